From an optimization exercise on the open Yosys and OpenROAD flow, aimed at small area; shortcuts taken in it are not production practice. Where RTL was checked, it was by simulation tests only, not by an equivalence proof against the original. Runs are listed by start time; runs that overlapped did not see each other's results, and the first one shown may already differ from the original design. Not every run is shown, and edits may drop behaviour that the tests do not exercise. Function not checked in runs 14 and 15: the RTL went through the layout flow alone.

==> design/flow/design.v <==
`timescale 1ns / 1ps
module full_adder(
    input a,
    input b,
    input c,
    output sum,
    output carry
    );
assign sum= a ^ b ^ c;
assign carry = a&b | b&c | c&a;
endmodule
`timescale 1ns / 1ps
module memory_reg_16bit(
	 input [15:0] d,
    input en,clk,rst,
    output [15:0] q
    );
	 reg [15:0] mem;
always@(posedge clk) begin
	if(rst)	mem<=16'b0;
	else begin
		if(en)
			mem<=d;
		else
			mem<=16'b0;
	end
end
assign q=mem;
endmodule
`timescale 1ns / 1ps
module adder_16bit(
    input [15:0] a,b,
	 input ctrl,en,clk,rst,
    output [15:0] sum
     );
	 wire [15:0] sum1,sum2;
	 wire [15:1] carry;
	 full_adder X1(a[0],ctrl^b[0],ctrl,sum1[0],carry[1]);
	 full_adder X2(a[1],ctrl^b[1],carry[1],sum1[1],carry[2]);
	 full_adder X3(a[2],ctrl^b[2],carry[2],sum1[2],carry[3]);
	 full_adder X4(a[3],ctrl^b[3],carry[3],sum1[3],carry[4]);
	 full_adder X5(a[4],ctrl^b[4],carry[4],sum1[4],carry[5]);
	 full_adder X6(a[5],ctrl^b[5],carry[5],sum1[5],carry[6]);
	 full_adder X7(a[6],ctrl^b[6],carry[6],sum1[6],carry[7]);
	 full_adder X8(a[7],ctrl^b[7],carry[7],sum1[7],carry[8]);
	 full_adder X9(a[8],ctrl^b[8],carry[8],sum1[8],carry[9]);
	 full_adder X10(a[9],ctrl^b[9],carry[9],sum1[9],carry[10]);
	 full_adder X11(a[10],ctrl^b[10],carry[10],sum1[10],carry[11]);
	 full_adder X12(a[11],ctrl^b[11],carry[11],sum1[11],carry[12]);
	 full_adder X13(a[12],ctrl^b[12],carry[12],sum1[12],carry[13]);
	 full_adder X14(a[13],ctrl^b[13],carry[13],sum1[13],carry[14]);
	 full_adder X15(a[14],ctrl^b[14],carry[14],sum1[14],carry[15]);
	 full_adder X16(a[15],ctrl^b[15],carry[15],sum1[15],);
	 memory_reg_16bit R1(sum1,en,clk,rst,sum2);
	 assign sum=sum2;
endmodule
`timescale 1ns / 1ps
module constant_multiplier_16bit_RSH1(
    input [15:0] in,
    output [15:0] out
    );
	assign out[0]=in[1];
	assign out[1]=in[2];
	assign out[2]=in[3];
	assign out[3]=in[4];
	assign out[4]=in[5];
	assign out[5]=in[6];
	assign out[6]=in[7];
	assign out[7]=in[8];
	assign out[8]=in[9];
	assign out[9]=in[10];
	assign out[10]=in[11];
	assign out[11]=in[12];
	assign out[12]=in[13];
	assign out[13]=in[14];
	assign out[14]=in[15];
	assign out[15]=in[15];
endmodule
`timescale 1ns / 1ps
module constant_multiplier_16bit_1byroot2(
    input [15:0] in,
	 input en,clk,rst,
    output [15:0] out
    );
	 wire[15:0] o [8:1];
	 wire[15:0] t1,t2,t3,t4,t5;
constant_multiplier_16bit_RSH1 X1(in,o[1]);
constant_multiplier_16bit_RSH1 X2(o[1],o[2]);
constant_multiplier_16bit_RSH1 X3(o[2],o[3]);
constant_multiplier_16bit_RSH1 X4(o[3],o[4]);
constant_multiplier_16bit_RSH1 X5(o[4],o[5]);
constant_multiplier_16bit_RSH1 X6(o[5],o[6]);
constant_multiplier_16bit_RSH1 X7(o[6],o[7]);
constant_multiplier_16bit_RSH1 X8(o[7],o[8]);
adder_16bit A1(o[1],o[3],1'b0,en,clk,rst,t1);
adder_16bit A2(o[4],o[6],1'b0,en,clk,rst,t2);
adder_16bit A3(t1,t2,1'b0,en,clk,rst,t3);
memory_reg_16bit d4(o[8],en,clk,rst,t4);
memory_reg_16bit d5(t4,en,clk,rst,t5);
adder_16bit A4(t3,t5,1'b0,en,clk,rst,out);
endmodule
`timescale 1ns / 1ps
module butterfly1_FFT(
    input [15:0] a,b,
	 input en,clk,rst,ctrl,
    output [15:0] c,d
    );
	adder_16bit A1(b,a,ctrl,en,clk,rst,c);
	adder_16bit A2(a,b,~ctrl,en,clk,rst,d);
endmodule
`timescale 1ns / 1ps
module butterfly2_FFT(
    input [15:0] r,i,
	 input en,clk,rst,
    output [15:0] r1,i1,r2,i2 );
	 wire [15:0] _i;
	 memory_reg_16bit R1(r,en,clk,rst,r1);
	 memory_reg_16bit R2(i,en,clk,rst,i1);
	 memory_reg_16bit R3(r,en,clk,rst,r2);
	 memory_reg_16bit R4(i,en,clk,rst,_i);
	 assign i2=-_i;
endmodule
`timescale 1ns / 1ps
module complex_multiplier_FFT(
    input [15:0] a,b,
	 input en,clk,rst,ctrl,
    output [15:0] r,i
    );
	 wire [15:0] t1,t2,r1,i1;
	adder_16bit A1(b,a,ctrl,en,clk,rst,t1);  
	adder_16bit A2(b,a,~ctrl,en,clk,rst,t2); 
	constant_multiplier_16bit_1byroot2 X1(t1,en,clk,rst,r1);
	constant_multiplier_16bit_1byroot2 X2(t2,en,clk,rst,i1);
	assign r=r1;
	assign i=i1;
endmodule
`timescale 1ns / 1ps
module delay_16bit_4unit(
    input [15:0] in,
    input en,clk,rst,
    output [15:0] out
    );
	 wire [15:0] t[2:0];
	memory_reg_16bit d1(in,en,clk,rst,t[0]);
	memory_reg_16bit d2(t[0],en,clk,rst,t[1]);
	memory_reg_16bit d3(t[1],en,clk,rst,t[2]);
	memory_reg_16bit d4(t[2],en,clk,rst,out);
endmodule
`timescale 1ns / 1ps
module FFT_8point_16bit(
    input [15:0] x0,x1,x2,x3,x4,x5,x6,x7,
	 input en,clk,rst,
    output [15:0] r7,r6,r5,r4,r3,r2,r1,r0,i7,i6,i5,i4,i3,i2,i1,i0);
	 wire [15:0] w[7:0];  
	 wire [15:0] r [7:0];  
	 wire [15:0] i [7:0];  
	 wire [15:0] t1,t2,t3,t4;  
	 wire [15:0] re[7:0];  
	 wire [15:0] im[7:0];  
	 assign r[6]=16'b0;
	 assign i0=16'b0;
	 assign i4=16'b0;
	butterfly1_FFT BF1(x0,x4,en,clk,rst,1'b0,w[0],w[1]);
	butterfly1_FFT BF2(x6,x2,en,clk,rst,1'b0,w[2],w[3]);
	butterfly1_FFT BF3(x1,x5,en,clk,rst,1'b0,w[4],w[5]);
	butterfly1_FFT BF4(x7,x3,en,clk,rst,1'b0,w[6],w[7]);
	butterfly1_FFT BF5(w[0],w[2],en,clk,rst,1'b0,re[0],re[2]);
	butterfly2_FFT BF6(w[1],w[3],en,clk,rst,re[1],im[1],re[3],im[3]);
	butterfly1_FFT BF7(w[4],w[6],en,clk,rst,1'b0,re[4],im[6]);
	delay_16bit_4unit D1(re[0],en,clk,rst,r[0]);   
	delay_16bit_4unit D2(re[2],en,clk,rst,r[2]);
	delay_16bit_4unit D3(re[1],en,clk,rst,r[1]);
	delay_16bit_4unit D4(re[3],en,clk,rst,r[3]);
	delay_16bit_4unit D5(re[4],en,clk,rst,r[4]);
	delay_16bit_4unit D6(im[1],en,clk,rst,i[1]);
	delay_16bit_4unit D7(im[3],en,clk,rst,i[3]);
	delay_16bit_4unit D8(im[6],en,clk,rst,i[6]);
	butterfly2_FFT BF8(w[5],w[7],en,clk,rst,t1,t2,t3,t4);
	complex_multiplier_FFT C1(t1,t2,en,clk,rst,1'b0,r[5],i[5]);
	complex_multiplier_FFT C2(t3,t4,en,clk,rst,1'b1,i[7],r[7]);
	butterfly1_FFT BF9(r[0],r[4],en,clk,rst,1'b0,r0,r4);
	butterfly1_FFT BF10(r[1],r[5],en,clk,rst,1'b0,r1,r5);
	butterfly1_FFT BF11(r[2],r[6],en,clk,rst,1'b0,r2,r6);
	butterfly1_FFT BF12(r[3],i[7],en,clk,rst,1'b0,r3,r7);  
	assign i[2]=16'b0;
	butterfly1_FFT BF13(i[1],i[5],en,clk,rst,1'b0,i1,i5);
	butterfly1_FFT BF14(i[2],i[6],en,clk,rst,1'b0,i6,i2);
	butterfly1_FFT BF15(r[7],i[3],en,clk,rst,1'b1,i3,i7);  
endmodule
==> design/flow/run.sh <==
#!/bin/bash
# synth_recipe.tcl (not shown) runs the flow's synth.tcl, then flattens the netlist and writes it again
# the make line also repeats each setting of config.mk as NAME=value (left out here)
make -C /OpenROAD-flow-scripts/flow DESIGN_CONFIG=/design/flow/config.mk WORK_HOME=/design/flow/orfs CLKGATE_MAP_FILE= SYNTH_SCRIPT=/design/flow/synth_recipe.tcl finish
==> design/flow/config.mk <==
export PLATFORM = sky130hd
export DESIGN_NAME = FFT_8point_16bit
export DESIGN_NICKNAME = FFT_8point_16bit
export VERILOG_FILES = /design/flow/design.v
export SDC_FILE = /design/flow/constraint.sdc
export NUM_CORES = 4
export LEC_CHECK = 0
export CAP_MARGIN = 20
export CORE_MARGIN = 2
export CORE_UTILIZATION = 40
export SLEW_MARGIN = 20
==> design/flow/constraint.sdc <==
create_clock -name core_clock -period 8.5 [get_ports {clk}]
set_input_delay 1.7000 -clock core_clock [delete_from_list [all_inputs] [get_ports {clk}]]
set_output_delay 1.7000 -clock core_clock [all_outputs]
set_load 0.01 [all_outputs]
==> run summary, run 1 <==
outcome=finished clean; Final GP Congestion=0.8079; I/O Buffers=354; pin count of the biggest net entering global routing=276; reg2reg start=D6.d4.mem[0]$_SDFF_PP0_; CP max-delay cell=clkdlybuf4s50_1; required time of the critical path=9.07 ns; Worst R2R Setup Slack=0.93 ns; first-pass GRT wire length=140500 um; total CTS buffers=136; clk_skew=0.02405 ns; # hold bufs at CTS=0; Mapped Area=0.04745 mm^2; grt ovf=0; CP Capture Type=register; most used cell, CP=fa_1; setup TNS=0 ns; Syn-to-layout area delta=20.01%; Post-DP HPWL=65360 um; maxcap violations=0; CTS H-tree depth=4; fin. max-slew vios=0; wire per inst=15.55 um; DR iter-0 viols=968; CP max stage delay=0.48 ns; CP arrival=8.17 ns; CP Cell Sequence=clkdlybuf4s50_1 -> inv_1 -> ha_1 -> fa_1 -> fa_1 -> fa_1 -> fa_1 -> fa_1 -> fa_1 -> fa_1 -> fa_1 -> fa_1 -> fa_1 -> fa_1 -> fa_1 -> fa_1 -> fa_1 -> xnor2_1 -> nor2_1; WL final=88390 um; Clk Latency, worst-skew pair=0.73 ns; Core ar.=0.1179 mm^2; Top Ports=387; main flop type after synthesis=dfxtp_1; Syn Inst Count=3709; remaining antenna violation count after routing=0; CTS Sinks=1268; sequential area share after synthesis=53.50%; Slew HR=37.07%; vias post-DR=23760; Synth Register Bits=1268; fillers=10490; Root Buffer=clkbuf_16; CTS tree=yes; WS Path Type=input port to register; setup ws final=0.8950 ns; Final Hold Fails=0; Die H=348.4 um; most frequent cells in the layout=1268 x dfxtp_1, 971 x and2_1, 568 x fa_1; post-CTS setup buffer count=0; share of layout cells above drive strength 1=5.689%; Avg Inst Size Synth=12.79 um^2; synth warn=4; Die Area=0.1214 mm^2; Post-synth EDFFs=0; Worst Setup SP=x1[0]; biggest area consumer among synthesized cells=dfxtp_1; Worst-path clk slew=0.06 ns; # DRC=0; post-CTS sizing=0; Place WS=0.1778 ns; Synth cell types=37; Yosys top cell area share=53.50%; CP max FO=2; vias in the first global route=25610; DR vias/cell=4.178; Clock Tree Buf Depth=3; actual slew at the worst max-slew pin=0.9439 ns; Initial Utilization=40.23%; Global Route Usage Sum=15.16%; setup violators final=0; RSZ-0062 raised after global routing=false; final period utilization=89.47%; NumNets Final=4797; most common cell after layout, fill and taps aside=dfxtp_1; top post-synthesis cells by area=dfxtp_1 54%, fa_1 24%, and2_1 13%; Register-to-Register Path Depth=18; min cycle time layout=7.605 ns; FF-to-FF End=BF15.A1.R1.mem[15]$_SDFF_PP0_; chip width=348.4 um; # rows=126; FFs w/ async S/R, synth=0%; initial antenna violation count=9; Startpoint Class=input port; HP Class=register to register; Critical Path End=BF3.A2.R1.mem[15]$_SDFF_PP0_; DR pass1 iterations=4; Max Fclk=131.5 MHz
==> cell families after synthesis <==
family	Yosys count	synth area share, %
AO/OA/AOI/OAI	9	0.1345
XOR/XNOR	82	1.514
adder cells (fa/ha/maj)	622	25.39
buffers and inverters	414	3.710
flip-flops	1268	53.50
multiplexers	1	0.02373
other	1	0.007904
AND/OR/NAND/NOR	1312	15.72
==> per-layer routing <==
metal  GRT usage, %  vias up  part of all wire, %
met5              0        -                    0
met4          5.428        0                  2.7
met3          3.070      140                  4.7
met2          25.30      421                   48
met1          19.56    11570                   44
li1               -    11630                    -
==> synthesized netlist by cell type, types with 2 or more instances <==
| cell | instances |
|---|---|
| a21oi_1 | 2 |
| xnor2_1 | 55 |
| buf_4 | 54 |
| nand4_1 | 4 |
| inv_1 | 218 |
| nor2b_1 | 2 |
| buf_1 | 3 |
| nand2b_1 | 3 |
| or3_1 | 4 |
| ha_1 | 54 |
| nor2_1 | 299 |
| xor2_1 | 27 |
| and2_1 | 971 |
| dfxtp_1 | 1268 |
| clkbuf_1 | 136 |
| o21ai_0 | 2 |
| nor4_1 | 4 |
| buf_2 | 3 |
| nand2_1 | 6 |
| fa_1 | 568 |
| nor3_1 | 6 |
| nand3_1 | 5 |
==> how the worst min path moves through the flow <==
stage | startpoint | endpoint | cells after the start
global route | D4.d3.mem[14]$_SDFF_PP0_ | D4.d4.mem[14]$_SDFF_PP0_ | 1
finish | D4.d3.mem[14]$_SDFF_PP0_ | D4.d4.mem[14]$_SDFF_PP0_ | 1
global placement | C2.X2.d4.mem[7]$_SDFF_PP0_ | C2.X2.d5.mem[7]$_SDFF_PP0_ | 1
floorplan | D2.d4.mem[10]$_SDFF_PP0_ | BF11.A2.R1.mem[10]$_SDFF_PP0_ | 1
CTS | D4.d1.mem[2]$_SDFF_PP0_ | D4.d2.mem[2]$_SDFF_PP0_ | 1
detailed placement | BF1.A2.R1.mem[6]$_SDFF_PP0_ | BF6.R1.mem[6]$_SDFF_PP0_ | 1
==> per-stage QoR <==
stage / std cells / instance area, um^2 / util, % / hold WS, ns
finish: 5686 / 56940 / 48.29 / 0.4040
detailed placement: 5442 / 52220 / 44.29 / 0.4097
floorplan: 3740 / 47560 / - / 0.4057
CTS: 5684 / 56930 / 48.28 / 0.4080
global placement: 5442 / 52220 / 44.29 / 0.4080
global route: 5684 / 56930 / 48.28 / 0.4225
==> final cells by class <==
type                       count  area (um^2)  share of cell area (%)
clock inverter                54        759.5                   1.334
sequential                  1268        25380                   44.58
antenna                        2        5.005                0.008790
clock buffer                 188         3946                   6.931
timing repair buffer         362         3666                   6.438
inverter                     218        818.3                   1.437
multi-input combinational   2058        20440                   35.89
tap                         1536         1922                   3.375
==> critical path, delay by kind of cell <==
kind | cells | cell delay, ns
and+or+nand+nor | 1 | 0.05
buffers and inverters | 2 | 0.53
xor gates and xnor gates | 1 | 0.16
adders and majority gates | 15 | 5.71
Power of run 1 is not shown: the default activity estimate is doubtful for this run.
--- run 2: outline of the changes from run 1 ---
design/flow/design.v: 189 -> 3259 lines; modules unchanged: 9
  FFT_8point_16bit: edited, 40 -> 3110 lines, shown in part
==> module FFT_8point_16bit as of run 2, first 58 of 3110 lines <==
module FFT_8point_16bit(
    input [15:0] x0,x1,x2,x3,x4,x5,x6,x7,
    input en,clk,rst,
    output [15:0] r7,r6,r5,r4,r3,r2,r1,r0,i7,i6,i5,i4,i3,i2,i1,i0);
  reg [120:0] q1;
  reg [119:0] q2, q3, q4, q5, q6;
  reg [125:0] q7;
  reg [5:0] v;
  wire ok = en & ~rst;
  wire g = v[5] & ok;
  wire n_1;
  assign n_1 = x0[0] ^ x4[0];
  wire n_2;
  assign n_2 = x0[0] & x4[0];
  wire n_3;
  assign n_3 = x0[1] ^ x4[1] ^ n_2;
  wire n_4;
  assign n_4 = (x0[1] & x4[1]) | (x0[1] & n_2) | (x4[1] & n_2);
  wire n_5;
  assign n_5 = x0[2] ^ x4[2] ^ n_4;
  wire n_6;
  assign n_6 = (x0[2] & x4[2]) | (x0[2] & n_4) | (x4[2] & n_4);
  wire n_7;
  assign n_7 = x0[3] ^ x4[3] ^ n_6;
  wire n_8;
  assign n_8 = (x0[3] & x4[3]) | (x0[3] & n_6) | (x4[3] & n_6);
  wire n_9;
  assign n_9 = x0[4] ^ x4[4] ^ n_8;
  wire n_10;
  assign n_10 = (x0[4] & x4[4]) | (x0[4] & n_8) | (x4[4] & n_8);
  wire n_11;
  assign n_11 = x0[5] ^ x4[5] ^ n_10;
  wire n_12;
  assign n_12 = (x0[5] & x4[5]) | (x0[5] & n_10) | (x4[5] & n_10);
  wire n_13;
  assign n_13 = x0[6] ^ x4[6] ^ n_12;
  wire n_14;
  assign n_14 = (x0[6] & x4[6]) | (x0[6] & n_12) | (x4[6] & n_12);
  wire n_15;
  assign n_15 = x0[7] ^ x4[7] ^ n_14;
  wire n_16;
  assign n_16 = (x0[7] & x4[7]) | (x0[7] & n_14) | (x4[7] & n_14);
  wire n_17;
  assign n_17 = x0[8] ^ x4[8] ^ n_16;
  wire n_18;
  assign n_18 = (x0[8] & x4[8]) | (x0[8] & n_16) | (x4[8] & n_16);
  wire n_19;
  assign n_19 = x0[9] ^ x4[9] ^ n_18;
  wire n_20;
  assign n_20 = (x0[9] & x4[9]) | (x0[9] & n_18) | (x4[9] & n_18);
  wire n_21;
  assign n_21 = x0[10] ^ x4[10] ^ n_20;
  wire n_22;
  assign n_22 = (x0[10] & x4[10]) | (x0[10] & n_20) | (x4[10] & n_20);
  wire n_23;
  assign n_23 = x0[11] ^ x4[11] ^ n_22;
  wire n_24;
  assign n_24 = (x0[11] & x4[11]) | (x0[11] & n_22) | (x4[11] & n_22);
==> run 2 against run 1 <==
Compared with the run above: the layout now fails its checks (setup timing); clock-buffer cell count shrank 80; synthesized area shrank 34%; final cell count down 32%; critical endpoint is now q7[122]$_DFF_P_.
==> run summary, run 2 <==
multiplexer share of the synthesized area=0.03193% (+0.0082 points); count leader, synth=dfxtp_1; main flop type after synthesis=dfxtp_1; SO Faults=setup timing; actual slew at the worst max-slew pin=0.5996 ns (-0.3443 ns); fin. max-slew vios=0 (unchanged); Final Hold Fails=0 (unchanged); initial antenna violation count=5 (-4); top post-synthesis cells by area=dfxtp_1 54%, fa_1 24%, inv_1 6.8%; largest registers=q7: 126 flops, q1: 121 flops; DR iter-0 viols=413 (-57%); Root Buffer=clkbuf_16; grt ovf=0 (unchanged); chip width=284.0 um (-19%); Worst R2R Setup Slack=-0.10 ns (-1.03 ns); Adder-Cell Fraction of Synth Area=27.89% (+2.5 points); WS Path Type=input port to register; biggest area consumer among synthesized cells=dfxtp_1; setup violators final=8 (+8); CTS tree=yes; Startpoint Class=input port; Die H=284.0 um (-19%); min cycle time layout=9.405 ns (+1.800 ns); Initial Utilization=40.47% (+0.23 points); Slew HR=59.93% (+23 points); Syn-to-layout area delta=24.00%; Clock Tree Buf Depth=3 (unchanged); post-synthesis simple-gate area fraction=2.598% (-13 points); vias in the first global route=17000 (-34%); Global Route Usage Sum=14.48% (-0.69 points); Core ar.=0.07747 mm^2 (-34%); wire per inst=14.72 um (-5.3%); NumNets Final=3369 (-30%); I/O Buffers=354 (unchanged); CP max FO=4 (+2); most common cell after layout, fill and taps aside=dfxtp_1; # DRC=0 (unchanged); FFs w/ async S/R, synth=0% (unchanged); Die Area=0.08063 mm^2 (-34%); final period utilization=110.6% (+21 points); vias post-DR=15070 (-37%); Top Ports=387 (unchanged); fillers=6738 (-36%); Synth cell types=32 (-14%); CP arrival=9.91 ns (+1.74 ns); sequential area share after synthesis=54.47% (+0.97 points); Max Fclk=106.3 MHz (-19%); max reg flops=126; Worst-path clk slew=0.06 ns (about the same); Mapped Area=0.03135 mm^2 (-34%); remaining antenna violation count after routing=0 (unchanged); synth warn=1 (-3); setup ws final=-0.9049 ns (-1.800 ns); CTS H-tree depth=3 (-1); Synth Area in XOR/XNOR=1.848% (+0.33 points); total CTS buffers=81 (-40%); area occupied by multi-input gates=0.01059 mm^2 (-48%); # rows=102 (-19%); Post-synth EDFFs=0 (unchanged); Avg Inst Size Synth=13.13 um^2 (+2.6%); CP Capture Type=register; Final GP Congestion=0.8093 (+0.17%); Synth Register Bits=853 (-33%); largest family of logic cells by synthesized area=adder cells; WL final=57050 um (-35%); Clk Latency, worst-skew pair=0.62 ns (-0.11 ns); storage element area=0.01708 mm^2 (-33%); DR pass1 iterations=5 (+1); most frequent cells in the layout=853 x dfxtp_1, 559 x inv_1, 351 x clkdlybuf4s50_1; DP Cell Count=3670 (-33%); first-pass GRT wire length=89900 um (-36%); required time of the critical path=9.00 ns (-0.07 ns); maxcap violations=0 (unchanged); Largest Register=q7; Yosys top cell area share=54.47% (+0.97 points); DR vias/cell=3.890 (-6.9%); Finished Layout Cells=3875 (-32%); compound-gate portion of the synthesized area=0.3273% (+0.19 points); Syn Inst Count=2388 (-36%); pin count of the biggest net entering global routing=47 (-83%); Post-DP HPWL=46080 um (-30%); CTS Sinks=853 (-33%); clk_skew=0.02133 ns (-0.002716 ns); RSZ-0062 raised after global routing=true; Synth top cells by count=853 x dfxtp_1, 570 x inv_1, 382 x fa_1; share of layout cells above drive strength 1=14.15% (+8.5 points); outcome=finished with violations; HP Class=register to register
-- run 2: worst paths after layout --
| kind | from | to | cells past startpoint |
|---|---|---|---|
| worst min register to register | q3[86]$_DFF_P_ | q4[86]$_DFF_P_ | 0 |
| worst max-delay path | rst | q7[122]$_DFF_P_ | 28 |
| worst min-delay path | q3[86]$_DFF_P_ | q4[86]$_DFF_P_ | 0 |
| worst max register to register | v[5]$_DFF_P_ | q7[122]$_DFF_P_ | 25 |
-- run 2: layout make-up --
class,count,area share (%)
inverters,570,5.511
multi-input cells,741,27.25
diodes,1,0.006438
well taps,1040,3.348
flip-flops and latches,853,43.93
repair buffers,523,12.57
clock buffers,108,6.000
clock inverters,39,1.387
-- run 2: critical path, stage by stage --
cell	delay, ns
buf_8	0.11
and3b_4	0.31
buf_6	0.11
nand2_4	0.05
inv_4	0.06
fa_1	0.44
fa_1	0.52
fa_1	0.53
inv_2	0.04
fa_2	0.54
inv_2	0.04
buf_6	0.10
maj3_2	0.31
fa_2	0.38
fa_2	0.40
fa_2	0.37
fa_2	0.35
fa_2	0.35
fa_2	0.36
fa_2	0.35
fa_2	0.36
fa_2	0.39
fa_2	0.35
fa_2	0.40
fa_2	0.37
fa_2	0.35
xor2_2	0.15
xnor2_1	0.12
-- run 2: metal layers --
metal	vias up	wire, um	part of all wire [%]	track usage [%]
met4	8	1887	3.3	6.071
met2	309	29570	52	25.84
met3	115	2913	5.1	3.264
met1	7354	22620	40	16.66
met5	-	51	0.089	0
li1	7288	-	-	-
-- run 2: per-stage QoR --
stage	setup WS [ns]	hold WS (ns)	TNS (ns)	instance area (um^2)	util (%)
after global routing	-1.069	0.3008	-6.508	38870	50.17
after floorplan	-1.256	0.3096	-8.002	31650	-
after CTS	-0.7255	0.2986	-3.966	38720	49.98
final	-0.9049	0.3056	-4.894	38870	50.18
after global placement	-1.777	0.3099	-24.11	35440	45.75
after detailed placement	-1.875	0.3121	-27.01	35440	45.75
-- run 2: timing repair --
item | 4_1_cts | 5_1_grt
setup endpoints to repair | 14 | 21
setup buffers | 50 | 8
hold buffers | 0 | 0
pin swaps | 13 | 8
hold endpoints to repair | 0 | 0
cloned | 1 | 0
resized for setup | 21 | 30
-- run 2: logic make-up (layout without fill, tap and decap cells) --
| group | count (synthesis) | count (layout) |
|---|---|---|
| other | 1 | 33 |
| buffers and inverters | 826 | 1240 |
| multiplexers | 1 | 1 |
| flip-flops | 853 | 853 |
| AND/OR/NAND/NOR | 160 | 161 |
| AO/OA/AOI/OAI | 15 | 15 |
| adder cells (fa/ha/maj) | 470 | 470 |
| XOR/XNOR | 62 | 62 |
Power of run 2 is not shown: the default activity estimate is doubtful for this run.
## Run 3: large edit since run 2, in outline
design/flow/design.v: 3259 -> 3296 lines; modules unchanged: 9
  FFT_8point_16bit: edited, 3110 -> 3147 lines, shown in part
==> module FFT_8point_16bit, changes in run 3, first 60 of 2749 lines <==
@@ -4,5 +4,6 @@
     output [15:0] r7,r6,r5,r4,r3,r2,r1,r0,i7,i6,i5,i4,i3,i2,i1,i0);
   reg [120:0] q1;
-  reg [119:0] q2, q3, q4, q5, q6;
+  reg [119:0] q2, q3, q4, q5;
+  reg [127:0] q6;
   reg [125:0] q7;
   reg [5:0] v;
@@ -1247,1515 +1248,1523 @@
   assign d2[119] = q1[120];
   wire n_498;
-  assign n_498 = q6[0] & g;
+  assign n_498 = q5[0] ^ q5[89];
   wire n_499;
-  assign n_499 = q6[1] & g;
+  assign n_499 = q5[1] ^ q5[15];
   wire n_500;
-  assign n_500 = q6[2] & g;
+  assign n_500 = ~q5[0] & n_498;
   wire n_501;
-  assign n_501 = q6[3] & g;
+  assign n_501 = n_499 ^ n_500;
   wire n_502;
-  assign n_502 = q6[4] & g;
+  assign n_502 = n_501 ^ q5[90];
   wire n_503;
-  assign n_503 = q6[5] & g;
+  assign n_503 = n_502 ^ q5[105];
   wire n_504;
-  assign n_504 = q6[6] & g;
+  assign n_504 = q5[90] ^ q5[92];
   wire n_505;
-  assign n_505 = q6[7] & g;
+  assign n_505 = q5[90] & q5[92];
   wire n_506;
-  assign n_506 = q6[8] & g;
+  assign n_506 = q5[91] ^ q5[93] ^ q5[94];
   wire n_507;
-  assign n_507 = q6[9] & g;
+  assign n_507 = (q5[91] & q5[93]) | (q5[91] & q5[94]) | (q5[93] & q5[94]);
   wire n_508;
-  assign n_508 = q6[10] & g;
+  assign n_508 = q5[92] ^ q5[94] ^ q5[95];
   wire n_509;
-  assign n_509 = q6[11] & g;
+  assign n_509 = (q5[92] & q5[94]) | (q5[92] & q5[95]) | (q5[94] & q5[95]);
   wire n_510;
-  assign n_510 = q6[12] & g;
+  assign n_510 = q5[93] ^ q5[95] ^ q5[96];
   wire n_511;
-  assign n_511 = q6[13] & g;
+  assign n_511 = (q5[93] & q5[95]) | (q5[93] & q5[96]) | (q5[95] & q5[96]);
   wire n_512;
-  assign n_512 = q6[14] & g;
+  assign n_512 = q5[94] ^ q5[96] ^ q5[97];
   wire n_513;
-  assign n_513 = q6[15] & g;
+  assign n_513 = (q5[94] & q5[96]) | (q5[94] & q5[97]) | (q5[96] & q5[97]);
   wire n_514;
-  assign n_514 = q6[16] & g;
==> run 3 against run 2 <==
Compared with the run above: now clean on timing, DRC and antenna; synthesized area increased by 4.2%; clock-buffer cell count up 12; final cell count grew 4.6%; via count up 13%; sequential cell count is 8 higher; first-iteration DRC count up 45%; non-clock buffer count shrank 106; wire length rose by 16%; register-to-register slack better by 1.1 ns; critical path depth is 6 lower; utilization is 1.6 points lower; synthesized cell count grew 11%; critical endpoint is now q1[58]$_DFF_P_.
==> run summary, run 3 <==
critical path depth in cells=22 (-21%); Post-DP HPWL=52910 um (+15%); Top Ports=387 (unchanged); biggest area consumer among synthesized cells=dfxtp_1; NumNets Final=3506 (+4.1%); outcome=finished clean; fin. max-slew vios=0 (unchanged); required time of the critical path=9.06 ns (+0.06 ns); largest family of logic cells by synthesized area=adder cells; CP max-delay cell=clkdlybuf4s50_1; count leader, synth=dfxtp_1; top post-synthesis cells by area=dfxtp_1 53%, fa_1 18%, inv_1 5.9%; setup TNS=0 ns (+4.894 ns); grt ovf=0 (unchanged); WL final=65980 um (+16%); remaining antenna violation count after routing=0 (unchanged); Worst-path clk slew=0.07 ns (about the same); main flop type after synthesis=dfxtp_1; sequential area share after synthesis=52.76% (-1.7 points); Mapped Area=0.03267 mm^2 (+4.2%); max reg flops=128 (+1.6%); post-synthesis simple-gate area fraction=4.316% (+1.7 points); Final GP Congestion=0.8701 (+7.5%); actual slew at the worst max-slew pin=1.088 ns (+0.4881 ns); Startpoint Class=input port; vias post-DR=17110 (+13%); Largest Register=q6; HP Class=register to register; share of layout cells above drive strength 1=8.021% (-6.1 points); Worst Setup SP=x3[0]; Initial Utilization=40.49% (about the same); Core ar.=0.08068 mm^2 (+4.1%); total CTS buffers=84 (+3.7%); Synth top cells by count=861 x dfxtp_1, 513 x inv_1, 301 x fa_1; Synth Area in XOR/XNOR=4.259% (+2.4 points); Max Fclk=119.9 MHz (+13%); Final Hold Fails=0 (unchanged); CP max stage delay=0.49 ns (-0.05 ns); maxcap violations=0 (unchanged); I/O Buffers=354 (unchanged); min cycle time layout=8.342 ns (-1.062 ns); # rows=104 (+2.0%); CP arrival=8.90 ns (-1.01 ns); Post-synth EDFFs=0 (unchanged); CP Capture Type=register; wire per inst=16.28 um (+11%); CP Cell Sequence=clkdlybuf4s50_1 -> ha_1 -> inv_1 -> fa_1 -> fa_1 -> fa_1 -> fa_1 -> fa_2 -> fa_1 -> fa_1 -> fa_2 -> fa_1 -> fa_2 -> fa_1 -> fa_2 -> fa_1 -> fa_2 -> xnor2_2 -> xnor2_2 -> buf_4 -> or4_1 -> nand3_1; Register-to-Register Path Depth=20 (-20%); largest registers=q6: 128 flops, q7: 126 flops, q1: 121 flops; number of buffers and inverters on the critical path=3 (-3); multiplexer share of the synthesized area=0.03064% (-0.0013 points); most common cell after layout, fill and taps aside=dfxtp_1; RSZ-0062 raised after global routing=false; initial antenna violation count=3 (-2); synth warn=1 (unchanged); CTS H-tree depth=3 (unchanged); DR pass1 iterations=5 (unchanged); CTS tree=yes; Root Buffer=clkbuf_16; clk_skew=0.02526 ns (+0.003931 ns); WS Path Type=input port to register; Yosys top cell area share=52.76% (-1.7 points); DR vias/cell=4.220 (+8.5%); delay-heaviest family, CP=adder cells; setup violators final=0 (-8); Clk Latency, worst-skew pair=0.62 ns (about the same); min-delay src=q4[60]$_DFF_P_; final period utilization=98.15% (-12 points); Avg Inst Size Synth=12.29 um^2 (-6.4%); chip width=289.8 um (+2.1%); Global Route Usage Sum=16.00% (+1.5 points); Clock Tree Buf Depth=3 (unchanged); pin count of the biggest net entering global routing=94 (+100%); vias in the first global route=18940 (+11%); Synth Register Bits=861 (+0.94%); Slew HR=27.49% (-32 points); CTS Sinks=861 (+0.94%); Syn Inst Count=2659 (+11%); Die H=289.8 um (+2.1%); FFs w/ async S/R, synth=0% (unchanged); Syn-to-layout area delta=19.85%; DR iter-0 viols=599 (+45%); reg2reg start=q5[90]$_DFF_P_; Worst R2R Setup Slack=0.99 ns (+1.09 ns); Die Area=0.08398 mm^2 (+4.2%); WHS Path Cells=0 (unchanged); CP max FO=7 (+3); first-pass GRT wire length=103200 um (+15%); FF-to-FF End=q6[103]$_DFF_P_; Critical Path End=q1[58]$_DFF_P_; compound-gate portion of the synthesized area=2.397% (+2.1 points); most used cell, CP=fa_1; Synth cell types=56 (+75%); # DRC=0 (unchanged); Adder-Cell Fraction of Synth Area=24.52% (-3.4 points); most frequent cells in the layout=860 x dfxtp_1, 513 x inv_1, 354 x clkdlybuf4s50_1
run 3: kinds of logic (layout without fill, tap and decap cells):
group	count (synthesis)	count (layout)
DFF	861	861
buffers and inverters	778	1080
xor gates and xnor gates	158	158
and+or+nand+nor	279	279
other	1	34
adders and majority gates	462	462
AOI/OAI and AO/OA	119	119
muxes	1	1
run 3: worst min-delay path by stage:
stage / endpoint / slack (ns)
6_report: q5[60]$_DFF_P_ / 0.31
5_1_grt: q4[89]$_DFF_P_ / 0.33
4_1_cts: q5[60]$_DFF_P_ / 0.31
3_5_place_dp: q4[31]$_DFF_P_ / 0.31
3_3_place_gp: q6[45]$_DFF_P_ / 0.31
2_1_floorplan: q2[100]$_DFF_P_ / 0.31
run 3: layout make-up:
type                       count  area (um^2)
antenna                        2        5.005
clock buffer                 120         2460
clock inverter                30        384.1
fill                        7072        41520
inverter                     513         1926
multi-input combinational   1051        11800
sequential                   861        17240
tap                         1060         1326
timing repair buffer         417         4016
run 3: timing repair:
action / in CTS / in global routing
gates resized for setup: 6 / 14
gates cloned: 0 / 0
pin swaps: 0 / 4
buffers inserted: 0 / 4
hold buffers: 0 / 0
setup endpoints to repair: 3 / 6
run 3: routing by layer:
layer	part of all wire [%]	wire length [um]	up-vias	global-route usage, %
met5	0.041	27	-	0
met4	2.7	1749	4	4.923
met3	4.6	3031	114	3.250
met2	49	32500	378	27.83
met1	43	28670	8337	19.99
li1	-	-	8274	-
run 3: worst reg2reg max path: cells and delay by family, from the launching register on:
kind       cells  cell delay [ns]
fa+ha+maj     16             6.76
flops          1             0.44
buf+inv        4             0.25
run 3: stage by stage:
step                worst slack [ns]  instance area [um^2]  cells  hold slack [ns]  util [%]
floorplan                     0.2991                 32790   2690           0.3096         -
global placement             -0.6244                 36210   3898           0.3100     44.88
detailed placement           -0.7981                 36210   3898           0.3121     44.88
CTS                          0.01963                 39080   4048           0.3094     48.44
global route                 0.01117                 39150   4053           0.3268     48.53
finish                        0.1576                 39160   4054           0.3068     48.53
Power of run 3 is not shown: the default activity estimate is doubtful for this run.
==> run 4, diff against run 3 <==
--- a/design/flow/config.mk
+++ b/design/flow/config.mk
@@ -9,3 +9,4 @@
 export CORE_MARGIN = 2
 export CORE_UTILIZATION = 40
+export CTS_BUF_LIST = sky130_fd_sc_hd__clkbuf_4
 export SLEW_MARGIN = 20
==> run 4 against run 3 <==
Compared with the run above: hold slack got worse by 0.0066 ns; non-clock buffer count decreased by 4; synthesized area unchanged; first-iteration DRC count decreased by 9.0%; fmax increased by 0.16%; clock-buffer cell count increased by 169; clock skew increased by 0.031 ns; final area decreased by 0.80%; register-to-register slack about the same; utilization decreased by 0.39 points; via count increased by 4.1%; critical endpoint is now q1[44]$_DFF_P_; highest routed layer unchanged.
==> run summary, run 4 <==
outcome=finished clean; FFs w/ async S/R, synth=0% (unchanged); HP Class=register to register; Worst-path clk slew=0.07 ns (about the same); CTS tree=yes; WL met1=28540 um (-0.47%); grt ovf=0 (unchanged); largest registers=q6: 128 flops, q7: 126 flops, q1: 121 flops; total CTS buffers=207 (+150%); # hold bufs at CTS=0 (unchanged); WL final=66700 um (+1.1%); post-CTS setup buffer count=0 (unchanged); max reg flops=128 (unchanged); Post-DP HPWL=52910 um (unchanged); remaining antenna violation count after routing=0 (unchanged); top post-synthesis cells by area=dfxtp_1 53%, fa_1 18%, inv_1 5.9%; biggest area consumer among synthesized cells=dfxtp_1; Post-synth EDFFs=0 (unchanged); count leader, synth=dfxtp_1; Max Fclk=120.1 MHz (+0.16%); CP Capture Type=register; metal2 WL=33150 um (+2.0%); Final Hold Fails=0 (unchanged); Avg Inst Size Synth=12.29 um^2 (unchanged); setup violators final=0 (unchanged); CTS Sinks=861 (unchanged); # DRC=0 (unchanged); vias post-DR=17810 (+4.1%); Global Route Usage Sum=16.36% (+0.36 points); most frequent cells in the layout=860 x dfxtp_1, 513 x inv_1, 353 x clkdlybuf4s50_1; chip width=289.8 um (unchanged); CP arrival=9.21 ns (+0.31 ns); Top Ports=387 (unchanged); NumNets Final=3625 (+3.4%); pin count of the biggest net entering global routing=94 (unchanged); Place WS=-0.7981 ns (unchanged); min cycle time layout=8.330 ns (-0.01291 ns); most common cell after layout, fill and taps aside=dfxtp_1; Mapped Area=0.03267 mm^2 (unchanged); met3 WL=3411 um (+13%); Syn-to-layout area delta=18.90%; actual slew at the worst max-slew pin=1.061 ns (-0.02693 ns); Yosys top cell area share=52.76% (unchanged); Synth cell types=56 (unchanged); DR pass1 iterations=5 (unchanged); Largest Register=q6; initial antenna violation count=5 (+2); Slew HR=29.28% (+1.8 points); fin. max-slew vios=0 (unchanged); share of layout cells above drive strength 1=12.54% (+4.5 points); Final GP Congestion=0.8701 (unchanged); Highest Signal Layer=met5; Die H=289.8 um (unchanged); WS Path Type=input port to register; # rows=104 (unchanged); setup ws final=0.1705 ns (+0.01291 ns); vias in the first global route=20060 (+5.9%); sequential area share after synthesis=52.76% (unchanged); Synth top cells by count=861 x dfxtp_1, 513 x inv_1, 301 x fa_1; DR iter-0 viols=545 (-9.0%); Die Area=0.08398 mm^2 (unchanged); Syn Inst Count=2659 (unchanged); I/O Buffers=354 (unchanged); Startpoint Class=input port; DR vias/cell=4.174 (-1.1%); synth warn=1 (unchanged); Synth Register Bits=861 (unchanged); wire per inst=15.63 um (-4.0%); Root Buffer=clkbuf_4; CP max FO=8 (+1); main flop type after synthesis=dfxtp_1; RSZ-0062 raised after global routing=false; Clk Latency, worst-skew pair=1.00 ns (+0.38 ns); clk_skew=0.05621 ns (+0.03095 ns); Clock Tree Buf Depth=3 (unchanged); Core ar.=0.08068 mm^2 (unchanged); CTS H-tree depth=4 (+1); required time of the critical path=9.38 ns (+0.32 ns); final period utilization=97.99% (-0.15 points); maxcap violations=0 (unchanged); Initial Utilization=40.49% (unchanged); first-pass GRT wire length=105100 um (+1.9%)
run 4: per-layer routing:
metal | track usage [%] | vias up
met3 | 4.317 | 96
li1 | - | 8660
met4 | 6.679 | 4
met1 | 19.59 | 8592
met2 | 27.94 | 461
met5 | 0 | -
run 4: timing repair:
| action | CTS | global route |
|---|---|---|
| gates resized for setup | 0 | 1 |
| endpoints found under the hold margin | 0 | 0 |
| setup endpoints to repair | 0 | 1 |
run 4: final timing paths:
check,from,endpoint,slack (ns),depth (start not counted)
setup / recovery,x3[0],q1[44]$_DFF_P_,0.17,23
hold / removal,q1[71]$_DFF_P_,q2[69]$_DFF_P_,0.30,0
setup reg to reg,q5[90]$_DFF_P_,q6[103]$_DFF_P_,1.00,20
hold reg to reg,q1[71]$_DFF_P_,q2[69]$_DFF_P_,0.30,0
run 4: cell type report:
type	count	area, um^2
Timing Repair Buffer	413	3989
Tap cell	1060	1326
Clock inverter	72	437.9
Fill cell	7257	41830
Inverter	513	1926
Multi-Input combinational cell	1051	11730
Clock buffer	289	2170
Sequential cell	861	17240
Antenna cell	9	22.52
run 4: worst max-delay path: stages:
cell and delay [ns]:
clkdlybuf4s50_1 0.49, ha_1 0.15, inv_1 0.05, fa_1 0.40
fa_1 0.40, fa_1 0.39, fa_1 0.39, fa_1 0.40
fa_1 0.40, fa_1 0.40, fa_1 0.43, fa_1 0.40
fa_1 0.42, fa_1 0.41, fa_1 0.41, fa_1 0.40
fa_1 0.39, xnor2_1 0.15, xnor2_1 0.49, nor3_1 0.14
a31oi_1 0.17, nand2_1 0.06, nor3_1 0.18
run 4: cells by family after synthesis:
| kind of cell | Yosys count | synth area share [%] |
|---|---|---|
| AO/OA/AOI/OAI | 119 | 2.397 |
| XOR/XNOR | 158 | 4.259 |
| adder cells (fa/ha/maj) | 462 | 24.52 |
| buffers and inverters | 778 | 11.71 |
| flip-flops | 861 | 52.76 |
| multiplexers | 1 | 0.03064 |
| other | 1 | 0.01148 |
| AND/OR/NAND/NOR | 279 | 4.316 |
run 4: stage by stage:
step | utilization (%) | hold WS [ns] | instances | setup TNS, ns | instance area, um^2
2_1_floorplan | - | 0.3096 | 2690 | 0 | 32790
3_3_place_gp | 44.88 | 0.3100 | 3898 | -3.696 | 36210
3_5_place_dp | 44.88 | 0.3121 | 3898 | -6.463 | 36210
4_1_cts | 48.12 | 0.2878 | 4259 | 0 | 38820
5_1_grt | 48.15 | 0.2833 | 4268 | 0 | 38840
6_report | 48.15 | 0.3003 | 4268 | 0 | 38840
Power of run 4 is not shown: the default activity estimate is doubtful for this run.
==> run 5, diff against run 4 <==
==> design/flow/design.v (replaced) <==
`timescale 1ns / 1ps
module full_adder(
    input a,
    input b,
    input c,
    output sum,
    output carry
    );
assign sum= a ^ b ^ c;
assign carry = a&b | b&c | c&a;
endmodule
`timescale 1ns / 1ps
module memory_reg_16bit(
	 input [15:0] d,
    input en,clk,rst,
    output [15:0] q
    );
	 reg [15:0] mem;
always@(posedge clk) begin
	if(rst)	mem<=16'b0;
	else begin
		if(en)
			mem<=d;
		else
			mem<=16'b0;
	end
end
assign q=mem;
endmodule
`timescale 1ns / 1ps
module adder_16bit(
    input [15:0] a,b,
	 input ctrl,en,clk,rst,
    output [15:0] sum
     );
	 wire [15:0] sum1,sum2;
	 wire [15:1] carry;
	 full_adder X1(a[0],ctrl^b[0],ctrl,sum1[0],carry[1]);
	 full_adder X2(a[1],ctrl^b[1],carry[1],sum1[1],carry[2]);
	 full_adder X3(a[2],ctrl^b[2],carry[2],sum1[2],carry[3]);
	 full_adder X4(a[3],ctrl^b[3],carry[3],sum1[3],carry[4]);
	 full_adder X5(a[4],ctrl^b[4],carry[4],sum1[4],carry[5]);
	 full_adder X6(a[5],ctrl^b[5],carry[5],sum1[5],carry[6]);
	 full_adder X7(a[6],ctrl^b[6],carry[6],sum1[6],carry[7]);
	 full_adder X8(a[7],ctrl^b[7],carry[7],sum1[7],carry[8]);
	 full_adder X9(a[8],ctrl^b[8],carry[8],sum1[8],carry[9]);
	 full_adder X10(a[9],ctrl^b[9],carry[9],sum1[9],carry[10]);
	 full_adder X11(a[10],ctrl^b[10],carry[10],sum1[10],carry[11]);
	 full_adder X12(a[11],ctrl^b[11],carry[11],sum1[11],carry[12]);
	 full_adder X13(a[12],ctrl^b[12],carry[12],sum1[12],carry[13]);
	 full_adder X14(a[13],ctrl^b[13],carry[13],sum1[13],carry[14]);
	 full_adder X15(a[14],ctrl^b[14],carry[14],sum1[14],carry[15]);
	 full_adder X16(a[15],ctrl^b[15],carry[15],sum1[15],);
	 memory_reg_16bit R1(sum1,en,clk,rst,sum2);
	 assign sum=sum2;
endmodule
`timescale 1ns / 1ps
module constant_multiplier_16bit_RSH1(
    input [15:0] in,
    output [15:0] out
    );
	assign out[0]=in[1];
	assign out[1]=in[2];
	assign out[2]=in[3];
	assign out[3]=in[4];
	assign out[4]=in[5];
	assign out[5]=in[6];
	assign out[6]=in[7];
	assign out[7]=in[8];
	assign out[8]=in[9];
	assign out[9]=in[10];
	assign out[10]=in[11];
	assign out[11]=in[12];
	assign out[12]=in[13];
	assign out[13]=in[14];
	assign out[14]=in[15];
	assign out[15]=in[15];
endmodule
`timescale 1ns / 1ps
module constant_multiplier_16bit_1byroot2(
    input [15:0] in,
	 input en,clk,rst,
    output [15:0] out
    );
	 wire[15:0] o [8:1];
	 wire[15:0] t1,t2,t3,t4,t5;
constant_multiplier_16bit_RSH1 X1(in,o[1]);
constant_multiplier_16bit_RSH1 X2(o[1],o[2]);
constant_multiplier_16bit_RSH1 X3(o[2],o[3]);
constant_multiplier_16bit_RSH1 X4(o[3],o[4]);
constant_multiplier_16bit_RSH1 X5(o[4],o[5]);
constant_multiplier_16bit_RSH1 X6(o[5],o[6]);
constant_multiplier_16bit_RSH1 X7(o[6],o[7]);
constant_multiplier_16bit_RSH1 X8(o[7],o[8]);
adder_16bit A1(o[1],o[3],1'b0,en,clk,rst,t1);
adder_16bit A2(o[4],o[6],1'b0,en,clk,rst,t2);
adder_16bit A3(t1,t2,1'b0,en,clk,rst,t3);
memory_reg_16bit d4(o[8],en,clk,rst,t4);
memory_reg_16bit d5(t4,en,clk,rst,t5);
adder_16bit A4(t3,t5,1'b0,en,clk,rst,out);
endmodule
`timescale 1ns / 1ps
module butterfly1_FFT(
    input [15:0] a,b,
	 input en,clk,rst,ctrl,
    output [15:0] c,d
    );
	adder_16bit A1(b,a,ctrl,en,clk,rst,c);
	adder_16bit A2(a,b,~ctrl,en,clk,rst,d);
endmodule
`timescale 1ns / 1ps
module butterfly2_FFT(
    input [15:0] r,i,
	 input en,clk,rst,
    output [15:0] r1,i1,r2,i2 );
	 wire [15:0] _i;
	 memory_reg_16bit R1(r,en,clk,rst,r1);
	 memory_reg_16bit R2(i,en,clk,rst,i1);
	 memory_reg_16bit R3(r,en,clk,rst,r2);
	 memory_reg_16bit R4(i,en,clk,rst,_i);
	 assign i2=-_i;
endmodule
`timescale 1ns / 1ps
module complex_multiplier_FFT(
    input [15:0] a,b,
	 input en,clk,rst,ctrl,
    output [15:0] r,i
    );
	 wire [15:0] t1,t2,r1,i1;
	adder_16bit A1(b,a,ctrl,en,clk,rst,t1);  
	adder_16bit A2(b,a,~ctrl,en,clk,rst,t2); 
	constant_multiplier_16bit_1byroot2 X1(t1,en,clk,rst,r1);
	constant_multiplier_16bit_1byroot2 X2(t2,en,clk,rst,i1);
	assign r=r1;
	assign i=i1;
endmodule
`timescale 1ns / 1ps
module delay_16bit_4unit(
    input [15:0] in,
    input en,clk,rst,
    output [15:0] out
    );
	 wire [15:0] t[2:0];
	memory_reg_16bit d1(in,en,clk,rst,t[0]);
	memory_reg_16bit d2(t[0],en,clk,rst,t[1]);
	memory_reg_16bit d3(t[1],en,clk,rst,t[2]);
	memory_reg_16bit d4(t[2],en,clk,rst,out);
endmodule
`timescale 1ns / 1ps
module FFT_8point_16bit(
    input [15:0] x0,x1,x2,x3,x4,x5,x6,x7,
    input en,clk,rst,
    output [15:0] r7,r6,r5,r4,r3,r2,r1,r0,i7,i6,i5,i4,i3,i2,i1,i0);
  reg [120:0] q1;
  reg [119:0] q2, q3, q4, q5;
  reg [127:0] q6;
  reg [125:0] q7;
  reg [5:0] v;
  wire ok = en & ~rst;
  wire g = v[5] & ok;
  wire n_1;
  wire n_2;
  half_adder h2(x0[0], x4[0], n_1, n_2);
  wire n_3;
  wire n_4;
  full_adder f4(x0[1], x4[1], n_2, n_3, n_4);
  wire n_5;
  wire n_6;
  full_adder f6(x0[2], x4[2], n_4, n_5, n_6);
  wire n_7;
  wire n_8;
  full_adder f8(x0[3], x4[3], n_6, n_7, n_8);
  wire n_9;
  wire n_10;
  full_adder f10(x0[4], x4[4], n_8, n_9, n_10);
  wire n_11;
  wire n_12;
  full_adder f12(x0[5], x4[5], n_10, n_11, n_12);
  wire n_13;
  wire n_14;
  full_adder f14(x0[6], x4[6], n_12, n_13, n_14);
  wire n_15;
  wire n_16;
  full_adder f16(x0[7], x4[7], n_14, n_15, n_16);
  wire n_17;
  wire n_18;
  full_adder f18(x0[8], x4[8], n_16, n_17, n_18);
  wire n_19;
  wire n_20;
  full_adder f20(x0[9], x4[9], n_18, n_19, n_20);
  wire n_21;
  wire n_22;
  full_adder f22(x0[10], x4[10], n_20, n_21, n_22);
  wire n_23;
  wire n_24;
  full_adder f24(x0[11], x4[11], n_22, n_23, n_24);
  wire n_25;
  wire n_26;
  full_adder f26(x0[12], x4[12], n_24, n_25, n_26);
  wire n_27;
  wire n_28;
  full_adder f28(x0[13], x4[13], n_26, n_27, n_28);
  wire n_29;
  wire n_30;
  full_adder f30(x0[14], x4[14], n_28, n_29, n_30);
  wire n_31;
  assign n_31 = x0[15] ^ x4[15] ^ n_30;
  wire n_32;
  assign n_32 = x0[0] ^ ~x4[0];
  wire n_33;
  assign n_33 = ~x0[0] & x4[0];
  wire n_34;
  wire n_35;
  full_adder f35(x0[1], ~x4[1], ~n_33, n_34, n_35);
  wire n_36;
  wire n_37;
  full_adder f37(x0[2], ~x4[2], n_35, n_36, n_37);
  wire n_38;
  wire n_39;
  full_adder f39(x0[3], ~x4[3], n_37, n_38, n_39);
  wire n_40;
  wire n_41;
  full_adder f41(x0[4], ~x4[4], n_39, n_40, n_41);
  wire n_42;
  wire n_43;
  full_adder f43(x0[5], ~x4[5], n_41, n_42, n_43);
  wire n_44;
  wire n_45;
  full_adder f45(x0[6], ~x4[6], n_43, n_44, n_45);
  wire n_46;
  wire n_47;
  full_adder f47(x0[7], ~x4[7], n_45, n_46, n_47);
  wire n_48;
  wire n_49;
  full_adder f49(x0[8], ~x4[8], n_47, n_48, n_49);
  wire n_50;
  wire n_51;
  full_adder f51(x0[9], ~x4[9], n_49, n_50, n_51);
  wire n_52;
  wire n_53;
  full_adder f53(x0[10], ~x4[10], n_51, n_52, n_53);
  wire n_54;
  wire n_55;
  full_adder f55(x0[11], ~x4[11], n_53, n_54, n_55);
  wire n_56;
  wire n_57;
  full_adder f57(x0[12], ~x4[12], n_55, n_56, n_57);
  wire n_58;
  wire n_59;
  full_adder f59(x0[13], ~x4[13], n_57, n_58, n_59);
  wire n_60;
  wire n_61;
  full_adder f61(x0[14], ~x4[14], n_59, n_60, n_61);
  wire n_62;
  assign n_62 = x0[15] ^ ~x4[15] ^ n_61;
  wire n_63;
  wire n_64;
  half_adder h64(x6[0], x2[0], n_63, n_64);
  wire n_65;
  wire n_66;
  full_adder f66(x6[1], x2[1], n_64, n_65, n_66);
  wire n_67;
  wire n_68;
  full_adder f68(x6[2], x2[2], n_66, n_67, n_68);
  wire n_69;
  wire n_70;
  full_adder f70(x6[3], x2[3], n_68, n_69, n_70);
  wire n_71;
  wire n_72;
  full_adder f72(x6[4], x2[4], n_70, n_71, n_72);
  wire n_73;
  wire n_74;
  full_adder f74(x6[5], x2[5], n_72, n_73, n_74);
  wire n_75;
  wire n_76;
  full_adder f76(x6[6], x2[6], n_74, n_75, n_76);
  wire n_77;
  wire n_78;
  full_adder f78(x6[7], x2[7], n_76, n_77, n_78);
  wire n_79;
  wire n_80;
  full_adder f80(x6[8], x2[8], n_78, n_79, n_80);
  wire n_81;
  wire n_82;
  full_adder f82(x6[9], x2[9], n_80, n_81, n_82);
  wire n_83;
  wire n_84;
  full_adder f84(x6[10], x2[10], n_82, n_83, n_84);
  wire n_85;
  wire n_86;
  full_adder f86(x6[11], x2[11], n_84, n_85, n_86);
  wire n_87;
  wire n_88;
  full_adder f88(x6[12], x2[12], n_86, n_87, n_88);
  wire n_89;
  wire n_90;
  full_adder f90(x6[13], x2[13], n_88, n_89, n_90);
  wire n_91;
  wire n_92;
  full_adder f92(x6[14], x2[14], n_90, n_91, n_92);
  wire n_93;
  assign n_93 = x6[15] ^ x2[15] ^ n_92;
  wire n_94;
  assign n_94 = x6[0] ^ ~x2[0];
  wire n_95;
  assign n_95 = ~x6[0] & x2[0];
  wire n_96;
  wire n_97;
  full_adder f97(x6[1], ~x2[1], ~n_95, n_96, n_97);
  wire n_98;
  wire n_99;
  full_adder f99(x6[2], ~x2[2], n_97, n_98, n_99);
  wire n_100;
  wire n_101;
  full_adder f101(x6[3], ~x2[3], n_99, n_100, n_101);
  wire n_102;
  wire n_103;
  full_adder f103(x6[4], ~x2[4], n_101, n_102, n_103);
  wire n_104;
  wire n_105;
  full_adder f105(x6[5], ~x2[5], n_103, n_104, n_105);
  wire n_106;
  wire n_107;
  full_adder f107(x6[6], ~x2[6], n_105, n_106, n_107);
  wire n_108;
  wire n_109;
  full_adder f109(x6[7], ~x2[7], n_107, n_108, n_109);
  wire n_110;
  wire n_111;
  full_adder f111(x6[8], ~x2[8], n_109, n_110, n_111);
  wire n_112;
  wire n_113;
  full_adder f113(x6[9], ~x2[9], n_111, n_112, n_113);
  wire n_114;
  wire n_115;
  full_adder f115(x6[10], ~x2[10], n_113, n_114, n_115);
  wire n_116;
  wire n_117;
  full_adder f117(x6[11], ~x2[11], n_115, n_116, n_117);
  wire n_118;
  wire n_119;
  full_adder f119(x6[12], ~x2[12], n_117, n_118, n_119);
  wire n_120;
  wire n_121;
  full_adder f121(x6[13], ~x2[13], n_119, n_120, n_121);
  wire n_122;
  wire n_123;
  full_adder f123(x6[14], ~x2[14], n_121, n_122, n_123);
  wire n_124;
  assign n_124 = x6[15] ^ ~x2[15] ^ n_123;
  wire n_125;
  wire n_126;
  half_adder h126(x1[0], x5[0], n_125, n_126);
  wire n_127;
  wire n_128;
  full_adder f128(x1[1], x5[1], n_126, n_127, n_128);
  wire n_129;
  wire n_130;
  full_adder f130(x1[2], x5[2], n_128, n_129, n_130);
  wire n_131;
  wire n_132;
  full_adder f132(x1[3], x5[3], n_130, n_131, n_132);
  wire n_133;
  wire n_134;
  full_adder f134(x1[4], x5[4], n_132, n_133, n_134);
  wire n_135;
  wire n_136;
  full_adder f136(x1[5], x5[5], n_134, n_135, n_136);
  wire n_137;
  wire n_138;
  full_adder f138(x1[6], x5[6], n_136, n_137, n_138);
  wire n_139;
  wire n_140;
  full_adder f140(x1[7], x5[7], n_138, n_139, n_140);
  wire n_141;
  wire n_142;
  full_adder f142(x1[8], x5[8], n_140, n_141, n_142);
  wire n_143;
  wire n_144;
  full_adder f144(x1[9], x5[9], n_142, n_143, n_144);
  wire n_145;
  wire n_146;
  full_adder f146(x1[10], x5[10], n_144, n_145, n_146);
  wire n_147;
  wire n_148;
  full_adder f148(x1[11], x5[11], n_146, n_147, n_148);
  wire n_149;
  wire n_150;
  full_adder f150(x1[12], x5[12], n_148, n_149, n_150);
  wire n_151;
  wire n_152;
  full_adder f152(x1[13], x5[13], n_150, n_151, n_152);
  wire n_153;
  wire n_154;
  full_adder f154(x1[14], x5[14], n_152, n_153, n_154);
  wire n_155;
  assign n_155 = x1[15] ^ x5[15] ^ n_154;
  wire n_156;
  assign n_156 = x1[0] ^ ~x5[0];
  wire n_157;
  assign n_157 = ~x1[0] & x5[0];
  wire n_158;
  wire n_159;
  full_adder f159(x1[1], ~x5[1], ~n_157, n_158, n_159);
  wire n_160;
  wire n_161;
  full_adder f161(x1[2], ~x5[2], n_159, n_160, n_161);
  wire n_162;
  wire n_163;
  full_adder f163(x1[3], ~x5[3], n_161, n_162, n_163);
  wire n_164;
  wire n_165;
  full_adder f165(x1[4], ~x5[4], n_163, n_164, n_165);
  wire n_166;
  wire n_167;
  full_adder f167(x1[5], ~x5[5], n_165, n_166, n_167);
  wire n_168;
  wire n_169;
  full_adder f169(x1[6], ~x5[6], n_167, n_168, n_169);
  wire n_170;
  wire n_171;
  full_adder f171(x1[7], ~x5[7], n_169, n_170, n_171);
  wire n_172;
  wire n_173;
  full_adder f173(x1[8], ~x5[8], n_171, n_172, n_173);
  wire n_174;
  wire n_175;
  full_adder f175(x1[9], ~x5[9], n_173, n_174, n_175);
  wire n_176;
  wire n_177;
  full_adder f177(x1[10], ~x5[10], n_175, n_176, n_177);
  wire n_178;
  wire n_179;
  full_adder f179(x1[11], ~x5[11], n_177, n_178, n_179);
  wire n_180;
  wire n_181;
  full_adder f181(x1[12], ~x5[12], n_179, n_180, n_181);
  wire n_182;
  wire n_183;
  full_adder f183(x1[13], ~x5[13], n_181, n_182, n_183);
  wire n_184;
  wire n_185;
  full_adder f185(x1[14], ~x5[14], n_183, n_184, n_185);
  wire n_186;
  assign n_186 = x1[15] ^ ~x5[15] ^ n_185;
  wire n_187;
  wire n_188;
  half_adder h188(x7[0], x3[0], n_187, n_188);
  wire n_189;
  wire n_190;
  full_adder f190(x7[1], x3[1], n_188, n_189, n_190);
  wire n_191;
  wire n_192;
  full_adder f192(x7[2], x3[2], n_190, n_191, n_192);
  wire n_193;
  wire n_194;
  full_adder f194(x7[3], x3[3], n_192, n_193, n_194);
  wire n_195;
  wire n_196;
  full_adder f196(x7[4], x3[4], n_194, n_195, n_196);
  wire n_197;
  wire n_198;
  full_adder f198(x7[5], x3[5], n_196, n_197, n_198);
  wire n_199;
  wire n_200;
  full_adder f200(x7[6], x3[6], n_198, n_199, n_200);
  wire n_201;
  wire n_202;
  full_adder f202(x7[7], x3[7], n_200, n_201, n_202);
  wire n_203;
  wire n_204;
  full_adder f204(x7[8], x3[8], n_202, n_203, n_204);
  wire n_205;
  wire n_206;
  full_adder f206(x7[9], x3[9], n_204, n_205, n_206);
  wire n_207;
  wire n_208;
  full_adder f208(x7[10], x3[10], n_206, n_207, n_208);
  wire n_209;
  wire n_210;
  full_adder f210(x7[11], x3[11], n_208, n_209, n_210);
  wire n_211;
  wire n_212;
  full_adder f212(x7[12], x3[12], n_210, n_211, n_212);
  wire n_213;
  wire n_214;
  full_adder f214(x7[13], x3[13], n_212, n_213, n_214);
  wire n_215;
  wire n_216;
  full_adder f216(x7[14], x3[14], n_214, n_215, n_216);
  wire n_217;
  assign n_217 = x7[15] ^ x3[15] ^ n_216;
  wire n_218;
  assign n_218 = x7[0] ^ ~x3[0];
  wire n_219;
  assign n_219 = ~x7[0] & x3[0];
  wire n_220;
  wire n_221;
  full_adder f221(x7[1], ~x3[1], ~n_219, n_220, n_221);
  wire n_222;
  wire n_223;
  full_adder f223(x7[2], ~x3[2], n_221, n_222, n_223);
  wire n_224;
  wire n_225;
  full_adder f225(x7[3], ~x3[3], n_223, n_224, n_225);
  wire n_226;
  wire n_227;
  full_adder f227(x7[4], ~x3[4], n_225, n_226, n_227);
  wire n_228;
  wire n_229;
  full_adder f229(x7[5], ~x3[5], n_227, n_228, n_229);
  wire n_230;
  wire n_231;
  full_adder f231(x7[6], ~x3[6], n_229, n_230, n_231);
  wire n_232;
  wire n_233;
  full_adder f233(x7[7], ~x3[7], n_231, n_232, n_233);
  wire n_234;
  wire n_235;
  full_adder f235(x7[8], ~x3[8], n_233, n_234, n_235);
  wire n_236;
  wire n_237;
  full_adder f237(x7[9], ~x3[9], n_235, n_236, n_237);
  wire n_238;
  wire n_239;
  full_adder f239(x7[10], ~x3[10], n_237, n_238, n_239);
  wire n_240;
  wire n_241;
  full_adder f241(x7[11], ~x3[11], n_239, n_240, n_241);
  wire n_242;
  wire n_243;
  full_adder f243(x7[12], ~x3[12], n_241, n_242, n_243);
  wire n_244;
  wire n_245;
  full_adder f245(x7[13], ~x3[13], n_243, n_244, n_245);
  wire n_246;
  wire n_247;
  full_adder f247(x7[14], ~x3[14], n_245, n_246, n_247);
  wire n_248;
  assign n_248 = x7[15] ^ ~x3[15] ^ n_247;
  wire n_249;
  wire n_250;
  half_adder h250(n_1, n_63, n_249, n_250);
  wire n_251;
  wire n_252;
  full_adder f252(n_3, n_65, n_250, n_251, n_252);
  wire n_253;
  wire n_254;
  full_adder f254(n_5, n_67, n_252, n_253, n_254);
  wire n_255;
  wire n_256;
  full_adder f256(n_7, n_69, n_254, n_255, n_256);
  wire n_257;
  wire n_258;
  full_adder f258(n_9, n_71, n_256, n_257, n_258);
  wire n_259;
  wire n_260;
  full_adder f260(n_11, n_73, n_258, n_259, n_260);
  wire n_261;
  wire n_262;
  full_adder f262(n_13, n_75, n_260, n_261, n_262);
  wire n_263;
  wire n_264;
  full_adder f264(n_15, n_77, n_262, n_263, n_264);
  wire n_265;
  wire n_266;
  full_adder f266(n_17, n_79, n_264, n_265, n_266);
  wire n_267;
  wire n_268;
  full_adder f268(n_19, n_81, n_266, n_267, n_268);
  wire n_269;
  wire n_270;
  full_adder f270(n_21, n_83, n_268, n_269, n_270);
  wire n_271;
  wire n_272;
  full_adder f272(n_23, n_85, n_270, n_271, n_272);
  wire n_273;
  wire n_274;
  full_adder f274(n_25, n_87, n_272, n_273, n_274);
  wire n_275;
  wire n_276;
  full_adder f276(n_27, n_89, n_274, n_275, n_276);
  wire n_277;
  wire n_278;
  full_adder f278(n_29, n_91, n_276, n_277, n_278);
  wire n_279;
  assign n_279 = n_31 ^ n_93 ^ n_278;
  wire n_280;
  assign n_280 = n_1 ^ ~n_63;
  wire n_281;
  assign n_281 = ~n_1 & n_63;
  wire n_282;
  wire n_283;
  full_adder f283(n_3, ~n_65, ~n_281, n_282, n_283);
  wire n_284;
  wire n_285;
  full_adder f285(n_5, ~n_67, n_283, n_284, n_285);
  wire n_286;
  wire n_287;
  full_adder f287(n_7, ~n_69, n_285, n_286, n_287);
  wire n_288;
  wire n_289;
  full_adder f289(n_9, ~n_71, n_287, n_288, n_289);
  wire n_290;
  wire n_291;
  full_adder f291(n_11, ~n_73, n_289, n_290, n_291);
  wire n_292;
  wire n_293;
  full_adder f293(n_13, ~n_75, n_291, n_292, n_293);
  wire n_294;
  wire n_295;
  full_adder f295(n_15, ~n_77, n_293, n_294, n_295);
  wire n_296;
  wire n_297;
  full_adder f297(n_17, ~n_79, n_295, n_296, n_297);
  wire n_298;
  wire n_299;
  full_adder f299(n_19, ~n_81, n_297, n_298, n_299);
  wire n_300;
  wire n_301;
  full_adder f301(n_21, ~n_83, n_299, n_300, n_301);
  wire n_302;
  wire n_303;
  full_adder f303(n_23, ~n_85, n_301, n_302, n_303);
  wire n_304;
  wire n_305;
  full_adder f305(n_25, ~n_87, n_303, n_304, n_305);
  wire n_306;
  wire n_307;
  full_adder f307(n_27, ~n_89, n_305, n_306, n_307);
  wire n_308;
  wire n_309;
  full_adder f309(n_29, ~n_91, n_307, n_308, n_309);
  wire n_310;
  assign n_310 = n_31 ^ ~n_93 ^ n_309;
  wire n_311;
  wire n_312;
  half_adder h312(n_125, n_187, n_311, n_312);
  wire n_313;
  wire n_314;
  full_adder f314(n_127, n_189, n_312, n_313, n_314);
  wire n_315;
  wire n_316;
  full_adder f316(n_129, n_191, n_314, n_315, n_316);
  wire n_317;
  wire n_318;
  full_adder f318(n_131, n_193, n_316, n_317, n_318);
  wire n_319;
  wire n_320;
  full_adder f320(n_133, n_195, n_318, n_319, n_320);
  wire n_321;
  wire n_322;
  full_adder f322(n_135, n_197, n_320, n_321, n_322);
  wire n_323;
  wire n_324;
  full_adder f324(n_137, n_199, n_322, n_323, n_324);
  wire n_325;
  wire n_326;
  full_adder f326(n_139, n_201, n_324, n_325, n_326);
  wire n_327;
  wire n_328;
  full_adder f328(n_141, n_203, n_326, n_327, n_328);
  wire n_329;
  wire n_330;
  full_adder f330(n_143, n_205, n_328, n_329, n_330);
  wire n_331;
  wire n_332;
  full_adder f332(n_145, n_207, n_330, n_331, n_332);
  wire n_333;
  wire n_334;
  full_adder f334(n_147, n_209, n_332, n_333, n_334);
  wire n_335;
  wire n_336;
  full_adder f336(n_149, n_211, n_334, n_335, n_336);
  wire n_337;
  wire n_338;
  full_adder f338(n_151, n_213, n_336, n_337, n_338);
  wire n_339;
  wire n_340;
  full_adder f340(n_153, n_215, n_338, n_339, n_340);
  wire n_341;
  assign n_341 = n_155 ^ n_217 ^ n_340;
  wire n_342;
  assign n_342 = n_187 ^ ~n_125;
  wire n_343;
  assign n_343 = ~n_187 & n_125;
  wire n_344;
  wire n_345;
  full_adder f345(n_189, ~n_127, ~n_343, n_344, n_345);
  wire n_346;
  wire n_347;
  full_adder f347(n_191, ~n_129, n_345, n_346, n_347);
  wire n_348;
  wire n_349;
  full_adder f349(n_193, ~n_131, n_347, n_348, n_349);
  wire n_350;
  wire n_351;
  full_adder f351(n_195, ~n_133, n_349, n_350, n_351);
  wire n_352;
  wire n_353;
  full_adder f353(n_197, ~n_135, n_351, n_352, n_353);
  wire n_354;
  wire n_355;
  full_adder f355(n_199, ~n_137, n_353, n_354, n_355);
  wire n_356;
  wire n_357;
  full_adder f357(n_201, ~n_139, n_355, n_356, n_357);
  wire n_358;
  wire n_359;
  full_adder f359(n_203, ~n_141, n_357, n_358, n_359);
  wire n_360;
  wire n_361;
  full_adder f361(n_205, ~n_143, n_359, n_360, n_361);
  wire n_362;
  wire n_363;
  full_adder f363(n_207, ~n_145, n_361, n_362, n_363);
  wire n_364;
  wire n_365;
  full_adder f365(n_209, ~n_147, n_363, n_364, n_365);
  wire n_366;
  wire n_367;
  full_adder f367(n_211, ~n_149, n_365, n_366, n_367);
  wire n_368;
  wire n_369;
  full_adder f369(n_213, ~n_151, n_367, n_368, n_369);
  wire n_370;
  wire n_371;
  full_adder f371(n_215, ~n_153, n_369, n_370, n_371);
  wire n_372;
  assign n_372 = n_217 ^ ~n_155 ^ n_371;
  wire n_373;
  assign n_373 = ~n_218 ^ ~n_156;
  wire n_374;
  assign n_374 = ~n_218 & ~n_156;
  wire n_375;
  wire n_376;
  full_adder f376(n_220, n_158, n_374, n_375, n_376);
  wire n_377;
  wire n_378;
  full_adder f378(n_222, n_160, n_376, n_377, n_378);
  wire n_379;
  wire n_380;
  full_adder f380(n_224, n_162, n_378, n_379, n_380);
  wire n_381;
  wire n_382;
  full_adder f382(n_226, n_164, n_380, n_381, n_382);
  wire n_383;
  wire n_384;
  full_adder f384(n_228, n_166, n_382, n_383, n_384);
  wire n_385;
  wire n_386;
  full_adder f386(n_230, n_168, n_384, n_385, n_386);
  wire n_387;
  wire n_388;
  full_adder f388(n_232, n_170, n_386, n_387, n_388);
  wire n_389;
  wire n_390;
  full_adder f390(n_234, n_172, n_388, n_389, n_390);
  wire n_391;
  wire n_392;
  full_adder f392(n_236, n_174, n_390, n_391, n_392);
  wire n_393;
  wire n_394;
  full_adder f394(n_238, n_176, n_392, n_393, n_394);
  wire n_395;
  wire n_396;
  full_adder f396(n_240, n_178, n_394, n_395, n_396);
  wire n_397;
  wire n_398;
  full_adder f398(n_242, n_180, n_396, n_397, n_398);
  wire n_399;
  wire n_400;
  full_adder f400(n_244, n_182, n_398, n_399, n_400);
  wire n_401;
  wire n_402;
  full_adder f402(n_246, n_184, n_400, n_401, n_402);
  wire n_403;
  assign n_403 = n_248 ^ n_186 ^ n_402;
  wire n_404;
  assign n_404 = ~n_218 ^ n_156;
  wire n_405;
  assign n_405 = n_218 & ~n_156;
  wire n_406;
  wire n_407;
  full_adder f407(n_220, ~n_158, ~n_405, n_406, n_407);
  wire n_408;
  wire n_409;
  full_adder f409(n_222, ~n_160, n_407, n_408, n_409);
  wire n_410;
  wire n_411;
  full_adder f411(n_224, ~n_162, n_409, n_410, n_411);
  wire n_412;
  wire n_413;
  full_adder f413(n_226, ~n_164, n_411, n_412, n_413);
  wire n_414;
  wire n_415;
  full_adder f415(n_228, ~n_166, n_413, n_414, n_415);
  wire n_416;
  wire n_417;
  full_adder f417(n_230, ~n_168, n_415, n_416, n_417);
  wire n_418;
  wire n_419;
  full_adder f419(n_232, ~n_170, n_417, n_418, n_419);
  wire n_420;
  wire n_421;
  full_adder f421(n_234, ~n_172, n_419, n_420, n_421);
  wire n_422;
  wire n_423;
  full_adder f423(n_236, ~n_174, n_421, n_422, n_423);
  wire n_424;
  wire n_425;
  full_adder f425(n_238, ~n_176, n_423, n_424, n_425);
  wire n_426;
  wire n_427;
  full_adder f427(n_240, ~n_178, n_425, n_426, n_427);
  wire n_428;
  wire n_429;
  full_adder f429(n_242, ~n_180, n_427, n_428, n_429);
  wire n_430;
  wire n_431;
  full_adder f431(n_244, ~n_182, n_429, n_430, n_431);
  wire n_432;
  wire n_433;
  full_adder f433(n_246, ~n_184, n_431, n_432, n_433);
  wire n_434;
  assign n_434 = n_248 ^ ~n_186 ^ n_433;
  wire [120:0] d1;
  assign d1[0] = n_251;
  assign d1[1] = n_253;
  assign d1[2] = n_255;
  assign d1[3] = n_257;
  assign d1[4] = n_259;
  assign d1[5] = n_261;
  assign d1[6] = n_263;
  assign d1[7] = n_265;
  assign d1[8] = n_267;
  assign d1[9] = n_269;
  assign d1[10] = n_271;
  assign d1[11] = n_273;
  assign d1[12] = n_275;
  assign d1[13] = n_277;
  assign d1[14] = n_279;
  assign d1[15] = n_284;
  assign d1[16] = n_286;
  assign d1[17] = n_288;
  assign d1[18] = n_290;
  assign d1[19] = n_292;
  assign d1[20] = n_294;
  assign d1[21] = n_296;
  assign d1[22] = n_298;
  assign d1[23] = n_300;
  assign d1[24] = n_302;
  assign d1[25] = n_304;
  assign d1[26] = n_306;
  assign d1[27] = n_308;
  assign d1[28] = n_310;
  assign d1[29] = n_311;
  assign d1[30] = n_313;
  assign d1[31] = n_315;
  assign d1[32] = n_317;
  assign d1[33] = n_319;
  assign d1[34] = n_321;
  assign d1[35] = n_323;
  assign d1[36] = n_325;
  assign d1[37] = n_327;
  assign d1[38] = n_329;
  assign d1[39] = n_331;
  assign d1[40] = n_333;
  assign d1[41] = n_335;
  assign d1[42] = n_337;
  assign d1[43] = n_339;
  assign d1[44] = n_341;
  assign d1[45] = n_346;
  assign d1[46] = n_348;
  assign d1[47] = n_350;
  assign d1[48] = n_352;
  assign d1[49] = n_354;
  assign d1[50] = n_356;
  assign d1[51] = n_358;
  assign d1[52] = n_360;
  assign d1[53] = n_362;
  assign d1[54] = n_364;
  assign d1[55] = n_366;
  assign d1[56] = n_368;
  assign d1[57] = n_370;
  assign d1[58] = n_372;
  assign d1[59] = ~n_32;
  assign d1[60] = n_34;
  assign d1[61] = n_36;
  assign d1[62] = n_38;
  assign d1[63] = n_40;
  assign d1[64] = n_42;
  assign d1[65] = n_44;
  assign d1[66] = n_46;
  assign d1[67] = n_48;
  assign d1[68] = n_50;
  assign d1[69] = n_52;
  assign d1[70] = n_54;
  assign d1[71] = n_56;
  assign d1[72] = n_58;
  assign d1[73] = n_60;
  assign d1[74] = n_62;
  assign d1[75] = ~n_94;
  assign d1[76] = n_96;
  assign d1[77] = n_98;
  assign d1[78] = n_100;
  assign d1[79] = n_102;
  assign d1[80] = n_104;
  assign d1[81] = n_106;
  assign d1[82] = n_108;
  assign d1[83] = n_110;
  assign d1[84] = n_112;
  assign d1[85] = n_114;
  assign d1[86] = n_116;
  assign d1[87] = n_118;
  assign d1[88] = n_120;
  assign d1[89] = n_122;
  assign d1[90] = n_124;
  assign d1[91] = n_375;
  assign d1[92] = n_377;
  assign d1[93] = n_379;
  assign d1[94] = n_381;
  assign d1[95] = n_383;
  assign d1[96] = n_385;
  assign d1[97] = n_387;
  assign d1[98] = n_389;
  assign d1[99] = n_391;
  assign d1[100] = n_393;
  assign d1[101] = n_395;
  assign d1[102] = n_397;
  assign d1[103] = n_399;
  assign d1[104] = n_401;
  assign d1[105] = n_403;
  assign d1[106] = n_406;
  assign d1[107] = n_408;
  assign d1[108] = n_410;
  assign d1[109] = n_412;
  assign d1[110] = n_414;
  assign d1[111] = n_416;
  assign d1[112] = n_418;
  assign d1[113] = n_420;
  assign d1[114] = n_422;
  assign d1[115] = n_424;
  assign d1[116] = n_426;
  assign d1[117] = n_428;
  assign d1[118] = n_430;
  assign d1[119] = n_432;
  assign d1[120] = n_434;
  wire n_435;
  assign n_435 = q1[59] ^ q1[75];
  wire n_436;
  wire n_437;
  half_adder h437(n_435, q1[29], n_436, n_437);
  wire n_438;
  wire n_439;
  full_adder f439(q1[0], q1[30], n_437, n_438, n_439);
  wire n_440;
  wire n_441;
  full_adder f441(q1[1], q1[31], n_439, n_440, n_441);
  wire n_442;
  wire n_443;
  full_adder f443(q1[2], q1[32], n_441, n_442, n_443);
  wire n_444;
  wire n_445;
  full_adder f445(q1[3], q1[33], n_443, n_444, n_445);
  wire n_446;
  wire n_447;
  full_adder f447(q1[4], q1[34], n_445, n_446, n_447);
  wire n_448;
  wire n_449;
  full_adder f449(q1[5], q1[35], n_447, n_448, n_449);
  wire n_450;
  wire n_451;
  full_adder f451(q1[6], q1[36], n_449, n_450, n_451);
  wire n_452;
  wire n_453;
  full_adder f453(q1[7], q1[37], n_451, n_452, n_453);
  wire n_454;
  wire n_455;
  full_adder f455(q1[8], q1[38], n_453, n_454, n_455);
  wire n_456;
  wire n_457;
  full_adder f457(q1[9], q1[39], n_455, n_456, n_457);
  wire n_458;
  wire n_459;
  full_adder f459(q1[10], q1[40], n_457, n_458, n_459);
  wire n_460;
  wire n_461;
  full_adder f461(q1[11], q1[41], n_459, n_460, n_461);
  wire n_462;
  wire n_463;
  full_adder f463(q1[12], q1[42], n_461, n_462, n_463);
  wire n_464;
  wire n_465;
  full_adder f465(q1[13], q1[43], n_463, n_464, n_465);
  wire n_466;
  assign n_466 = q1[14] ^ q1[44] ^ n_465;
  wire n_467;
  assign n_467 = n_435 ^ ~q1[29];
  wire n_468;
  assign n_468 = ~n_435 & q1[29];
  wire n_469;
  wire n_470;
  full_adder f470(q1[0], ~q1[30], ~n_468, n_469, n_470);
  wire n_471;
  wire n_472;
  full_adder f472(q1[1], ~q1[31], n_470, n_471, n_472);
  wire n_473;
  wire n_474;
  full_adder f474(q1[2], ~q1[32], n_472, n_473, n_474);
  wire n_475;
  wire n_476;
  full_adder f476(q1[3], ~q1[33], n_474, n_475, n_476);
  wire n_477;
  wire n_478;
  full_adder f478(q1[4], ~q1[34], n_476, n_477, n_478);
  wire n_479;
  wire n_480;
  full_adder f480(q1[5], ~q1[35], n_478, n_479, n_480);
  wire n_481;
  wire n_482;
  full_adder f482(q1[6], ~q1[36], n_480, n_481, n_482);
  wire n_483;
  wire n_484;
  full_adder f484(q1[7], ~q1[37], n_482, n_483, n_484);
  wire n_485;
  wire n_486;
  full_adder f486(q1[8], ~q1[38], n_484, n_485, n_486);
  wire n_487;
  wire n_488;
  full_adder f488(q1[9], ~q1[39], n_486, n_487, n_488);
  wire n_489;
  wire n_490;
  full_adder f490(q1[10], ~q1[40], n_488, n_489, n_490);
  wire n_491;
  wire n_492;
  full_adder f492(q1[11], ~q1[41], n_490, n_491, n_492);
  wire n_493;
  wire n_494;
  full_adder f494(q1[12], ~q1[42], n_492, n_493, n_494);
  wire n_495;
  wire n_496;
  full_adder f496(q1[13], ~q1[43], n_494, n_495, n_496);
  wire n_497;
  assign n_497 = q1[14] ^ ~q1[44] ^ n_496;
  wire [119:0] d2;
  assign d2[0] = n_438;
  assign d2[1] = n_440;
  assign d2[2] = n_442;
  assign d2[3] = n_444;
  assign d2[4] = n_446;
  assign d2[5] = n_448;
  assign d2[6] = n_450;
  assign d2[7] = n_452;
  assign d2[8] = n_454;
  assign d2[9] = n_456;
  assign d2[10] = n_458;
  assign d2[11] = n_460;
  assign d2[12] = n_462;
  assign d2[13] = n_464;
  assign d2[14] = n_466;
  assign d2[15] = n_471;
  assign d2[16] = n_473;
  assign d2[17] = n_475;
  assign d2[18] = n_477;
  assign d2[19] = n_479;
  assign d2[20] = n_481;
  assign d2[21] = n_483;
  assign d2[22] = n_485;
  assign d2[23] = n_487;
  assign d2[24] = n_489;
  assign d2[25] = n_491;
  assign d2[26] = n_493;
  assign d2[27] = n_495;
  assign d2[28] = n_497;
  assign d2[29] = q1[15];
  assign d2[30] = q1[16];
  assign d2[31] = q1[17];
  assign d2[32] = q1[18];
  assign d2[33] = q1[19];
  assign d2[34] = q1[20];
  assign d2[35] = q1[21];
  assign d2[36] = q1[22];
  assign d2[37] = q1[23];
  assign d2[38] = q1[24];
  assign d2[39] = q1[25];
  assign d2[40] = q1[26];
  assign d2[41] = q1[27];
  assign d2[42] = q1[28];
  assign d2[43] = q1[45];
  assign d2[44] = q1[46];
  assign d2[45] = q1[47];
  assign d2[46] = q1[48];
  assign d2[47] = q1[49];
  assign d2[48] = q1[50];
  assign d2[49] = q1[51];
  assign d2[50] = q1[52];
  assign d2[51] = q1[53];
  assign d2[52] = q1[54];
  assign d2[53] = q1[55];
  assign d2[54] = q1[56];
  assign d2[55] = q1[57];
  assign d2[56] = q1[58];
  assign d2[57] = q1[59];
  assign d2[58] = q1[60];
  assign d2[59] = q1[61];
  assign d2[60] = q1[62];
  assign d2[61] = q1[63];
  assign d2[62] = q1[64];
  assign d2[63] = q1[65];
  assign d2[64] = q1[66];
  assign d2[65] = q1[67];
  assign d2[66] = q1[68];
  assign d2[67] = q1[69];
  assign d2[68] = q1[70];
  assign d2[69] = q1[71];
  assign d2[70] = q1[72];
  assign d2[71] = q1[73];
  assign d2[72] = q1[74];
  assign d2[73] = q1[75];
  assign d2[74] = q1[76];
  assign d2[75] = q1[77];
  assign d2[76] = q1[78];
  assign d2[77] = q1[79];
  assign d2[78] = q1[80];
  assign d2[79] = q1[81];
  assign d2[80] = q1[82];
  assign d2[81] = q1[83];
  assign d2[82] = q1[84];
  assign d2[83] = q1[85];
  assign d2[84] = q1[86];
  assign d2[85] = q1[87];
  assign d2[86] = q1[88];
  assign d2[87] = q1[89];
  assign d2[88] = q1[90];
  assign d2[89] = q1[29];
  assign d2[90] = q1[91];
  assign d2[91] = q1[92];
  assign d2[92] = q1[93];
  assign d2[93] = q1[94];
  assign d2[94] = q1[95];
  assign d2[95] = q1[96];
  assign d2[96] = q1[97];
  assign d2[97] = q1[98];
  assign d2[98] = q1[99];
  assign d2[99] = q1[100];
  assign d2[100] = q1[101];
  assign d2[101] = q1[102];
  assign d2[102] = q1[103];
  assign d2[103] = q1[104];
  assign d2[104] = q1[105];
  assign d2[105] = q1[106];
  assign d2[106] = q1[107];
  assign d2[107] = q1[108];
  assign d2[108] = q1[109];
  assign d2[109] = q1[110];
  assign d2[110] = q1[111];
  assign d2[111] = q1[112];
  assign d2[112] = q1[113];
  assign d2[113] = q1[114];
  assign d2[114] = q1[115];
  assign d2[115] = q1[116];
  assign d2[116] = q1[117];
  assign d2[117] = q1[118];
  assign d2[118] = q1[119];
  assign d2[119] = q1[120];
  wire n_498;
  assign n_498 = q5[0] ^ q5[89];
  wire n_499;
  assign n_499 = q5[1] ^ q5[15];
  wire n_500;
  assign n_500 = ~q5[0] & n_498;
  wire n_501;
  assign n_501 = n_499 ^ n_500;
  wire n_502;
  assign n_502 = n_501 ^ q5[90];
  wire n_503;
  assign n_503 = n_502 ^ q5[105];
  wire n_504;
  wire n_505;
  half_adder h505(q5[90], q5[92], n_504, n_505);
  wire n_506;
  wire n_507;
  full_adder f507(q5[91], q5[93], q5[94], n_506, n_507);
  wire n_508;
  wire n_509;
  full_adder f509(q5[92], q5[94], q5[95], n_508, n_509);
  wire n_510;
  wire n_511;
  full_adder f511(q5[93], q5[95], q5[96], n_510, n_511);
  wire n_512;
  wire n_513;
  full_adder f513(q5[94], q5[96], q5[97], n_512, n_513);
  wire n_514;
  wire n_515;
  full_adder f515(q5[95], q5[97], q5[98], n_514, n_515);
  wire n_516;
  wire n_517;
  full_adder f517(q5[96], q5[98], q5[99], n_516, n_517);
  wire n_518;
  wire n_519;
  full_adder f519(q5[97], q5[99], q5[100], n_518, n_519);
  wire n_520;
  wire n_521;
  full_adder f521(q5[98], q5[100], q5[101], n_520, n_521);
  wire n_522;
  wire n_523;
  half_adder h523(q5[93], q5[95], n_522, n_523);
  wire n_524;
  wire n_525;
  full_adder f525(q5[96], q5[98], n_505, n_524, n_525);
  wire n_526;
  wire n_527;
  full_adder f527(q5[97], q5[99], n_507, n_526, n_527);
  wire n_528;
  wire n_529;
  full_adder f529(q5[98], q5[100], n_509, n_528, n_529);
  wire n_530;
  wire n_531;
  full_adder f531(q5[99], q5[101], n_511, n_530, n_531);
  wire n_532;
  wire n_533;
  full_adder f533(q5[100], q5[102], n_513, n_532, n_533);
  wire n_534;
  wire n_535;
  full_adder f535(q5[101], q5[103], n_515, n_534, n_535);
  wire n_536;
  wire n_537;
  full_adder f537(q5[102], q5[104], n_517, n_536, n_537);
  wire n_538;
  wire n_539;
  full_adder f539(q5[103], q5[104], n_519, n_538, n_539);
  wire n_540;
  wire n_541;
  full_adder f541(q5[99], q5[101], q5[102], n_540, n_541);
  wire n_542;
  wire n_543;
  full_adder f543(q5[100], q5[102], q5[103], n_542, n_543);
  wire n_544;
  wire n_545;
  half_adder h545(q5[97], n_504, n_544, n_545);
  wire n_546;
  wire n_547;
  full_adder f547(n_506, n_523, n_524, n_546, n_547);
  wire n_548;
  wire n_549;
  full_adder f549(n_508, n_525, n_526, n_548, n_549);
  wire n_550;
  wire n_551;
  full_adder f551(n_510, n_527, n_528, n_550, n_551);
  wire n_552;
  wire n_553;
  full_adder f553(n_512, n_529, n_530, n_552, n_553);
  wire n_554;
  wire n_555;
  full_adder f555(n_514, n_531, n_532, n_554, n_555);
  wire n_556;
  wire n_557;
  full_adder f557(n_516, n_533, n_534, n_556, n_557);
  wire n_558;
  wire n_559;
  full_adder f559(n_518, n_535, n_536, n_558, n_559);
  wire n_560;
  wire n_561;
  full_adder f561(n_520, n_537, n_538, n_560, n_561);
  wire n_562;
  wire n_563;
  full_adder f563(n_521, n_539, n_540, n_562, n_563);
  wire n_564;
  wire n_565;
  full_adder f565(q5[104], n_541, n_542, n_564, n_565);
  wire n_566;
  wire n_567;
  full_adder f567(q5[101], q5[103], n_543, n_566, n_567);
  wire n_568;
  wire n_569;
  half_adder h569(n_522, n_544, n_568, n_569);
  wire n_570;
  wire n_571;
  full_adder f571(n_545, n_546, n_569, n_570, n_571);
  wire n_572;
  wire n_573;
  full_adder f573(n_547, n_548, n_571, n_572, n_573);
  wire n_574;
  wire n_575;
  full_adder f575(n_549, n_550, n_573, n_574, n_575);
  wire n_576;
  wire n_577;
  full_adder f577(n_551, n_552, n_575, n_576, n_577);
  wire n_578;
  wire n_579;
  full_adder f579(n_553, n_554, n_577, n_578, n_579);
  wire n_580;
  wire n_581;
  full_adder f581(n_555, n_556, n_579, n_580, n_581);
  wire n_582;
  wire n_583;
  full_adder f583(n_557, n_558, n_581, n_582, n_583);
  wire n_584;
  wire n_585;
  full_adder f585(n_559, n_560, n_583, n_584, n_585);
  wire n_586;
  wire n_587;
  full_adder f587(n_561, n_562, n_585, n_586, n_587);
  wire n_588;
  wire n_589;
  full_adder f589(n_563, n_564, n_587, n_588, n_589);
  wire n_590;
  wire n_591;
  full_adder f591(n_565, n_566, n_589, n_590, n_591);
  wire n_592;
  wire n_593;
  full_adder f593(q5[102], n_567, n_591, n_592, n_593);
  wire n_594;
  wire n_595;
  full_adder f595(q5[103], q5[104], n_593, n_594, n_595);
  wire n_596;
  wire n_597;
  half_adder h597(q5[105], q5[107], n_596, n_597);
  wire n_598;
  wire n_599;
  full_adder f599(q5[106], q5[108], q5[109], n_598, n_599);
  wire n_600;
  wire n_601;
  full_adder f601(q5[107], q5[109], q5[110], n_600, n_601);
  wire n_602;
  wire n_603;
  full_adder f603(q5[108], q5[110], q5[111], n_602, n_603);
  wire n_604;
  wire n_605;
  full_adder f605(q5[109], q5[111], q5[112], n_604, n_605);
  wire n_606;
  wire n_607;
  full_adder f607(q5[110], q5[112], q5[113], n_606, n_607);
  wire n_608;
  wire n_609;
  full_adder f609(q5[111], q5[113], q5[114], n_608, n_609);
  wire n_610;
  wire n_611;
  full_adder f611(q5[112], q5[114], q5[115], n_610, n_611);
  wire n_612;
  wire n_613;
  full_adder f613(q5[113], q5[115], q5[116], n_612, n_613);
  wire n_614;
  wire n_615;
  half_adder h615(q5[108], q5[110], n_614, n_615);
  wire n_616;
  wire n_617;
  full_adder f617(q5[111], q5[113], n_597, n_616, n_617);
  wire n_618;
  wire n_619;
  full_adder f619(q5[112], q5[114], n_599, n_618, n_619);
  wire n_620;
  wire n_621;
  full_adder f621(q5[113], q5[115], n_601, n_620, n_621);
  wire n_622;
  wire n_623;
  full_adder f623(q5[114], q5[116], n_603, n_622, n_623);
  wire n_624;
  wire n_625;
  full_adder f625(q5[115], q5[117], n_605, n_624, n_625);
  wire n_626;
  wire n_627;
  full_adder f627(q5[116], q5[118], n_607, n_626, n_627);
  wire n_628;
  wire n_629;
  full_adder f629(q5[117], q5[119], n_609, n_628, n_629);
  wire n_630;
  wire n_631;
  full_adder f631(q5[118], q5[119], n_611, n_630, n_631);
  wire n_632;
  wire n_633;
  full_adder f633(q5[114], q5[116], q5[117], n_632, n_633);
  wire n_634;
  wire n_635;
  full_adder f635(q5[115], q5[117], q5[118], n_634, n_635);
  wire n_636;
  wire n_637;
  half_adder h637(q5[112], n_596, n_636, n_637);
  wire n_638;
  wire n_639;
  full_adder f639(n_598, n_615, n_616, n_638, n_639);
  wire n_640;
  wire n_641;
  full_adder f641(n_600, n_617, n_618, n_640, n_641);
  wire n_642;
  wire n_643;
  full_adder f643(n_602, n_619, n_620, n_642, n_643);
  wire n_644;
  wire n_645;
  full_adder f645(n_604, n_621, n_622, n_644, n_645);
  wire n_646;
  wire n_647;
  full_adder f647(n_606, n_623, n_624, n_646, n_647);
  wire n_648;
  wire n_649;
  full_adder f649(n_608, n_625, n_626, n_648, n_649);
  wire n_650;
  wire n_651;
  full_adder f651(n_610, n_627, n_628, n_650, n_651);
  wire n_652;
  wire n_653;
  full_adder f653(n_612, n_629, n_630, n_652, n_653);
  wire n_654;
  wire n_655;
  full_adder f655(n_613, n_631, n_632, n_654, n_655);
  wire n_656;
  wire n_657;
  full_adder f657(q5[119], n_633, n_634, n_656, n_657);
  wire n_658;
  wire n_659;
  full_adder f659(q5[116], q5[118], n_635, n_658, n_659);
  wire n_660;
  wire n_661;
  half_adder h661(n_614, n_636, n_660, n_661);
  wire n_662;
  wire n_663;
  full_adder f663(n_637, n_638, n_661, n_662, n_663);
  wire n_664;
  wire n_665;
  full_adder f665(n_639, n_640, n_663, n_664, n_665);
  wire n_666;
  wire n_667;
  full_adder f667(n_641, n_642, n_665, n_666, n_667);
  wire n_668;
  wire n_669;
  full_adder f669(n_643, n_644, n_667, n_668, n_669);
  wire n_670;
  wire n_671;
  full_adder f671(n_645, n_646, n_669, n_670, n_671);
  wire n_672;
  wire n_673;
  full_adder f673(n_647, n_648, n_671, n_672, n_673);
  wire n_674;
  wire n_675;
  full_adder f675(n_649, n_650, n_673, n_674, n_675);
  wire n_676;
  wire n_677;
  full_adder f677(n_651, n_652, n_675, n_676, n_677);
  wire n_678;
  wire n_679;
  full_adder f679(n_653, n_654, n_677, n_678, n_679);
  wire n_680;
  wire n_681;
  full_adder f681(n_655, n_656, n_679, n_680, n_681);
  wire n_682;
  wire n_683;
  full_adder f683(n_657, n_658, n_681, n_682, n_683);
  wire n_684;
  wire n_685;
  full_adder f685(q5[117], n_659, n_683, n_684, n_685);
  wire n_686;
  wire n_687;
  full_adder f687(q5[118], q5[119], n_685, n_686, n_687);
  wire n_688;
  assign n_688 = ~q5[89] & ~q5[90];
  wire n_689;
  assign n_689 = n_688 & ~q5[91];
  wire n_690;
  assign n_690 = n_689 & ~q5[92];
  wire n_691;
  assign n_691 = n_690 & ~q5[93];
  wire n_692;
  assign n_692 = n_691 & ~q5[94];
  wire n_693;
  assign n_693 = n_692 & ~q5[95];
  wire n_694;
  assign n_694 = n_693 & ~q5[96];
  wire n_695;
  assign n_695 = ~q5[97] & ~q5[98];
  wire n_696;
  assign n_696 = n_695 & ~q5[99];
  wire n_697;
  assign n_697 = n_696 & ~q5[100];
  wire n_698;
  assign n_698 = n_697 & ~q5[101];
  wire n_699;
  assign n_699 = n_698 & ~q5[102];
  wire n_700;
  assign n_700 = n_699 & ~q5[103];
  wire n_701;
  assign n_701 = n_700 & n_694;
  wire n_702;
  assign n_702 = q5[104] & n_701;
  wire n_703;
  assign n_703 = ~n_694 & n_692;
  wire n_704;
  assign n_704 = ~n_690 & n_689;
  wire n_705;
  assign n_705 = ~n_703 & ~n_704;
  wire n_706;
  assign n_706 = n_705 & ~q5[89];
  wire n_707;
  assign n_707 = ~n_692 & n_689;
  wire n_708;
  assign n_708 = ~n_707 & ~n_702;
  wire n_709;
  assign n_709 = n_689 & ~n_702;
  wire n_710;
  assign n_710 = ~q5[89] & ~q5[105];
  wire n_711;
  assign n_711 = n_710 & ~q5[106];
  wire n_712;
  assign n_712 = n_711 & ~q5[107];
  wire n_713;
  assign n_713 = n_712 & ~q5[108];
  wire n_714;
  assign n_714 = n_713 & ~q5[109];
  wire n_715;
  assign n_715 = n_714 & ~q5[110];
  wire n_716;
  assign n_716 = n_715 & ~q5[111];
  wire n_717;
  assign n_717 = ~q5[112] & ~q5[113];
  wire n_718;
  assign n_718 = n_717 & ~q5[114];
  wire n_719;
  assign n_719 = n_718 & ~q5[115];
  wire n_720;
  assign n_720 = n_719 & ~q5[116];
  wire n_721;
  assign n_721 = n_720 & ~q5[117];
  wire n_722;
  assign n_722 = n_721 & ~q5[118];
  wire n_723;
  assign n_723 = n_722 & n_716;
  wire n_724;
  assign n_724 = q5[119] & n_723;
  wire n_725;
  assign n_725 = ~n_716 & n_714;
  wire n_726;
  assign n_726 = ~n_712 & n_711;
  wire n_727;
  assign n_727 = ~n_725 & ~n_726;
  wire n_728;
  assign n_728 = n_727 & ~q5[89];
  wire n_729;
  assign n_729 = ~n_714 & n_711;
  wire n_730;
  assign n_730 = ~n_729 & ~n_724;
  wire n_731;
  assign n_731 = n_711 & ~n_724;
  wire [127:0] d6;
  assign d6[0] = q5[0];
  assign d6[1] = q5[1];
  assign d6[2] = q5[2];
  assign d6[3] = q5[3];
  assign d6[4] = q5[4];
  assign d6[5] = q5[5];
  assign d6[6] = q5[6];
  assign d6[7] = q5[7];
  assign d6[8] = q5[8];
  assign d6[9] = q5[9];
  assign d6[10] = q5[10];
  assign d6[11] = q5[11];
  assign d6[12] = q5[12];
  assign d6[13] = q5[13];
  assign d6[14] = q5[14];
  assign d6[15] = q5[15];
  assign d6[16] = q5[16];
  assign d6[17] = q5[17];
  assign d6[18] = q5[18];
  assign d6[19] = q5[19];
  assign d6[20] = q5[20];
  assign d6[21] = q5[21];
  assign d6[22] = q5[22];
  assign d6[23] = q5[23];
  assign d6[24] = q5[24];
  assign d6[25] = q5[25];
  assign d6[26] = q5[26];
  assign d6[27] = q5[27];
  assign d6[28] = q5[28];
  assign d6[29] = q5[29];
  assign d6[30] = q5[30];
  assign d6[31] = q5[31];
  assign d6[32] = q5[32];
  assign d6[33] = q5[33];
  assign d6[34] = q5[34];
  assign d6[35] = q5[35];
  assign d6[36] = q5[36];
  assign d6[37] = q5[37];
  assign d6[38] = q5[38];
  assign d6[39] = q5[39];
  assign d6[40] = q5[40];
  assign d6[41] = q5[41];
  assign d6[42] = q5[42];
  assign d6[43] = n_503;
  assign d6[44] = q5[43];
  assign d6[45] = q5[44];
  assign d6[46] = q5[45];
  assign d6[47] = q5[46];
  assign d6[48] = q5[47];
  assign d6[49] = q5[48];
  assign d6[50] = q5[49];
  assign d6[51] = q5[50];
  assign d6[52] = q5[51];
  assign d6[53] = q5[52];
  assign d6[54] = q5[53];
  assign d6[55] = q5[54];
  assign d6[56] = q5[55];
  assign d6[57] = q5[56];
  assign d6[58] = q5[57];
  assign d6[59] = q5[58];
  assign d6[60] = q5[59];
  assign d6[61] = q5[60];
  assign d6[62] = q5[61];
  assign d6[63] = q5[62];
  assign d6[64] = q5[63];
  assign d6[65] = q5[64];
  assign d6[66] = q5[65];
  assign d6[67] = q5[66];
  assign d6[68] = q5[67];
  assign d6[69] = q5[68];
  assign d6[70] = q5[69];
  assign d6[71] = q5[70];
  assign d6[72] = q5[71];
  assign d6[73] = q5[72];
  assign d6[74] = q5[73];
  assign d6[75] = q5[74];
  assign d6[76] = q5[75];
  assign d6[77] = q5[76];
  assign d6[78] = q5[77];
  assign d6[79] = q5[78];
  assign d6[80] = q5[79];
  assign d6[81] = q5[80];
  assign d6[82] = q5[81];
  assign d6[83] = q5[82];
  assign d6[84] = q5[83];
  assign d6[85] = q5[84];
  assign d6[86] = q5[85];
  assign d6[87] = q5[86];
  assign d6[88] = q5[87];
  assign d6[89] = q5[88];
  assign d6[90] = n_568;
  assign d6[91] = n_570;
  assign d6[92] = n_572;
  assign d6[93] = n_574;
  assign d6[94] = n_576;
  assign d6[95] = n_578;
  assign d6[96] = n_580;
  assign d6[97] = n_582;
  assign d6[98] = n_584;
  assign d6[99] = n_586;
  assign d6[100] = n_588;
  assign d6[101] = n_590;
  assign d6[102] = n_592;
  assign d6[103] = n_594;
  assign d6[104] = n_595;
  assign d6[105] = q5[104];
  assign d6[106] = n_660;
  assign d6[107] = n_662;
  assign d6[108] = n_664;
  assign d6[109] = n_666;
  assign d6[110] = n_668;
  assign d6[111] = n_670;
  assign d6[112] = n_672;
  assign d6[113] = n_674;
  assign d6[114] = n_676;
  assign d6[115] = n_678;
  assign d6[116] = n_680;
  assign d6[117] = n_682;
  assign d6[118] = n_684;
  assign d6[119] = n_686;
  assign d6[120] = n_687;
  assign d6[121] = q5[119];
  assign d6[122] = ~n_706;
  assign d6[123] = ~n_708;
  assign d6[124] = ~n_709;
  assign d6[125] = ~n_728;
  assign d6[126] = ~n_730;
  assign d6[127] = ~n_731;
  wire n_732;
  wire n_733;
  half_adder h733(q6[58], q6[90], n_732, n_733);
  wire n_734;
  wire n_735;
  full_adder f735(q6[59], q6[91], n_733, n_734, n_735);
  wire n_736;
  wire n_737;
  full_adder f737(q6[60], q6[92], n_735, n_736, n_737);
  wire n_738;
  wire n_739;
  full_adder f739(q6[61], q6[93], n_737, n_738, n_739);
  wire n_740;
  wire n_741;
  full_adder f741(q6[62], q6[94], n_739, n_740, n_741);
  wire n_742;
  wire n_743;
  full_adder f743(q6[63], q6[95], n_741, n_742, n_743);
  wire n_744;
  wire n_745;
  full_adder f745(q6[64], q6[96], n_743, n_744, n_745);
  wire n_746;
  wire n_747;
  full_adder f747(q6[65], q6[97], n_745, n_746, n_747);
  wire n_748;
  wire n_749;
  full_adder f749(q6[66], q6[98], n_747, n_748, n_749);
  wire n_750;
  wire n_751;
  full_adder f751(q6[67], q6[99], n_749, n_750, n_751);
  wire n_752;
  wire n_753;
  full_adder f753(q6[68], q6[100], n_751, n_752, n_753);
  wire n_754;
  wire n_755;
  full_adder f755(q6[69], q6[101], n_753, n_754, n_755);
  wire n_756;
  wire n_757;
  full_adder f757(q6[70], q6[102], n_755, n_756, n_757);
  wire n_758;
  wire n_759;
  full_adder f759(q6[71], q6[103], n_757, n_758, n_759);
  wire n_760;
  wire n_761;
  full_adder f761(q6[72], q6[104], n_759, n_760, n_761);
  wire n_762;
  assign n_762 = q6[73] ^ q6[105] ^ n_761;
  wire n_763;
  assign n_763 = q6[58] ^ ~q6[90];
  wire n_764;
  assign n_764 = ~q6[58] & q6[90];
  wire n_765;
  wire n_766;
  full_adder f766(q6[59], ~q6[91], ~n_764, n_765, n_766);
  wire n_767;
  wire n_768;
  full_adder f768(q6[60], ~q6[92], n_766, n_767, n_768);
  wire n_769;
  wire n_770;
  full_adder f770(q6[61], ~q6[93], n_768, n_769, n_770);
  wire n_771;
  wire n_772;
  full_adder f772(q6[62], ~q6[94], n_770, n_771, n_772);
  wire n_773;
  wire n_774;
  full_adder f774(q6[63], ~q6[95], n_772, n_773, n_774);
  wire n_775;
  wire n_776;
  full_adder f776(q6[64], ~q6[96], n_774, n_775, n_776);
  wire n_777;
  wire n_778;
  full_adder f778(q6[65], ~q6[97], n_776, n_777, n_778);
  wire n_779;
  wire n_780;
  full_adder f780(q6[66], ~q6[98], n_778, n_779, n_780);
  wire n_781;
  wire n_782;
  full_adder f782(q6[67], ~q6[99], n_780, n_781, n_782);
  wire n_783;
  wire n_784;
  full_adder f784(q6[68], ~q6[100], n_782, n_783, n_784);
  wire n_785;
  wire n_786;
  full_adder f786(q6[69], ~q6[101], n_784, n_785, n_786);
  wire n_787;
  wire n_788;
  full_adder f788(q6[70], ~q6[102], n_786, n_787, n_788);
  wire n_789;
  wire n_790;
  full_adder f790(q6[71], ~q6[103], n_788, n_789, n_790);
  wire n_791;
  wire n_792;
  full_adder f792(q6[72], ~q6[104], n_790, n_791, n_792);
  wire n_793;
  assign n_793 = q6[73] ^ ~q6[105] ^ n_792;
  wire n_794;
  wire n_795;
  half_adder h795(q6[74], q6[106], n_794, n_795);
  wire n_796;
  wire n_797;
  full_adder f797(q6[75], q6[107], n_795, n_796, n_797);
  wire n_798;
  wire n_799;
  full_adder f799(q6[76], q6[108], n_797, n_798, n_799);
  wire n_800;
  wire n_801;
  full_adder f801(q6[77], q6[109], n_799, n_800, n_801);
  wire n_802;
  wire n_803;
  full_adder f803(q6[78], q6[110], n_801, n_802, n_803);
  wire n_804;
  wire n_805;
  full_adder f805(q6[79], q6[111], n_803, n_804, n_805);
  wire n_806;
  wire n_807;
  full_adder f807(q6[80], q6[112], n_805, n_806, n_807);
  wire n_808;
  wire n_809;
  full_adder f809(q6[81], q6[113], n_807, n_808, n_809);
  wire n_810;
  wire n_811;
  full_adder f811(q6[82], q6[114], n_809, n_810, n_811);
  wire n_812;
  wire n_813;
  full_adder f813(q6[83], q6[115], n_811, n_812, n_813);
  wire n_814;
  wire n_815;
  full_adder f815(q6[84], q6[116], n_813, n_814, n_815);
  wire n_816;
  wire n_817;
  full_adder f817(q6[85], q6[117], n_815, n_816, n_817);
  wire n_818;
  wire n_819;
  full_adder f819(q6[86], q6[118], n_817, n_818, n_819);
  wire n_820;
  wire n_821;
  full_adder f821(q6[87], q6[119], n_819, n_820, n_821);
  wire n_822;
  wire n_823;
  full_adder f823(q6[88], q6[120], n_821, n_822, n_823);
  wire n_824;
  assign n_824 = q6[89] ^ q6[121] ^ n_823;
  wire n_825;
  assign n_825 = q6[74] ^ ~q6[106];
  wire n_826;
  assign n_826 = ~q6[74] & q6[106];
  wire n_827;
  wire n_828;
  full_adder f828(q6[75], ~q6[107], ~n_826, n_827, n_828);
  wire n_829;
  wire n_830;
  full_adder f830(q6[76], ~q6[108], n_828, n_829, n_830);
  wire n_831;
  wire n_832;
  full_adder f832(q6[77], ~q6[109], n_830, n_831, n_832);
  wire n_833;
  wire n_834;
  full_adder f834(q6[78], ~q6[110], n_832, n_833, n_834);
  wire n_835;
  wire n_836;
  full_adder f836(q6[79], ~q6[111], n_834, n_835, n_836);
  wire n_837;
  wire n_838;
  full_adder f838(q6[80], ~q6[112], n_836, n_837, n_838);
  wire n_839;
  wire n_840;
  full_adder f840(q6[81], ~q6[113], n_838, n_839, n_840);
  wire n_841;
  wire n_842;
  full_adder f842(q6[82], ~q6[114], n_840, n_841, n_842);
  wire n_843;
  wire n_844;
  full_adder f844(q6[83], ~q6[115], n_842, n_843, n_844);
  wire n_845;
  wire n_846;
  full_adder f846(q6[84], ~q6[116], n_844, n_845, n_846);
  wire n_847;
  wire n_848;
  full_adder f848(q6[85], ~q6[117], n_846, n_847, n_848);
  wire n_849;
  wire n_850;
  full_adder f850(q6[86], ~q6[118], n_848, n_849, n_850);
  wire n_851;
  wire n_852;
  full_adder f852(q6[87], ~q6[119], n_850, n_851, n_852);
  wire n_853;
  wire n_854;
  full_adder f854(q6[88], ~q6[120], n_852, n_853, n_854);
  wire n_855;
  assign n_855 = q6[89] ^ ~q6[121] ^ n_854;
  wire n_856;
  assign n_856 = q6[0] & g;
  wire n_857;
  assign n_857 = q6[1] & g;
  wire n_858;
  assign n_858 = q6[2] & g;
  wire n_859;
  assign n_859 = q6[3] & g;
  wire n_860;
  assign n_860 = q6[4] & g;
  wire n_861;
  assign n_861 = q6[5] & g;
  wire n_862;
  assign n_862 = q6[6] & g;
  wire n_863;
  assign n_863 = q6[7] & g;
  wire n_864;
  assign n_864 = q6[8] & g;
  wire n_865;
  assign n_865 = q6[9] & g;
  wire n_866;
  assign n_866 = q6[10] & g;
  wire n_867;
  assign n_867 = q6[11] & g;
  wire n_868;
  assign n_868 = q6[12] & g;
  wire n_869;
  assign n_869 = q6[13] & g;
  wire n_870;
  assign n_870 = q6[14] & g;
  wire n_871;
  assign n_871 = q6[15] & g;
  wire n_872;
  assign n_872 = q6[16] & g;
  wire n_873;
  assign n_873 = q6[17] & g;
  wire n_874;
  assign n_874 = q6[18] & g;
  wire n_875;
  assign n_875 = q6[19] & g;
  wire n_876;
  assign n_876 = q6[20] & g;
  wire n_877;
  assign n_877 = q6[21] & g;
  wire n_878;
  assign n_878 = q6[22] & g;
  wire n_879;
  assign n_879 = q6[23] & g;
  wire n_880;
  assign n_880 = q6[24] & g;
  wire n_881;
  assign n_881 = q6[25] & g;
  wire n_882;
  assign n_882 = q6[26] & g;
  wire n_883;
  assign n_883 = q6[27] & g;
  wire n_884;
  assign n_884 = q6[28] & g;
  wire n_885;
  assign n_885 = q6[29] & g;
  wire n_886;
  assign n_886 = q6[30] & g;
  wire n_887;
  assign n_887 = q6[31] & g;
  wire n_888;
  assign n_888 = q6[32] & g;
  wire n_889;
  assign n_889 = q6[33] & g;
  wire n_890;
  assign n_890 = q6[34] & g;
  wire n_891;
  assign n_891 = q6[35] & g;
  wire n_892;
  assign n_892 = q6[36] & g;
  wire n_893;
  assign n_893 = q6[37] & g;
  wire n_894;
  assign n_894 = q6[38] & g;
  wire n_895;
  assign n_895 = q6[39] & g;
  wire n_896;
  assign n_896 = q6[40] & g;
  wire n_897;
  assign n_897 = q6[41] & g;
  wire n_898;
  assign n_898 = q6[42] & g;
  wire n_899;
  assign n_899 = q6[43] & g;
  wire n_900;
  assign n_900 = q6[44] & g;
  wire n_901;
  assign n_901 = q6[45] & g;
  wire n_902;
  assign n_902 = q6[46] & g;
  wire n_903;
  assign n_903 = q6[47] & g;
  wire n_904;
  assign n_904 = q6[48] & g;
  wire n_905;
  assign n_905 = q6[49] & g;
  wire n_906;
  assign n_906 = q6[50] & g;
  wire n_907;
  assign n_907 = q6[51] & g;
  wire n_908;
  assign n_908 = q6[52] & g;
  wire n_909;
  assign n_909 = q6[53] & g;
  wire n_910;
  assign n_910 = q6[54] & g;
  wire n_911;
  assign n_911 = q6[55] & g;
  wire n_912;
  assign n_912 = q6[56] & g;
  wire n_913;
  assign n_913 = q6[57] & g;
  wire n_914;
  assign n_914 = n_732 & g;
  wire n_915;
  assign n_915 = n_734 & g;
  wire n_916;
  assign n_916 = n_736 & g;
  wire n_917;
  assign n_917 = n_738 & g;
  wire n_918;
  assign n_918 = n_740 & g;
  wire n_919;
  assign n_919 = n_742 & g;
  wire n_920;
  assign n_920 = n_744 & g;
  wire n_921;
  assign n_921 = n_746 & g;
  wire n_922;
  assign n_922 = n_748 & g;
  wire n_923;
  assign n_923 = n_750 & g;
  wire n_924;
  assign n_924 = n_752 & g;
  wire n_925;
  assign n_925 = n_754 & g;
  wire n_926;
  assign n_926 = n_756 & g;
  wire n_927;
  assign n_927 = n_758 & g;
  wire n_928;
  assign n_928 = n_760 & g;
  wire n_929;
  assign n_929 = n_762 & g;
  wire n_930;
  assign n_930 = n_765 & g;
  wire n_931;
  assign n_931 = n_767 & g;
  wire n_932;
  assign n_932 = n_769 & g;
  wire n_933;
  assign n_933 = n_771 & g;
  wire n_934;
  assign n_934 = n_773 & g;
  wire n_935;
  assign n_935 = n_775 & g;
  wire n_936;
  assign n_936 = n_777 & g;
  wire n_937;
  assign n_937 = n_779 & g;
  wire n_938;
  assign n_938 = n_781 & g;
  wire n_939;
  assign n_939 = n_783 & g;
  wire n_940;
  assign n_940 = n_785 & g;
  wire n_941;
  assign n_941 = n_787 & g;
  wire n_942;
  assign n_942 = n_789 & g;
  wire n_943;
  assign n_943 = n_791 & g;
  wire n_944;
  assign n_944 = n_793 & g;
  wire n_945;
  assign n_945 = q6[122] & g;
  wire n_946;
  assign n_946 = q6[123] & g;
  wire n_947;
  assign n_947 = q6[124] & g;
  wire n_948;
  assign n_948 = n_794 & g;
  wire n_949;
  assign n_949 = n_796 & g;
  wire n_950;
  assign n_950 = n_798 & g;
  wire n_951;
  assign n_951 = n_800 & g;
  wire n_952;
  assign n_952 = n_802 & g;
  wire n_953;
  assign n_953 = n_804 & g;
  wire n_954;
  assign n_954 = n_806 & g;
  wire n_955;
  assign n_955 = n_808 & g;
  wire n_956;
  assign n_956 = n_810 & g;
  wire n_957;
  assign n_957 = n_812 & g;
  wire n_958;
  assign n_958 = n_814 & g;
  wire n_959;
  assign n_959 = n_816 & g;
  wire n_960;
  assign n_960 = n_818 & g;
  wire n_961;
  assign n_961 = n_820 & g;
  wire n_962;
  assign n_962 = n_822 & g;
  wire n_963;
  assign n_963 = n_824 & g;
  wire n_964;
  assign n_964 = n_827 & g;
  wire n_965;
  assign n_965 = n_829 & g;
  wire n_966;
  assign n_966 = n_831 & g;
  wire n_967;
  assign n_967 = n_833 & g;
  wire n_968;
  assign n_968 = n_835 & g;
  wire n_969;
  assign n_969 = n_837 & g;
  wire n_970;
  assign n_970 = n_839 & g;
  wire n_971;
  assign n_971 = n_841 & g;
  wire n_972;
  assign n_972 = n_843 & g;
  wire n_973;
  assign n_973 = n_845 & g;
  wire n_974;
  assign n_974 = n_847 & g;
  wire n_975;
  assign n_975 = n_849 & g;
  wire n_976;
  assign n_976 = n_851 & g;
  wire n_977;
  assign n_977 = n_853 & g;
  wire n_978;
  assign n_978 = n_855 & g;
  wire n_979;
  assign n_979 = q6[125] & g;
  wire n_980;
  assign n_980 = q6[126] & g;
  wire n_981;
  assign n_981 = q6[127] & g;
  wire [125:0] d7;
  assign d7[0] = n_856;
  assign d7[1] = n_857;
  assign d7[2] = n_858;
  assign d7[3] = n_859;
  assign d7[4] = n_860;
  assign d7[5] = n_861;
  assign d7[6] = n_862;
  assign d7[7] = n_863;
  assign d7[8] = n_864;
  assign d7[9] = n_865;
  assign d7[10] = n_866;
  assign d7[11] = n_867;
  assign d7[12] = n_868;
  assign d7[13] = n_869;
  assign d7[14] = n_870;
  assign d7[15] = n_871;
  assign d7[16] = n_872;
  assign d7[17] = n_873;
  assign d7[18] = n_874;
  assign d7[19] = n_875;
  assign d7[20] = n_876;
  assign d7[21] = n_877;
  assign d7[22] = n_878;
  assign d7[23] = n_879;
  assign d7[24] = n_880;
  assign d7[25] = n_881;
  assign d7[26] = n_882;
  assign d7[27] = n_883;
  assign d7[28] = n_884;
  assign d7[29] = n_885;
  assign d7[30] = n_886;
  assign d7[31] = n_887;
  assign d7[32] = n_888;
  assign d7[33] = n_889;
  assign d7[34] = n_890;
  assign d7[35] = n_891;
  assign d7[36] = n_892;
  assign d7[37] = n_893;
  assign d7[38] = n_894;
  assign d7[39] = n_895;
  assign d7[40] = n_896;
  assign d7[41] = n_897;
  assign d7[42] = n_898;
  assign d7[43] = n_899;
  assign d7[44] = n_900;
  assign d7[45] = n_901;
  assign d7[46] = n_902;
  assign d7[47] = n_903;
  assign d7[48] = n_904;
  assign d7[49] = n_905;
  assign d7[50] = n_906;
  assign d7[51] = n_907;
  assign d7[52] = n_908;
  assign d7[53] = n_909;
  assign d7[54] = n_910;
  assign d7[55] = n_911;
  assign d7[56] = n_912;
  assign d7[57] = n_913;
  assign d7[58] = n_914;
  assign d7[59] = n_915;
  assign d7[60] = n_916;
  assign d7[61] = n_917;
  assign d7[62] = n_918;
  assign d7[63] = n_919;
  assign d7[64] = n_920;
  assign d7[65] = n_921;
  assign d7[66] = n_922;
  assign d7[67] = n_923;
  assign d7[68] = n_924;
  assign d7[69] = n_925;
  assign d7[70] = n_926;
  assign d7[71] = n_927;
  assign d7[72] = n_928;
  assign d7[73] = n_929;
  assign d7[74] = n_930;
  assign d7[75] = n_931;
  assign d7[76] = n_932;
  assign d7[77] = n_933;
  assign d7[78] = n_934;
  assign d7[79] = n_935;
  assign d7[80] = n_936;
  assign d7[81] = n_937;
  assign d7[82] = n_938;
  assign d7[83] = n_939;
  assign d7[84] = n_940;
  assign d7[85] = n_941;
  assign d7[86] = n_942;
  assign d7[87] = n_943;
  assign d7[88] = n_944;
  assign d7[89] = n_945;
  assign d7[90] = n_946;
  assign d7[91] = n_947;
  assign d7[92] = n_948;
  assign d7[93] = n_949;
  assign d7[94] = n_950;
  assign d7[95] = n_951;
  assign d7[96] = n_952;
  assign d7[97] = n_953;
  assign d7[98] = n_954;
  assign d7[99] = n_955;
  assign d7[100] = n_956;
  assign d7[101] = n_957;
  assign d7[102] = n_958;
  assign d7[103] = n_959;
  assign d7[104] = n_960;
  assign d7[105] = n_961;
  assign d7[106] = n_962;
  assign d7[107] = n_963;
  assign d7[108] = n_964;
  assign d7[109] = n_965;
  assign d7[110] = n_966;
  assign d7[111] = n_967;
  assign d7[112] = n_968;
  assign d7[113] = n_969;
  assign d7[114] = n_970;
  assign d7[115] = n_971;
  assign d7[116] = n_972;
  assign d7[117] = n_973;
  assign d7[118] = n_974;
  assign d7[119] = n_975;
  assign d7[120] = n_976;
  assign d7[121] = n_977;
  assign d7[122] = n_978;
  assign d7[123] = n_979;
  assign d7[124] = n_980;
  assign d7[125] = n_981;
  wire n_982;
  assign n_982 = q7[91] & q7[89];
  wire n_983;
  assign n_983 = q7[59] ^ q7[74];
  wire n_984;
  assign n_984 = n_983 ^ q7[58];
  wire n_985;
  assign n_985 = q7[93] ^ q7[108];
  wire n_986;
  assign n_986 = n_985 ^ q7[92];
  wire n_987;
  assign n_987 = n_984 ^ n_986;
  wire n_988;
  assign n_988 = n_987 ^ n_982;
  wire n_989;
  assign n_989 = q7[0] ^ n_982;
  wire n_990;
  assign n_990 = q7[0] & n_989;
  wire n_991;
  assign n_991 = q7[0] & n_988;
  wire n_992;
  assign n_992 = ~n_990 & ~n_991;
  wire n_993;
  assign n_993 = n_989 & n_988;
  wire n_994;
  assign n_994 = n_992 & ~n_993;
  wire n_995;
  assign n_995 = q7[1] ^ q7[15];
  wire n_996;
  assign n_996 = n_995 ^ ~n_994;
  wire n_997;
  assign n_997 = n_996 ^ n_986;
  wire n_998;
  assign n_998 = q7[91] & q7[90];
  wire n_999;
  assign n_999 = q7[90] & ~q7[91];
  wire n_1000;
  assign n_1000 = q7[91] & ~q7[90];
  wire n_1001;
  assign n_1001 = q7[125] & q7[124];
  wire n_1002;
  assign n_1002 = q7[124] & ~q7[125];
  wire n_1003;
  assign n_1003 = q7[125] & ~q7[124];
  wire n_1004;
  wire n_1005;
  half_adder h1005(q7[58], q7[89], n_1004, n_1005);
  wire n_1006;
  wire n_1007;
  full_adder f1007(q7[59], n_999, n_1005, n_1006, n_1007);
  wire n_1008;
  wire n_1009;
  full_adder f1009(q7[60], n_1000, n_1007, n_1008, n_1009);
  wire n_1010;
  wire n_1011;
  half_adder h1011(q7[61], n_1009, n_1010, n_1011);
  wire n_1012;
  wire n_1013;
  half_adder h1013(q7[62], n_1011, n_1012, n_1013);
  wire n_1014;
  wire n_1015;
  half_adder h1015(q7[63], n_1013, n_1014, n_1015);
  wire n_1016;
  wire n_1017;
  half_adder h1017(q7[64], n_1015, n_1016, n_1017);
  wire n_1018;
  wire n_1019;
  half_adder h1019(q7[65], n_1017, n_1018, n_1019);
  wire n_1020;
  wire n_1021;
  full_adder f1021(q7[66], n_998, n_1019, n_1020, n_1021);
  wire n_1022;
  wire n_1023;
  half_adder h1023(q7[67], n_1021, n_1022, n_1023);
  wire n_1024;
  wire n_1025;
  full_adder f1025(q7[68], n_998, n_1023, n_1024, n_1025);
  wire n_1026;
  wire n_1027;
  half_adder h1027(q7[69], n_1025, n_1026, n_1027);
  wire n_1028;
  wire n_1029;
  full_adder f1029(q7[70], n_998, n_1027, n_1028, n_1029);
  wire n_1030;
  wire n_1031;
  full_adder f1031(q7[71], n_998, n_1029, n_1030, n_1031);
  wire n_1032;
  wire n_1033;
  half_adder h1033(q7[72], n_1031, n_1032, n_1033);
  wire n_1034;
  assign n_1034 = q7[73] ^ n_998 ^ n_1033;
  wire n_1035;
  assign n_1035 = ~q7[58] ^ q7[89];
  wire n_1036;
  assign n_1036 = ~q7[58] & q7[89];
  wire n_1037;
  wire n_1038;
  full_adder f1038(~q7[74], n_999, n_1036, n_1037, n_1038);
  wire n_1039;
  wire n_1040;
  full_adder f1040(~q7[75], n_1000, n_1038, n_1039, n_1040);
  wire n_1041;
  assign n_1041 = ~q7[76] ^ n_1040;
  wire n_1042;
  assign n_1042 = ~q7[76] & n_1040;
  wire n_1043;
  assign n_1043 = ~q7[77] ^ n_1042;
  wire n_1044;
  assign n_1044 = ~q7[77] & n_1042;
  wire n_1045;
  assign n_1045 = ~q7[78] ^ n_1044;
  wire n_1046;
  assign n_1046 = ~q7[78] & n_1044;
  wire n_1047;
  assign n_1047 = ~q7[79] ^ n_1046;
  wire n_1048;
  assign n_1048 = ~q7[79] & n_1046;
  wire n_1049;
  assign n_1049 = ~q7[80] ^ n_1048;
  wire n_1050;
  assign n_1050 = ~q7[80] & n_1048;
  wire n_1051;
  wire n_1052;
  full_adder f1052(~q7[81], n_998, n_1050, n_1051, n_1052);
  wire n_1053;
  assign n_1053 = ~q7[82] ^ n_1052;
  wire n_1054;
  assign n_1054 = ~q7[82] & n_1052;
  wire n_1055;
  wire n_1056;
  full_adder f1056(~q7[83], n_998, n_1054, n_1055, n_1056);
  wire n_1057;
  assign n_1057 = ~q7[84] ^ n_1056;
  wire n_1058;
  assign n_1058 = ~q7[84] & n_1056;
  wire n_1059;
  wire n_1060;
  full_adder f1060(~q7[85], n_998, n_1058, n_1059, n_1060);
  wire n_1061;
  wire n_1062;
  full_adder f1062(~q7[86], n_998, n_1060, n_1061, n_1062);
  wire n_1063;
  assign n_1063 = ~q7[87] ^ n_1062;
  wire n_1064;
  assign n_1064 = ~q7[87] & n_1062;
  wire n_1065;
  assign n_1065 = ~q7[88] ^ n_998 ^ n_1064;
  wire n_1066;
  assign n_1066 = ~q7[92] ^ q7[123];
  wire n_1067;
  assign n_1067 = q7[92] & ~q7[123];
  wire n_1068;
  wire n_1069;
  full_adder f1069(~q7[108], n_1002, ~n_1067, n_1068, n_1069);
  wire n_1070;
  wire n_1071;
  full_adder f1071(~q7[109], n_1003, n_1069, n_1070, n_1071);
  wire n_1072;
  assign n_1072 = ~q7[110] ^ n_1071;
  wire n_1073;
  assign n_1073 = ~q7[110] & n_1071;
  wire n_1074;
  assign n_1074 = ~q7[111] ^ n_1073;
  wire n_1075;
  assign n_1075 = ~q7[111] & n_1073;
  wire n_1076;
  assign n_1076 = ~q7[112] ^ n_1075;
  wire n_1077;
  assign n_1077 = ~q7[112] & n_1075;
  wire n_1078;
  assign n_1078 = ~q7[113] ^ n_1077;
  wire n_1079;
  assign n_1079 = ~q7[113] & n_1077;
  wire n_1080;
  assign n_1080 = ~q7[114] ^ n_1079;
  wire n_1081;
  assign n_1081 = ~q7[114] & n_1079;
  wire n_1082;
  wire n_1083;
  full_adder f1083(~q7[115], n_1001, n_1081, n_1082, n_1083);
  wire n_1084;
  assign n_1084 = ~q7[116] ^ n_1083;
  wire n_1085;
  assign n_1085 = ~q7[116] & n_1083;
  wire n_1086;
  wire n_1087;
  full_adder f1087(~q7[117], n_1001, n_1085, n_1086, n_1087);
  wire n_1088;
  assign n_1088 = ~q7[118] ^ n_1087;
  wire n_1089;
  assign n_1089 = ~q7[118] & n_1087;
  wire n_1090;
  wire n_1091;
  full_adder f1091(~q7[119], n_1001, n_1089, n_1090, n_1091);
  wire n_1092;
  wire n_1093;
  full_adder f1093(~q7[120], n_1001, n_1091, n_1092, n_1093);
  wire n_1094;
  assign n_1094 = ~q7[121] ^ n_1093;
  wire n_1095;
  assign n_1095 = ~q7[121] & n_1093;
  wire n_1096;
  assign n_1096 = ~q7[122] ^ n_1001 ^ n_1095;
  wire n_1097;
  wire n_1098;
  half_adder h1098(q7[92], q7[123], n_1097, n_1098);
  wire n_1099;
  wire n_1100;
  full_adder f1100(q7[93], n_1002, n_1098, n_1099, n_1100);
  wire n_1101;
  wire n_1102;
  full_adder f1102(q7[94], n_1003, n_1100, n_1101, n_1102);
  wire n_1103;
  wire n_1104;
  half_adder h1104(q7[95], n_1102, n_1103, n_1104);
  wire n_1105;
  wire n_1106;
  half_adder h1106(q7[96], n_1104, n_1105, n_1106);
  wire n_1107;
  wire n_1108;
  half_adder h1108(q7[97], n_1106, n_1107, n_1108);
  wire n_1109;
  wire n_1110;
  half_adder h1110(q7[98], n_1108, n_1109, n_1110);
  wire n_1111;
  wire n_1112;
  half_adder h1112(q7[99], n_1110, n_1111, n_1112);
  wire n_1113;
  wire n_1114;
  full_adder f1114(q7[100], n_1001, n_1112, n_1113, n_1114);
  wire n_1115;
  wire n_1116;
  half_adder h1116(q7[101], n_1114, n_1115, n_1116);
  wire n_1117;
  wire n_1118;
  full_adder f1118(q7[102], n_1001, n_1116, n_1117, n_1118);
  wire n_1119;
  wire n_1120;
  half_adder h1120(q7[103], n_1118, n_1119, n_1120);
  wire n_1121;
  wire n_1122;
  full_adder f1122(q7[104], n_1001, n_1120, n_1121, n_1122);
  wire n_1123;
  wire n_1124;
  full_adder f1124(q7[105], n_1001, n_1122, n_1123, n_1124);
  wire n_1125;
  wire n_1126;
  half_adder h1126(q7[106], n_1124, n_1125, n_1126);
  wire n_1127;
  assign n_1127 = q7[107] ^ n_1001 ^ n_1126;
  wire n_1128;
  assign n_1128 = ~n_1099 ^ ~n_1097;
  wire n_1129;
  assign n_1129 = ~n_1099 & ~n_1097;
  wire n_1130;
  assign n_1130 = ~n_1101 ^ n_1129;
  wire n_1131;
  assign n_1131 = ~n_1101 & n_1129;
  wire n_1132;
  assign n_1132 = ~n_1103 ^ n_1131;
  wire n_1133;
  assign n_1133 = ~n_1103 & n_1131;
  wire n_1134;
  assign n_1134 = ~n_1105 ^ n_1133;
  wire n_1135;
  assign n_1135 = ~n_1105 & n_1133;
  wire n_1136;
  assign n_1136 = ~n_1107 ^ n_1135;
  wire n_1137;
  assign n_1137 = ~n_1107 & n_1135;
  wire n_1138;
  assign n_1138 = ~n_1109 ^ n_1137;
  wire n_1139;
  assign n_1139 = ~n_1109 & n_1137;
  wire n_1140;
  assign n_1140 = ~n_1111 ^ n_1139;
  wire n_1141;
  assign n_1141 = ~n_1111 & n_1139;
  wire n_1142;
  assign n_1142 = ~n_1113 ^ n_1141;
  wire n_1143;
  assign n_1143 = ~n_1113 & n_1141;
  wire n_1144;
  assign n_1144 = ~n_1115 ^ n_1143;
  wire n_1145;
  assign n_1145 = ~n_1115 & n_1143;
  wire n_1146;
  assign n_1146 = ~n_1117 ^ n_1145;
  wire n_1147;
  assign n_1147 = ~n_1117 & n_1145;
  wire n_1148;
  assign n_1148 = ~n_1119 ^ n_1147;
  wire n_1149;
  assign n_1149 = ~n_1119 & n_1147;
  wire n_1150;
  assign n_1150 = ~n_1121 ^ n_1149;
  wire n_1151;
  assign n_1151 = ~n_1121 & n_1149;
  wire n_1152;
  assign n_1152 = ~n_1123 ^ n_1151;
  wire n_1153;
  assign n_1153 = ~n_1123 & n_1151;
  wire n_1154;
  assign n_1154 = ~n_1125 ^ n_1153;
  wire n_1155;
  assign n_1155 = ~n_1125 & n_1153;
  wire n_1156;
  assign n_1156 = ~n_1127 ^ n_1155;
  wire n_1157;
  assign n_1157 = ~q7[43] ^ ~n_982;
  wire n_1158;
  assign n_1158 = ~q7[43] & ~n_982;
  wire n_1159;
  assign n_1159 = ~q7[44] ^ n_1158;
  wire n_1160;
  assign n_1160 = ~q7[44] & n_1158;
  wire n_1161;
  assign n_1161 = ~q7[45] ^ n_1160;
  wire n_1162;
  assign n_1162 = ~q7[45] & n_1160;
  wire n_1163;
  assign n_1163 = ~q7[46] ^ n_1162;
  wire n_1164;
  assign n_1164 = ~q7[46] & n_1162;
  wire n_1165;
  assign n_1165 = ~q7[47] ^ n_1164;
  wire n_1166;
  assign n_1166 = ~q7[47] & n_1164;
  wire n_1167;
  assign n_1167 = ~q7[48] ^ n_1166;
  wire n_1168;
  assign n_1168 = ~q7[48] & n_1166;
  wire n_1169;
  assign n_1169 = ~q7[49] ^ n_1168;
  wire n_1170;
  assign n_1170 = ~q7[49] & n_1168;
  wire n_1171;
  assign n_1171 = ~q7[50] ^ n_1170;
  wire n_1172;
  assign n_1172 = ~q7[50] & n_1170;
  wire n_1173;
  assign n_1173 = ~q7[51] ^ n_1172;
  wire n_1174;
  assign n_1174 = ~q7[51] & n_1172;
  wire n_1175;
  assign n_1175 = ~q7[52] ^ n_1174;
  wire n_1176;
  assign n_1176 = ~q7[52] & n_1174;
  wire n_1177;
  assign n_1177 = ~q7[53] ^ n_1176;
  wire n_1178;
  assign n_1178 = ~q7[53] & n_1176;
  wire n_1179;
  assign n_1179 = ~q7[54] ^ n_1178;
  wire n_1180;
  assign n_1180 = ~q7[54] & n_1178;
  wire n_1181;
  assign n_1181 = ~q7[55] ^ n_1180;
  wire n_1182;
  assign n_1182 = ~q7[55] & n_1180;
  wire n_1183;
  assign n_1183 = ~q7[56] ^ n_1182;
  wire n_1184;
  assign n_1184 = ~q7[56] & n_1182;
  wire n_1185;
  assign n_1185 = ~q7[57] ^ n_1184;
  assign r0[0] = n_988;
  assign r0[1] = q7[0];
  assign r0[2] = q7[1];
  assign r0[3] = q7[2];
  assign r0[4] = q7[3];
  assign r0[5] = q7[4];
  assign r0[6] = q7[5];
  assign r0[7] = q7[6];
  assign r0[8] = q7[7];
  assign r0[9] = q7[8];
  assign r0[10] = q7[9];
  assign r0[11] = q7[10];
  assign r0[12] = q7[11];
  assign r0[13] = q7[12];
  assign r0[14] = q7[13];
  assign r0[15] = q7[14];
  assign r1[0] = q7[58];
  assign r1[1] = q7[59];
  assign r1[2] = q7[60];
  assign r1[3] = q7[61];
  assign r1[4] = q7[62];
  assign r1[5] = q7[63];
  assign r1[6] = q7[64];
  assign r1[7] = q7[65];
  assign r1[8] = q7[66];
  assign r1[9] = q7[67];
  assign r1[10] = q7[68];
  assign r1[11] = q7[69];
  assign r1[12] = q7[70];
  assign r1[13] = q7[71];
  assign r1[14] = q7[72];
  assign r1[15] = q7[73];
  assign r2[0] = n_987;
  assign r2[1] = n_997;
  assign r2[2] = q7[29];
  assign r2[3] = q7[30];
  assign r2[4] = q7[31];
  assign r2[5] = q7[32];
  assign r2[6] = q7[33];
  assign r2[7] = q7[34];
  assign r2[8] = q7[35];
  assign r2[9] = q7[36];
  assign r2[10] = q7[37];
  assign r2[11] = q7[38];
  assign r2[12] = q7[39];
  assign r2[13] = q7[40];
  assign r2[14] = q7[41];
  assign r2[15] = q7[42];
  assign r3[0] = ~n_1035;
  assign r3[1] = ~n_1037;
  assign r3[2] = ~n_1039;
  assign r3[3] = ~n_1041;
  assign r3[4] = ~n_1043;
  assign r3[5] = ~n_1045;
  assign r3[6] = ~n_1047;
  assign r3[7] = ~n_1049;
  assign r3[8] = ~n_1051;
  assign r3[9] = ~n_1053;
  assign r3[10] = ~n_1055;
  assign r3[11] = ~n_1057;
  assign r3[12] = ~n_1059;
  assign r3[13] = ~n_1061;
  assign r3[14] = ~n_1063;
  assign r3[15] = ~n_1065;
  assign r4[0] = n_988;
  assign r4[1] = n_989;
  assign r4[2] = q7[15];
  assign r4[3] = q7[16];
  assign r4[4] = q7[17];
  assign r4[5] = q7[18];
  assign r4[6] = q7[19];
  assign r4[7] = q7[20];
  assign r4[8] = q7[21];
  assign r4[9] = q7[22];
  assign r4[10] = q7[23];
  assign r4[11] = q7[24];
  assign r4[12] = q7[25];
  assign r4[13] = q7[26];
  assign r4[14] = q7[27];
  assign r4[15] = q7[28];
  assign r5[0] = q7[58];
  assign r5[1] = q7[74];
  assign r5[2] = q7[75];
  assign r5[3] = q7[76];
  assign r5[4] = q7[77];
  assign r5[5] = q7[78];
  assign r5[6] = q7[79];
  assign r5[7] = q7[80];
  assign r5[8] = q7[81];
  assign r5[9] = q7[82];
  assign r5[10] = q7[83];
  assign r5[11] = q7[84];
  assign r5[12] = q7[85];
  assign r5[13] = q7[86];
  assign r5[14] = q7[87];
  assign r5[15] = q7[88];
  assign r6[0] = n_987;
  assign r6[1] = n_997;
  assign r6[2] = q7[29];
  assign r6[3] = q7[30];
  assign r6[4] = q7[31];
  assign r6[5] = q7[32];
  assign r6[6] = q7[33];
  assign r6[7] = q7[34];
  assign r6[8] = q7[35];
  assign r6[9] = q7[36];
  assign r6[10] = q7[37];
  assign r6[11] = q7[38];
  assign r6[12] = q7[39];
  assign r6[13] = q7[40];
  assign r6[14] = q7[41];
  assign r6[15] = q7[42];
  assign r7[0] = n_1004;
  assign r7[1] = n_1006;
  assign r7[2] = n_1008;
  assign r7[3] = n_1010;
  assign r7[4] = n_1012;
  assign r7[5] = n_1014;
  assign r7[6] = n_1016;
  assign r7[7] = n_1018;
  assign r7[8] = n_1020;
  assign r7[9] = n_1022;
  assign r7[10] = n_1024;
  assign r7[11] = n_1026;
  assign r7[12] = n_1028;
  assign r7[13] = n_1030;
  assign r7[14] = n_1032;
  assign r7[15] = n_1034;
  assign i0[0] = 1'b0;
  assign i0[1] = 1'b0;
  assign i0[2] = 1'b0;
  assign i0[3] = 1'b0;
  assign i0[4] = 1'b0;
  assign i0[5] = 1'b0;
  assign i0[6] = 1'b0;
  assign i0[7] = 1'b0;
  assign i0[8] = 1'b0;
  assign i0[9] = 1'b0;
  assign i0[10] = 1'b0;
  assign i0[11] = 1'b0;
  assign i0[12] = 1'b0;
  assign i0[13] = 1'b0;
  assign i0[14] = 1'b0;
  assign i0[15] = 1'b0;
  assign i1[0] = q7[92];
  assign i1[1] = q7[93];
  assign i1[2] = q7[94];
  assign i1[3] = q7[95];
  assign i1[4] = q7[96];
  assign i1[5] = q7[97];
  assign i1[6] = q7[98];
  assign i1[7] = q7[99];
  assign i1[8] = q7[100];
  assign i1[9] = q7[101];
  assign i1[10] = q7[102];
  assign i1[11] = q7[103];
  assign i1[12] = q7[104];
  assign i1[13] = q7[105];
  assign i1[14] = q7[106];
  assign i1[15] = q7[107];
  assign i2[0] = n_982;
  assign i2[1] = q7[43];
  assign i2[2] = q7[44];
  assign i2[3] = q7[45];
  assign i2[4] = q7[46];
  assign i2[5] = q7[47];
  assign i2[6] = q7[48];
  assign i2[7] = q7[49];
  assign i2[8] = q7[50];
  assign i2[9] = q7[51];
  assign i2[10] = q7[52];
  assign i2[11] = q7[53];
  assign i2[12] = q7[54];
  assign i2[13] = q7[55];
  assign i2[14] = q7[56];
  assign i2[15] = q7[57];
  assign i3[0] = ~n_1066;
  assign i3[1] = n_1068;
  assign i3[2] = n_1070;
  assign i3[3] = n_1072;
  assign i3[4] = n_1074;
  assign i3[5] = n_1076;
  assign i3[6] = n_1078;
  assign i3[7] = n_1080;
  assign i3[8] = n_1082;
  assign i3[9] = n_1084;
  assign i3[10] = n_1086;
  assign i3[11] = n_1088;
  assign i3[12] = n_1090;
  assign i3[13] = n_1092;
  assign i3[14] = n_1094;
  assign i3[15] = n_1096;
  assign i4[0] = 1'b0;
  assign i4[1] = 1'b0;
  assign i4[2] = 1'b0;
  assign i4[3] = 1'b0;
  assign i4[4] = 1'b0;
  assign i4[5] = 1'b0;
  assign i4[6] = 1'b0;
  assign i4[7] = 1'b0;
  assign i4[8] = 1'b0;
  assign i4[9] = 1'b0;
  assign i4[10] = 1'b0;
  assign i4[11] = 1'b0;
  assign i4[12] = 1'b0;
  assign i4[13] = 1'b0;
  assign i4[14] = 1'b0;
  assign i4[15] = 1'b0;
  assign i5[0] = q7[92];
  assign i5[1] = q7[108];
  assign i5[2] = q7[109];
  assign i5[3] = q7[110];
  assign i5[4] = q7[111];
  assign i5[5] = q7[112];
  assign i5[6] = q7[113];
  assign i5[7] = q7[114];
  assign i5[8] = q7[115];
  assign i5[9] = q7[116];
  assign i5[10] = q7[117];
  assign i5[11] = q7[118];
  assign i5[12] = q7[119];
  assign i5[13] = q7[120];
  assign i5[14] = q7[121];
  assign i5[15] = q7[122];
  assign i6[0] = n_982;
  assign i6[1] = n_1157;
  assign i6[2] = n_1159;
  assign i6[3] = n_1161;
  assign i6[4] = n_1163;
  assign i6[5] = n_1165;
  assign i6[6] = n_1167;
  assign i6[7] = n_1169;
  assign i6[8] = n_1171;
  assign i6[9] = n_1173;
  assign i6[10] = n_1175;
  assign i6[11] = n_1177;
  assign i6[12] = n_1179;
  assign i6[13] = n_1181;
  assign i6[14] = n_1183;
  assign i6[15] = n_1185;
  assign i7[0] = n_1097;
  assign i7[1] = n_1128;
  assign i7[2] = n_1130;
  assign i7[3] = n_1132;
  assign i7[4] = n_1134;
  assign i7[5] = n_1136;
  assign i7[6] = n_1138;
  assign i7[7] = n_1140;
  assign i7[8] = n_1142;
  assign i7[9] = n_1144;
  assign i7[10] = n_1146;
  assign i7[11] = n_1148;
  assign i7[12] = n_1150;
  assign i7[13] = n_1152;
  assign i7[14] = n_1154;
  assign i7[15] = n_1156;
  always @(posedge clk) begin
    v <= {v[4:0], 1'b1} & {6{ok}};
    q1 <= d1;
    q2 <= d2;
    q3 <= q2;
    q4 <= q3;
    q5 <= q4;
    q6 <= d6;
    q7 <= d7;
  end
endmodule
module half_adder(input a, b, output sum, carry);
  assign sum = a ^ b;
  assign carry = a & b;
endmodule
--- a/design/flow/config.mk
+++ b/design/flow/config.mk
@@ -9,4 +9,4 @@
 export CORE_MARGIN = 2
 export CORE_UTILIZATION = 40
-export CTS_BUF_LIST = sky130_fd_sc_hd__clkbuf_4
 export SLEW_MARGIN = 20
+export SYNTH_HIERARCHICAL = 1
==> run 5 against run 4 <==
Compared with the run above: sequential cell count stayed put; worst setup slack better by 0.058 ns; critical path type unchanged; final area is 5.8% lower; hold slack better by 0.0078 ns; die area is 6.9% lower; sequential share of layout area is 2.7 points higher; utilization is 0.26 points higher; still clean on timing, DRC and antenna; global-route usage is 1.4 points lower.
==> run summary, run 5 <==
CP Capture Type=register; WS Path Type=input port to register; biggest area consumer among synthesized cells=dfxtp_1; CP arrival=8.76 ns (-0.45 ns); first-pass GRT wire length=87800 um (-16%); WL final=57410 um (-14%); Die Area=0.07815 mm^2 (-6.9%); DR pass1 iterations=4 (-1); Slew HR=46.01% (+17 points); CP max FO=2 (-6); total CTS buffers=85 (-59%); most frequent cells in the layout=860 x dfxtp_1, 388 x fa_1, 354 x clkdlybuf4s50_1; grt ovf=0 (unchanged); outcome=finished clean; clk_skew=0.01936 ns (-0.03685 ns); pin count of the biggest net entering global routing=86 (-8.5%); sequential area share after synthesis=56.75% (+4.0 points); Root Buffer=clkbuf_16; max reg flops=128 (unchanged); NumNets Final=2896 (-20%); post-CTS setup buffer count=0 (unchanged); Final GP Congestion=0.8075 (-7.2%); min cycle time layout=8.272 ns (-0.05774 ns); wire per inst=17.16 um (+9.8%); fin area=0.03658 mm^2 (-5.8%); Startpoint Class=input port; Post-synth EDFFs=0 (unchanged); final period utilization=97.32% (-0.68 points); main flop type after synthesis=dfxtp_1; Initial Utilization=40.19% (-0.30 points); Top Ports=387 (unchanged); placed cell area=0.03362 mm^2 (-7.2%); vias post-DR=13700 (-23%); maxcap violations=0 (unchanged); top post-synthesis cells by area=dfxtp_1 57%, fa_1 26%, buf_4 5.9%; Yosys top cell area share=56.75% (+4.0 points); actual slew at the worst max-slew pin=0.8099 ns (-0.2509 ns); CTS H-tree depth=3 (-1); count leader, synth=dfxtp_1; # hold bufs at CTS=0 (unchanged); share of layout cells above drive strength 1=7.288% (-5.2 points); Syn-to-layout area delta=20.43%; Avg Inst Size Synth=14.78 um^2 (+20%); Max Fclk=120.9 MHz (+0.70%); fillers=6494 (-11%); Clk Latency, worst-skew pair=0.63 ns (-0.37 ns); CTS Sinks=861 (unchanged); initial antenna violation count=17 (+12); Post-DP HPWL=46460 um (-12%); Synth Register Bits=861 (unchanged); Syn Inst Count=2055 (-23%); synth warn=7 (+6); post-CTS sizing=0 (unchanged); storage element area=0.01724 mm^2 (unchanged); setup violators final=0 (unchanged); CTS tree=yes; Core ar.=0.07557 mm^2 (-6.3%); # DRC=0 (unchanged); fin. max-slew vios=0 (unchanged); Clock Tree Buf Depth=3 (unchanged); I/O Buffers=354 (unchanged); Mapped Area=0.03037 mm^2 (-7.0%); Largest Register=q6; Synth top cells by count=861 x dfxtp_1, 388 x fa_1, 239 x buf_4; chip width=279.6 um (-3.5%); HP Class=register to register; Die H=279.6 um (-3.5%); most common cell after layout, fill and taps aside=dfxtp_1; FFs w/ async S/R, synth=0% (unchanged); required time of the critical path=8.99 ns (-0.39 ns); largest registers=q6: 128 flops, q7: 126 flops, q1: 121 flops; DR iter-0 viols=402 (-26%); # rows=101 (-2.9%); Worst-path clk slew=0.06 ns (about the same); area occupied by multi-input gates=0.01050 mm^2 (-11%); Final Hold Fails=0 (unchanged); Global Route Usage Sum=14.98% (-1.4 points); vias in the first global route=15530 (-23%); Synth cell types=28 (-50%); DR vias/cell=4.094 (-1.9%); remaining antenna violation count after routing=0 (unchanged); Hold Slack=0.3081 ns (+0.007803 ns); RSZ-0062 raised after global routing=false
## run 5: changes by cell type after synthesis, sizes merged, moves of 15 or more
cell | previous run | this run
fa | 301 | 388
nand2 | 67 | 4
and3 | 95 | 122
xor2 | 45 | 16
ha | 146 | 85
inv | 513 | 231
maj3 | 15 | 0
xnor2 | 113 | 34
o21ai | 18 | 2
a21oi | 40 | 0
nor2 | 66 | 7
## run 5: final cells by class
| cell class | count | area share [%] |
|---|---|---|
| Tap cell | 978 | 3.345 |
| Inverter | 231 | 2.371 |
| Antenna cell | 8 | 0.05473 |
| Timing Repair Buffer | 385 | 10.36 |
| Sequential cell | 861 | 47.13 |
| Clock inverter | 35 | 1.399 |
| Multi-Input combinational cell | 728 | 28.70 |
| Clock buffer | 120 | 6.643 |
## run 5: kinds of logic after synthesis
| kind of cell | Yosys count | share of synthesized area, % |
|---|---|---|
| simple gates | 164 | 3.271 |
| mux | 1 | 0.03296 |
| flops | 861 | 56.75 |
| fa+ha+maj | 473 | 29.08 |
| other cells | 1 | 0.01235 |
| compound gates | 6 | 0.1401 |
| xor+xnor | 52 | 1.619 |
| buf+inv | 497 | 9.100 |
## run 5: worst paths after layout
check / slack, ns / cells past startpoint / to / startpoint
setup / recovery: 0.23 / 18 / q1[28]$_DFF_P_ / x0[0]
hold / removal: 0.31 / 0 / q4[107]$_DFF_P_ / q3[107]$_DFF_P_
setup reg to reg: 1.56 / 15 / q6[119]$_DFF_P_ / q5[113]$_DFF_P_
hold reg to reg: 0.31 / 0 / q4[107]$_DFF_P_ / q3[107]$_DFF_P_
## run 5: worst max-delay path: stages
cell,delay [ns]
clkdlybuf4s50_1,0.45
ha_1,0.25
fa_1,0.40
fa_1,0.39
fa_1,0.39
fa_1,0.40
fa_1,0.42
fa_1,0.40
fa_1,0.39
fa_1,0.39
fa_1,0.40
fa_1,0.41
fa_1,0.40
fa_1,0.41
fa_1,0.41
fa_1,0.52
fa_1,0.46
xor2_1,0.18
## run 5: layer usage
layer	vias up	share of wire (%)	global-route usage, %
met1	6812	42	18.69
met5	-	0.19	0
met3	87	6.7	3.887
met2	330	50	25.59
li1	6451	-	-
met4	18	1.9	4.429
## run 5: per-module statistics from Yosys, one instance, submodules excluded
module,area (um^2),flip-flops and latches
full_adder,20.02,0
half_adder,12.51,0
FFT_8point_16bit,22170,861
## run 5: metrics by stage
stage | setup WS (ns) | utilization [%] | TNS (ns) | cells
2_1_floorplan | 0.4028 | - | 0 | 2086
3_3_place_gp | -0.3390 | 44.46 | -3.146 | 3182
3_5_place_dp | -0.5298 | 44.48 | -4.814 | 3183
4_1_cts | 0.1904 | 48.38 | 0 | 3338
5_1_grt | 0.02495 | 48.38 | 0 | 3338
6_report | 0.2282 | 48.40 | 0 | 3346
Power of run 5 is not shown: the default activity estimate is doubtful for this run.
==> run 6, diff against run 5 <==
--- a/design/flow/config.mk
+++ b/design/flow/config.mk
@@ -9,4 +9,7 @@
 export CORE_MARGIN = 2
 export CORE_UTILIZATION = 40
+export CTS_BUF_LIST = sky130_fd_sc_hd__clkbuf_8
+export CTS_CLUSTER_DIAMETER = 40
+export CTS_CLUSTER_SIZE = 20
 export SLEW_MARGIN = 20
 export SYNTH_HIERARCHICAL = 1
==> run 6 against run 5 <==
Compared with the run above: still clean; die area unchanged; synthesized cell count unchanged; critical path depth unchanged; first-iteration DRC count increased by 24%; sequential cell count unchanged; utilization decreased by 0.71 points; hold slack got worse by 0.0077 ns; register-to-register slack about the same; fmax increased by 1.0%; non-clock buffer count unchanged; worst setup slack improved by 0.083 ns; critical endpoint unchanged; largest cell class unchanged.
==> run summary, run 6 <==
max reg flops=128 (unchanged); pin count of the biggest net entering global routing=86 (unchanged); count leader, synth=dfxtp_1; CP max FO=2 (unchanged); remaining antenna violation count after routing=0 (unchanged); WS Path Type=input port to register; Post-DP HPWL=46460 um (unchanged); main flop type after synthesis=dfxtp_1; Mapped Area=0.03037 mm^2 (unchanged); CTS Sinks=861 (unchanged); CP Capture Type=register; Synth top cells by count=861 x dfxtp_1, 388 x fa_1, 239 x buf_4; min-delay src=q3[100]$_DFF_P_; DR pass1 iterations=6 (+2); fin. max-slew vios=0 (unchanged); Worst Setup SP=x0[0]; Max Fclk=122.1 MHz (+1.0%); Final Hold Fails=0 (unchanged); Root Buffer=clkbuf_8; first-pass GRT wire length=87250 um (-0.63%); Top Ports=387 (unchanged); Largest Register=q6; Core ar.=0.07557 mm^2 (unchanged); Global Route Usage Sum=14.90% (-0.081 points); required time of the critical path=9.07 ns (+0.08 ns); Post-synth EDFFs=0 (unchanged); most common cell after layout, fill and taps aside=dfxtp_1; most frequent cells in the layout=860 x dfxtp_1, 388 x fa_1, 354 x clkdlybuf4s50_1; # hold bufs at CTS=0 (unchanged); Worst R2R Setup Slack=1.55 ns (about the same); Final GP Congestion=0.8075 (unchanged); share of layout cells above drive strength 1=9.034% (+1.7 points); fin area=0.03604 mm^2 (-1.5%); Synth Register Bits=861 (unchanged); largest family of logic cells by synthesized area=adder cells; WL final=57260 um (-0.26%); Avg Inst Size Synth=14.78 um^2 (unchanged); initial antenna violation count=18 (+1); Syn-to-layout area delta=18.65%; Yosys top cell area share=56.75% (unchanged); post-CTS sizing=0 (unchanged); Clock Tree Buf Depth=3 (unchanged); Clk Latency, worst-skew pair=0.71 ns (+0.08 ns); grt ovf=0 (unchanged); Syn Inst Count=2055 (unchanged); min cycle time layout=8.189 ns (-0.08284 ns); multiplexer share of the synthesized area=0.03296% (unchanged); # rows=101 (unchanged); gr busiest metal=met2; Die Area=0.07815 mm^2 (unchanged); clk_skew=0.04351 ns (+0.02415 ns); M3 GR Usage=3.711% (-0.18 points); grt met1 use=18.76% (+0.070 points); setup violators final=0 (unchanged); I/O Buffers=354 (unchanged); Synth cell types=28 (unchanged); placed cell area=0.03362 mm^2 (unchanged); total CTS buffers=98 (+15%); Slew HR=43.36% (-2.7 points); fillers=6538 (+0.68%); outcome=finished clean; Startpoint Class=input port; chip width=279.6 um (unchanged); post-synthesis simple-gate area fraction=3.271% (unchanged); top post-synthesis cells by area=dfxtp_1 57%, fa_1 26%, buf_4 5.9%; synth warn=7 (unchanged); largest registers=q6: 128 flops, q7: 126 flops, q1: 121 flops; wire per inst=16.95 um (-1.2%); reg2reg start=q5[113]$_DFF_P_; met2 Use GR=25.19% (-0.40 points); vias in the first global route=15520 (-0.019%); final period utilization=96.34% (-0.97 points); RSZ-0062 raised after global routing=false; compound-gate portion of the synthesized area=0.1401% (unchanged); CTS H-tree depth=3 (unchanged); maxcap violations=0 (unchanged); CP arrival=8.76 ns (about the same); FFs w/ async S/R, synth=0% (unchanged); CTS tree=yes; Die H=279.6 um (unchanged); post-CTS setup buffer count=0 (unchanged); NumNets Final=2909 (+0.45%); DR vias/cell=4.097 (about the same); actual slew at the worst max-slew pin=0.8496 ns (+0.03975 ns); biggest area consumer among synthesized cells=dfxtp_1; sequential area share after synthesis=56.75% (unchanged); Worst-path clk slew=0.10 ns (+0.04 ns); # DRC=0 (unchanged); vias post-DR=13840 (+1.0%); DR iter-0 viols=497 (+24%); Initial Utilization=40.19% (unchanged); Synth Area in XOR/XNOR=1.619% (unchanged); Adder-Cell Fraction of Synth Area=29.08% (unchanged); HP Class=register to register
## run 6: changes by cell type in the layout (fill, tap and decap cells not counted), sizes merged
cell | before | now
inv | 234 | 272
clkbuf | 120 | 105
clkinv | 17 | 23
clkinvlp | 5 | 10
bufinv | 10 | 7
diode | 8 | 9
## run 6: worst paths after layout
path,end,depth (start not counted)
max,q1[28]$_DFF_P_,18
max reg2reg,q6[119]$_DFF_P_,15
min reg2reg,q4[100]$_DFF_P_,0
min,q4[100]$_DFF_P_,0
## run 6: critical path: stages
cell and delay (ns):
clkdlybuf4s50_1 0.45, ha_1 0.25, fa_1 0.40, fa_1 0.39
fa_1 0.39, fa_1 0.40, fa_1 0.43, fa_1 0.40
fa_1 0.39, fa_1 0.39, fa_1 0.40, fa_1 0.41
fa_1 0.39, fa_1 0.41, fa_1 0.41, fa_1 0.52
fa_1 0.46, xor2_1 0.18
## run 6: modules after synthesis, one instance, submodules excluded
module            cells inside  flip-flops and latches  times used  cell area [um^2]
full_adder                   1                       0         388             20.02
half_adder                   1                       0          35             12.51
FFT_8point_16bit          1632                     861           1             22170
## run 6: kinds of logic after synthesis
group	count (synthesis)
AND/OR/NAND/NOR	164
flip-flops	861
buffers and inverters	497
other	1
XOR/XNOR	52
AO/OA/AOI/OAI	6
adder cells (fa/ha/maj)	473
multiplexers	1
## run 6: metal layers
layer | vias to the layer above | share of wire, %
met1 | 6871 | 41
li1 | 6501 | -
met5 | - | 0.18
met3 | 93 | 7.5
met4 | 16 | 2.0
met2 | 357 | 49
## run 6: through the flow
| stage | std cells | TNS, ns | hold slack, ns | setup WS, ns | util [%] |
|---|---|---|---|---|---|
| after floorplan | 2086 | 0 | 0.3096 | 0.4028 | - |
| after global placement | 3182 | -3.146 | 0.3099 | -0.3390 | 44.46 |
| after detailed placement | 3183 | -4.814 | 0.3121 | -0.5298 | 44.48 |
| after CTS | 3369 | 0 | 0.3017 | 0.2462 | 47.66 |
| after global routing | 3370 | 0 | 0.3073 | 0.01402 | 47.66 |
| final | 3378 | 0 | 0.3003 | 0.3111 | 47.69 |
## run 6: area by class of cell
cell class                 count  area (um^2)  share of cell area, %
tap                          978         1224                  3.395
inverter                     231        867.1                  2.406
sequential                   861        17240                  47.84
clock inverter                81        954.7                  2.649
timing repair buffer         385         3789                  10.51
multi-input combinational    728        10500                  29.13
clock buffer                 105         1445                  4.010
antenna                        9        22.52                0.06249
Power of run 6 is not shown: the default activity estimate is doubtful for this run.
==> run 7, diff against run 6 <==
--- a/design/flow/config.mk
+++ b/design/flow/config.mk
@@ -10,6 +10,6 @@
 export CORE_UTILIZATION = 40
 export CTS_BUF_LIST = sky130_fd_sc_hd__clkbuf_8
-export CTS_CLUSTER_DIAMETER = 40
-export CTS_CLUSTER_SIZE = 20
+export CTS_CLUSTER_DIAMETER = 50
+export CTS_CLUSTER_SIZE = 16
 export SLEW_MARGIN = 20
 export SYNTH_HIERARCHICAL = 1
==> run 7 against run 6 <==
Compared with the run above: utilization is 1.1 points lower; non-clock buffer count stayed put; hold slack better by 0.016 ns; largest cell class unchanged; first-iteration DRC count is 13% lower; die area stayed put; highest routed layer unchanged; critical path depth stayed put; critical endpoint unchanged; wire length is 0.94% lower; sequential cell count stayed put; clock skew is 0.012 ns lower; synthesized area stayed put; worst setup slack worse by 0.024 ns; global-route usage is 0.085 points lower.
==> run summary, run 7 <==
outcome=finished clean; Syn-to-layout area delta=15.98%; DR vias/cell=4.101 (+0.12%); Final Hold Fails=0 (unchanged); I/O Buffers=354 (unchanged); Synth Register Bits=861 (unchanged); # hold bufs at CTS=0 (unchanged); post-CTS setup buffer count=0 (unchanged); most used cell, CP=fa_1; # DRC=0 (unchanged); Post-DP HPWL=46460 um (unchanged); Yosys top cell area share=56.75% (unchanged); Root Buffer=clkbuf_8; Die H=279.6 um (unchanged); CTS Sinks=861 (unchanged); setup violators final=0 (unchanged); WS Path Type=input port to register; chip width=279.6 um (unchanged); HP Class=register to register; DP Cell Count=3183 (unchanged); CP max FO=2 (unchanged); wire per inst=17.11 um (+0.94%); most frequent cells in the layout=860 x dfxtp_1, 388 x fa_1, 353 x clkdlybuf4s50_1; fin. max-slew vios=0 (unchanged); Initial Utilization=40.19% (unchanged); final period utilization=96.62% (+0.28 points); actual slew at the worst max-slew pin=0.8238 ns (-0.02584 ns); top post-synthesis cells by area=dfxtp_1 57%, fa_1 26%, buf_4 5.9%; Post-synth EDFFs=0 (unchanged); CP max stage delay=0.52 ns (about the same); synth warn=7 (unchanged); largest registers=q6: 128 flops, q7: 126 flops, q1: 121 flops; Max Fclk=121.8 MHz (-0.29%); maxcap violations=0 (unchanged); Worst-path clk slew=0.09 ns (about the same); Mapped Area=0.03037 mm^2 (unchanged); remaining antenna violation count after routing=0 (unchanged); Avg Inst Size Synth=14.78 um^2 (unchanged); WL final=56720 um (-0.94%); grt ovf=0 (unchanged); Global Route Usage Sum=14.82% (-0.085 points); RSZ-0062 raised after global routing=false; min cycle time layout=8.213 ns (+0.02380 ns); Die Area=0.07815 mm^2 (unchanged); Syn Inst Count=2055 (unchanged); Startpoint Class=input port; count leader, synth=dfxtp_1; Final GP Congestion=0.8075 (unchanged); most common cell after layout, fill and taps aside=dfxtp_1; Core ar.=0.07557 mm^2 (unchanged); Slew HR=45.08% (+1.7 points); first-pass GRT wire length=86700 um (-0.63%); Largest Register=q6; Synth top cells by count=861 x dfxtp_1, 388 x fa_1, 239 x buf_4; CP Capture Type=register; NumNets Final=2889 (-0.69%); pin count of the biggest net entering global routing=86 (unchanged); main flop type after synthesis=dfxtp_1; Synth cell types=28 (unchanged); CP max-delay cell=fa_1; CTS H-tree depth=3 (unchanged); CP arrival=8.75 ns (about the same); FFs w/ async S/R, synth=0% (unchanged); sequential area share after synthesis=56.75% (unchanged); post-CTS sizing=0 (unchanged); clk_skew=0.03160 ns (-0.01191 ns); CTS tree=yes; share of layout cells above drive strength 1=6.650% (-2.4 points); DR iter-0 viols=431 (-13%); # rows=101 (unchanged); biggest area consumer among synthesized cells=dfxtp_1; required time of the critical path=9.04 ns (-0.03 ns); vias post-DR=13600 (-1.7%); Clock Tree Buf Depth=3 (unchanged); vias in the first global route=15380 (-0.95%); initial antenna violation count=18 (unchanged); DR pass1 iterations=5 (-1); Clk Latency, worst-skew pair=0.67 ns (-0.04 ns); CP Cell Sequence=clkdlybuf4s50_1 -> ha_1 -> fa_1 -> fa_1 -> fa_1 -> fa_1 -> fa_1 -> fa_1 -> fa_1 -> fa_1 -> fa_1 -> fa_1 -> fa_1 -> fa_1 -> fa_1 -> fa_1 -> fa_1 -> xor2_1; max reg flops=128 (unchanged); Finished Layout Cells=3315 (-1.9%); Worst R2R Setup Slack=1.56 ns (about the same); total CTS buffers=78 (-20%); Top Ports=387 (unchanged)
## run 7: routing by layer
| layer | GRT usage (%) | share of wire (%) | wire length [um] | vias up |
|---|---|---|---|---|
| li1 | - | - | - | 6407 |
| met5 | 0 | 0.18 | 103 | - |
| met3 | 3.686 | 6.8 | 3862 | 91 |
| met2 | 25.14 | 49 | 27930 | 332 |
| met4 | 4.511 | 2.0 | 1158 | 16 |
| met1 | 18.68 | 42 | 23660 | 6750 |
## run 7: final timing paths
check,startpoint,to,cells past startpoint
worst max-delay path,x0[0],q1[28]$_DFF_P_,18
worst min-delay path,q1[88]$_DFF_P_,q2[86]$_DFF_P_,0
worst max register to register,q5[113]$_DFF_P_,q6[119]$_DFF_P_,15
worst min register to register,q1[88]$_DFF_P_,q2[86]$_DFF_P_,0
## run 7: cells by family after synthesis
group	after synthesis	synth area share, %
AOI/OAI and AO/OA	6	0.1401
xor gates and xnor gates	52	1.619
adders and majority gates	473	29.08
buffers and inverters	497	9.100
DFF	861	56.75
muxes	1	0.03296
other	1	0.01235
and+or+nand+nor	164	3.271
## run 7: worst max-delay path, delay by kind of cell
family | cells | cell delay (ns)
fa+ha+maj | 16 | 6.45
xor+xnor | 1 | 0.18
buf+inv | 1 | 0.45
## run 7: stage by stage
step                area, um^2  hold WS [ns]  utilization (%)  TNS, ns  setup WS (ns)
floorplan                30490        0.3096                -        0         0.4028
global placement         33600        0.3099            44.46   -3.146        -0.3390
detailed placement       33620        0.3121            44.48   -4.814        -0.5298
CTS                      35210        0.3135            46.59        0         0.2355
global route             35220        0.3088            46.60        0         0.1024
finish                   35230        0.3159            46.62        0         0.2873
## run 7: modules after synthesis, one instance, submodules excluded
module	cells inside	flops+latches	area [um^2]
full_adder	1	0	20.02
FFT_8point_16bit	1632	861	22170
half_adder	1	0	12.51
## run 7: cell type report
cell class	count	area, um^2
flip-flops and latches	861	17240
repair buffers	385	3791
clock inverters	42	437.9
multi-input cells	728	10500
fillers	6586	40340
inverters	231	867.1
diodes	6	15.01
well taps	978	1224
clock buffers	84	1156
Power of run 7 is not shown: the default activity estimate is doubtful for this run.
==> run 8, diff against run 7 <==
--- a/design/flow/config.mk
+++ b/design/flow/config.mk
@@ -8,5 +8,5 @@
 export CAP_MARGIN = 20
 export CORE_MARGIN = 2
-export CORE_UTILIZATION = 40
+export CORE_UTILIZATION = 60
 export CTS_BUF_LIST = sky130_fd_sc_hd__clkbuf_8
 export CTS_CLUSTER_DIAMETER = 50
==> run 8 against run 7 <==
Compared with the run above: largest cell class unchanged; global-route usage rose by 5.5 points; synthesized cell count did not move; synthesized area did not move; first-iteration DRC count rose by 7.7%.
==> run summary, run 8 <==
outcome=finished clean; CP Capture Type=register; total CTS buffers=69 (-12%); Avg Inst Size Synth=14.78 um^2 (unchanged); CP arrival=8.81 ns (+0.06 ns); DR iter-0 viols=464 (+7.7%); Syn Inst Count=2055 (unchanged); CP max FO=2 (unchanged); largest registers=q6: 128 flops, q7: 126 flops, q1: 121 flops; HP Class=register to register; DR pass1 iterations=4 (-1); compound-gate portion of the synthesized area=0.1401% (unchanged); WS Path Type=input port to register; Clk Latency, worst-skew pair=0.64 ns (-0.03 ns); Final Hold Fails=0 (unchanged); # DRC=0 (unchanged); Adder-Cell Fraction of Synth Area=29.08% (unchanged); Initial Utilization=60.66% (+20 points); FFs w/ async S/R, synth=0% (unchanged); RSZ-0062 raised after global routing=false; main flop type after synthesis=dfxtp_1; Critical Path End=q1[58]$_DFF_P_; vias in the first global route=14520 (-5.6%); clk_skew=0.03535 ns (+0.003759 ns); final period utilization=97.62% (+1.0 points); Slew HR=39.96% (-5.1 points); multiplexer share of the synthesized area=0.03296% (unchanged); wire per inst=17.31 um (+1.2%); first-pass GRT wire length=79430 um (-8.4%); I/O Buffers=354 (unchanged); Core ar.=0.05007 mm^2 (-34%); Register-to-Register Path Depth=15 (unchanged); Die Area=0.05244 mm^2 (-33%); # hold bufs at CTS=0 (unchanged); Post-synth EDFFs=0 (unchanged); WL final=51560 um (-9.1%); post-synthesis simple-gate area fraction=3.271% (unchanged); CTS Sinks=861 (unchanged); pin count of the biggest net entering global routing=89 (+3.5%); FF-to-FF End=q6[103]$_DFF_P_; Post-DP HPWL=41780 um (-10%); DR vias/cell=4.519 (+10%); count leader, synth=dfxtp_1; top post-synthesis cells by area=dfxtp_1 57%, fa_1 26%, buf_4 5.9%; NumNets Final=2878 (-0.38%); Yosys top cell area share=56.75% (unchanged); Max Fclk=120.5 MHz (-1.0%); min cycle time layout=8.298 ns (+0.08513 ns); vias post-DR=13460 (-1.0%); maxcap violations=0 (unchanged); Die H=229.0 um (-18%); Worst R2R Setup Slack=1.58 ns (+0.02 ns); chip width=229.0 um (-18%); CTS H-tree depth=3 (unchanged); actual slew at the worst max-slew pin=0.9006 ns (+0.07682 ns); Global Route Usage Sum=20.29% (+5.5 points); Root Buffer=clkbuf_8; fin area=0.03442 mm^2 (-2.3%); share of layout cells above drive strength 1=5.493% (-1.2 points); Synth cell types=28 (unchanged); required time of the critical path=9.01 ns (-0.03 ns); Largest Register=q6; Clock Tree Buf Depth=3 (unchanged); max reg flops=128 (unchanged); sequential area share after synthesis=56.75% (unchanged); initial antenna violation count=7 (-11); fin. max-slew vios=0 (unchanged); Startpoint Class=input port; # rows=82 (-19%); Worst Setup SP=x1[0]; biggest area consumer among synthesized cells=dfxtp_1; Final GP Congestion=0.8626 (+6.8%); remaining antenna violation count after routing=0 (unchanged); reg2reg start=q5[98]$_DFF_P_; most common cell after layout, fill and taps aside=dfxtp_1; Synth top cells by count=861 x dfxtp_1, 388 x fa_1, 239 x buf_4; CTS tree=yes; largest family of logic cells by synthesized area=adder cells; synth warn=7 (unchanged); placed cell area=0.03321 mm^2 (-1.2%); Syn-to-layout area delta=13.31%; grt ovf=0 (unchanged); Worst-path clk slew=0.09 ns (about the same); Mapped Area=0.03037 mm^2 (unchanged); Synth Register Bits=861 (unchanged); Synth Area in XOR/XNOR=1.619% (unchanged); setup violators final=0 (unchanged); most frequent cells in the layout=860 x dfxtp_1, 387 x fa_1, 354 x clkdlybuf4s50_1; Top Ports=387 (unchanged)
-- run 8: cell counts after synthesis --
No cell type changed its count.
-- run 8: routing by layer --
| layer | vias up | global-route usage (%) | share of wire (%) |
|---|---|---|---|
| li1 | 6367 | - | - |
| met3 | 88 | 3.573 | 5.1 |
| met5 | - | 0 | 0.023 |
| met4 | 2 | 8.076 | 3.0 |
| met1 | 6696 | 25.60 | 41 |
| met2 | 305 | 34.94 | 51 |
-- run 8: through the flow --
stage          hold WS, ns  setup slack, ns  instances  utilization, %  TNS [ns]
2_1_floorplan       0.3096           0.4028       2086               -         0
3_3_place_gp        0.3098          -0.4610       2875           66.32    -3.254
3_5_place_dp        0.3121          -0.6114       2875           66.32    -4.817
4_1_cts             0.3044           0.1901       2966           68.66         0
5_1_grt             0.3208          0.03209       2970           68.70         0
6_report            0.3019           0.2021       2978           68.74         0
-- run 8: Yosys stat by module, one instance, submodules excluded --
module | cell area (um^2) | cells | flops+latches
full_adder | 20.02 | 1 | 0
half_adder | 12.51 | 1 | 0
FFT_8point_16bit | 22170 | 1632 | 861
-- run 8: cell type report --
type / instances / area, um^2
antenna: 12 / 30.03
clock buffer: 73 / 1005
clock inverter: 18 / 165.2
fill: 3623 / 15650
inverter: 231 / 867.1
multi-input combinational: 728 / 10510
sequential: 861 / 17240
tap: 672 / 840.8
timing repair buffer: 383 / 3761
-- run 8: logic make-up after synthesis --
logic type / after synthesis
and+or+nand+nor: 164
AOI/OAI and AO/OA: 6
DFF: 861
xor gates and xnor gates: 52
buffers and inverters: 497
muxes: 1
adders and majority gates: 473
other: 1
-- run 8: worst min path at each step --
stage,startpoint,endpoint,slack [ns],cells after the start
6_report,q3[76]$_DFF_P_,q4[76]$_DFF_P_,0.30,0
5_1_grt,q2[104]$_DFF_P_,q3[104]$_DFF_P_,0.32,0
4_1_cts,q4[2]$_DFF_P_,q5[2]$_DFF_P_,0.30,0
3_5_place_dp,q3[45]$_DFF_P_,q4[45]$_DFF_P_,0.31,0
3_3_place_gp,q5[58]$_DFF_P_,q6[59]$_DFF_P_,0.31,0
2_1_floorplan,q1[101]$_DFF_P_,q2[100]$_DFF_P_,0.31,0
-- run 8: repair_timing --
action / in CTS / in global routing
setup endpoints to repair: 0 / 2
setup buffers: 0 / 0
resized for setup: 0 / 2
-- run 8: worst max-delay path, stage by stage --
cell	delay, ns
clkdlybuf4s50_1	0.45
ha_1	0.23
fa_1	0.40
fa_1	0.40
fa_1	0.39
fa_1	0.40
fa_1	0.40
fa_1	0.39
fa_1	0.39
fa_1	0.40
fa_1	0.56
inv_1	0.08
fa_1	0.41
fa_1	0.40
fa_1	0.41
fa_1	0.42
fa_1	0.40
fa_1	0.39
xor2_1	0.17
Power of run 8 is not shown: the default activity estimate is doubtful for this run.
==> run 9, diff against run 8 <==
==> design/flow/flow/run.sh (new file) <==
#!/bin/bash
# The standard layout (standard.sh, all ORFS steps), with two changes:
# the port buffers use the smallest buffer cell, and CTS inserts no dummy loads.
set -o pipefail
export BUFFER_PORTS_ARGS="-buffer_cell sky130_fd_sc_hd__buf_1"
export CTS_ARGS="-sink_clustering_enable -repair_clock_nets -buf_list sky130_fd_sc_hd__clkbuf_8 -sink_clustering_size 16 -sink_clustering_max_diameter 50 -dont_use_dummy_load"
bash standard.sh > standard.log 2>&1
==> design/flow/standard.sh (new file) <==
#!/bin/bash
# synth_recipe.tcl (not shown) runs the flow's synth.tcl, then flattens the netlist and writes it again
# the make line also repeats each setting of config.mk as NAME=value (left out here)
make -C /OpenROAD-flow-scripts/flow DESIGN_CONFIG=/design/flow/config.mk WORK_HOME=/design/flow/orfs CLKGATE_MAP_FILE= SYNTH_SCRIPT=/design/flow/synth_recipe.tcl "${@:-finish}"
--- a/design/flow/config.mk
+++ b/design/flow/config.mk
@@ -8,5 +8,5 @@
 export CAP_MARGIN = 20
 export CORE_MARGIN = 2
-export CORE_UTILIZATION = 60
+export CORE_UTILIZATION = 40
 export CTS_BUF_LIST = sky130_fd_sc_hd__clkbuf_8
 export CTS_CLUSTER_DIAMETER = 50
removed: design/flow/run.sh
==> run 9 against run 8 <==
Compared with the run above: still clean; final area down 6.0%; clock-buffer cell count rose by 4; global-route usage fell by 5.5 points; critical path depth up 2; synthesized cell count is the same; sequential share of layout area grew 3.2 points; clock skew rose by 0.046 ns; die area up 49%; fmax increased by 5.3%; via count grew 0.21%; utilization shrank 26 points; largest cell class unchanged.
==> run summary, run 9 <==
outcome=finished clean; Syn Inst Count=2055 (unchanged); delay-heaviest family, CP=adder cells; CTS Sinks=861 (unchanged); CP Cell Sequence=buf_1 -> inv_1 -> ha_1 -> inv_1 -> fa_1 -> inv_1 -> fa_1 -> fa_1 -> fa_1 -> fa_1 -> fa_1 -> fa_1 -> fa_1 -> fa_1 -> fa_1 -> fa_1 -> fa_1 -> fa_1 -> fa_1 -> fa_1 -> xor2_1; met2 Use GR=24.53% (-10 points); Avg Inst Size Synth=14.78 um^2 (unchanged); RSZ-0062 raised after global routing=false; placed cell area=0.03127 mm^2 (-5.8%); final period utilization=92.70% (-4.9 points); fin area=0.03236 mm^2 (-6.0%); top post-synthesis cells by area=dfxtp_1 57%, fa_1 26%, buf_4 5.9%; most frequent cells in the layout=860 x dfxtp_1, 388 x fa_1, 354 x buf_1; Top Ports=387 (unchanged); wire per inst=17.45 um (+0.79%); required time of the critical path=9.01 ns (about the same); Post-DP HPWL=46480 um (+11%); Worst-path clk slew=0.09 ns (about the same); most common cell after layout, fill and taps aside=dfxtp_1; HP Class=register to register; WL final=56800 um (+10%); DR pass1 iterations=7 (+3); vias in the first global route=14850 (+2.3%); DR iter-0 viols=519 (+12%); Slew HR=56.77% (+17 points); # DRC=0 (unchanged); critical path depth in cells=21 (+2); Die H=279.6 um (+22%); share of layout cells above drive strength 1=4.281% (-1.2 points); Core ar.=0.07557 mm^2 (+51%); DR vias/cell=4.143 (-8.3%); Synth cell types=28 (unchanged); total CTS buffers=77 (+12%); reg2reg start=q5[113]$_DFF_P_; post-CTS setup buffer count=0 (unchanged); maxcap violations=0 (unchanged); Root Buffer=clkbuf_8; pin count of the biggest net entering global routing=70 (-21%); FFs w/ async S/R, synth=0% (unchanged); Initial Utilization=40.19% (-20 points); Clock Tree Buf Depth=3 (unchanged); # rows=101 (+23%); Largest Register=q6; Final Hold Fails=0 (unchanged); WHS Path Cells=0 (unchanged); WS Path Type=input port to register; M3 GR Usage=4.554% (+0.98 points); setup violators final=0 (unchanged); initial antenna violation count=25 (+18); Die Area=0.07815 mm^2 (+49%); Synth Register Bits=861 (unchanged); count leader, synth=dfxtp_1; min cycle time layout=7.880 ns (-0.4184 ns); number of buffers and inverters on the critical path=4 (+2); most used cell, CP=fa_1; Final GP Congestion=0.8543 (-0.96%); I/O Buffers=354 (unchanged); Clk Latency, worst-skew pair=0.67 ns (+0.03 ns); vias post-DR=13490 (+0.21%); CP Capture Type=register; fin. max-slew vios=0 (unchanged); synth warn=7 (unchanged); Max Fclk=126.9 MHz (+5.3%); CP max stage delay=0.53 ns (-0.03 ns); Yosys top cell area share=56.75% (unchanged); CTS H-tree depth=3 (unchanged); actual slew at the worst max-slew pin=0.6463 ns (-0.2543 ns); clk_skew=0.08145 ns (+0.04610 ns); # hold bufs at CTS=0 (unchanged); grt ovf=0 (unchanged); CTS tree=yes; min-delay src=q3[61]$_DFF_P_; Global Route Usage Sum=14.77% (-5.5 points); NumNets Final=2872 (-0.21%); CP max-delay cell=fa_1; biggest area consumer among synthesized cells=dfxtp_1; main flop type after synthesis=dfxtp_1; first-pass GRT wire length=85400 um (+7.5%); FF-to-FF End=q6[119]$_DFF_P_; Register-to-Register Path Depth=15 (unchanged); sequential area share after synthesis=56.75% (unchanged); Worst R2R Setup Slack=1.44 ns (-0.14 ns); max reg flops=128 (unchanged); largest registers=q6: 128 flops, q7: 126 flops, q1: 121 flops; Post-synth EDFFs=0 (unchanged); chip width=279.6 um (+22%); WHS Endpoint=q4[61]$_DFF_P_; gr busiest metal=met2; Syn-to-layout area delta=6.529%; Mapped Area=0.03037 mm^2 (unchanged); Synth top cells by count=861 x dfxtp_1, 388 x fa_1, 239 x buf_4; CP max FO=2 (unchanged); Startpoint Class=input port; CP arrival=8.39 ns (-0.42 ns); grt met1 use=18.33% (-7.3 points); remaining antenna violation count after routing=0 (unchanged); post-CTS sizing=0 (unchanged)
==> run 9: Yosys stat by module (local to each module, per instance) <==
module,cells inside,times used,cell area (um^2)
FFT_8point_16bit,1632,1,22170
full_adder,1,388,20.02
half_adder,1,35,12.51
==> run 9: worst max path at each step <==
stage | start | end | slack (ns)
finish | x1[0] | q1[120]$_DFF_P_ | 0.62
global route | q7[92]$_DFF_P_ | i7[15] | 0.40
floorplan | x1[0] | q1[120]$_DFF_P_ | 0.40
detailed placement | x4[0] | q1[28]$_DFF_P_ | -0.15
CTS | x1[0] | q1[120]$_DFF_P_ | 0.63
global placement | x6[0] | q1[28]$_DFF_P_ | -0.007
==> run 9: final cells by class <==
cell class / instances / area [um^2]
clock buffer: 77 / 1060
sequential: 861 / 17240
multi-input combinational: 728 / 10500
inverter: 231 / 867.1
timing repair buffer: 369 / 1441
fill: 6932 / 43210
antenna: 11 / 27.53
tap: 978 / 1224
==> run 9: cell families after synthesis <==
logic type	synth area share [%]
flops	56.75
buf+inv	9.100
fa+ha+maj	29.08
simple gates	3.271
xor+xnor	1.619
compound gates	0.1401
other cells	0.01235
mux	0.03296
==> run 9: routing by layer <==
| layer | up-vias | share of wire, % |
|---|---|---|
| met5 | - | 0.20 |
| met4 | 16 | 2.9 |
| met3 | 119 | 6.1 |
| met2 | 330 | 48 |
| met1 | 6700 | 42 |
| li1 | 6321 | - |
==> run 9: worst reg2reg max path: stages (launching register included) <==
cell	delay (ns)
dfxtp_1	0.64
fa_1	0.53
fa_1	0.48
fa_1	0.43
fa_1	0.40
fa_1	0.39
fa_1	0.39
fa_1	0.39
fa_1	0.39
fa_1	0.40
fa_1	0.41
fa_1	0.42
fa_1	0.40
fa_1	0.41
fa_1	0.40
fa_1	0.45
==> run 9: per-stage QoR <==
step	worst slack (ns)	TNS, ns	util [%]	std cells	hold WS, ns
6_report	0.6205	0	42.82	3255	0.2766
5_1_grt	0.4039	0	42.79	3246	0.2702
4_1_cts	0.6298	0	42.78	3244	0.2751
3_5_place_dp	-0.1474	-0.6535	41.38	3167	0.3121
3_3_place_gp	-0.006771	-0.006771	41.38	3167	0.3096
2_1_floorplan	0.4028	0	-	2086	0.3096
Power of run 9 is not shown: the default activity estimate is doubtful for this run.
==> run 10, diff against run 9 <==
==> design/flow/flow/run.sh (replaced) <==
#!/bin/bash
# The standard layout (standard.sh, all ORFS steps), with two changes:
# the port buffers use the smallest buffer cell, and CTS inserts no dummy loads.
set -o pipefail
export BUFFER_PORTS_ARGS="-buffer_cell sky130_fd_sc_hd__buf_1"
export CTS_ARGS="-sink_clustering_enable -repair_clock_nets -buf_list sky130_fd_sc_hd__clkbuf_8 -sink_clustering_size 20 -sink_clustering_max_diameter 50 -dont_use_dummy_load"
bash standard.sh > standard.log 2>&1
--- a/design/flow/config.mk
+++ b/design/flow/config.mk
@@ -8,8 +8,5 @@
 export CAP_MARGIN = 20
 export CORE_MARGIN = 2
-export CORE_UTILIZATION = 40
-export CTS_BUF_LIST = sky130_fd_sc_hd__clkbuf_8
-export CTS_CLUSTER_DIAMETER = 50
-export CTS_CLUSTER_SIZE = 16
+export CORE_UTILIZATION = 60
 export SLEW_MARGIN = 20
 export SYNTH_HIERARCHICAL = 1
==> run 10 against run 9 <==
Compared with the run above: sequential cell count is the same; worst setup slack improved by 0.0015 ns; highest routed layer is now met4; utilization increased by 20 points; via count shrank 2.4%; clock skew down 0.0065 ns; largest cell class unchanged; hold slack improved by 0.0057 ns; critical endpoint unchanged; die area decreased by 33%.
==> run summary, run 10 <==
outcome=finished clean; Avg Inst Size Synth=14.78 um^2 (unchanged); CP arrival=8.39 ns (about the same); compound-gate portion of the synthesized area=0.1401% (unchanged); WL final=49220 um (-13%); final period utilization=92.68% (about the same); total CTS buffers=59 (-23%); Worst R2R Setup Slack=1.54 ns (+0.10 ns); max reg flops=128 (unchanged); most common cell after layout, fill and taps aside=dfxtp_1; CTS Sinks=861 (unchanged); Hold Slack=0.2823 ns (+0.005668 ns); main flop type after synthesis=dfxtp_1; multiplexer share of the synthesized area=0.03296% (unchanged); Synth top cells by count=861 x dfxtp_1, 388 x fa_1, 239 x buf_4; FFs w/ async S/R, synth=0% (unchanged); vias in the first global route=14120 (-5.0%); Syn Inst Count=2055 (unchanged); min cycle time layout=7.878 ns (-0.001471 ns); first-pass GRT wire length=76710 um (-10%); # DRC=0 (unchanged); Worst-path clk slew=0.10 ns (about the same); post-CTS sizing=0 (unchanged); Clk Latency, worst-skew pair=0.69 ns (+0.02 ns); Synth Register Bits=861 (unchanged); grt ovf=0 (unchanged); CTS H-tree depth=2 (-1); CP max FO=2 (unchanged); wire per inst=16.91 um (-3.1%); Initial Utilization=60.66% (+20 points); Synth cell types=28 (unchanged); sequential area share after synthesis=56.75% (unchanged); post-synthesis simple-gate area fraction=3.271% (unchanged); initial antenna violation count=3 (-88%); Die H=229.0 um (-18%); largest registers=q6: 128 flops, q7: 126 flops, q1: 121 flops; biggest area consumer among synthesized cells=dfxtp_1; setup violators final=0 (unchanged); WS Path Type=input port to register; chip width=229.0 um (-18%); DR vias/cell=4.521 (+9.1%); actual slew at the worst max-slew pin=0.9023 ns (+0.2560 ns); DR pass1 iterations=4 (-3); CP Capture Type=register; Slew HR=39.85% (-17 points); count leader, synth=dfxtp_1; Adder-Cell Fraction of Synth Area=29.08% (unchanged); maxcap violations=0 (unchanged); setup TNS=0 ns (unchanged); pin count of the biggest net entering global routing=108 (+54%); Syn-to-layout area delta=4.066%; Synth Area in XOR/XNOR=1.619% (unchanged); Core ar.=0.05007 mm^2 (-34%); # hold bufs at CTS=0 (unchanged); CTS tree=yes; synth warn=7 (unchanged); largest family of logic cells by synthesized area=adder cells; # rows=82 (-19%); required time of the critical path=9.02 ns (about the same); RSZ-0062 raised after global routing=false; Global Route Usage Sum=19.35% (+4.6 points); Largest Register=q6; most frequent cells in the layout=860 x dfxtp_1, 388 x fa_1, 354 x buf_1; Die Area=0.05244 mm^2 (-33%); Final Hold Fails=0 (unchanged); Clock Tree Buf Depth=3 (unchanged); HP Class=register to register; remaining antenna violation count after routing=0 (unchanged); Max Fclk=126.9 MHz (about the same); I/O Buffers=354 (unchanged); top post-synthesis cells by area=dfxtp_1 57%, fa_1 26%, buf_4 5.9%; NumNets Final=2841 (-1.1%); Post-synth EDFFs=0 (unchanged); Post-DP HPWL=40120 um (-14%); Root Buffer=clkbuf_8; fin. max-slew vios=0 (unchanged); Yosys top cell area share=56.75% (unchanged); Mapped Area=0.03037 mm^2 (unchanged); Final GP Congestion=0.8574 (+0.36%); vias post-DR=13160 (-2.4%); post-CTS setup buffer count=0 (unchanged); share of layout cells above drive strength 1=2.953% (-1.3 points); DR iter-0 viols=522 (+0.58%); Startpoint Class=input port; clk_skew=0.07495 ns (-0.006502 ns); Finished Core Util=63.13% (+20 points); Top Ports=387 (unchanged)
run 10: cell types whose count changed in the layout (fill, tap and decap cells not counted):
cell	previous run	this run
buf_4	15	2
diode_2	11	3
clkbuf_8	77	59
run 10: logic make-up after synthesis:
kind of cell	Yosys count
simple gates	164
buf+inv	497
xor+xnor	52
fa+ha+maj	473
flops	861
other cells	1
compound gates	6
mux	1
run 10: area by class of cell:
cell class,count,area [um^2]
multi-input cells,728,10500
repair buffers,356,1344
well taps,672,840.8
clock buffers,59,812.0
diodes,3,7.507
flip-flops and latches,861,17240
inverters,231,867.1
fillers,3938,18460
run 10: worst paths after layout:
check / depth (start not counted) / end / start
min: 0 / q4[52]$_DFF_P_ / q3[52]$_DFF_P_
min reg2reg: 0 / q4[52]$_DFF_P_ / q3[52]$_DFF_P_
max: 21 / q1[120]$_DFF_P_ / x1[0]
max reg2reg: 15 / q6[103]$_DFF_P_ / q5[98]$_DFF_P_
run 10: through the flow:
stage | instances | worst slack [ns] | instance area [um^2]
6_report | 2910 | 0.6220 | 31610
3_3_place_gp | 2848 | 0.02691 | 30790
4_1_cts | 2907 | 0.6638 | 31600
2_1_floorplan | 2086 | 0.4028 | 30490
3_5_place_dp | 2848 | -0.08755 | 30790
5_1_grt | 2909 | 0.4621 | 31610
run 10: layer usage:
layer,track usage (%),wire (um),up-vias
li1,-,-,6254
met1,25.35,21190,6541
met2,33.17,24770,289
met3,3.760,2138,72
met4,5.235,1118,0
met5,0,0,-
run 10: worst max-delay path, stage by stage:
cell and delay (ns):
buf_1 0.09, inv_1 0.06, ha_1 0.15, inv_1 0.06, fa_1 0.38, fa_1 0.39, fa_1 0.39, fa_1 0.38
fa_1 0.41, fa_1 0.39, fa_1 0.39, fa_1 0.39, fa_1 0.40, fa_1 0.40, fa_1 0.56, inv_1 0.08
fa_1 0.42, fa_1 0.40, fa_1 0.39, fa_1 0.38, xor2_1 0.17
run 10: per-module statistics from Yosys (local to each module, per instance):
| module | cells inside | area (um^2) | flops+latches |
|---|---|---|---|
| FFT_8point_16bit | 1632 | 22170 | 861 |
| half_adder | 1 | 12.51 | 0 |
| full_adder | 1 | 20.02 | 0 |
Power of run 10 is not shown: the default activity estimate is doubtful for this run.
==> run 11, diff against run 10 <==
--- a/design/flow/design.v
+++ b/design/flow/design.v
@@ -541,5 +541,5 @@
   wire n_249;
   wire n_250;
-  half_adder h250(n_1, n_63, n_249, n_250);
+  assign n_250 = n_1 & n_63;
   wire n_251;
   wire n_252;
@@ -587,10 +587,9 @@
   assign n_279 = n_31 ^ n_93 ^ n_278;
   wire n_280;
-  assign n_280 = n_1 ^ ~n_63;
   wire n_281;
   assign n_281 = ~n_1 & n_63;
   wire n_282;
   wire n_283;
-  full_adder f283(n_3, ~n_65, ~n_281, n_282, n_283);
+  assign n_283 = (n_3 & ~n_65) | (n_3 & ~n_281) | (~n_65 & ~n_281);
   wire n_284;
   wire n_285;
@@ -682,10 +681,9 @@
   assign n_341 = n_155 ^ n_217 ^ n_340;
   wire n_342;
-  assign n_342 = n_187 ^ ~n_125;
   wire n_343;
   assign n_343 = ~n_187 & n_125;
   wire n_344;
   wire n_345;
-  full_adder f345(n_189, ~n_127, ~n_343, n_344, n_345);
+  assign n_345 = (n_189 & ~n_127) | (n_189 & ~n_343) | (~n_127 & ~n_343);
   wire n_346;
   wire n_347;
@@ -730,5 +728,4 @@
   assign n_372 = n_217 ^ ~n_155 ^ n_371;
   wire n_373;
-  assign n_373 = ~n_218 ^ ~n_156;
   wire n_374;
   assign n_374 = ~n_218 & ~n_156;
@@ -778,5 +775,4 @@
   assign n_403 = n_248 ^ n_186 ^ n_402;
   wire n_404;
-  assign n_404 = ~n_218 ^ n_156;
   wire n_405;
   assign n_405 = n_218 & ~n_156;
@@ -951,5 +947,5 @@
   wire n_436;
   wire n_437;
-  half_adder h437(n_435, q1[29], n_436, n_437);
+  assign n_437 = n_435 & q1[29];
   wire n_438;
   wire n_439;
@@ -997,10 +993,9 @@
   assign n_466 = q1[14] ^ q1[44] ^ n_465;
   wire n_467;
-  assign n_467 = n_435 ^ ~q1[29];
   wire n_468;
   assign n_468 = ~n_435 & q1[29];
   wire n_469;
   wire n_470;
-  full_adder f470(q1[0], ~q1[30], ~n_468, n_469, n_470);
+  assign n_470 = (q1[0] & ~q1[30]) | (q1[0] & ~n_468) | (~q1[30] & ~n_468);
   wire n_471;
   wire n_472;
@@ -1718,5 +1713,4 @@
   assign n_762 = q6[73] ^ q6[105] ^ n_761;
   wire n_763;
-  assign n_763 = q6[58] ^ ~q6[90];
   wire n_764;
   assign n_764 = ~q6[58] & q6[90];
@@ -1813,5 +1807,4 @@
   assign n_824 = q6[89] ^ q6[121] ^ n_823;
   wire n_825;
-  assign n_825 = q6[74] ^ ~q6[106];
   wire n_826;
   assign n_826 = ~q6[74] & q6[106];
--- a/design/flow/config.mk
+++ b/design/flow/config.mk
@@ -8,5 +8,5 @@
 export CAP_MARGIN = 20
 export CORE_MARGIN = 2
-export CORE_UTILIZATION = 60
+export CORE_UTILIZATION = 70
 export SLEW_MARGIN = 20
 export SYNTH_HIERARCHICAL = 1
==> run 11 against run 10 <==
Compared with the run above: still clean; wire length decreased by 2.2%; sequential cell count unchanged; final area decreased by 0.56%; fmax increased by 0.26%; worst setup slack improved by 0.020 ns; clock-buffer cell count decreased by 4; utilization increased by 10 points; global-route usage increased by 2.7 points; first-iteration DRC count decreased by 5.6%; critical path depth unchanged; register-to-register slack got worse by 0.06 ns; synthesized area decreased by 0.16%; largest cell class unchanged.
==> run summary, run 11 <==
Yosys top cell area share=56.84% (+0.094 points); Slew HR=44.20% (+4.4 points); maxcap violations=0 (unchanged); Clock Tree Buf Depth=3 (unchanged); Die Area=0.04500 mm^2 (-14%); # rows=76 (-7.3%); Root Buffer=clkbuf_8; required time of the critical path=9.04 ns (+0.02 ns); most common cell after layout, fill and taps aside=dfxtp_1; NumNets Final=2832 (-0.32%); Post-DP HPWL=38760 um (-3.4%); share of layout cells above drive strength 1=2.734% (-0.22 points); CP max FO=2 (unchanged); chip width=212.1 um (-7.4%); Syn-to-layout area delta=3.652%; fin area=0.03143 mm^2 (-0.56%); Clk Latency, worst-skew pair=0.67 ns (-0.02 ns); final period utilization=92.45% (-0.24 points); WL final=48140 um (-2.2%); min cycle time layout=7.858 ns (-0.02007 ns); DR iter-0 viols=493 (-5.6%); sequential area share after synthesis=56.84% (+0.094 points); post-CTS sizing=0 (unchanged); pin count of the biggest net entering global routing=130 (+20%); Top Ports=387 (unchanged); Core ar.=0.04289 mm^2 (-14%); FFs w/ async S/R, synth=0% (unchanged); setup violators final=0 (unchanged); CP Capture Type=register; post-CTS setup buffer count=0 (unchanged); Worst-path clk slew=0.11 ns (about the same); Syn Inst Count=2055 (unchanged); biggest area consumer among synthesized cells=dfxtp_1; Synth cell types=29 (+3.6%); Post-synth EDFFs=0 (unchanged); clk_skew=0.07151 ns (-0.003435 ns); CP arrival=8.40 ns (about the same); HP Class=register to register; WS Path Type=input port to register; placed cell area=0.03062 mm^2 (-0.54%); Hold Slack=0.2403 ns (-0.04202 ns); Finished Layout Cells=2824 (-3.0%); Max Fclk=127.3 MHz (+0.26%); Synth top cells by count=861 x dfxtp_1, 385 x fa_1, 239 x buf_4; synth warn=7 (unchanged); # DRC=0 (unchanged); fin. max-slew vios=0 (unchanged); top post-synthesis cells by area=dfxtp_1 57%, fa_1 25%, buf_4 5.9%; Die H=212.1 um (-7.4%); Mapped Area=0.03032 mm^2 (-0.16%); I/O Buffers=354 (unchanged); remaining antenna violation count after routing=0 (unchanged); CTS Sinks=861 (unchanged); DP Cell Count=2760 (-3.1%); DR vias/cell=4.677 (+3.5%); Startpoint Class=input port; outcome=finished clean; RSZ-0062 raised after global routing=false; main flop type after synthesis=dfxtp_1; largest registers=q6: 128 flops, q7: 126 flops, q1: 121 flops; Synth Register Bits=861 (unchanged); Final Hold Fails=0 (unchanged); DR pass1 iterations=4 (unchanged); # hold bufs at CTS=0 (unchanged); grt ovf=0 (unchanged); initial antenna violation count=13 (+10); max reg flops=128 (unchanged); Avg Inst Size Synth=14.76 um^2 (-0.16%); Final GP Congestion=0.8382 (-2.2%); most frequent cells in the layout=860 x dfxtp_1, 385 x fa_1, 354 x buf_1; Global Route Usage Sum=22.08% (+2.7 points); Largest Register=q6; actual slew at the worst max-slew pin=0.8370 ns (-0.06533 ns); vias post-DR=13210 (+0.40%); Initial Utilization=70.71% (+10 points); total CTS buffers=55 (-6.8%); wire per inst=17.05 um (+0.79%); first-pass GRT wire length=73390 um (-4.3%); count leader, synth=dfxtp_1; CTS H-tree depth=2 (unchanged); CTS tree=yes; vias in the first global route=13910 (-1.5%)
## run 11: logic make-up (layout without fill, tap and decap cells)
logic type / Yosys count / after routing / share of synthesized area [%]
AO/OA/AOI/OAI: 9 / 9 / 0.2022
XOR/XNOR: 52 / 52 / 1.622
adder cells (fa/ha/maj): 469 / 469 / 28.88
buffers and inverters: 495 / 640 / 9.090
flip-flops: 861 / 861 / 56.84
multiplexers: 1 / 1 / 0.03301
other: 1 / 40 / 0.01237
AND/OR/NAND/NOR: 167 / 167 / 3.322
## run 11: routing by layer
layer | track usage, % | routed length [um]
met1 | 27.92 | 20020
met2 | 38.30 | 24470
met3 | 4.594 | 2401
met4 | 7.212 | 1175
met5 | 0 | 74
## run 11: cell type report
class	count	area, um^2
Multi-Input combinational cell	730	10450
Timing Repair Buffer	356	1368
Sequential cell	861	17240
Tap cell	585	732.0
Fill cell	2822	11460
Inverter	229	859.6
Clock buffer	55	757.0
Antenna cell	8	20.02
## run 11: critical path, cell delays in order
cell and delay, ns:
buf_1 0.09, inv_1 0.05, ha_1 0.13, inv_1 0.04, fa_1 0.38, fa_1 0.58, inv_1 0.08, fa_1 0.41
fa_1 0.39, fa_1 0.39, fa_1 0.39, fa_1 0.40, fa_1 0.40, fa_1 0.41, fa_1 0.40, fa_1 0.39
fa_1 0.39, fa_1 0.41, fa_1 0.40, fa_1 0.39, xor2_1 0.18
## run 11: final timing paths
path,start,end,slack [ns],cells after the start
worst max-delay path,x1[0],q1[120]$_DFF_P_,0.64,21
worst min register to register,q1[64]$_DFF_P_,q2[62]$_DFF_P_,0.24,0
worst min-delay path,q1[64]$_DFF_P_,q2[62]$_DFF_P_,0.24,0
worst max register to register,q5[113]$_DFF_P_,q6[119]$_DFF_P_,1.48,15
## run 11: Yosys stat by module (local to each module, per instance)
module,copies in the design,area (um^2),flip-flops and latches
full_adder,385,20.02,0
FFT_8point_16bit,1,22200,861
half_adder,33,12.51,0
## run 11: metrics by stage
stage                     setup TNS [ns]  util, %  worst slack [ns]
after detailed placement         -0.3190    71.40          -0.09743
after global routing                   0    73.25            0.4529
after global placement                 0    71.40          0.009687
after floorplan                        0        -            0.4028
after CTS                              0    73.17            0.6546
final                                  0    73.29            0.6420
Power of run 11 is not shown: the default activity estimate is doubtful for this run.
==> run 12, diff against run 11 <==
==> design/flow/flow/run.sh (replaced) <==
#!/bin/bash
# The standard layout (standard.sh, all ORFS steps), with two changes:
# the port buffers use the smallest buffer cell, and CTS inserts no dummy loads.
set -o pipefail
export BUFFER_PORTS_ARGS="-buffer_cell sky130_fd_sc_hd__buf_1"
export CTS_ARGS="-sink_clustering_enable -repair_clock_nets -buf_list sky130_fd_sc_hd__clkbuf_8 -sink_clustering_size 20 -sink_clustering_max_diameter 45 -dont_use_dummy_load"
bash standard.sh > standard.log 2>&1
--- a/design/flow/config.mk
+++ b/design/flow/config.mk
@@ -8,5 +8,5 @@
 export CAP_MARGIN = 20
 export CORE_MARGIN = 2
-export CORE_UTILIZATION = 70
+export CORE_UTILIZATION = 88
 export SLEW_MARGIN = 20
 export SYNTH_HIERARCHICAL = 1
==> run 12 against run 11 <==
Compared with the run above: the run now fails in detailed placement; synthesized cell count is the same; synthesized area is the same.
==> run summary, run 12 <==
Synth cell types=29 (unchanged); Synth top cells by count=861 x dfxtp_1, 385 x fa_1, 239 x buf_4; chip width=189.6 um (-11%); compound-gate portion of the synthesized area=0.2022% (unchanged); Post-synth EDFFs=0 (unchanged); count leader, synth=dfxtp_1; I/O Buffers=354 (unchanged); Initial Utilization=89.98% (+19 points); Stopped at=detailed placement; multiplexer share of the synthesized area=0.03301% (unchanged); Mapped Area=0.03032 mm^2 (unchanged); Syn Inst Count=2055 (unchanged); Final GP Congestion=0.8746 (+4.3%); Synth Area in XOR/XNOR=1.622% (unchanged); outcome=aborted with a tool error; post-synthesis simple-gate area fraction=3.322% (unchanged); largest family of logic cells by synthesized area=adder cells; # rows=67 (-12%); top post-synthesis cells by area=dfxtp_1 57%, fa_1 25%, buf_4 5.9%; main flop type after synthesis=dfxtp_1; Post-DP HPWL=53080 um (+37%); Yosys top cell area share=56.84% (unchanged); Avg Inst Size Synth=14.76 um^2 (unchanged); sequential area share after synthesis=56.84% (unchanged); Adder-Cell Fraction of Synth Area=28.88% (unchanged); synth warn=7 (unchanged); first error=[ERROR DPL-0033] detailed placement checks failed during check placement.; Die H=189.6 um (-11%); Synth Register Bits=861 (unchanged); biggest area consumer among synthesized cells=dfxtp_1; Top Ports=387 (unchanged); FFs w/ async S/R, synth=0% (unchanged)
[run 12: cell families after synthesis]
group / count (synthesis)
fa+ha+maj: 469
simple gates: 167
compound gates: 9
buf+inv: 495
other cells: 1
xor+xnor: 52
mux: 1
flops: 861
[run 12: Yosys stat by module (local to each module, per instance)]
| module | copies in the design | flops+latches | cell area [um^2] |
|---|---|---|---|
| half_adder | 33 | 0 | 12.51 |
| full_adder | 385 | 0 | 20.02 |
| FFT_8point_16bit | 1 | 861 | 22200 |
[run 12: worst max-delay path by stage]
| stage | from | to | slack (ns) | depth (start not counted) |
|---|---|---|---|---|
| after global placement | x6[0] | q1[28]$_DFF_P_ | 0.08 | 19 |
| after floorplan | x1[0] | q1[120]$_DFF_P_ | 0.40 | 20 |
[run 12: metrics by stage]
step,cells,hold WS (ns),instance area (um^2),setup WS (ns)
after global placement,2624,0.3098,30460,0.07698
after floorplan,2086,0.3096,30440,0.4028
==> run 13, diff against run 12 <==
==> design/flow/flow/run.sh (replaced) <==
#!/bin/bash
# The standard layout (standard.sh, all ORFS steps), with two changes:
# the port buffers use the smallest buffer cell, and CTS inserts no dummy loads.
set -o pipefail
export BUFFER_PORTS_ARGS="-buffer_cell sky130_fd_sc_hd__buf_1"
export CTS_ARGS="-sink_clustering_enable -repair_clock_nets -buf_list sky130_fd_sc_hd__clkbuf_8 -sink_clustering_size 20 -sink_clustering_max_diameter 50 -dont_use_dummy_load"
bash standard.sh > standard.log 2>&1
--- a/design/flow/config.mk
+++ b/design/flow/config.mk
@@ -8,5 +8,5 @@
 export CAP_MARGIN = 20
 export CORE_MARGIN = 2
-export CORE_UTILIZATION = 88
+export CORE_UTILIZATION = 80
 export SLEW_MARGIN = 20
 export SYNTH_HIERARCHICAL = 1
==> run 13 against run 12 <==
Compared with the run above: the run now finishes clean; synthesized area is the same; synthesized cell count is the same.
==> run summary, run 13 <==
total CTS buffers=52; WS Path Type=input port to register; Synth cell types=29 (unchanged); top post-synthesis cells by area=dfxtp_1 57%, fa_1 25%, buf_4 5.9%; Core ar.=0.03749 mm^2; post-CTS setup buffer count=0; Syn Inst Count=2055 (unchanged); CTS H-tree depth=2; # DRC=0; RSZ-0062 raised after global routing=false; Syn-to-layout area delta=3.173%; synth warn=7 (unchanged); DR vias/cell=4.957; Synth Area in XOR/XNOR=1.622% (unchanged); CP max FO=2; CP Capture Type=register; vias post-DR=13620; sequential area share after synthesis=56.84% (unchanged); DR iter-0 viols=547; Finished Layout Cells=2747; maxcap violations=0; Startpoint Class=input port; Final GP Congestion=0.8788 (+0.48%); clk_skew=0.06469 ns; CTS tree=yes; Clock Tree Buf Depth=3; multiplexer share of the synthesized area=0.03301% (unchanged); WL final=53620 um; Largest Register=q6; Worst Setup SP=x0[0]; Avg Inst Size Synth=14.76 um^2 (unchanged); Post-synth EDFFs=0 (unchanged); I/O Buffers=354 (unchanged); CTS Sinks=861; post-synthesis simple-gate area fraction=3.322% (unchanged); FFs w/ async S/R, synth=0% (unchanged); Global Route Usage Sum=27.86%; fillers=1883; chip width=198.7 um (+4.8%); largest registers=q6: 128 flops, q7: 126 flops, q1: 121 flops; Final Hold Fails=0; Worst-path clk slew=0.11 ns; compound-gate portion of the synthesized area=0.2022% (unchanged); min-delay src=q2[46]$_DFF_P_; reg2reg start=q5[98]$_DFF_P_; DP Cell Count=2686; Mapped Area=0.03032 mm^2 (unchanged); Max Fclk=122.7 MHz; HP Class=register to register; grt ovf=0; vias in the first global route=14830; wire per inst=19.52 um; largest family of logic cells by synthesized area=adder cells; Synth Register Bits=861 (unchanged); Die Area=0.03948 mm^2; remaining antenna violation count after routing=0; Slew HR=26.53%; Yosys top cell area share=56.84% (unchanged); # hold bufs at CTS=0; initial antenna violation count=14; most common cell after layout, fill and taps aside=dfxtp_1; CP arrival=8.70 ns; Die H=198.7 um (+4.8%); # rows=71 (+6.0%); setup violators final=0; Post-DP HPWL=42030 um (-21%); pin count of the biggest net entering global routing=124; share of layout cells above drive strength 1=2.603%; biggest area consumer among synthesized cells=dfxtp_1; Root Buffer=clkbuf_8; Synth top cells by count=861 x dfxtp_1, 385 x fa_1, 239 x buf_4; fin. max-slew vios=0; outcome=finished clean; Initial Utilization=80.89% (-9.1 points); Adder-Cell Fraction of Synth Area=28.88% (unchanged); count leader, synth=dfxtp_1; main flop type after synthesis=dfxtp_1; Clk Latency, worst-skew pair=0.65 ns; required time of the critical path=9.05 ns; actual slew at the worst max-slew pin=1.102 ns; most frequent cells in the layout=860 x dfxtp_1, 385 x fa_1, 354 x buf_1; min cycle time layout=8.148 ns; post-CTS sizing=0; first-pass GRT wire length=79640 um; DR pass1 iterations=4; Top Ports=387 (unchanged); NumNets Final=2829; final period utilization=95.85%; max reg flops=128
## run 13: cell families after synthesis
logic type / Yosys count
AOI/OAI and AO/OA: 9
xor gates and xnor gates: 52
adders and majority gates: 469
buffers and inverters: 495
DFF: 861
muxes: 1
other: 1
and+or+nand+nor: 167
## run 13: layer usage
| metal | wire length (um) | up-vias | global-route usage [%] |
|---|---|---|---|
| li1 | - | 6254 | - |
| met1 | 20170 | 6828 | 32.54 |
| met2 | 28480 | 398 | 50.63 |
| met3 | 2866 | 125 | 5.426 |
| met4 | 2014 | 12 | 11.33 |
| met5 | 87 | - | 0 |
## run 13: Yosys stat by module (local to each module, per instance)
module	cell area (um^2)	flops+latches	cells inside
FFT_8point_16bit	22200	861	1637
full_adder	20.02	0	1
half_adder	12.51	0	1
## run 13: final timing paths
kind         slack [ns]               to  cells past startpoint
min reg2reg        0.28   q3[46]$_DFF_P_                      0
max                0.35   q1[28]$_DFF_P_                     18
min                0.28   q3[46]$_DFF_P_                      0
max reg2reg        1.51  q6[103]$_DFF_P_                     15
## run 13: critical path: stages
cell and delay, ns:
buf_1 0.09, ha_1 0.21, fa_1 0.45, fa_1 0.43, fa_1 0.45, fa_1 0.41, fa_1 0.42, fa_1 0.43
fa_1 0.47, fa_1 0.43, fa_1 0.40, fa_1 0.40, fa_1 0.41, fa_1 0.42, fa_1 0.40, fa_1 0.54
fa_1 0.47, xor2_1 0.17
## run 13: final cells by class
cell class / count / area (um^2) / area share [%]
Antenna cell: 8 / 20.02 / 0.06399
Multi-Input combinational cell: 730 / 10450 / 33.41
Sequential cell: 861 / 17240 / 55.11
Inverter: 229 / 859.6 / 2.748
Clock buffer: 52 / 715.7 / 2.288
Tap cell: 511 / 639.4 / 2.044
Timing Repair Buffer: 356 / 1356 / 4.335
## run 13: metrics by stage
| stage | TNS [ns] | util, % | instance area, um^2 | setup slack (ns) | hold WS [ns] |
|---|---|---|---|---|---|
| after floorplan | 0 | - | 30440 | 0.4028 | 0.3096 |
| after global placement | 0 | 81.44 | 30530 | 0.06334 | 0.3099 |
| after detailed placement | -0.7938 | 81.44 | 30530 | -0.2497 | 0.3121 |
| after CTS | 0 | 83.35 | 31250 | 0.4644 | 0.2857 |
| after global routing | 0 | 83.43 | 31280 | 0.2839 | 0.2811 |
| final | 0 | 83.45 | 31290 | 0.3524 | 0.2848 |
Power of run 13 is not shown: the default activity estimate is doubtful for this run.
==> run 14, diff against run 13 <==
--- a/design/flow/design.v
+++ b/design/flow/design.v
@@ -2380,222 +2380,201 @@
   assign n_1065 = ~q7[88] ^ n_998 ^ n_1064;
   wire n_1066;
-  assign n_1066 = ~q7[92] ^ q7[123];
+  assign n_1066 = q7[92] ^ ~q7[123];
   wire n_1067;
   assign n_1067 = q7[92] & ~q7[123];
   wire n_1068;
   wire n_1069;
-  full_adder f1069(~q7[108], n_1002, ~n_1067, n_1068, n_1069);
+  full_adder f1069(q7[108], ~n_1002, n_1067, n_1068, n_1069);
   wire n_1070;
   wire n_1071;
-  full_adder f1071(~q7[109], n_1003, n_1069, n_1070, n_1071);
+  full_adder f1071(q7[109], ~n_1003, n_1069, n_1070, n_1071);
   wire n_1072;
-  assign n_1072 = ~q7[110] ^ n_1071;
+  assign n_1072 = q7[110] ^ n_1071;
   wire n_1073;
-  assign n_1073 = ~q7[110] & n_1071;
+  assign n_1073 = ~q7[110] & ~n_1071;
   wire n_1074;
-  assign n_1074 = ~q7[111] ^ n_1073;
+  assign n_1074 = q7[111] ^ ~n_1073;
   wire n_1075;
   assign n_1075 = ~q7[111] & n_1073;
   wire n_1076;
-  assign n_1076 = ~q7[112] ^ n_1075;
+  assign n_1076 = q7[112] ^ ~n_1075;
   wire n_1077;
   assign n_1077 = ~q7[112] & n_1075;
   wire n_1078;
-  assign n_1078 = ~q7[113] ^ n_1077;
+  assign n_1078 = q7[113] ^ ~n_1077;
   wire n_1079;
   assign n_1079 = ~q7[113] & n_1077;
   wire n_1080;
-  assign n_1080 = ~q7[114] ^ n_1079;
+  assign n_1080 = q7[114] ^ ~n_1079;
   wire n_1081;
   assign n_1081 = ~q7[114] & n_1079;
   wire n_1082;
   wire n_1083;
-  full_adder f1083(~q7[115], n_1001, n_1081, n_1082, n_1083);
+  full_adder f1083(q7[115], ~n_1001, ~n_1081, n_1082, n_1083);
   wire n_1084;
-  assign n_1084 = ~q7[116] ^ n_1083;
+  assign n_1084 = q7[116] ^ n_1083;
   wire n_1085;
-  assign n_1085 = ~q7[116] & n_1083;
+  assign n_1085 = ~q7[116] & ~n_1083;
   wire n_1086;
   wire n_1087;
-  full_adder f1087(~q7[117], n_1001, n_1085, n_1086, n_1087);
+  full_adder f1087(q7[117], ~n_1001, ~n_1085, n_1086, n_1087);
   wire n_1088;
-  assign n_1088 = ~q7[118] ^ n_1087;
+  assign n_1088 = q7[118] ^ n_1087;
   wire n_1089;
-  assign n_1089 = ~q7[118] & n_1087;
+  assign n_1089 = ~q7[118] & ~n_1087;
   wire n_1090;
   wire n_1091;
-  full_adder f1091(~q7[119], n_1001, n_1089, n_1090, n_1091);
+  full_adder f1091(q7[119], ~n_1001, ~n_1089, n_1090, n_1091);
   wire n_1092;
   wire n_1093;
-  full_adder f1093(~q7[120], n_1001, n_1091, n_1092, n_1093);
+  full_adder f1093(q7[120], ~n_1001, n_1091, n_1092, n_1093);
   wire n_1094;
-  assign n_1094 = ~q7[121] ^ n_1093;
+  assign n_1094 = q7[121] ^ n_1093;
   wire n_1095;
-  assign n_1095 = ~q7[121] & n_1093;
+  assign n_1095 = ~q7[121] & ~n_1093;
   wire n_1096;
-  assign n_1096 = ~q7[122] ^ n_1001 ^ n_1095;
+  assign n_1096 = q7[122] ^ ~n_1001 ^ ~n_1095;
   wire n_1097;
+  assign n_1097 = q7[125] & q7[124];
   wire n_1098;
-  half_adder h1098(q7[92], q7[123], n_1097, n_1098);
   wire n_1099;
   wire n_1100;
-  full_adder f1100(q7[93], n_1002, n_1098, n_1099, n_1100);
+  assign n_1100 = ~q7[123] & ~q7[124];
   wire n_1101;
+  assign n_1101 = n_1100 & ~q7[125];
   wire n_1102;
-  full_adder f1102(q7[94], n_1003, n_1100, n_1101, n_1102);
+  assign n_1102 = q7[124] ^ q7[123];
   wire n_1103;
+  assign n_1103 = n_1102 & ~n_1097;
   wire n_1104;
-  half_adder h1104(q7[95], n_1102, n_1103, n_1104);
+  assign n_1104 = q7[125] & q7[123];
   wire n_1105;
+  assign n_1105 = ~n_1101 & ~n_1104;
   wire n_1106;
-  half_adder h1106(q7[96], n_1104, n_1105, n_1106);
+  assign n_1106 = n_1105 & ~n_1097;
   wire n_1107;
+  assign n_1107 = ~n_1101 & ~n_1097;
   wire n_1108;
-  half_adder h1108(q7[97], n_1106, n_1107, n_1108);
+  assign n_1108 = ~n_1101 & ~n_1097;
   wire n_1109;
+  assign n_1109 = ~n_1101 & ~n_1097;
   wire n_1110;
-  half_adder h1110(q7[98], n_1108, n_1109, n_1110);
+  assign n_1110 = ~n_1101 & ~n_1097;
   wire n_1111;
+  assign n_1111 = ~n_1101 & ~n_1097;
   wire n_1112;
-  half_adder h1112(q7[99], n_1110, n_1111, n_1112);
+  assign n_1112 = ~n_1101 & ~n_1097;
   wire n_1113;
+  assign n_1113 = ~n_1101 & ~n_1097;
   wire n_1114;
-  full_adder f1114(q7[100], n_1001, n_1112, n_1113, n_1114);
+  assign n_1114 = ~n_1101 & ~n_1097;
   wire n_1115;
+  assign n_1115 = ~n_1101 & ~n_1097;
   wire n_1116;
-  half_adder h1116(q7[101], n_1114, n_1115, n_1116);
+  assign n_1116 = q7[92] ^ ~q7[123];
   wire n_1117;
+  assign n_1117 = q7[92] & ~q7[123];
   wire n_1118;
-  full_adder f1118(q7[102], n_1001, n_1116, n_1117, n_1118);
   wire n_1119;
+  full_adder f1119(q7[93], ~n_1103, n_1117, n_1118, n_1119);
   wire n_1120;
-  half_adder h1120(q7[103], n_1118, n_1119, n_1120);
   wire n_1121;
+  full_adder f1121(q7[94], ~n_1106, n_1119, n_1120, n_1121);
   wire n_1122;
-  full_adder f1122(q7[104], n_1001, n_1120, n_1121, n_1122);
   wire n_1123;
+  full_adder f1123(q7[95], ~n_1107, n_1121, n_1122, n_1123);
   wire n_1124;
-  full_adder f1124(q7[105], n_1001, n_1122, n_1123, n_1124);
   wire n_1125;
+  full_adder f1125(q7[96], ~n_1108, n_1123, n_1124, n_1125);
   wire n_1126;
-  half_adder h1126(q7[106], n_1124, n_1125, n_1126);
   wire n_1127;
-  assign n_1127 = q7[107] ^ n_1001 ^ n_1126;
+  full_adder f1127(q7[97], ~n_1109, n_1125, n_1126, n_1127);
   wire n_1128;
-  assign n_1128 = ~n_1099 ^ ~n_1097;
   wire n_1129;
-  assign n_1129 = ~n_1099 & ~n_1097;
+  full_adder f1129(q7[98], ~n_1110, n_1127, n_1128, n_1129);
   wire n_1130;
-  assign n_1130 = ~n_1101 ^ n_1129;
   wire n_1131;
-  assign n_1131 = ~n_1101 & n_1129;
+  full_adder f1131(q7[99], ~n_1111, n_1129, n_1130, n_1131);
   wire n_1132;
-  assign n_1132 = ~n_1103 ^ n_1131;
   wire n_1133;
-  assign n_1133 = ~n_1103 & n_1131;
+  full_adder f1133(q7[100], n_1101, n_1131, n_1132, n_1133);
   wire n_1134;
-  assign n_1134 = ~n_1105 ^ n_1133;
   wire n_1135;
-  assign n_1135 = ~n_1105 & n_1133;
+  full_adder f1135(q7[101], n_1101, n_1133, n_1134, n_1135);
   wire n_1136;
-  assign n_1136 = ~n_1107 ^ n_1135;
   wire n_1137;
-  assign n_1137 = ~n_1107 & n_1135;
+  full_adder f1137(q7[102], ~n_1112, n_1135, n_1136, n_1137);
   wire n_1138;
-  assign n_1138 = ~n_1109 ^ n_1137;
   wire n_1139;
-  assign n_1139 = ~n_1109 & n_1137;
+  full_adder f1139(q7[103], n_1101, n_1137, n_1138, n_1139);
   wire n_1140;
-  assign n_1140 = ~n_1111 ^ n_1139;
   wire n_1141;
-  assign n_1141 = ~n_1111 & n_1139;
+  full_adder f1141(q7[104], ~n_1113, n_1139, n_1140, n_1141);
   wire n_1142;
-  assign n_1142 = ~n_1113 ^ n_1141;
   wire n_1143;
-  assign n_1143 = ~n_1113 & n_1141;
+  full_adder f1143(q7[105], ~n_1114, n_1141, n_1142, n_1143);
   wire n_1144;
-  assign n_1144 = ~n_1115 ^ n_1143;
   wire n_1145;
-  assign n_1145 = ~n_1115 & n_1143;
+  full_adder f1145(q7[106], n_1101, n_1143, n_1144, n_1145);
   wire n_1146;
-  assign n_1146 = ~n_1117 ^ n_1145;
+  assign n_1146 = q7[107] ^ ~n_1115 ^ n_1145;
   wire n_1147;
-  assign n_1147 = ~n_1117 & n_1145;
+  assign n_1147 = ~q7[43] ^ ~n_982;
   wire n_1148;
-  assign n_1148 = ~n_1119 ^ n_1147;
+  assign n_1148 = ~q7[43] & ~n_982;
   wire n_1149;
-  assign n_1149 = ~n_1119 & n_1147;
+  assign n_1149 = ~q7[44] ^ n_1148;
   wire n_1150;
-  assign n_1150 = ~n_1121 ^ n_1149;
+  assign n_1150 = ~q7[44] & n_1148;
   wire n_1151;
-  assign n_1151 = ~n_1121 & n_1149;
+  assign n_1151 = ~q7[45] ^ n_1150;
   wire n_1152;
-  assign n_1152 = ~n_1123 ^ n_1151;
+  assign n_1152 = ~q7[45] & n_1150;
   wire n_1153;
-  assign n_1153 = ~n_1123 & n_1151;
+  assign n_1153 = ~q7[46] ^ n_1152;
   wire n_1154;
-  assign n_1154 = ~n_1125 ^ n_1153;
+  assign n_1154 = ~q7[46] & n_1152;
   wire n_1155;
-  assign n_1155 = ~n_1125 & n_1153;
+  assign n_1155 = ~q7[47] ^ n_1154;
   wire n_1156;
-  assign n_1156 = ~n_1127 ^ n_1155;
+  assign n_1156 = ~q7[47] & n_1154;
   wire n_1157;
-  assign n_1157 = ~q7[43] ^ ~n_982;
+  assign n_1157 = ~q7[48] ^ n_1156;
   wire n_1158;
-  assign n_1158 = ~q7[43] & ~n_982;
+  assign n_1158 = ~q7[48] & n_1156;
   wire n_1159;
-  assign n_1159 = ~q7[44] ^ n_1158;
+  assign n_1159 = ~q7[49] ^ n_1158;
   wire n_1160;
-  assign n_1160 = ~q7[44] & n_1158;
+  assign n_1160 = ~q7[49] & n_1158;
   wire n_1161;
-  assign n_1161 = ~q7[45] ^ n_1160;
+  assign n_1161 = ~q7[50] ^ n_1160;
   wire n_1162;
-  assign n_1162 = ~q7[45] & n_1160;
+  assign n_1162 = ~q7[50] & n_1160;
   wire n_1163;
-  assign n_1163 = ~q7[46] ^ n_1162;
+  assign n_1163 = ~q7[51] ^ n_1162;
   wire n_1164;
-  assign n_1164 = ~q7[46] & n_1162;
+  assign n_1164 = ~q7[51] & n_1162;
   wire n_1165;
-  assign n_1165 = ~q7[47] ^ n_1164;
+  assign n_1165 = ~q7[52] ^ n_1164;
   wire n_1166;
-  assign n_1166 = ~q7[47] & n_1164;
+  assign n_1166 = ~q7[52] & n_1164;
   wire n_1167;
-  assign n_1167 = ~q7[48] ^ n_1166;
+  assign n_1167 = ~q7[53] ^ n_1166;
   wire n_1168;
-  assign n_1168 = ~q7[48] & n_1166;
+  assign n_1168 = ~q7[53] & n_1166;
   wire n_1169;
-  assign n_1169 = ~q7[49] ^ n_1168;
+  assign n_1169 = ~q7[54] ^ n_1168;
   wire n_1170;
-  assign n_1170 = ~q7[49] & n_1168;
+  assign n_1170 = ~q7[54] & n_1168;
   wire n_1171;
-  assign n_1171 = ~q7[50] ^ n_1170;
+  assign n_1171 = ~q7[55] ^ n_1170;
   wire n_1172;
-  assign n_1172 = ~q7[50] & n_1170;
+  assign n_1172 = ~q7[55] & n_1170;
   wire n_1173;
-  assign n_1173 = ~q7[51] ^ n_1172;
+  assign n_1173 = ~q7[56] ^ n_1172;
   wire n_1174;
-  assign n_1174 = ~q7[51] & n_1172;
+  assign n_1174 = ~q7[56] & n_1172;
   wire n_1175;
-  assign n_1175 = ~q7[52] ^ n_1174;
-  wire n_1176;
-  assign n_1176 = ~q7[52] & n_1174;
-  wire n_1177;
-  assign n_1177 = ~q7[53] ^ n_1176;
-  wire n_1178;
-  assign n_1178 = ~q7[53] & n_1176;
-  wire n_1179;
-  assign n_1179 = ~q7[54] ^ n_1178;
-  wire n_1180;
-  assign n_1180 = ~q7[54] & n_1178;
-  wire n_1181;
-  assign n_1181 = ~q7[55] ^ n_1180;
-  wire n_1182;
-  assign n_1182 = ~q7[55] & n_1180;
-  wire n_1183;
-  assign n_1183 = ~q7[56] ^ n_1182;
-  wire n_1184;
-  assign n_1184 = ~q7[56] & n_1182;
-  wire n_1185;
-  assign n_1185 = ~q7[57] ^ n_1184;
+  assign n_1175 = ~q7[57] ^ n_1174;
   assign r0[0] = n_988;
   assign r0[1] = q7[0];
@@ -2775,6 +2754,6 @@
   assign i2[15] = q7[57];
   assign i3[0] = ~n_1066;
-  assign i3[1] = n_1068;
-  assign i3[2] = n_1070;
+  assign i3[1] = ~n_1068;
+  assign i3[2] = ~n_1070;
   assign i3[3] = n_1072;
   assign i3[4] = n_1074;
@@ -2782,12 +2761,12 @@
   assign i3[6] = n_1078;
   assign i3[7] = n_1080;
-  assign i3[8] = n_1082;
+  assign i3[8] = ~n_1082;
   assign i3[9] = n_1084;
-  assign i3[10] = n_1086;
+  assign i3[10] = ~n_1086;
   assign i3[11] = n_1088;
-  assign i3[12] = n_1090;
-  assign i3[13] = n_1092;
+  assign i3[12] = ~n_1090;
+  assign i3[13] = ~n_1092;
   assign i3[14] = n_1094;
-  assign i3[15] = n_1096;
+  assign i3[15] = ~n_1096;
   assign i4[0] = 1'b0;
   assign i4[1] = 1'b0;
@@ -2823,35 +2802,35 @@
   assign i5[15] = q7[122];
   assign i6[0] = n_982;
-  assign i6[1] = n_1157;
-  assign i6[2] = n_1159;
-  assign i6[3] = n_1161;
-  assign i6[4] = n_1163;
-  assign i6[5] = n_1165;
-  assign i6[6] = n_1167;
-  assign i6[7] = n_1169;
-  assign i6[8] = n_1171;
-  assign i6[9] = n_1173;
-  assign i6[10] = n_1175;
-  assign i6[11] = n_1177;
-  assign i6[12] = n_1179;
-  assign i6[13] = n_1181;
-  assign i6[14] = n_1183;
-  assign i6[15] = n_1185;
-  assign i7[0] = n_1097;
-  assign i7[1] = n_1128;
-  assign i7[2] = n_1130;
-  assign i7[3] = n_1132;
-  assign i7[4] = n_1134;
-  assign i7[5] = n_1136;
-  assign i7[6] = n_1138;
-  assign i7[7] = n_1140;
-  assign i7[8] = n_1142;
-  assign i7[9] = n_1144;
-  assign i7[10] = n_1146;
-  assign i7[11] = n_1148;
-  assign i7[12] = n_1150;
-  assign i7[13] = n_1152;
-  assign i7[14] = n_1154;
-  assign i7[15] = n_1156;
+  assign i6[1] = n_1147;
+  assign i6[2] = n_1149;
+  assign i6[3] = n_1151;
+  assign i6[4] = n_1153;
+  assign i6[5] = n_1155;
+  assign i6[6] = n_1157;
+  assign i6[7] = n_1159;
+  assign i6[8] = n_1161;
+  assign i6[9] = n_1163;
+  assign i6[10] = n_1165;
+  assign i6[11] = n_1167;
+  assign i6[12] = n_1169;
+  assign i6[13] = n_1171;
+  assign i6[14] = n_1173;
+  assign i6[15] = n_1175;
+  assign i7[0] = ~n_1116;
+  assign i7[1] = ~n_1118;
+  assign i7[2] = ~n_1120;
+  assign i7[3] = ~n_1122;
+  assign i7[4] = ~n_1124;
+  assign i7[5] = ~n_1126;
+  assign i7[6] = ~n_1128;
+  assign i7[7] = ~n_1130;
+  assign i7[8] = ~n_1132;
+  assign i7[9] = ~n_1134;
+  assign i7[10] = ~n_1136;
+  assign i7[11] = ~n_1138;
+  assign i7[12] = ~n_1140;
+  assign i7[13] = ~n_1142;
+  assign i7[14] = ~n_1144;
+  assign i7[15] = ~n_1146;
   always @(posedge clk) begin
     v <= {v[4:0], 1'b1} & {6{ok}};
==> run 14 against run 13 <==
Compared with the run above: final area about the same; still clean on timing, DRC and antenna; final cell count down 1.5%; sequential cell count unchanged; sequential share of layout area about the same; fmax down 2.0%; largest cell class unchanged; via count down 2.8%; global-route usage down 2.4 points; die area down 0.78%; register-to-register slack better by 0.07 ns; synthesized area down 0.79%.
==> run summary, run 14 <==
outcome=finished clean; multiplexer share of the synthesized area=0.03327% (+0.00026 points); total CTS buffers=53 (+1.9%); CP Capture Type=primary output; Mapped Area=0.03008 mm^2 (-0.79%); top post-synthesis cells by area=dfxtp_1 57%, fa_1 26%, buf_4 5.4%; CTS Sinks=861 (unchanged); chip width=197.9 um (-0.39%); Initial Utilization=80.63% (-0.26 points); remaining antenna violation count after routing=0 (unchanged); vias post-DR=13240 (-2.8%); WS Path Type=register to primary output; wire per inst=17.82 um (-8.7%); fillers=1910 (+1.4%); Syn Inst Count=2027 (-1.4%); DP Cell Count=2646 (-1.5%); synth warn=7 (unchanged); final period utilization=97.77% (+1.9 points); Largest Register=q6; placed cell area=0.03045 mm^2 (-0.26%); CP arrival=6.61 ns (-2.09 ns); setup ws final=0.1899 ns (-0.1625 ns); Core ar.=0.03731 mm^2 (-0.47%); CTS H-tree depth=2 (unchanged); maxcap violations=0 (unchanged); Final Hold Fails=0 (unchanged); sequential area share after synthesis=57.30% (+0.45 points); DR vias/cell=4.894 (-1.3%); DR iter-0 viols=519 (-5.1%); Synth cell types=31 (+6.9%); WHS Path Cells=0 (unchanged); Max Fclk=120.3 MHz (-2.0%); Synth Register Bits=861 (unchanged); Register-to-Register Path Depth=15 (unchanged); DR pass1 iterations=4 (unchanged); first-pass GRT wire length=73800 um (-7.3%); fin. max-slew vios=0 (unchanged); Global Route Usage Sum=25.48% (-2.4 points); Worst R2R Setup Slack=1.58 ns (+0.07 ns); Worst Setup SP=q7[124]$_DFF_P_; HP Class=register to register; initial antenna violation count=12 (-2); CTS tree=yes; area occupied by multi-input gates=0.01041 mm^2 (-0.42%); setup violators final=0 (unchanged); post-synthesis simple-gate area fraction=3.394% (+0.072 points); share of layout cells above drive strength 1=3.774% (+1.2 points); post-CTS setup buffer count=0 (unchanged); largest registers=q6: 128 flops, q7: 126 flops, q1: 121 flops; max reg flops=128 (unchanged); Post-synth EDFFs=0 (unchanged); Startpoint Class=register; fin area=0.03127 mm^2 (about the same); actual slew at the worst max-slew pin=0.6908 ns (-0.4112 ns); Finished Layout Cells=2705 (-1.5%); Yosys top cell area share=57.30% (+0.45 points); vias in the first global route=14190 (-4.3%); required time of the critical path=6.80 ns (-2.25 ns); FFs w/ async S/R, synth=0% (unchanged); count leader, synth=dfxtp_1; Die Area=0.03917 mm^2 (-0.78%); biggest area consumer among synthesized cells=dfxtp_1; setup TNS=0 ns (unchanged); pin count of the biggest net entering global routing=124 (unchanged); main flop type after synthesis=dfxtp_1; most frequent cells in the layout=858 x dfxtp_1, 379 x fa_1, 353 x buf_1; CP max-delay cell=dfxtp_2; Final GP Congestion=0.8798 (+0.11%); Clock Tree Buf Depth=3 (unchanged); Critical Path End=i7[15]; I/O Buffers=354 (unchanged); Root Buffer=clkbuf_8; Clk Latency, worst-skew pair=0.64 ns (about the same); Top Ports=387 (unchanged); NumNets Final=2813 (-0.57%); # DRC=0 (unchanged); CP max FO=3 (+1); compound-gate portion of the synthesized area=0.2329% (+0.031 points); Avg Inst Size Synth=14.84 um^2 (+0.58%); largest family of logic cells by synthesized area=adder cells; Place WS=-0.1360 ns (+0.1137 ns); clk_skew=0.06062 ns (-0.004063 ns); Synth Area in XOR/XNOR=1.630% (+0.0088 points); FF-to-FF End=q6[119]$_DFF_P_; min cycle time layout=8.310 ns (+0.1625 ns); # rows=71 (unchanged); Die H=197.9 um (-0.39%); Adder-Cell Fraction of Synth Area=28.72% (-0.15 points); WL final=48210 um (-10%); # hold bufs at CTS=0 (unchanged); Synth top cells by count=861 x dfxtp_1, 393 x fa_1, 234 x inv_1; CP max stage delay=0.35 ns (-0.19 ns); storage element area=0.01724 mm^2 (about the same); Post-DP HPWL=39250 um (-6.6%); reg2reg start=q5[113]$_DFF_P_; CP Cell Sequence=inv_2 -> ha_4 -> nand2_2 -> fa_2 -> fa_2 -> fa_2 -> fa_2 -> fa_2 -> fa_2 -> fa_2 -> fa_2 -> fa_2 -> fa_2 -> fa_2 -> fa_2 -> fa_2 -> fa_2 -> xor2_1 -> xnor2_1 -> buf_2; Syn-to-layout area delta=3.959%; Slew HR=53.85% (+27 points); Worst-path clk slew=0.10 ns (about the same); most common cell after layout, fill and taps aside=dfxtp_1; grt ovf=0 (unchanged); most used cell, CP=fa_2; RSZ-0062 raised after global routing=true
[run 14: cells by family after synthesis]
group | Yosys count
buf+inv | 478
flops | 861
compound gates | 10
mux | 1
other cells | 1
xor+xnor | 51
fa+ha+maj | 455
simple gates | 170
[run 14: stage by stage]
| stage | util [%] | hold slack (ns) |
|---|---|---|
| 6_report | 83.82 | 0.2710 |
| 5_1_grt | 83.79 | 0.2737 |
| 4_1_cts | 83.66 | 0.2718 |
| 3_5_place_dp | 81.61 | 0.3121 |
| 3_3_place_gp | 81.54 | 0.3100 |
| 2_1_floorplan | - | 0.3096 |
[run 14: routing by layer]
metal / wire [um] / share of wire [%] / global-route usage, %
met5: 74 / 0.15 / 0
met2: 25440 / 53 / 45.80
met4: 1551 / 3.2 / 8.855
met1: 18460 / 38 / 30.48
met3: 2685 / 5.6 / 5.638
[run 14: worst min path at each step]
stage                           end            start  slack [ns]
floorplan           q2[100]$_DFF_P_  q1[101]$_DFF_P_        0.31
finish               q4[27]$_DFF_P_   q3[27]$_DFF_P_        0.27
CTS                  q4[27]$_DFF_P_   q3[27]$_DFF_P_        0.27
global placement     q6[28]$_DFF_P_   q5[28]$_DFF_P_        0.31
detailed placement   q2[49]$_DFF_P_   q1[51]$_DFF_P_        0.31
global route         q4[27]$_DFF_P_   q3[27]$_DFF_P_        0.27
[run 14: critical path, delay by kind of cell, from the launching register on]
| family | cells | cell delay (ns) |
|---|---|---|
| XOR/XNOR | 2 | 0.31 |
| adder cells (fa/ha/maj) | 15 | 5.11 |
| buffers and inverters | 2 | 0.20 |
| flip-flops | 1 | 0.35 |
| AND/OR/NAND/NOR | 1 | 0.05 |
[run 14: modules after synthesis, one instance, submodules excluded]
module | flops+latches | cell area [um^2] | copies in the design | cells
FFT_8point_16bit | 861 | 21910 | 1 | 1610
full_adder | 0 | 20.02 | 393 | 1
half_adder | 0 | 12.51 | 24 | 1
[run 14: final cells by class]
cell class | instances | share of cell area [%]
well taps | 474 | 1.896
multi-input cells | 719 | 33.29
inverters | 234 | 2.809
repair buffers | 359 | 4.501
clock buffers | 53 | 2.332
diodes | 5 | 0.04001
flip-flops and latches | 861 | 55.14
[run 14: repair_timing]
| item | CTS | global route |
|---|---|---|
| pin swaps | 0 | 2 |
| endpoints found under the setup margin | 2 | 2 |
| resized for setup | 15 | 6 |
Power of run 14 is not shown: the default activity estimate is doubtful for this run.
==> run 15, diff against run 14 <==
==> design/flow/flow/run.sh (replaced) <==
#!/bin/bash
# The standard layout (standard.sh, all ORFS steps), with three changes:
# the port buffers use the smallest buffer cell, and CTS inserts no dummy loads, and one tie cell drives all constant outputs.
set -o pipefail
export BUFFER_PORTS_ARGS="-buffer_cell sky130_fd_sc_hd__buf_1"
export SKIP_REPAIR_TIE_FANOUT=1
export CTS_ARGS="-sink_clustering_enable -repair_clock_nets -buf_list sky130_fd_sc_hd__clkbuf_8 -sink_clustering_size 20 -sink_clustering_max_diameter 50 -dont_use_dummy_load"
bash standard.sh > standard.log 2>&1
==> run 15 against run 14 <==
Compared with the run above: wire length grew 3.0%; synthesized cell count stayed put; worst setup slack got worse by 0.10 ns; first-iteration DRC count up 7.7%; sequential cell count is the same.
==> run summary, run 15 <==
Post-DP HPWL=39750 um (+1.3%); setup ws final=0.08664 ns (-0.1032 ns); remaining antenna violation count after routing=0 (unchanged); Slew HR=27.45% (-26 points); Global Route Usage Sum=26.28% (+0.80 points); setup violators final=0 (unchanged); Finished Core Util=83.46% (-0.36 points); WS Path Type=register to primary output; most common cell after layout, fill and taps aside=dfxtp_1; WL final=49680 um (+3.0%); Die H=197.9 um (unchanged); # rows=71 (unchanged); Startpoint Class=register; FFs w/ async S/R, synth=0% (unchanged); Synth Register Bits=861 (unchanged); Worst-path clk slew=0.11 ns (about the same); DR vias/cell=4.966 (+1.5%); NumNets Final=2781 (-1.1%); synth warn=7 (unchanged); Final Hold Fails=0 (unchanged); Max Fclk=118.9 MHz (-1.2%); Top Ports=387 (unchanged); actual slew at the worst max-slew pin=1.088 ns (+0.3974 ns); top post-synthesis cells by area=dfxtp_1 57%, fa_1 26%, buf_4 5.4%; Mapped Area=0.03008 mm^2 (unchanged); wire per inst=18.57 um (+4.2%); gr busiest metal=met2; Place WS=-0.1643 ns (-0.02837 ns); Syn Inst Count=2027 (unchanged); met2 Use GR=47.01% (+1.2 points); fillers=1901 (-0.47%); Hold Slack=0.2802 ns (+0.009272 ns); min cycle time layout=8.413 ns (+0.1032 ns); main flop type after synthesis=dfxtp_1; HP Class=register to register; CTS tree=yes; Yosys top cell area share=57.30% (unchanged); M3 GR Usage=6.404% (+0.77 points); required time of the critical path=6.80 ns (about the same); sequential area share after synthesis=57.30% (unchanged); Initial Utilization=80.63% (unchanged); Root Buffer=clkbuf_8; CTS Sinks=861 (unchanged); largest registers=q6: 128 flops, q7: 126 flops, q1: 121 flops; Clock Tree Buf Depth=3 (unchanged); Synth top cells by count=861 x dfxtp_1, 393 x fa_1, 234 x inv_1; Clk Latency, worst-skew pair=0.63 ns (about the same); CP arrival=6.71 ns (+0.10 ns); CTS H-tree depth=2 (unchanged); Largest Register=q6; I/O Buffers=354 (unchanged); placed cell area=0.03033 mm^2 (-0.41%); CP Capture Type=primary output; most frequent cells in the layout=858 x dfxtp_1, 379 x fa_1, 352 x buf_1; vias post-DR=13280 (+0.35%); CP max FO=3 (unchanged); maxcap violations=0 (unchanged); share of layout cells above drive strength 1=3.874% (+0.10 points); clk_skew=0.04189 ns (-0.01873 ns); count leader, synth=dfxtp_1; Syn-to-layout area delta=3.519%; fin area=0.03114 mm^2 (-0.42%); max reg flops=128 (unchanged); Avg Inst Size Synth=14.84 um^2 (unchanged); # DRC=0 (unchanged); outcome=finished clean; biggest area consumer among synthesized cells=dfxtp_1; Final GP Congestion=0.8352 (-5.1%); chip width=197.9 um (unchanged); Post-synth EDFFs=0 (unchanged); DR pass1 iterations=5 (+1); Core ar.=0.03731 mm^2 (unchanged); RSZ-0062 raised after global routing=true; total CTS buffers=53 (unchanged); DR iter-0 viols=559 (+7.7%); first-pass GRT wire length=75380 um (+2.1%); vias in the first global route=14370 (+1.3%); fin. max-slew vios=0 (unchanged); grt met1 use=31.02% (+0.54 points); Synth cell types=31 (unchanged); initial antenna violation count=15 (+3); grt ovf=0 (unchanged); pin count of the biggest net entering global routing=124 (unchanged); Die Area=0.03917 mm^2 (unchanged); final period utilization=98.98% (+1.2 points)
[run 15: cell count changes in the layout (fill, tap and decap cells not counted)]
cell,change
nand2_2,-1
clkbuf_2,+1
xor2_2,+1
buf_1,-1
nand2_4,+1
diode_2,+2
conb_1,-31
buf_16,-2
buf_12,+1
xor2_1,-1
[run 15: layout make-up]
cell class,instances,area (um^2),area share (%)
Clock buffer,53,729.5,2.342
Inverter,234,878.3,2.821
Sequential cell,861,17240,55.37
Antenna cell,7,17.52,0.05625
Timing Repair Buffer,358,1374,4.412
Tap cell,474,593.1,1.904
Multi-Input combinational cell,688,10310,33.09
[run 15: cells by family (layout without fill, tap and decap cells)]
family	after synthesis	count (layout)	synth area share, %
other	1	8	0.01247
adders and majority gates	455	455	28.72
AOI/OAI and AO/OA	10	10	0.2329
buffers and inverters	478	645	8.676
muxes	1	1	0.03328
and+or+nand+nor	170	170	3.394
DFF	861	861	57.30
xor gates and xnor gates	51	51	1.630
[run 15: modules after synthesis, one instance, submodules excluded]
| module | flip-flops and latches | copies in the design | cell area [um^2] | cells inside |
|---|---|---|---|---|
| full_adder | 0 | 393 | 20.02 | 1 |
| half_adder | 0 | 24 | 12.51 | 1 |
| FFT_8point_16bit | 861 | 1 | 21910 | 1610 |
[run 15: through the flow]
step                      TNS, ns  std cells
after floorplan                 0       2027
after global placement          0       2614
after detailed placement  -0.4082       2615
after CTS                       0       2668
after global routing      -0.1195       2671
final                           0       2675
[run 15: layer usage]
metal,routed length (um),vias to the layer above,share of wire (%)
met5,80,-,0.16
met4,1754,14,3.5
met3,3127,104,6.3
met2,25950,392,52
met1,18770,6588,38
li1,-,6186,-
[run 15: what timing repair did]
item,in CTS,in global routing
hold buffers,0,0
gates resized for setup,18,6
pin swaps,0,0
endpoints found under the setup margin,3,2
buffers inserted,0,0
[run 15: path summary, 6_finish.rpt]
path                                       from               to  slack (ns)  cells after the start
worst max-delay path            q7[124]$_DFF_P_           i7[15]        0.09                     20
worst min-delay path            q1[113]$_DFF_P_  q2[112]$_DFF_P_        0.28                      0
worst max register to register   q5[92]$_DFF_P_  q6[103]$_DFF_P_        1.49                     16
worst min register to register  q1[113]$_DFF_P_  q2[112]$_DFF_P_        0.28                      0
[run 15: worst max-delay path, stage by stage (launching register included)]
cell and delay [ns]:
dfxtp_2 0.36, inv_2 0.05, ha_4 0.27, nand2_4 0.04, fa_2 0.35, fa_2 0.35
fa_2 0.34, fa_2 0.35, fa_2 0.35, fa_2 0.35, fa_2 0.35, fa_2 0.35
fa_2 0.34, fa_2 0.35, fa_2 0.35, fa_2 0.35, fa_2 0.35, fa_2 0.36
xor2_2 0.18, xnor2_1 0.14, buf_2 0.15
Power of run 15 is not shown: the default activity estimate is doubtful for this run.
==> run 16, diff against run 15 <==
--- a/design/flow/design.v
+++ b/design/flow/design.v
@@ -2436,145 +2436,166 @@
   assign n_1096 = q7[122] ^ ~n_1001 ^ ~n_1095;
   wire n_1097;
-  assign n_1097 = q7[125] & q7[124];
   wire n_1098;
+  half_adder h1098(q7[92], q7[123], n_1097, n_1098);
   wire n_1099;
   wire n_1100;
-  assign n_1100 = ~q7[123] & ~q7[124];
+  full_adder f1100(q7[93], n_1002, n_1098, n_1099, n_1100);
   wire n_1101;
-  assign n_1101 = n_1100 & ~q7[125];
   wire n_1102;
-  assign n_1102 = q7[124] ^ q7[123];
+  full_adder f1102(q7[94], n_1003, n_1100, n_1101, n_1102);
   wire n_1103;
-  assign n_1103 = n_1102 & ~n_1097;
   wire n_1104;
-  assign n_1104 = q7[125] & q7[123];
+  half_adder h1104(q7[95], n_1102, n_1103, n_1104);
   wire n_1105;
-  assign n_1105 = ~n_1101 & ~n_1104;
   wire n_1106;
-  assign n_1106 = n_1105 & ~n_1097;
+  half_adder h1106(q7[96], n_1104, n_1105, n_1106);
   wire n_1107;
-  assign n_1107 = ~n_1101 & ~n_1097;
   wire n_1108;
-  assign n_1108 = ~n_1101 & ~n_1097;
+  half_adder h1108(q7[97], n_1106, n_1107, n_1108);
   wire n_1109;
-  assign n_1109 = ~n_1101 & ~n_1097;
   wire n_1110;
-  assign n_1110 = ~n_1101 & ~n_1097;
+  half_adder h1110(q7[98], n_1108, n_1109, n_1110);
   wire n_1111;
-  assign n_1111 = ~n_1101 & ~n_1097;
   wire n_1112;
-  assign n_1112 = ~n_1101 & ~n_1097;
+  half_adder h1112(q7[99], n_1110, n_1111, n_1112);
   wire n_1113;
-  assign n_1113 = ~n_1101 & ~n_1097;
   wire n_1114;
-  assign n_1114 = ~n_1101 & ~n_1097;
+  full_adder f1114(q7[100], n_1001, n_1112, n_1113, n_1114);
   wire n_1115;
-  assign n_1115 = ~n_1101 & ~n_1097;
   wire n_1116;
-  assign n_1116 = q7[92] ^ ~q7[123];
+  half_adder h1116(q7[101], n_1114, n_1115, n_1116);
   wire n_1117;
-  assign n_1117 = q7[92] & ~q7[123];
   wire n_1118;
+  full_adder f1118(q7[102], n_1001, n_1116, n_1117, n_1118);
   wire n_1119;
-  full_adder f1119(q7[93], ~n_1103, n_1117, n_1118, n_1119);
   wire n_1120;
+  half_adder h1120(q7[103], n_1118, n_1119, n_1120);
   wire n_1121;
-  full_adder f1121(q7[94], ~n_1106, n_1119, n_1120, n_1121);
   wire n_1122;
+  full_adder f1122(q7[104], n_1001, n_1120, n_1121, n_1122);
   wire n_1123;
-  full_adder f1123(q7[95], ~n_1107, n_1121, n_1122, n_1123);
   wire n_1124;
+  full_adder f1124(q7[105], n_1001, n_1122, n_1123, n_1124);
   wire n_1125;
-  full_adder f1125(q7[96], ~n_1108, n_1123, n_1124, n_1125);
   wire n_1126;
+  half_adder h1126(q7[106], n_1124, n_1125, n_1126);
   wire n_1127;
-  full_adder f1127(q7[97], ~n_1109, n_1125, n_1126, n_1127);
+  assign n_1127 = q7[107] ^ n_1001 ^ n_1126;
   wire n_1128;
+  assign n_1128 = ~n_1099 ^ ~n_1097;
   wire n_1129;
-  full_adder f1129(q7[98], ~n_1110, n_1127, n_1128, n_1129);
+  assign n_1129 = ~n_1099 & ~n_1097;
   wire n_1130;
+  assign n_1130 = ~n_1101 ^ n_1129;
   wire n_1131;
-  full_adder f1131(q7[99], ~n_1111, n_1129, n_1130, n_1131);
+  assign n_1131 = ~n_1101 & n_1129;
   wire n_1132;
+  assign n_1132 = ~n_1103 ^ n_1131;
   wire n_1133;
-  full_adder f1133(q7[100], n_1101, n_1131, n_1132, n_1133);
+  assign n_1133 = ~n_1103 & n_1131;
   wire n_1134;
+  assign n_1134 = ~n_1105 ^ n_1133;
   wire n_1135;
-  full_adder f1135(q7[101], n_1101, n_1133, n_1134, n_1135);
+  assign n_1135 = ~n_1105 & n_1133;
   wire n_1136;
+  assign n_1136 = ~n_1107 ^ n_1135;
   wire n_1137;
-  full_adder f1137(q7[102], ~n_1112, n_1135, n_1136, n_1137);
+  assign n_1137 = ~n_1107 & n_1135;
   wire n_1138;
+  assign n_1138 = ~n_1109 ^ n_1137;
   wire n_1139;
-  full_adder f1139(q7[103], n_1101, n_1137, n_1138, n_1139);
+  assign n_1139 = ~n_1109 & n_1137;
   wire n_1140;
+  assign n_1140 = ~n_1111 ^ n_1139;
   wire n_1141;
-  full_adder f1141(q7[104], ~n_1113, n_1139, n_1140, n_1141);
+  assign n_1141 = ~n_1111 & n_1139;
   wire n_1142;
+  assign n_1142 = ~n_1113 ^ n_1141;
   wire n_1143;
-  full_adder f1143(q7[105], ~n_1114, n_1141, n_1142, n_1143);
+  assign n_1143 = ~n_1113 & n_1141;
   wire n_1144;
+  assign n_1144 = ~n_1115 ^ n_1143;
   wire n_1145;
-  full_adder f1145(q7[106], n_1101, n_1143, n_1144, n_1145);
+  assign n_1145 = ~n_1115 & n_1143;
   wire n_1146;
-  assign n_1146 = q7[107] ^ ~n_1115 ^ n_1145;
+  assign n_1146 = ~n_1117 ^ n_1145;
   wire n_1147;
-  assign n_1147 = ~q7[43] ^ ~n_982;
+  assign n_1147 = ~n_1117 & n_1145;
   wire n_1148;
-  assign n_1148 = ~q7[43] & ~n_982;
+  assign n_1148 = ~n_1119 ^ n_1147;
   wire n_1149;
-  assign n_1149 = ~q7[44] ^ n_1148;
+  assign n_1149 = ~n_1119 & n_1147;
   wire n_1150;
-  assign n_1150 = ~q7[44] & n_1148;
+  assign n_1150 = ~n_1121 ^ n_1149;
   wire n_1151;
-  assign n_1151 = ~q7[45] ^ n_1150;
+  assign n_1151 = ~n_1121 & n_1149;
   wire n_1152;
-  assign n_1152 = ~q7[45] & n_1150;
+  assign n_1152 = ~n_1123 ^ n_1151;
   wire n_1153;
-  assign n_1153 = ~q7[46] ^ n_1152;
+  assign n_1153 = ~n_1123 & n_1151;
   wire n_1154;
-  assign n_1154 = ~q7[46] & n_1152;
+  assign n_1154 = ~n_1125 ^ n_1153;
   wire n_1155;
-  assign n_1155 = ~q7[47] ^ n_1154;
+  assign n_1155 = ~n_1125 & n_1153;
   wire n_1156;
-  assign n_1156 = ~q7[47] & n_1154;
+  assign n_1156 = ~n_1127 ^ n_1155;
   wire n_1157;
-  assign n_1157 = ~q7[48] ^ n_1156;
+  assign n_1157 = ~q7[43] ^ ~n_982;
   wire n_1158;
-  assign n_1158 = ~q7[48] & n_1156;
+  assign n_1158 = ~q7[43] & ~n_982;
   wire n_1159;
-  assign n_1159 = ~q7[49] ^ n_1158;
+  assign n_1159 = ~q7[44] ^ n_1158;
   wire n_1160;
-  assign n_1160 = ~q7[49] & n_1158;
+  assign n_1160 = ~q7[44] & n_1158;
   wire n_1161;
-  assign n_1161 = ~q7[50] ^ n_1160;
+  assign n_1161 = ~q7[45] ^ n_1160;
   wire n_1162;
-  assign n_1162 = ~q7[50] & n_1160;
+  assign n_1162 = ~q7[45] & n_1160;
   wire n_1163;
-  assign n_1163 = ~q7[51] ^ n_1162;
+  assign n_1163 = ~q7[46] ^ n_1162;
   wire n_1164;
-  assign n_1164 = ~q7[51] & n_1162;
+  assign n_1164 = ~q7[46] & n_1162;
   wire n_1165;
-  assign n_1165 = ~q7[52] ^ n_1164;
+  assign n_1165 = ~q7[47] ^ n_1164;
   wire n_1166;
-  assign n_1166 = ~q7[52] & n_1164;
+  assign n_1166 = ~q7[47] & n_1164;
   wire n_1167;
-  assign n_1167 = ~q7[53] ^ n_1166;
+  assign n_1167 = ~q7[48] ^ n_1166;
   wire n_1168;
-  assign n_1168 = ~q7[53] & n_1166;
+  assign n_1168 = ~q7[48] & n_1166;
   wire n_1169;
-  assign n_1169 = ~q7[54] ^ n_1168;
+  assign n_1169 = ~q7[49] ^ n_1168;
   wire n_1170;
-  assign n_1170 = ~q7[54] & n_1168;
+  assign n_1170 = ~q7[49] & n_1168;
   wire n_1171;
-  assign n_1171 = ~q7[55] ^ n_1170;
+  assign n_1171 = ~q7[50] ^ n_1170;
   wire n_1172;
-  assign n_1172 = ~q7[55] & n_1170;
+  assign n_1172 = ~q7[50] & n_1170;
   wire n_1173;
-  assign n_1173 = ~q7[56] ^ n_1172;
+  assign n_1173 = ~q7[51] ^ n_1172;
   wire n_1174;
-  assign n_1174 = ~q7[56] & n_1172;
+  assign n_1174 = ~q7[51] & n_1172;
   wire n_1175;
-  assign n_1175 = ~q7[57] ^ n_1174;
+  assign n_1175 = ~q7[52] ^ n_1174;
+  wire n_1176;
+  assign n_1176 = ~q7[52] & n_1174;
+  wire n_1177;
+  assign n_1177 = ~q7[53] ^ n_1176;
+  wire n_1178;
+  assign n_1178 = ~q7[53] & n_1176;
+  wire n_1179;
+  assign n_1179 = ~q7[54] ^ n_1178;
+  wire n_1180;
+  assign n_1180 = ~q7[54] & n_1178;
+  wire n_1181;
+  assign n_1181 = ~q7[55] ^ n_1180;
+  wire n_1182;
+  assign n_1182 = ~q7[55] & n_1180;
+  wire n_1183;
+  assign n_1183 = ~q7[56] ^ n_1182;
+  wire n_1184;
+  assign n_1184 = ~q7[56] & n_1182;
+  wire n_1185;
+  assign n_1185 = ~q7[57] ^ n_1184;
   assign r0[0] = n_988;
   assign r0[1] = q7[0];
@@ -2802,35 +2823,35 @@
   assign i5[15] = q7[122];
   assign i6[0] = n_982;
-  assign i6[1] = n_1147;
-  assign i6[2] = n_1149;
-  assign i6[3] = n_1151;
-  assign i6[4] = n_1153;
-  assign i6[5] = n_1155;
-  assign i6[6] = n_1157;
-  assign i6[7] = n_1159;
-  assign i6[8] = n_1161;
-  assign i6[9] = n_1163;
-  assign i6[10] = n_1165;
-  assign i6[11] = n_1167;
-  assign i6[12] = n_1169;
-  assign i6[13] = n_1171;
-  assign i6[14] = n_1173;
-  assign i6[15] = n_1175;
-  assign i7[0] = ~n_1116;
-  assign i7[1] = ~n_1118;
-  assign i7[2] = ~n_1120;
-  assign i7[3] = ~n_1122;
-  assign i7[4] = ~n_1124;
-  assign i7[5] = ~n_1126;
-  assign i7[6] = ~n_1128;
-  assign i7[7] = ~n_1130;
-  assign i7[8] = ~n_1132;
-  assign i7[9] = ~n_1134;
-  assign i7[10] = ~n_1136;
-  assign i7[11] = ~n_1138;
-  assign i7[12] = ~n_1140;
-  assign i7[13] = ~n_1142;
-  assign i7[14] = ~n_1144;
-  assign i7[15] = ~n_1146;
+  assign i6[1] = n_1157;
+  assign i6[2] = n_1159;
+  assign i6[3] = n_1161;
+  assign i6[4] = n_1163;
+  assign i6[5] = n_1165;
+  assign i6[6] = n_1167;
+  assign i6[7] = n_1169;
+  assign i6[8] = n_1171;
+  assign i6[9] = n_1173;
+  assign i6[10] = n_1175;
+  assign i6[11] = n_1177;
+  assign i6[12] = n_1179;
+  assign i6[13] = n_1181;
+  assign i6[14] = n_1183;
+  assign i6[15] = n_1185;
+  assign i7[0] = n_1097;
+  assign i7[1] = n_1128;
+  assign i7[2] = n_1130;
+  assign i7[3] = n_1132;
+  assign i7[4] = n_1134;
+  assign i7[5] = n_1136;
+  assign i7[6] = n_1138;
+  assign i7[7] = n_1140;
+  assign i7[8] = n_1142;
+  assign i7[9] = n_1144;
+  assign i7[10] = n_1146;
+  assign i7[11] = n_1148;
+  assign i7[12] = n_1150;
+  assign i7[13] = n_1152;
+  assign i7[14] = n_1154;
+  assign i7[15] = n_1156;
   always @(posedge clk) begin
     v <= {v[4:0], 1'b1} & {6{ok}};
==> design/flow/flow/run.sh (replaced) <==
#!/bin/bash
# The standard layout (standard.sh, all ORFS steps), with three changes:
# the port buffers use the smallest buffer cell, and CTS inserts no dummy loads, and one tie cell drives all constant outputs.
set -o pipefail
export BUFFER_PORTS_ARGS="-buffer_cell sky130_fd_sc_hd__buf_1"
export SKIP_REPAIR_TIE_FANOUT=1
export CTS_ARGS="-sink_clustering_enable -repair_clock_nets -buf_list sky130_fd_sc_hd__clkbuf_8 -sink_clustering_size 24 -sink_clustering_max_diameter 40 -dont_use_dummy_load"
bash standard.sh > standard.log 2>&1
==> run 16 against run 15 <==
Compared with the run above: first-iteration DRC count fell by 16%; sequential cell count is the same; fmax increased by 6.7%; clock-buffer cell count rose by 7; die area is 0.73% higher; critical path depth is 1 higher; synthesized area grew 0.75%.
==> run summary, run 16 <==
sequential area share after synthesis=56.87% (-0.43 points); Die H=198.6 um (+0.37%); Top Ports=387 (unchanged); HP Class=register to register; clk_skew=0.05790 ns (+0.01601 ns); setup violators final=0 (unchanged); Syn Inst Count=2056 (+1.4%); Die Area=0.03946 mm^2 (+0.73%); pin count of the biggest net entering global routing=124 (unchanged); Avg Inst Size Synth=14.74 um^2 (-0.67%); share of layout cells above drive strength 1=2.984% (-0.89 points); compound-gate portion of the synthesized area=0.2023% (-0.031 points); Post-synth EDFFs=0 (unchanged); grt ovf=0 (unchanged); Clock Tree Buf Depth=3 (unchanged); met3 WL=3637 um (+16%); Highest Signal Layer=met5; most frequent cells in the layout=860 x dfxtp_1, 385 x fa_1, 354 x buf_1; CP arrival=8.42 ns (+1.71 ns); vias in the first global route=14390 (+0.12%); Largest Register=q6; Synth cell types=30 (-3.2%); Final Hold Fails=0 (unchanged); Post-DP HPWL=39790 um (about the same); top post-synthesis cells by area=dfxtp_1 57%, fa_1 25%, buf_4 5.7%; largest family of logic cells by synthesized area=adder cells; initial antenna violation count=18 (+3); Finished Core Util=83.48% (about the same); fillers=1979 (+4.1%); setup TNS=0 ns (unchanged); chip width=198.6 um (+0.37%); Max Fclk=126.8 MHz (+6.7%); fin. max-slew vios=0 (unchanged); NumNets Final=2813 (+1.2%); WL met1=18200 um (-3.0%); DR iter-0 viols=472 (-16%); required time of the critical path=9.03 ns (+2.23 ns); # rows=71 (unchanged); DR vias/cell=4.904 (-1.2%); Syn-to-layout area delta=3.261%; synth warn=7 (unchanged); post-CTS setup buffer count=0 (unchanged); wire per inst=18.23 um (-1.9%); Final GP Congestion=0.8652 (+3.6%); CTS Sinks=861 (unchanged); I/O Buffers=354 (unchanged); Worst-path clk slew=0.12 ns (about the same); Core ar.=0.03749 mm^2 (+0.48%); actual slew at the worst max-slew pin=1.115 ns (+0.02726 ns); Mapped Area=0.03031 mm^2 (+0.75%); outcome=finished clean; Slew HR=25.64% (-1.8 points); Clk Latency, worst-skew pair=0.68 ns (+0.05 ns); final period utilization=92.79% (-6.2 points); post-CTS sizing=0 (-18); vias post-DR=13390 (+0.83%); Global Route Usage Sum=26.19% (-0.096 points); CP max FO=2 (-1); WL final=49770 um (+0.19%); # DRC=0 (unchanged); Synth Area in XOR/XNOR=1.647% (+0.017 points); CP Capture Type=register; post-synthesis simple-gate area fraction=3.323% (-0.071 points); multiplexer share of the synthesized area=0.03303% (-0.00025 points); WS Path Type=input port to register; main flop type after synthesis=dfxtp_1; RSZ-0062 raised after global routing=false; most common cell after layout, fill and taps aside=dfxtp_1; total CTS buffers=60 (+13%); Synth top cells by count=861 x dfxtp_1, 385 x fa_1, 237 x inv_1; metal2 WL=26530 um (+2.2%); Yosys top cell area share=56.87% (-0.43 points); count leader, synth=dfxtp_1; Root Buffer=clkbuf_8; min cycle time layout=7.887 ns (-0.5261 ns); remaining antenna violation count after routing=0 (unchanged); Initial Utilization=80.85% (+0.22 points); Startpoint Class=input port; first-pass GRT wire length=75000 um (-0.50%); Synth Register Bits=861 (unchanged); largest registers=q6: 128 flops, q7: 126 flops, q1: 121 flops; biggest area consumer among synthesized cells=dfxtp_1; # hold bufs at CTS=0 (unchanged); CTS H-tree depth=2 (unchanged); Adder-Cell Fraction of Synth Area=28.89% (+0.17 points); FFs w/ async S/R, synth=0% (unchanged); CTS tree=yes; max reg flops=128 (unchanged); maxcap violations=0 (unchanged); DR pass1 iterations=5 (unchanged)
run 16: final timing paths:
kind | from | endpoint | slack (ns) | cells after the start
worst min-delay path | q3[53]$_DFF_P_ | q4[53]$_DFF_P_ | 0.27 | 0
worst max register to register | q5[92]$_DFF_P_ | q6[104]$_DFF_P_ | 1.46 | 16
worst max-delay path | x1[0] | q1[120]$_DFF_P_ | 0.61 | 21
worst min register to register | q3[53]$_DFF_P_ | q4[53]$_DFF_P_ | 0.27 | 0
run 16: per-module statistics from Yosys (local to each module, per instance):
| module | cells | copies in the design | flip-flops and latches |
|---|---|---|---|
| FFT_8point_16bit | 1638 | 1 | 861 |
| half_adder | 1 | 33 | 0 |
| full_adder | 1 | 385 | 0 |
run 16: per-layer routing:
| layer | vias to the layer above | global-route usage [%] |
|---|---|---|
| li1 | 6258 | - |
| met1 | 6641 | 30.33 |
| met2 | 376 | 47.67 |
| met3 | 99 | 6.629 |
| met4 | 20 | 8.596 |
| met5 | - | 0 |
run 16: logic make-up after synthesis:
logic type / after synthesis
adders and majority gates: 469
AOI/OAI and AO/OA: 9
other: 1
buffers and inverters: 496
xor gates and xnor gates: 52
DFF: 861
muxes: 1
and+or+nand+nor: 167
run 16: through the flow:
stage          setup slack, ns  hold slack [ns]  area [um^2]  cells
6_report                0.6127           0.2722        31300   2731
5_1_grt                 0.4336           0.2610        31280   2724
4_1_cts                 0.6213           0.2702        31280   2723
3_5_place_dp           -0.1257           0.3121        30450   2663
3_3_place_gp           0.07386           0.3096        30450   2663
2_1_floorplan           0.4028           0.3096        30310   2056
run 16: area by class of cell:
class                   instances  area, um^2  area share [%]
clock buffers                  60       825.8           2.639
repair buffers                355        1336           4.270
inverters                     237       889.6           2.843
multi-input cells             699       10340           33.05
well taps                     511       639.4           2.043
flip-flops and latches        861       17240           55.09
diodes                          8       20.02         0.06397
run 16: critical path, stage by stage:
cell and delay (ns):
buf_1 0.09, inv_1 0.07, ha_1 0.15, inv_1 0.05, fa_1 0.37, fa_1 0.41, fa_1 0.41, fa_1 0.39
fa_1 0.38, fa_1 0.39, fa_1 0.39, fa_1 0.39, fa_1 0.39, fa_1 0.39, fa_1 0.41, fa_1 0.39
fa_1 0.40, fa_1 0.56, inv_1 0.09, fa_1 0.42, xor2_1 0.18
Power of run 16 is not shown: the default activity estimate is doubtful for this run.
==> run 17, diff against run 16 <==
==> design/flow/flow/run.sh (replaced) <==
#!/bin/bash
# The standard layout (standard.sh, all ORFS steps), with three changes:
# the port buffers use the smallest buffer cell, and CTS inserts no dummy loads, and one tie cell drives all constant outputs.
set -o pipefail
export BUFFER_PORTS_ARGS="-buffer_cell sky130_fd_sc_hd__buf_1"
export SKIP_REPAIR_TIE_FANOUT=1
export CTS_ARGS="-sink_clustering_enable -repair_clock_nets -buf_list sky130_fd_sc_hd__clkbuf_8 -sink_clustering_size 20 -sink_clustering_max_diameter 50 -dont_use_dummy_load"
bash standard.sh > standard.log 2>&1
==> run 17 against run 16 <==
Compared with the run above: highest routed layer unchanged; hold slack lost 0.0058 ns; via count is 0.28% lower; still clean; clock skew decreased by 0.0043 ns; synthesized cell count stayed put; largest cell class unchanged; global-route usage is 0.23 points lower.
==> run summary, run 17 <==
outcome=finished clean; Final GP Congestion=0.8652 (unchanged); Syn Inst Count=2056 (unchanged); Slew HR=26.08% (+0.45 points); CP max FO=2 (unchanged); biggest area consumer among synthesized cells=dfxtp_1; remaining antenna violation count after routing=0 (unchanged); max reg flops=128 (unchanged); Max Fclk=127.0 MHz (+0.18%); vias post-DR=13360 (-0.28%); initial antenna violation count=17 (-1); actual slew at the worst max-slew pin=1.109 ns (-0.006718 ns); min cycle time layout=7.873 ns (-0.01435 ns); CP Capture Type=register; total CTS buffers=53 (-12%); maxcap violations=0 (unchanged); fillers=1979 (unchanged); wire per inst=18.20 um (-0.16%); fin. max-slew vios=0 (unchanged); largest registers=q6: 128 flops, q7: 126 flops, q1: 121 flops; min-delay src=q3[23]$_DFF_P_; Clock Tree Buf Depth=3 (unchanged); Root Buffer=clkbuf_8; Yosys top cell area share=56.87% (unchanged); DR pass1 iterations=5 (unchanged); setup ws final=0.6270 ns (+0.01435 ns); Synth Register Bits=861 (unchanged); # DRC=0 (unchanged); Synth cell types=30 (unchanged); DP Cell Count=2663 (unchanged); vias in the first global route=14280 (-0.76%); HP Class=register to register; Core ar.=0.03749 mm^2 (unchanged); Worst R2R Setup Slack=1.46 ns (about the same); FF-to-FF End=q6[103]$_DFF_P_; first-pass GRT wire length=74700 um (-0.41%); Register-to-Register Path Depth=16 (unchanged); required time of the critical path=9.01 ns (-0.02 ns); post-CTS sizing=0 (unchanged); Die H=198.6 um (unchanged); WS Path Type=input port to register; most frequent cells in the layout=860 x dfxtp_1, 385 x fa_1, 354 x buf_1; Post-DP HPWL=39790 um (unchanged); setup violators final=0 (unchanged); synth warn=7 (unchanged); Die Area=0.03946 mm^2 (unchanged); RSZ-0062 raised after global routing=false; # hold bufs at CTS=0 (unchanged); Initial Utilization=80.85% (unchanged); Clk Latency, worst-skew pair=0.61 ns (-0.07 ns); Largest Register=q6; # rows=71 (unchanged); Worst-path clk slew=0.11 ns (about the same); WL final=49550 um (-0.45%); DR iter-0 viols=510 (+8.1%); Synth top cells by count=861 x dfxtp_1, 385 x fa_1, 237 x inv_1; Avg Inst Size Synth=14.74 um^2 (unchanged); Startpoint Class=input port; Post-synth EDFFs=0 (unchanged); WHS Path Cells=0 (unchanged); Finished Core Util=83.22% (-0.26 points); I/O Buffers=354 (unchanged); Syn-to-layout area delta=2.935%; pin count of the biggest net entering global routing=124 (unchanged); storage element area=0.01724 mm^2 (unchanged); clk_skew=0.05364 ns (-0.004254 ns); final period utilization=92.62% (-0.17 points); main flop type after synthesis=dfxtp_1; chip width=198.6 um (unchanged); Finished Layout Cells=2723 (-0.29%); most common cell after layout, fill and taps aside=dfxtp_1; reg2reg start=q5[92]$_DFF_P_; sequential area share after synthesis=56.87% (unchanged); grt ovf=0 (unchanged); NumNets Final=2806 (-0.25%); CTS Sinks=861 (unchanged); post-CTS setup buffer count=0 (unchanged); Top Ports=387 (unchanged); Place WS=-0.1257 ns (unchanged); share of layout cells above drive strength 1=2.676% (-0.31 points); top post-synthesis cells by area=dfxtp_1 57%, fa_1 25%, buf_4 5.7%; Global Route Usage Sum=25.96% (-0.23 points); Mapped Area=0.03031 mm^2 (unchanged); CP arrival=8.38 ns (-0.04 ns); CTS H-tree depth=2 (unchanged); FFs w/ async S/R, synth=0% (unchanged); CTS tree=yes; Final Hold Fails=0 (unchanged); area occupied by multi-input gates=0.01034 mm^2 (unchanged); DR vias/cell=4.905 (about the same); count leader, synth=dfxtp_1; WHS Endpoint=q4[23]$_DFF_P_
==> run 17: cell counts after synthesis <==
No cell type changed its count.
==> run 17: layer usage <==
metal	vias up	part of all wire, %	global-route usage (%)
met5	-	0.28	0
met4	20	2.5	7.214
met3	95	6.4	6.494
met2	380	53	47.80
met1	6622	38	30.19
li1	6240	-	-
==> run 17: final cells by class <==
class | count | share of cell area, %
timing repair buffer | 355 | 4.283
inverter | 237 | 2.852
multi-input combinational | 699 | 33.16
antenna | 7 | 0.05615
tap | 511 | 2.049
sequential | 861 | 55.26
clock buffer | 53 | 2.338
==> run 17: logic make-up after synthesis <==
group	after synthesis	share of synthesized area [%]
fa+ha+maj	469	28.89
compound gates	9	0.2023
mux	1	0.03303
buf+inv	496	9.020
xor+xnor	52	1.647
simple gates	167	3.323
flops	861	56.87
other cells	1	0.01237
==> run 17: modules after synthesis, one instance, submodules excluded <==
module	flip-flops and latches	cell area, um^2
FFT_8point_16bit	861	22190
full_adder	0	20.02
half_adder	0	12.51
==> run 17: per-stage QoR <==
step	TNS [ns]	cell area [um^2]	hold slack (ns)
global route	0	31180	0.2724
detailed placement	-0.2720	30450	0.3121
finish	0	31200	0.2664
floorplan	0	30310	0.3096
CTS	0	31180	0.2661
global placement	0	30450	0.3096
==> run 17: worst max path at each step <==
stage	startpoint	endpoint	cells past startpoint
4_1_cts	x0[0]	q1[14]$_DFF_P_	18
5_1_grt	x5[0]	q1[58]$_DFF_P_	19
3_3_place_gp	x7[0]	q1[120]$_DFF_P_	20
2_1_floorplan	x1[0]	q1[120]$_DFF_P_	20
6_report	x4[0]	q1[14]$_DFF_P_	18
3_5_place_dp	x0[0]	q1[14]$_DFF_P_	18
==> run 17: critical path, cell delays in order <==
cell	delay (ns)
buf_1	0.10
ha_1	0.25
fa_1	0.40
fa_1	0.41
fa_1	0.39
fa_1	0.39
fa_1	0.53
fa_1	0.48
fa_1	0.39
fa_1	0.41
fa_1	0.41
fa_1	0.39
fa_1	0.40
fa_1	0.40
fa_1	0.39
fa_1	0.40
fa_1	0.39
xnor2_1	0.14
Power of run 17 is not shown: the default activity estimate is doubtful for this run.
==> run 18, diff against run 17 <==
==> design/flow/flow/run.sh (replaced) <==
#!/bin/bash
# The standard layout (standard.sh, all ORFS steps), with three changes:
# the port buffers use the smallest buffer cell, and CTS inserts no dummy loads, and one tie cell drives all constant outputs.
set -o pipefail
export BUFFER_PORTS_ARGS="-buffer_cell sky130_fd_sc_hd__buf_1"
export SKIP_REPAIR_TIE_FANOUT=1
export CTS_ARGS="-sink_clustering_enable -repair_clock_nets -buf_list sky130_fd_sc_hd__clkbuf_16 -sink_clustering_size 30 -sink_clustering_max_diameter 50 -dont_use_dummy_load"
bash standard.sh > standard.log 2>&1
==> run 18 against run 17 <==
Compared with the run above: clock skew fell by 0.0029 ns; final area rose by 1.4%; first-iteration DRC count rose by 22%; highest routed layer unchanged; sequential share of layout area fell by 0.75 points; wire length rose by 12%; register-to-register slack got worse by 0.04 ns; synthesized cell count did not move; utilization rose by 1.1 points; still clean; via count rose by 2.4%; sequential cell count did not move; final cell count fell by 0.18%.
==> run summary, run 18 <==
outcome=finished clean; post-CTS setup buffer count=0 (unchanged); Syn Inst Count=2056 (unchanged); HP Class=register to register; remaining antenna violation count after routing=0 (unchanged); Global Route Usage Sum=28.67% (+2.7 points); CP max-delay cell=fa_1; Core ar.=0.03749 mm^2 (unchanged); wire per inst=20.45 um (+12%); most frequent cells in the layout=860 x dfxtp_1, 385 x fa_1, 354 x buf_1; Post-synth EDFFs=0 (unchanged); NumNets Final=2799 (-0.25%); final period utilization=97.92% (+5.3 points); Slew HR=39.42% (+13 points); I/O Buffers=354 (unchanged); WL final=55600 um (+12%); CTS tree=yes; CP Cell Sequence=buf_1 -> ha_1 -> fa_1 -> fa_1 -> fa_1 -> fa_1 -> fa_1 -> fa_1 -> fa_1 -> fa_1 -> fa_1 -> fa_1 -> fa_1 -> fa_1 -> fa_1 -> fa_1 -> xnor2_1 -> xnor2_1 -> xnor2_1 -> xnor2_1; # rows=71 (unchanged); pin count of the biggest net entering global routing=124 (unchanged); fin. max-slew vios=0 (unchanged); Top Ports=387 (unchanged); share of layout cells above drive strength 1=2.366% (-0.31 points); Register-to-Register Path Depth=15 (-1); most common cell after layout, fill and taps aside=dfxtp_1; post-CTS sizing=0 (unchanged); largest registers=q6: 128 flops, q7: 126 flops, q1: 121 flops; min-delay src=q3[46]$_DFF_P_; Clk Latency, worst-skew pair=0.58 ns (-0.03 ns); DR pass1 iterations=5 (unchanged); setup violators final=0 (unchanged); Largest Register=q6; CP arrival=8.81 ns (+0.43 ns); DP Cell Count=2663 (unchanged); RSZ-0062 raised after global routing=false; Place WS=-0.1257 ns (unchanged); actual slew at the worst max-slew pin=0.9068 ns (-0.2019 ns); total CTS buffers=45 (-15%); Clock Tree Buf Depth=3 (unchanged); biggest area consumer among synthesized cells=dfxtp_1; initial antenna violation count=17 (unchanged); top post-synthesis cells by area=dfxtp_1 57%, fa_1 25%, buf_4 5.7%; Post-DP HPWL=39790 um (unchanged); synth warn=7 (unchanged); maxcap violations=0 (unchanged); main flop type after synthesis=dfxtp_1; setup ws final=0.1772 ns (-0.4499 ns); Startpoint Class=input port; most used cell, CP=fa_1; CTS Sinks=861 (unchanged); delay-heaviest family, CP=adder cells; FFs w/ async S/R, synth=0% (unchanged); min cycle time layout=8.323 ns (+0.4499 ns); # DRC=0 (unchanged); vias in the first global route=15030 (+5.2%); DR iter-0 viols=620 (+22%); required time of the critical path=8.99 ns (-0.02 ns); CP Capture Type=register; Yosys top cell area share=56.87% (unchanged); DR vias/cell=5.031 (+2.6%); number of buffers and inverters on the critical path=1 (unchanged); Synth Register Bits=861 (unchanged); CTS H-tree depth=2 (unchanged); max reg flops=128 (unchanged); Avg Inst Size Synth=14.74 um^2 (unchanged); Final GP Congestion=0.8652 (unchanged); clk_skew=0.05071 ns (-0.002931 ns); Synth top cells by count=861 x dfxtp_1, 385 x fa_1, 237 x inv_1; Worst-path clk slew=0.10 ns (about the same); Mapped Area=0.03031 mm^2 (unchanged); FF-to-FF End=q6[103]$_DFF_P_; count leader, synth=dfxtp_1; Finished Layout Cells=2718 (-0.18%); sequential area share after synthesis=56.87% (unchanged); Final Hold Fails=0 (unchanged); Die Area=0.03946 mm^2 (unchanged); CP max FO=2 (unchanged); Max Fclk=120.2 MHz (-5.4%); Root Buffer=clkbuf_16; Initial Utilization=80.85% (unchanged); vias post-DR=13670 (+2.4%); WHS Endpoint=q4[46]$_DFF_P_; first-pass GRT wire length=81700 um (+9.4%); reg2reg start=q5[98]$_DFF_P_; chip width=198.6 um (unchanged); Die H=198.6 um (unchanged); grt ovf=0 (unchanged); Synth cell types=30 (unchanged); WS Path Type=input port to register; CP max stage delay=0.46 ns (-0.07 ns); # hold bufs at CTS=0 (unchanged); Worst R2R Setup Slack=1.42 ns (-0.04 ns); Syn-to-layout area delta=4.351%; WHS Path Cells=0 (unchanged)
[run 18: changes by cell type in the layout (fill, tap and decap cells not counted), sizes merged]
cell,before,now
buf,355,356
diode,7,9
clkbuf,53,45
[run 18: how the worst max path moves through the flow]
stage | cells after the start | slack (ns) | to | start
3_3_place_gp | 20 | 0.07 | q1[120]$_DFF_P_ | x7[0]
4_1_cts | 20 | 0.17 | q1[14]$_DFF_P_ | x0[0]
3_5_place_dp | 18 | -0.13 | q1[14]$_DFF_P_ | x0[0]
6_report | 20 | 0.18 | q1[14]$_DFF_P_ | x0[0]
5_1_grt | 20 | 0.02 | q1[14]$_DFF_P_ | x0[0]
2_1_floorplan | 20 | 0.40 | q1[120]$_DFF_P_ | x1[0]
[run 18: cell type report]
class                           instances  area [um^2]
Sequential cell                       861        17240
Tap cell                              511        639.4
Multi-Input combinational cell        699        10340
Timing Repair Buffer                  356         1364
Clock buffer                           45         1126
Antenna cell                            9        22.52
Fill cell                            1859         5862
Inverter                              237        889.6
[run 18: kinds of logic after synthesis]
| family | synth area share, % |
|---|---|
| flip-flops | 56.87 |
| buffers and inverters | 9.020 |
| adder cells (fa/ha/maj) | 28.89 |
| AND/OR/NAND/NOR | 3.323 |
| XOR/XNOR | 1.647 |
| AO/OA/AOI/OAI | 0.2023 |
| other | 0.01237 |
| multiplexers | 0.03303 |
[run 18: per-module statistics from Yosys, one instance, submodules excluded]
| module | cells | area [um^2] | copies in the design | flops+latches |
|---|---|---|---|---|
| full_adder | 1 | 20.02 | 385 | 0 |
| FFT_8point_16bit | 1638 | 22190 | 1 | 861 |
| half_adder | 1 | 12.51 | 33 | 0 |
[run 18: worst register-to-register path, cell delays in order (launching register included)]
cell     delay [ns]
dfxtp_1        0.65
fa_1           0.53
fa_1           0.48
fa_1           0.46
fa_1           0.42
fa_1           0.41
fa_1           0.41
fa_1           0.40
fa_1           0.40
fa_1           0.39
fa_1           0.39
fa_1           0.40
fa_1           0.39
fa_1           0.39
fa_1           0.40
fa_1           0.42
[run 18: metrics by stage]
step	instance area [um^2]	hold slack (ns)	setup TNS, ns	utilization, %
3_5_place_dp	30450	0.3121	-0.2720	81.23
2_1_floorplan	30310	0.3096	0	-
3_3_place_gp	30450	0.3096	0	81.23
4_1_cts	31580	0.2815	0	84.23
5_1_grt	31610	0.2796	0	84.31
6_report	31630	0.2809	0	84.36
[run 18: metal layers]
metal / vias to the layer above / wire length (um) / global-route usage, %
met5: - / 132 / 0
met2: 425 / 30070 / 52.90
li1: 6244 / - / -
met4: 20 / 2395 / 12.77
met3: 141 / 3182 / 5.697
met1: 6844 / 19820 / 32.18
Power of run 18 is not shown: the default activity estimate is doubtful for this run.
==> run 19, diff against run 18 <==
==> design/flow/flow/run.sh (replaced) <==
#!/bin/bash
# The standard layout (standard.sh, all ORFS steps), with three changes:
# the port buffers use the smallest buffer cell, and CTS inserts no dummy loads, and one tie cell drives all constant outputs.
set -o pipefail
export BUFFER_PORTS_ARGS="-buffer_cell sky130_fd_sc_hd__buf_1"
export SKIP_REPAIR_TIE_FANOUT=1
export CTS_ARGS="-sink_clustering_enable -repair_clock_nets -buf_list sky130_fd_sc_hd__clkbuf_4 -sink_clustering_size 10 -sink_clustering_max_diameter 40 -dont_use_dummy_load"
bash standard.sh > standard.log 2>&1
==> run 19 against run 18 <==
Compared with the run above: still clean on timing, DRC and antenna; sequential share of layout area grew 0.73 points; non-clock buffer count shrank 1; clock skew up 0.018 ns; die area did not move; global-route usage is 2.7 points lower; critical path type is now register to primary output; largest cell class unchanged.
==> run summary, run 19 <==
post-CTS setup buffer count=0 (unchanged); # hold bufs at CTS=0 (unchanged); pin count of the biggest net entering global routing=124 (unchanged); fillers=2045 (+10%); CTS H-tree depth=3 (+1); most used cell, CP=ha_1; Register-to-Register Path Depth=15 (unchanged); WHS Endpoint=q3[119]$_DFF_P_; Clock Tree Buf Depth=3 (unchanged); WL final=49050 um (-12%); Initial Utilization=80.85% (unchanged); Max Fclk=128.0 MHz (+6.5%); placed cell area=0.03045 mm^2 (unchanged); Yosys top cell area share=56.87% (unchanged); chip width=198.6 um (unchanged); NumNets Final=2851 (+1.9%); post-CTS sizing=0 (unchanged); reg2reg start=q5[98]$_DFF_P_; CP Capture Type=primary output; Synth top cells by count=861 x dfxtp_1, 385 x fa_1, 237 x inv_1; FFs w/ async S/R, synth=0% (unchanged); min-delay src=q2[119]$_DFF_P_; Syn-to-layout area delta=2.981%; fin area=0.03121 mm^2 (-1.3%); synth warn=7 (unchanged); RSZ-0062 raised after global routing=false; first-pass GRT wire length=74580 um (-8.7%); largest registers=q6: 128 flops, q7: 126 flops, q1: 121 flops; fin. max-slew vios=0 (unchanged); CP arrival=6.11 ns (-2.70 ns); count leader, synth=dfxtp_1; vias in the first global route=14600 (-2.8%); # DRC=0 (unchanged); most common cell after layout, fill and taps aside=dfxtp_1; Post-synth EDFFs=0 (unchanged); Global Route Usage Sum=25.97% (-2.7 points); WHS Path Cells=0 (unchanged); I/O Buffers=354 (unchanged); total CTS buffers=98 (+120%); actual slew at the worst max-slew pin=1.056 ns (+0.1487 ns); Largest Register=q6; max reg flops=128 (unchanged); most frequent cells in the layout=860 x dfxtp_1, 385 x fa_1, 354 x buf_1; Clk Latency, worst-skew pair=0.79 ns (+0.21 ns); clk_skew=0.06913 ns (+0.01842 ns); Avg Inst Size Synth=14.74 um^2 (unchanged); Final GP Congestion=0.8652 (unchanged); CTS Sinks=861 (unchanged); Root Buffer=clkbuf_4; Worst-path clk slew=0.10 ns (about the same); sequential area share after synthesis=56.87% (unchanged); Synth Register Bits=861 (unchanged); required time of the critical path=6.80 ns (-2.19 ns); grt ovf=0 (unchanged); DR iter-0 viols=454 (-27%); Final Hold Fails=0 (unchanged); WS Path Type=register to primary output; CTS tree=yes; min cycle time layout=7.813 ns (-0.5097 ns); HP Class=register to register; final period utilization=91.92% (-6.0 points); CP max FO=3 (+1); Synth cell types=30 (unchanged); Die H=198.6 um (unchanged); Post-DP HPWL=39790 um (unchanged); Worst R2R Setup Slack=1.51 ns (+0.09 ns); remaining antenna violation count after routing=0 (unchanged); vias post-DR=13490 (-1.3%); Die Area=0.03946 mm^2 (unchanged); FF-to-FF End=q6[103]$_DFF_P_; main flop type after synthesis=dfxtp_1; top post-synthesis cells by area=dfxtp_1 57%, fa_1 25%, buf_4 5.7%; Startpoint Class=register; Top Ports=387 (unchanged); DR pass1 iterations=4 (-1); setup violators final=0 (unchanged); # rows=71 (unchanged); DR vias/cell=4.869 (-3.2%); CP max-delay cell=fa_1; maxcap violations=0 (unchanged); initial antenna violation count=18 (+1); CP max stage delay=0.41 ns (-0.05 ns); Syn Inst Count=2056 (unchanged); Mapped Area=0.03031 mm^2 (unchanged); biggest area consumer among synthesized cells=dfxtp_1; CP Cell Sequence=nand2b_1 -> inv_1 -> fa_1 -> fa_1 -> ha_1 -> ha_1 -> ha_1 -> ha_1 -> ha_1 -> fa_1 -> ha_1 -> fa_1 -> ha_1 -> fa_1 -> fa_1 -> ha_1 -> inv_1 -> ha_1 -> xor2_1 -> xnor2_1 -> xnor2_1 -> buf_1; Slew HR=29.63% (-9.8 points); share of layout cells above drive strength 1=4.622% (+2.3 points); wire per inst=17.70 um (-13%); outcome=finished clean; Core ar.=0.03749 mm^2 (unchanged)
==> run 19: cell counts after synthesis <==
No cell type changed its count.
==> run 19: area by class of cell <==
type                       instances  area, um^2  area share, %
timing repair buffer             355        1336          4.281
tap                              511       639.4          2.049
inverter                         237       889.6          2.850
antenna                           10       25.02        0.08018
multi-input combinational        699       10340          33.14
clock buffer                      98       735.7          2.357
sequential                       861       17240          55.24
==> run 19: metal layers <==
| metal | vias up | global-route usage (%) | wire, um |
|---|---|---|---|
| met2 | 384 | 46.56 | 25890 |
| met3 | 92 | 7.138 | 3715 |
| met5 | - | 0 | 119 |
| met1 | 6627 | 30.09 | 18160 |
| li1 | 6372 | - | - |
| met4 | 18 | 9.093 | 1167 |
==> run 19: Yosys stat by module, one instance, submodules excluded <==
module            copies in the design  cells
full_adder                         385      1
half_adder                          33      1
FFT_8point_16bit                     1   1638
==> run 19: kinds of logic after synthesis <==
| logic type | after synthesis | share of synthesized area [%] |
|---|---|---|
| flip-flops | 861 | 56.87 |
| buffers and inverters | 496 | 9.020 |
| adder cells (fa/ha/maj) | 469 | 28.89 |
| AND/OR/NAND/NOR | 167 | 3.323 |
| XOR/XNOR | 52 | 1.647 |
| AO/OA/AOI/OAI | 9 | 0.2023 |
| other | 1 | 0.01237 |
| multiplexers | 1 | 0.03303 |
==> run 19: how the worst max path moves through the flow <==
| stage | slack (ns) | startpoint | cells past startpoint | to |
|---|---|---|---|---|
| global route | 0.38 | q7[125]$_DFF_P_ | 22 | i7[15] |
| detailed placement | -0.13 | x0[0] | 18 | q1[14]$_DFF_P_ |
| CTS | 0.53 | q7[125]$_DFF_P_ | 22 | i7[15] |
| finish | 0.69 | q7[125]$_DFF_P_ | 22 | i7[15] |
| global placement | 0.07 | x7[0] | 20 | q1[120]$_DFF_P_ |
| floorplan | 0.40 | x1[0] | 20 | q1[120]$_DFF_P_ |
==> run 19: metrics by stage <==
step	setup TNS [ns]	hold WS [ns]	utilization [%]	setup slack, ns	cells
5_1_grt	0	0.2839	83.20	0.3750	2762
4_1_cts	0	0.2713	83.19	0.5302	2761
3_3_place_gp	0	0.3096	81.23	0.07386	2663
3_5_place_dp	-0.2720	0.3121	81.23	-0.1257	2663
6_report	0	0.2810	83.26	0.6868	2771
2_1_floorplan	0	0.3096	-	0.4028	2056
==> run 19: worst max-delay path: cells and delay by family, from the launching register on <==
kind / cells / cell delay (ns)
and+or+nand+nor: 1 / 0.18
adders and majority gates: 15 / 4.08
buffers and inverters: 3 / 0.28
DFF: 1 / 0.38
xor gates and xnor gates: 3 / 0.44
Power of run 19 is not shown: the default activity estimate is doubtful for this run.
==> run 20, diff against run 19 <==
==> design/flow/flow/run.sh (replaced) <==
#!/bin/bash
# The standard layout (standard.sh, all ORFS steps), with three changes:
# the port buffers use the smallest buffer cell, and CTS inserts no dummy loads, and one tie cell drives all constant outputs.
set -o pipefail
export BUFFER_PORTS_ARGS="-buffer_cell sky130_fd_sc_hd__buf_1"
export SKIP_REPAIR_TIE_FANOUT=1
export CTS_ARGS="-sink_clustering_enable -repair_clock_nets -buf_list sky130_fd_sc_hd__clkbuf_8 -sink_clustering_size 20 -sink_clustering_max_diameter 50 -dont_use_dummy_load"
bash standard.sh > standard.log 2>&1
--- a/design/flow/config.mk
+++ b/design/flow/config.mk
@@ -8,5 +8,5 @@
 export CAP_MARGIN = 20
 export CORE_MARGIN = 2
-export CORE_UTILIZATION = 80
+export CORE_UTILIZATION = 75
 export SLEW_MARGIN = 20
 export SYNTH_HIERARCHICAL = 1
==> run 20 against run 19 <==
Compared with the run above: hold slack lost 0.027 ns; global-route usage shrank 2.3 points; via count shrank 2.2%; critical endpoint is now q1[58]$_DFF_P_; largest cell class unchanged; highest routed layer unchanged.
==> run summary, run 20 <==
outcome=finished clean; Mapped Area=0.03031 mm^2 (unchanged); Avg Inst Size Synth=14.74 um^2 (unchanged); # rows=73 (+2.8%); top post-synthesis cells by area=dfxtp_1 57%, fa_1 25%, buf_4 5.7%; Largest Register=q6; CP max FO=2 (-1); Post-synth EDFFs=0 (unchanged); CP Capture Type=register; synth warn=7 (unchanged); WS Path Type=input port to register; total CTS buffers=54 (-45%); DR iter-0 viols=491 (+8.1%); reg2reg start=q5[113]$_DFF_P_; Root Buffer=clkbuf_8; fin area=0.03125 mm^2 (+0.12%); vias in the first global route=14100 (-3.5%); WHS Path Cells=0 (unchanged); Post-DP HPWL=38680 um (-2.8%); DP Cell Count=2677 (+0.53%); RSZ-0062 raised after global routing=false; most common cell after layout, fill and taps aside=dfxtp_1; Worst-path clk slew=0.11 ns (about the same); max reg flops=128 (unchanged); actual slew at the worst max-slew pin=0.8237 ns (-0.2318 ns); first-pass GRT wire length=73590 um (-1.3%); Initial Utilization=76.11% (-4.7 points); Die H=205.0 um (+3.2%); NumNets Final=2808 (-1.5%); maxcap violations=0 (unchanged); Synth top cells by count=861 x dfxtp_1, 385 x fa_1, 237 x inv_1; Hold Slack=0.2543 ns (-0.02677 ns); largest registers=q6: 128 flops, q7: 126 flops, q1: 121 flops; fin. max-slew vios=0 (unchanged); sequential area share after synthesis=56.87% (unchanged); Final GP Congestion=0.8417 (-2.7%); vias post-DR=13190 (-2.2%); Register-to-Register Path Depth=15 (unchanged); required time of the critical path=8.98 ns (+2.18 ns); post-CTS sizing=0 (unchanged); Clock Tree Buf Depth=3 (unchanged); Syn Inst Count=2056 (unchanged); # hold bufs at CTS=0 (unchanged); Final Hold Fails=0 (unchanged); wire per inst=17.46 um (-1.4%); post-CTS setup buffer count=0 (unchanged); clk_skew=0.06251 ns (-0.006626 ns); initial antenna violation count=13 (-5); DR vias/cell=4.820 (-1.0%); Worst Setup SP=x1[0]; Slew HR=45.09% (+15 points); min-delay src=q2[54]$_DFF_P_; Top Ports=387 (unchanged); final period utilization=93.01% (+1.1 points); CP arrival=8.39 ns (+2.28 ns); WL final=47780 um (-2.6%); # DRC=0 (unchanged); grt ovf=0 (unchanged); Finished Layout Cells=2737 (-1.2%); pin count of the biggest net entering global routing=130 (+4.8%); FFs w/ async S/R, synth=0% (unchanged); min cycle time layout=7.906 ns (+0.09234 ns); count leader, synth=dfxtp_1; HP Class=register to register; biggest area consumer among synthesized cells=dfxtp_1; Global Route Usage Sum=23.64% (-2.3 points); Startpoint Class=input port; chip width=205.0 um (+3.2%); main flop type after synthesis=dfxtp_1; CTS H-tree depth=2 (-1); I/O Buffers=354 (unchanged); setup violators final=0 (unchanged); Syn-to-layout area delta=3.100%; Die Area=0.04204 mm^2 (+6.5%); setup TNS=0 ns (unchanged); Clk Latency, worst-skew pair=0.67 ns (-0.12 ns); CTS Sinks=861 (unchanged); placed cell area=0.03047 mm^2 (about the same); Yosys top cell area share=56.87% (unchanged); Synth cell types=30 (unchanged); Max Fclk=126.5 MHz (-1.2%); CTS tree=yes; remaining antenna violation count after routing=0 (unchanged); Synth Register Bits=861 (unchanged); Core ar.=0.03982 mm^2 (+6.2%); most frequent cells in the layout=860 x dfxtp_1, 385 x fa_1, 354 x buf_1; DR pass1 iterations=4 (unchanged); share of layout cells above drive strength 1=2.764% (-1.9 points)
==> run 20: cell types whose count changed in the layout (fill, tap and decap cells not counted), sizes merged <==
cell / change
diode: -5
buf: +1
clkbuf: -44
==> run 20: path summary, 6_finish.rpt <==
path	to	slack, ns
worst max register to register	q6[119]$_DFF_P_	1.60
worst min-delay path	q3[54]$_DFF_P_	0.25
worst min register to register	q3[54]$_DFF_P_	0.25
worst max-delay path	q1[58]$_DFF_P_	0.59
==> run 20: per-module statistics from Yosys, one instance, submodules excluded <==
module / cells inside / area, um^2 / flip-flops and latches / copies in the design
full_adder: 1 / 20.02 / 0 / 385
FFT_8point_16bit: 1638 / 22190 / 861 / 1
half_adder: 1 / 12.51 / 0 / 33
==> run 20: logic make-up (layout without fill, tap and decap cells) <==
kind of cell / Yosys count / in the layout / synth area share, %
DFF: 861 / 861 / 56.87
buffers and inverters: 496 / 647 / 9.020
adders and majority gates: 469 / 469 / 28.89
and+or+nand+nor: 167 / 167 / 3.323
xor gates and xnor gates: 52 / 52 / 1.647
AOI/OAI and AO/OA: 9 / 9 / 0.2023
other: 1 / 6 / 0.01237
muxes: 1 / 1 / 0.03303
==> run 20: critical path: stages <==
cell,delay (ns)
buf_1,0.09
ha_1,0.21
fa_1,0.39
fa_1,0.39
fa_1,0.40
fa_1,0.39
fa_1,0.40
fa_1,0.39
fa_1,0.38
fa_1,0.39
fa_1,0.42
fa_1,0.39
fa_1,0.40
fa_1,0.40
fa_1,0.42
fa_1,0.57
inv_1,0.08
fa_1,0.40
xor2_1,0.17
==> run 20: per-stage QoR <==
step / setup WS (ns) / util [%]
final: 0.5945 / 78.47
after global routing: 0.3969 / 78.43
after CTS: 0.6269 / 78.37
after detailed placement: -0.06406 / 76.51
after global placement: 0.02189 / 76.51
after floorplan: 0.4028 / -
==> run 20: final cells by class <==
type / instances / area, um^2
Sequential cell: 861 / 17240
Multi-Input combinational cell: 699 / 10340
Fill cell: 2414 / 8576
Timing Repair Buffer: 356 / 1360
Inverter: 237 / 889.6
Clock buffer: 54 / 743.2
Tap cell: 525 / 656.9
Antenna cell: 5 / 12.51
==> run 20: routing by layer <==
metal | track usage (%) | part of all wire [%] | up-vias | wire (um)
met5 | 0 | 0.27 | - | 130
met3 | 6.443 | 6.7 | 79 | 3206
li1 | - | - | 6232 | -
met4 | 6.012 | 2.1 | 18 | 995
met1 | 29.03 | 39 | 6554 | 18810
met2 | 41.63 | 52 | 309 | 24640
Power of run 20 is not shown: the default activity estimate is doubtful for this run.
==> run 21, diff against run 20 <==
--- a/design/flow/config.mk
+++ b/design/flow/config.mk
@@ -8,5 +8,6 @@
 export CAP_MARGIN = 20
 export CORE_MARGIN = 2
-export CORE_UTILIZATION = 75
+export CORE_UTILIZATION = 80
+export GPL_TIMING_DRIVEN = 0
 export SLEW_MARGIN = 20
 export SYNTH_HIERARCHICAL = 1
==> run 21 against run 20 <==
Compared with the run above: first-iteration DRC count up 31%; final cell count up 8.8%; worst setup slack worse by 0.41 ns; clock skew fell by 0.019 ns; fmax is 4.9% lower; hold slack gained 0.040 ns; wire length grew 28%; critical path depth unchanged; via count grew 13%; sequential share of layout area fell by 2.9 points.
==> run summary, run 21 <==
wire per inst=20.52 um (+18%); CP Capture Type=register; Core ar.=0.03749 mm^2 (-5.9%); setup violators final=0 (unchanged); Top Ports=387 (unchanged); CTS H-tree depth=2 (unchanged); Root Buffer=clkbuf_8; reg2reg start=q5[98]$_DFF_P_; DR pass1 iterations=5 (+1); count leader, synth=dfxtp_1; clk_skew=0.04308 ns (-0.01943 ns); vias post-DR=14930 (+13%); Hold Slack=0.2946 ns (+0.04032 ns); chip width=198.6 um (-3.1%); Avg Inst Size Synth=14.74 um^2 (unchanged); Post-synth EDFFs=0 (unchanged); WL final=61110 um (+28%); final period utilization=97.79% (+4.8 points); I/O Buffers=354 (unchanged); max reg flops=128 (unchanged); Die Area=0.03946 mm^2 (-6.1%); WHS Path Cells=0 (unchanged); share of layout cells above drive strength 1=11.66% (+8.9 points); main flop type after synthesis=dfxtp_1; Yosys top cell area share=56.87% (unchanged); remaining antenna violation count after routing=0 (unchanged); CP arrival=8.81 ns (+0.42 ns); FF-to-FF End=q6[103]$_DFF_P_; min cycle time layout=8.312 ns (+0.4063 ns); Synth Register Bits=861 (unchanged); DR iter-0 viols=645 (+31%); placed cell area=0.03228 mm^2 (+5.9%); Register-to-Register Path Depth=15 (unchanged); Syn-to-layout area delta=8.859%; Slew HR=49.67% (+4.6 points); DR vias/cell=5.014 (+4.0%); pin count of the biggest net entering global routing=33 (-75%); CP max FO=2 (unchanged); outcome=finished clean; Synth cell types=30 (unchanged); post-CTS setup buffer count=0 (unchanged); grt ovf=0 (unchanged); Die H=198.6 um (-3.1%); fin. max-slew vios=0 (unchanged); top post-synthesis cells by area=dfxtp_1 57%, fa_1 25%, buf_4 5.7%; actual slew at the worst max-slew pin=0.7549 ns (-0.06876 ns); HP Class=register to register; Final GP Congestion=0.8550 (+1.6%); CTS tree=yes; min-delay src=q2[106]$_DFF_P_; initial antenna violation count=10 (-3); Largest Register=q6; WHS Endpoint=q3[106]$_DFF_P_; required time of the critical path=9.00 ns (+0.02 ns); largest registers=q6: 128 flops, q7: 126 flops, q1: 121 flops; Syn Inst Count=2056 (unchanged); Worst R2R Setup Slack=1.50 ns (-0.10 ns); RSZ-0062 raised after global routing=false; Max Fclk=120.3 MHz (-4.9%); biggest area consumer among synthesized cells=dfxtp_1; # rows=71 (-2.7%); synth warn=7 (unchanged); most common cell after layout, fill and taps aside=dfxtp_1; WS Path Type=input port to register; # DRC=0 (unchanged); Mapped Area=0.03031 mm^2 (unchanged); Clk Latency, worst-skew pair=0.64 ns (-0.03 ns); Startpoint Class=input port; fin area=0.03299 mm^2 (+5.6%); NumNets Final=3062 (+9.0%); Worst-path clk slew=0.12 ns (about the same); Final Hold Fails=0 (unchanged); maxcap violations=0 (unchanged); vias in the first global route=16650 (+18%); FFs w/ async S/R, synth=0% (unchanged); Clock Tree Buf Depth=3 (unchanged); CTS Sinks=861 (unchanged); Synth top cells by count=861 x dfxtp_1, 385 x fa_1, 237 x inv_1; first-pass GRT wire length=91430 um (+24%); sequential area share after synthesis=56.87% (unchanged); Post-DP HPWL=46460 um (+20%); Initial Utilization=80.85% (+4.7 points); post-CTS sizing=0 (unchanged); Global Route Usage Sum=31.93% (+8.3 points); total CTS buffers=51 (-5.6%); # hold bufs at CTS=0 (unchanged); most frequent cells in the layout=861 x dfxtp_1, 385 x fa_1, 354 x buf_1
## run 21: changes by cell type in the layout (fill, tap and decap cells not counted), sizes merged
cell / previous run / this run
diode: 5 / 6
clkbuf: 54 / 77
buf: 356 / 587
## run 21: cell families (layout without fill, tap and decap cells)
| group | Yosys count | count (layout) | synth area share, % |
|---|---|---|---|
| mux | 1 | 1 | 0.03303 |
| xor+xnor | 52 | 52 | 1.647 |
| flops | 861 | 861 | 56.87 |
| buf+inv | 496 | 901 | 9.020 |
| compound gates | 9 | 9 | 0.2023 |
| simple gates | 167 | 167 | 3.323 |
| fa+ha+maj | 469 | 469 | 28.89 |
| other cells | 1 | 7 | 0.01237 |
## run 21: layout make-up
type                    instances  area [um^2]
flip-flops and latches        861        17240
diodes                          6        15.01
plain buffers                 259         1844
well taps                     511        639.4
inverters                     237        889.6
clock buffers                  51        701.9
fillers                      1540         4496
multi-input cells             699        10340
repair buffers                354         1329
## run 21: routing by layer
metal  global-route usage [%]  part of all wire (%)  vias up
li1                         -                     -     6749
met1                    35.31                    35     7433
met2                    60.08                    55      564
met3                    5.816                   5.4      176
met4                    13.76                   4.3       10
met5                        0                  0.10        -
## run 21: critical path, stage by stage
cell    delay, ns
buf_1        0.11
ha_1         0.27
fa_1         0.40
fa_1         0.39
fa_1         0.66
inv_1        0.11
fa_1         0.43
fa_1         0.41
fa_1         0.41
fa_1         0.39
fa_1         0.39
fa_1         0.40
fa_1         0.45
fa_1         0.44
fa_1         0.43
fa_1         0.44
fa_1         0.40
fa_1         0.39
xor2_1       0.17
## run 21: per-stage QoR
step                worst slack [ns]  setup TNS [ns]  std cells  util (%)
detailed placement           -0.4460          -2.152       2921     86.10
CTS                           0.2214               0       2972     87.97
global placement            -0.09767         -0.1932       2921     86.10
finish                        0.1882               0       2978     88.01
floorplan                     0.4028               0       2056         -
global route                  0.1102               0       2974     87.98
## run 21: worst max-delay path by stage
stage               start         endpoint  slack (ns)  depth (start not counted)
finish              x2[0]   q1[28]$_DFF_P_        0.19                         19
CTS                 x2[0]   q1[28]$_DFF_P_        0.22                         19
global placement    x6[0]   q1[28]$_DFF_P_        -0.1                         19
detailed placement  x6[0]   q1[28]$_DFF_P_       -0.45                         19
floorplan           x1[0]  q1[120]$_DFF_P_        0.40                         20
global route        x2[0]   q1[28]$_DFF_P_        0.11                         19
## run 21: per-module statistics from Yosys (local to each module, per instance)
module / cells / cell area [um^2] / times used
FFT_8point_16bit: 1638 / 22190 / 1
full_adder: 1 / 20.02 / 385
half_adder: 1 / 12.51 / 33
Power of run 21 is not shown: the default activity estimate is doubtful for this run.

[port drivers added, routing unchanged]
How much do the figures lean on ideal ports? The routed layouts below were timed once more, with nothing changed but the port constraints. Step 1 sets driving cells, clkbuf_16 on the clock port and buf_2 on the other inputs (assumed; they add their load-dependent delay and slew). Step 2 moves the port delays by t, midway between the first and last clock arrival at a register: inputs arrive t later, outputs are due t later. That takes back most of the time a late clock gives input paths. Three values: ideal ports, drivers, drivers and shift; two values: the first two.
| run | shift t [ns] | slack for setup (ns) | slew at the worst register clock pin (ns) | cell pins on the clock port's net |
|---|---|---|---|---|
| run 1 | 0.784 | 0.895 / 0.931 / 0.158 | 0.06 / 0.06 | 1 |
| run 2 | 0.665 | -0.905 / -0.882 / -1.548 | 0.07 / 0.07 | 1 |
| run 3 | 0.671 | 0.158 / 0.092 / -0.579 | 0.07 / 0.07 | 1 |
| run 4 | 1.032 | 0.170 / 0.205 / -0.827 | 0.07 / 0.07 | 1 |
| run 5 | 0.678 | 0.228 / 0.268 / -0.410 | 0.06 / 0.06 | 1 |
| run 6 | 0.735 | 0.311 / 0.323 / -0.392 | 0.11 / 0.11 | 1 |
| run 7 | 0.714 | 0.287 / 0.319 / -0.395 | 0.10 / 0.10 | 1 |
| run 8 | 0.682 | 0.202 / 0.234 / -0.448 | 0.10 / 0.10 | 1 |
| run 9 | 0.698 | 0.620 / 0.655 / -0.043 | 0.10 / 0.10 | 1 |
| run 10 | 0.702 | 0.622 / 0.649 / -0.053 | 0.11 / 0.11 | 1 |
| run 11 | 0.685 | 0.642 / 0.671 / -0.014 | 0.11 / 0.11 | 1 |
| run 13 | 0.681 | 0.352 / 0.385 / -0.296 | 0.12 / 0.12 | 1 |
| run 14 | 0.658 | 0.190 / 0.140 / -0.085 | 0.12 / 0.12 | 1 |
| run 15 | 0.667 | 0.087 / 0.033 / -0.167 | 0.11 / 0.11 | 1 |
| run 16 | 0.698 | 0.613 / 0.645 / -0.053 | 0.12 / 0.12 | 1 |
| run 17 | 0.645 | 0.627 / 0.658 / 0.013 | 0.12 / 0.12 | 1 |
| run 18 | 0.613 | 0.177 / 0.209 / -0.404 | 0.11 / 0.11 | 1 |
| run 19 | 0.794 | 0.687 / 0.634 / -0.028 | 0.11 / 0.11 | 1 |
| run 20 | 0.685 | 0.594 / 0.621 / -0.064 | 0.11 / 0.11 | 1 |
| run 21 | 0.665 | 0.188 / 0.172 / -0.494 | 0.12 / 0.12 | 1 |
With both steps, setup timing fails in 17 of these runs, where it was met with ideal ports. For run 4, which loses most, drivers alone change the setup slack by +0.035 ns; drivers and shift together by -0.997 ns.
